What follows belongs to an exercise in optimizing a design on an open flow for small area and a short achievable clock period; a production flow would make more cautious choices.
At most, simulation tests tie the RTL to the original design; equivalence was not proved.
Runs are listed by start time; runs that overlapped did not see each other's results, and the first one shown may already differ from the original design.
Not every run is shown, and edits may drop behaviour that the tests do not exercise.
For runs 2, 7, 8, 14, 16, 27, 29 and 35, only the layout was checked, not whether the RTL still works.
Power figures rest on the tool's default switching activity, not on a simulated workload.

File: flow/design.v
`timescale 1ns / 1ps
module Console(
    output [6:0]sseg,
    input [3:0]hex,
	 input n_valid   
    );
    assign sseg = (n_valid) ? 7'b1000000:
						(hex == 4'd0) ? 7'b0111111 :
						(hex == 4'd1) ? 7'b0000110 :
						(hex == 4'd2) ? 7'b1011011 :
						(hex == 4'd3) ? 7'b1001111:
						(hex == 4'd4) ? 7'b1100110 :
						(hex == 4'd5) ? 7'b1101101 :
						(hex == 4'd6) ? 7'b1111101 :
						(hex == 4'd7) ? 7'b0000111 :
						(hex == 4'd8) ? 7'b1111111 :
						(hex == 4'd9) ? 7'b1100111 :
						(hex == 4'd10) ? 7'b1110111 :
						(hex == 4'd11) ? 7'b1111100 :
						(hex == 4'd12) ? 7'b0111001 :
						(hex == 4'd13) ? 7'b1011110 :
						(hex == 4'd14) ? 7'b1111001 :
						7'b1110001 ;
endmodule
`timescale 1ns / 1ps
module Microprocessor(
    output mem_write,
    output mem_read,
    output reg_write,
    output [1:0]op,
    output [6:0]reg_num,
    output [6:0]pc_high,
    output [6:0]pc_low,
    output [7:0]instruction_address,
    output [6:0]rwd_1,
    output [6:0]rwd_0,
    output [1:0]r_symbol,
    input oscillator,
    input reset,
    input [7:0]instruction
    );
    reg [7:0]registers[3:0];
    reg [7:0]pc;
    reg [7:0]memory[31:0];
    reg [4:0]rw_num;
    reg [1:0]op_out;
    reg data_invalid;
    reg reg_invalid;
    wire [7:0]immediate;
    wire [7:0]display_bus = registers[rw_num];
    wire [7:0]mem_addr = registers[instruction[5:4]]+immediate;
    wire [7:0]mem_rdata = (mem_addr < 8'd32) ? memory[mem_addr[4:0]] : 8'd0;
    Console data1(rwd_1, display_bus[7:4],data_invalid);
    Console data0(rwd_0, display_bus[3:0],data_invalid);
    Console  pc_counter_high(pc_high, pc[7:4],1'b0);
    Console  pc_counter_low(pc_low, pc[3:0], 1'b0);
    Console reg_num_(reg_num, rw_num,reg_invalid);
    assign instruction_address = pc;
    assign immediate = {instruction[1],instruction[1],instruction[1],
                        instruction[1],instruction[1],instruction[1],
                        instruction[1],instruction[0]};  
    assign mem_write = (op == 2'b10);
    assign mem_read = (op == 2'b01);
    assign reg_write = ~op[1];
    assign op = op_out;
    assign r_symbol = 2'b11;
    always @ (posedge oscillator or posedge reset) begin
		if (reset) begin
			pc <= 8'd0;
			data_invalid <= 1'b1;
			reg_invalid <= 1'b1;
			registers[0] <= 8'd0;
			registers[1] <= 8'd0;
			registers[2] <= 8'd0;
			registers[3] <= 8'd0;
			memory[0] <= 0;
			memory[1] <= 1;
			memory[2] <= 2;
			memory[3] <= 3;
			memory[4] <= 4;
			memory[5] <= 5;
			memory[6] <= 6;
			memory[7] <= 7;
			memory[8] <= 8;
			memory[9] <= 9;
			memory[10] <= 10;
			memory[11] <= 11;
			memory[12] <= 12;
			memory[13] <= 13;
			memory[14] <= 14;
			memory[15] <= 15;
			memory[16] <= 0;
			memory[17] <= -1;
			memory[18] <= -2;
			memory[19] <= -3;
			memory[20] <= -4;
			memory[21] <= -5;
			memory[22] <= -6;
			memory[23] <= -7;
			memory[24] <= -8;
			memory[25] <= -9;
			memory[26] <= -10;
			memory[27] <= -11;
			memory[28] <= -12;
			memory[29] <= -13;
			memory[30] <= -14;
			memory[31] <= -15;
		end
  else begin
			op_out <= instruction[7:6];
		  data_invalid <= 1'b0;
		  reg_invalid <= 1'b0;
        if (instruction[7:6] == 2'b00) begin
					pc <= pc+1;
			     rw_num <= instruction[1:0];
				registers[instruction[1:0]] <= registers[instruction[3:2]] +
                                registers[instruction[5:4]];
        end
        else if (instruction[7:6] == 2'b01) begin
					pc <= pc+1;
			     rw_num <= instruction[3:2];
					registers[instruction[3:2]] <= mem_rdata;
        end
        else if (instruction[7:6] == 2'b10) begin
				pc <= pc+1;
			     data_invalid <= 1'b1;
			     reg_invalid <= 1'b1;
			     if (mem_addr < 8'd32) memory[mem_addr[4:0]] <= registers[instruction[3:2]];
        end
        else if (instruction[7:6] == 2'b11) begin
			     data_invalid <= 1'b1;
			     reg_invalid <= 1'b1;
			     pc <= pc + immediate+1;
		    end
      end
	  end
endmodule
File: flow/run.sh
#!/bin/bash
# synth_recipe.tcl (not shown) runs the flow's synth.tcl, then flattens the netlist and writes it again
# the make line also repeats each setting of config.mk as NAME=value (left out here)
make -C /OpenROAD-flow-scripts/flow DESIGN_CONFIG=/design/flow/config.mk WORK_HOME=/design/flow/orfs CLKGATE_MAP_FILE= SYNTH_SCRIPT=/design/flow/synth_recipe.tcl finish
File: flow/config.mk
export PLATFORM = sky130hd
export DESIGN_NAME = Microprocessor
export DESIGN_NICKNAME = Microprocessor
export VERILOG_FILES = /design/flow/design.v
export SDC_FILE = /design/flow/constraint.sdc
export NUM_CORES = 4
export LEC_CHECK = 0
export CAP_MARGIN = 20
export CORE_MARGIN = 2
export CORE_UTILIZATION = 40
export SLEW_MARGIN = 20
File: flow/constraint.sdc
create_clock -name core_clock -period 6.0 [get_ports {oscillator}]
set_input_delay 1.2000 -clock core_clock [delete_from_list [all_inputs] [get_ports {oscillator}]]
set_output_delay 1.2000 -clock core_clock [all_outputs]
set_load 0.01 [all_outputs]
==> impl_metrics.tcl, run 1 <==
set metrics [dict create \
    status "no timing/DRC/antenna violations" \
    synthTopCellsByArea "dfrtp_1, dfstp_2, nand2_1" \
    core_area_sq_um 41020 \
    grt_pass1_vias 13370 \
    yosys.area.top_type_share_pct 25.84 \
    grt-ovfl-total 0 \
    num_io_pins 60 \
    final_area_sq_um 19450 \
    drive_gt1_share_pct 23.67 \
    crit_type "input pin to flip-flop" \
    maxClockFrequency_mhz 184.0 \
    cts_sinks 301 \
    critical_path.top_delay_family "simple AND/OR/NAND/NOR gates" \
    place.gp.congestion 0.9981 \
    async_flop_share_pct 98.67 \
    hpwl_um 40680 \
    hold_viol_final 0 \
    cts_hold_buffers 0 \
    synth_cells 1710 \
    path_cells "clkdlybuf4s50_1, mux4_2, ha_1, and3_1, nor3_2, nor2_4, buf_4, a311o_1, a22oi_1, nand4_1, o311ai_1, o21ai_1" \
    numCtsBuffers 36 \
    syn2layout_area_growth_pct 16.73 \
    clk_pin_slew_worst_paths_ps 60 \
    antenna_cells 0 \
    finalWorstSetupSlack_ps 566.0 \
    nNetsFinal 1804 \
    numPortBuffers 57 \
    worst_pin_slew_ps 1042 \
    drtIter0Drc 1404 \
    insertion_delay_ps 550 \
    final-setup-viol-count 0 \
    ys_warn_count 4 \
    die_h_um 208.1 \
    fin_tns_setup_ps 0 \
    end_kind "flip-flop" \
    via_count 13750 \
    num_rows 74 \
    skew_ps 13.50 \
    grt_usage_pct 26.80 \
    antenna_found_initial 0 \
    critPathRequiredTime_ps 6400 \
    cp-start-kind "input pin" \
    grt_max_degree 168 \
    wl_per_cell_um 24.91 \
    total_power_w 0.01014 \
    p_leak_nw 7.912 \
    dp_cells 2259 \
    cp.arrival_ps 5840 \
    htreeDepth 2 \
    ys_ff_latch 301 \
    fp.dieW_um 208.1 \
    avgViaCountPerCell 5.917 \
    first_pass_iters 7 \
    period_needed_ps 5434 \
    grt_pass1_wl_um 87320 \
    antenna_left 0 \
    place_ws_ps 125.8 \
    stdcell_count 2323 \
    wl_um 57860 \
    synth.distinct_cells 87 \
    syn_area_sq_um 16660 \
    synth_edf_count 4 \
    post_cts_resized 0 \
    remaining_drc_errors 0 \
    cts_tree "done" \
    placed_area_sq_um 18240 \
    root_buffer "clkbuf_16" \
    synth_area_leader_cell "dfrtp_1" \
    initial_core_util_pct 40.62 \
    cp_num_buf_inv 2 \
    slowest_delay_ps 620 \
    slew-limit-headroom_pct 30.25 \
    cp_max_fo 15 \
    postSynthAreaPerCell_sq_um 9.743 \
    cp_slowest_cell "clkdlybuf4s50_1" \
    synth_top_flop_cell "dfrtp_1" \
    worstHoldPathType "flip-flop to flip-flop" \
    ir_worst_vdd_mv 0.2375 \
    seq_area_frac_synth_pct 46.27 \
    yosysMostFrequentCell "nand2_1" \
    clockBufferDepth 3 \
    drv_slew 0 \
    netlist_top_cells_count "nand2_1, o21ai_1, dfrtp_1, dfstp_2, clkbuf_1" \
    rsz0062_at_grt "false" \
    post-route-period-util_pct 90.57 \
    maxCapViolations 0 \
    die-area_sq_um 43300 \
    cts_setup_buffers 0 \
    p_per_area_nw_per_um2 521.2 \
]
## path summary, 6_finish.rpt
kind | startpoint | end | slack [ps] | cells after the start
setup / recovery | instruction[5] | registers[3][5] | 570 | 12
hold / removal | memory[18][4] | memory[18][4] | 460 | 2
setup reg to reg | registers[3][2] | registers[3][5] | 1470 | 11
hold reg to reg | memory[18][4] | memory[18][4] | 460 | 2
max in group asynchronous | reset | memory[14][4] | 3670 | 3
min in group asynchronous | reset | registers[2][6] | 1040 | 2
## per-stage QoR
step           hold WS (ps)  utilization (%)
3_3_place_gp          449.2            44.39
5_1_grt               477.5            47.41
6_report              459.9            47.41
4_1_cts               462.4            47.41
2_1_floorplan         443.0                -
3_5_place_dp          454.0            44.46
## registers in the layout, indices dropped and copies added, names as in the netlist
| signal | count |
|---|---|
| rw_num | 2 |
| memory | 256 |
| pc | 8 |
| op_out | 2 |
| reg_invalid | 1 |
| registers | 32 |
## kinds of logic (layout without fill, tap and decap cells)
family	after synthesis	after routing	synth area share, %
DFF	301	301	46.27
xor gates and xnor gates	25	25	1.404
adders and majority gates	29	29	2.313
other	1	2	0.02251
AOI/OAI and AO/OA	491	491	18.36
buffers and inverters	185	265	4.949
and+or+nand+nor	535	535	15.06
muxes	143	143	11.63
## worst reg2reg max path, stage by stage (launching register included)
cell,delay (ps)
dfrtp_1,420
mux4_2,560
ha_1,410
and3_1,290
nor3_2,570
nor2_4,240
buf_4,270
a311o_1,390
a22oi_1,230
nand4_1,320
o311ai_1,550
o21ai_1,140
## metal layers
layer  vias to the layer above  share of wire [%]  global-route usage (%)
met4                         0                5.3                   14.26
met5                         -                  0                       0
li1                       6291                  -                       -
met1                      6725                 43                   35.76
met2                       597                 45                   41.80
met3                       133                7.1                   4.679
## layout make-up
cell class | instances | area (sq um)
Timing Repair Buffer | 166 | 1496
Sequential cell | 301 | 7709
Clock buffer | 48 | 1017
Tap cell | 532 | 665.6
Multi-Input combinational cell | 1225 | 8230
Fill cell | 3844 | 21570
Inverter | 35 | 135.1
Clock inverter | 16 | 192.7
## cell usage in the layout (no fill, tap or decap), types with 9 or more instances in the layout
master	synthesis	layout
mux2i_1	36	36
nand3_1	33	33
a221oi_1	10	10
o21ai_1	205	204
mux2_4	48	48
xnor2_1	14	14
mux2_2	25	25
mux4_2	17	17
a22o_1	10	10
a211oi_1	14	14
a222oi_1	9	9
nor2_1	55	51
dfstp_2	125	125
clkdlybuf4s50_1	0	57
dfrtp_1	172	172
a22oi_1	35	35
o21ai_0	46	39
o21ai_2	3	9
ha_1	26	26
nor2b_1	13	13
nor3_1	22	20
inv_1	35	34
nand2_1	307	307
or3_1	33	33
mux2_1	17	17
clkbuf_16	0	37
buf_4	4	101
nand4_1	19	19
a21oi_1	62	62
## where the power goes
| group | total (W) | switching (W) | internal [W] |
|---|---|---|---|
| sequential | 0.00302 | 0.000443 | 0.00257 |
| combinational | 0.00486 | 0.00302 | 0.00185 |
| clock | 0.00226 | 0.000888 | 0.00137 |
| total | 0.0101 | 0.00435 | 0.00579 |
==> run 2: changes to the inputs <==
==> flow/design.v (replaced) <==
module Console(
    output [6:0] sseg,
    input  [3:0] hex,
    input        n_valid    
    );
    reg [6:0] s;
    always @(*) begin
        case (hex)
            4'h0: s = 7'h3F; 4'h1: s = 7'h06; 4'h2: s = 7'h5B; 4'h3: s = 7'h4F;
            4'h4: s = 7'h66; 4'h5: s = 7'h6D; 4'h6: s = 7'h7D; 4'h7: s = 7'h07;
            4'h8: s = 7'h7F; 4'h9: s = 7'h67; 4'hA: s = 7'h77; 4'hB: s = 7'h7C;
            4'hC: s = 7'h39; 4'hD: s = 7'h5E; 4'hE: s = 7'h79; default: s = 7'h71;
        endcase
    end
    assign sseg = n_valid ? 7'b1000000 : s;
endmodule
module Microprocessor(
    output mem_write,
    output mem_read,
    output reg_write,
    output [1:0]op,
    output [6:0]reg_num,
    output [6:0]pc_high,
    output [6:0]pc_low,
    output [7:0]instruction_address,
    output [6:0]rwd_1,
    output [6:0]rwd_0,
    output [1:0]r_symbol,
    input oscillator,
    input reset,
    input [7:0]instruction
    );
    reg [7:0] pc;
    reg [7:0] r0, r1, r2, r3;
    reg       valid;       
    reg [1:0] opc;         
    reg [1:0] rn;          
    reg [7:0] disp;        
    wire [1:0] op_i = instruction[7:6];
    wire [7:0] imm  = {{7{instruction[1]}}, instruction[0]};
    reg [7:0] ra, rb;
    always @(*) begin
        case (instruction[5:4])
            2'd0: ra = r0; 2'd1: ra = r1; 2'd2: ra = r2; default: ra = r3;
        endcase
        case (instruction[3:2])
            2'd0: rb = r0; 2'd1: rb = r1; 2'd2: rb = r2; default: rb = r3;
        endcase
    end
    wire [7:0] addr = ra + imm;
    wire       inr  = (addr[7:5] == 3'b000);
    wire       st   = (op_i == 2'b10) & inr;
    wire [7:0] mw [0:31];
    genvar i;
    generate
        for (i = 0; i < 32; i = i + 1) begin : m
            reg [7:0] w;
            always @(posedge oscillator or posedge reset)
                if (reset)
                    w <= (i < 16) ? i : 16 - i;
                else if (st && addr[4:0] == i)
                    w <= rb;
            assign mw[i] = w;
        end
    endgenerate
    wire [7:0] rdata = inr ? mw[addr[4:0]] : 8'd0;
    wire [7:0] sum   = ra + rb;
    wire [7:0] wdata = instruction[6] ? rdata : sum;
    wire [1:0] wsel  = instruction[6] ? instruction[3:2] : instruction[1:0];
    wire       wen   = ~instruction[7];
    always @(posedge oscillator or posedge reset) begin
        if (reset) begin
            pc <= 8'd0;
            r0 <= 8'd0; r1 <= 8'd0; r2 <= 8'd0; r3 <= 8'd0;
            valid <= 1'b0;
        end else begin
            pc <= pc + ((op_i == 2'b11) ? imm : 8'd0) + 8'd1;
            if (wen && wsel == 2'd0) r0 <= wdata;
            if (wen && wsel == 2'd1) r1 <= wdata;
            if (wen && wsel == 2'd2) r2 <= wdata;
            if (wen && wsel == 2'd3) r3 <= wdata;
            valid <= wen;
        end
    end
    always @(posedge oscillator) begin
        opc  <= op_i;
        rn   <= wsel;
        disp <= wdata;
    end
    Console c_rwd1(rwd_1,   disp[7:4], ~valid);
    Console c_rwd0(rwd_0,   disp[3:0], ~valid);
    Console c_pch (pc_high, pc[7:4],   1'b0);
    Console c_pcl (pc_low,  pc[3:0],   1'b0);
    Console c_rn  (reg_num, {2'b00, rn}, ~valid);
    assign instruction_address = pc;
    assign op        = opc;
    assign mem_write = (opc == 2'b10);
    assign mem_read  = (opc == 2'b01);
    assign reg_write = ~opc[1];
    assign r_symbol  = 2'b11;
endmodule
==> run 2 against run 1 <==
Net effect: routed wire length down 13%; first-iteration DRC count shrank 13%; power increased by 11%; synthesized area is 3.3% lower; synthesized cell count fell by 5.3%; setup slack lost 290 ps; cell count decreased by 0.86%; critical endpoint is now c_rwd1.s[0].
==> impl_metrics.tcl, run 2 <==
set metrics [dict create \
    status "no timing/DRC/antenna violations" \
    synth_xor_area_share_pct 1.576 \
    total_power_w 0.01123 \
    seq_area_frac_synth_pct 49.70 \
    place.gp.congestion 0.9546 \
    antenna_found_initial 2 \
    initial_core_util_pct 40.55 \
    p_per_area_nw_per_um2 581.1 \
    largest_register_ff_count 256 \
    final_cell_mix "nand2_1, o21ai_0, dfrtp_1" \
    grt_pass1_wl_um 78110 \
    clk_pin_slew_worst_paths_ps 60 \
    cts_hold_buffers 0 \
    hold_path_end "m[12].w[4]" \
    post_cts_resized 0 \
    cp.arrival_ps 6160 \
    worst_pin_slew_ps 1045 \
    slew-limit-headroom_pct 29.78 \
    avgViaCountPerCell 5.608 \
    grt_pass1_vias 12820 \
    synth_compound_area_share_pct 17.80 \
    worstHoldPathType "flip-flop to flip-flop" \
    cp-start-kind "input pin" \
    antenna_left 0 \
    synth_top_flop_cell "dfrtp_1" \
    final_area_sq_um 19330 \
    synthMuxAreaShare_pct 9.808 \
    cp_max_fo 11 \
    maxCapViolations 0 \
    fillerInstances 3675 \
    nNetsFinal 1808 \
    wl_per_cell_um 21.96 \
    insertion_delay_ps 540 \
    reg2reg_to "c_rwd1.s[0]" \
    wl_um 50570 \
    critPathRequiredTime_ps 6430 \
    whs_path_depth 2 \
    cts_setup_buffers 0 \
    remaining_drc_errors 0 \
    clockBufferDepth 3 \
    root_buffer "clkbuf_16" \
    hold_viol_final 0 \
    final-setup-viol-count 0 \
    first_pass_iters 7 \
    regMostFlops "m.w" \
    post-route-period-util_pct 95.46 \
    synth_cells 1620 \
    htreeDepth 2 \
    synth_top_family_by_area "compound AO/OA/AOI/OAI gates" \
    core_area_sq_um 39730 \
    drv_slew 0 \
    fp.dieW_um 204.7 \
    skew_ps 24.50 \
    ff2ff_path_depth 18 \
    synth_fa_ha_area_share_pct 3.945 \
    yosys.area.top_type_share_pct 26.87 \
    synth-simple-area-share_pct 13.12 \
    netlist_top_cells_count "nand2_1, o21ai_0, dfrtp_1, dfstp_2, mux2_2" \
    crit_type "input pin to flip-flop" \
    async_flop_share_pct 93.40 \
    ys_warn_count 2 \
    r2r_slack_ps 1050 \
    grt_max_degree 124 \
    period_needed_ps 5728 \
    die_h_um 204.7 \
    cts_sinks 318 \
    ys_ff_latch 318 \
    worst_r2r_startpoint "r2[0]" \
    placed_area_sq_um 18090 \
    synth.distinct_cells 83 \
    end_kind "flip-flop" \
    worstHoldStart "m[12].w[4]" \
    rsz0062_at_grt "false" \
    fin_worst_hold_slack_ps 471.1 \
    hpwl_um 35300 \
    ir_worst_vdd_mv 0.2954 \
    maxClockFrequency_mhz 174.6 \
    grt-ovfl-total 0 \
    via_count 12920 \
    synthTopCellsByArea "dfrtp_1, dfstp_2, o21ai_0" \
    num_rows 73 \
    numCtsBuffers 37 \
    drive_gt1_share_pct 26.00 \
    die-area_sq_um 41900 \
    num_io_pins 60 \
    grt_usage_pct 24.61 \
    numPortBuffers 57 \
    postSynthAreaPerCell_sq_um 9.945 \
    cts_tree "done" \
    synth_area_leader_cell "dfrtp_1" \
    synth_edf_count 0 \
    final_common_cell "nand2_1" \
    yosysMostFrequentCell "nand2_1" \
    drtIter0Drc 1216 \
    syn2layout_area_growth_pct 20.00 \
    p_leak_nw 8.139 \
    syn_area_sq_um 16110 \
]
-- run 2: changes by cell type after synthesis, sizes merged, moves of 9 or more --
cell and delta:
o21ai -10, dfxtp +21, nand2 -15, ha +20, nor2 +13, a31oi +9
and2 +15, buf -41, nand3 -9, or3 -32
-- run 2: worst max-delay path, stage by stage --
cell	delay, ps
clkdlybuf4s50_1	500
mux4_2	570
ha_1	230
inv_1	80
fa_1	530
nand2b_1	160
nor2_1	100
buf_4	180
a22oi_1	200
nand2_1	140
a32o_1	230
a2111oi_0	670
buf_4	230
nand4_1	120
buf_4	190
a22oi_4	230
buf_4	250
nor3b_1	70
a211o_1	260
-- run 2: cell families (layout without fill, tap and decap cells) --
group / after synthesis / count (layout)
other: 1 / 3
AO/OA/AOI/OAI: 463 / 463
buffers and inverters: 151 / 307
multiplexers: 135 / 135
XOR/XNOR: 23 / 23
AND/OR/NAND/NOR: 480 / 480
adder cells (fa/ha/maj): 49 / 49
flip-flops: 318 / 318
-- run 2: how the worst max path moves through the flow --
stage / start / endpoint
floorplan: instruction[4] / c_rwd1.s[1]
global placement: instruction[4] / c_rwd1.s[0]
detailed placement: instruction[4] / c_rwd1.s[0]
CTS: instruction[4] / c_rwd1.s[0]
global route: instruction[4] / c_rwd1.s[0]
finish: instruction[4] / c_rwd1.s[0]
-- run 2: report_power, final --
group	total [W]	internal, W	switching (W)	leakage (nW)
sequential	0.00349	0.00299	0.000491	3.78
combinational	0.00545	0.00230	0.00315	3.75
clock	0.00230	0.00138	0.000923	0.601
total	0.0112	0.00667	0.00457	8.14
-- run 2: layer usage --
layer / routed length, um / up-vias / track usage (%)
li1: - / 6016 / -
met1: 22880 / 6359 / 34.19
met2: 22920 / 459 / 39.15
met3: 3263 / 82 / 4.168
met4: 1504 / 0 / 7.816
met5: 0 / - / 0
-- run 2: layout make-up --
type | count | area, sq um | area share, %
inverter | 43 | 165.2 | 0.8543
multi-input combinational | 1152 | 7502 | 38.80
antenna | 1 | 2.502 | 0.01294
tap | 525 | 656.9 | 3.398
timing repair buffer | 197 | 1759 | 9.099
clock inverter | 12 | 123.9 | 0.6407
clock buffer | 55 | 1116 | 5.773
sequential | 318 | 8008 | 41.42
-- run 2: per-stage QoR --
step	std cells	setup TNS (ps)	utilization, %	worst slack, ps
5_1_grt	2302	0	48.65	103.8
3_3_place_gp	2235	-1361	45.53	-259.8
6_report	2303	0	48.66	272.1
2_1_floorplan	1621	0	-	714.7
4_1_cts	2302	0	48.65	323.1
3_5_place_dp	2235	-1117	45.53	-226.4
==> run 3: changes to the inputs <==
--- a/flow/design.v
+++ b/flow/design.v
@@ -1,16 +1,24 @@
+`timescale 1ns / 1ps
 module Console(
-    output [6:0] sseg,
-    input  [3:0] hex,
-    input        n_valid    
+    output [6:0]sseg,
+    input [3:0]hex,
+	 input n_valid   
     );
-    reg [6:0] s;
-    always @(*) begin
-        case (hex)
-            4'h0: s = 7'h3F; 4'h1: s = 7'h06; 4'h2: s = 7'h5B; 4'h3: s = 7'h4F;
-            4'h4: s = 7'h66; 4'h5: s = 7'h6D; 4'h6: s = 7'h7D; 4'h7: s = 7'h07;
-            4'h8: s = 7'h7F; 4'h9: s = 7'h67; 4'hA: s = 7'h77; 4'hB: s = 7'h7C;
-            4'hC: s = 7'h39; 4'hD: s = 7'h5E; 4'hE: s = 7'h79; default: s = 7'h71;
-        endcase
-    end
-    assign sseg = n_valid ? 7'b1000000 : s;
+    assign sseg = (n_valid) ? 7'b1000000:
+						(hex == 4'd0) ? 7'b0111111 :
+						(hex == 4'd1) ? 7'b0000110 :
+						(hex == 4'd2) ? 7'b1011011 :
+						(hex == 4'd3) ? 7'b1001111:
+						(hex == 4'd4) ? 7'b1100110 :
+						(hex == 4'd5) ? 7'b1101101 :
+						(hex == 4'd6) ? 7'b1111101 :
+						(hex == 4'd7) ? 7'b0000111 :
+						(hex == 4'd8) ? 7'b1111111 :
+						(hex == 4'd9) ? 7'b1100111 :
+						(hex == 4'd10) ? 7'b1110111 :
+						(hex == 4'd11) ? 7'b1111100 :
+						(hex == 4'd12) ? 7'b0111001 :
+						(hex == 4'd13) ? 7'b1011110 :
+						(hex == 4'd14) ? 7'b1111001 :
+						7'b1110001 ;
 endmodule
@@ -49,6 +57,38 @@
     end
-    wire [7:0] addr = ra + imm;
-    wire       inr  = (addr[7:5] == 3'b000);
-    wire       st   = (op_i == 2'b10) & inr;
-    wire [7:0] mw [0:31];
+    wire [5:0] q = ra[7:2];
+    wire [1:0] l = ra[1:0];
+    wire [9:0] qd;                  
+    assign qd[0] = (q == 6'd63);
+    genvar k;
+    generate
+        for (k = 1; k < 10; k = k + 1) begin : qdec
+            assign qd[k] = (q == k - 1);
+        end
+    endgenerate
+    wire       b0p = (l == 2'd3);
+    wire       b2m = (l == 2'd0);
+    wire       b3m = ~l[1];
+    wire [7:0] rs0, rs1, rs2, rs3;
+    generate
+        for (k = 0; k < 8; k = k + 1) begin : rsel
+            assign rs0[k] = b0p ? qd[k]   : qd[k+1];
+            assign rs1[k] = qd[k+1];
+            assign rs2[k] = b2m ? qd[k+2] : qd[k+1];
+            assign rs3[k] = b3m ? qd[k+2] : qd[k+1];
+        end
+    endgenerate
+    wire [1:0] bk = l + instruction[1:0];
+    wire [3:0] bs = 4'b0001 << bk;
+    wire [31:0] sel;                
+    assign sel = {rs3[7] & bs[3], rs2[7] & bs[2], rs1[7] & bs[1], rs0[7] & bs[0],
+                  rs3[6] & bs[3], rs2[6] & bs[2], rs1[6] & bs[1], rs0[6] & bs[0],
+                  rs3[5] & bs[3], rs2[5] & bs[2], rs1[5] & bs[1], rs0[5] & bs[0],
+                  rs3[4] & bs[3], rs2[4] & bs[2], rs1[4] & bs[1], rs0[4] & bs[0],
+                  rs3[3] & bs[3], rs2[3] & bs[2], rs1[3] & bs[1], rs0[3] & bs[0],
+                  rs3[2] & bs[3], rs2[2] & bs[2], rs1[2] & bs[1], rs0[2] & bs[0],
+                  rs3[1] & bs[3], rs2[1] & bs[2], rs1[1] & bs[1], rs0[1] & bs[0],
+                  rs3[0] & bs[3], rs2[0] & bs[2], rs1[0] & bs[1], rs0[0] & bs[0]};
+    wire       st = (op_i == 2'b10);
+    wire [7:0] rd [0:32];
+    assign rd[0] = 8'd0;
     genvar i;
@@ -60,8 +100,8 @@
                     w <= (i < 16) ? i : 16 - i;
-                else if (st && addr[4:0] == i)
+                else if (st && sel[i])
                     w <= rb;
-            assign mw[i] = w;
+            assign rd[i+1] = rd[i] | ({8{sel[i]}} & w);
         end
     endgenerate
-    wire [7:0] rdata = inr ? mw[addr[4:0]] : 8'd0;
+    wire [7:0] rdata = rd[32];
     wire [7:0] sum   = ra + rb;
==> run 3 against run 2 <==
Net effect: still clean; die area down 2.3%; non-clock buffer count down 82; first-iteration DRC count down 8.9%; utilization down 1.8 points; power down 13%.
==> impl_metrics.tcl, run 3 <==
set metrics [dict create \
    die_h_um 202.3 \
    synth_edf_count 0 \
    drtIter0Drc 1108 \
    hpwl_um 35700 \
    synth.distinct_cells 92 \
    seq_area_frac_synth_pct 49.75 \
    slowest_delay_ps 760 \
    post_cts_resized 0 \
    ys_ff_latch 309 \
    place_ws_ps 458.6 \
    htreeDepth 2 \
    path_cells "clkdlybuf4s50_1, mux4_2, ha_1, xnor2_1, buf_4, or3b_1, a211oi_2, buf_4, a32oi_1, nand4_1, a2111oi_0, a32oi_1, mux2_2" \
    critical_path.top_delay_family "compound AO/OA/AOI/OAI gates" \
    initial_core_util_pct 40.62 \
    final-setup-viol-count 0 \
    num_rows 72 \
    cts_hold_buffers 0 \
    postSynthAreaPerCell_sq_um 10.04 \
    crit_type "input pin to flip-flop" \
    end_kind "flip-flop" \
    syn2layout_area_growth_pct 15.32 \
    synthTopCellsByArea "dfrtp_1, dfstp_2, mux2_2" \
    skew_ps 19.17 \
    antenna_left 0 \
    die-area_sq_um 40940 \
    async_flop_share_pct 96.12 \
    regMostFlops "m.w" \
    p_per_area_nw_per_um2 537.1 \
    yosys.area.top_type_share_pct 27.51 \
    largest_register_ff_count 256 \
    startpoint "instruction[5]" \
    slew-limit-headroom_pct 24.86 \
    worst_pin_slew_ps 1118 \
    netlist_top_cells_count "nand2_1, o21ai_0, dfrtp_1, mux2_2, dfstp_2" \
    drv_slew 0 \
    synth_top_flop_cell "dfrtp_1" \
    worstHoldPathType "flip-flop to flip-flop" \
    cts_setup_buffers 0 \
    core_area_sq_um 38740 \
    num_io_pins 60 \
    fin_tns_setup_ps 0 \
    ir_worst_vdd_mv 0.2113 \
    yosysMostFrequentCell "nand2_1" \
    stdcell_count 2144 \
    syn_area_sq_um 15730 \
    final-seq-area_sq_um 7828 \
    fin_worst_hold_slack_ps 473.9 \
    place.gp.congestion 0.9921 \
    final_common_cell "nand2_1" \
    grt_pass1_vias 12390 \
    worst_r2r_startpoint "r2[0]" \
    clk_pin_slew_worst_paths_ps 50 \
    wl_um 52200 \
    grt_max_degree 126 \
    clockBufferDepth 3 \
    maxCapViolations 0 \
    cp_slowest_cell "clkdlybuf4s50_1" \
    numPortBuffers 57 \
    cp_num_buf_inv 3 \
    grt-ovfl-total 0 \
    wl_per_cell_um 24.35 \
    whs_path_depth 2 \
    status "no timing/DRC/antenna violations" \
    post-route-period-util_pct 88.08 \
    multi_input_area_sq_um 7310 \
    numCtsBuffers 36 \
    fp.dieW_um 202.3 \
    dp_cells 2078 \
    first_pass_iters 5 \
    p_leak_nw 7.396 \
    fillerInstances 3640 \
    rsz0062_at_grt "false" \
    grt_pass1_wl_um 79460 \
    hold_viol_final 0 \
    synth_area_leader_cell "dfrtp_1" \
    via_count 12670 \
    finalWorstSetupSlack_ps 715.0 \
    insertion_delay_ps 520 \
    cp_max_fo 10 \
    maxClockFrequency_mhz 189.2 \
    worst-path-stages 13 \
    cts_tree "done" \
    antenna_found_initial 2 \
    drive_gt1_share_pct 25.48 \
    cp.arrival_ps 5670 \
    ys_warn_count 1 \
    root_buffer "clkbuf_16" \
    period_needed_ps 5285 \
    synth_cells 1567 \
    grt_usage_pct 25.56 \
    cp-start-kind "input pin" \
    remaining_drc_errors 0 \
    avgViaCountPerCell 5.908 \
    final_cell_mix "nand2_1, o21ai_0, dfrtp_1" \
    nNetsFinal 1626 \
    worstHoldStart "m[10].w[4]" \
    cts_sinks 309 \
    ff2ff_path_depth 12 \
    critPathRequiredTime_ps 6390 \
]
[run 3: cell families (layout without fill, tap and decap cells)]
kind of cell,Yosys count,in the layout,synth area share [%]
other,1,3,0.02383
flip-flops,309,309,49.75
AO/OA/AOI/OAI,404,404,16.49
XOR/XNOR,15,15,0.8827
adder cells (fa/ha/maj),17,17,1.447
AND/OR/NAND/NOR,488,488,14.51
buffers and inverters,160,217,4.159
multiplexers,173,173,12.74
[run 3: final timing paths]
check	to	slack (ps)
worst min register to register	m[10].w[4]	470
worst max-delay path	r1[1]	710
min in group asynchronous	pc[0]	950
max in group asynchronous	m[6].w[0]	3560
worst min-delay path	m[10].w[4]	470
worst max register to register	r1[1]	1680
[run 3: metrics by stage]
step	power (W)	instance area [sq um]	utilization (%)
floorplan	0.005852	15740	-
global placement	0.007445	16960	43.77
detailed placement	0.007518	16960	43.77
CTS	0.009704	18110	46.76
global route	0.01026	18140	46.83
finish	0.009746	18140	46.84
[run 3: worst reg2reg max path, stage by stage, from the launching register on]
cell,delay (ps)
dfrtp_1,400
mux4_2,620
ha_1,250
xnor2_1,240
buf_4,210
or3b_1,230
a211oi_2,120
buf_4,200
a32oi_1,230
nand4_1,190
a2111oi_0,710
a32oi_1,410
mux2_2,380
[run 3: routing by layer]
metal  global-route usage (%)  part of all wire [%]  wire length (um)
met1                    35.24                    43             22570
met2                    39.80                    45             23500
met3                    4.692                   7.4              3860
met4                    10.35                   4.3              2265
met5                        0                 0.021                11
[run 3: power by group]
| part | switching, W | total (W) | internal [W] | leakage (nW) |
|---|---|---|---|---|
| clock | 0.000855 | 0.00216 | 0.00130 | 0.578 |
| sequential | 0.000605 | 0.00362 | 0.00301 | 3.70 |
| combinational | 0.00246 | 0.00397 | 0.00151 | 3.12 |
| total | 0.00392 | 0.00975 | 0.00582 | 7.40 |
[run 3: layout make-up]
cell class	instances	share of cell area, %
timing repair buffer	115	5.792
tap	518	3.572
sequential	309	43.14
inverter	38	0.8068
multi-input combinational	1099	40.28
clock buffer	54	5.841
antenna	1	0.01379
clock inverter	10	0.5516
==> run 4: changes to the inputs <==
--- a/flow/config.mk
+++ b/flow/config.mk
@@ -9,3 +9,4 @@
 export CORE_MARGIN = 2
-export CORE_UTILIZATION = 40
+export CORE_UTILIZATION = 55
+export SETUP_SLACK_MARGIN = 2.0
 export SLEW_MARGIN = 20
==> run 4 against run 3 <==
Net effect: combinational power increased by 13%; non-clock buffer count increased by 36; utilization increased by 21 points; die area decreased by 27%; sequential power increased by 1%; clock-buffer cell count decreased by 3; clock power about the same; global-route usage increased by 9.2 points; sequential share of layout area decreased by 1.9 points; cell count decreased by 4.8%; setup slack improved by 1300 ps; synthesized cell count unchanged.
==> impl_metrics.tcl, run 4 <==
set metrics [dict create \
    numCtsBuffers 35 \
    rsz0062_at_grt "true" \
    maxCapViolations 0 \
    wl_um 52420 \
    first_pass_iters 7 \
    grt_pass1_wl_um 79040 \
    remaining_drc_errors 0 \
    cp-start-kind "input pin" \
    drtIter0Drc 1341 \
    synth_cells 1567 \
    hold_viol_final 0 \
    num_io_pins 60 \
    grt_pass1_vias 12530 \
    grt_max_degree 150 \
    core_area_sq_um 28010 \
    nNetsFinal 1665 \
    highest_layer "met4" \
    largest_register_ff_count 256 \
    grt_usage_pct 34.76 \
    fp.dieW_um 173.1 \
    antenna_found_initial 1 \
    die-area_sq_um 29980 \
    slew-limit-headroom_pct 34.67 \
    grt-ovfl-total 0 \
    seq_area_frac_synth_pct 49.75 \
    cp_max_fo 10 \
    drive_gt1_share_pct 30.61 \
    cp.arrival_ps 4460 \
    ys_warn_count 1 \
    p_leak_nw 7.838 \
    end_kind "flip-flop" \
    place.gp.congestion 1.005 \
    root_buffer "clkbuf_16" \
    avgViaCountPerCell 6.416 \
    final_common_cell "nand2_1" \
    die_h_um 173.1 \
    critPathRequiredTime_ps 6440 \
    stdcell_count 2041 \
    initial_core_util_pct 56.17 \
    period_needed_ps 4028 \
    hpwl_um 34540 \
    antenna_cells 0 \
    synth_area_leader_cell "dfrtp_1" \
    final_util_pct 67.69 \
    fillerInstances 2190 \
    post-route-period-util_pct 67.13 \
    p_per_area_nw_per_um2 542.3 \
    postSynthAreaPerCell_sq_um 10.04 \
    num_rows 61 \
    yosys.area.top_type_share_pct 27.51 \
    synthTopCellsByArea "dfrtp_1, dfstp_2, mux2_2" \
    htreeDepth 2 \
    clk_pin_slew_worst_paths_ps 60 \
    dp_cells 1932 \
    cts_hold_buffers 0 \
    synth_top_flop_cell "dfrtp_1" \
    final-setup-viol-count 0 \
    final_cell_mix "nand2_1, o21ai_0, dfrtp_1" \
    async_flop_share_pct 96.12 \
    insertion_delay_ps 520 \
    maxClockFrequency_mhz 248.3 \
    status "no timing/DRC/antenna violations" \
    met3WireLength_um 4475 \
    ys_ff_latch 309 \
    worstHoldPathType "flip-flop to flip-flop" \
    synth.distinct_cells 92 \
    cts_tree "done" \
    synth_edf_count 0 \
    fin_tns_setup_ps 0 \
    ir_worst_vdd_mv 0.2751 \
    via_count 13100 \
    crit_type "input pin to flip-flop" \
    wl_per_cell_um 25.68 \
    syn2layout_area_growth_pct 20.51 \
    skew_ps 29.40 \
    syn_area_sq_um 15730 \
    numPortBuffers 57 \
    antenna_left 0 \
    drt-met1-wl_um 21960 \
    clockBufferDepth 3 \
    regMostFlops "m.w" \
    cts_sinks 309 \
    wl_met2_um 23340 \
    yosysMostFrequentCell "nand2_1" \
    drv_slew 0 \
    worst_pin_slew_ps 974.7 \
    netlist_top_cells_count "nand2_1, o21ai_0, dfrtp_1, mux2_2, dfstp_2" \
]
[run 4: cell families (layout without fill, tap and decap cells)]
logic type | after synthesis | after routing | share of synthesized area [%]
simple gates | 488 | 489 | 14.51
flops | 309 | 309 | 49.75
xor+xnor | 15 | 15 | 0.8827
fa+ha+maj | 17 | 17 | 1.447
other cells | 1 | 2 | 0.02383
mux | 173 | 174 | 12.74
buf+inv | 160 | 251 | 4.159
compound gates | 404 | 406 | 16.49
[run 4: final timing paths]
kind	start	end	slack (ps)	depth (start not counted)
setup / recovery	instruction[4]	r2[4]	1970	14
hold / removal	m[5].w[6]	m[5].w[6]	480	2
setup reg to reg	r3[0]	r2[4]	2410	13
hold reg to reg	m[5].w[6]	m[5].w[6]	480	2
max in group asynchronous	reset	r1[6]	4000	3
min in group asynchronous	reset	m[2].w[7]	1230	3
[run 4: power breakdown]
| group | internal [W] | leakage [nW] | switching, W |
|---|---|---|---|
| Combinational | 0.00182 | 3.59 | 0.00267 |
| Clock | 0.00127 | 0.552 | 0.000867 |
| Sequential | 0.00301 | 3.70 | 0.000644 |
| Total | 0.00610 | 7.84 | 0.00418 |
[run 4: area by class of cell]
cell class / count / area, sq um / share of cell area, %
well taps: 378 / 473.0 / 2.494
multi-input cells: 1103 / 7975 / 42.06
repair buffers: 151 / 1390 / 7.331
clock buffers: 51 / 1016 / 5.358
clock inverters: 11 / 123.9 / 0.6533
flip-flops and latches: 309 / 7828 / 41.28
inverters: 38 / 155.1 / 0.8183
[run 4: stage by stage]
| stage | hold slack, ps | instance area [sq um] | setup WS, ps | total power (W) |
|---|---|---|---|---|
| 2_1_floorplan | 441.8 | 16230 | 956.1 | 0.006096 |
| 3_3_place_gp | 457.8 | 17120 | 429.7 | 0.007548 |
| 3_5_place_dp | 468.9 | 17120 | 403.5 | 0.007627 |
| 4_1_cts | 482.7 | 18590 | 1991 | 0.009968 |
| 5_1_grt | 499.5 | 18960 | 1966 | 0.01074 |
| 6_report | 478.5 | 18960 | 1972 | 0.01028 |
[run 4: critical path: stages]
cell       delay (ps)
buf_12            110
mux4_2            570
ha_4              210
xnor2_4           250
buf_4             170
buf_4              90
nand3b_1          100
buf_4             170
a21oi_4           280
o21ai_0           250
o2111ai_1         220
and4b_1           250
a21oi_2           330
mux2_4            230
[run 4: timing repair]
item                       CTS  global route
pin swaps                   16            12
resized for setup           46            33
buffers inserted            19            24
cloned                       3             1
setup endpoints to repair  294            69
[run 4: layer usage]
layer	GRT usage (%)	vias to the layer above
met1	48.53	6456
li1	-	5793
met3	6.069	174
met2	54.02	672
met5	0	-
met4	14.37	0
==> run 5: changes to the inputs <==
==> flow/design.v (replaced) <==
`timescale 1ns / 1ps
module Console(
    output [6:0]sseg,
    input [3:0]hex,
	 input n_valid   
    );
    assign sseg = (n_valid) ? 7'b1000000:
						(hex == 4'd0) ? 7'b0111111 :
						(hex == 4'd1) ? 7'b0000110 :
						(hex == 4'd2) ? 7'b1011011 :
						(hex == 4'd3) ? 7'b1001111:
						(hex == 4'd4) ? 7'b1100110 :
						(hex == 4'd5) ? 7'b1101101 :
						(hex == 4'd6) ? 7'b1111101 :
						(hex == 4'd7) ? 7'b0000111 :
						(hex == 4'd8) ? 7'b1111111 :
						(hex == 4'd9) ? 7'b1100111 :
						(hex == 4'd10) ? 7'b1110111 :
						(hex == 4'd11) ? 7'b1111100 :
						(hex == 4'd12) ? 7'b0111001 :
						(hex == 4'd13) ? 7'b1011110 :
						(hex == 4'd14) ? 7'b1111001 :
						7'b1110001 ;
endmodule
module Microprocessor(
    output mem_write,
    output mem_read,
    output reg_write,
    output [1:0]op,
    output [6:0]reg_num,
    output [6:0]pc_high,
    output [6:0]pc_low,
    output [7:0]instruction_address,
    output [6:0]rwd_1,
    output [6:0]rwd_0,
    output [1:0]r_symbol,
    input oscillator,
    input reset,
    input [7:0]instruction
    );
    reg [7:0] pc;
    reg [7:0] r [0:3];
    reg       valid;       
    reg [1:0] opc;         
    reg [1:0] rn;          
    reg [7:0] disp;        
    wire [1:0] op_i = instruction[7:6];
    wire [1:0] sa   = instruction[5:4];
    wire [1:0] sb   = instruction[3:2];
    wire [7:0] ra = r[sa];
    wire [7:0] rb = r[sb];
    wire [9:0] qd [0:3];
    genvar k, n;
    generate
        for (k = 0; k < 4; k = k + 1) begin : rq
            assign qd[k][0] = (r[k][7:2] == 6'd63);
            for (n = 1; n < 10; n = n + 1) begin : d
                assign qd[k][n] = (r[k][7:2] == n - 1);
            end
        end
    endgenerate
    wire [9:0] qs = qd[sa];
    wire [1:0] l  = ra[1:0];
    wire       b0p = (l == 2'd3);
    wire       b2m = (l == 2'd0);
    wire       b3m = ~l[1];
    wire [7:0] rs [0:3];
    generate
        for (n = 0; n < 8; n = n + 1) begin : rsel
            assign rs[0][n] = b0p ? qs[n]   : qs[n+1];
            assign rs[1][n] = qs[n+1];
            assign rs[2][n] = b2m ? qs[n+2] : qs[n+1];
            assign rs[3][n] = b3m ? qs[n+2] : qs[n+1];
        end
    endgenerate
    wire [1:0] bk = l + instruction[1:0];
    wire [3:0] bs = 4'b0001 << bk;
    wire       st = (op_i == 2'b10);
    wire [7:0] bd [0:3];            
    generate
        for (k = 0; k < 4; k = k + 1) begin : bank
            wire [7:0] acc [0:8];
            assign acc[0] = 8'd0;
            for (n = 0; n < 8; n = n + 1) begin : row
                localparam integer A = 4 * n + k;
                reg [7:0] w;
                always @(posedge oscillator or posedge reset)
                    if (reset)
                        w <= (A < 16) ? A : 16 - A;
                    else if (st && bs[k] && rs[k][n])
                        w <= rb;
                assign acc[n+1] = acc[n] | ({8{rs[k][n]}} & w);
            end
            assign bd[k] = acc[8];
        end
    endgenerate
    wire [7:0] rdata = ({8{bs[0]}} & bd[0]) | ({8{bs[1]}} & bd[1]) |
                       ({8{bs[2]}} & bd[2]) | ({8{bs[3]}} & bd[3]);
    wire [7:0] g0 = ra & rb;
    wire [7:0] p0 = ra ^ rb;
    wire [7:0] g1, p1, g2, p2, g3;
    generate
        for (n = 0; n < 8; n = n + 1) begin : pfx
            if (n >= 1) begin : l1
                assign g1[n] = g0[n] | (p0[n] & g0[n-1]);
                assign p1[n] = p0[n] & p0[n-1];
            end else begin : l1z
                assign g1[n] = g0[n];
                assign p1[n] = p0[n];
            end
            if (n >= 2) begin : l2
                assign g2[n] = g1[n] | (p1[n] & g1[n-2]);
                assign p2[n] = p1[n] & p1[n-2];
            end else begin : l2z
                assign g2[n] = g1[n];
                assign p2[n] = p1[n];
            end
            if (n >= 4) begin : l3
                assign g3[n] = g2[n] | (p2[n] & g2[n-4]);
            end else begin : l3z
                assign g3[n] = g2[n];
            end
        end
    endgenerate
    wire [7:0] sum = p0 ^ {g3[6:0], 1'b0};
    wire [7:0] wdata = instruction[6] ? rdata : sum;
    wire [1:0] wsel  = instruction[6] ? sb : instruction[1:0];
    wire       wen   = ~instruction[7];
    wire [7:0] pc_p1 = pc + 8'd1;
    wire [7:0] pc_p2 = {pc[7:1] + 7'd1, pc[0]};
    wire [7:0] pc_m1 = pc - 8'd1;
    reg  [7:0] pc_next;
    always @(*) begin
        if (op_i != 2'b11)
            pc_next = pc_p1;
        else case (instruction[1:0])
            2'b00: pc_next = pc_p1;
            2'b01: pc_next = pc_p2;
            2'b10: pc_next = pc_m1;
            default: pc_next = pc;
        endcase
    end
    always @(posedge oscillator or posedge reset) begin
        if (reset) begin
            pc <= 8'd0;
            r[0] <= 8'd0; r[1] <= 8'd0; r[2] <= 8'd0; r[3] <= 8'd0;
            valid <= 1'b0;
        end else begin
            pc <= pc_next;
            if (wen) r[wsel] <= wdata;
            valid <= wen;
        end
    end
    always @(posedge oscillator) begin
        opc  <= op_i;
        rn   <= wsel;
        disp <= wdata;
    end
    Console c_rwd1(rwd_1,   disp[7:4], ~valid);
    Console c_rwd0(rwd_0,   disp[3:0], ~valid);
    Console c_pch (pc_high, pc[7:4],   1'b0);
    Console c_pcl (pc_low,  pc[3:0],   1'b0);
    Console c_rn  (reg_num, {2'b00, rn}, ~valid);
    assign instruction_address = pc;
    assign op        = opc;
    assign mem_write = (opc == 2'b10);
    assign mem_read  = (opc == 2'b01);
    assign reg_write = ~opc[1];
    assign r_symbol  = 2'b11;
endmodule
==> flow/flow/run.sh (new file) <==
#!/bin/bash
# Standard layout, with plain buffers (not delay cells) on the ports.
set -euo pipefail
export BUFFER_PORTS_ARGS="-buffer_cell sky130_fd_sc_hd__buf_2"
bash standard.sh finish > standard_flow.log 2>&1
==> flow/standard.sh (new file) <==
#!/bin/bash
# synth_recipe.tcl (not shown) runs the flow's synth.tcl, then flattens the netlist and writes it again
# the make line also repeats each setting of config.mk as NAME=value (left out here)
make -C /OpenROAD-flow-scripts/flow DESIGN_CONFIG=/design/flow/config.mk WORK_HOME=/design/flow/orfs CLKGATE_MAP_FILE= SYNTH_SCRIPT=/design/flow/synth_recipe.tcl "${@:-finish}"
--- a/flow/config.mk
+++ b/flow/config.mk
@@ -7,2 +7,3 @@
 export LEC_CHECK = 0
+export ABC_AREA = 1
 export CAP_MARGIN = 20
@@ -10,3 +11,4 @@
 export CORE_UTILIZATION = 55
-export SETUP_SLACK_MARGIN = 2.0
+export CTS_BUF_LIST = sky130_fd_sc_hd__clkbuf_4 sky130_fd_sc_hd__clkbuf_8
+export SETUP_SLACK_MARGIN = 3.0
 export SLEW_MARGIN = 20
removed: flow/run.sh
==> run 5 against run 4 <==
Net effect: still clean on timing, DRC and antenna; global-route usage about the same; hold slack got worse by 9.8 ps; clock power decreased by 2%.
==> impl_metrics.tcl, run 5 <==
set metrics [dict create \
    worstHoldStart "bank[1].row[1].w[2]" \
    final_common_cell "nand2_1" \
    period_needed_ps 3411 \
    first_pass_iters 8 \
    synthTopCellsByArea "dfrtp_1, dfstp_2, nand2_1" \
    top_regs "bank.row.w x256, r x32" \
    htreeDepth 2 \
    synth_cells 2110 \
    p_leak_nw 10.09 \
    p_per_area_nw_per_um2 392.6 \
    clk_pin_slew_worst_paths_ps 60 \
    die-area_sq_um 30490 \
    clockBufferDepth 3 \
    fin_worst_hold_slack_ps 468.8 \
    final_cell_mix "nand2_1, o21ai_1, dfrtp_1" \
    cp.arrival_ps 2210 \
    skew_ps 18.24 \
    num_rows 62 \
    maxCapViolations 0 \
    regMostFlops "bank.row.w" \
    remaining_drc_errors 0 \
    numCtsBuffers 52 \
    cts_tree "done" \
    grt_usage_pct 34.75 \
    post-route-period-util_pct 56.85 \
    rsz0062_at_grt "true" \
    seq_area_frac_synth_pct 48.89 \
    end_kind "primary output" \
    drv_slew 0 \
    wl_um 58600 \
    core_area_sq_um 28700 \
    drive_gt1_share_pct 37.61 \
    syn2layout_area_growth_pct 38.14 \
    cts_sinks 309 \
    synth_edf_count 0 \
    place.gp.congestion 0.9244 \
    largest_register_ff_count 256 \
    cp_max_fo 5 \
    grt_max_degree 132 \
    slew-limit-headroom_pct 41.93 \
    grt_pass1_wl_um 83360 \
    netlist_top_cells_count "nand2_1, o21ai_0, dfrtp_1, inv_1, dfstp_2" \
    fp.dieW_um 174.6 \
    r2r_slack_ps 3030 \
    initial_core_util_pct 55.78 \
    grt-ovfl-total 0 \
    synth_area_leader_cell "dfrtp_1" \
    avgViaCountPerCell 5.963 \
    worstHoldPathType "flip-flop to flip-flop" \
    synth.distinct_cells 55 \
    synth_top_flop_cell "dfrtp_1" \
    via_count 16650 \
    syn_area_sq_um 16010 \
    ys_ff_latch 309 \
    ir_worst_vdd_mv 0.2243 \
    antenna_found_initial 1 \
    total_power_w 0.008684 \
    final_util_pct 77.06 \
    crit_type "flip-flop to primary output" \
    yosysMostFrequentCell "nand2_1" \
    worst_pin_slew_ps 871.1 \
    synth_compound_area_share_pct 14.87 \
    maxClockFrequency_mhz 293.2 \
    ff2ff_path_depth 18 \
    whs_path_depth 2 \
    insertion_delay_ps 590 \
    numPortBuffers 57 \
    worst_r2r_startpoint "r[1][7]" \
    drtIter0Drc 1600 \
    final-setup-viol-count 0 \
    yosys.area.top_type_share_pct 27.04 \
    fin_tns_setup_ps 0 \
    async_flop_share_pct 96.12 \
    hpwl_um 31760 \
    critPathRequiredTime_ps 4800 \
    synth-simple-area-share_pct 28.45 \
    root_buffer "clkbuf_8" \
    antenna_cells 0 \
    wl_per_cell_um 20.98 \
    cp-start-kind "flip-flop" \
    postSynthAreaPerCell_sq_um 7.588 \
    status "no timing/DRC/antenna violations" \
    ys_warn_count 2 \
    nNetsFinal 2395 \
    dp_cells 2490 \
    synthMuxAreaShare_pct 0 \
    reg2reg_to "r[3][0]" \
    fillerInstances 2037 \
    synth_top_family_by_area "simple AND/OR/NAND/NOR gates" \
    die_h_um 174.6 \
    hold_viol_final 0 \
    num_io_pins 60 \
    cts_hold_buffers 0 \
    hold_path_end "bank[1].row[1].w[2]" \
    synth_xor_area_share_pct 0.4376 \
    stdcell_count 2793 \
    grt_pass1_vias 15100 \
    synth_fa_ha_area_share_pct 1.532 \
    antenna_left 0 \
]
==> run 5: cell count changes after synthesis, sizes merged, moves of 31 or more <==
cell and delta:
mux2i -36, nor2 +80, o21ai +108, inv +110, clkbuf -31, mux2 -128, nand3 +42, nand2 +553
==> run 5: routing by layer <==
layer | routed length, um | global-route usage, % | vias to the layer above
met5 | 0 | 0 | -
li1 | - | - | 7478
met4 | 3842 | 15.63 | 0
met2 | 26740 | 54.30 | 959
met1 | 22380 | 47.68 | 7926
met3 | 5637 | 6.245 | 291
==> run 5: cells by family after synthesis <==
family                     Yosys count
AOI/OAI and AO/OA                  440
DFF                                309
buffers and inverters              230
and+or+nand+nor                   1103
other                                1
adders and majority gates           19
xor gates and xnor gates             8
==> run 5: what timing repair did <==
| item | CTS | global route |
|---|---|---|
| buffers inserted | 86 | 100 |
| gates cloned | 12 | 8 |
| endpoints found under the setup margin | 318 | 316 |
| resized for setup | 221 | 343 |
| pin swaps | 59 | 155 |
==> run 5: area by class of cell <==
type	instances	area [sq um]	share of cell area, %
tap	384	480.5	2.172
multi-input combinational	1583	9457	42.76
timing repair buffer	266	2464	11.14
inverter	152	683.2	3.089
clock inverter	10	106.4	0.4809
timing repair inverter	2	16.27	0.07354
clock buffer	87	1054	4.763
sequential	309	7858	35.53
==> run 5: power breakdown <==
group          switching (W)  internal, W
combinational        0.00219      0.00144
clock               0.000882      0.00119
sequential          0.000380      0.00260
total                0.00345      0.00524
==> run 5: critical path: stages (launching register included) <==
cell,delay [ps]
dfrtp_2,460
inv_4,100
ha_4,170
inv_4,60
buf_12,120
nor3_4,230
nor2_2,80
a21oi_2,140
nor3_2,50
nand2_1,70
buf_2,150
==> run 5: worst max-delay path by stage <==
stage / cells past startpoint / endpoint / startpoint
3_3_place_gp: 18 / disp[2] / instruction[5]
5_1_grt: 10 / pc_low[1] / pc[1]
3_5_place_dp: 18 / disp[2] / instruction[5]
4_1_cts: 9 / pc_low[2] / pc[1]
2_1_floorplan: 1 / bank[0].row[0].w[0] / reset
6_report: 10 / pc_low[1] / pc[1]
==> run 5: metrics by stage <==
stage / setup slack [ps] / instance area, sq um
2_1_floorplan: 956.1 / 16680
6_report: 2589 / 22120
3_3_place_gp: 1617 / 17000
5_1_grt: 2507 / 22120
3_5_place_dp: 1496 / 17000
4_1_cts: 2658 / 19870
==> run 6: changes to the inputs <==
==> flow/run.sh (new file) <==
#!/bin/bash
# synth_recipe.tcl (not shown) runs the flow's synth.tcl, then flattens the netlist and writes it again
# the make line also repeats each setting of config.mk as NAME=value (left out here)
make -C /OpenROAD-flow-scripts/flow DESIGN_CONFIG=/design/flow/config.mk WORK_HOME=/design/flow/orfs CLKGATE_MAP_FILE= SYNTH_SCRIPT=/design/flow/synth_recipe.tcl finish
removed: flow/flow/run.sh
removed: flow/standard.sh
==> run 6 against run 5 <==
Net effect: non-clock buffer count shrank 27; first-iteration DRC count grew 6.2%; synthesized cell count is the same; power shrank 3.3%; register-to-register slack gained 160 ps; hold slack gained 3.6 ps; critical path depth grew 1; critical path type unchanged; largest cell class unchanged.
==> impl_metrics.tcl, run 6 <==
set metrics [dict create \
    clk_pin_slew_worst_paths_ps 60 \
    maxClockFrequency_mhz 288.3 \
    period_needed_ps 3468 \
    rsz0062_at_grt "true" \
    power.share.clock_pct 24.4 \
    htreeDepth 2 \
    numCtsBuffers 52 \
    synth.distinct_cells 55 \
    fp.dieW_um 174.6 \
    async_flop_share_pct 96.12 \
    antenna_found_initial 0 \
    seq_power_share_pct 35.6 \
    cp_max_fo 7 \
    core_area_sq_um 28700 \
    num_rows 62 \
    antenna_left 0 \
    die-area_sq_um 30490 \
    internal_power_w 0.005104 \
    ir_worst_vdd_mv 0.3185 \
    switching_share_pct 39.24 \
    p_per_area_nw_per_um2 390.3 \
    grt_pass1_wl_um 79370 \
    wl_per_cell_um 19.80 \
    end_kind "primary output" \
    cp_slowest_cell "dfrtp_2" \
    slowest_delay_ps 470 \
    grt_pass1_vias 14490 \
    synth_top_flop_cell "dfrtp_1" \
    comb_power_share_pct 40.0 \
    numPortBuffers 57 \
    fin_tns_setup_ps 0 \
    largest_register_ff_count 256 \
    synth_edf_count 0 \
    maxCapViolations 0 \
    netlist_top_cells_count "nand2_1, o21ai_0, dfrtp_1, inv_1, dfstp_2" \
    post-route-period-util_pct 57.81 \
    synthTopCellsByArea "dfrtp_1, dfstp_2, nand2_1" \
    via_count 16130 \
    p_sw_w 0.003297 \
    final-setup-viol-count 0 \
    avgViaCountPerCell 5.838 \
    grt_max_degree 158 \
    initial_core_util_pct 55.78 \
    remaining_drc_errors 0 \
    synth_cells 2110 \
    cp.arrival_ps 2270 \
    crit_type "flip-flop to primary output" \
    root_buffer "clkbuf_8" \
    grt_usage_pct 32.81 \
    final_cell_mix "nand2_1, o21ai_1, dfrtp_1" \
    p_leak_nw 9.847 \
    cts_hold_buffers 0 \
    antenna_cells 0 \
    skew_ps 22.28 \
    stdcell_count 2762 \
    yosys.area.top_type_share_pct 27.04 \
    slew-limit-headroom_pct 41.39 \
    hold_viol_final 0 \
    path_cells "inv_4, ha_4, nor2_4, a21oi_1, a21oi_1, o22ai_1, o21ai_1, inv_1, o21ai_1, nand2_1, buf_2" \
    critPathRequiredTime_ps 4800 \
    grt-ovfl-total 0 \
    cp-start-kind "flip-flop" \
    cts_tree "done" \
    dp_cells 2491 \
    regMostFlops "bank.row.w" \
    wl_um 54680 \
    first_pass_iters 6 \
    worst_pin_slew_ps 879.1 \
    ys_ff_latch 309 \
    drive_gt1_share_pct 34.65 \
    postSynthAreaPerCell_sq_um 7.588 \
    status "no timing/DRC/antenna violations" \
    drtIter0Drc 1699 \
    ys_warn_count 2 \
    syn2layout_area_growth_pct 34.45 \
    worstHoldPathType "flip-flop to flip-flop" \
    place.gp.congestion 0.9510 \
    fin_worst_hold_slack_ps 472.3 \
    insertion_delay_ps 590 \
    syn_area_sq_um 16010 \
    hpwl_um 32210 \
    top_regs "bank.row.w x256, r x32" \
    die_h_um 174.6 \
    yosysMostFrequentCell "nand2_1" \
    num_io_pins 60 \
    clockBufferDepth 3 \
    cts_sinks 309 \
    seq_area_frac_synth_pct 48.89 \
    nNetsFinal 2364 \
    drv_slew 0 \
    final_common_cell "nand2_1" \
    synth_area_leader_cell "dfrtp_1" \
]
## run 6: metal layers
layer / share of wire, % / routed length, um / track usage, % / vias up
met1: 40 / 22060 / 45.13 / 7754
met5: 0 / 0 / 0 / -
met3: 7.6 / 4175 / 4.352 / 194
met2: 47 / 25790 / 53.52 / 770
li1: - / - / - / 7407
met4: 4.8 / 2644 / 12.29 / 0
## run 6: worst paths after layout
path                                startpoint                  end  slack (ps)  cells past startpoint
max                                      pc[0]            pc_low[3]        2530                     11
min                        bank[3].row[6].w[6]  bank[3].row[6].w[6]         470                      2
max reg2reg                            r[2][4]              r[3][7]        3190                     19
min reg2reg                bank[3].row[6].w[6]  bank[3].row[6].w[6]         470                      2
max in group asynchronous                reset                valid        4080                      3
min in group asynchronous                reset  bank[3].row[0].w[2]        1190                      3
## run 6: repair_timing
action                     CTS  global route
gates cloned                 4            10
buffers inserted            74            86
resized for setup          300           315
setup endpoints to repair  332           293
pin swaps                   67           138
## run 6: kinds of logic after synthesis
group / synth area share [%]
XOR/XNOR: 0.4377
other: 0.02342
adder cells (fa/ha/maj): 1.532
flip-flops: 48.89
buffers and inverters: 5.791
AO/OA/AOI/OAI: 14.87
AND/OR/NAND/NOR: 28.45
## run 6: layout make-up
class | count | area [sq um]
clock buffer | 88 | 1074
clock inverter | 9 | 78.83
fill | 2133 | 7177
inverter | 152 | 685.7
multi-input combinational | 1580 | 9124
sequential | 309 | 7866
tap | 384 | 480.5
timing repair buffer | 239 | 2208
timing repair inverter | 1 | 8.758
## run 6: power by group through the flow
stage	clock, W	sequential, W	combinational (W)
floorplan	0	0.00283	0.00158
global placement	0	0.00299	0.00231
detailed placement	0	0.00299	0.00235
CTS	0.00207	0.00296	0.00269
global route	0.00216	0.00303	0.00359
finish	0.00205	0.00299	0.00336
## run 6: stage by stage
step                      util (%)  total power, W  worst slack, ps  cell area [sq um]
after floorplan                  -        0.004411            956.1              16680
after global placement       60.29        0.005300            990.3              17300
after detailed placement     60.29        0.005338            922.4              17300
after CTS                    68.58        0.007720             2645              19680
after global routing         75.00        0.008773             2446              21530
final                        75.00        0.008401             2532              21530
## run 6: critical path, delay by kind of cell (launching register included)
kind / cells / cell delay, ps
DFF: 1 / 470
and+or+nand+nor: 2 / 180
buffers and inverters: 3 / 280
adders and majority gates: 1 / 200
AOI/OAI and AO/OA: 5 / 560
==> run 7: changes to the inputs <==
--- a/flow/design.v
+++ b/flow/design.v
@@ -42,6 +42,4 @@
     reg [7:0] r [0:3];
-    reg       valid;       
     reg [1:0] opc;         
-    reg [1:0] rn;          
-    reg [7:0] disp;        
+    reg [6:0] pch_q, pcl_q, rw1_q, rw0_q, rn_q;
     wire [1:0] op_i = instruction[7:6];
@@ -142,2 +140,8 @@
     end
+    wire [6:0] pch_d, pcl_d, rw1_d, rw0_d, rn_d;
+    Console c_pch (pch_d, pc_next[7:4], 1'b0);
+    Console c_pcl (pcl_d, pc_next[3:0], 1'b0);
+    Console c_rwd1(rw1_d, wdata[7:4],   ~wen);
+    Console c_rwd0(rw0_d, wdata[3:0],   ~wen);
+    Console c_rn  (rn_d,  {2'b00, wsel}, ~wen);
     always @(posedge oscillator or posedge reset) begin
@@ -146,3 +150,4 @@
             r[0] <= 8'd0; r[1] <= 8'd0; r[2] <= 8'd0; r[3] <= 8'd0;
-            valid <= 1'b0;
+            pch_q <= 7'h3F; pcl_q <= 7'h3F;                
+            rw1_q <= 7'h40; rw0_q <= 7'h40; rn_q <= 7'h40;  
         end else begin
@@ -150,15 +155,13 @@
             if (wen) r[wsel] <= wdata;
-            valid <= wen;
+            pch_q <= pch_d; pcl_q <= pcl_d;
+            rw1_q <= rw1_d; rw0_q <= rw0_d; rn_q <= rn_d;
         end
     end
-    always @(posedge oscillator) begin
-        opc  <= op_i;
-        rn   <= wsel;
-        disp <= wdata;
-    end
-    Console c_rwd1(rwd_1,   disp[7:4], ~valid);
-    Console c_rwd0(rwd_0,   disp[3:0], ~valid);
-    Console c_pch (pc_high, pc[7:4],   1'b0);
-    Console c_pcl (pc_low,  pc[3:0],   1'b0);
-    Console c_rn  (reg_num, {2'b00, rn}, ~valid);
+    always @(posedge oscillator)
+        opc <= op_i;
+    assign pc_high   = pch_q;
+    assign pc_low    = pcl_q;
+    assign rwd_1     = rw1_q;
+    assign rwd_0     = rw0_q;
+    assign reg_num   = rn_q;
     assign instruction_address = pc;
--- a/flow/config.mk
+++ b/flow/config.mk
@@ -11,4 +11,3 @@
 export CORE_UTILIZATION = 55
-export CTS_BUF_LIST = sky130_fd_sc_hd__clkbuf_4 sky130_fd_sc_hd__clkbuf_8
-export SETUP_SLACK_MARGIN = 3.0
+export SETUP_SLACK_MARGIN = 2.5
 export SLEW_MARGIN = 20
==> run 7 against run 6 <==
Net effect: register-to-register slack got worse by 280 ps; sequential power rose by 15%; routed wire length fell by 9.1%; first-iteration DRC count fell by 31%; non-clock buffer count fell by 86; clock skew fell by 0.55 ps; setup slack got worse by 150 ps; highest routed layer unchanged; critical path depth rose by 11.
==> impl_metrics.tcl, run 7 <==
set metrics [dict create \
    cp_max_fo 8 \
    num_io_pins 60 \
    top_regs "bank.row.w x256, r x32, pc x8" \
    avgViaCountPerCell 5.545 \
    critical_path.top_delay_family "simple AND/OR/NAND/NOR gates" \
    drtIter0Drc 1169 \
    total_power_w 0.009407 \
    syn2layout_area_growth_pct 21.37 \
    cpMostUsedCell "nand2_1" \
    insertion_delay_ps 540 \
    cp.arrival_ps 4040 \
    cts_tree "done" \
    die-area_sq_um 32600 \
    largest_register_ff_count 256 \
    status "no timing/DRC/antenna violations" \
    wl_per_cell_um 18.23 \
    post-route-period-util_pct 60.27 \
    first_pass_iters 5 \
    synth_edf_count 0 \
    yosysMostFrequentCell "nand2_1" \
    stdcell_count 2725 \
    drive_gt1_share_pct 25.29 \
    hold_viol_final 0 \
    fp.dieW_um 180.6 \
    seq_area_frac_synth_pct 49.42 \
    wl_um 49690 \
    clockBufferDepth 3 \
    synth_cells 2181 \
    root_buffer "clkbuf_16" \
    ir_worst_vdd_mv 0.3223 \
    r2r_slack_ps 2910 \
    numCtsBuffers 38 \
    whs_path_depth 2 \
    cp_num_buf_inv 6 \
    grt_pass1_wl_um 78140 \
    yosys.area.top_type_share_pct 27.88 \
    ys_ff_latch 332 \
    antenna_found_initial 0 \
    grt_pass1_vias 14180 \
    dp_cells 2570 \
    die_h_um 180.6 \
    remaining_drc_errors 0 \
    clk_pin_slew_worst_paths_ps 60 \
    grt_usage_pct 29.82 \
    slew-limit-headroom_pct 40.14 \
    final-setup-viol-count 0 \
    maxClockFrequency_mhz 276.5 \
    crit_type "input pin to flip-flop" \
    synth_area_leader_cell "dfrtp_1" \
    hpwl_um 32020 \
    num_rows 64 \
    regMostFlops "bank.row.w" \
    drv_slew 0 \
    rsz0062_at_grt "true" \
    netlist_top_cells_count "nand2_1, o21ai_0, dfrtp_1, dfstp_2, nor2_1" \
    worstHoldPathType "flip-flop to flip-flop" \
    cp-start-kind "input pin" \
    grt_max_degree 146 \
    core_area_sq_um 30670 \
    worst-path-stages 22 \
    synth_top_flop_cell "dfrtp_1" \
    end_kind "flip-flop" \
    period_needed_ps 3616 \
    place.gp.congestion 0.9415 \
    syn_area_sq_um 17140 \
    synthTopCellsByArea "dfrtp_1, dfstp_2, nand2_1" \
    fin_tns_setup_ps 0 \
    antenna_cells 0 \
    maxCapViolations 0 \
    cts_sinks 332 \
    cp_slowest_cell "o21bai_4" \
    grt-ovfl-total 0 \
    skew_ps 21.74 \
    final_cell_mix "nand2_1, o21ai_0, dfrtp_1" \
    slowest_delay_ps 270 \
    postSynthAreaPerCell_sq_um 7.861 \
    worst_pin_slew_ps 897.9 \
    numPortBuffers 57 \
    ys_warn_count 2 \
    p_leak_nw 9.412 \
    final_common_cell "nand2_1" \
    htreeDepth 2 \
    synth.distinct_cells 56 \
    path_cells "buf_12, buf_8, nor2_4, inv_2, or2_0, nand2_2, inv_4, ha_4, xor2_2, or2_1, nand2_4, inv_8, nor2_4, nand2_1, nand2_1, nor2_4, o21bai_4, nand2_2, nand2_1, nand3_2, nand2_1, inv_1" \
    async_flop_share_pct 99.40 \
    ff2ff_path_depth 22 \
    initial_core_util_pct 55.90 \
    antenna_left 0 \
    nNetsFinal 2320 \
    via_count 15110 \
    critPathRequiredTime_ps 6430 \
    p_per_area_nw_per_um2 452.1 \
]
## run 7: path summary, 6_finish.rpt
kind | to | from
setup / recovery | rw1_q[2] | instruction[5]
max in group asynchronous | bank[2].row[5].w[0] | reset
setup reg to reg | rw1_q[2] | r[0][4]
min in group asynchronous | bank[1].row[7].w[3] | reset
hold / removal | bank[3].row[4].w[5] | bank[3].row[4].w[5]
hold reg to reg | bank[3].row[4].w[5] | bank[3].row[4].w[5]
## run 7: metal layers
metal / track usage, % / wire length, um
met4: 9.581 / 1273
met3: 4.022 / 3296
met5: 0 / 0
met2: 46.29 / 22840
met1: 43.52 / 22280
## run 7: layout make-up
cell class                 instances  area [sq um]
fill                            2598          9862
multi-input combinational       1630          8534
sequential                       332          8472
timing repair buffer             153          1489
clock buffer                      53          1047
inverter                         144         605.6
tap                              396         495.5
clock inverter                    17         163.9
## run 7: worst register-to-register path: cells and delay by family (launching register included)
kind / cells / cell delay, ps
flops: 1 / 460
simple gates: 17 / 1920
buf+inv: 4 / 300
compound gates: 1 / 330
## run 7: cells by family after synthesis
group	Yosys count	share of synthesized area, %
buffers and inverters	225	5.430
other	1	0.02187
and+or+nand+nor	1183	30.59
DFF	332	49.42
AOI/OAI and AO/OA	415	12.98
adders and majority gates	11	0.8466
xor gates and xnor gates	14	0.7152
## run 7: what timing repair did
action                                 in CTS  in global routing
setup endpoints to repair                 302                232
endpoints found under the hold margin       0                  0
pin swaps                                  23                 58
buffers inserted                           36                 42
gates resized for setup                    66                137
gates cloned                                4                  3
hold buffers                                0                  0
## run 7: where the power goes
group          leakage (nW)  internal (W)  switching (W)
registers              3.99       0.00300       0.000424
logic                  4.82       0.00137        0.00234
clock network         0.604       0.00132       0.000949
## run 7: through the flow
stage	hold slack [ps]	cell area (sq um)	util, %	setup WS, ps
after floorplan	450.1	17490	-	506.8
after global placement	461.2	18240	59.46	934.3
after detailed placement	463.9	18240	59.46	849.7
after CTS	473.4	19920	64.96	2481
after global routing	485.2	20810	67.84	2229
final	471.8	20810	67.84	2384
==> run 8: changes to the inputs <==
--- a/flow/config.mk
+++ b/flow/config.mk
@@ -11,2 +11,4 @@
 export CORE_UTILIZATION = 55
+export CTS_CLUSTER_DIAMETER = 100
+export CTS_CLUSTER_SIZE = 30
 export SETUP_SLACK_MARGIN = 2.5
==> run 8 against run 7 <==
Net effect: still clean; critical path depth grew 2; power shrank 14%; synthesized area is the same; highest routed layer unchanged.
==> impl_metrics.tcl, run 8 <==
set metrics [dict create \
    multi_input_area_sq_um 8305 \
    r2r_slack_ps 3000 \
    crit_type "input pin to flip-flop" \
    p_per_area_nw_per_um2 416.9 \
    syn_area_sq_um 17140 \
    final_common_cell "nand2_1" \
    synth_cells 2181 \
    ys_ff_latch 332 \
    antenna_left 0 \
    maxClockFrequency_mhz 280.9 \
    clk_pin_slew_worst_paths_ps 110 \
    worstHoldPathType "flip-flop to flip-flop" \
    wl_per_cell_um 17.96 \
    largest_register_ff_count 256 \
    numPortBuffers 57 \
    worst_pin_slew_ps 978.2 \
    antenna_cells 0 \
    place.gp.congestion 0.9415 \
    final_util_pct 63.55 \
    avgViaCountPerCell 5.540 \
    remaining_drc_errors 0 \
    yosysMostFrequentCell "nand2_1" \
    regMostFlops "bank.row.w" \
    cts_tree "done" \
    numCtsBuffers 15 \
    postSynthAreaPerCell_sq_um 7.861 \
    wl_um 47610 \
    maxCapViolations 0 \
    drtIter0Drc 1114 \
    top_regs "bank.row.w x256, r x32, pc x8" \
    netlist_top_cells_count "nand2_1, o21ai_0, dfrtp_1, dfstp_2, nor2_1" \
    clockBufferDepth 3 \
    cp-start-kind "input pin" \
    critPathRequiredTime_ps 6420 \
    period_needed_ps 3560 \
    via_count 14690 \
    grt_pass1_vias 13900 \
    core_area_sq_um 30670 \
    cp.arrival_ps 3980 \
    grt_usage_pct 29.23 \
    first_pass_iters 5 \
    final-seq-area_sq_um 8472 \
    worstSetupEndpoint "rw1_q[3]" \
    end_kind "flip-flop" \
    grt-ovfl-total 0 \
    grt_pass1_wl_um 76920 \
    post-route-period-util_pct 59.34 \
    comb_power_share_pct 43.0 \
    nNetsFinal 2268 \
    die_h_um 180.6 \
    seq_area_frac_synth_pct 49.42 \
    hpwl_um 32020 \
    synth_fa_ha_area_share_pct 0.8466 \
    synthTopCellsByArea "dfrtp_1, dfstp_2, nand2_1" \
    reg2reg_to "rw1_q[2]" \
    antenna_found_initial 0 \
    synthMuxAreaShare_pct 0 \
    ys_warn_count 2 \
    root_buffer "clkbuf_16" \
    synth_top_flop_cell "dfrtp_1" \
    num_io_pins 60 \
    cts_sinks 332 \
    drv_slew 0 \
    synth_xor_area_share_pct 0.7152 \
    internal_power_w 0.004737 \
    synth_top_family_by_area "simple AND/OR/NAND/NOR gates" \
    synth_edf_count 0 \
    fillerInstances 2756 \
    synth_compound_area_share_pct 12.98 \
    rsz0062_at_grt "true" \
    syn2layout_area_growth_pct 13.69 \
    htreeDepth 1 \
    final-setup-viol-count 0 \
    insertion_delay_ps 520 \
    startpoint "instruction[5]" \
    fin_tns_setup_ps 0 \
    num_rows 64 \
    status "no timing/DRC/antenna violations" \
    switching_share_pct 41.71 \
    synth.distinct_cells 56 \
    initial_core_util_pct 55.90 \
    drive_gt1_share_pct 21.29 \
    worst_r2r_startpoint "r[3][4]" \
    yosys.area.top_type_share_pct 27.88 \
    ir_worst_vdd_mv 0.3464 \
    synth_area_leader_cell "dfrtp_1" \
    slew-limit-headroom_pct 34.78 \
    p_sw_w 0.003389 \
    final_cell_mix "nand2_1, o21ai_0, dfrtp_1" \
    hold_viol_final 0 \
    ff2ff_path_depth 24 \
    cp_max_fo 9 \
    async_flop_share_pct 99.40 \
    grt_max_degree 146 \
    fp.dieW_um 180.6 \
    die-area_sq_um 32600 \
    power.share.clock_pct 15.0 \
    seq_power_share_pct 42.0 \
    synth-simple-area-share_pct 30.59 \
    skew_ps 26.53 \
    p_leak_nw 8.794 \
]
run 8: critical path: stages:
cell      delay [ps]
buf_12           110
buf_4            150
inv_2            130
nand3_1          100
nand4_1          230
inv_4             90
nand2_4          160
clkinv_4         130
nand3_2          110
nand2_4          120
nand2_1          120
nand2_1           70
nor2_2           150
nand2_1           70
nand2_1           80
nand2_1           90
nor2_4           190
nor2_2            70
nor2_4           190
nand2_1          120
nand2_2          110
inv_2             30
nor2_1            90
nor2_1            50
run 8: stage by stage:
step,cells,worst slack [ps],cell area (sq um),hold slack [ps],power (W)
final,2651,2440,19490,479.9,0.008126
after floorplan,2182,506.8,17490,450.1,0.005546
after detailed placement,2570,849.7,18240,463.9,0.006581
after CTS,2633,2450,19120,481.3,0.007979
after global placement,2570,934.3,18240,461.2,0.006509
after global routing,2651,2268,19490,494.0,0.008653
run 8: cells by family (layout without fill, tap and decap cells):
family / after synthesis / after routing
buf+inv: 225 / 295
compound gates: 415 / 415
flops: 332 / 332
other cells: 1 / 2
xor+xnor: 14 / 14
simple gates: 1183 / 1186
fa+ha+maj: 11 / 11
run 8: power groups by stage:
stage / Combinational, W / Sequential (W) / Clock [W]
global route: 0.00385 / 0.00348 / 0.00132
CTS: 0.00333 / 0.00340 / 0.00125
finish: 0.00349 / 0.00341 / 0.00122
global placement: 0.00308 / 0.00343 / 0
floorplan: 0.00218 / 0.00337 / 0
detailed placement: 0.00315 / 0.00343 / 0
run 8: how the worst min path moves through the flow:
stage,endpoint,cells after the start,startpoint
floorplan,bank[3].row[4].w[0],2,bank[3].row[4].w[0]
global placement,bank[3].row[0].w[0],2,bank[3].row[0].w[0]
detailed placement,bank[3].row[4].w[3],2,bank[3].row[4].w[3]
CTS,bank[3].row[4].w[3],2,bank[3].row[4].w[3]
global route,bank[2].row[3].w[2],2,bank[2].row[3].w[2]
finish,bank[3].row[4].w[3],2,bank[3].row[4].w[3]
run 8: what timing repair did:
item | in CTS | in global routing
endpoints found under the setup margin | 302 | 237
resized for setup | 59 | 70
hold endpoints to repair | 0 | 0
gates cloned | 4 | 0
hold buffers | 0 | 0
buffers inserted | 34 | 18
pin swaps | 26 | 22
run 8: routing by layer:
metal | routed length (um) | share of wire (%) | global-route usage [%] | up-vias
met5 | 0 | 0 | 0 | -
met4 | 1061 | 2.2 | 6.613 | 0
met3 | 2614 | 5.5 | 3.759 | 63
met2 | 22040 | 46 | 46.50 | 406
met1 | 21890 | 46 | 42.94 | 7081
li1 | - | - | - | 7136
run 8: area by class of cell:
class	instances	share of cell area, %
multi-input cells	1628	42.61
repair buffers	126	6.143
clock buffers	22	2.061
clock inverters	3	0.1733
inverters	144	3.004
well taps	396	2.542
flip-flops and latches	332	43.47
==> run 9: changes to the inputs <==
--- a/flow/design.v
+++ b/flow/design.v
@@ -42,4 +42,6 @@
     reg [7:0] r [0:3];
+    reg       valid;       
     reg [1:0] opc;         
-    reg [6:0] pch_q, pcl_q, rw1_q, rw0_q, rn_q;
+    reg [1:0] rn;          
+    reg [7:0] disp;        
     wire [1:0] op_i = instruction[7:6];
@@ -140,8 +142,2 @@
     end
-    wire [6:0] pch_d, pcl_d, rw1_d, rw0_d, rn_d;
-    Console c_pch (pch_d, pc_next[7:4], 1'b0);
-    Console c_pcl (pcl_d, pc_next[3:0], 1'b0);
-    Console c_rwd1(rw1_d, wdata[7:4],   ~wen);
-    Console c_rwd0(rw0_d, wdata[3:0],   ~wen);
-    Console c_rn  (rn_d,  {2'b00, wsel}, ~wen);
     always @(posedge oscillator or posedge reset) begin
@@ -150,4 +146,3 @@
             r[0] <= 8'd0; r[1] <= 8'd0; r[2] <= 8'd0; r[3] <= 8'd0;
-            pch_q <= 7'h3F; pcl_q <= 7'h3F;                
-            rw1_q <= 7'h40; rw0_q <= 7'h40; rn_q <= 7'h40;  
+            valid <= 1'b0;
         end else begin
@@ -155,13 +150,15 @@
             if (wen) r[wsel] <= wdata;
-            pch_q <= pch_d; pcl_q <= pcl_d;
-            rw1_q <= rw1_d; rw0_q <= rw0_d; rn_q <= rn_d;
+            valid <= wen;
         end
     end
-    always @(posedge oscillator)
-        opc <= op_i;
-    assign pc_high   = pch_q;
-    assign pc_low    = pcl_q;
-    assign rwd_1     = rw1_q;
-    assign rwd_0     = rw0_q;
-    assign reg_num   = rn_q;
+    always @(posedge oscillator) begin
+        opc  <= op_i;
+        rn   <= wsel;
+        disp <= wdata;
+    end
+    Console c_rwd1(rwd_1,   disp[7:4], ~valid);
+    Console c_rwd0(rwd_0,   disp[3:0], ~valid);
+    Console c_pch (pc_high, pc[7:4],   1'b0);
+    Console c_pcl (pc_low,  pc[3:0],   1'b0);
+    Console c_rn  (reg_num, {2'b00, rn}, ~valid);
     assign instruction_address = pc;
==> flow/flow/run.sh (new file) <==
#!/bin/bash
# Standard layout, with plain buffers (not delay cells) on the ports.
set -euo pipefail
export BUFFER_PORTS_ARGS="-buffer_cell sky130_fd_sc_hd__buf_2"
bash standard.sh finish > standard_flow.log 2>&1
==> flow/standard.sh (new file) <==
#!/bin/bash
# synth_recipe.tcl (not shown) runs the flow's synth.tcl, then flattens the netlist and writes it again
# the make line also repeats each setting of config.mk as NAME=value (left out here)
make -C /OpenROAD-flow-scripts/flow DESIGN_CONFIG=/design/flow/config.mk WORK_HOME=/design/flow/orfs CLKGATE_MAP_FILE= SYNTH_SCRIPT=/design/flow/synth_recipe.tcl "${@:-finish}"
--- a/flow/config.mk
+++ b/flow/config.mk
@@ -11,4 +11,2 @@
 export CORE_UTILIZATION = 55
-export CTS_CLUSTER_DIAMETER = 100
-export CTS_CLUSTER_SIZE = 30
 export SETUP_SLACK_MARGIN = 2.5
removed: flow/run.sh
==> run 9 against run 8 <==
Net effect: flip-flop and latch count is 23 lower; synthesized area decreased by 6.6%; synthesized cell count fell by 3.3%; utilization increased by 2.4 points; critical endpoint is now disp[6].
==> impl_metrics.tcl, run 9 <==
set metrics [dict create \
    final-setup-viol-count 0 \
    hold_viol_final 0 \
    fp.dieW_um 174.6 \
    hold_path_end "bank[2].row[1].w[4]" \
    worstHoldPathType "flip-flop to flip-flop" \
    async_flop_share_pct 96.12 \
    drtIter0Drc 1638 \
    initial_core_util_pct 55.78 \
    ff2ff_path_depth 14 \
    yosysMostFrequentCell "nand2_1" \
    critPathRequiredTime_ps 6400 \
    postSynthAreaPerCell_sq_um 7.588 \
    die-area_sq_um 30490 \
    clk_pin_slew_worst_paths_ps 60 \
    first_pass_iters 6 \
    maxCapViolations 0 \
    crit_type "input pin to flip-flop" \
    cts_tree "done" \
    num_io_pins 60 \
    synth_top_flop_cell "dfrtp_1" \
    syn_area_sq_um 16010 \
    synth_edf_count 0 \
    insertion_delay_ps 540 \
    worst_r2r_startpoint "r[2][0]" \
    htreeDepth 2 \
    seq_area_frac_synth_pct 48.89 \
    slew-limit-headroom_pct 36.18 \
    regMostFlops "bank.row.w" \
    total_power_w 0.007617 \
    numCtsBuffers 35 \
    grt_usage_pct 31.60 \
    grt_pass1_vias 13640 \
    largest_register_ff_count 256 \
    reg2reg_to "disp[6]" \
    period_needed_ps 3471 \
    die_h_um 174.6 \
    synthTopCellsByArea "dfrtp_1, dfstp_2, nand2_1" \
    post-route-period-util_pct 57.84 \
    ys_ff_latch 309 \
    drv_slew 0 \
    avgViaCountPerCell 5.672 \
    cp_max_fo 5 \
    via_count 14760 \
    synth.distinct_cells 55 \
    maxClockFrequency_mhz 288.1 \
    numPortBuffers 57 \
    drive_gt1_share_pct 22.00 \
    root_buffer "clkbuf_16" \
    cp_slowest_cell "fa_2" \
    skew_ps 30.59 \
    cp-start-kind "input pin" \
    yosys.area.top_type_share_pct 27.04 \
    hpwl_um 31730 \
    grt_pass1_wl_um 76260 \
    top_regs "bank.row.w x256, r x32" \
    whs_path_depth 2 \
    ir_worst_vdd_mv 0.2677 \
    grt-ovfl-total 0 \
    antenna_cells 0 \
    r2r_slack_ps 3130 \
    nNetsFinal 2221 \
    fin_worst_hold_slack_ps 484.9 \
    num_rows 62 \
    cp.arrival_ps 3870 \
    grt_max_degree 124 \
    final_common_cell "nand2_1" \
    synth_area_leader_cell "dfrtp_1" \
    netlist_top_cells_count "nand2_1, o21ai_0, dfrtp_1, inv_1, dfstp_2" \
    final_util_pct 65.96 \
    core_area_sq_um 28700 \
    critical_path.top_delay_family "compound AO/OA/AOI/OAI gates" \
    p_per_area_nw_per_um2 402.4 \
    ys_warn_count 2 \
    clockBufferDepth 3 \
    wl_um 49020 \
    path_cells "buf_8, clkinvlp_4, buf_6, a221o_1, o22ai_4, buf_12, inv_4, ha_4, fa_2, nand3_2, and2_4, inv_2, a21oi_2, o21ai_2, xnor2_1, nand2_2, a21boi_2" \
    syn2layout_area_growth_pct 18.25 \
    remaining_drc_errors 0 \
    antenna_found_initial 0 \
    slowest_delay_ps 390 \
    worst_pin_slew_ps 957.3 \
    p_leak_nw 8.572 \
    rsz0062_at_grt "true" \
    antenna_left 0 \
    status "no timing/DRC/antenna violations" \
    synth_cells 2110 \
    fin_tns_setup_ps 0 \
    cts_sinks 309 \
    final_cell_mix "nand2_1, o21ai_0, dfrtp_1" \
    worstHoldStart "bank[2].row[1].w[4]" \
    place.gp.congestion 0.9961 \
    end_kind "flip-flop" \
    wl_per_cell_um 18.84 \
    cp_num_buf_inv 6 \
    worst-path-stages 17 \
]
## run 9: cell count changes after synthesis, sizes merged, moves of 8 or more
cell | previous run | this run
nand2 | 885 | 809
nor2 | 161 | 122
nand4 | 14 | 39
dfrtp | 191 | 173
o21ai | 349 | 331
dfstp | 139 | 124
o22ai | 6 | 19
dfxtp | 2 | 12
inv | 139 | 148
ha | 10 | 18
## run 9: worst register-to-register path: stages (launching register included)
cell and delay (ps):
dfrtp_1 420, a221o_1 410, o22ai_4 190, buf_12 150
inv_4 40, ha_4 150, fa_2 390, nand3_2 70
and2_4 140, inv_2 40, a21oi_2 130, o21ai_2 70
xnor2_1 180, nand2_2 160, a21boi_2 200
## run 9: metrics by stage
stage          worst slack (ps)  std cells  area, sq um
6_report                   2529       2602        18930
5_1_grt                    2421       2602        18930
4_1_cts                    2383       2561        18080
3_5_place_dp               1622       2493        16700
3_3_place_gp               1689       2491        16670
2_1_floorplan             956.1       2111        16140
## run 9: per-layer routing
metal | routed length (um) | track usage [%]
met5 | 0 | 0
met2 | 22420 | 48.66
met3 | 3448 | 3.982
met4 | 1428 | 11.70
met1 | 21710 | 46.14
## run 9: repair_timing
| action | 4_1_cts | 5_1_grt |
|---|---|---|
| resized for setup | 36 | 142 |
| endpoints found under the setup margin | 118 | 285 |
| buffers inserted | 4 | 36 |
| hold buffers | 0 | 0 |
| pin swaps | 3 | 34 |
| cloned | 1 | 5 |
## run 9: power breakdown
group | total [W] | switching (W) | internal [W]
clock network | 0.00218 | 0.000883 | 0.00130
logic | 0.00247 | 0.00159 | 0.000878
registers | 0.00296 | 0.000373 | 0.00259
total | 0.00762 | 0.00285 | 0.00477
## run 9: logic make-up (layout without fill, tap and decap cells)
logic type / count (synthesis) / after routing / synth area share (%)
other: 1 / 2 / 0.02342
AND/OR/NAND/NOR: 1103 / 1105 / 28.45
adder cells (fa/ha/maj): 19 / 19 / 1.532
flip-flops: 309 / 309 / 48.89
XOR/XNOR: 8 / 8 / 0.4377
buffers and inverters: 230 / 335 / 5.791
AO/OA/AOI/OAI: 440 / 440 / 14.87
## run 9: cell type report
class                           count  area, sq um
Fill cell                        2552         9771
Clock inverter                     14        181.4
Multi-Input combinational cell   1574         7819
Sequential cell                   309         7833
Tap cell                          384        480.5
Timing Repair inverter              1        5.005
Clock buffer                       49        998.5
Timing Repair Buffer              119        997.2
Inverter                          152        618.1
## run 9: how the worst max path moves through the flow
| stage | from | endpoint | slack (ps) |
|---|---|---|---|
| global route | pc[1] | pc_low[5] | 2420 |
| detailed placement | instruction[5] | r[1][0] | 1620 |
| CTS | instruction[5] | r[3][7] | 2380 |
| finish | instruction[2] | disp[6] | 2530 |
| global placement | instruction[5] | r[2][6] | 1690 |
| floorplan | reset | bank[0].row[0].w[0] | 960 |
==> run 10: changes to the inputs <==
==> flow/run.sh (new file) <==
#!/bin/bash
# synth_recipe.tcl (not shown) runs the flow's synth.tcl, then flattens the netlist and writes it again
# the make line also repeats each setting of config.mk as NAME=value (left out here)
make -C /OpenROAD-flow-scripts/flow DESIGN_CONFIG=/design/flow/config.mk WORK_HOME=/design/flow/orfs CLKGATE_MAP_FILE= SYNTH_SCRIPT=/design/flow/synth_recipe.tcl finish
--- a/flow/config.mk
+++ b/flow/config.mk
@@ -7,3 +7,2 @@
 export LEC_CHECK = 0
-export ABC_AREA = 1
 export CAP_MARGIN = 20
removed: flow/flow/run.sh
removed: flow/standard.sh
==> run 10 against run 9 <==
Net effect: highest routed layer is now met5; clock power grew 3%; utilization increased by 9.3 points; clock skew decreased by 15 ps; largest cell class is now multi-input gates.
==> impl_metrics.tcl, run 10 <==
set metrics [dict create \
    status "no timing/DRC/antenna violations" \
    grt_max_degree 163 \
    initial_core_util_pct 55.78 \
    worstHoldStart "bank[1].row[0].w[0]" \
    synth_cells 1577 \
    grt_usage_pct 35.92 \
    r2r_slack_ps 2300 \
    drive_gt1_share_pct 45.87 \
    synth_compound_area_share_pct 15.39 \
    p_per_area_nw_per_um2 539.0 \
    wl_um 58710 \
    synth_fa_ha_area_share_pct 1.483 \
    drv_slew 0 \
    largest_register_ff_count 256 \
    insertion_delay_ps 520 \
    synth_top_flop_cell "dfrtp_1" \
    via_count 14470 \
    skew_ps 15.63 \
    wl_per_cell_um 26.93 \
    ys_warn_count 2 \
    period_needed_ps 4136 \
    grt_pass1_wl_um 85150 \
    worst_pin_slew_ps 928.5 \
    cp_max_fo 11 \
    async_flop_share_pct 96.12 \
    fin_worst_hold_slack_ps 474.6 \
    synth_top_family_by_area "multiplexers" \
    synth.distinct_cells 89 \
    cp-start-kind "input pin" \
    stdcell_count 2180 \
    final-setup-viol-count 0 \
    grt_pass1_vias 13810 \
    worstHoldPathType "flip-flop to flip-flop" \
    ff2ff_path_depth 12 \
    worst_r2r_startpoint "r[3][3]" \
    avgViaCountPerCell 6.636 \
    synth_edf_count 0 \
    grt-ovfl-total 0 \
    rsz0062_at_grt "true" \
    syn_area_sq_um 16530 \
    yosys.area.top_type_share_pct 26.19 \
    ys_ff_latch 309 \
    num_rows 63 \
    numCtsBuffers 35 \
    place.gp.congestion 0.9474 \
    synth-simple-area-share_pct 11.95 \
    first_pass_iters 9 \
    synth_xor_area_share_pct 1.128 \
    crit_type "input pin to flip-flop" \
    slew-limit-headroom_pct 38.10 \
    dp_cells 1956 \
    cts_hold_buffers 0 \
    post-route-period-util_pct 68.94 \
    numPortBuffers 57 \
    p_leak_nw 9.308 \
    fin_tns_setup_ps 0 \
    cts_tree "done" \
    fp.dieW_um 177.4 \
    antenna_cells 0 \
    final_cell_mix "mux2_4, dfrtp_1, nand2_1" \
    die-area_sq_um 31460 \
    postSynthAreaPerCell_sq_um 10.48 \
    remaining_drc_errors 0 \
    ir_worst_vdd_mv 0.3048 \
    htreeDepth 2 \
    netlist_top_cells_count "mux2_2, nand2_1, dfrtp_1, o21ai_0, dfstp_2" \
    root_buffer "clkbuf_16" \
    yosysMostFrequentCell "mux2_2" \
    final_common_cell "mux2_4" \
    die_h_um 177.4 \
    cts_sinks 309 \
    antenna_left 0 \
    clk_pin_slew_worst_paths_ps 70 \
    startpoint "instruction[5]" \
    nNetsFinal 1793 \
    cp.arrival_ps 4550 \
    final_util_pct 75.26 \
    hold_viol_final 0 \
    critPathRequiredTime_ps 6420 \
    synthTopCellsByArea "dfrtp_1, dfstp_2, mux2_2" \
    end_kind "flip-flop" \
    num_io_pins 60 \
    synthMuxAreaShare_pct 18.60 \
    antenna_found_initial 2 \
    top_regs "bank.row.w x256, r x32" \
    seq_area_frac_synth_pct 47.35 \
    core_area_sq_um 29640 \
    maxClockFrequency_mhz 241.8 \
    clockBufferDepth 3 \
    regMostFlops "bank.row.w" \
    synth_area_leader_cell "dfrtp_1" \
    syn2layout_area_growth_pct 34.93 \
    whs_path_depth 2 \
    hpwl_um 34240 \
    maxCapViolations 0 \
    drtIter0Drc 1697 \
    total_power_w 0.01202 \
]
run 10: changes by cell type in the layout (fill, tap and decap cells not counted), moves of 54 or more:
cell and delta:
inv_1 -88, nand2_1 -577, buf_2 -54, nand3_1 -70, mux2_4 +192, o21ai_0 -189, buf_4 +95
run 10: logic make-up (layout without fill, tap and decap cells):
group           Yosys count  count (layout)
compound gates          387             387
xor+xnor                 17              18
fa+ha+maj                19              19
buf+inv                 164             373
flops                   309             309
mux                     261             263
other cells               1               2
simple gates            419             419
run 10: final timing paths:
check | end
setup reg to reg | disp[7]
hold / removal | bank[1].row[0].w[0]
min in group asynchronous | pc[2]
setup / recovery | disp[7]
hold reg to reg | bank[1].row[0].w[0]
max in group asynchronous | bank[2].row[1].w[3]
run 10: critical path, cell delays in order:
cell and delay [ps]:
buf_8 100, buf_8 130, buf_6 120, buf_4 140, mux4_2 500, bufbuf_16 340
nor2_1 80, and3_1 240, a31oi_1 350, o211ai_1 180, a211oi_2 580, a211oi_2 130
o22ai_2 260, buf_4 170, inv_2 20
run 10: metrics by stage:
| stage | area [sq um] | setup WS [ps] |
|---|---|---|
| after floorplan | 17970 | 956.1 |
| after global placement | 18640 | 764.0 |
| after detailed placement | 18640 | 733.3 |
| after CTS | 21510 | 2164 |
| after global routing | 22310 | 1923 |
| final | 22310 | 1864 |
run 10: routing by layer:
layer,track usage [%],up-vias,wire [um]
li1,-,6120,-
met1,49.77,7143,23500
met2,53.96,901,25480
met3,8.119,300,6171
met4,16.50,2,3550
met5,0,-,10
run 10: area by class of cell:
class	instances	area, sq um
Multi-Input combinational cell	1108	9893
Clock inverter	9	106.4
Fill cell	1972	7333
Clock buffer	54	1100
Tap cell	390	488.0
Sequential cell	309	7840
Timing Repair Buffer	267	2698
Inverter	43	180.2
run 10: what timing repair did:
action / 4_1_cts / 5_1_grt
endpoints found under the setup margin: 305 / 261
cloned: 6 / 1
resized for setup: 170 / 109
pin swaps: 73 / 63
setup buffers: 113 / 41
run 10: power by group:
part	switching (W)	leakage, nW	internal, W
Sequential	0.000662	3.68	0.00288
Combinational	0.00336	5.04	0.00289
Clock	0.000889	0.587	0.00135
==> run 11: changes to the inputs <==
--- a/flow/config.mk
+++ b/flow/config.mk
@@ -7,2 +7,3 @@
 export LEC_CHECK = 0
+export ABC_AREA = 1
 export CAP_MARGIN = 20
==> run 11 against run 10 <==
Net effect: sequential power is 16% lower; die area is 3.1% lower; register-to-register slack better by 770 ps; critical path type is now flip-flop to primary output; global-route usage is 4.3 points lower; still clean; critical endpoint is now pc_low[2]; non-clock buffer count is 154 lower; via count is 2.5% higher; first-iteration DRC count is 13% lower.
==> impl_metrics.tcl, run 11 <==
set metrics [dict create \
    root_buffer "clkbuf_16" \
    p_per_area_nw_per_um2 405.8 \
    via_count 14820 \
    drtIter0Drc 1481 \
    wl_um 48020 \
    critPathRequiredTime_ps 4800 \
    skew_ps 20.72 \
    post-route-period-util_pct 58.46 \
    final_area_sq_um 18980 \
    dp_cells 2491 \
    maxCapViolations 0 \
    p_leak_nw 8.512 \
    numPortBuffers 57 \
    synth_cells 2110 \
    ir_worst_vdd_mv 0.3168 \
    stdcell_count 2595 \
    clk_pin_slew_worst_paths_ps 60 \
    synth.distinct_cells 55 \
    syn_area_sq_um 16010 \
    cp-start-kind "flip-flop" \
    wl_met2_um 21680 \
    synth_edf_count 0 \
    drt-met1-wl_um 21380 \
    grt_pass1_vias 13760 \
    grt_usage_pct 31.58 \
    grt-ovfl-total 0 \
    antenna_cells 0 \
    grt_max_degree 184 \
    yosysMostFrequentCell "nand2_1" \
    comb_power_share_pct 32.9 \
    fp.dieW_um 174.6 \
    clockBufferDepth 3 \
    nNetsFinal 2214 \
    synth_area_leader_cell "dfrtp_1" \
    largest_register_ff_count 256 \
    fin_worst_hold_slack_ps 484.9 \
    switching_share_pct 36.60 \
    cp.arrival_ps 2310 \
    remaining_drc_errors 0 \
    core_area_sq_um 28700 \
    startpoint "pc[0]" \
    place.gp.congestion 0.9389 \
    insertion_delay_ps 520 \
    die_h_um 174.6 \
    met3WireLength_um 3159 \
    highest_layer "met4" \
    rsz0062_at_grt "true" \
    syn2layout_area_growth_pct 18.56 \
    num_io_pins 60 \
    slew-limit-headroom_pct 28.82 \
    antenna_found_initial 0 \
    num_rows 62 \
    internal_power_w 0.004884 \
    final_util_pct 66.13 \
    die-area_sq_um 30490 \
    synth_top_flop_cell "dfrtp_1" \
    hold_viol_final 0 \
    cts_sinks 309 \
    grt_pass1_wl_um 76420 \
    wl_per_cell_um 18.51 \
    first_pass_iters 6 \
    worst_pin_slew_ps 1068 \
    cp_max_fo 5 \
    worst_r2r_startpoint "r[1][2]" \
    maxClockFrequency_mhz 285.1 \
    ys_warn_count 2 \
    async_flop_share_pct 96.12 \
    status "no timing/DRC/antenna violations" \
    avgViaCountPerCell 5.713 \
    seq_area_frac_synth_pct 48.89 \
    power.share.clock_pct 28.7 \
    top_regs "bank.row.w x256, r x32" \
    drv_slew 0 \
    worstHoldPathType "flip-flop to flip-flop" \
    antenna_left 0 \
    regMostFlops "bank.row.w" \
    crit_type "flip-flop to primary output" \
    cts_hold_buffers 0 \
    p_sw_w 0.002819 \
    placed_area_sq_um 16970 \
    end_kind "primary output" \
    worstHoldStart "bank[2].row[2].w[2]" \
    numCtsBuffers 34 \
    netlist_top_cells_count "nand2_1, o21ai_0, dfrtp_1, inv_1, dfstp_2" \
    hpwl_um 31490 \
    seq_power_share_pct 38.4 \
    final_cell_mix "nand2_1, o21ai_0, dfrtp_1" \
    ys_ff_latch 309 \
    period_needed_ps 3507 \
    yosys.area.top_type_share_pct 27.04 \
    fin_tns_setup_ps 0 \
    drive_gt1_share_pct 19.49 \
    final-setup-viol-count 0 \
    postSynthAreaPerCell_sq_um 7.588 \
    cts_tree "done" \
    final_common_cell "nand2_1" \
    htreeDepth 2 \
    synthTopCellsByArea "dfrtp_1, dfstp_2, nand2_1" \
    initial_core_util_pct 55.78 \
]
-- run 11: power groups by stage --
stage	clock [W]	combinational, W	sequential, W
after global routing	0.00231	0.00278	0.00301
final	0.00221	0.00253	0.00296
after global placement	0	0.00219	0.00297
after floorplan	0	0.00146	0.00283
after detailed placement	0	0.00222	0.00297
after CTS	0.00223	0.00236	0.00294
-- run 11: metal layers --
layer | vias to the layer above | track usage (%)
met4 | 0 | 11.32
li1 | 7058 | -
met1 | 7041 | 45.79
met5 | - | 0
met3 | 114 | 3.742
met2 | 611 | 49.37
-- run 11: layout make-up --
| cell class | count | area (sq um) |
|---|---|---|
| clock buffers | 52 | 1020 |
| clock inverters | 10 | 175.2 |
| fillers | 2490 | 9721 |
| inverters | 152 | 595.6 |
| multi-input cells | 1575 | 7806 |
| flip-flops and latches | 309 | 7841 |
| well taps | 384 | 480.5 |
| repair buffers | 113 | 1064 |
-- run 11: critical path, cell delays in order, from the launching register on --
cell      delay (ps)
dfrtp_2          460
buf_4            160
ha_4             170
inv_4             70
nand2_2           70
o21ai_2          190
buf_4            140
nand2_2           60
o41ai_2          220
nand2_1          100
clkbuf_2         140
-- run 11: cells by family after synthesis --
group / share of synthesized area [%]
adder cells (fa/ha/maj): 1.532
buffers and inverters: 5.791
other: 0.02342
XOR/XNOR: 0.4377
flip-flops: 48.89
AND/OR/NAND/NOR: 28.45
AO/OA/AOI/OAI: 14.87
-- run 11: per-stage QoR --
step                      setup slack, ps  total power (W)
after global routing                 2416         0.008094
final                                2493         0.007703
after floorplan                     956.1         0.004296
after detailed placement             1009         0.005195
after global placement               1048         0.005159
after CTS                            2373         0.007540
-- run 11: timing repair --
| item | in CTS | in global routing |
|---|---|---|
| pin swaps | 10 | 18 |
| gates cloned | 2 | 1 |
| setup endpoints to repair | 308 | 290 |
| setup buffers | 22 | 17 |
| resized for setup | 103 | 88 |
-- run 11: worst paths after layout --
path                                  endpoint  slack (ps)  cells after the start
max                                  pc_low[2]        2490                     10
max reg2reg                            r[0][7]        3070                     18
min                        bank[2].row[2].w[2]         480                      2
min reg2reg                bank[2].row[2].w[2]         480                      2
max in group asynchronous                valid        3810                      3
min in group asynchronous  bank[3].row[4].w[1]        1210                      3
==> run 12: changes to the inputs <==
--- a/flow/config.mk
+++ b/flow/config.mk
@@ -11,2 +11,4 @@
 export CORE_UTILIZATION = 55
+export CTS_CLUSTER_DIAMETER = 70
+export CTS_CLUSTER_SIZE = 25
 export SETUP_SLACK_MARGIN = 2.5
==> run 12 against run 11 <==
Net effect: clock power decreased by 31%; critical path type unchanged; still clean on timing, DRC and antenna; via count shrank 1.5%; cell count is 1.2% lower; power down 9.2%.
==> impl_metrics.tcl, run 12 <==
set metrics [dict create \
    numCtsBuffers 21 \
    fillerInstances 2546 \
    num_io_pins 60 \
    wl_um 47280 \
    cp_slowest_cell "dfrtp_2" \
    grt_pass1_wl_um 75040 \
    reg2reg_to "r[1][1]" \
    die-area_sq_um 30490 \
    p_per_area_nw_per_um2 380.4 \
    die_h_um 174.6 \
    drive_gt1_share_pct 18.36 \
    skew_ps 21.82 \
    fp.dieW_um 174.6 \
    post-route-period-util_pct 58.03 \
    slowest_delay_ps 490 \
    seq_area_frac_synth_pct 48.89 \
    clockBufferDepth 3 \
    hold_viol_final 0 \
    multi_input_area_sq_um 7771 \
    grt_max_degree 184 \
    path_cells "inv_4, ha_4, buf_4, nor3_4, buf_4, o41ai_2, nand2_1, clkdlybuf4s15_1" \
    first_pass_iters 5 \
    regMostFlops "bank.row.w" \
    whs_path_depth 2 \
    fin_tns_setup_ps 0 \
    total_power_w 0.006997 \
    top_regs "bank.row.w x256, r x32" \
    cp.arrival_ps 2280 \
    numPortBuffers 57 \
    ys_warn_count 2 \
    grt-ovfl-total 0 \
    netlist_top_cells_count "nand2_1, o21ai_0, dfrtp_1, inv_1, dfstp_2" \
    grt_pass1_vias 13450 \
    core_area_sq_um 28700 \
    avgViaCountPerCell 5.696 \
    cp-start-kind "flip-flop" \
    rsz0062_at_grt "true" \
    period_needed_ps 3482 \
    antenna_left 0 \
    drtIter0Drc 1376 \
    async_flop_share_pct 96.12 \
    slew-limit-headroom_pct 29.20 \
    largest_register_ff_count 256 \
    root_buffer "clkbuf_16" \
    ff2ff_path_depth 16 \
    stdcell_count 2563 \
    end_kind "primary output" \
    hold_path_end "bank[2].row[3].w[0]" \
    ys_ff_latch 309 \
    worstHoldStart "bank[2].row[3].w[0]" \
    cts_tree "done" \
    ir_worst_vdd_mv 0.2930 \
    final-seq-area_sq_um 7841 \
    clk_pin_slew_worst_paths_ps 90 \
    cp_max_fo 5 \
    syn2layout_area_growth_pct 14.90 \
    num_rows 62 \
    maxCapViolations 0 \
    cpMostUsedCell "buf_4" \
    insertion_delay_ps 530 \
    crit_type "flip-flop to primary output" \
    maxClockFrequency_mhz 287.2 \
    drv_slew 0 \
    r2r_slack_ps 3040 \
    yosys.area.top_type_share_pct 27.04 \
    final_common_cell "nand2_1" \
    remaining_drc_errors 0 \
    postSynthAreaPerCell_sq_um 7.588 \
    nNetsFinal 2194 \
    final-setup-viol-count 0 \
    grt_usage_pct 30.94 \
    cts_hold_buffers 0 \
    syn_area_sq_um 16010 \
    htreeDepth 1 \
    synth_top_flop_cell "dfrtp_1" \
    critPathRequiredTime_ps 4800 \
    initial_core_util_pct 55.78 \
    synth_edf_count 0 \
    worst_pin_slew_ps 1062 \
    worst_r2r_startpoint "r[1][2]" \
    synth_area_leader_cell "dfrtp_1" \
    synth.distinct_cells 55 \
    final_cell_mix "nand2_1, o21ai_0, dfrtp_1" \
    cts_sinks 309 \
    status "no timing/DRC/antenna violations" \
    synthTopCellsByArea "dfrtp_1, dfstp_2, nand2_1" \
    hpwl_um 31490 \
    via_count 14600 \
    synth_cells 2110 \
    p_leak_nw 8.216 \
    worstHoldPathType "flip-flop to flip-flop" \
    place.gp.congestion 0.9389 \
    antenna_cells 0 \
    antenna_found_initial 0 \
    dp_cells 2491 \
    wl_per_cell_um 18.45 \
    final_util_pct 64.09 \
    yosysMostFrequentCell "nand2_1" \
]
run 12: worst max-delay path, delay by kind of cell (launching register included):
family / cells / cell delay, ps
AO/OA/AOI/OAI: 1 / 310
flip-flops: 1 / 490
buffers and inverters: 4 / 630
adder cells (fa/ha/maj): 1 / 180
AND/OR/NAND/NOR: 2 / 140
run 12: metrics by stage:
| step | hold slack (ps) | setup slack (ps) | cell area (sq um) |
|---|---|---|---|
| after floorplan | 449.1 | 956.1 | 16140 |
| after detailed placement | 472.1 | 1009 | 16970 |
| after global routing | 506.2 | 2436 | 18400 |
| after CTS | 494.5 | 2259 | 18030 |
| final | 489.0 | 2518 | 18400 |
| after global placement | 466.2 | 1048 | 16970 |
run 12: logic make-up after synthesis:
group                      count (synthesis)  share of synthesized area (%)
and+or+nand+nor                         1103                          28.45
AOI/OAI and AO/OA                        440                          14.87
DFF                                      309                          48.89
buffers and inverters                    230                          5.791
adders and majority gates                 19                          1.532
xor gates and xnor gates                   8                         0.4377
other                                      1                        0.02342
run 12: timing repair:
action | 4_1_cts | 5_1_grt
pin swaps | 8 | 10
endpoints found under the setup margin | 309 | 262
gates resized for setup | 95 | 88
cloned | 1 | 0
hold endpoints to repair | 0 | 0
buffers inserted | 16 | 18
run 12: per-layer routing:
layer	wire length, um	vias up	track usage, %
met1	21370	6910	45.58
met4	1736	0	9.444
met5	0	-	0
met3	3032	122	3.285
met2	21140	561	48.66
li1	-	7007	-
run 12: worst max-delay path by stage:
stage                              start                   to  slack, ps  cells after the start
final                              pc[0]            pc_low[2]       2520                      8
after global routing      instruction[4]              r[1][6]       2440                     19
after CTS                          pc[1]            pc_low[1]       2260                      9
after detailed placement  instruction[5]              r[0][0]       1010                     17
after global placement    instruction[5]              disp[0]       1050                     15
after floorplan                    reset  bank[0].row[0].w[0]        960                      1
run 12: power by group:
part	internal, W	total, W	switching [W]
clock network	0.000700	0.00153	0.000834
registers	0.00259	0.00296	0.000367
logic	0.000929	0.00251	0.00158
total	0.00422	0.00700	0.00278
run 12: final cells by class:
type	instances	share of cell area, %
Sequential cell	309	42.62
Multi-Input combinational cell	1573	42.24
Timing Repair Buffer	108	5.421
Inverter	152	3.237
Clock buffer	23	2.897
Tap cell	384	2.612
Clock inverter	14	0.9658
==> run 13: changes to the inputs <==
--- a/flow/config.mk
+++ b/flow/config.mk
@@ -11,4 +11,4 @@
 export CORE_UTILIZATION = 55
-export CTS_CLUSTER_DIAMETER = 70
-export CTS_CLUSTER_SIZE = 25
+export CTS_CLUSTER_DIAMETER = 100
+export CTS_CLUSTER_SIZE = 30
 export SETUP_SLACK_MARGIN = 2.5
==> run 13 against run 12 <==
Net effect: setup slack improved by 24 ps; cell area decreased by 0.47%; flip-flop and latch count unchanged; non-clock buffer count increased by 11; highest routed layer unchanged; clock skew decreased by 6.4 ps; critical path type unchanged; global-route usage about the same; fmax increased by 0.70%.
==> impl_metrics.tcl, run 13 <==
set metrics [dict create \
    wl_um 47520 \
    avgViaCountPerCell 5.705 \
    syn_area_sq_um 16010 \
    numCtsBuffers 14 \
    fp.dieW_um 174.6 \
    initial_core_util_pct 55.78 \
    clk_pin_slew_worst_paths_ps 120 \
    first_pass_iters 8 \
    final_common_cell "nand2_1" \
    grt_max_degree 184 \
    final_area_sq_um 18310 \
    rsz0062_at_grt "true" \
    slowest_delay_ps 460 \
    grt_usage_pct 30.98 \
    cp_max_fo 4 \
    synthTopCellsByArea "dfrtp_1, dfstp_2, nand2_1" \
    clockBufferDepth 3 \
    path_cells "buf_4, ha_4, inv_2, nand2_2, o21ai_2, nand2_2, o41ai_2, nand2_1, buf_2" \
    reg2reg_to "disp[7]" \
    hold_path_end "bank[0].row[4].w[6]" \
    ff2ff_path_depth 17 \
    p_per_area_nw_per_um2 365.3 \
    grt_pass1_wl_um 75160 \
    core_area_sq_um 28700 \
    hpwl_um 31490 \
    ys_warn_count 2 \
    cp_slowest_cell "dfrtp_2" \
    antenna_left 0 \
    end_kind "primary output" \
    yosys.area.top_type_share_pct 27.04 \
    drive_gt1_share_pct 18.45 \
    crit_type "flip-flop to primary output" \
    worstHoldPathType "flip-flop to flip-flop" \
    synth.distinct_cells 55 \
    skew_ps 15.45 \
    synth_cells 2110 \
    status "no timing/DRC/antenna violations" \
    postSynthAreaPerCell_sq_um 7.588 \
    cpMostUsedCell "nand2_2" \
    final-setup-viol-count 0 \
    ys_ff_latch 309 \
    numPortBuffers 57 \
    cp.arrival_ps 2260 \
    die-area_sq_um 30490 \
    nNetsFinal 2200 \
    num_rows 62 \
    hold_viol_final 0 \
    grt_pass1_vias 13430 \
    placed_area_sq_um 16970 \
    insertion_delay_ps 520 \
    critical_path.top_delay_family "compound AO/OA/AOI/OAI gates" \
    largest_register_ff_count 256 \
    place_ws_ps 1009 \
    synth_edf_count 0 \
    antenna_cells 0 \
    num_io_pins 60 \
    finalWorstSetupSlack_ps 2543 \
    top_regs "bank.row.w x256, r x32" \
    drtIter0Drc 1464 \
    cp_num_buf_inv 3 \
    dp_cells 2491 \
    antenna_found_initial 0 \
    drv_slew 0 \
    r2r_slack_ps 3050 \
    startpoint "pc[1]" \
    regMostFlops "bank.row.w" \
    cts_tree "done" \
    maxCapViolations 0 \
    ir_worst_vdd_mv 0.2884 \
    syn2layout_area_growth_pct 14.36 \
    grt-ovfl-total 0 \
    final_cell_mix "nand2_1, o21ai_0, dfrtp_1" \
    worst_pin_slew_ps 1046 \
    seq_area_frac_synth_pct 48.89 \
    cts_hold_buffers 0 \
    netlist_top_cells_count "nand2_1, o21ai_0, dfrtp_1, inv_1, dfstp_2" \
    synth_area_leader_cell "dfrtp_1" \
    cp-start-kind "flip-flop" \
    remaining_drc_errors 0 \
    period_needed_ps 3457 \
    critPathRequiredTime_ps 4800 \
    die_h_um 174.6 \
    wl_per_cell_um 18.54 \
    maxClockFrequency_mhz 289.2 \
    fillerInstances 2564 \
    synth_top_flop_cell "dfrtp_1" \
    htreeDepth 1 \
    root_buffer "clkbuf_16" \
    via_count 14620 \
    place.gp.congestion 0.9389 \
    p_leak_nw 8.163 \
    yosysMostFrequentCell "nand2_1" \
    worstHoldStart "bank[0].row[4].w[6]" \
    worst-path-stages 9 \
    worst_r2r_startpoint "r[1][2]" \
    whs_path_depth 2 \
    fin_tns_setup_ps 0 \
    post-route-period-util_pct 57.62 \
    stdcell_count 2563 \
    cts_sinks 309 \
    slew-limit-headroom_pct 30.28 \
    async_flop_share_pct 96.12 \
]
-- run 13: routing by layer --
| layer | routed length [um] | up-vias | track usage [%] |
|---|---|---|---|
| li1 | - | 7007 | - |
| met1 | 21690 | 6979 | 45.82 |
| met2 | 21350 | 546 | 48.36 |
| met3 | 2935 | 90 | 3.503 |
| met4 | 1542 | 0 | 9.444 |
| met5 | 0 | - | 0 |
-- run 13: cells by family after synthesis --
| logic type | after synthesis | synth area share [%] |
|---|---|---|
| buffers and inverters | 230 | 5.791 |
| other | 1 | 0.02342 |
| AND/OR/NAND/NOR | 1103 | 28.45 |
| AO/OA/AOI/OAI | 440 | 14.87 |
| XOR/XNOR | 8 | 0.4377 |
| flip-flops | 309 | 48.89 |
| adder cells (fa/ha/maj) | 19 | 1.532 |
-- run 13: power breakdown --
| part | switching (W) | internal (W) |
|---|---|---|
| Sequential | 0.000354 | 0.00259 |
| Combinational | 0.00162 | 0.000963 |
| Clock | 0.000685 | 0.000481 |
| Total | 0.00266 | 0.00403 |
-- run 13: how the worst max path moves through the flow --
stage / endpoint / slack, ps
after global placement: disp[0] / 1050
after detailed placement: r[0][0] / 1010
after global routing: pc_low[3] / 2420
after CTS: pc_low[1] / 2270
after floorplan: bank[0].row[0].w[0] / 960
final: pc_low[2] / 2540
-- run 13: worst min-delay path, stage by stage, from the launching register on --
cell	delay (ps)
dfrtp_1	360
nand2_1	50
o21ai_0	60
-- run 13: layout make-up --
| class | instances | area, sq um | area share [%] |
|---|---|---|---|
| Timing Repair Buffer | 119 | 1101 | 6.013 |
| Tap cell | 384 | 480.5 | 2.624 |
| Multi-Input combinational cell | 1575 | 7849 | 42.87 |
| Clock buffer | 22 | 401.6 | 2.194 |
| Inverter | 152 | 608.1 | 3.321 |
| Clock inverter | 2 | 27.53 | 0.1503 |
| Sequential cell | 309 | 7843 | 42.83 |
-- run 13: stage by stage --
stage	utilization, %	hold WS, ps	power, W
CTS	62.21	499.4	0.006487
floorplan	-	449.1	0.004296
detailed placement	59.13	472.1	0.005195
global route	63.79	510.8	0.007074
finish	63.79	495.8	0.006688
global placement	59.13	466.2	0.005159
-- run 13: timing repair --
item | 4_1_cts | 5_1_grt
resized for setup | 114 | 99
gates cloned | 2 | 1
endpoints found under the setup margin | 309 | 311
buffers inserted | 20 | 25
pin swaps | 8 | 25
==> run 14: changes to the inputs <==
--- a/flow/design.v
+++ b/flow/design.v
@@ -75,4 +75,18 @@
     endgenerate
-    wire [1:0] bk = l + instruction[1:0];
-    wire [3:0] bs = 4'b0001 << bk;
+    wire [3:0] ld [0:3];
+    generate
+        for (k = 0; k < 4; k = k + 1) begin : rl
+            assign ld[k] = 4'b0001 << r[k][1:0];
+        end
+    endgenerate
+    wire [3:0] ls = ld[sa];
+    reg  [3:0] bs;
+    always @(*) begin
+        case (instruction[1:0])
+            2'd0: bs = ls;
+            2'd1: bs = {ls[2:0], ls[3]};
+            2'd2: bs = {ls[1:0], ls[3:2]};
+            default: bs = {ls[0], ls[3:1]};
+        endcase
+    end
     wire       st = (op_i == 2'b10);
--- a/flow/config.mk
+++ b/flow/config.mk
@@ -11,4 +11,4 @@
 export CORE_UTILIZATION = 55
-export CTS_CLUSTER_DIAMETER = 100
-export CTS_CLUSTER_SIZE = 30
+export CTS_CLUSTER_DIAMETER = 70
+export CTS_CLUSTER_SIZE = 25
 export SETUP_SLACK_MARGIN = 2.5
==> run 14 against run 13 <==
Net effect: non-clock buffer count decreased by 1; highest routed layer unchanged; cell area increased by 4.3%; register-to-register slack improved by 80 ps; critical path type unchanged; global-route usage increased by 0.58 points; power increased by 23%; sequential share of layout area decreased by 1.7 points; die area increased by 4.7%; cell count increased by 2.0%.
==> impl_metrics.tcl, run 14 <==
set metrics [dict create \
    ir_worst_vdd_mv 0.3233 \
    fillerInstances 2721 \
    antenna_cells 0 \
    r2r_slack_ps 3130 \
    insertion_delay_ps 570 \
    grt-ovfl-total 0 \
    critPathRequiredTime_ps 4800 \
    gr-usage-met2_pct 50.55 \
    post-route-period-util_pct 59.27 \
    largest_register_ff_count 256 \
    p_leak_nw 8.638 \
    hold_path_end "bank[3].row[0].w[1]" \
    postSynthAreaPerCell_sq_um 7.834 \
    num_rows 63 \
    final_cell_mix "nand2_1, nor2_1, dfrtp_1" \
    drv_slew 0 \
    syn2layout_area_growth_pct 13.76 \
    grt_usage_pct 31.56 \
    period_needed_ps 3556 \
    cp-start-kind "flip-flop" \
    maxCapViolations 0 \
    netlist_top_cells_count "nand2_1, nor2_1, dfrtp_1, inv_1, a21oi_1" \
    cp_max_fo 5 \
    regMostFlops "bank.row.w" \
    final-seq-area_sq_um 7850 \
    yosysMostFrequentCell "nand2_1" \
    cp.arrival_ps 2360 \
    rsz0062_at_grt "true" \
    die_h_um 178.7 \
    async_flop_share_pct 96.12 \
    use_met3_pct 4.050 \
    met1_usage_pct 44.52 \
    avgViaCountPerCell 5.702 \
    worstHoldPathType "flip-flop to flip-flop" \
    initial_core_util_pct 56.19 \
    cts_hold_buffers 0 \
    via_count 14900 \
    htreeDepth 1 \
    seq_area_frac_synth_pct 46.63 \
    synth_xor_area_share_pct 0.3130 \
    fin_worst_hold_slack_ps 478.2 \
    synth_fa_ha_area_share_pct 1.461 \
    maxClockFrequency_mhz 281.2 \
    numCtsBuffers 22 \
    grt_pass1_vias 13960 \
    busiest_layer "met2" \
    synth_top_flop_cell "dfrtp_1" \
    synth_area_leader_cell "dfrtp_1" \
    remaining_drc_errors 0 \
    clockBufferDepth 3 \
    antenna_found_initial 0 \
    status "no timing/DRC/antenna violations" \
    core_area_sq_um 29870 \
    nNetsFinal 2237 \
    multi_input_area_sq_um 8061 \
    clk_pin_slew_worst_paths_ps 90 \
    stdcell_count 2614 \
    hold_viol_final 0 \
    syn_area_sq_um 16790 \
    hpwl_um 33700 \
    synth-simple-area-share_pct 26.78 \
    grt_pass1_wl_um 78040 \
    root_buffer "clkbuf_16" \
    synth.distinct_cells 58 \
    die-area_sq_um 31940 \
    place.gp.congestion 0.9250 \
    synth_top_family_by_area "simple AND/OR/NAND/NOR gates" \
    fin_tns_setup_ps 0 \
    worst_r2r_startpoint "r[1][5]" \
    wl_per_cell_um 19.10 \
    antenna_left 0 \
    ys_ff_latch 309 \
    fp.dieW_um 178.7 \
    final-setup-viol-count 0 \
    skew_ps 20.55 \
    whs_path_depth 2 \
    crit_type "flip-flop to primary output" \
    worst_pin_slew_ps 1183 \
    first_pass_iters 5 \
    final_util_pct 63.92 \
    synthMuxAreaShare_pct 0 \
    ff2ff_path_depth 16 \
    grt_max_degree 155 \
    p_per_area_nw_per_um2 430.1 \
    end_kind "primary output" \
    synth_cells 2143 \
    worstHoldStart "bank[3].row[0].w[1]" \
    final_common_cell "nand2_1" \
    slew-limit-headroom_pct 21.03 \
    top_regs "bank.row.w x256, r x32" \
    reg2reg_to "r[1][6]" \
    cts_tree "done" \
    wl_um 49920 \
    drtIter0Drc 1200 \
    numPortBuffers 57 \
    total_power_w 0.008214 \
    synth_compound_area_share_pct 17.33 \
    synthTopCellsByArea "dfrtp_1, dfstp_2, nand2_1" \
    num_io_pins 60 \
    drive_gt1_share_pct 20.14 \
    cts_sinks 309 \
    synth_edf_count 0 \
    ys_warn_count 2 \
    yosys.area.top_type_share_pct 25.79 \
    dp_cells 2528 \
]
-- run 14: changes by cell type after synthesis, sizes merged, moves of 12 or more --
cell    before  now
o22ai       19   31
inv        148  192
a21oi       41  198
buf         16   47
clkbuf      62   33
nor2       122  262
o21ai      331  202
nand2      809  627
-- run 14: cell families after synthesis --
family                   Yosys count
AO/OA/AOI/OAI                    481
AND/OR/NAND/NOR                 1053
XOR/XNOR                           6
other                              1
adder cells (fa/ha/maj)           19
flip-flops                       309
buffers and inverters            274
-- run 14: repair_timing --
| item | in CTS | in global routing |
|---|---|---|
| pin swaps | 5 | 8 |
| endpoints found under the setup margin | 312 | 305 |
| buffers inserted | 21 | 22 |
| gates resized for setup | 96 | 68 |
| cloned | 2 | 0 |
-- run 14: how the worst max path moves through the flow --
stage / from / endpoint / slack [ps] / cells after the start
detailed placement: instruction[4] / r[1][7] / 950 / 19
global route: pc[0] / pc_low[3] / 2350 / 11
finish: pc[0] / pc_low[3] / 2440 / 11
CTS: pc[3] / pc_low[3] / 2400 / 11
floorplan: reset / bank[0].row[0].w[0] / 960 / 1
global placement: instruction[4] / r[1][7] / 1010 / 19
-- run 14: report_power, final --
part           switching [W]  leakage [nW]  total [W]  internal [W]
Clock               0.000889         0.370    0.00163      0.000742
Combinational        0.00199          4.65    0.00314       0.00116
Sequential          0.000499          3.62    0.00344       0.00294
-- run 14: stage by stage --
step	instance area (sq um)	worst slack, ps
floorplan	16820	956.1
global placement	17540	1014
detailed placement	17540	949.4
CTS	18680	2396
global route	19100	2347
finish	19100	2444
-- run 14: cell type report --
| cell class | instances | share of cell area (%) |
|---|---|---|
| Clock inverter | 16 | 1.120 |
| Clock buffer | 24 | 2.922 |
| Multi-Input combinational cell | 1563 | 42.21 |
| Inverter | 194 | 4.095 |
| Timing Repair Buffer | 118 | 5.988 |
| Tap cell | 390 | 2.555 |
| Sequential cell | 309 | 41.11 |
-- run 14: per-layer routing --
metal / routed length [um] / share of wire [%] / vias to the layer above
met4: 1667 / 3.3 / 0
met3: 3179 / 6.4 / 115
met1: 22260 / 45 / 7133
met5: 0 / 0 / -
met2: 22810 / 46 / 524
li1: - / - / 7132
-- run 14: critical path, stage by stage, from the launching register on --
cell,delay [ps]
dfrtp_2,460
buf_4,160
ha_4,180
nor2_2,100
a21oi_1,70
nor2_1,110
o22ai_1,70
o21ai_1,120
inv_1,40
o21ai_0,130
nand2_1,60
dlygate4sd2_1,280
==> run 15: changes to the inputs <==
--- a/flow/design.v
+++ b/flow/design.v
@@ -75,18 +75,4 @@
     endgenerate
-    wire [3:0] ld [0:3];
-    generate
-        for (k = 0; k < 4; k = k + 1) begin : rl
-            assign ld[k] = 4'b0001 << r[k][1:0];
-        end
-    endgenerate
-    wire [3:0] ls = ld[sa];
-    reg  [3:0] bs;
-    always @(*) begin
-        case (instruction[1:0])
-            2'd0: bs = ls;
-            2'd1: bs = {ls[2:0], ls[3]};
-            2'd2: bs = {ls[1:0], ls[3:2]};
-            default: bs = {ls[0], ls[3:1]};
-        endcase
-    end
+    wire [1:0] bk = l + instruction[1:0];
+    wire [3:0] bs = 4'b0001 << bk;
     wire       st = (op_i == 2'b10);
--- a/flow/config.mk
+++ b/flow/config.mk
@@ -10,3 +10,3 @@
 export CORE_MARGIN = 2
-export CORE_UTILIZATION = 55
+export CORE_UTILIZATION = 70
 export CTS_CLUSTER_DIAMETER = 70
==> run 15 against run 14 <==
Net effect: setup slack lost 170 ps; register-to-register slack lost 40 ps; utilization grew 17 points; global-route usage grew 7.1 points; hold slack gained 15 ps; synthesized area shrank 4.6%; cell area shrank 4.2%; clock-buffer cell count is the same; routed wire length shrank 4.1%; critical path depth shrank 2; critical endpoint is now pc_low[1].
==> impl_metrics.tcl, run 15 <==
set metrics [dict create \
    numCtsBuffers 18 \
    total_power_w 0.006948 \
    cts_sinks 309 \
    worstHoldPathType "flip-flop to flip-flop" \
    core_area_sq_um 22570 \
    grt_pass1_wl_um 73760 \
    ys_ff_latch 309 \
    p_per_area_nw_per_um2 379.7 \
    final_cell_mix "nand2_1, o21ai_0, dfrtp_1" \
    regMostFlops "bank.row.w" \
    clockBufferDepth 3 \
    synthTopCellsByArea "dfrtp_1, dfstp_2, nand2_1" \
    maxClockFrequency_mhz 268.7 \
    grt-ovfl-total 0 \
    crit_type "flip-flop to primary output" \
    place.gp.congestion 0.9848 \
    synth_cells 2110 \
    drv_slew 0 \
    synth_top_flop_cell "dfrtp_1" \
    drive_gt1_share_pct 17.83 \
    htreeDepth 1 \
    cp_max_fo 7 \
    largest_register_ff_count 256 \
    wl_per_cell_um 19.45 \
    end_kind "primary output" \
    maxCapViolations 0 \
    yosys.area.top_type_share_pct 27.04 \
    grt_max_degree 163 \
    clk_pin_slew_worst_paths_ps 90 \
    avgViaCountPerCell 6.239 \
    synth_edf_count 0 \
    syn_area_sq_um 16010 \
    ir_worst_vdd_mv 0.2677 \
    seq_area_frac_synth_pct 48.89 \
    post-route-period-util_pct 62.02 \
    hold_viol_final 0 \
    first_pass_iters 9 \
    die-area_sq_um 24100 \
    top_regs "bank.row.w x256, r x32" \
    fin_tns_setup_ps 0 \
    insertion_delay_ps 530 \
    antenna_found_initial 0 \
    final-setup-viol-count 0 \
    yosysMostFrequentCell "nand2_1" \
    worst_pin_slew_ps 869.0 \
    antenna_left 0 \
    nNetsFinal 2194 \
    async_flop_share_pct 96.12 \
    fin_worst_hold_slack_ps 493.0 \
    cp.arrival_ps 2520 \
    stdcell_count 2461 \
    netlist_top_cells_count "nand2_1, o21ai_0, dfrtp_1, inv_1, dfstp_2" \
    num_rows 55 \
    cp-start-kind "flip-flop" \
    status "no timing/DRC/antenna violations" \
    root_buffer "clkbuf_16" \
    num_io_pins 60 \
    wl_um 47860 \
    p_leak_nw 8.266 \
    cts_tree "done" \
    ys_warn_count 2 \
    cts_hold_buffers 0 \
    hpwl_um 30700 \
    drtIter0Drc 1928 \
    grt_usage_pct 38.71 \
    slew-limit-headroom_pct 42.07 \
    dp_cells 2391 \
    synth_area_leader_cell "dfrtp_1" \
    remaining_drc_errors 0 \
    period_needed_ps 3721 \
    die_h_um 155.2 \
    numPortBuffers 57 \
    final_common_cell "nand2_1" \
    via_count 15350 \
    initial_core_util_pct 70.93 \
    antenna_cells 0 \
    rsz0062_at_grt "true" \
    grt_pass1_vias 13920 \
    syn2layout_area_growth_pct 14.29 \
    skew_ps 24.30 \
    synth.distinct_cells 55 \
    fp.dieW_um 155.2 \
    postSynthAreaPerCell_sq_um 7.588 \
    critPathRequiredTime_ps 4800 \
]
## run 15: repair_timing
item,4_1_cts,5_1_grt
endpoints found under the setup margin,309,252
pin swaps,5,8
cloned,2,2
resized for setup,105,75
buffers inserted,15,20
## run 15: stage by stage
step	setup slack, ps	instance area [sq um]	utilization [%]
global route	2172	18300	81.06
global placement	1060	16840	74.61
finish	2279	18300	81.06
floorplan	956.1	16140	-
CTS	2298	17880	79.22
detailed placement	989.2	16840	74.61
## run 15: power breakdown
group          internal [W]  switching [W]  leakage (nW)
clock              0.000612       0.000738         0.277
combinational      0.000994        0.00165          4.30
sequential          0.00259       0.000369          3.68
total               0.00419        0.00275          8.27
## run 15: kinds of logic after synthesis
| kind of cell | count (synthesis) | share of synthesized area, % |
|---|---|---|
| AO/OA/AOI/OAI | 440 | 14.87 |
| XOR/XNOR | 8 | 0.4377 |
| adder cells (fa/ha/maj) | 19 | 1.532 |
| buffers and inverters | 230 | 5.791 |
| flip-flops | 309 | 48.89 |
| other | 1 | 0.02342 |
| AND/OR/NAND/NOR | 1103 | 28.45 |
## run 15: layer usage
layer / global-route usage (%) / share of wire [%]
met5: 0 / 0
met4: 15.68 / 4.8
met3: 6.880 / 11
met2: 60.70 / 45
met1: 54.30 / 39
## run 15: critical path: stages, from the launching register on
cell             delay (ps)
dfrtp_2                 460
inv_4                   120
ha_2                    240
inv_2                    80
nor3_4                  220
nor2_1                   90
a21oi_1                 130
nor3_1                   70
nand2_1                  60
clkdlybuf4s50_1         530
## run 15: path summary, 6_finish.rpt
path	start	to	slack, ps	depth (start not counted)
setup / recovery	pc[1]	pc_low[1]	2280	9
hold / removal	bank[3].row[1].w[6]	bank[3].row[1].w[6]	490	2
setup reg to reg	r[3][3]	r[1][7]	3090	18
hold reg to reg	bank[3].row[1].w[6]	bank[3].row[1].w[6]	490	2
max in group asynchronous	reset	bank[0].row[4].w[4]	4080	3
min in group asynchronous	reset	bank[3].row[0].w[2]	1230	3
## run 15: area by class of cell
| class | count | area, sq um |
|---|---|---|
| Clock inverter | 7 | 78.83 |
| Multi-Input combinational cell | 1573 | 7749 |
| Sequential cell | 309 | 7841 |
| Inverter | 152 | 598.1 |
| Clock buffer | 24 | 494.2 |
| Fill cell | 1478 | 4274 |
| Timing Repair Buffer | 111 | 1180 |
| Tap cell | 285 | 356.6 |
==> run 16: changes to the inputs <==
--- a/flow/design.v
+++ b/flow/design.v
@@ -51,13 +51,10 @@
     wire [7:0] rb = r[sb];
-    wire [9:0] qd [0:3];
+    wire [9:0] qs;
     genvar k, n;
+    assign qs[0] = (ra[7:2] == 6'd63);
     generate
-        for (k = 0; k < 4; k = k + 1) begin : rq
-            assign qd[k][0] = (r[k][7:2] == 6'd63);
-            for (n = 1; n < 10; n = n + 1) begin : d
-                assign qd[k][n] = (r[k][7:2] == n - 1);
-            end
+        for (n = 1; n < 10; n = n + 1) begin : qdec
+            assign qs[n] = (ra[7:2] == n - 1);
         end
     endgenerate
-    wire [9:0] qs = qd[sa];
     wire [1:0] l  = ra[1:0];
--- a/flow/config.mk
+++ b/flow/config.mk
@@ -10,3 +10,3 @@
 export CORE_MARGIN = 2
-export CORE_UTILIZATION = 70
+export CORE_UTILIZATION = 55
 export CTS_CLUSTER_DIAMETER = 70
==> run 16 against run 15 <==
Net effect: still clean; via count decreased by 7.1%; critical path depth increased by 2; synthesized cell count decreased by 1.0%; synthesized area increased by 0.24%; sequential power decreased by 3%; hold slack got worse by 17 ps; critical path type unchanged; largest cell class is now multi-input gates.
==> impl_metrics.tcl, run 16 <==
set metrics [dict create \
    synth_top_flop_cell "dfrtp_1" \
    die-area_sq_um 30560 \
    synth.distinct_cells 54 \
    seq_area_frac_synth_pct 48.77 \
    drive_gt1_share_pct 18.83 \
    synthTopCellsByArea "dfrtp_1, dfstp_2, nand2_1" \
    post-route-period-util_pct 58.58 \
    htreeDepth 1 \
    r2r_slack_ps 3330 \
    clk_pin_slew_worst_paths_ps 80 \
    avgViaCountPerCell 5.605 \
    place.gp.congestion 0.9295 \
    root_buffer "clkbuf_16" \
    ys_warn_count 2 \
    first_pass_iters 7 \
    cp_num_buf_inv 2 \
    maxClockFrequency_mhz 284.5 \
    skew_ps 26.74 \
    final_common_cell "nand2_1" \
    synth_cells 2088 \
    top_regs "bank.row.w x256, r x32" \
    fin_worst_hold_slack_ps 476.3 \
    synth_edf_count 0 \
    wl_um 46150 \
    p_per_area_nw_per_um2 368.4 \
    crit_type "flip-flop to primary output" \
    netlist_top_cells_count "nand2_1, o21ai_0, dfrtp_1, dfstp_2, nand3_1" \
    cts_sinks 309 \
    wl_per_cell_um 18.13 \
    cp.arrival_ps 2310 \
    ys_ff_latch 309 \
    async_flop_share_pct 96.12 \
    yosysMostFrequentCell "nand2_1" \
    ff2ff_path_depth 14 \
    final_cell_mix "nand2_1, o21ai_0, dfrtp_1" \
    slew-limit-headroom_pct 34.39 \
    whs_path_depth 2 \
    worstHoldPathType "flip-flop to flip-flop" \
    synth_area_leader_cell "dfrtp_1" \
    antenna_left 0 \
    antenna_cells 0 \
    remaining_drc_errors 0 \
    fp.dieW_um 174.8 \
    largest_register_ff_count 256 \
    cp-start-kind "flip-flop" \
    via_count 14270 \
    initial_core_util_pct 55.92 \
    grt_max_degree 184 \
    hold_viol_final 0 \
    antenna_found_initial 0 \
    syn2layout_area_growth_pct 15.74 \
    final-setup-viol-count 0 \
    grt-ovfl-total 0 \
    cts_tree "done" \
    p_leak_nw 8.419 \
    rsz0062_at_grt "true" \
    clockBufferDepth 3 \
    drv_slew 0 \
    worst_pin_slew_ps 984.2 \
    status "no timing/DRC/antenna violations" \
    die_h_um 174.8 \
    cp_slowest_cell "dfrtp_2" \
    grt_pass1_wl_um 73170 \
    worst_r2r_startpoint "r[1][0]" \
    num_rows 62 \
    ir_worst_vdd_mv 0.2746 \
    period_needed_ps 3515 \
    grt_pass1_vias 13250 \
    num_io_pins 60 \
    numCtsBuffers 23 \
    drtIter0Drc 1206 \
    grt_usage_pct 29.98 \
    numPortBuffers 57 \
    path_cells "buf_12, ha_4, nor2_2, a21oi_1, a21oi_1, o21ai_0, o21ai_0, nand2_1, nand2_1, nand2_1, dlygate4sd2_1" \
    hpwl_um 30260 \
    postSynthAreaPerCell_sq_um 7.686 \
    hold_path_end "bank[3].row[7].w[0]" \
    critPathRequiredTime_ps 4800 \
    nNetsFinal 2172 \
    syn_area_sq_um 16050 \
    cts_hold_buffers 0 \
    core_area_sq_um 28700 \
    regMostFlops "bank.row.w" \
    slowest_delay_ps 430 \
    cpMostUsedCell "nand2_1" \
    fin_tns_setup_ps 0 \
    worstHoldStart "bank[3].row[7].w[0]" \
    reg2reg_to "bank[2].row[2].w[0]" \
    cp_max_fo 5 \
    maxCapViolations 0 \
    critical_path.top_delay_family "compound AO/OA/AOI/OAI gates" \
    end_kind "primary output" \
    yosys.area.top_type_share_pct 26.97 \
    insertion_delay_ps 550 \
]
## run 16: cell types whose count changed after synthesis, sizes merged, moves of 3 or more
cell	previous run	this run
nand3	105	117
inv	148	121
o21ai	331	328
a21oi	41	33
nor2	122	107
nand2	809	841
nand3b	0	3
nand4	39	43
o22ai	19	13
o21bai	6	1
o211ai	6	10
nor3	16	12
## run 16: report_power, final
group | internal, W | switching [W]
registers | 0.00256 | 0.000306
logic | 0.000848 | 0.00143
clock network | 0.000879 | 0.000824
total | 0.00428 | 0.00256
## run 16: what timing repair did
item / CTS / global route
setup buffers: 18 / 14
cloned: 1 / 1
resized for setup: 105 / 68
endpoints found under the setup margin: 310 / 271
pin swaps: 8 / 9
## run 16: cells by family (layout without fill, tap and decap cells)
logic type | Yosys count | in the layout | share of synthesized area [%]
simple gates | 1131 | 1132 | 30.34
compound gates | 420 | 420 | 13.99
flops | 309 | 309 | 48.77
buf+inv | 202 | 274 | 5.067
fa+ha+maj | 17 | 17 | 1.372
xor+xnor | 8 | 8 | 0.4366
other cells | 1 | 2 | 0.02337
## run 16: worst reg2reg max path: stages (launching register included)
cell	delay (ps)
dfrtp_1	400
o21ai_0	180
nand3_1	150
nand2_4	140
inv_2	60
ha_1	190
xor2_1	160
or2_1	270
nand2_4	130
inv_4	70
nor3_4	210
buf_12	170
nand2_2	180
nand2_1	120
o21ai_0	100
## run 16: cell type report
class | instances | area [sq um]
fill | 2479 | 10130
clock buffer | 25 | 593.1
sequential | 309 | 7841
multi-input combinational | 1579 | 7870
inverter | 124 | 481.7
clock inverter | 17 | 224.0
timing repair buffer | 108 | 1085
tap | 384 | 480.5
## run 16: layer usage
layer	GRT usage (%)	routed length, um	vias up
met5	0	0	-
met4	6.979	1007	0
met3	3.721	2857	77
met2	47.38	20950	456
met1	44.36	21340	6782
li1	-	-	6955
## run 16: through the flow
| stage | util [%] | instance area (sq um) | setup WS [ps] | total power, W | instances |
|---|---|---|---|---|---|
| after floorplan | - | 16060 | 956.1 | 0.004172 | 2089 |
| after global placement | 59.26 | 17010 | 1182 | 0.004873 | 2470 |
| after detailed placement | 59.26 | 17010 | 1076 | 0.004923 | 2470 |
| after CTS | 63.74 | 18290 | 2498 | 0.006747 | 2531 |
| after global routing | 64.72 | 18580 | 2402 | 0.007215 | 2546 |
| final | 64.72 | 18580 | 2485 | 0.006843 | 2546 |
## run 16: worst max path at each step
stage               slack, ps                  end  cells past startpoint            from
floorplan                 960  bank[0].row[0].w[0]                      1           reset
global placement         1180  bank[1].row[0].w[3]                     13  instruction[4]
detailed placement       1080  bank[1].row[0].w[1]                     12  instruction[4]
CTS                      2500            pc_low[3]                     11           pc[0]
global route             2400            pc_low[3]                     11           pc[1]
finish                   2490            pc_low[3]                     11           pc[0]
==> run 17: changes to the inputs <==
--- a/flow/design.v
+++ b/flow/design.v
@@ -51,10 +51,13 @@
     wire [7:0] rb = r[sb];
-    wire [9:0] qs;
+    wire [9:0] qd [0:3];
     genvar k, n;
-    assign qs[0] = (ra[7:2] == 6'd63);
     generate
-        for (n = 1; n < 10; n = n + 1) begin : qdec
-            assign qs[n] = (ra[7:2] == n - 1);
+        for (k = 0; k < 4; k = k + 1) begin : rq
+            assign qd[k][0] = (r[k][7:2] == 6'd63);
+            for (n = 1; n < 10; n = n + 1) begin : d
+                assign qd[k][n] = (r[k][7:2] == n - 1);
+            end
         end
     endgenerate
+    wire [9:0] qs = qd[sa];
     wire [1:0] l  = ra[1:0];
--- a/flow/config.mk
+++ b/flow/config.mk
@@ -13,3 +13,4 @@
 export CTS_CLUSTER_SIZE = 25
-export SETUP_SLACK_MARGIN = 2.5
+export SETUP_SLACK_MARGIN = 3.0
 export SLEW_MARGIN = 20
+export TNS_END_PERCENT = 0
==> run 17 against run 16 <==
Net effect: still clean; sequential power up 3%; sequential share of layout area fell by 0.46 points; synthesized area decreased by 0.24%; global-route usage up 1.1 points; synthesized cell count grew 1.1%; clock skew shrank 8.4 ps; first-iteration DRC count rose by 12%; critical endpoint is now pc_low[2].
==> impl_metrics.tcl, run 17 <==
set metrics [dict create \
    status "no timing/DRC/antenna violations" \
    ys_ff_latch 309 \
    numPortBuffers 57 \
    worstHoldPathType "flip-flop to flip-flop" \
    synth_top_flop_cell "dfrtp_1" \
    p_per_area_nw_per_um2 392.4 \
    drive_gt1_share_pct 19.75 \
    antenna_cells 0 \
    first_pass_iters 6 \
    ir_worst_vdd_mv 0.2573 \
    seq_area_frac_synth_pct 48.89 \
    slowest_delay_ps 480 \
    ff2ff_path_depth 18 \
    grt_pass1_vias 13640 \
    cp_slowest_cell "dfrtp_2" \
    synthTopCellsByArea "dfrtp_1, dfstp_2, nand2_1" \
    netlist_top_cells_count "nand2_1, o21ai_0, dfrtp_1, inv_1, dfstp_2" \
    worst_r2r_startpoint "r[1][2]" \
    synth_area_leader_cell "dfrtp_1" \
    maxClockFrequency_mhz 294.2 \
    core_area_sq_um 28700 \
    stdcell_count 2582 \
    cts_tree "done" \
    fin_tns_setup_ps 0 \
    nNetsFinal 2209 \
    avgViaCountPerCell 5.684 \
    rsz0062_at_grt "true" \
    top_regs "bank.row.w x256, r x32" \
    cts_sinks 309 \
    final-setup-viol-count 0 \
    drv_slew 0 \
    antenna_found_initial 0 \
    reg2reg_to "r[2][5]" \
    grt-ovfl-total 0 \
    synth_edf_count 0 \
    initial_core_util_pct 55.78 \
    yosys.area.top_type_share_pct 27.04 \
    cp_max_fo 5 \
    die-area_sq_um 30490 \
    multi_input_area_sq_um 7818 \
    hold_viol_final 0 \
    grt_max_degree 183 \
    final-seq-area_sq_um 7843 \
    cp.arrival_ps 2200 \
    syn_area_sq_um 16010 \
    wl_um 47540 \
    via_count 14680 \
    post-route-period-util_pct 56.65 \
    async_flop_share_pct 96.12 \
    worstSetupEndpoint "pc_low[2]" \
    num_rows 62 \
    wl_per_cell_um 18.41 \
    place.gp.congestion 0.9637 \
    worst_pin_slew_ps 848.5 \
    remaining_drc_errors 0 \
    antenna_left 0 \
    final_cell_mix "nand2_1, o21ai_0, dfrtp_1" \
    clk_pin_slew_worst_paths_ps 80 \
    hpwl_um 31550 \
    grt_pass1_wl_um 75620 \
    startpoint "pc[0]" \
    cp-start-kind "flip-flop" \
    regMostFlops "bank.row.w" \
    num_io_pins 60 \
    numCtsBuffers 24 \
    root_buffer "clkbuf_16" \
    fillerInstances 2564 \
    maxCapViolations 0 \
    p_leak_nw 8.403 \
    final_common_cell "nand2_1" \
    end_kind "primary output" \
    synth.distinct_cells 55 \
    fp.dieW_um 174.6 \
    path_cells "inv_4, ha_4, buf_6, o21ai_4, nand2_2, o41ai_2, nand2_1, buf_2" \
    critPathRequiredTime_ps 4800 \
    slew-limit-headroom_pct 43.43 \
    fin_worst_hold_slack_ps 489.7 \
    ys_warn_count 2 \
    clockBufferDepth 3 \
    final_util_pct 65.44 \
    total_power_w 0.007371 \
    r2r_slack_ps 3130 \
    synth_cells 2110 \
    syn2layout_area_growth_pct 17.31 \
    yosysMostFrequentCell "nand2_1" \
    skew_ps 18.36 \
    largest_register_ff_count 256 \
    grt_usage_pct 31.06 \
    dp_cells 2491 \
    htreeDepth 1 \
    drtIter0Drc 1348 \
    postSynthAreaPerCell_sq_um 7.588 \
    die_h_um 174.6 \
    period_needed_ps 3399 \
    crit_type "flip-flop to primary output" \
    insertion_delay_ps 550 \
]
==> run 17: cell types whose count changed after synthesis, moves of 13 or more <==
cell	previous run	this run
inv_1	101	140
nand2_1	805	786
nor2_1	86	110
nor2_4	14	1
o21ai_0	297	326
o21ai_1	31	4
==> run 17: cell families (layout without fill, tap and decap cells) <==
group	count (synthesis)	after routing	synth area share, %
buf+inv	230	317	5.791
compound gates	440	440	14.87
fa+ha+maj	19	19	1.532
xor+xnor	8	8	0.4377
simple gates	1103	1103	28.45
other cells	1	2	0.02342
flops	309	309	48.89
==> run 17: how the worst min path moves through the flow <==
stage / start / to / slack (ps) / cells after the start
after floorplan: r[1][2] / r[1][2] / 450 / 2
final: bank[0].row[2].w[2] / bank[0].row[2].w[2] / 490 / 2
after global placement: bank[0].row[5].w[1] / bank[0].row[5].w[1] / 470 / 2
after CTS: r[1][5] / r[1][5] / 490 / 2
after global routing: bank[3].row[5].w[7] / bank[3].row[5].w[7] / 510 / 2
after detailed placement: r[1][5] / r[1][5] / 470 / 2
==> run 17: stage by stage <==
step	cell area, sq um	worst slack [ps]
finish	18780	2601
global route	18780	2458
CTS	18540	2662
detailed placement	16900	794.4
global placement	16900	772.8
floorplan	16020	956.1
==> run 17: what timing repair did <==
item	4_1_cts	5_1_grt
setup buffers	38	8
hold buffers	0	0
resized for setup	198	44
endpoints found under the setup margin	330	335
pin swaps	26	14
==> run 17: layout make-up <==
cell class | count | share of cell area [%]
well taps | 384 | 2.558
clock inverters | 17 | 1.446
clock buffers | 27 | 3.484
repair buffers | 121 | 5.949
multi-input cells | 1572 | 41.62
inverters | 152 | 3.184
flip-flops and latches | 309 | 41.76
==> run 17: metal layers <==
layer	track usage [%]	wire length, um
met2	50.33	21860
met1	44.99	21290
met3	2.372	2707
met4	9.653	1677
met5	0	0
==> run 17: where the power goes <==
| part | leakage, nW | internal (W) | switching, W |
|---|---|---|---|
| Clock | 0.448 | 0.000917 | 0.000931 |
| Combinational | 4.27 | 0.000975 | 0.00161 |
| Sequential | 3.69 | 0.00259 | 0.000348 |
| Total | 8.40 | 0.00448 | 0.00289 |
==> run 17: worst max-delay path, delay by kind of cell, from the launching register on <==
family,cells,cell delay [ps]
fa+ha+maj,1,190
simple gates,2,190
buf+inv,3,360
flops,1,480
compound gates,2,450
==> run 18: changes to the inputs <==
--- a/flow/config.mk
+++ b/flow/config.mk
@@ -15,2 +15,2 @@
 export SLEW_MARGIN = 20
-export TNS_END_PERCENT = 0
+export TNS_END_PERCENT = 10
==> run 18 against run 17 <==
Net effect: die area did not move; critical endpoint unchanged; largest power group unchanged; flip-flop and latch count did not move; critical path type unchanged; setup slack better by 7.5 ps; utilization increased by 3.7 points; via count grew 2.8%; clock power hardly changed.
==> impl_metrics.tcl, run 18 <==
set metrics [dict create \
    hpwl_um 31550 \
    die-area_sq_um 30490 \
    yosys.area.top_type_share_pct 27.04 \
    syn2layout_area_growth_pct 23.97 \
    top_regs "bank.row.w x256, r x32" \
    clk_pin_slew_worst_paths_ps 80 \
    yosysMostFrequentCell "nand2_1" \
    clockBufferDepth 3 \
    initial_core_util_pct 55.78 \
    remaining_drc_errors 0 \
    synth_cells 2110 \
    end_kind "primary output" \
    drv_slew 0 \
    nNetsFinal 2262 \
    grt_pass1_wl_um 79090 \
    wl_per_cell_um 18.88 \
    grt-ovfl-total 0 \
    grt_max_degree 183 \
    final_cell_mix "nand2_1, o21ai_0, dfrtp_1" \
    core_area_sq_um 28700 \
    final_area_sq_um 19850 \
    regMostFlops "bank.row.w" \
    synth_area_leader_cell "dfrtp_1" \
    synth_edf_count 0 \
    seq_area_frac_synth_pct 48.89 \
    numPortBuffers 57 \
    antenna_cells 0 \
    numCtsBuffers 24 \
    postSynthAreaPerCell_sq_um 7.588 \
    total_power_w 0.007727 \
    final_common_cell "nand2_1" \
    ys_warn_count 2 \
    maxClockFrequency_mhz 294.9 \
    maxCapViolations 0 \
    drive_gt1_share_pct 25.50 \
    via_count 15090 \
    root_buffer "clkbuf_16" \
    largest_register_ff_count 256 \
    cts_hold_buffers 0 \
    status "no timing/DRC/antenna violations" \
    synth.distinct_cells 55 \
    highest_layer "met4" \
    met3WireLength_um 3132 \
    fillerInstances 2397 \
    rsz0062_at_grt "true" \
    wl_um 49740 \
    fin_tns_setup_ps 0 \
    post-route-period-util_pct 56.53 \
    worstHoldPathType "flip-flop to flip-flop" \
    antenna_left 0 \
    worst_pin_slew_ps 939.4 \
    grt_usage_pct 32.52 \
    synthTopCellsByArea "dfrtp_1, dfstp_2, nand2_1" \
    avgViaCountPerCell 5.727 \
    antenna_found_initial 0 \
    syn_area_sq_um 16010 \
    slew-limit-headroom_pct 37.38 \
    cp-start-kind "flip-flop" \
    placed_area_sq_um 16900 \
    grt_pass1_vias 14260 \
    wl_met2_um 23140 \
    synth_top_flop_cell "dfrtp_1" \
    cp.arrival_ps 2190 \
    dp_cells 2491 \
    skew_ps 25.86 \
    htreeDepth 1 \
    num_rows 62 \
    cts_sinks 309 \
    final_util_pct 69.15 \
    fp.dieW_um 174.6 \
    crit_type "flip-flop to primary output" \
    p_per_area_nw_per_um2 389.3 \
    die_h_um 174.6 \
    ir_worst_vdd_mv 0.2558 \
    period_needed_ps 3392 \
    insertion_delay_ps 560 \
    netlist_top_cells_count "nand2_1, o21ai_0, dfrtp_1, inv_1, dfstp_2" \
    cts_tree "done" \
    cp_max_fo 5 \
    ys_ff_latch 309 \
    first_pass_iters 6 \
    place.gp.congestion 0.9637 \
    p_leak_nw 8.866 \
    num_io_pins 60 \
    drt-met1-wl_um 21450 \
    critPathRequiredTime_ps 4800 \
    drtIter0Drc 1398 \
    async_flop_share_pct 96.12 \
    hold_viol_final 0 \
    stdcell_count 2635 \
    final-setup-viol-count 0 \
]
## run 18: cell types whose count changed in the layout (fill, tap and decap cells not counted), sizes merged
cell | before | now
clkdlybuf4s50 | 42 | 31
buf | 72 | 125
o21ai | 331 | 332
nand2 | 809 | 811
clkinv | 7 | 5
dlymetal6s2s | 0 | 6
inv | 159 | 160
clkinvlp | 2 | 3
clkbuf | 29 | 32
clkdlybuf4s15 | 1 | 0
## run 18: final timing paths
kind	slack, ps	to	depth (start not counted)	from
hold reg to reg	480	bank[1].row[6].w[0]	2	bank[1].row[6].w[0]
setup reg to reg	3180	r[1][6]	17	r[1][3]
hold / removal	480	bank[1].row[6].w[0]	2	bank[1].row[6].w[0]
min in group asynchronous	1100	bank[3].row[0].w[7]	3	reset
max in group asynchronous	3890	valid	4	reset
setup / recovery	2610	pc_low[2]	8	pc[0]
## run 18: layout make-up
class	instances	area [sq um]	share of cell area (%)
multi-input combinational	1575	8335	42.00
sequential	309	7856	39.58
timing repair buffer	171	1617	8.145
clock buffer	27	654.4	3.297
inverter	152	633.1	3.190
tap	384	480.5	2.421
clock inverter	17	271.5	1.368
## run 18: timing repair
item | CTS | global route
setup buffers | 71 | 25
setup endpoints to repair | 330 | 335
endpoints found under the hold margin | 0 | 0
resized for setup | 344 | 96
gates cloned | 3 | 0
pin swaps | 75 | 24
## run 18: critical path, stage by stage (launching register included)
cell,delay [ps]
dfrtp_2,480
inv_4,80
ha_4,190
buf_6,130
o21ai_4,180
nand2_4,80
o41ai_2,290
nand2_1,80
buf_2,150
## run 18: report_power, final
group          switching [W]  internal [W]
logic                0.00178       0.00115
clock network       0.000936      0.000917
registers           0.000349       0.00259
total                0.00307       0.00466
## run 18: layer usage
layer | global-route usage [%] | up-vias
met5 | 0 | -
met4 | 11.77 | 0
met3 | 3.394 | 130
met2 | 52.51 | 568
met1 | 45.94 | 7232
li1 | - | 7161
## run 18: kinds of logic (layout without fill, tap and decap cells)
family,after synthesis,after routing,synth area share (%)
AOI/OAI and AO/OA,440,441,14.87
DFF,309,309,48.89
other,1,2,0.02342
xor gates and xnor gates,8,8,0.4377
buffers and inverters,230,367,5.791
adders and majority gates,19,19,1.532
and+or+nand+nor,1103,1105,28.45
## run 18: through the flow
stage	hold WS (ps)	setup slack (ps)
floorplan	449.1	956.1
global placement	465.2	772.8
detailed placement	466.2	794.4
CTS	490.3	2662
global route	504.4	2542
finish	477.1	2608
==> run 19: changes to the inputs <==
--- a/flow/config.mk
+++ b/flow/config.mk
@@ -13,4 +13,4 @@
 export CTS_CLUSTER_SIZE = 25
-export SETUP_SLACK_MARGIN = 3.0
+export SETUP_SLACK_MARGIN = 3.5
 export SLEW_MARGIN = 20
-export TNS_END_PERCENT = 10
+export TNS_END_PERCENT = 0
==> run 19 against run 18 <==
Net effect: routed wire length decreased by 4.4%; cell area is 5.4% lower; clock skew fell by 7.5 ps; non-clock buffer count fell by 50; sequential power is essentially flat; critical path type unchanged.
==> impl_metrics.tcl, run 19 <==
set metrics [dict create \
    initial_core_util_pct 55.78 \
    internal_power_w 0.004481 \
    switching_share_pct 39.21 \
    cts_tree "done" \
    place.gp.congestion 0.9637 \
    cts_hold_buffers 0 \
    gr-usage-met2_pct 50.33 \
    grt_max_degree 183 \
    ir_worst_vdd_mv 0.2573 \
    root_buffer "clkbuf_16" \
    first_pass_iters 6 \
    grt_pass1_vias 13640 \
    synth_top_flop_cell "dfrtp_1" \
    post-route-period-util_pct 56.65 \
    fin_tns_setup_ps 0 \
    met1_usage_pct 44.99 \
    crit_type "flip-flop to primary output" \
    avgViaCountPerCell 5.684 \
    num_io_pins 60 \
    numCtsBuffers 24 \
    via_count 14680 \
    synth_cells 2110 \
    postSynthAreaPerCell_sq_um 7.588 \
    netlist_top_cells_count "nand2_1, o21ai_0, dfrtp_1, inv_1, dfstp_2" \
    syn_area_sq_um 16010 \
    p_leak_nw 8.403 \
    ys_ff_latch 309 \
    htreeDepth 1 \
    nNetsFinal 2209 \
    insertion_delay_ps 550 \
    clockBufferDepth 3 \
    worst_r2r_startpoint "r[1][2]" \
    synth_area_leader_cell "dfrtp_1" \
    antenna_found_initial 0 \
    wl_um 47540 \
    cp-start-kind "flip-flop" \
    antenna_left 0 \
    die_h_um 174.6 \
    maxCapViolations 0 \
    hpwl_um 31550 \
    period_needed_ps 3399 \
    numPortBuffers 57 \
    drv_slew 0 \
    status "no timing/DRC/antenna violations" \
    final-setup-viol-count 0 \
    ys_warn_count 2 \
    startpoint "pc[0]" \
    die-area_sq_um 30490 \
    async_flop_share_pct 96.12 \
    worstHoldPathType "flip-flop to flip-flop" \
    seq_area_frac_synth_pct 48.89 \
    cts_sinks 309 \
    yosys.area.top_type_share_pct 27.04 \
    cp_max_fo 5 \
    wl_per_cell_um 18.41 \
    yosysMostFrequentCell "nand2_1" \
    grt-ovfl-total 0 \
    drtIter0Drc 1348 \
    num_rows 62 \
    finalWorstSetupSlack_ps 2601 \
    synth.distinct_cells 55 \
    grt_usage_pct 31.06 \
    maxClockFrequency_mhz 294.2 \
    worst_pin_slew_ps 848.5 \
    synth_edf_count 0 \
    use_met3_pct 2.372 \
    remaining_drc_errors 0 \
    grt_pass1_wl_um 75620 \
    core_area_sq_um 28700 \
    hold_viol_final 0 \
    cp.arrival_ps 2200 \
    drive_gt1_share_pct 19.75 \
    top_regs "bank.row.w x256, r x32" \
    synthTopCellsByArea "dfrtp_1, dfstp_2, nand2_1" \
    power.share.clock_pct 25.1 \
    final-seq-area_sq_um 7843 \
    regMostFlops "bank.row.w" \
    final_common_cell "nand2_1" \
    total_power_w 0.007371 \
    antenna_cells 0 \
    comb_power_share_pct 35.1 \
    syn2layout_area_growth_pct 17.31 \
    fillerInstances 2564 \
    seq_power_share_pct 39.8 \
    clk_pin_slew_worst_paths_ps 80 \
    critPathRequiredTime_ps 4800 \
    p_sw_w 0.002890 \
    r2r_slack_ps 3130 \
    busiest_layer "met2" \
    end_kind "primary output" \
    largest_register_ff_count 256 \
    final_util_pct 65.44 \
    multi_input_area_sq_um 7818 \
    fp.dieW_um 174.6 \
    place_ws_ps 794.4 \
    final_cell_mix "nand2_1, o21ai_0, dfrtp_1" \
    skew_ps 18.36 \
    p_per_area_nw_per_um2 392.4 \
    rsz0062_at_grt "true" \
    worstHoldStart "bank[0].row[2].w[2]" \
    slew-limit-headroom_pct 43.43 \
]
==> run 19: cell counts after synthesis <==
No cell type changed its count.
==> run 19: worst paths after layout <==
path	end	depth (start not counted)
max in group asynchronous	valid	4
min	bank[0].row[2].w[2]	2
max	pc_low[2]	8
min reg2reg	bank[0].row[2].w[2]	2
min in group asynchronous	bank[3].row[0].w[7]	3
max reg2reg	r[2][5]	18
==> run 19: power by group through the flow <==
stage                     combinational [W]  sequential (W)  clock (W)
final                               0.00259         0.00294    0.00185
after CTS                           0.00245         0.00293    0.00188
after global placement              0.00216         0.00296          0
after floorplan                     0.00145         0.00283          0
after global routing                0.00284         0.00298    0.00195
after detailed placement            0.00220         0.00296          0
==> run 19: area by class of cell <==
type,count,area share (%)
timing repair buffer,121,5.949
sequential,309,41.76
multi-input combinational,1572,41.62
clock buffer,27,3.484
inverter,152,3.184
clock inverter,17,1.446
tap,384,2.558
==> run 19: through the flow <==
step                      area, sq um  hold WS (ps)  std cells
final                           18780         489.7       2582
after global routing            18780         505.2       2582
after CTS                       18540         490.3       2573
after detailed placement        16900         466.2       2491
after global placement          16900         465.2       2491
after floorplan                 16020         449.1       2111
==> run 19: kinds of logic after synthesis <==
logic type               share of synthesized area (%)
other                                          0.02342
flip-flops                                       48.89
XOR/XNOR                                        0.4377
AO/OA/AOI/OAI                                    14.87
AND/OR/NAND/NOR                                  28.45
buffers and inverters                            5.791
adder cells (fa/ha/maj)                          1.532
==> run 19: worst max-delay path, cell delays in order (launching register included) <==
cell and delay, ps:
dfrtp_2 480, inv_4 80, ha_4 190, buf_6 130, o21ai_4 160, nand2_2 100
o41ai_2 290, nand2_1 90, buf_2 150
==> run 19: per-layer routing <==
layer	wire, um	vias to the layer above	part of all wire (%)
met5	0	-	0
met1	21290	7020	45
met3	2707	100	5.7
met4	1677	0	3.5
li1	-	7053	-
met2	21860	504	46
==> run 19: repair_timing <==
item                       CTS  global route
setup buffers               38             8
gates cloned                 0             0
pin swaps                   26            14
gates resized for setup    198            44
setup endpoints to repair  352           351
==> run 20: changes to the inputs <==
--- a/flow/design.v
+++ b/flow/design.v
@@ -46,2 +46,3 @@
     reg [7:0] disp;        
+    reg [6:0] pch_q, pcl_q;  
     wire [1:0] op_i = instruction[7:6];
@@ -142,2 +143,5 @@
     end
+    wire [6:0] pch_d, pcl_d;
+    Console c_pch (pch_d, pc_next[7:4], 1'b0);
+    Console c_pcl (pcl_d, pc_next[3:0], 1'b0);
     always @(posedge oscillator or posedge reset) begin
@@ -147,4 +151,6 @@
             valid <= 1'b0;
+            pch_q <= 7'h3F; pcl_q <= 7'h3F;    
         end else begin
             pc <= pc_next;
+            pch_q <= pch_d; pcl_q <= pcl_d;
             if (wen) r[wsel] <= wdata;
@@ -160,5 +166,5 @@
     Console c_rwd0(rwd_0,   disp[3:0], ~valid);
-    Console c_pch (pc_high, pc[7:4],   1'b0);
-    Console c_pcl (pc_low,  pc[3:0],   1'b0);
     Console c_rn  (reg_num, {2'b00, rn}, ~valid);
+    assign pc_high   = pch_q;
+    assign pc_low    = pcl_q;
     assign instruction_address = pc;
--- a/flow/config.mk
+++ b/flow/config.mk
@@ -13,3 +13,3 @@
 export CTS_CLUSTER_SIZE = 25
-export SETUP_SLACK_MARGIN = 3.5
+export SETUP_SLACK_MARGIN = 3.0
 export SLEW_MARGIN = 20
==> run 20 against run 19 <==
Net effect: global-route usage fell by 0.67 points; utilization fell by 1.1 points; clock skew rose by 14 ps; synthesized area rose by 3.4%; power rose by 0.11%; routed wire length rose by 0.11%; sequential power rose by 6%; still clean on timing, DRC and antenna; largest cell class unchanged; highest routed layer unchanged.
==> impl_metrics.tcl, run 20 <==
set metrics [dict create \
    numCtsBuffers 24 \
    synth_cells 2130 \
    synth.distinct_cells 49 \
    root_buffer "clkbuf_16" \
    hold_path_end "bank[2].row[5].w[5]" \
    grt_pass1_vias 13290 \
    initial_core_util_pct 55.88 \
    synth_top_flop_cell "dfrtp_1" \
    final_common_cell "nand2_1" \
    yosys.area.top_type_share_pct 26.44 \
    ff2ff_path_depth 15 \
    stdcell_count 2584 \
    maxCapViolations 0 \
    synthTopCellsByArea "dfrtp_1, dfstp_2, nand2_1" \
    yosysMostFrequentCell "nand2_1" \
    seq_area_frac_synth_pct 49.47 \
    slew-limit-headroom_pct 35.80 \
    num_io_pins 60 \
    synth_edf_count 0 \
    crit_type "flip-flop to primary output" \
    worst_r2r_startpoint "pc[2]" \
    grt_max_degree 134 \
    clk_pin_slew_worst_paths_ps 90 \
    critPathRequiredTime_ps 4800 \
    end_kind "primary output" \
    worstHoldPathType "flip-flop to flip-flop" \
    top_regs "bank.row.w x256, r x32" \
    worstHoldStart "bank[2].row[5].w[5]" \
    drive_gt1_share_pct 19.51 \
    die-area_sq_um 31520 \
    ys_ff_latch 323 \
    status "no timing/DRC/antenna violations" \
    skew_ps 32.59 \
    fin_tns_setup_ps 0 \
    synth_area_leader_cell "dfrtp_1" \
    rsz0062_at_grt "true" \
    met3WireLength_um 3220 \
    wl_met2_um 21860 \
    final_area_sq_um 19070 \
    core_area_sq_um 29640 \
    place.gp.congestion 0.9371 \
    avgViaCountPerCell 5.599 \
    first_pass_iters 5 \
    htreeDepth 1 \
    hpwl_um 31390 \
    reg2reg_to "pch_q[6]" \
    grt-ovfl-total 0 \
    numPortBuffers 57 \
    largest_register_ff_count 256 \
    fp.dieW_um 177.5 \
    regMostFlops "bank.row.w" \
    r2r_slack_ps 3170 \
    drt-met1-wl_um 21350 \
    fin_worst_hold_slack_ps 475.3 \
    insertion_delay_ps 570 \
    hold_viol_final 0 \
    drtIter0Drc 1419 \
    async_flop_share_pct 96.28 \
    highest_layer "met4" \
    grt_usage_pct 30.40 \
    via_count 14470 \
    syn2layout_area_growth_pct 15.16 \
    p_per_area_nw_per_um2 386.9 \
    period_needed_ps 3252 \
    cp.arrival_ps 2050 \
    worst_pin_slew_ps 963.0 \
    syn_area_sq_um 16560 \
    dp_cells 2513 \
    placed_area_sq_um 17410 \
    antenna_found_initial 0 \
    final_cell_mix "nand2_1, dfrtp_1, o21ai_0" \
    die_h_um 177.5 \
    cp-start-kind "flip-flop" \
    wl_um 47590 \
    cts_sinks 323 \
    grt_pass1_wl_um 74790 \
    cp_max_fo 8 \
    drv_slew 0 \
    nNetsFinal 2199 \
    postSynthAreaPerCell_sq_um 7.775 \
    wl_per_cell_um 18.42 \
    post-route-period-util_pct 54.21 \
    whs_path_depth 2 \
    final-setup-viol-count 0 \
    maxClockFrequency_mhz 307.5 \
    netlist_top_cells_count "nand2_1, o21ai_0, dfrtp_1, dfstp_2, o21ai_1" \
    ir_worst_vdd_mv 0.3077 \
    num_rows 63 \
    antenna_cells 0 \
    clockBufferDepth 3 \
    remaining_drc_errors 0 \
    p_leak_nw 8.685 \
    cts_tree "done" \
    antenna_left 0 \
    ys_warn_count 2 \
]
-- run 20: kinds of logic (layout without fill, tap and decap cells) --
kind of cell,Yosys count,count (layout),share of synthesized area (%)
flops,323,323,49.47
fa+ha+maj,13,13,1.027
xor+xnor,14,14,0.7404
other cells,1,2,0.02264
simple gates,1151,1153,29.19
buf+inv,221,282,5.976
compound gates,407,407,13.57
-- run 20: where the power goes --
| part | switching, W | internal (W) |
|---|---|---|
| logic | 0.00159 | 0.000876 |
| clock network | 0.000941 | 0.000857 |
| registers | 0.000373 | 0.00274 |
-- run 20: metal layers --
| metal | GRT usage (%) | vias to the layer above |
|---|---|---|
| li1 | - | 7039 |
| met1 | 44.88 | 6919 |
| met2 | 47.27 | 441 |
| met3 | 4.284 | 69 |
| met4 | 7.684 | 0 |
| met5 | 0 | - |
-- run 20: through the flow --
stage	power, W	util (%)	worst slack (ps)
2_1_floorplan	0.004518	-	770.1
3_3_place_gp	0.005315	58.73	1085
3_5_place_dp	0.005370	58.73	1061
4_1_cts	0.007303	63.21	2739
5_1_grt	0.007817	64.34	2636
6_report	0.007379	64.34	2748
-- run 20: worst max-delay path by stage --
stage | depth (start not counted) | slack (ps) | end | from
2_1_floorplan | 1 | 770 | bank[0].row[0].w[0] | reset
3_3_place_gp | 21 | 1080 | r[2][7] | instruction[2]
3_5_place_dp | 21 | 1060 | r[2][7] | instruction[2]
4_1_cts | 18 | 2740 | r[2][7] | instruction[5]
5_1_grt | 18 | 2640 | r[2][6] | instruction[3]
6_report | 5 | 2750 | rwd_1[6] | disp[4]
-- run 20: layout make-up --
class                           instances  area (sq um)
Clock inverter                         19         277.8
Timing Repair Buffer                  100          1005
Inverter                              138         551.8
Sequential cell                       323          8222
Multi-Input combinational cell       1589          7923
Tap cell                              390         488.0
Fill cell                            2616         10570
Clock buffer                           25         604.3
-- run 20: repair_timing --
| item | 4_1_cts | 5_1_grt |
|---|---|---|
| setup buffers | 14 | 9 |
| pin swaps | 9 | 28 |
| gates resized for setup | 128 | 79 |
| endpoints found under the hold margin | 0 | 0 |
| cloned | 3 | 1 |
| hold buffers | 0 | 0 |
| setup endpoints to repair | 331 | 333 |
-- run 20: worst max-delay path: stages, from the launching register on --
cell and delay, ps:
dfxtp_4 400, inv_1 110, o21ai_0 210, a211oi_1 70, o21ai_0 160, clkdlybuf4s50_1 560
==> run 21: changes to the inputs <==
--- a/flow/config.mk
+++ b/flow/config.mk
@@ -13,2 +13,3 @@
 export CTS_CLUSTER_SIZE = 25
+export PLACE_DENSITY = 0.75
 export SETUP_SLACK_MARGIN = 3.0
==> run 21 against run 20 <==
Net effect: setup slack worse by 49 ps; cell count down 0.39%; critical path type is now input pin to flip-flop; cell area down 1.0%; highest routed layer unchanged; die area unchanged.
==> impl_metrics.tcl, run 21 <==
set metrics [dict create \
    ys_warn_count 2 \
    crit_type "input pin to flip-flop" \
    grt_usage_pct 29.41 \
    seq_power_share_pct 43.2 \
    final-seq-area_sq_um 8217 \
    nNetsFinal 2192 \
    comb_power_share_pct 33.5 \
    drtIter0Drc 1659 \
    num_io_pins 60 \
    cp.arrival_ps 3730 \
    p_per_area_nw_per_um2 382.3 \
    p_sw_w 0.002796 \
    skew_ps 30.53 \
    cp_max_fo 15 \
    internal_power_w 0.004422 \
    root_buffer "clkbuf_16" \
    grt-ovfl-total 0 \
    maxClockFrequency_mhz 302.9 \
    ir_worst_vdd_mv 0.3249 \
    post-route-period-util_pct 55.03 \
    numCtsBuffers 22 \
    stdcell_count 2574 \
    antenna_left 0 \
    regMostFlops "bank.row.w" \
    p_leak_nw 8.574 \
    insertion_delay_ps 550 \
    dp_cells 2511 \
    syn2layout_area_growth_pct 14.00 \
    synth_area_leader_cell "dfrtp_1" \
    slowest_delay_ps 300 \
    worst_pin_slew_ps 958.9 \
    cp_slowest_cell "or2_2" \
    netlist_top_cells_count "nand2_1, o21ai_0, dfrtp_1, dfstp_2, o21ai_1" \
    syn_area_sq_um 16560 \
    fp.dieW_um 177.5 \
    postSynthAreaPerCell_sq_um 7.775 \
    drv_slew 0 \
    num_rows 63 \
    hold_viol_final 0 \
    antenna_found_initial 0 \
    antenna_cells 0 \
    cp-start-kind "input pin" \
    wl_um 45840 \
    via_count 14670 \
    numPortBuffers 57 \
    hpwl_um 30360 \
    maxCapViolations 0 \
    final_cell_mix "nand2_1, dfrtp_1, o21ai_0" \
    remaining_drc_errors 0 \
    final_common_cell "nand2_1" \
    path_cells "buf_6, inv_4, nand2_4, or2_2, nand2_4, inv_2, ha_1, xor2_1, or2_4, nand2_8, inv_2, nor2_1, buf_4, o21ai_1, nand2_1, inv_2, nand2_1, nand3_1, nand2_1" \
    cts_sinks 323 \
    end_kind "flip-flop" \
    power.share.clock_pct 23.3 \
    top_regs "bank.row.w x256, r x32" \
    fin_tns_setup_ps 0 \
    final_util_pct 63.70 \
    yosys.area.top_type_share_pct 26.44 \
    core_area_sq_um 29640 \
    largest_register_ff_count 256 \
    ys_ff_latch 323 \
    synth_cells 2130 \
    fillerInstances 2507 \
    die_h_um 177.5 \
    status "no timing/DRC/antenna violations" \
    htreeDepth 1 \
    grt_max_degree 169 \
    avgViaCountPerCell 5.699 \
    worstHoldPathType "flip-flop to flip-flop" \
    grt_pass1_wl_um 73920 \
    first_pass_iters 8 \
    die-area_sq_um 31520 \
    multi_input_area_sq_um 7834 \
    wl_per_cell_um 17.81 \
    initial_core_util_pct 55.88 \
    clk_pin_slew_worst_paths_ps 90 \
    slew-limit-headroom_pct 36.07 \
    seq_area_frac_synth_pct 49.47 \
    clockBufferDepth 3 \
    switching_share_pct 38.73 \
    final-setup-viol-count 0 \
    synth_edf_count 0 \
    synth_top_flop_cell "dfrtp_1" \
    critPathRequiredTime_ps 6430 \
    period_needed_ps 3302 \
    yosysMostFrequentCell "nand2_1" \
    place.gp.congestion 0.9396 \
    async_flop_share_pct 96.28 \
    cts_tree "done" \
    synth.distinct_cells 49 \
    grt_pass1_vias 13820 \
    drive_gt1_share_pct 18.68 \
    rsz0062_at_grt "true" \
    synthTopCellsByArea "dfrtp_1, dfstp_2, nand2_1" \
]
[run 21: changes by cell type in the layout (fill, tap and decap cells not counted), sizes merged]
cell	previous run	this run
clkdlybuf4s50	42	43
buf	46	42
dlymetal6s2s	3	1
clkinv	14	9
bufinv	1	2
nor2	123	122
clkdlybuf4s15	0	2
inv	140	137
dlygate4sd2	6	7
[run 21: logic make-up after synthesis]
logic type	after synthesis	synth area share [%]
buffers and inverters	221	5.976
and+or+nand+nor	1151	29.19
xor gates and xnor gates	14	0.7404
DFF	323	49.47
other	1	0.02264
AOI/OAI and AO/OA	407	13.57
adders and majority gates	13	1.027
[run 21: stage by stage]
stage / worst slack [ps] / hold slack, ps / power, W / area (sq um)
floorplan: 770.1 / 449.0 / 0.004518 / 16570
global placement: 1103 / 460.5 / 0.005265 / 17390
detailed placement: 1046 / 464.3 / 0.005335 / 17390
CTS: 2774 / 479.3 / 0.007136 / 18680
global route: 2605 / 490.3 / 0.007660 / 18880
finish: 2698 / 477.7 / 0.007218 / 18880
[run 21: final cells by class]
class | instances | area share [%]
Inverter | 138 | 2.929
Timing Repair Buffer | 96 | 5.222
Tap cell | 390 | 2.585
Clock inverter | 12 | 1.067
Sequential cell | 323 | 43.52
Clock buffer | 27 | 3.181
Multi-Input combinational cell | 1588 | 41.49
[run 21: critical path: cells and delay by family]
kind / cells / cell delay (ps)
AND/OR/NAND/NOR: 10 / 1210
XOR/XNOR: 1 / 220
adder cells (fa/ha/maj): 1 / 190
buffers and inverters: 6 / 700
AO/OA/AOI/OAI: 1 / 180
[run 21: timing repair]
action	4_1_cts	5_1_grt
cloned	2	0
resized for setup	135	43
setup buffers	16	6
pin swaps	13	11
hold endpoints to repair	0	0
endpoints found under the setup margin	332	332
hold buffers	0	0
[run 21: worst paths after layout]
path	cells past startpoint	end	slack, ps	from
min in group asynchronous	3	bank[0].row[2].w[6]	1200	reset
max in group asynchronous	3	r[3][2]	3960	reset
hold reg to reg	2	bank[3].row[1].w[2]	480	bank[3].row[1].w[2]
setup / recovery	19	r[0][1]	2700	instruction[5]
setup reg to reg	16	r[0][1]	3220	r[0][0]
hold / removal	2	bank[3].row[1].w[2]	480	bank[3].row[1].w[2]
[run 21: power by group through the flow]
| stage | Combinational, W | Sequential (W) | Clock, W |
|---|---|---|---|
| floorplan | 0.00150 | 0.00302 | 0 |
| finish | 0.00242 | 0.00312 | 0.00168 |
| global route | 0.00270 | 0.00317 | 0.00179 |
| CTS | 0.00233 | 0.00310 | 0.00170 |
| global placement | 0.00214 | 0.00312 | 0 |
| detailed placement | 0.00221 | 0.00313 | 0 |
[run 21: per-layer routing]
metal / track usage [%] / up-vias / routed length (um)
met3: 3.299 / 93 / 3046
met5: 0 / - / 0
li1: - / 6998 / -
met1: 42.76 / 7074 / 20260
met2: 46.66 / 505 / 21190
met4: 8.333 / 0 / 1346
==> run 22: changes to the inputs <==
==> flow/flow/run.sh (new file) <==
#!/bin/bash
# Layout flow: the standard flow (standard.sh) with plain buf_2 cells
# buffering the ports instead of the delay cells buffer_ports picks by default.
# Its full output goes to layout.log here; ORFS's own logs are in orfs/logs.
set -euo pipefail
export BUFFER_PORTS_ARGS="-buffer_cell sky130_fd_sc_hd__buf_2"
bash standard.sh finish > layout.log 2>&1
==> flow/standard.sh (new file) <==
#!/bin/bash
# synth_recipe.tcl (not shown) runs the flow's synth.tcl, then flattens the netlist and writes it again
# the make line also repeats each setting of config.mk as NAME=value (left out here)
make -C /OpenROAD-flow-scripts/flow DESIGN_CONFIG=/design/flow/config.mk WORK_HOME=/design/flow/orfs CLKGATE_MAP_FILE= SYNTH_SCRIPT=/design/flow/synth_recipe.tcl "${@:-finish}"
--- a/flow/config.mk
+++ b/flow/config.mk
@@ -13,3 +13,2 @@
 export CTS_CLUSTER_SIZE = 25
-export PLACE_DENSITY = 0.75
 export SETUP_SLACK_MARGIN = 3.0
removed: flow/run.sh
==> run 22 against run 21 <==
Net effect: power is 5.1% higher; clock-buffer cell count shrank 3; critical path depth rose by 1; routed wire length up 12%; flip-flop and latch count stayed put; largest power group unchanged.
==> impl_metrics.tcl, run 22 <==
set metrics [dict create \
    p_leak_nw 9.142 \
    cp.arrival_ps 3660 \
    top_regs "bank.row.w x256, r x32" \
    insertion_delay_ps 580 \
    num_io_pins 60 \
    status "no timing/DRC/antenna violations" \
    cp_max_fo 5 \
    final-setup-viol-count 0 \
    synth_top_family_by_area "simple AND/OR/NAND/NOR gates" \
    antenna_left 0 \
    clockBufferDepth 3 \
    grt_usage_pct 31.40 \
    synth_xor_area_share_pct 0.7404 \
    netlist_top_cells_count "nand2_1, o21ai_0, dfrtp_1, dfstp_2, o21ai_1" \
    period_needed_ps 3164 \
    gr-usage-met2_pct 50.37 \
    drive_gt1_share_pct 26.11 \
    final-seq-area_sq_um 8194 \
    numCtsBuffers 24 \
    hpwl_um 31630 \
    synth_edf_count 0 \
    final_cell_mix "nand2_1, dfrtp_1, o21ai_0" \
    numPortBuffers 57 \
    clk_pin_slew_worst_paths_ps 90 \
    use_met3_pct 3.728 \
    avgViaCountPerCell 5.728 \
    regMostFlops "bank.row.w" \
    grt_pass1_vias 14010 \
    drtIter0Drc 1398 \
    fin_tns_setup_ps 0 \
    postSynthAreaPerCell_sq_um 7.775 \
    rsz0062_at_grt "true" \
    grt_max_degree 156 \
    synthMuxAreaShare_pct 0 \
    fillerInstances 2552 \
    htreeDepth 1 \
    die-area_sq_um 31520 \
    end_kind "flip-flop" \
    finalWorstSetupSlack_ps 2836 \
    cts_sinks 323 \
    wl_per_cell_um 19.44 \
    place.gp.congestion 0.9143 \
    drv_slew 0 \
    antenna_found_initial 0 \
    synth_compound_area_share_pct 13.57 \
    hold_viol_final 0 \
    num_rows 63 \
    via_count 15110 \
    wl_um 51280 \
    yosysMostFrequentCell "nand2_1" \
    worst_pin_slew_ps 952.0 \
    synth.distinct_cells 49 \
    synth_fa_ha_area_share_pct 1.028 \
    post-route-period-util_pct 52.73 \
    yosys.area.top_type_share_pct 26.44 \
    initial_core_util_pct 55.88 \
    multi_input_area_sq_um 8368 \
    seq_area_frac_synth_pct 49.47 \
    busiest_layer "met2" \
    maxClockFrequency_mhz 316.1 \
    remaining_drc_errors 0 \
    critPathRequiredTime_ps 6490 \
    synthTopCellsByArea "dfrtp_1, dfstp_2, nand2_1" \
    syn2layout_area_growth_pct 19.49 \
    worstHoldPathType "flip-flop to flip-flop" \
    fin_worst_hold_slack_ps 477.6 \
    ir_worst_vdd_mv 0.3514 \
    async_flop_share_pct 96.28 \
    p_per_area_nw_per_um2 383.4 \
    total_power_w 0.007587 \
    ys_warn_count 2 \
    first_pass_iters 10 \
    place_ws_ps 1483 \
    skew_ps 31.73 \
    grt_pass1_wl_um 77340 \
    final_util_pct 66.77 \
    slew-limit-headroom_pct 36.53 \
    synth_cells 2130 \
    grt-ovfl-total 0 \
    root_buffer "clkbuf_16" \
    maxCapViolations 0 \
    met1_usage_pct 44.73 \
    cp-start-kind "input pin" \
    die_h_um 177.5 \
    antenna_cells 0 \
    core_area_sq_um 29640 \
    cts_tree "done" \
    synth-simple-area-share_pct 29.19 \
    fp.dieW_um 177.5 \
    final_common_cell "nand2_1" \
    synth_top_flop_cell "dfrtp_1" \
    synth_area_leader_cell "dfrtp_1" \
    largest_register_ff_count 256 \
    ys_ff_latch 323 \
    crit_type "input pin to flip-flop" \
    syn_area_sq_um 16560 \
    nNetsFinal 2253 \
]
==> run 22: cell counts after synthesis <==
Identical to the previous run, type by type.
==> run 22: cell type report <==
cell class                 instances  share of cell area [%]
clock inverter                    20                   1.454
timing repair inverter             2                 0.08220
timing repair buffer             143                   6.304
tap                              390                   2.466
clock buffer                      24                   3.035
inverter                         138                   2.965
multi-input combinational       1598                   42.29
sequential                       323                   41.41
==> run 22: worst max-delay path: stages <==
cell,delay [ps]
buf_12,110
nand2_4,70
inv_4,50
a221o_1,350
o22ai_4,160
buf_12,140
inv_8,30
ha_4,140
a21oi_2,160
nand2_2,110
a21oi_2,170
o21bai_2,100
nand2_1,80
nand2_2,70
a21oi_2,160
xor2_1,160
nand2_1,110
nand2_4,140
nand2_2,60
nand2_1,70
==> run 22: where the power goes <==
group          internal, W  switching (W)  leakage [nW]
combinational     0.000927        0.00174          4.85
sequential         0.00273       0.000382          3.87
clock             0.000858       0.000953         0.430
total              0.00451        0.00307          9.14
==> run 22: logic make-up after synthesis <==
logic type | after synthesis
compound gates | 407
xor+xnor | 14
fa+ha+maj | 13
buf+inv | 221
flops | 323
other cells | 1
simple gates | 1151
==> run 22: repair_timing <==
item,in CTS,in global routing
setup endpoints to repair,306,313
cloned,6,10
pin swaps,32,67
hold buffers,0,0
gates resized for setup,147,134
buffers inserted,19,45
==> run 22: final timing paths <==
path                                     start             endpoint  slack (ps)  cells after the start
hold / removal             bank[3].row[6].w[4]  bank[3].row[6].w[4]         480                      2
min in group asynchronous                reset  bank[2].row[1].w[0]         610                      2
max in group asynchronous                reset              r[3][0]        4170                      3
setup / recovery                instruction[3]              r[2][7]        2840                     20
hold reg to reg            bank[3].row[6].w[4]  bank[3].row[6].w[4]         480                      2
setup reg to reg                       r[2][1]              r[2][7]        3240                     17
==> run 22: per-stage QoR <==
stage | cells | instance area, sq um
3_5_place_dp | 2514 | 17120
5_1_grt | 2638 | 19790
4_1_cts | 2583 | 18800
6_report | 2638 | 19790
2_1_floorplan | 2131 | 16570
3_3_place_gp | 2514 | 17120
==> run 22: layer usage <==
layer / routed length [um] / vias to the layer above
met2: 23640 / 571
li1: - / 7154
met5: 0 / -
met4: 1796 / 0
met3: 3750 / 139
met1: 22090 / 7247
==> run 23: changes to the inputs <==
==> flow/run.sh (new file) <==
#!/bin/bash
# synth_recipe.tcl (not shown) runs the flow's synth.tcl, then flattens the netlist and writes it again
# the make line also repeats each setting of config.mk as NAME=value (left out here)
make -C /OpenROAD-flow-scripts/flow DESIGN_CONFIG=/design/flow/config.mk WORK_HOME=/design/flow/orfs CLKGATE_MAP_FILE= SYNTH_SCRIPT=/design/flow/synth_recipe.tcl finish
--- a/flow/config.mk
+++ b/flow/config.mk
@@ -8,3 +8,3 @@
 export ABC_AREA = 1
-export CAP_MARGIN = 20
+export CAP_MARGIN = 10
 export CORE_MARGIN = 2
@@ -14,3 +14,3 @@
 export SETUP_SLACK_MARGIN = 3.0
-export SLEW_MARGIN = 20
+export SLEW_MARGIN = 10
 export TNS_END_PERCENT = 0
removed: flow/flow/run.sh
removed: flow/standard.sh
==> run 23 against run 22 <==
Net effect: still clean; clock skew is 0.85 ps higher; combinational power fell by 7%; sequential share of layout area increased by 1.7 points; routed wire length fell by 7.2%; synthesized area stayed put; cell count down 2.0%; clock power about the same; sequential power hardly changed; non-clock buffer count down 43; hold slack worse by 2.3 ps; first-iteration DRC count grew 1.5%.
==> impl_metrics.tcl, run 23 <==
set metrics [dict create \
    regMostFlops "bank.row.w" \
    syn_area_sq_um 16560 \
    grt-ovfl-total 0 \
    drtIter0Drc 1419 \
    slew-limit-headroom_pct 35.80 \
    root_buffer "clkbuf_16" \
    htreeDepth 1 \
    fp.dieW_um 177.5 \
    final-setup-viol-count 0 \
    synth_top_family_by_area "simple AND/OR/NAND/NOR gates" \
    final_common_cell "nand2_1" \
    cts_sinks 323 \
    cp.arrival_ps 2050 \
    cp_max_fo 8 \
    critPathRequiredTime_ps 4800 \
    crit_type "flip-flop to primary output" \
    synth_fa_ha_area_share_pct 1.028 \
    remaining_drc_errors 0 \
    yosysMostFrequentCell "nand2_1" \
    hpwl_um 31390 \
    wl_per_cell_um 18.42 \
    grt_pass1_wl_um 74790 \
    place.gp.congestion 0.9371 \
    final_cell_mix "nand2_1, dfrtp_1, o21ai_0" \
    num_io_pins 60 \
    synthMuxAreaShare_pct 0 \
    ir_worst_vdd_mv 0.3077 \
    synth_top_flop_cell "dfrtp_1" \
    ys_warn_count 2 \
    largest_register_ff_count 256 \
    worstHoldPathType "flip-flop to flip-flop" \
    hold_viol_final 0 \
    maxClockFrequency_mhz 307.5 \
    die-area_sq_um 31520 \
    num_rows 63 \
    final_area_sq_um 19070 \
    p_per_area_nw_per_um2 386.9 \
    status "no timing/DRC/antenna violations" \
    p_leak_nw 8.685 \
    worst_pin_slew_ps 963.0 \
    cp-start-kind "flip-flop" \
    ys_ff_latch 323 \
    syn2layout_area_growth_pct 15.16 \
    first_pass_iters 5 \
    netlist_top_cells_count "nand2_1, o21ai_0, dfrtp_1, dfstp_2, o21ai_1" \
    core_area_sq_um 29640 \
    via_count 14470 \
    initial_core_util_pct 55.88 \
    grt_pass1_vias 13290 \
    post-route-period-util_pct 54.21 \
    insertion_delay_ps 570 \
    skew_ps 32.59 \
    clockBufferDepth 3 \
    maxCapViolations 0 \
    fin_tns_setup_ps 0 \
    synth_cells 2130 \
    drive_gt1_share_pct 19.51 \
    cts_hold_buffers 0 \
    rsz0062_at_grt "true" \
    wl_um 47590 \
    die_h_um 177.5 \
    async_flop_share_pct 96.28 \
    synth_edf_count 0 \
    synth_area_leader_cell "dfrtp_1" \
    final_util_pct 64.34 \
    period_needed_ps 3252 \
    grt_max_degree 134 \
    numPortBuffers 57 \
    placed_area_sq_um 17410 \
    synth-simple-area-share_pct 29.19 \
    numCtsBuffers 24 \
    yosys.area.top_type_share_pct 26.44 \
    antenna_left 0 \
    drv_slew 0 \
    antenna_cells 0 \
    antenna_found_initial 0 \
    synth.distinct_cells 49 \
    postSynthAreaPerCell_sq_um 7.775 \
    synth_xor_area_share_pct 0.7404 \
    nNetsFinal 2199 \
    avgViaCountPerCell 5.599 \
    synthTopCellsByArea "dfrtp_1, dfstp_2, nand2_1" \
    synth_compound_area_share_pct 13.57 \
    end_kind "primary output" \
    cts_tree "done" \
    grt_usage_pct 30.40 \
    clk_pin_slew_worst_paths_ps 90 \
    seq_area_frac_synth_pct 49.47 \
    fillerInstances 2616 \
    top_regs "bank.row.w x256, r x32" \
]
## run 23: cell count changes in the layout (fill, tap and decap cells not counted), sizes merged
cell	change
dlymetal6s2s	+3
inv	-4
buf	-94
nor2	-1
bufbuf	-1
dlygate4sd2	+6
nand2	-8
clkdlybuf4s50	+42
clkinv	+1
clkbuf	+2
## run 23: worst max-delay path, cell delays in order (launching register included)
cell,delay (ps)
dfxtp_4,400
inv_1,110
o21ai_0,210
a211oi_1,70
o21ai_0,160
clkdlybuf4s50_1,560
## run 23: area by class of cell
type	instances	area, sq um	area share [%]
Sequential cell	323	8222	43.11
Inverter	138	551.8	2.893
Multi-Input combinational cell	1589	7923	41.54
Clock buffer	25	604.3	3.169
Timing Repair Buffer	100	1005	5.268
Clock inverter	19	277.8	1.456
Tap cell	390	488.0	2.559
## run 23: what timing repair did
action | 4_1_cts | 5_1_grt
gates resized for setup | 128 | 79
setup endpoints to repair | 331 | 333
pin swaps | 9 | 28
buffers inserted | 14 | 9
gates cloned | 3 | 1
## run 23: logic make-up after synthesis
family	after synthesis
AO/OA/AOI/OAI	407
buffers and inverters	221
XOR/XNOR	14
AND/OR/NAND/NOR	1151
flip-flops	323
other	1
adder cells (fa/ha/maj)	13
## run 23: power by group
part           internal (W)  switching (W)
logic              0.000876        0.00159
clock network      0.000857       0.000941
registers           0.00274       0.000373
total               0.00447        0.00291
## run 23: path summary, 6_finish.rpt
kind	to	slack, ps	cells past startpoint	start
setup reg to reg	pch_q[6]	3170	15	pc[2]
setup / recovery	rwd_1[6]	2750	5	disp[4]
hold reg to reg	bank[2].row[5].w[5]	480	2	bank[2].row[5].w[5]
min in group asynchronous	bank[2].row[6].w[0]	1180	3	reset
max in group asynchronous	bank[3].row[3].w[4]	3980	3	reset
hold / removal	bank[2].row[5].w[5]	480	2	bank[2].row[5].w[5]
## run 23: metal layers
| metal | global-route usage (%) | up-vias | share of wire [%] |
|---|---|---|---|
| met5 | 0 | - | 0 |
| met3 | 4.284 | 69 | 6.8 |
| met2 | 47.27 | 441 | 46 |
| met4 | 7.684 | 0 | 2.4 |
| li1 | - | 7039 | - |
| met1 | 44.88 | 6919 | 45 |
## run 23: stage by stage
stage / hold slack (ps) / instances / total power, W / setup slack [ps]
global placement: 460.1 / 2513 / 0.005315 / 1085
global route: 488.5 / 2584 / 0.007817 / 2636
finish: 475.3 / 2584 / 0.007379 / 2748
CTS: 478.0 / 2574 / 0.007303 / 2739
floorplan: 449.0 / 2131 / 0.004518 / 770.1
detailed placement: 464.3 / 2513 / 0.005370 / 1061
==> run 24: changes to the inputs <==
==> flow/flow/run.sh (new file) <==
#!/bin/bash
# Layout flow: the standard flow (standard.sh) with plain buf_2 cells
# buffering the ports instead of the delay cells buffer_ports picks by default.
# Its full output goes to layout.log here; ORFS's own logs are in orfs/logs.
set -euo pipefail
export BUFFER_PORTS_ARGS="-buffer_cell sky130_fd_sc_hd__buf_2"
bash standard.sh finish > layout.log 2>&1
==> flow/standard.sh (new file) <==
#!/bin/bash
# synth_recipe.tcl (not shown) runs the flow's synth.tcl, then flattens the netlist and writes it again
# the make line also repeats each setting of config.mk as NAME=value (left out here)
make -C /OpenROAD-flow-scripts/flow DESIGN_CONFIG=/design/flow/config.mk WORK_HOME=/design/flow/orfs CLKGATE_MAP_FILE= SYNTH_SCRIPT=/design/flow/synth_recipe.tcl "${@:-finish}"
--- a/flow/config.mk
+++ b/flow/config.mk
@@ -8,3 +8,3 @@
 export ABC_AREA = 1
-export CAP_MARGIN = 10
+export CAP_MARGIN = 20
 export CORE_MARGIN = 2
@@ -13,4 +13,4 @@
 export CTS_CLUSTER_SIZE = 25
-export SETUP_SLACK_MARGIN = 3.0
-export SLEW_MARGIN = 10
+export SETUP_SLACK_MARGIN = 2.75
+export SLEW_MARGIN = 20
 export TNS_END_PERCENT = 0
removed: flow/run.sh
==> run 24 against run 23 <==
Net effect: die area is the same; clock-buffer cell count shrank 1; sequential share of layout area shrank 0.051 points; critical endpoint is now r[2][7]; cell area shrank 0.22%; global-route usage shrank 0.10 points; setup slack gained 16 ps; critical path type is now input pin to flip-flop; power shrank 0.44%; critical path depth grew 15; utilization shrank 0.14 points; hold slack is essentially flat.
==> impl_metrics.tcl, run 24 <==
set metrics [dict create \
    top_regs "bank.row.w x256, r x32" \
    grt_max_degree 156 \
    ir_worst_vdd_mv 0.3515 \
    regMostFlops "bank.row.w" \
    synth-simple-area-share_pct 29.19 \
    netlist_top_cells_count "nand2_1, o21ai_0, dfrtp_1, dfstp_2, o21ai_1" \
    multi_input_area_sq_um 7990 \
    syn_area_sq_um 16560 \
    avgViaCountPerCell 5.621 \
    maxClockFrequency_mhz 309.0 \
    final-setup-viol-count 0 \
    synthMuxAreaShare_pct 0 \
    clk_pin_slew_worst_paths_ps 90 \
    hpwl_um 31630 \
    fin_tns_setup_ps 0 \
    crit_type "input pin to flip-flop" \
    wl_per_cell_um 18.72 \
    cp-start-kind "input pin" \
    period_needed_ps 3236 \
    critPathRequiredTime_ps 6490 \
    yosys.area.top_type_share_pct 26.44 \
    p_leak_nw 8.608 \
    synth_top_family_by_area "simple AND/OR/NAND/NOR gates" \
    final_cell_mix "nand2_1, dfrtp_1, o21ai_0" \
    drtIter0Drc 1240 \
    core_area_sq_um 29640 \
    grt_pass1_vias 13530 \
    worstHoldPathType "flip-flop to flip-flop" \
    seq_area_frac_synth_pct 49.47 \
    nNetsFinal 2209 \
    fp.dieW_um 177.5 \
    reg2reg_to "r[2][7]" \
    p_per_area_nw_per_um2 386.0 \
    drive_gt1_share_pct 22.10 \
    synth_top_flop_cell "dfrtp_1" \
    antenna_cells 0 \
    htreeDepth 1 \
    synth.distinct_cells 49 \
    maxCapViolations 0 \
    num_rows 63 \
    synth_edf_count 0 \
    place.gp.congestion 0.9143 \
    first_pass_iters 7 \
    hold_viol_final 0 \
    cts_hold_buffers 0 \
    wl_um 48550 \
    synth_area_leader_cell "dfrtp_1" \
    cts_tree "done" \
    numPortBuffers 57 \
    largest_register_ff_count 256 \
    worst_pin_slew_ps 929.8 \
    final_common_cell "nand2_1" \
    initial_core_util_pct 55.88 \
    whs_path_depth 2 \
    async_flop_share_pct 96.28 \
    status "no timing/DRC/antenna violations" \
    fillerInstances 2648 \
    ys_warn_count 2 \
    skew_ps 30.07 \
    slew-limit-headroom_pct 38.01 \
    num_io_pins 60 \
    die_h_um 177.5 \
    r2r_slack_ps 3130 \
    drv_slew 0 \
    postSynthAreaPerCell_sq_um 7.775 \
    cp.arrival_ps 3730 \
    antenna_left 0 \
    synth_cells 2130 \
    rsz0062_at_grt "true" \
    ys_ff_latch 323 \
    synthTopCellsByArea "dfrtp_1, dfstp_2, nand2_1" \
    cp_max_fo 6 \
    post-route-period-util_pct 53.94 \
    remaining_drc_errors 0 \
    synth_compound_area_share_pct 13.57 \
    clockBufferDepth 3 \
    final-seq-area_sq_um 8194 \
    final_util_pct 64.21 \
    yosysMostFrequentCell "nand2_1" \
    numCtsBuffers 24 \
    grt_usage_pct 30.29 \
    grt-ovfl-total 0 \
    end_kind "flip-flop" \
    worst_r2r_startpoint "r[2][1]" \
    insertion_delay_ps 580 \
    ff2ff_path_depth 17 \
    hold_path_end "bank[3].row[6].w[4]" \
    syn2layout_area_growth_pct 14.91 \
    worstHoldStart "bank[3].row[6].w[4]" \
    die-area_sq_um 31520 \
    synth_fa_ha_area_share_pct 1.028 \
    grt_pass1_wl_um 74660 \
    synth_xor_area_share_pct 0.7404 \
    via_count 14580 \
    root_buffer "clkbuf_16" \
    antenna_found_initial 0 \
    cts_sinks 323 \
]
-- run 24: cell counts after synthesis --
Identical to the previous run, type by type.
-- run 24: metrics by stage --
step / instance area, sq um / power, W / std cells / hold slack, ps / setup slack [ps]
after global routing: 19030 / 0.007792 / 2594 / 489.4 / 2594
after floorplan: 16570 / 0.004518 / 2131 / 449.0 / 770.1
final: 19030 / 0.007346 / 2594 / 475.1 / 2764
after detailed placement: 17120 / 0.005268 / 2514 / 465.4 / 1483
after global placement: 17120 / 0.005227 / 2514 / 461.6 / 1500
after CTS: 18040 / 0.007093 / 2559 / 478.8 / 2224
-- run 24: what timing repair did --
| action | in CTS | in global routing |
|---|---|---|
| buffers inserted | 1 | 31 |
| resized for setup | 5 | 178 |
| cloned | 0 | 4 |
| endpoints found under the setup margin | 296 | 298 |
| pin swaps | 1 | 32 |
-- run 24: cell type report --
type / instances / area share, %
flip-flops and latches: 323 / 43.06
clock buffers: 24 / 3.156
clock inverters: 20 / 1.512
repair buffers: 110 / 4.760
well taps: 390 / 2.564
repair inverters: 1 / 0.02630
multi-input cells: 1588 / 41.99
inverters: 138 / 2.932
-- run 24: power by group --
part	internal (W)	total, W	leakage, nW	switching, W
clock network	0.000858	0.00181	0.430	0.000952
registers	0.00273	0.00311	3.87	0.000377
logic	0.000810	0.00243	4.31	0.00162
total	0.00440	0.00735	8.61	0.00295
-- run 24: per-layer routing --
layer | vias up | track usage [%] | part of all wire, %
met5 | - | 0 | 0
met4 | 0 | 8.880 | 3.3
met3 | 117 | 4.220 | 6.8
met2 | 469 | 48.43 | 46
met1 | 6938 | 43.11 | 44
li1 | 7058 | - | -
-- run 24: logic make-up after synthesis --
logic type | after synthesis
adders and majority gates | 13
buffers and inverters | 221
xor gates and xnor gates | 14
other | 1
and+or+nand+nor | 1151
AOI/OAI and AO/OA | 407
DFF | 323
-- run 24: worst max-delay path by stage --
stage / startpoint / end / cells after the start
6_report: instruction[2] / r[2][7] / 20
5_1_grt: instruction[3] / r[3][7] / 19
4_1_cts: instruction[4] / r[3][3] / 16
3_5_place_dp: instruction[2] / r[2][6] / 18
3_3_place_gp: instruction[4] / r[1][5] / 18
2_1_floorplan: reset / bank[0].row[0].w[0] / 1
-- run 24: worst max-delay path: stages --
cell and delay [ps]:
buf_12 120, nand2_8 80, inv_8 40, a221o_1 350, o22ai_4 190, buf_12 130
inv_1 60, ha_1 300, nand3_1 80, nand2_1 110, a21oi_2 150, o21bai_1 100
nand2_1 70, nand2_1 70, a21oi_2 160, xor2_1 160, nand2_1 110, nand2_4 130
nand2_1 70, nand2_1 60
==> run 25: changes to the inputs <==
==> flow/run.sh (new file) <==
#!/bin/bash
# synth_recipe.tcl (not shown) runs the flow's synth.tcl, then flattens the netlist and writes it again
# the make line also repeats each setting of config.mk as NAME=value (left out here)
make -C /OpenROAD-flow-scripts/flow DESIGN_CONFIG=/design/flow/config.mk WORK_HOME=/design/flow/orfs CLKGATE_MAP_FILE= SYNTH_SCRIPT=/design/flow/synth_recipe.tcl finish
--- a/flow/config.mk
+++ b/flow/config.mk
@@ -10,6 +10,6 @@
 export CORE_MARGIN = 2
-export CORE_UTILIZATION = 55
+export CORE_UTILIZATION = 62
 export CTS_CLUSTER_DIAMETER = 70
 export CTS_CLUSTER_SIZE = 25
-export SETUP_SLACK_MARGIN = 2.75
+export SETUP_SLACK_MARGIN = 3.0
 export SLEW_MARGIN = 20
removed: flow/flow/run.sh
removed: flow/standard.sh
==> run 25 against run 24 <==
Net effect: still clean; synthesized area is the same; critical path depth fell by 1; clock power decreased by 15%; first-iteration DRC count increased by 37%; via count grew 1.9%; fmax is 1.7% lower; clock skew decreased by 5.0 ps; sequential power barely moved; routed wire length down 4.1%; register-to-register slack lost 30 ps; die area decreased by 11%; critical path type unchanged; largest cell class unchanged.
==> impl_metrics.tcl, run 25 <==
set metrics [dict create \
    regMostFlops "bank.row.w" \
    syn2layout_area_growth_pct 14.48 \
    htreeDepth 1 \
    final_cell_mix "nand2_1, dfrtp_1, o21ai_0" \
    multi_input_area_sq_um 7949 \
    place.gp.congestion 0.9335 \
    period_needed_ps 3293 \
    numPortBuffers 57 \
    postSynthAreaPerCell_sq_um 7.775 \
    nNetsFinal 2203 \
    cp_max_fo 15 \
    hold_viol_final 0 \
    stdcell_count 2530 \
    critPathRequiredTime_ps 6460 \
    insertion_delay_ps 550 \
    worst_pin_slew_ps 1068 \
    internal_power_w 0.004361 \
    drv_slew 0 \
    seq_power_share_pct 43.4 \
    cp-start-kind "input pin" \
    comb_power_share_pct 35.1 \
    cp_slowest_cell "or2_2" \
    avgViaCountPerCell 5.875 \
    final-seq-area_sq_um 8212 \
    remaining_drc_errors 0 \
    synth_top_flop_cell "dfrtp_1" \
    cp.arrival_ps 3760 \
    via_count 14870 \
    antenna_cells 0 \
    maxClockFrequency_mhz 303.7 \
    p_sw_w 0.002816 \
    num_rows 59 \
    grt-ovfl-total 0 \
    rsz0062_at_grt "true" \
    slowest_delay_ps 310 \
    yosys.area.top_type_share_pct 26.44 \
    grt_max_degree 141 \
    root_buffer "clkbuf_16" \
    core_area_sq_um 26130 \
    fin_worst_hold_slack_ps 477.6 \
    synth.distinct_cells 49 \
    cts_sinks 323 \
    skew_ps 25.07 \
    cts_hold_buffers 0 \
    initial_core_util_pct 63.37 \
    wl_um 46570 \
    grt_pass1_wl_um 73640 \
    final_util_pct 72.55 \
    netlist_top_cells_count "nand2_1, o21ai_0, dfrtp_1, dfstp_2, o21ai_1" \
    clockBufferDepth 3 \
    wl_per_cell_um 18.41 \
    seq_area_frac_synth_pct 49.47 \
    top_regs "bank.row.w x256, r x32" \
    antenna_left 0 \
    grt_pass1_vias 13710 \
    die-area_sq_um 28030 \
    fp.dieW_um 167.4 \
    dp_cells 2456 \
    fillerInstances 2044 \
    end_kind "flip-flop" \
    numCtsBuffers 21 \
    drtIter0Drc 1694 \
    cts_tree "done" \
    num_io_pins 60 \
    synth_area_leader_cell "dfrtp_1" \
    die_h_um 167.4 \
    final-setup-viol-count 0 \
    maxCapViolations 0 \
    yosysMostFrequentCell "nand2_1" \
    ir_worst_vdd_mv 0.3333 \
    first_pass_iters 17 \
    power.share.clock_pct 21.5 \
    worstHoldPathType "flip-flop to flip-flop" \
    p_leak_nw 8.608 \
    grt_usage_pct 32.81 \
    status "no timing/DRC/antenna violations" \
    fin_tns_setup_ps 0 \
    synth_edf_count 0 \
    hpwl_um 30600 \
    antenna_found_initial 0 \
    async_flop_share_pct 96.28 \
    drive_gt1_share_pct 19.82 \
    p_per_area_nw_per_um2 378.6 \
    post-route-period-util_pct 54.89 \
    clk_pin_slew_worst_paths_ps 90 \
    slew-limit-headroom_pct 28.36 \
    total_power_w 0.007178 \
    switching_share_pct 39.24 \
    ys_ff_latch 323 \
    synth_cells 2130 \
    syn_area_sq_um 16560 \
    synthTopCellsByArea "dfrtp_1, dfstp_2, nand2_1" \
    path_cells "buf_4, inv_6, nand2_4, or2_2, nand2_4, inv_2, ha_2, xor2_2, or2_4, nand2_8, inv_4, nor2_4, buf_4, o21ai_2, nand2_1, inv_2, nand2_2, nand3_1, nand2_1" \
    ys_warn_count 2 \
    final_common_cell "nand2_1" \
    largest_register_ff_count 256 \
    crit_type "input pin to flip-flop" \
]
## run 25: cell counts after synthesis
Identical to the previous run, type by type.
## run 25: timing repair
item	4_1_cts	5_1_grt
resized for setup	153	62
buffers inserted	17	14
setup endpoints to repair	331	331
gates cloned	3	2
pin swaps	23	28
hold endpoints to repair	0	0
## run 25: routing by layer
layer  track usage, %  part of all wire, %
met1            48.31                   43
met2            50.64                   45
met3            4.916                  8.1
met4            10.32                  3.4
met5                0                    0
## run 25: power by group through the flow
stage               Sequential (W)  Clock, W  Combinational, W
finish                     0.00311   0.00154           0.00252
detailed placement         0.00312         0           0.00221
global route               0.00317   0.00163           0.00277
CTS                        0.00310   0.00157           0.00236
global placement           0.00312         0           0.00215
floorplan                  0.00302         0           0.00150
## run 25: worst paths after layout
kind | start | endpoint | slack, ps | cells past startpoint
min | bank[3].row[1].w[1] | bank[3].row[1].w[1] | 480 | 2
min in group asynchronous | reset | bank[0].row[2].w[5] | 1170 | 3
max reg2reg | r[1][2] | r[3][7] | 3100 | 18
max in group asynchronous | reset | bank[3].row[4].w[1] | 3620 | 4
max | instruction[5] | r[3][1] | 2710 | 19
min reg2reg | bank[3].row[1].w[1] | bank[3].row[1].w[1] | 480 | 2
## run 25: area by class of cell
class                   count  share of cell area [%]
flip-flops and latches    323                   43.31
clock inverters            12                  0.8514
multi-input cells        1589                   41.93
inverters                 138                   2.937
repair buffers            106                   5.847
repair inverters            1                 0.03960
clock buffers              26                   2.871
well taps                 335                   2.211
## run 25: cell families after synthesis
kind of cell	after synthesis	synth area share, %
compound gates	407	13.57
xor+xnor	14	0.7404
fa+ha+maj	13	1.027
other cells	1	0.02264
simple gates	1151	29.19
flops	323	49.47
buf+inv	221	5.976
## run 25: critical path, delay by kind of cell
| kind | cells | cell delay (ps) |
|---|---|---|
| compound gates | 1 | 60 |
| xor+xnor | 1 | 160 |
| fa+ha+maj | 1 | 190 |
| buf+inv | 6 | 640 |
| simple gates | 10 | 1500 |
## run 25: per-stage QoR
step                setup slack, ps  cell area, sq um
finish                         2707             18960
CTS                            2776             18610
detailed placement            982.9             17310
global route                   2627             18960
global placement               1013             17310
floorplan                     770.1             16570
==> run 26: changes to the inputs <==
--- a/flow/config.mk
+++ b/flow/config.mk
@@ -10,3 +10,3 @@
 export CORE_MARGIN = 2
-export CORE_UTILIZATION = 62
+export CORE_UTILIZATION = 48
 export CTS_CLUSTER_DIAMETER = 70
==> run 26 against run 25 <==
Net effect: sequential share of layout area down 0.28 points; combinational power down 3%; highest routed layer unchanged; register-to-register slack better by 120 ps; global-route usage down 6.3 points; non-clock buffer count down 10; setup slack better by 1.2 ps.
==> impl_metrics.tcl, run 26 <==
set metrics [dict create \
    largest_register_ff_count 256 \
    clockBufferDepth 3 \
    wl_per_cell_um 18.07 \
    syn_area_sq_um 16560 \
    synth.distinct_cells 49 \
    nNetsFinal 2198 \
    p_sw_w 0.002866 \
    seq_area_frac_synth_pct 49.47 \
    antenna_found_initial 0 \
    num_io_pins 60 \
    grt_pass1_wl_um 75110 \
    synth_cells 2130 \
    comb_power_share_pct 33.0 \
    maxClockFrequency_mhz 303.8 \
    yosysMostFrequentCell "nand2_1" \
    numCtsBuffers 25 \
    synth_top_flop_cell "dfrtp_1" \
    switching_share_pct 38.74 \
    final_cell_mix "nand2_1, dfrtp_1, o21ai_0" \
    worstSetupEndpoint "r[1][1]" \
    drtIter0Drc 1110 \
    reg2reg_to "r[1][1]" \
    cp-start-kind "input pin" \
    synth_area_leader_cell "dfrtp_1" \
    synthTopCellsByArea "dfrtp_1, dfstp_2, nand2_1" \
    num_rows 68 \
    internal_power_w 0.004531 \
    worst_pin_slew_ps 1002 \
    final-setup-viol-count 0 \
    avgViaCountPerCell 5.462 \
    die-area_sq_um 36000 \
    root_buffer "clkbuf_16" \
    antenna_left 0 \
    worstHoldPathType "flip-flop to flip-flop" \
    fp.dieW_um 189.7 \
    core_area_sq_um 34290 \
    fin_tns_setup_ps 0 \
    final_common_cell "nand2_1" \
    ff2ff_path_depth 15 \
    slew-limit-headroom_pct 33.17 \
    maxCapViolations 0 \
    numPortBuffers 57 \
    cts_hold_buffers 0 \
    place.gp.congestion 0.8851 \
    first_pass_iters 5 \
    end_kind "flip-flop" \
    syn2layout_area_growth_pct 15.22 \
    die_h_um 189.7 \
    period_needed_ps 3292 \
    critPathRequiredTime_ps 6490 \
    via_count 14470 \
    ir_worst_vdd_mv 0.2933 \
    initial_core_util_pct 48.30 \
    skew_ps 27.93 \
    drive_gt1_share_pct 19.14 \
    grt_max_degree 159 \
    cp.arrival_ps 3780 \
    antenna_cells 0 \
    postSynthAreaPerCell_sq_um 7.775 \
    hold_viol_final 0 \
    r2r_slack_ps 3220 \
    startpoint "instruction[5]" \
    hpwl_um 31660 \
    placed_area_sq_um 17470 \
    grt-ovfl-total 0 \
    ys_warn_count 2 \
    synth_edf_count 0 \
    insertion_delay_ps 570 \
    rsz0062_at_grt "true" \
    post-route-period-util_pct 54.87 \
    grt_usage_pct 26.46 \
    cts_sinks 323 \
    regMostFlops "bank.row.w" \
    worst_r2r_startpoint "r[1][2]" \
    htreeDepth 1 \
    clk_pin_slew_worst_paths_ps 80 \
    crit_type "input pin to flip-flop" \
    seq_power_share_pct 42.1 \
    final_area_sq_um 19080 \
    cts_tree "done" \
    async_flop_share_pct 96.28 \
    status "no timing/DRC/antenna violations" \
    grt_pass1_vias 13240 \
    wl_um 47870 \
    p_leak_nw 8.645 \
    netlist_top_cells_count "nand2_1, o21ai_0, dfrtp_1, dfstp_2, o21ai_1" \
    p_per_area_nw_per_um2 387.7 \
    remaining_drc_errors 0 \
    top_regs "bank.row.w x256, r x32" \
    power.share.clock_pct 25.0 \
    ys_ff_latch 323 \
    drv_slew 0 \
    yosys.area.top_type_share_pct 26.44 \
    cp_max_fo 15 \
]
==> run 26: critical path: stages <==
cell and delay (ps):
buf_4 180, inv_6 100, nand2_4 80, or2_2 310, nand2_4 110, inv_1 90
ha_2 180, xor2_1 150, or2_4 280, nand2_4 150, inv_4 90, nor2_4 230
o21ai_1 140, nand2_1 100, inv_2 40, nand2_1 140, nand3_1 90, nand2_1 100
==> run 26: layer usage <==
metal,vias to the layer above,track usage (%),share of wire (%)
li1,7028,-,-
met1,6966,39.31,47
met2,400,41.17,45
met3,75,2.878,5.5
met4,0,7.454,2.6
met5,-,0,0
==> run 26: per-stage QoR <==
step	worst slack (ps)	instances	hold WS [ps]	power, W	utilization, %
after floorplan	770.1	2131	449.0	0.004518	-
after global placement	1011	2577	460.8	0.005333	50.95
after detailed placement	929.0	2577	464.6	0.005371	50.95
after CTS	2734	2641	477.3	0.007351	54.96
after global routing	2594	2649	488.6	0.007839	55.65
final	2708	2649	475.6	0.007397	55.65
==> run 26: how the worst min path moves through the flow <==
stage,from,endpoint,cells past startpoint
floorplan,r[2][6],r[2][6],2
global placement,bank[3].row[6].w[7],bank[3].row[6].w[7],2
detailed placement,bank[2].row[6].w[4],bank[2].row[6].w[4],2
CTS,bank[3].row[7].w[7],bank[3].row[7].w[7],2
global route,bank[2].row[4].w[5],bank[2].row[4].w[5],2
finish,bank[3].row[7].w[7],bank[3].row[7].w[7],2
==> run 26: cell families after synthesis <==
group / Yosys count / share of synthesized area, %
other: 1 / 0.02264
and+or+nand+nor: 1151 / 29.19
buffers and inverters: 221 / 5.976
AOI/OAI and AO/OA: 407 / 13.57
DFF: 323 / 49.47
adders and majority gates: 13 / 1.027
xor gates and xnor gates: 14 / 0.7404
==> run 26: final cells by class <==
class	instances	area, sq um
Multi-Input combinational cell	1590	7860
Sequential cell	323	8212
Timing Repair inverter	1	7.507
Inverter	138	553.0
Tap cell	455	569.3
Clock buffer	26	639.4
Timing Repair Buffer	96	973.4
Clock inverter	20	266.5
Fill cell	3212	15210
==> run 26: repair_timing <==
| action | 4_1_cts | 5_1_grt |
|---|---|---|
| setup buffers | 15 | 6 |
| gates cloned | 3 | 2 |
| pin swaps | 17 | 13 |
| setup endpoints to repair | 327 | 328 |
| gates resized for setup | 131 | 42 |
==> run 26: power groups by stage <==
| stage | combinational [W] | sequential (W) | clock, W |
|---|---|---|---|
| floorplan | 0.00150 | 0.00302 | 0 |
| global placement | 0.00220 | 0.00313 | 0 |
| detailed placement | 0.00224 | 0.00313 | 0 |
| CTS | 0.00236 | 0.00310 | 0.00188 |
| global route | 0.00271 | 0.00317 | 0.00196 |
| finish | 0.00244 | 0.00311 | 0.00185 |
==> run 27: changes to the inputs <==
--- a/flow/design.v
+++ b/flow/design.v
@@ -129,2 +129,4 @@
     wire       wen   = ~instruction[7];
+    wire [3:0] wa = {4{op_i == 2'b00}} & (4'b0001 << instruction[1:0]);
+    wire [3:0] wl = {4{op_i == 2'b01}} & (4'b0001 << sb);
     wire [7:0] pc_p1 = pc + 8'd1;
@@ -155,3 +157,6 @@
             pch_q <= pch_d; pcl_q <= pcl_d;
-            if (wen) r[wsel] <= wdata;
+            r[0] <= ({8{wa[0]}} & sum) | ({8{wl[0]}} & rdata) | ({8{~(wa[0] | wl[0])}} & r[0]);
+            r[1] <= ({8{wa[1]}} & sum) | ({8{wl[1]}} & rdata) | ({8{~(wa[1] | wl[1])}} & r[1]);
+            r[2] <= ({8{wa[2]}} & sum) | ({8{wl[2]}} & rdata) | ({8{~(wa[2] | wl[2])}} & r[2]);
+            r[3] <= ({8{wa[3]}} & sum) | ({8{wl[3]}} & rdata) | ({8{~(wa[3] | wl[3])}} & r[3]);
             valid <= wen;
--- a/flow/config.mk
+++ b/flow/config.mk
@@ -10,3 +10,3 @@
 export CORE_MARGIN = 2
-export CORE_UTILIZATION = 48
+export CORE_UTILIZATION = 55
 export CTS_CLUSTER_DIAMETER = 70
==> run 27 against run 26 <==
Net effect: still clean on timing, DRC and antenna; first-iteration DRC count grew 40%; synthesized cell count grew 4.7%; critical path depth shrank 2; setup slack improved by 75 ps; cell count is 2.0% higher; flip-flop and latch count did not move; critical path type unchanged.
==> impl_metrics.tcl, run 27 <==
set metrics [dict create \
    grt_max_degree 185 \
    cp_max_fo 16 \
    period_needed_ps 3217 \
    antenna_found_initial 0 \
    numPortBuffers 57 \
    insertion_delay_ps 570 \
    nNetsFinal 2314 \
    antenna_cells 0 \
    slowest_delay_ps 290 \
    post-route-period-util_pct 53.61 \
    seq_area_frac_synth_pct 48.60 \
    ys_warn_count 2 \
    wl_um 50590 \
    first_pass_iters 6 \
    grt_usage_pct 31.57 \
    cp_num_buf_inv 5 \
    grt-ovfl-total 0 \
    yosys.area.top_type_share_pct 25.98 \
    die_h_um 179.1 \
    critPathRequiredTime_ps 6430 \
    grt_pass1_vias 13940 \
    drive_gt1_share_pct 17.56 \
    final-setup-viol-count 0 \
    remaining_drc_errors 0 \
    avgViaCountPerCell 5.710 \
    initial_core_util_pct 55.55 \
    hold_viol_final 0 \
    num_io_pins 60 \
    status "no timing/DRC/antenna violations" \
    placed_area_sq_um 17780 \
    end_kind "flip-flop" \
    rsz0062_at_grt "true" \
    final-seq-area_sq_um 8208 \
    top_regs "bank.row.w x256, r x32" \
    p_leak_nw 9.213 \
    path_cells "buf_4, inv_4, o21ai_0, nand3_2, nand2_4, inv_2, ha_2, xor2_1, or2_1, nand2_4, inv_2, nor3_4, buf_12, nand3_4, nand2_1, o21ai_0" \
    p_per_area_nw_per_um2 456.6 \
    wl_per_cell_um 18.72 \
    yosysMostFrequentCell "nand2_1" \
    clk_pin_slew_worst_paths_ps 100 \
    worst_pin_slew_ps 768.4 \
    final_area_sq_um 19560 \
    slew-limit-headroom_pct 48.40 \
    fillerInstances 2692 \
    synth.distinct_cells 48 \
    synth_area_leader_cell "dfrtp_1" \
    fin_tns_setup_ps 0 \
    synth_cells 2230 \
    postSynthAreaPerCell_sq_um 7.559 \
    clockBufferDepth 3 \
    crit_type "input pin to flip-flop" \
    async_flop_share_pct 96.28 \
    syn_area_sq_um 16860 \
    cts_tree "done" \
    cp.arrival_ps 3650 \
    syn2layout_area_growth_pct 16.04 \
    via_count 15430 \
    cp_slowest_cell "or2_1" \
    synthTopCellsByArea "dfrtp_1, dfstp_2, nand2_1" \
    maxCapViolations 0 \
    worstHoldPathType "flip-flop to flip-flop" \
    final_util_pct 64.45 \
    root_buffer "clkbuf_16" \
    fp.dieW_um 179.1 \
    final_cell_mix "nand2_1, o21ai_0, inv_1" \
    antenna_left 0 \
    numCtsBuffers 22 \
    netlist_top_cells_count "nand2_1, o21ai_0, inv_1, dfrtp_1, nand3_1" \
    die-area_sq_um 32070 \
    drtIter0Drc 1554 \
    final_common_cell "nand2_1" \
    hpwl_um 33760 \
    r2r_slack_ps 3260 \
    critical_path.top_delay_family "simple AND/OR/NAND/NOR gates" \
    place.gp.congestion 1.012 \
    synth_edf_count 0 \
    drv_slew 0 \
    num_rows 64 \
    core_area_sq_um 30350 \
    maxClockFrequency_mhz 310.9 \
    skew_ps 44.36 \
    ir_worst_vdd_mv 0.3535 \
    multi_input_area_sq_um 8107 \
    grt_pass1_wl_um 78250 \
    synth_top_flop_cell "dfrtp_1" \
    ys_ff_latch 323 \
    htreeDepth 1 \
    largest_register_ff_count 256 \
    regMostFlops "bank.row.w" \
    cts_sinks 323 \
    cp-start-kind "input pin" \
]
-- run 27: area by class of cell --
class	count	share of cell area (%)
inverters	218	4.375
multi-input cells	1615	41.44
clock buffers	26	3.000
flip-flops and latches	323	41.96
clock inverters	14	0.8187
well taps	396	2.533
repair buffers	111	5.872
-- run 27: timing repair --
action                     in CTS  in global routing
hold buffers                    0                  0
gates cloned                    1                  3
setup endpoints to repair     327                331
pin swaps                       9                  5
buffers inserted               24                  8
gates resized for setup       163                 61
-- run 27: worst paths after layout --
path	startpoint	to	depth (start not counted)
setup / recovery	instruction[4]	bank[3].row[7].w[2]	16
min in group asynchronous	reset	bank[1].row[3].w[6]	3
setup reg to reg	r[1][0]	bank[3].row[7].w[2]	14
hold / removal	bank[2].row[5].w[6]	bank[2].row[5].w[6]	2
hold reg to reg	bank[2].row[5].w[6]	bank[2].row[5].w[6]	2
max in group asynchronous	reset	bank[2].row[7].w[6]	4
-- run 27: report_power, final --
group	total [W]	switching, W	internal, W
clock network	0.00161	0.000858	0.000749
logic	0.00377	0.00250	0.00127
registers	0.00356	0.000457	0.00310
-- run 27: cell families after synthesis --
family | after synthesis | synth area share, %
other cells | 1 | 0.02225
flops | 323 | 48.60
xor+xnor | 16 | 0.8313
buf+inv | 295 | 6.940
compound gates | 480 | 15.30
simple gates | 1102 | 27.30
fa+ha+maj | 13 | 1.009
-- run 27: tightest hold or removal path: cells and delay by family, from the launching register on --
kind             cells  cell delay, ps
AND/OR/NAND/NOR      1              50
AO/OA/AOI/OAI        1              50
flip-flops           1             380
-- run 27: per-stage QoR --
| stage | worst slack [ps] | power, W | hold slack [ps] | instances |
|---|---|---|---|---|
| 5_1_grt | 2660 | 0.009507 | 492.2 | 2703 |
| 6_report | 2783 | 0.008932 | 476.9 | 2703 |
| 3_3_place_gp | 821.1 | 0.006883 | 461.0 | 2626 |
| 2_1_floorplan | 770.1 | 0.005708 | 450.1 | 2231 |
| 4_1_cts | 2774 | 0.008813 | 479.6 | 2691 |
| 3_5_place_dp | 810.8 | 0.006946 | 464.9 | 2626 |
-- run 27: layer usage --
metal / wire length [um] / vias to the layer above / track usage [%]
li1: - / 7403 / -
met1: 22370 / 7331 / 45.76
met2: 23060 / 595 / 49.36
met3: 3394 / 104 / 3.880
met4: 1758 / 0 / 10.33
met5: 0 / - / 0
==> run 28: changes to the inputs <==
--- a/flow/design.v
+++ b/flow/design.v
@@ -129,4 +129,2 @@
     wire       wen   = ~instruction[7];
-    wire [3:0] wa = {4{op_i == 2'b00}} & (4'b0001 << instruction[1:0]);
-    wire [3:0] wl = {4{op_i == 2'b01}} & (4'b0001 << sb);
     wire [7:0] pc_p1 = pc + 8'd1;
@@ -157,6 +155,3 @@
             pch_q <= pch_d; pcl_q <= pcl_d;
-            r[0] <= ({8{wa[0]}} & sum) | ({8{wl[0]}} & rdata) | ({8{~(wa[0] | wl[0])}} & r[0]);
-            r[1] <= ({8{wa[1]}} & sum) | ({8{wl[1]}} & rdata) | ({8{~(wa[1] | wl[1])}} & r[1]);
-            r[2] <= ({8{wa[2]}} & sum) | ({8{wl[2]}} & rdata) | ({8{~(wa[2] | wl[2])}} & r[2]);
-            r[3] <= ({8{wa[3]}} & sum) | ({8{wl[3]}} & rdata) | ({8{~(wa[3] | wl[3])}} & r[3]);
+            if (wen) r[wsel] <= wdata;
             valid <= wen;
--- a/flow/config.mk
+++ b/flow/config.mk
@@ -13,2 +13,3 @@
 export CTS_CLUSTER_SIZE = 25
+export GPL_ROUTABILITY_DRIVEN = 0
 export SETUP_SLACK_MARGIN = 3.0
==> run 28 against run 27 <==
Net effect: clock-buffer cell count unchanged; non-clock buffer count is 10 lower; highest routed layer unchanged; sequential share of layout area is 1.2 points higher; clock power increased by 15%; fmax decreased by 1.3%; critical path depth is the same; die area decreased by 1.7%; cell count fell by 4.4%; synthesized area decreased by 1.8%; flip-flop and latch count unchanged; setup slack got worse by 41 ps; register-to-register slack lost 140 ps.
==> impl_metrics.tcl, run 28 <==
set metrics [dict create \
    status "no timing/DRC/antenna violations" \
    period_needed_ps 3258 \
    maxClockFrequency_mhz 306.9 \
    root_buffer "clkbuf_16" \
    place_ws_ps 1116 \
    die-area_sq_um 31520 \
    finalWorstSetupSlack_ps 2742 \
    avgViaCountPerCell 5.614 \
    num_io_pins 60 \
    grt_usage_pct 30.30 \
    slew-limit-headroom_pct 38.36 \
    antenna_left 0 \
    worstHoldPathType "flip-flop to flip-flop" \
    synth_cells 2130 \
    drv_slew 0 \
    top_regs "bank.row.w x256, r x32" \
    maxCapViolations 0 \
    die_h_um 177.5 \
    hpwl_um 31450 \
    drive_gt1_share_pct 19.18 \
    netlist_top_cells_count "nand2_1, o21ai_0, dfrtp_1, dfstp_2, o21ai_1" \
    synth_edf_count 0 \
    cp_max_fo 14 \
    syn_area_sq_um 16560 \
    num_rows 63 \
    first_pass_iters 8 \
    final-setup-viol-count 0 \
    via_count 14510 \
    cpMostUsedCell "nand2_1" \
    initial_core_util_pct 55.88 \
    wl_per_cell_um 18.27 \
    seq_area_frac_synth_pct 49.47 \
    remaining_drc_errors 0 \
    grt_max_degree 123 \
    p_per_area_nw_per_um2 387.8 \
    critPathRequiredTime_ps 6450 \
    numPortBuffers 57 \
    cts_hold_buffers 0 \
    cp_slowest_cell "nand4_1" \
    htreeDepth 1 \
    final_cell_mix "nand2_1, dfrtp_1, o21ai_0" \
    nNetsFinal 2200 \
    largest_register_ff_count 256 \
    yosysMostFrequentCell "nand2_1" \
    ir_worst_vdd_mv 0.3009 \
    grt_pass1_wl_um 74850 \
    cts_sinks 323 \
    clockBufferDepth 3 \
    end_kind "flip-flop" \
    fin_tns_setup_ps 0 \
    slowest_delay_ps 250 \
    worst_pin_slew_ps 918.9 \
    ys_warn_count 2 \
    rsz0062_at_grt "true" \
    cts_tree "done" \
    grt-ovfl-total 0 \
    clk_pin_slew_worst_paths_ps 80 \
    p_leak_nw 8.649 \
    insertion_delay_ps 560 \
    regMostFlops "bank.row.w" \
    cp-start-kind "input pin" \
    yosys.area.top_type_share_pct 26.44 \
    cp.arrival_ps 3710 \
    synth_area_leader_cell "dfrtp_1" \
    grt_pass1_vias 13610 \
    fp.dieW_um 177.5 \
    antenna_cells 0 \
    postSynthAreaPerCell_sq_um 7.775 \
    core_area_sq_um 29640 \
    hold_viol_final 0 \
    async_flop_share_pct 96.28 \
    wl_um 47220 \
    post-route-period-util_pct 54.30 \
    drtIter0Drc 1401 \
    final_common_cell "nand2_1" \
    synth.distinct_cells 49 \
    skew_ps 18.20 \
    crit_type "input pin to flip-flop" \
    antenna_found_initial 0 \
    synthTopCellsByArea "dfrtp_1, dfstp_2, nand2_1" \
    path_cells "buf_6, clkinvlp_4, o21a_1, o21bai_1, nor2_1, buf_4, nand3_1, nand2_2, nand2_1, nand4_1, o21ai_2, nand2_1, inv_1, nand2_1, nand3_1, nand2_1" \
    numCtsBuffers 24 \
    syn2layout_area_growth_pct 14.90 \
    ys_ff_latch 323 \
    synth_top_flop_cell "dfrtp_1" \
]
[run 28: power by group]
part / internal (W) / switching, W
registers: 0.00274 / 0.000371
clock network: 0.000919 / 0.000927
logic: 0.000866 / 0.00156
[run 28: critical path: cells and delay by family]
family                 cells  cell delay, ps
buffers and inverters      4             610
and+or+nand+nor            9            1200
AOI/OAI and AO/OA          3             690
[run 28: logic make-up after synthesis]
group	count (synthesis)	synth area share [%]
and+or+nand+nor	1151	29.19
other	1	0.02264
xor gates and xnor gates	14	0.7404
AOI/OAI and AO/OA	407	13.57
adders and majority gates	13	1.027
buffers and inverters	221	5.976
DFF	323	49.47
[run 28: timing repair]
| item | CTS | global route |
|---|---|---|
| endpoints found under the setup margin | 331 | 328 |
| pin swaps | 12 | 20 |
| gates resized for setup | 116 | 59 |
| buffers inserted | 17 | 9 |
| cloned | 2 | 0 |
[run 28: metal layers]
| layer | global-route usage, % | share of wire (%) |
|---|---|---|
| met3 | 3.770 | 6.8 |
| met1 | 44.30 | 45 |
| met4 | 9.392 | 3.3 |
| met2 | 47.17 | 45 |
| met5 | 0 | 0 |
[run 28: per-stage QoR]
stage,hold slack [ps],utilization (%),std cells,power [W],cell area (sq um)
floorplan,449.0,-,2131,0.004518,16570
global placement,459.5,58.73,2513,0.005321,17410
detailed placement,464.6,58.73,2513,0.005349,17410
CTS,477.2,63.24,2576,0.007287,18740
global route,488.3,64.20,2585,0.007812,19030
finish,475.0,64.20,2585,0.007378,19030
[run 28: worst paths after layout]
check | start | depth (start not counted) | slack [ps] | to
max | instruction[4] | 16 | 2740 | r[3][4]
min | bank[3].row[6].w[4] | 2 | 470 | bank[3].row[6].w[4]
max reg2reg | r[1][2] | 16 | 3120 | r[3][4]
min reg2reg | bank[3].row[6].w[4] | 2 | 470 | bank[3].row[6].w[4]
max in group asynchronous | reset | 3 | 3560 | valid
min in group asynchronous | reset | 2 | 1160 | bank[0].row[5].w[0]
[run 28: cell type report]
class                   count  area (sq um)
fillers                  2636         10610
clock buffers              26         639.4
repair buffers            101          1005
repair inverters            1         7.507
flip-flops and latches    323          8209
well taps                 390         488.0
multi-input cells        1588          7870
inverters                 138         548.0
clock inverters            18         261.5
==> run 29: changes to the inputs <==
--- a/flow/design.v
+++ b/flow/design.v
@@ -99,29 +99,3 @@
                        ({8{bs[2]}} & bd[2]) | ({8{bs[3]}} & bd[3]);
-    wire [7:0] g0 = ra & rb;
-    wire [7:0] p0 = ra ^ rb;
-    wire [7:0] g1, p1, g2, p2, g3;
-    generate
-        for (n = 0; n < 8; n = n + 1) begin : pfx
-            if (n >= 1) begin : l1
-                assign g1[n] = g0[n] | (p0[n] & g0[n-1]);
-                assign p1[n] = p0[n] & p0[n-1];
-            end else begin : l1z
-                assign g1[n] = g0[n];
-                assign p1[n] = p0[n];
-            end
-            if (n >= 2) begin : l2
-                assign g2[n] = g1[n] | (p1[n] & g1[n-2]);
-                assign p2[n] = p1[n] & p1[n-2];
-            end else begin : l2z
-                assign g2[n] = g1[n];
-                assign p2[n] = p1[n];
-            end
-            if (n >= 4) begin : l3
-                assign g3[n] = g2[n] | (p2[n] & g2[n-4]);
-            end else begin : l3z
-                assign g3[n] = g2[n];
-            end
-        end
-    endgenerate
-    wire [7:0] sum = p0 ^ {g3[6:0], 1'b0};
+    wire [7:0] sum = ra + rb;
     wire [7:0] wdata = instruction[6] ? rdata : sum;
--- a/flow/config.mk
+++ b/flow/config.mk
@@ -13,3 +13,2 @@
 export CTS_CLUSTER_SIZE = 25
-export GPL_ROUTABILITY_DRIVEN = 0
 export SETUP_SLACK_MARGIN = 3.0
==> run 29 against run 28 <==
Net effect: still clean on timing, DRC and antenna; critical path depth shrank 10; combinational power is 24% higher; largest cell class unchanged; clock skew rose by 16 ps; cell count increased by 2.9%; critical endpoint is now rwd_1[2].
==> impl_metrics.tcl, run 29 <==
set metrics [dict create \
    syn_area_sq_um 16500 \
    hold_viol_final 0 \
    async_flop_share_pct 96.28 \
    hpwl_um 31300 \
    worstHoldPathType "flip-flop to flip-flop" \
    cts_tree "done" \
    die_h_um 177.2 \
    fp.dieW_um 177.2 \
    largest_register_ff_count 256 \
    synth.distinct_cells 52 \
    cp-start-kind "flip-flop" \
    die-area_sq_um 31400 \
    clockBufferDepth 3 \
    drv_slew 0 \
    postSynthAreaPerCell_sq_um 7.547 \
    final_cell_mix "nand2_1, o21ai_0, dfrtp_1" \
    grt_pass1_vias 13770 \
    antenna_left 0 \
    ys_ff_latch 323 \
    seq_area_frac_synth_pct 49.66 \
    final-setup-viol-count 0 \
    netlist_top_cells_count "nand2_1, o21ai_0, dfrtp_1, nor2_1, dfstp_2" \
    synth_top_flop_cell "dfrtp_1" \
    synth_area_leader_cell "dfrtp_1" \
    worst_pin_slew_ps 917.0 \
    grt_max_degree 159 \
    synth_cells 2186 \
    ys_warn_count 2 \
    num_io_pins 60 \
    yosysMostFrequentCell "nand2_1" \
    clk_pin_slew_worst_paths_ps 90 \
    htreeDepth 1 \
    syn2layout_area_growth_pct 16.23 \
    maxCapViolations 0 \
    comb_power_share_pct 37.5 \
    post-route-period-util_pct 53.94 \
    skew_ps 33.88 \
    num_rows 63 \
    ir_worst_vdd_mv 0.3329 \
    core_area_sq_um 29560 \
    power.share.clock_pct 20.5 \
    critPathRequiredTime_ps 4800 \
    insertion_delay_ps 560 \
    status "no timing/DRC/antenna violations" \
    numCtsBuffers 22 \
    path_cells "inv_1, nand3_1, nor2_1, inv_1, a31oi_1, clkdlybuf4s50_1" \
    p_sw_w 0.003310 \
    p_per_area_nw_per_um2 420.7 \
    first_pass_iters 8 \
    cp_slowest_cell "clkdlybuf4s50_1" \
    internal_power_w 0.004758 \
    drtIter0Drc 1507 \
    slowest_delay_ps 560 \
    yosys.area.top_type_share_pct 26.55 \
    antenna_found_initial 1 \
    slew-limit-headroom_pct 38.87 \
    rsz0062_at_grt "true" \
    wl_per_cell_um 17.85 \
    via_count 14830 \
    drive_gt1_share_pct 18.41 \
    nNetsFinal 2277 \
    cp.arrival_ps 2040 \
    grt_pass1_wl_um 75110 \
    final_common_cell "nand2_1" \
    regMostFlops "bank.row.w" \
    p_leak_nw 9.128 \
    crit_type "flip-flop to primary output" \
    place.gp.congestion 0.9037 \
    period_needed_ps 3236 \
    avgViaCountPerCell 5.577 \
    grt-ovfl-total 0 \
    wl_um 47480 \
    antenna_cells 0 \
    switching_share_pct 41.03 \
    total_power_w 0.008068 \
    cts_hold_buffers 0 \
    maxClockFrequency_mhz 309.0 \
    root_buffer "clkbuf_16" \
    grt_usage_pct 30.43 \
    fin_tns_setup_ps 0 \
    cpMostUsedCell "inv_1" \
    cts_sinks 323 \
    cp_max_fo 5 \
    end_kind "primary output" \
    place_ws_ps 1037 \
    initial_core_util_pct 55.81 \
    top_regs "bank.row.w x256, r x32" \
    synth_edf_count 0 \
    finalWorstSetupSlack_ps 2764 \
    seq_power_share_pct 42.0 \
    remaining_drc_errors 0 \
    numPortBuffers 57 \
    final_util_pct 64.87 \
    synthTopCellsByArea "dfrtp_1, dfstp_2, nand2_1" \
]
-- run 29: worst paths after layout --
path                                          start                  end  slack, ps  depth (start not counted)
max in group asynchronous                     reset                valid       3620                          3
worst max register to register              r[1][2]              r[3][1]       3210                         17
worst min-delay path            bank[3].row[0].w[1]  bank[3].row[0].w[1]        470                          2
worst min register to register  bank[3].row[0].w[1]  bank[3].row[0].w[1]        470                          2
min in group asynchronous                     reset  bank[2].row[5].w[0]       1080                          2
worst max-delay path                        disp[4]             rwd_1[2]       2760                          6
-- run 29: layout make-up --
cell class	instances	area, sq um
Fill cell	2564	10390
Sequential cell	323	8203
Multi-Input combinational cell	1651	8039
Timing Repair Buffer	115	1040
Inverter	139	598.1
Clock buffer	24	558.0
Tap cell	390	488.0
Clock inverter	16	234.0
Timing Repair inverter	2	15.01
-- run 29: stage by stage --
step / hold WS, ps / instance area [sq um] / instances
after floorplan: 449.2 / 16500 / 2187
after global placement: 460.5 / 17370 / 2568
after detailed placement: 465.7 / 17370 / 2568
after CTS: 478.4 / 18700 / 2632
after global routing: 490.9 / 19170 / 2660
final: 474.9 / 19170 / 2660
-- run 29: metal layers --
metal | up-vias | GRT usage [%] | routed length (um)
met5 | - | 0 | 0
met4 | 0 | 8.953 | 1528
met3 | 111 | 4.575 | 3342
met2 | 511 | 46.29 | 20980
met1 | 7001 | 45.13 | 21630
li1 | 7211 | - | -
-- run 29: kinds of logic after synthesis --
kind of cell    count (synthesis)  synth area share (%)
compound gates                379                 12.31
xor+xnor                       14                0.7433
buf+inv                       216                 5.354
other cells                     1               0.02273
flops                         323                 49.66
fa+ha+maj                      13                 1.031
simple gates                 1240                 30.88
-- run 29: worst max-delay path: cells and delay by family (launching register included) --
family                 cells  cell delay, ps
AOI/OAI and AO/OA          1             120
buffers and inverters      3             750
and+or+nand+nor            2             270
DFF                        1             360
-- run 29: timing repair --
action | CTS | global route
setup endpoints to repair | 330 | 330
buffers inserted | 21 | 26
gates cloned | 3 | 2
pin swaps | 14 | 18
resized for setup | 135 | 78
-- run 29: power groups by stage --
stage | combinational [W] | sequential, W | clock (W)
after floorplan | 0.00180 | 0.00328 | 0
after global placement | 0.00262 | 0.00340 | 0
after detailed placement | 0.00267 | 0.00340 | 0
after CTS | 0.00283 | 0.00337 | 0.00168
after global routing | 0.00334 | 0.00346 | 0.00177
final | 0.00302 | 0.00339 | 0.00165
==> run 30: changes to the inputs <==
--- a/flow/design.v
+++ b/flow/design.v
@@ -99,3 +99,29 @@
                        ({8{bs[2]}} & bd[2]) | ({8{bs[3]}} & bd[3]);
-    wire [7:0] sum = ra + rb;
+    wire [7:0] g0 = ra & rb;
+    wire [7:0] p0 = ra ^ rb;
+    wire [7:0] g1, p1, g2, p2, g3;
+    generate
+        for (n = 0; n < 8; n = n + 1) begin : pfx
+            if (n >= 1) begin : l1
+                assign g1[n] = g0[n] | (p0[n] & g0[n-1]);
+                assign p1[n] = p0[n] & p0[n-1];
+            end else begin : l1z
+                assign g1[n] = g0[n];
+                assign p1[n] = p0[n];
+            end
+            if (n >= 2) begin : l2
+                assign g2[n] = g1[n] | (p1[n] & g1[n-2]);
+                assign p2[n] = p1[n] & p1[n-2];
+            end else begin : l2z
+                assign g2[n] = g1[n];
+                assign p2[n] = p1[n];
+            end
+            if (n >= 4) begin : l3
+                assign g3[n] = g2[n] | (p2[n] & g2[n-4]);
+            end else begin : l3z
+                assign g3[n] = g2[n];
+            end
+        end
+    endgenerate
+    wire [7:0] sum = p0 ^ {g3[6:0], 1'b0};
     wire [7:0] wdata = instruction[6] ? rdata : sum;
--- a/flow/config.mk
+++ b/flow/config.mk
@@ -11,2 +11,3 @@
 export CORE_UTILIZATION = 55
+export CTS_BUF_LIST = sky130_fd_sc_hd__clkbuf_8 sky130_fd_sc_hd__clkbuf_16
 export CTS_CLUSTER_DIAMETER = 70
==> run 30 against run 29 <==
Net effect: still clean; first-iteration DRC count fell by 5.8%; sequential share of layout area rose by 0.33 points; register-to-register slack worse by 30 ps; clock power rose by 9%; fmax shrank 0.50%; sequential power fell by 8.3%; routed wire length grew 0.26%; clock skew is 0.89 ps lower; non-clock buffer count fell by 15; critical path depth fell by 1; die area is 0.38% higher; combinational power fell by 18%; highest routed layer unchanged.
==> impl_metrics.tcl, run 30 <==
set metrics [dict create \
    status "no timing/DRC/antenna violations" \
    cp_max_fo 8 \
    cp.arrival_ps 2050 \
    regMostFlops "bank.row.w" \
    ir_worst_vdd_mv 0.3070 \
    cts_hold_buffers 0 \
    dp_cells 2513 \
    clk_pin_slew_worst_paths_ps 90 \
    cp-start-kind "flip-flop" \
    seq_power_share_pct 42.2 \
    place_ws_ps 1061 \
    largest_register_ff_count 256 \
    seq_area_frac_synth_pct 49.47 \
    maxClockFrequency_mhz 307.5 \
    die_h_um 177.5 \
    syn2layout_area_growth_pct 15.16 \
    yosysMostFrequentCell "nand2_1" \
    comb_power_share_pct 33.5 \
    antenna_found_initial 0 \
    num_rows 63 \
    grt_max_degree 134 \
    grt_pass1_wl_um 74790 \
    numPortBuffers 57 \
    maxCapViolations 0 \
    crit_type "flip-flop to primary output" \
    final_common_cell "nand2_1" \
    p_per_area_nw_per_um2 387.0 \
    postSynthAreaPerCell_sq_um 7.775 \
    drive_gt1_share_pct 19.51 \
    hpwl_um 31390 \
    internal_power_w 0.004470 \
    yosys.area.top_type_share_pct 26.44 \
    synth_top_flop_cell "dfrtp_1" \
    async_flop_share_pct 96.28 \
    ys_warn_count 2 \
    ys_ff_latch 323 \
    num_io_pins 60 \
    final_cell_mix "nand2_1, dfrtp_1, o21ai_0" \
    finalWorstSetupSlack_ps 2748 \
    grt_usage_pct 30.40 \
    synth_area_leader_cell "dfrtp_1" \
    stdcell_count 2584 \
    drv_slew 0 \
    power.share.clock_pct 24.4 \
    wl_um 47600 \
    grt-ovfl-total 0 \
    htreeDepth 1 \
    fin_worst_hold_slack_ps 475.7 \
    avgViaCountPerCell 5.600 \
    worstHoldPathType "flip-flop to flip-flop" \
    path_cells "inv_1, o21ai_0, a211oi_1, o21ai_0, clkdlybuf4s50_1" \
    drtIter0Drc 1420 \
    core_area_sq_um 29640 \
    insertion_delay_ps 570 \
    remaining_drc_errors 0 \
    top_regs "bank.row.w x256, r x32" \
    synth_cells 2130 \
    first_pass_iters 5 \
    netlist_top_cells_count "nand2_1, o21ai_0, dfrtp_1, dfstp_2, o21ai_1" \
    cts_sinks 323 \
    worst_pin_slew_ps 963.2 \
    critical_path.top_delay_family "buffers and inverters" \
    cp_num_buf_inv 2 \
    cts_tree "done" \
    slowest_delay_ps 560 \
    total_power_w 0.007380 \
    final-setup-viol-count 0 \
    via_count 14470 \
    numCtsBuffers 24 \
    rsz0062_at_grt "true" \
    synth_edf_count 0 \
    root_buffer "clkbuf_16" \
    nNetsFinal 2199 \
    p_sw_w 0.002910 \
    critPathRequiredTime_ps 4800 \
    place.gp.congestion 0.9371 \
    antenna_cells 0 \
    post-route-period-util_pct 54.21 \
    antenna_left 0 \
    period_needed_ps 3252 \
    syn_area_sq_um 16560 \
    skew_ps 33.00 \
    synth.distinct_cells 49 \
    end_kind "primary output" \
    wl_per_cell_um 18.42 \
    p_leak_nw 8.690 \
    clockBufferDepth 3 \
    fp.dieW_um 177.5 \
    grt_pass1_vias 13290 \
    cp_slowest_cell "clkdlybuf4s50_1" \
    switching_share_pct 39.43 \
    fin_tns_setup_ps 0 \
    die-area_sq_um 31520 \
    synthTopCellsByArea "dfrtp_1, dfstp_2, nand2_1" \
    slew-limit-headroom_pct 35.79 \
    hold_viol_final 0 \
    cpMostUsedCell "o21ai_0" \
    initial_core_util_pct 55.88 \
]
run 30: timing repair:
action / CTS / global route
setup endpoints to repair: 331 / 333
gates resized for setup: 128 / 79
buffers inserted: 14 / 9
gates cloned: 3 / 1
pin swaps: 9 / 28
run 30: final timing paths:
kind	cells after the start	endpoint	from	slack, ps
setup / recovery	5	rwd_1[6]	disp[4]	2750
setup reg to reg	15	pch_q[6]	pc[2]	3180
max in group asynchronous	3	bank[3].row[3].w[4]	reset	3980
hold reg to reg	2	bank[2].row[5].w[5]	bank[2].row[5].w[5]	480
hold / removal	2	bank[2].row[5].w[5]	bank[2].row[5].w[5]	480
min in group asynchronous	3	bank[2].row[6].w[0]	reset	1180
run 30: power groups by stage:
stage	logic (W)	clock network [W]	registers, W
after floorplan	0.00150	0	0.00302
after global placement	0.00220	0	0.00312
after detailed placement	0.00225	0	0.00312
after CTS	0.00238	0.00183	0.00310
after global routing	0.00273	0.00192	0.00317
final	0.00247	0.00180	0.00311
run 30: layer usage:
metal	track usage, %	wire [um]	vias to the layer above
li1	-	-	7039
met1	44.88	21420	6927
met2	47.27	21840	432
met3	4.284	3148	73
met4	7.684	1201	0
met5	0	0	-
run 30: worst reg2reg max path, delay by kind of cell (launching register included):
family	cells	cell delay, ps
compound gates	2	370
xor+xnor	1	200
fa+ha+maj	1	250
buf+inv	3	500
flops	1	550
simple gates	8	880
run 30: per-stage QoR:
stage | cell area (sq um) | util, %
after global routing | 19070 | 64.34
after detailed placement | 17410 | 58.73
after global placement | 17410 | 58.73
final | 19070 | 64.34
after floorplan | 16570 | -
after CTS | 18740 | 63.21
run 30: cells by family (layout without fill, tap and decap cells):
family                   after synthesis  count (layout)  synth area share, %
buffers and inverters                221             282                5.976
flip-flops                           323             323                49.47
AND/OR/NAND/NOR                     1151            1153                29.19
XOR/XNOR                              14              14               0.7404
AO/OA/AOI/OAI                        407             407                13.57
other                                  1               2              0.02264
adder cells (fa/ha/maj)               13              13                1.027
run 30: area by class of cell:
type | count | area [sq um]
tap | 390 | 488.0
inverter | 138 | 551.8
fill | 2616 | 10570
sequential | 323 | 8222
clock buffer | 24 | 600.6
timing repair buffer | 100 | 1005
clock inverter | 20 | 281.5
multi-input combinational | 1589 | 7923
==> run 31: changes to the inputs <==
--- a/flow/config.mk
+++ b/flow/config.mk
@@ -11,5 +11,4 @@
 export CORE_UTILIZATION = 55
-export CTS_BUF_LIST = sky130_fd_sc_hd__clkbuf_8 sky130_fd_sc_hd__clkbuf_16
-export CTS_CLUSTER_DIAMETER = 70
-export CTS_CLUSTER_SIZE = 25
+export CTS_CLUSTER_DIAMETER = 80
+export CTS_CLUSTER_SIZE = 30
 export SETUP_SLACK_MARGIN = 3.0
==> run 31 against run 30 <==
Net effect: die area unchanged; utilization down 0.75 points; flip-flop and latch count unchanged; critical endpoint is now rwd_0[5]; non-clock buffer count up 1; setup slack better by 17 ps; largest power group unchanged.
==> impl_metrics.tcl, run 31 <==
set metrics [dict create \
    total_power_w 0.007078 \
    wl_um 47720 \
    ir_worst_vdd_mv 0.2753 \
    netlist_top_cells_count "nand2_1, o21ai_0, dfrtp_1, dfstp_2, o21ai_1" \
    maxClockFrequency_mhz 309.1 \
    fillerInstances 2644 \
    worstHoldPathType "flip-flop to flip-flop" \
    postSynthAreaPerCell_sq_um 7.775 \
    final_cell_mix "nand2_1, dfrtp_1, o21ai_0" \
    antenna_cells 0 \
    p_per_area_nw_per_um2 375.5 \
    hold_viol_final 0 \
    cts_hold_buffers 0 \
    final-seq-area_sq_um 8217 \
    clockBufferDepth 3 \
    yosys.area.top_type_share_pct 26.44 \
    insertion_delay_ps 550 \
    critPathRequiredTime_ps 4800 \
    initial_core_util_pct 55.88 \
    antenna_left 0 \
    syn2layout_area_growth_pct 13.82 \
    grt-ovfl-total 0 \
    first_pass_iters 5 \
    synth_cells 2130 \
    wl_per_cell_um 18.54 \
    final-setup-viol-count 0 \
    avgViaCountPerCell 5.639 \
    p_leak_nw 8.577 \
    placed_area_sq_um 17410 \
    cts_tree "done" \
    num_io_pins 60 \
    htreeDepth 1 \
    yosysMostFrequentCell "nand2_1" \
    multi_input_area_sq_um 7910 \
    ys_warn_count 2 \
    slew-limit-headroom_pct 35.88 \
    rsz0062_at_grt "true" \
    end_kind "primary output" \
    die-area_sq_um 31520 \
    largest_register_ff_count 256 \
    place.gp.congestion 0.9371 \
    async_flop_share_pct 96.28 \
    die_h_um 177.5 \
    seq_area_frac_synth_pct 49.47 \
    synth.distinct_cells 49 \
    final_area_sq_um 18850 \
    skew_ps 41.10 \
    core_area_sq_um 29640 \
    cts_sinks 323 \
    hpwl_um 31390 \
    cp_max_fo 4 \
    grt_max_degree 134 \
    synthTopCellsByArea "dfrtp_1, dfstp_2, nand2_1" \
    root_buffer "clkbuf_16" \
    crit_type "flip-flop to primary output" \
    ys_ff_latch 323 \
    fin_tns_setup_ps 0 \
    remaining_drc_errors 0 \
    syn_area_sq_um 16560 \
    clk_pin_slew_worst_paths_ps 110 \
    cp-start-kind "flip-flop" \
    grt_usage_pct 30.51 \
    synth_edf_count 0 \
    period_needed_ps 3235 \
    numPortBuffers 57 \
    fp.dieW_um 177.5 \
    num_rows 63 \
    synth_area_leader_cell "dfrtp_1" \
    status "no timing/DRC/antenna violations" \
    antenna_found_initial 0 \
    drv_slew 0 \
    worst_pin_slew_ps 961.8 \
    top_regs "bank.row.w x256, r x32" \
    drtIter0Drc 1517 \
    nNetsFinal 2195 \
    maxCapViolations 0 \
    grt_pass1_vias 13410 \
    regMostFlops "bank.row.w" \
    synth_top_flop_cell "dfrtp_1" \
    numCtsBuffers 18 \
    via_count 14510 \
    final_common_cell "nand2_1" \
    drive_gt1_share_pct 19.00 \
    cp.arrival_ps 2040 \
    grt_pass1_wl_um 74980 \
    post-route-period-util_pct 53.92 \
]
==> run 31: cell counts after synthesis <==
Identical to the previous run, type by type.
==> run 31: final cells by class <==
type	count	share of cell area (%)
multi-input cells	1590	41.96
repair buffers	101	5.536
inverters	138	2.901
clock inverters	9	0.7036
well taps	390	2.589
flip-flops and latches	323	43.59
clock buffers	23	2.715
==> run 31: where the power goes <==
group          total, W  switching, W  internal, W  leakage [nW]
Sequential      0.00311      0.000371      0.00274          3.87
Combinational   0.00248       0.00159     0.000882          4.40
Clock           0.00149      0.000834     0.000660         0.308
==> run 31: path summary, 6_finish.rpt <==
check / start / end / slack, ps / depth (start not counted)
worst min-delay path: bank[2].row[6].w[1] / bank[2].row[6].w[1] / 480 / 2
max in group asynchronous: reset / bank[0].row[0].w[3] / 3950 / 3
worst min register to register: bank[2].row[6].w[1] / bank[2].row[6].w[1] / 480 / 2
worst max register to register: pc[2] / pch_q[6] / 3180 / 15
worst max-delay path: disp[2] / rwd_0[5] / 2760 / 7
min in group asynchronous: reset / bank[2].row[6].w[0] / 1180 / 3
==> run 31: layer usage <==
metal	vias to the layer above	GRT usage [%]	routed length [um]
li1	7005	-	-
met1	6976	44.91	21810
met2	458	47.82	22080
met3	75	3.792	2578
met4	0	8.094	1254
met5	-	0	0
==> run 31: cell families (layout without fill, tap and decap cells) <==
group                      count (synthesis)  count (layout)  share of synthesized area, %
AOI/OAI and AO/OA                        407             407                         13.57
xor gates and xnor gates                  14              14                        0.7404
DFF                                      323             323                         49.47
and+or+nand+nor                         1151            1154                         29.19
other                                      1               2                       0.02264
buffers and inverters                    221             271                         5.976
adders and majority gates                 13              13                         1.027
==> run 31: repair_timing <==
item / in CTS / in global routing
buffers inserted: 22 / 2
setup endpoints to repair: 331 / 329
pin swaps: 24 / 14
resized for setup: 157 / 42
cloned: 4 / 1
==> run 31: critical path: stages, from the launching register on <==
cell and delay (ps):
dfxtp_4 410, inv_1 110, nor2_4 160, nand2_2 90, o211ai_1 100, nand2_1 70
inv_1 50, clkdlybuf4s50_1 520
==> run 31: per-stage QoR <==
| step | util (%) | hold slack [ps] | cells | worst slack (ps) |
|---|---|---|---|---|
| after floorplan | - | 449.0 | 2131 | 770.1 |
| after detailed placement | 58.73 | 464.3 | 2513 | 1061 |
| after global placement | 58.73 | 460.1 | 2513 | 1085 |
| after CTS | 63.10 | 478.9 | 2571 | 2784 |
| final | 63.60 | 477.8 | 2574 | 2765 |
| after global routing | 63.60 | 489.3 | 2574 | 2612 |
==> run 32: changes to the inputs <==
--- a/flow/config.mk
+++ b/flow/config.mk
@@ -12,3 +12,3 @@
 export CTS_CLUSTER_DIAMETER = 80
-export CTS_CLUSTER_SIZE = 30
+export CTS_CLUSTER_SIZE = 35
 export SETUP_SLACK_MARGIN = 3.0
==> run 32 against run 31 <==
Net effect: largest power group unchanged; global-route usage about the same; critical path depth up 13; highest routed layer unchanged; die area stayed put; clock-buffer cell count fell by 4.
==> impl_metrics.tcl, run 32 <==
set metrics [dict create \
    ys_ff_latch 323 \
    r2r_slack_ps 3150 \
    drive_gt1_share_pct 19.56 \
    post-route-period-util_pct 54.07 \
    num_rows 63 \
    final_cell_mix "nand2_1, dfrtp_1, o21ai_0" \
    maxCapViolations 0 \
    antenna_found_initial 0 \
    dp_cells 2513 \
    grt-ovfl-total 0 \
    grt_pass1_wl_um 74910 \
    path_cells "buf_6, inv_6, buf_4, nand3_1, nand2_1, nand2_1, nand2_1, nand2_4, nor2_4, buf_12, nand3_1, nand2_4, nand2_1, nand4_1, o21ai_2, nand2_1, inv_1, nand2_1, nand3_1, nand2_1" \
    syn2layout_area_growth_pct 14.42 \
    synthTopCellsByArea "dfrtp_1, dfstp_2, nand2_1" \
    yosys.area.top_type_share_pct 26.44 \
    cpMostUsedCell "nand2_1" \
    cts_sinks 323 \
    ir_worst_vdd_mv 0.2793 \
    critPathRequiredTime_ps 6410 \
    worst_r2r_startpoint "r[1][2]" \
    worstHoldPathType "flip-flop to flip-flop" \
    fin_tns_setup_ps 0 \
    core_area_sq_um 29640 \
    first_pass_iters 6 \
    clk_pin_slew_worst_paths_ps 90 \
    drtIter0Drc 1434 \
    largest_register_ff_count 256 \
    worstSetupEndpoint "r[3][4]" \
    numPortBuffers 57 \
    period_needed_ps 3244 \
    skew_ps 38.16 \
    synth_edf_count 0 \
    hold_viol_final 0 \
    p_leak_nw 8.658 \
    num_io_pins 60 \
    grt_max_degree 134 \
    fp.dieW_um 177.5 \
    netlist_top_cells_count "nand2_1, o21ai_0, dfrtp_1, dfstp_2, o21ai_1" \
    clockBufferDepth 3 \
    slew-limit-headroom_pct 35.46 \
    hpwl_um 31390 \
    nNetsFinal 2209 \
    startpoint "instruction[4]" \
    synth_area_leader_cell "dfrtp_1" \
    via_count 14590 \
    rsz0062_at_grt "true" \
    cp.arrival_ps 3650 \
    async_flop_share_pct 96.28 \
    initial_core_util_pct 55.88 \
    synth.distinct_cells 49 \
    insertion_delay_ps 550 \
    cp-start-kind "input pin" \
    slowest_delay_ps 230 \
    root_buffer "clkbuf_16" \
    avgViaCountPerCell 5.636 \
    seq_area_frac_synth_pct 49.47 \
    postSynthAreaPerCell_sq_um 7.775 \
    antenna_left 0 \
    worst_pin_slew_ps 968.1 \
    regMostFlops "bank.row.w" \
    stdcell_count 2588 \
    wl_um 47960 \
    die_h_um 177.5 \
    wl_per_cell_um 18.53 \
    numCtsBuffers 18 \
    place.gp.congestion 0.9371 \
    top_regs "bank.row.w x256, r x32" \
    yosysMostFrequentCell "nand2_1" \
    reg2reg_to "r[3][7]" \
    status "no timing/DRC/antenna violations" \
    syn_area_sq_um 16560 \
    ff2ff_path_depth 18 \
    whs_path_depth 2 \
    cts_tree "done" \
    remaining_drc_errors 0 \
    grt_usage_pct 30.47 \
    p_per_area_nw_per_um2 374.5 \
    grt_pass1_vias 13370 \
    ys_warn_count 2 \
    final-setup-viol-count 0 \
    drv_slew 0 \
    die-area_sq_um 31520 \
    htreeDepth 1 \
    synth_top_flop_cell "dfrtp_1" \
    synth_cells 2130 \
    cp_slowest_cell "nand4_1" \
    crit_type "input pin to flip-flop" \
    end_kind "flip-flop" \
    cp_max_fo 13 \
    final_common_cell "nand2_1" \
    antenna_cells 0 \
    maxClockFrequency_mhz 308.3 \
]
==> run 32: cell counts after synthesis <==
Identical to the previous run, type by type.
==> run 32: cells by family (layout without fill, tap and decap cells) <==
group / Yosys count / count (layout) / synth area share (%)
and+or+nand+nor: 1151 / 1155 / 29.19
DFF: 323 / 323 / 49.47
AOI/OAI and AO/OA: 407 / 407 / 13.57
xor gates and xnor gates: 14 / 14 / 0.7404
adders and majority gates: 13 / 13 / 1.027
buffers and inverters: 221 / 284 / 5.976
other: 1 / 2 / 0.02264
==> run 32: repair_timing <==
item,in CTS,in global routing
buffers inserted,29,8
resized for setup,162,34
hold buffers,0,0
endpoints found under the setup margin,331,330
pin swaps,27,18
cloned,4,2
==> run 32: critical path, delay by kind of cell <==
kind | cells | cell delay, ps
buffers and inverters | 5 | 600
AO/OA/AOI/OAI | 1 | 220
AND/OR/NAND/NOR | 14 | 1590
==> run 32: per-stage QoR <==
| step | util (%) | power [W] | setup slack (ps) | hold slack [ps] | cell area, sq um |
|---|---|---|---|---|---|
| after detailed placement | 58.73 | 0.005370 | 1061 | 464.3 | 17410 |
| after CTS | 63.26 | 0.007028 | 2785 | 478.9 | 18750 |
| after global routing | 63.93 | 0.007508 | 2589 | 489.3 | 18950 |
| after floorplan | - | 0.004518 | 770.1 | 449.0 | 16570 |
| final | 63.93 | 0.007096 | 2756 | 477.6 | 18950 |
| after global placement | 58.73 | 0.005315 | 1085 | 460.1 | 17410 |
==> run 32: area by class of cell <==
cell class                      count  area (sq um)
Fill cell                        2638         10690
Inverter                          138         555.5
Clock buffer                       19         475.5
Timing Repair Buffer              114          1139
Tap cell                          390         488.0
Clock inverter                     13         165.2
Sequential cell                   323          8217
Multi-Input combinational cell   1591          7909
==> run 32: power breakdown <==
group | total (W) | leakage, nW | switching [W] | internal [W]
clock network | 0.00148 | 0.306 | 0.000846 | 0.000639
registers | 0.00311 | 3.87 | 0.000373 | 0.00274
logic | 0.00250 | 4.48 | 0.00160 | 0.000899
==> run 32: routing by layer <==
| metal | GRT usage, % | up-vias | share of wire (%) |
|---|---|---|---|
| met1 | 44.92 | 7028 | 45 |
| li1 | - | 7045 | - |
| met4 | 7.514 | 0 | 2.4 |
| met5 | 0 | - | 0 |
| met3 | 3.792 | 78 | 6.3 |
| met2 | 47.93 | 435 | 46 |
==> run 32: how the worst min path moves through the flow <==
stage                     slack, ps             endpoint                 from
after floorplan                 450              r[2][6]              r[2][6]
after global placement          460  bank[2].row[5].w[5]  bank[2].row[5].w[5]
after detailed placement        460  bank[2].row[6].w[1]  bank[2].row[6].w[1]
after CTS                       480  bank[2].row[6].w[1]  bank[2].row[6].w[1]
after global routing            490  bank[2].row[6].w[1]  bank[2].row[6].w[1]
final                           480  bank[2].row[6].w[1]  bank[2].row[6].w[1]
==> run 33: changes to the inputs <==
--- a/flow/config.mk
+++ b/flow/config.mk
@@ -10,5 +10,5 @@
 export CORE_MARGIN = 2
-export CORE_UTILIZATION = 55
+export CORE_UTILIZATION = 58
 export CTS_CLUSTER_DIAMETER = 80
-export CTS_CLUSTER_SIZE = 35
+export CTS_CLUSTER_SIZE = 30
 export SETUP_SLACK_MARGIN = 3.0
==> run 33 against run 32 <==
Net effect: still clean; clock skew fell by 12 ps; routed wire length fell by 3.5%; clock power fell by 11%; first-iteration DRC count rose by 0.56%; cell area fell by 1.5%; cell count fell by 1.2%; largest cell class unchanged.
==> impl_metrics.tcl, run 33 <==
set metrics [dict create \
    status "no timing/DRC/antenna violations" \
    grt_max_degree 98 \
    reg2reg_to "r[2][1]" \
    fp.dieW_um 173.0 \
    wl_per_cell_um 18.10 \
    slowest_delay_ps 310 \
    async_flop_share_pct 96.28 \
    seq_power_share_pct 45.3 \
    worstHoldPathType "flip-flop to flip-flop" \
    rsz0062_at_grt "true" \
    remaining_drc_errors 0 \
    regMostFlops "bank.row.w" \
    worst_r2r_startpoint "r[1][2]" \
    critical_path.top_delay_family "simple AND/OR/NAND/NOR gates" \
    cp_max_fo 15 \
    die-area_sq_um 29920 \
    htreeDepth 1 \
    numPortBuffers 57 \
    place.gp.congestion 0.9286 \
    root_buffer "clkbuf_16" \
    ff2ff_path_depth 16 \
    synthTopCellsByArea "dfrtp_1, dfstp_2, nand2_1" \
    ir_worst_vdd_mv 0.3059 \
    cts_sinks 323 \
    antenna_left 0 \
    largest_register_ff_count 256 \
    clk_pin_slew_worst_paths_ps 110 \
    syn2layout_area_growth_pct 12.73 \
    r2r_slack_ps 3200 \
    avgViaCountPerCell 5.687 \
    yosysMostFrequentCell "nand2_1" \
    switching_share_pct 39.28 \
    cp-start-kind "input pin" \
    final_util_pct 66.83 \
    seq_area_frac_synth_pct 49.47 \
    ys_warn_count 2 \
    critPathRequiredTime_ps 6470 \
    path_cells "buf_4, inv_4, nand2_4, or2_2, nand2_4, inv_2, ha_2, xor2_2, or2_4, nand2_8, inv_2, nor2_1, buf_4, o21ai_1, nand2_1, inv_2, nand2_2, nand3_1, nand2_1" \
    postSynthAreaPerCell_sq_um 7.775 \
    initial_core_util_pct 59.29 \
    num_rows 61 \
    internal_power_w 0.004158 \
    fin_worst_hold_slack_ps 478.1 \
    syn_area_sq_um 16560 \
    drv_slew 0 \
    worstSetupEndpoint "r[2][3]" \
    synth_area_leader_cell "dfrtp_1" \
    p_per_area_nw_per_um2 366.8 \
    maxCapViolations 0 \
    yosys.area.top_type_share_pct 26.44 \
    grt_usage_pct 30.61 \
    post-route-period-util_pct 53.97 \
    numCtsBuffers 16 \
    clockBufferDepth 3 \
    synth_top_flop_cell "dfrtp_1" \
    final-setup-viol-count 0 \
    cp_slowest_cell "or2_2" \
    nNetsFinal 2191 \
    startpoint "instruction[5]" \
    die_h_um 173.0 \
    final_cell_mix "nand2_1, dfrtp_1, o21ai_0" \
    place_ws_ps 1065 \
    core_area_sq_um 27930 \
    ys_ff_latch 323 \
    synth.distinct_cells 49 \
    p_leak_nw 8.490 \
    num_io_pins 60 \
    antenna_cells 0 \
    comb_power_share_pct 35.6 \
    power.share.clock_pct 19.1 \
    top_regs "bank.row.w x256, r x32" \
    worst-path-stages 19 \
    final_common_cell "nand2_1" \
    cts_hold_buffers 0 \
    finalWorstSetupSlack_ps 2762 \
    worst_pin_slew_ps 811.9 \
    cpMostUsedCell "inv_2" \
    crit_type "input pin to flip-flop" \
    drive_gt1_share_pct 18.82 \
    end_kind "flip-flop" \
    first_pass_iters 6 \
    fin_tns_setup_ps 0 \
    via_count 14540 \
    cp.arrival_ps 3710 \
    hpwl_um 30900 \
    grt-ovfl-total 0 \
    antenna_found_initial 0 \
    netlist_top_cells_count "nand2_1, o21ai_0, dfrtp_1, dfstp_2, o21ai_1" \
    cts_tree "done" \
    hold_viol_final 0 \
    cp_num_buf_inv 6 \
    synth_cells 2130 \
    grt_pass1_wl_um 73690 \
    period_needed_ps 3238 \
    drtIter0Drc 1442 \
    maxClockFrequency_mhz 308.8 \
    wl_um 46260 \
    synth_edf_count 0 \
    slew-limit-headroom_pct 45.76 \
    grt_pass1_vias 13480 \
    insertion_delay_ps 530 \
    skew_ps 25.92 \
    p_sw_w 0.002690 \
]
==> run 33: cell families after synthesis <==
group	count (synthesis)	share of synthesized area, %
simple gates	1151	29.19
fa+ha+maj	13	1.027
buf+inv	221	5.976
other cells	1	0.02264
flops	323	49.47
xor+xnor	14	0.7404
compound gates	407	13.57
==> run 33: routing by layer <==
metal  vias to the layer above  wire length [um]  global-route usage, %
met2                       475             21170                  47.38
met1                      7001             21060                  45.66
met3                        70              3061                  4.376
met4                         0               971                  7.592
li1                       6989                 -                      -
met5                         -                 0                      0
==> run 33: area by class of cell <==
type                    count  area (sq um)
repair buffers             99         992.2
clock inverters             6         75.07
fillers                  2478          9265
multi-input cells        1589          7916
inverters                 138         551.8
well taps                 378         473.0
flip-flops and latches    323          8209
repair inverters            1         7.507
clock buffers              22         444.2
==> run 33: what timing repair did <==
item,CTS,global route
pin swaps,16,20
resized for setup,141,54
endpoints found under the setup margin,331,329
gates cloned,3,1
setup buffers,13,7
==> run 33: through the flow <==
step                std cells  cell area (sq um)  total power [W]
finish                   2556              18670         0.006847
global route             2556              18670         0.007260
CTS                      2548              18420         0.006766
detailed placement       2504              17430         0.005357
global placement         2504              17430         0.005303
floorplan                2131              16570         0.004518
==> run 33: worst min path at each step <==
stage | to | startpoint | slack (ps) | cells past startpoint
floorplan | r[2][6] | r[2][6] | 450 | 2
global placement | bank[2].row[7].w[6] | bank[2].row[7].w[6] | 460 | 2
detailed placement | bank[2].row[4].w[6] | bank[2].row[4].w[6] | 460 | 2
CTS | bank[3].row[2].w[1] | bank[3].row[2].w[1] | 480 | 2
global route | bank[3].row[4].w[7] | bank[3].row[4].w[7] | 500 | 2
finish | bank[3].row[2].w[1] | bank[3].row[2].w[1] | 480 | 2
==> run 33: tightest hold or removal path, cell delays in order, from the launching register on <==
cell and delay [ps]:
dfstp_2 380, nand2_1 50, o21ai_1 50
==> run 33: power groups by stage <==
stage / registers (W) / clock network (W) / logic (W)
6_report: 0.00310 / 0.00131 / 0.00244
5_1_grt: 0.00316 / 0.00140 / 0.00270
4_1_cts: 0.00309 / 0.00133 / 0.00235
3_5_place_dp: 0.00312 / 0 / 0.00224
3_3_place_gp: 0.00311 / 0 / 0.00219
2_1_floorplan: 0.00302 / 0 / 0.00150
==> run 34: changes to the inputs <==
==> flow/flow/run.sh (new file) <==
#!/bin/bash
# Layout flow: the standard flow (standard.sh), except that the ports are
# buffered with plain buf_1 cells instead of the delay cells buffer_ports picks
# by default, and clock tree synthesis adds no dummy loads.
# Its full output goes to layout.log here; ORFS's own logs are in orfs/logs.
set -euo pipefail
export BUFFER_PORTS_ARGS="-buffer_cell sky130_fd_sc_hd__buf_1"
export CTS_ARGS="-sink_clustering_enable -repair_clock_nets -sink_clustering_size 30 -sink_clustering_max_diameter 80 -dont_use_dummy_load"
bash standard.sh finish > layout.log 2>&1
==> flow/standard.sh (new file) <==
#!/bin/bash
# synth_recipe.tcl (not shown) runs the flow's synth.tcl, then flattens the netlist and writes it again
# the make line also repeats each setting of config.mk as NAME=value (left out here)
make -C /OpenROAD-flow-scripts/flow DESIGN_CONFIG=/design/flow/config.mk WORK_HOME=/design/flow/orfs CLKGATE_MAP_FILE= SYNTH_SCRIPT=/design/flow/synth_recipe.tcl "${@:-finish}"
removed: flow/run.sh
==> run 34 against run 33 <==
Net effect: still clean; fmax is 0.46% higher; cell count increased by 0.51%; clock power decreased by 11%; combinational power is 4% higher; synthesized cell count is the same; die area stayed put; setup slack improved by 15 ps; sequential share of layout area decreased by 0.47 points; synthesized area unchanged; routed wire length grew 3.8%; clock-buffer cell count down 6; power down 0.63%; largest cell class unchanged; largest power group unchanged; highest routed layer unchanged.
==> impl_metrics.tcl, run 34 <==
set metrics [dict create \
    cts_hold_buffers 0 \
    nNetsFinal 2216 \
    largest_register_ff_count 256 \
    grt_usage_pct 30.90 \
    numCtsBuffers 16 \
    critPathRequiredTime_ps 6400 \
    core_area_sq_um 27930 \
    p_leak_nw 8.599 \
    numPortBuffers 57 \
    seq_area_frac_synth_pct 49.47 \
    slew-limit-headroom_pct 27.01 \
    drv_slew 0 \
    placed_area_sq_um 17000 \
    drive_gt1_share_pct 20.45 \
    crit_type "input pin to flip-flop" \
    worstHoldStart "bank[2].row[7].w[1]" \
    cts_tree "done" \
    synth_cells 2130 \
    fin_tns_setup_ps 0 \
    via_count 14770 \
    maxCapViolations 0 \
    final_common_cell "nand2_1" \
    post-route-period-util_pct 53.72 \
    cp_slowest_cell "or2_2" \
    total_power_w 0.006804 \
    cts_sinks 323 \
    maxClockFrequency_mhz 310.3 \
    synth_edf_count 0 \
    num_io_pins 60 \
    hold_path_end "bank[2].row[7].w[1]" \
    first_pass_iters 5 \
    regMostFlops "bank.row.w" \
    worst_pin_slew_ps 1095 \
    initial_core_util_pct 59.29 \
    final_util_pct 67.42 \
    reg2reg_to "pch_q[6]" \
    die-area_sq_um 29920 \
    clockBufferDepth 3 \
    fillerInstances 2397 \
    cp-start-kind "input pin" \
    remaining_drc_errors 0 \
    postSynthAreaPerCell_sq_um 7.775 \
    wl_um 48030 \
    status "no timing/DRC/antenna violations" \
    netlist_top_cells_count "nand2_1, o21ai_0, dfrtp_1, dfstp_2, o21ai_1" \
    worstHoldPathType "flip-flop to flip-flop" \
    final_cell_mix "nand2_1, dfrtp_1, o21ai_0" \
    die_h_um 173.0 \
    hpwl_um 30770 \
    ff2ff_path_depth 15 \
    wl_per_cell_um 18.70 \
    cp_max_fo 15 \
    fp.dieW_um 173.0 \
    whs_path_depth 2 \
    r2r_slack_ps 3160 \
    final_area_sq_um 18830 \
    root_buffer "clkbuf_16" \
    ir_worst_vdd_mv 0.2761 \
    clk_pin_slew_worst_paths_ps 90 \
    async_flop_share_pct 96.28 \
    cp.arrival_ps 3620 \
    antenna_left 0 \
    syn_area_sq_um 16560 \
    grt_pass1_vias 13490 \
    antenna_cells 0 \
    hold_viol_final 0 \
    avgViaCountPerCell 5.748 \
    synth_top_flop_cell "dfrtp_1" \
    final-setup-viol-count 0 \
    p_per_area_nw_per_um2 361.3 \
    synthTopCellsByArea "dfrtp_1, dfstp_2, nand2_1" \
    path_cells "buf_8, inv_8, nand2_4, or2_2, nand2_4, inv_4, ha_4, xor2_2, or2_4, nand2_8, buf_12, nor2_4, nand2_1, nand2_1, a21oi_1, nand2_1, nand3_1, nand2_1" \
    antenna_found_initial 0 \
    end_kind "flip-flop" \
    period_needed_ps 3223 \
    yosysMostFrequentCell "nand2_1" \
    num_rows 61 \
    htreeDepth 1 \
    synth_area_leader_cell "dfrtp_1" \
    insertion_delay_ps 530 \
    ys_warn_count 2 \
    grt_max_degree 188 \
    drtIter0Drc 1456 \
    fin_worst_hold_slack_ps 476.5 \
    cpMostUsedCell "nand2_1" \
    worst_r2r_startpoint "pc[2]" \
    rsz0062_at_grt "true" \
    grt-ovfl-total 0 \
    syn2layout_area_growth_pct 13.73 \
    ys_ff_latch 323 \
    grt_pass1_wl_um 73880 \
    synth.distinct_cells 49 \
    slowest_delay_ps 300 \
    yosys.area.top_type_share_pct 26.44 \
    skew_ps 52.19 \
    top_regs "bank.row.w x256, r x32" \
    place.gp.congestion 0.9165 \
]
## run 34: cell counts after synthesis
Identical to the previous run, type by type.
## run 34: how the worst max path moves through the flow
stage,start,to,slack [ps]
final,instruction[5],r[1][2],2780
after global routing,instruction[5],r[2][6],2690
after CTS,instruction[2],r[2][6],2770
after detailed placement,instruction[2],r[0][7],1290
after global placement,instruction[2],r[3][7],1340
after floorplan,reset,bank[0].row[0].w[0],770
## run 34: routing by layer
| metal | share of wire (%) | track usage [%] |
|---|---|---|
| met1 | 44 | 45.94 |
| met2 | 45 | 47.23 |
| met3 | 8.0 | 4.024 |
| met4 | 3.0 | 9.781 |
| met5 | 0 | 0 |
## run 34: critical path, delay by kind of cell
family	cells	cell delay, ps
fa+ha+maj	1	160
buf+inv	4	400
simple gates	11	1470
compound gates	1	200
xor+xnor	1	160
## run 34: cells by family (layout without fill, tap and decap cells)
logic type | Yosys count | in the layout | synth area share (%)
AO/OA/AOI/OAI | 407 | 407 | 13.57
XOR/XNOR | 14 | 14 | 0.7404
adder cells (fa/ha/maj) | 13 | 13 | 1.027
buffers and inverters | 221 | 279 | 5.976
flip-flops | 323 | 323 | 49.47
other | 1 | 2 | 0.02264
AND/OR/NAND/NOR | 1151 | 1153 | 29.19
## run 34: power breakdown
group	switching [W]	internal (W)	total (W)	leakage, nW
Clock	0.000687	0.000482	0.00117	0.197
Sequential	0.000381	0.00273	0.00311	3.87
Combinational	0.00165	0.000875	0.00253	4.54
## run 34: per-stage QoR
| stage | setup WS (ps) | std cells |
|---|---|---|
| finish | 2777 | 2569 |
| global route | 2693 | 2569 |
| CTS | 2765 | 2543 |
| detailed placement | 1293 | 2498 |
| global placement | 1337 | 2498 |
| floorplan | 770.1 | 2131 |
## run 34: cell type report
type                    count  area, sq um  share of cell area (%)
repair buffers            124         1050                   5.574
well taps                 378        473.0                   2.511
clock buffers              16        400.4                   2.126
inverters                 138        570.5                   3.029
multi-input cells        1589         8139                   43.21
flip-flops and latches    323         8194                   43.51
repair inverters            1        7.507                 0.03986
## run 34: what timing repair did
item / in CTS / in global routing
endpoints found under the hold margin: 0 / 0
gates resized for setup: 136 / 107
gates cloned: 5 / 3
pin swaps: 29 / 57
buffers inserted: 24 / 23
setup endpoints to repair: 316 / 328
==> run 35: changes to the inputs <==
--- a/flow/design.v
+++ b/flow/design.v
@@ -46,3 +46,3 @@
     reg [7:0] disp;        
-    reg [6:0] pch_q, pcl_q;  
+    reg [6:0] pcl_q;       
     wire [1:0] op_i = instruction[7:6];
@@ -143,4 +143,3 @@
     end
-    wire [6:0] pch_d, pcl_d;
-    Console c_pch (pch_d, pc_next[7:4], 1'b0);
+    wire [6:0] pcl_d;
     Console c_pcl (pcl_d, pc_next[3:0], 1'b0);
@@ -151,6 +150,6 @@
             valid <= 1'b0;
-            pch_q <= 7'h3F; pcl_q <= 7'h3F;    
+            pcl_q <= 7'h3F;                    
         end else begin
             pc <= pc_next;
-            pch_q <= pch_d; pcl_q <= pcl_d;
+            pcl_q <= pcl_d;
             if (wen) r[wsel] <= wdata;
@@ -167,3 +166,3 @@
     Console c_rn  (reg_num, {2'b00, rn}, ~valid);
-    assign pc_high   = pch_q;
+    Console c_pch (pc_high, pc[7:4],   1'b0);
     assign pc_low    = pcl_q;
==> flow/run.sh (new file) <==
#!/bin/bash
# synth_recipe.tcl (not shown) runs the flow's synth.tcl, then flattens the netlist and writes it again
# the make line also repeats each setting of config.mk as NAME=value (left out here)
make -C /OpenROAD-flow-scripts/flow DESIGN_CONFIG=/design/flow/config.mk WORK_HOME=/design/flow/orfs CLKGATE_MAP_FILE= SYNTH_SCRIPT=/design/flow/synth_recipe.tcl finish
removed: flow/flow/run.sh
removed: flow/standard.sh
==> run 35 against run 34 <==
Net effect: setup slack got worse by 100 ps; still clean on timing, DRC and antenna; cell count rose by 2.5%; clock-buffer cell count rose by 3; highest routed layer unchanged; non-clock buffer count rose by 12; routed wire length fell by 1.6%; register-to-register slack improved by 30 ps; first-iteration DRC count rose by 6.1%; hold slack barely moved; synthesized area fell by 0.91%; largest power group unchanged; critical endpoint is now r[1][6].
==> impl_metrics.tcl, run 35 <==
set metrics [dict create \
    slew-limit-headroom_pct 39.20 \
    top_regs "bank.row.w x256, r x32" \
    initial_core_util_pct 58.91 \
    final_util_pct 68.30 \
    synth_edf_count 0 \
    crit_type "input pin to flip-flop" \
    drive_gt1_share_pct 19.51 \
    drtIter0Drc 1545 \
    r2r_slack_ps 3190 \
    async_flop_share_pct 96.20 \
    status "no timing/DRC/antenna violations" \
    grt_pass1_wl_um 73240 \
    critPathRequiredTime_ps 6450 \
    die_h_um 172.2 \
    drv_slew 0 \
    hold_viol_final 0 \
    die-area_sq_um 29660 \
    p_leak_nw 8.907 \
    antenna_left 0 \
    clk_pin_slew_worst_paths_ps 110 \
    period_needed_ps 3325 \
    rsz0062_at_grt "true" \
    worstHoldStart "bank[3].row[4].w[2]" \
    seq_area_frac_synth_pct 48.81 \
    via_count 14830 \
    cp_max_fo 6 \
    maxClockFrequency_mhz 300.7 \
    gr-usage-met2_pct 49.57 \
    nNetsFinal 2268 \
    postSynthAreaPerCell_sq_um 7.584 \
    numCtsBuffers 16 \
    reg2reg_to "r[3][0]" \
    synth_area_leader_cell "dfrtp_1" \
    wl_per_cell_um 17.96 \
    netlist_top_cells_count "nand2_1, o21ai_0, dfrtp_1, dfstp_2, inv_1" \
    grt_pass1_vias 13260 \
    yosysMostFrequentCell "nand2_1" \
    ys_ff_latch 316 \
    wl_um 47280 \
    final-setup-viol-count 0 \
    maxCapViolations 0 \
    ff2ff_path_depth 15 \
    use_met3_pct 2.907 \
    regMostFlops "bank.row.w" \
    largest_register_ff_count 256 \
    insertion_delay_ps 530 \
    whs_path_depth 2 \
    synth_top_flop_cell "dfrtp_1" \
    cts_hold_buffers 0 \
    grt-ovfl-total 0 \
    grt_max_degree 148 \
    busiest_layer "met2" \
    root_buffer "clkbuf_16" \
    worstHoldPathType "flip-flop to flip-flop" \
    yosys.area.top_type_share_pct 26.53 \
    core_area_sq_um 27860 \
    syn2layout_area_growth_pct 15.95 \
    post-route-period-util_pct 55.42 \
    cp-start-kind "input pin" \
    clockBufferDepth 3 \
    end_kind "flip-flop" \
    remaining_drc_errors 0 \
    syn_area_sq_um 16410 \
    htreeDepth 1 \
    synthTopCellsByArea "dfrtp_1, dfstp_2, nand2_1" \
    num_io_pins 60 \
    synth.distinct_cells 57 \
    worst_r2r_startpoint "r[1][4]" \
    hold_path_end "bank[3].row[4].w[2]" \
    cts_sinks 316 \
    final_common_cell "nand2_1" \
    p_per_area_nw_per_um2 372.5 \
    fp.dieW_um 172.2 \
    avgViaCountPerCell 5.633 \
    worst_pin_slew_ps 911.0 \
    synth_cells 2164 \
    ir_worst_vdd_mv 0.2643 \
    first_pass_iters 5 \
    met1_usage_pct 47.48 \
    cts_tree "done" \
    numPortBuffers 57 \
    final_cell_mix "nand2_1, o21ai_0, dfrtp_1" \
    fin_tns_setup_ps 0 \
    num_rows 61 \
    hpwl_um 31380 \
    skew_ps 26.56 \
    ys_warn_count 2 \
    antenna_cells 0 \
    cp.arrival_ps 3770 \
    antenna_found_initial 1 \
    grt_usage_pct 31.65 \
    place.gp.congestion 0.9729 \
]
## run 35: cell type report
cell class	count	area, sq um
repair buffers	136	1262
clock inverters	9	100.1
flip-flops and latches	316	8036
multi-input cells	1626	8074
fillers	2396	8830
clock buffers	19	432.9
inverters	146	623.1
well taps	378	473.0
repair inverters	3	26.28
## run 35: critical path, cell delays in order
cell	delay (ps)
clkbuf_4	180
inv_6	60
nor2_4	150
buf_4	140
nand2_1	50
nand3_1	160
o21a_1	260
inv_1	110
fa_2	380
o21ai_2	160
a21oi_1	100
o21ai_0	150
inv_1	70
or2_2	280
nand3_2	120
nand3_1	100
nand2_1	90
## run 35: cell families (layout without fill, tap and decap cells)
family,count (synthesis),count (layout),share of synthesized area [%]
and+or+nand+nor,1194,1199,30.29
DFF,316,316,48.81
xor gates and xnor gates,16,16,0.8540
buffers and inverters,230,313,5.909
other,1,2,0.02285
AOI/OAI and AO/OA,394,396,13.08
adders and majority gates,13,13,1.037
## run 35: worst max-delay path by stage
stage	depth (start not counted)	end	from
2_1_floorplan	1	bank[0].row[0].w[0]	reset
3_3_place_gp	18	r[1][6]	instruction[2]
3_5_place_dp	13	bank[0].row[6].w[5]	instruction[5]
4_1_cts	8	rwd_0[3]	disp[0]
5_1_grt	19	r[1][6]	instruction[4]
6_report	17	r[1][6]	instruction[2]
## run 35: layer usage
| metal | routed length, um | vias up |
|---|---|---|
| met2 | 21320 | 524 |
| met5 | 0 | - |
| met1 | 21300 | 7078 |
| met3 | 3171 | 99 |
| met4 | 1485 | 0 |
| li1 | - | 7132 |
## run 35: repair_timing
| action | 4_1_cts | 5_1_grt |
|---|---|---|
| cloned | 3 | 8 |
| gates resized for setup | 132 | 100 |
| hold endpoints to repair | 0 | 0 |
| pin swaps | 24 | 45 |
| setup buffers | 32 | 33 |
| endpoints found under the setup margin | 329 | 327 |
## run 35: stage by stage
step	instance area (sq um)	total power (W)	worst slack [ps]	instances	hold slack, ps
after floorplan	16420	0.004602	863.1	2165	449.2
after global placement	17200	0.005396	1079	2529	461.6
after detailed placement	17200	0.005445	1023	2529	465.2
after CTS	18290	0.006893	2739	2592	481.5
after global routing	19030	0.007508	2627	2633	495.6
final	19030	0.007088	2675	2633	476.1
## run 35: report_power, final
group,switching [W],internal [W]
registers,0.000395,0.00277
clock network,0.000749,0.000552
logic,0.00166,0.000958
total,0.00281,0.00428
==> run 36: changes to the inputs <==
--- a/flow/design.v
+++ b/flow/design.v
@@ -46,3 +46,3 @@
     reg [7:0] disp;        
-    reg [6:0] pcl_q;       
+    reg [6:0] pch_q, pcl_q;  
     wire [1:0] op_i = instruction[7:6];
@@ -143,3 +143,4 @@
     end
-    wire [6:0] pcl_d;
+    wire [6:0] pch_d, pcl_d;
+    Console c_pch (pch_d, pc_next[7:4], 1'b0);
     Console c_pcl (pcl_d, pc_next[3:0], 1'b0);
@@ -150,6 +151,6 @@
             valid <= 1'b0;
-            pcl_q <= 7'h3F;                    
+            pch_q <= 7'h3F; pcl_q <= 7'h3F;    
         end else begin
             pc <= pc_next;
-            pcl_q <= pcl_d;
+            pch_q <= pch_d; pcl_q <= pcl_d;
             if (wen) r[wsel] <= wdata;
@@ -166,3 +167,3 @@
     Console c_rn  (reg_num, {2'b00, rn}, ~valid);
-    Console c_pch (pc_high, pc[7:4],   1'b0);
+    assign pc_high   = pch_q;
     assign pc_low    = pcl_q;
==> flow/flow/run.sh (new file) <==
#!/bin/bash
# Layout flow: the standard flow (standard.sh), except that the ports are
# buffered with plain buf_1 cells instead of the delay cells buffer_ports picks
# by default, and clock tree synthesis adds no dummy loads.
# Its full output goes to layout.log here; ORFS's own logs are in orfs/logs.
set -euo pipefail
export BUFFER_PORTS_ARGS="-buffer_cell sky130_fd_sc_hd__buf_1"
export CTS_ARGS="-sink_clustering_enable -repair_clock_nets -sink_clustering_size 25 -sink_clustering_max_diameter 70 -dont_use_dummy_load"
bash standard.sh finish > layout.log 2>&1
==> flow/standard.sh (new file) <==
#!/bin/bash
# synth_recipe.tcl (not shown) runs the flow's synth.tcl, then flattens the netlist and writes it again
# the make line also repeats each setting of config.mk as NAME=value (left out here)
make -C /OpenROAD-flow-scripts/flow DESIGN_CONFIG=/design/flow/config.mk WORK_HOME=/design/flow/orfs CLKGATE_MAP_FILE= SYNTH_SCRIPT=/design/flow/synth_recipe.tcl "${@:-finish}"
--- a/flow/config.mk
+++ b/flow/config.mk
@@ -11,4 +11,4 @@
 export CORE_UTILIZATION = 58
-export CTS_CLUSTER_DIAMETER = 80
-export CTS_CLUSTER_SIZE = 30
+export CTS_CLUSTER_DIAMETER = 70
+export CTS_CLUSTER_SIZE = 25
 export SETUP_SLACK_MARGIN = 3.0
removed: flow/run.sh
==> run 36 against run 35 <==
Net effect: global-route usage fell by 0.37 points; critical path depth rose by 5; sequential power fell by 2%; clock power rose by 11%; clock skew rose by 31 ps; setup slack improved by 120 ps; power fell by 1.0%; synthesized area rose by 0.91%; fmax rose by 3.7%; critical endpoint is now r[0][0]; largest power group unchanged.
==> impl_metrics.tcl, run 36 <==
set metrics [dict create \
    seq_power_share_pct 44.4 \
    worst_pin_slew_ps 1129 \
    slew-limit-headroom_pct 24.74 \
    cp_max_fo 21 \
    end_kind "flip-flop" \
    rsz0062_at_grt "true" \
    syn2layout_area_growth_pct 13.21 \
    drive_gt1_share_pct 19.70 \
    largest_register_ff_count 256 \
    core_area_sq_um 27930 \
    antenna_cells 0 \
    insertion_delay_ps 560 \
    die_h_um 173.0 \
    p_leak_nw 8.500 \
    drtIter0Drc 1696 \
    numPortBuffers 57 \
    initial_core_util_pct 59.29 \
    clk_pin_slew_worst_paths_ps 70 \
    final_common_cell "nand2_1" \
    internal_power_w 0.004280 \
    grt_max_degree 188 \
    drv_slew 0 \
    total_power_w 0.007017 \
    worstHoldPathType "flip-flop to flip-flop" \
    yosys.area.top_type_share_pct 26.44 \
    skew_ps 57.21 \
    crit_type "input pin to flip-flop" \
    synth_cells 2130 \
    cpMostUsedCell "nand2_1" \
    num_rows 61 \
    antenna_found_initial 2 \
    place.gp.congestion 0.9165 \
    top_regs "bank.row.w x256, r x32" \
    finalWorstSetupSlack_ps 2793 \
    remaining_drc_errors 0 \
    grt_pass1_wl_um 74590 \
    yosysMostFrequentCell "nand2_1" \
    netlist_top_cells_count "nand2_1, o21ai_0, dfrtp_1, dfstp_2, o21ai_1" \
    final_util_pct 67.12 \
    async_flop_share_pct 96.28 \
    ys_ff_latch 323 \
    critPathRequiredTime_ps 6430 \
    seq_area_frac_synth_pct 49.47 \
    synth_edf_count 0 \
    fin_worst_hold_slack_ps 470.1 \
    fp.dieW_um 173.0 \
    place_ws_ps 1293 \
    avgViaCountPerCell 5.769 \
    via_count 14800 \
    cts_tree "done" \
    numCtsBuffers 24 \
    root_buffer "clkbuf_16" \
    cp_slowest_cell "nor2_1" \
    fillerInstances 2423 \
    p_per_area_nw_per_um2 374.3 \
    regMostFlops "bank.row.w" \
    maxClockFrequency_mhz 311.8 \
    htreeDepth 1 \
    cp-start-kind "input pin" \
    ir_worst_vdd_mv 0.2768 \
    cts_sinks 323 \
    grt-ovfl-total 0 \
    hpwl_um 30770 \
    grt_pass1_vias 13600 \
    postSynthAreaPerCell_sq_um 7.775 \
    power.share.clock_pct 20.5 \
    switching_share_pct 39.01 \
    hold_viol_final 0 \
    maxCapViolations 0 \
    post-route-period-util_pct 53.46 \
    wl_per_cell_um 18.75 \
    cp.arrival_ps 3630 \
    period_needed_ps 3207 \
    grt_usage_pct 31.28 \
    status "no timing/DRC/antenna violations" \
    synthTopCellsByArea "dfrtp_1, dfstp_2, nand2_1" \
    synth_area_leader_cell "dfrtp_1" \
    ys_warn_count 2 \
    synth.distinct_cells 49 \
    path_cells "buf_6, inv_4, buf_4, nand3_1, nand2_1, nand2_1, nand2_1, nand2_4, nor2_1, buf_6, nand2_2, inv_1, nand2_1, nand2_1, nor2_1, nand2_1, nand2_1, nand2_1, a21oi_1, nand2_1, nand3_1, nand2_1" \
    final_cell_mix "nand2_1, dfrtp_1, o21ai_0" \
    antenna_left 0 \
    clockBufferDepth 3 \
    fin_tns_setup_ps 0 \
    cts_hold_buffers 0 \
    nNetsFinal 2213 \
    final-setup-viol-count 0 \
    syn_area_sq_um 16560 \
    wl_um 48120 \
    comb_power_share_pct 35.2 \
    slowest_delay_ps 190 \
    num_io_pins 60 \
    first_pass_iters 7 \
    die-area_sq_um 29920 \
    synth_top_flop_cell "dfrtp_1" \
    p_sw_w 0.002737 \
]
==> run 36: cell count changes after synthesis, moves of 12 or more <==
cell | previous run | this run
o21ai_2 | 0 | 20
o21ai_0 | 263 | 176
nand4_1 | 11 | 37
nand2_1 | 857 | 830
buf_2 | 17 | 5
nand2_4 | 2 | 18
o21ai_1 | 48 | 125
nand2_2 | 49 | 16
==> run 36: power by group through the flow <==
stage,sequential (W),clock [W],combinational (W)
global placement,0.00313,0,0.00203
floorplan,0.00302,0,0.00150
detailed placement,0.00313,0,0.00207
CTS,0.00310,0.00146,0.00231
global route,0.00317,0.00153,0.00272
finish,0.00311,0.00144,0.00247
==> run 36: logic make-up (layout without fill, tap and decap cells) <==
group	Yosys count	after routing	synth area share, %
and+or+nand+nor	1151	1152	29.19
xor gates and xnor gates	14	14	0.7404
buffers and inverters	221	277	5.976
AOI/OAI and AO/OA	407	407	13.57
DFF	323	323	49.47
other	1	2	0.02264
adders and majority gates	13	13	1.027
==> run 36: worst paths after layout <==
kind	start	endpoint	slack, ps	depth (start not counted)
setup / recovery	instruction[4]	r[0][0]	2790	22
hold / removal	bank[2].row[7].w[1]	bank[2].row[7].w[1]	470	2
setup reg to reg	r[1][2]	r[0][0]	3140	18
hold reg to reg	bank[2].row[7].w[1]	bank[2].row[7].w[1]	470	2
max in group asynchronous	reset	pch_q[6]	3650	3
min in group asynchronous	reset	bank[0].row[0].w[4]	800	2
==> run 36: routing by layer <==
metal	routed length [um]	GRT usage, %
met1	21030	45.62
met2	21460	48.02
met3	4010	5.233
met4	1608	9.746
met5	8	0
==> run 36: cell type report <==
class                      instances  area, sq um  share of cell area (%)
timing repair buffer             114        940.9                   5.018
inverter                         138        561.8                   2.996
clock buffer                      24        600.6                   3.203
multi-input combinational       1588         7969                   42.50
tap                              378        473.0                   2.523
sequential                       323         8197                   43.72
timing repair inverter             1        7.507                 0.04004
==> run 36: worst max-delay path, delay by kind of cell <==
family	cells	cell delay, ps
simple gates	16	1590
compound gates	1	190
buf+inv	5	640
==> run 36: per-stage QoR <==
step	std cells	instance area, sq um
floorplan	2131	16570
global placement	2498	17000
detailed placement	2498	17000
CTS	2554	18420
global route	2566	18750
finish	2566	18750
==> run 36: what timing repair did <==
| action | 4_1_cts | 5_1_grt |
|---|---|---|
| gates resized for setup | 135 | 59 |
| buffers inserted | 27 | 11 |
| gates cloned | 5 | 1 |
| pin swaps | 28 | 29 |
| endpoints found under the setup margin | 321 | 328 |

afterwards: timing with drivers on the ports:
How much do the figures lean on ideal ports? The routed layouts below were timed once more, with nothing changed but the port constraints.
Step 1 (the two cells are an assumption about what drives the block):
set clk [get_ports {oscillator}]
set_driving_cell -lib_cell sky130_fd_sc_hd__clkbuf_16 $clk
set_driving_cell -lib_cell sky130_fd_sc_hd__buf_2 [delete_from_list [all_inputs] $clk]
Step 2 times the ports against the registers' clock, not the clock port: input delays grow and output delays shrink by t, the midpoint of the rising clock arrivals with the driver on.
a / b / c = no drivers / after step 1 / after step 2; a / b = the first two.
run | shift t [ns] | slack for setup (ns) | latest minus earliest clock arrival (ns) | worst data-port slew with drivers (ns)
run 1 | 0.599 | 0.566 / 0.593 / -0.006 | 0.016 / 0.016 | 0.05
run 2 | 0.583 | 0.272 / 0.299 / -0.284 | 0.025 / 0.026 | 0.04
run 3 | 0.564 | 0.715 / 0.729 / 0.165 | 0.019 / 0.019 | 0.04
run 4 | 0.557 | 1.972 / 1.961 / 1.404 | 0.030 / 0.029 | 0.06
run 5 | 0.629 | 2.589 / 2.541 / 1.999 | 0.023 / 0.023 | 0.14
run 6 | 0.631 | 2.532 / 2.479 / 2.149 | 0.023 / 0.023 | 0.13
run 7 | 0.589 | 2.384 / 2.392 / 1.804 | 0.022 / 0.021 | 0.06
run 8 | 0.570 | 2.440 / 2.446 / 1.876 | 0.035 / 0.035 | 0.06
run 9 | 0.579 | 2.529 / 2.503 / 1.950 | 0.031 / 0.031 | 0.05
run 10 | 0.572 | 1.864 / 1.876 / 1.304 | 0.015 / 0.016 | 0.07
run 11 | 0.568 | 2.493 / 2.438 / 2.092 | 0.020 / 0.021 | 0.04
run 12 | 0.573 | 2.518 / 2.467 / 2.025 | 0.022 / 0.022 | 0.04
run 13 | 0.565 | 2.543 / 2.490 / 2.054 | 0.018 / 0.019 | 0.04
run 14 | 0.611 | 2.444 / 2.388 / 2.012 | 0.026 / 0.025 | 0.05
run 15 | 0.567 | 2.279 / 2.227 / 2.017 | 0.025 / 0.025 | 0.04
run 16 | 0.587 | 2.485 / 2.432 / 2.033 | 0.026 / 0.027 | 0.04
run 17 | 0.599 | 2.601 / 2.547 / 2.084 | 0.019 / 0.019 | 0.03
run 18 | 0.597 | 2.608 / 2.558 / 2.174 | 0.026 / 0.026 | 0.07
run 19 | 0.599 | 2.601 / 2.547 / 2.084 | 0.019 / 0.019 | 0.03
run 20 | 0.601 | 2.748 / 2.699 / 2.211 | 0.033 / 0.033 | 0.04
run 21 | 0.587 | 2.698 / 2.695 / 2.128 | 0.032 / 0.033 | 0.04
run 22 | 0.613 | 2.836 / 2.822 / 2.209 | 0.040 / 0.040 | 0.07
run 23 | 0.601 | 2.748 / 2.699 / 2.211 | 0.033 / 0.033 | 0.04
run 24 | 0.613 | 2.764 / 2.770 / 2.157 | 0.036 / 0.036 | 0.06
run 25 | 0.583 | 2.707 / 2.703 / 2.151 | 0.025 / 0.025 | 0.04
run 26 | 0.611 | 2.708 / 2.707 / 2.131 | 0.028 / 0.028 | 0.04
run 27 | 0.603 | 2.783 / 2.734 / 2.195 | 0.044 / 0.045 | 0.06
run 28 | 0.607 | 2.742 / 2.709 / 2.148 | 0.020 / 0.020 | 0.05
run 29 | 0.594 | 2.764 / 2.711 / 2.201 | 0.034 / 0.034 | 0.04
run 30 | 0.601 | 2.748 / 2.699 / 2.209 | 0.034 / 0.033 | 0.04
run 31 | 0.579 | 2.765 / 2.715 / 2.215 | 0.043 / 0.043 | 0.04
run 32 | 0.578 | 2.756 / 2.707 / 2.190 | 0.040 / 0.039 | 0.04
run 33 | 0.575 | 2.762 / 2.729 / 2.221 | 0.031 / 0.031 | 0.04
run 34 | 0.554 | 2.777 / 2.787 / 2.233 | 0.054 / 0.054 | 0.07
run 35 | 0.567 | 2.675 / 2.692 / 2.135 | 0.031 / 0.031 | 0.05
run 36 | 0.584 | 2.793 / 2.807 / 2.224 | 0.057 / 0.057 | 0.06
With both steps, setup timing fails in run 1 and run 2, where it was met with ideal ports. The setup slack of run 22, which loses most, moves by -0.014 ns with the drivers and by -0.627 ns with both steps.
